This is an optimization exercise on Yosys and OpenROAD, whose aim is small area and a short achievable clock period, not a production implementation.
The RTL was checked by simulation tests, not by an equivalence proof against the original design.
Order is by start time. A run may have started before the one above it ended, and the first run may already hold edits.
The series may have gaps, and a smaller design here may also do less where the tests do not look.
Power is estimated from default activity; no workload was simulated.

**flow/config.mk**
```make
export PLATFORM = sky130hd
export DESIGN_NAME = multiply
export DESIGN_NICKNAME = multiply
export VERILOG_FILES = /design/flow/design.v
export SDC_FILE = /design/flow/constraint.sdc
export NUM_CORES = 4
export LEC_CHECK = 0
export CAP_MARGIN = 20
export CORE_MARGIN = 2
export CORE_UTILIZATION = 40
export PLACE_DENSITY = 0.6
export SLEW_MARGIN = 20
```
**flow/run.sh**
```bash
#!/bin/bash
# synth_recipe.tcl (not shown) runs the flow's synth.tcl, then flattens the netlist and writes it again
# the make line also repeats each setting of config.mk as NAME=value (left out here)
make -C /OpenROAD-flow-scripts/flow DESIGN_CONFIG=/design/flow/config.mk WORK_HOME=/design/flow/orfs CLKGATE_MAP_FILE= SYNTH_SCRIPT=/design/flow/synth_recipe.tcl finish
```
**flow/design.v**
```verilog
module full_add(
    input wire a,
    input wire b,
    input wire ci,
    output wire co,
    output wire s
);
    assign s = ~a & ~b &  ci |
                ~a &  b & ~ci |
                a & ~b & ~ci |
                a &  b &  ci ;
    assign co= ~a &  b &  ci |
                a & ~b &  ci |
                a &  b & ~ci |
                a &  b &  ci ;
endmodule  
module half_add(
    input wire a,
    input wire b,
    output wire co,
    output wire s
);
    assign s  = a & ~b | ~a & b;
    assign co = a & b ;
endmodule  
module booth(
    input wire[2:0] y,
    input wire[67:0] X,
    output wire[67:0] P,
    output wire c
);
	wire [3:0]	s;
    assign s[0] = (y[2] & y[1] & ~y[0]) | (y[2] & ~y[1] & y[0]);	 
	assign s[1] = (~y[2] & y[1] & ~y[0])| (~y[2] & ~y[1] & y[0]); 	 
	assign s[2] = y[2] & ~y[1] & ~y[0];								 
	assign s[3] = ~y[2] & y[1] & y[0];								 
	assign c = s[0] | s[2];
	assign P[0] = (s[0] & ~X[0]) | (s[1] & X[0]) | s[2] ;
	generate
	   genvar i;
	   for (i = 1; i < 68; i = i + 1)
	   begin
		  assign P[i] = s[0] & ~X[i] | s[1] & X[i] | s[2] & ~X[i-1] | s[3] & X[i-1];
	   end
	endgenerate
endmodule  
module Wallace (
    input wire[16:0] P,
    input wire[14:0] ci,
    output wire[14:0] co,
    output wire s,
    output wire c
);
    wire[14:0] st;  
    full_add a0  ( .a(P[0 ] ), .b(P[1 ] ), .ci(P[2 ]), .co(co[0 ]), .s(st[0]) );
    full_add a1  ( .a(P[3 ] ), .b(P[4 ] ), .ci(P[5 ]), .co(co[1 ]), .s(st[1]) );
    full_add a2  ( .a(P[6 ] ), .b(P[7 ] ), .ci(P[8 ]), .co(co[2 ]), .s(st[2]) );
    full_add a3  ( .a(P[9 ] ), .b(P[10] ), .ci(P[11]), .co(co[3 ]), .s(st[3]) );
    full_add a4  ( .a(P[12] ), .b(P[13] ), .ci(P[14]), .co(co[4 ]), .s(st[4]) );
    half_add a5  ( .a(P[15] ), .b(P[16] ),             .co(co[5 ]), .s(st[5]) );  
    full_add a6  ( .a(st[0 ]), .b(st[1] ), .ci(st[2]), .co(co[6 ]), .s(st[6 ]) );
    full_add a7  ( .a(st[3 ]), .b(st[4] ), .ci(st[5]), .co(co[7 ]), .s(st[7 ]) );
    full_add a8  ( .a(ci[0 ]), .b(ci[1] ), .ci(ci[2]), .co(co[8 ]), .s(st[8 ]) );
    full_add a9  ( .a(ci[3 ]), .b(ci[4] ), .ci(ci[5]), .co(co[9 ]), .s(st[9 ]) );
    full_add a10 ( .a(st[6 ]), .b(st[7] ), .ci(st[8]), .co(co[10]), .s(st[10]) );
    full_add a11 ( .a(st[9 ]), .b(ci[6] ), .ci(ci[7]), .co(co[11]), .s(st[11]) );
    full_add a12 ( .a(st[10]), .b(st[11]), .ci(ci[8 ]), .co(co[12]), .s(st[12]) );
    full_add a13 ( .a(ci[9 ]), .b(ci[10]), .ci(ci[11]), .co(co[13]), .s(st[13]) );
    full_add a14 ( .a(st[12]), .b(st[13]), .ci(ci[12]), .co(co[14]), .s(st[14]) );
    full_add a15 ( .a(st[14]), .b(ci[13]), .ci(ci[14]), .co(c)     , .s(s)      );
endmodule 
module multiply(
    input wire clk,
    input wire resetn,
    input wire[31:0] A,
    input wire[31:0] B,
    input wire sign,
    output wire[63:0] result
);
    wire[67:0] op_a,op_b;
    assign op_a={{36{A[31] & sign}},A};
    assign op_b={{36{B[31] & sign}},B};
    wire[67:0] P[16:0];
    wire[16:0] cb;  
            booth boo_0( .y({op_b[1:0],1'b0}),  .X(op_a), .P(P[0]), .c(cb[0]) );
    generate
        genvar i;
        for(i=1 ; i<17 ; i=i+1) begin
            booth boo_i( .y(op_b[i*2+1:i*2-1]), .X({op_a[67-2*i:0],{i{2'b00}}}), .P(P[i]), .c(cb[i]) );
        end
    endgenerate
    wire[16:0] PP[67:0];
    reg[16:0] reg_PP[67:0];
    generate
        genvar j,k;
        for(j=0; j<17 ; j=j+1) begin
            for(k=0; k<68 ; k=k+1) begin
                assign PP[k][j] = P[j][k];
            end
        end
    endgenerate
    wire[67:0] sout,cout;
    wire[14:0] ct[67:0];  
            Wallace wal_0(.P(PP[0]), .ci(cb[14:0]), .co(ct[0]), .s(sout[0]), .c(cout[0]) );
    generate
        genvar y;
        for(y=1; y<68; y=y+1) begin
            Wallace wal_y(.P(PP[y]), .ci(ct[y-1]),  .co(ct[y]), .s(sout[y]), .c(cout[y]) );
        end
    endgenerate
    reg[67:0] reg_sout,reg_cout;
    always@(posedge clk) begin
        reg_sout <= sout;
        reg_cout <= cout;
    end
    reg[16:0] reg_cb;
    always@(posedge clk) begin
        reg_cb <= cb;
    end
    assign result = reg_sout[63:0] + {reg_cout[62:0], reg_cb[15]} + reg_cb[16];
endmodule  
```
**flow/constraint.sdc**
```tcl
create_clock -name core_clock -period 6.5 [get_ports {clk}]
set_input_delay 1.3000 -clock core_clock [delete_from_list [all_inputs] [get_ports {clk}]]
set_output_delay 1.3000 -clock core_clock [all_outputs]
set_load 0.01 [all_outputs]
```
==> results of run 1 <==
## stage by stage
stage	TNS [ps]	instances	setup WS (ps)
2_1_floorplan	0	5660	11.2
3_3_place_gp	-151	7015	-151
6_report	0	7060	237
3_5_place_dp	-131	7015	-131
4_1_cts	-10.3	7050	-10.3
5_1_grt	-29.1	7055	-29.1
## final timing paths
check	from	end	slack [ps]	cells after the start
setup / recovery	reg_sout[1]$_DFF_P_	result[57]	240	20
hold / removal	B[31]	reg_cb[15]$_DFF_P_	1260	2
## flip-flops by register name, summed over array words and instances, names as in the netlist
signal / cells
reg_sout: 64
reg_cout: 63
reg_cb: 2
## routing by layer
metal  wire length [um]  track usage (%)  share of wire, %  vias to the layer above
li1                   -                -                 -                    19247
met1              65900             36.5                44                    19443
met2              67800             43.7                45                     1567
met3              10500             3.37               7.0                      279
met4               5990             11.1               4.0                       14
met5                 93                0             0.062                        -
## cells in the mapped netlist (9+ instances only)
master / count
xnor2_1: 1106
xor2_1: 552
nor2_1: 484
a21oi_1: 384
maj3_1: 365
inv_1: 317
nand2_1: 313
clkbuf_1: 262
o21ai_0: 245
a221oi_1: 205
o22ai_1: 200
fa_1: 153
dfxtp_1: 129
buf_1: 104
a22oi_1: 100
ha_1: 96
a21o_1: 68
buf_2: 68
and2_1: 41
nor2b_1: 41
mux2i_1: 39
o221ai_1: 31
nand2b_1: 30
o21a_1: 29
nand3_1: 20
a211oi_1: 16
nor3_1: 14
o211ai_1: 14
and3_1: 13
or3b_2: 13
a31oi_1: 12
a22o_1: 11
nand4_1: 11
o21bai_1: 11
o31ai_1: 10
a21boi_0: 9
## critical path, delay by kind of cell, from the launching register on
kind / cells / cell delay [ps]
compound gates: 11 / 2060
xor+xnor: 1 / 150
fa+ha+maj: 1 / 280
buf+inv: 5 / 1290
flops: 1 / 330
simple gates: 2 / 270
## logic make-up after synthesis
group                      after synthesis  share of synthesized area (%)
buffers and inverters                  766                           7.12
DFF                                    129                           6.06
muxes                                   43                           1.06
and+or+nand+nor                       1015                           10.3
other                                    1                        0.00879
xor gates and xnor gates              1684                           35.4
adders and majority gates              619                           18.7
AOI/OAI and AO/OA                     1400                           21.4
## cell type report
type	instances	area (um2)
Fill cell	10616	58600
Multi-Input combinational cell	4765	37300
Timing Repair Buffer	420	3440
Sequential cell	129	2580
Tap cell	1391	1740
Inverter	318	1200
Clock buffer	20	457
Clock inverter	12	204
Antenna cell	5	12.5
## timing repair
item,in CTS,in global routing
resized for setup,26,18
endpoints found under the setup margin,16,14
pin swaps,3,5
setup buffers,3,5
hold buffers,0,0
==> qor.txt, run 1 <==
DRC violations left: 0
clock sinks: 129
Final nets: 5967
Mean Syn Cell Area: 7.54 um2
final instance area: 46900 um2
final setup fails: 0
CP max FO: 4
grt ovf: 0
initial DRC count: 4066
final worst-path cycle share: 96.3%
fraction of registers with async set/reset: 0%
H-tree depth: 4
Post-Syn Instances: 5657
most common cell after layout, fill and taps aside: xnor2_1
status: complete, no violations
area grow syn2layout: 10.0%
GRT Total Usage: 27.1%
sequential area share after synthesis: 6.06%
# port buffers: 129
Pins Over Slew Limit: 0
dominant cell type by area after synthesis: xnor2_1
largest net degree at the start of global routing: 50
f_max: 160 MHz
routed vias: 40550
clk slew on worst S/H paths: 70 ps
commonest non-fill, non-tap cells in the layout: 1103 x xnor2_1, 546 x xor2_1, 471 x nor2_1, 378 x a21oi_1, 365 x maj3_1
clk root buf: clkbuf_16
starting density of the core: 40.4%
max cap viols: 0
CP peak stage delay: 560 ps
die width: 330 um
Area contributors post-synth: xnor2_1 23%, xor2_1 11%, maj3_1 8.6%, fa_1 7.2%, dfxtp_1 6.1%
placed cell areas: 46000 um2
drt pass-1 iters: 6
hpwl dp: 119 mm
Util after Layout: 44.4%
Fin. Hold Viols: 0
routability cong.: 0.950
wire length per cell: 21.3 um
min Tclk post-route: 6260 ps
Inserted Clock Buffers: 17
CORE AREA: 106000 um2
Max Root-Sink Buffers: 2
Yosys warnings: 1
die area: 109000 um2
global-route wire length before repair: 229 mm
Max transition margin: 22.1%
hold crit path type: in2reg
I/O pin total: 131
Chip Height: 330 um
vias in the first global route: 37876
worst hold slack: 1260 ps
top-area cell type share of the netlist area: 22.7%
count of cell types in the netlist: 95
CTS tree: done
worst path required time: 5200 ps
Least-Margin Pin Slew: 1170 ps
prevailing post-synth register cell: dfxtp_1
number of synthesized register bits: 129
share of cells above drive strength 1: 8.79%
critical path data arrival time: 4960 ps
initial antenna violation count: 17
crit start category: flop
Slowest-stage cell, CP: clkdlybuf4s50_1
number of synthesized flops with an enable pin: 0
Via density: 5.74
crit-path cells: ha_1, nor2b_1, o21ai_2, a21boi_2, o32ai_1, buf_4, o31ai_2, buf_4, a21oi_4, buf_6, nand4b_1, o311ai_1, buf_4, a221o_1, a21oi_2, o21ai_1, a21o_1, a21boi_0, xnor2_1, clkdlybuf4s50_1
Detailed Route WL: 150 mm
Row Count: 119
Routed Antenna Nets: 0
Cell Area, Synth: 42600 um2
Crit. End Element: output port
critical path class: reg2out
cell repeated most along the worst path: buf_4
Power of run 1 is not shown: the default activity estimate is doubtful for this run.
--- run 2: outline of the changes from run 1 ---
flow/design.v: 121 -> 2748 lines; modules unchanged: 0
  multiply: edited, 50 -> 2748 lines, shown in part
  removed: full_add, half_add, booth, Wallace
==> module multiply, changes in run 2, first 80 of 2786 lines <==
@@ -6,45 +6,2743 @@
     input wire sign,
     output wire[63:0] result
 );
-    wire[67:0] op_a,op_b;
-    assign op_a={{36{A[31] & sign}},A};
-    assign op_b={{36{B[31] & sign}},B};
-    wire[67:0] P[16:0];
-    wire[16:0] cb;  
-            booth boo_0( .y({op_b[1:0],1'b0}),  .X(op_a), .P(P[0]), .c(cb[0]) );
-    generate
-        genvar i;
-        for(i=1 ; i<17 ; i=i+1) begin
-            booth boo_i( .y(op_b[i*2+1:i*2-1]), .X({op_a[67-2*i:0],{i{2'b00}}}), .P(P[i]), .c(cb[i]) );
-        end
-    endgenerate
-    wire[16:0] PP[67:0];
-    reg[16:0] reg_PP[67:0];
-    generate
-        genvar j,k;
-        for(j=0; j<17 ; j=j+1) begin
-            for(k=0; k<68 ; k=k+1) begin
-                assign PP[k][j] = P[j][k];
-            end
-        end
-    endgenerate
-    wire[67:0] sout,cout;
-    wire[14:0] ct[67:0];  
-            Wallace wal_0(.P(PP[0]), .ci(cb[14:0]), .co(ct[0]), .s(sout[0]), .c(cout[0]) );
-    generate
-        genvar y;
-        for(y=1; y<68; y=y+1) begin
-            Wallace wal_y(.P(PP[y]), .ci(ct[y-1]),  .co(ct[y]), .s(sout[y]), .c(cout[y]) );
-        end
-    endgenerate
-    reg[67:0] reg_sout,reg_cout;
-    always@(posedge clk) begin
-        reg_sout <= sout;
-        reg_cout <= cout;
-    end
-    reg[16:0] reg_cb;
-    always@(posedge clk) begin
-        reg_cb <= cb;
-    end
-    assign result = reg_sout[63:0] + {reg_cout[62:0], reg_cb[15]} + reg_cb[16];
-endmodule  
+wire s1;
+wire c2;
+wire s3;
+wire c4;
+wire s5;
+wire c6;
+wire s7;
+wire c8;
+wire s9;
+wire c10;
+wire s11;
+wire c12;
+wire s13;
+wire c14;
+wire s15;
+wire c16;
+wire s17;
+wire c18;
+wire s19;
+wire c20;
+wire s21;
+wire c22;
+wire s23;
+wire c24;
+wire s25;
+wire c26;
+wire s27;
+wire c28;
+wire s29;
+wire c30;
+wire s31;
+wire c32;
+wire s33;
+wire c34;
==> qor.txt, run 2 <==
hold_buf cts: 0 (unchanged)
share of cells above drive strength 1: 6.97% (-1.8 points)
crit-path cells: ha_1, nand3_1, nor4b_2, a211oi_2, a2111oi_4, o2111ai_2, a2111oi_4, o21ai_2, nand3_1, a41oi_1, xnor2_1, clkdlybuf4s50_1
Area contributors post-synth: fa_1 25%, nand2_1 7.2%, a21oi_1 7.0%, dfxtp_1 6.7%, inv_1 5.5%
Largest register FFs: 64 (unchanged)
Crit. End Element: output port
number of synthesized flops with an enable pin: 0 (unchanged)
# port buffers: 129 (unchanged)
CP peak stage delay: 750 ps (+190 ps)
min Tclk post-route: 6200 ps (-64.6 ps)
worst path required time: 5200 ps (about the same)
die area: 97900 um2 (-10%)
grt ovf: 0 (unchanged)
fraction of registers with async set/reset: 0% (unchanged)
Cell Area, Synth: 38200 um2 (-10%)
setup bufs post-CTS: 0 (-3)
drt pass-1 iters: 8 (+2)
max cap viols: 0 (unchanged)
Setup TNS Final: 0 ps (unchanged)
die width: 313 um (-5.3%)
largest family of logic cells by synthesized area: adder cells
routability cong.: 0.968 (+1.9%)
Mean Syn Cell Area: 7.03 um2 (-6.8%)
number of synthesized register bits: 127 (-1.6%)
commonest non-fill, non-tap cells in the layout: 735 x nand2_1, 560 x inv_1, 536 x a21oi_1, 468 x fa_1, 371 x nor2_1
area grow syn2layout: 6.92%
Detailed Route WL: 149 mm (-1.1%)
clk slew on worst S/H paths: 70 ps (about the same)
f_max: 161 MHz (+1.0%)
largest registers: rx: 64 flops, ry: 63 flops
Pins Over Slew Limit: 0 (unchanged)
starting density of the core: 40.2% (-0.14 points)
GRT Total Usage: 29.8% (+2.7 points)
crit path buf inv count: 1 (-4)
clock sinks: 127 (-1.6%)
unrepaired setup endpoints after global routing: no
hold crit path type: in2reg
Fin. Hold Viols: 0 (unchanged)
Row Count: 113 (-5.0%)
total power: 17100 uW
Layout fillers: 9696 (-8.7%)
Via density: 6.16 (+7.3%)
initial DRC count: 5358 (+32%)
CORE AREA: 94900 um2 (-10%)
Final nets: 5787 (-3.0%)
critical path class: reg2out
Adder-Cell Fraction of Synth Area: 33.0% (+14 points)
prevailing post-synth register cell: dfxtp_1
Least-Margin Pin Slew: 1040 ps (-126 ps)
critical path data arrival time: 4900 ps (-60 ps)
initial antenna violation count: 8 (-9)
DRC violations left: 0 (unchanged)
final worst-path cycle share: 95.4% (-0.99 points)
dominant cell type by area after synthesis: fa_1
clk root buf: clkbuf_16
Cell Pwr Density: 419 nW/um2
most frequent cell after synthesis: nand2_1
Synth Area in Compound Gates: 29.9% (+8.5 points)
final setup fails: 0 (unchanged)
hpwl dp: 113 mm (-4.8%)
xor/xnor share of the synthesized area: 2.04% (-33 points)
Yosys warnings: 1 (unchanged)
Max transition margin: 30.5% (+8.4 points)
Post-Syn Instances: 5434 (-3.9%)
H-tree depth: 4 (unchanged)
count of cell types in the netlist: 76 (-20%)
sequential area share after synthesis: 6.66% (+0.60 points)
Largest Register: rx
Max Root-Sink Buffers: 2 (unchanged)
global-route wire length before repair: 226 mm (-1.5%)
vias in the first global route: 35256 (-6.9%)
largest net degree at the start of global routing: 94 (+88%)
post-synthesis mux area share: 0.164% (-0.90 points)
CP max FO: 7 (+3)
top cells by count, synth: 735 x nand2_1, 560 x inv_1, 541 x clkbuf_1
simple-gate portion of the synthesized area: 15.9% (+5.6 points)
crit start category: flop
Routed Antenna Nets: 0 (unchanged)
most common cell after layout, fill and taps aside: nand2_1
CTS tree: done
worst vdd ir: 0.000421 V
Chip Height: 313 um (-5.3%)
wire length per cell: 23.2 um (+8.8%)
status: complete, no violations
Largest delay share family, worst path: compound AO/OA/AOI/OAI gates
Slowest-stage cell, CP: a2111oi_4
Pleak: 0.0168 uW
I/O pin total: 131 (unchanged)
CTS resizes: 0 (-100%)
Inserted Clock Buffers: 17 (unchanged)
routed vias: 39535 (-2.5%)
top-area cell type share of the netlist area: 24.5% (+1.8 points)
==> run 2: cell count changes in the layout (fill, tap and decap cells not counted), sizes merged, moves of 54 or more <==
| cell | previous run | this run |
|---|---|---|
| maj3 | 370 | 181 |
| o311a | 1 | 67 |
| nand2 | 315 | 735 |
| nor2b | 41 | 148 |
| a221oi | 206 | 152 |
| a21oi | 385 | 537 |
| xor2 | 554 | 36 |
| xnor2 | 1121 | 53 |
| nor2 | 487 | 380 |
| a22oi | 101 | 174 |
| o21ai | 247 | 318 |
| fa | 153 | 468 |
| inv | 319 | 567 |
==> run 2: through the flow <==
step           setup slack, ps  cell area, um2  hold WS, ps  cells  util [%]
6_report                   302           40800         1230   6416      43.0
5_1_grt                   81.3           40800         1240   6415      43.0
4_1_cts                    319           40800         1190   6414      43.0
3_5_place_dp               274           40200         1740   6383      42.4
3_3_place_gp               284           40200         1730   6383      42.4
2_1_floorplan              812           38200         1330   5434         -
==> run 2: layout make-up <==
| type | count | area (um2) | area share (%) |
|---|---|---|---|
| well taps | 1265 | 1580 | 3.88 |
| diodes | 2 | 5.00 | 0.0123 |
| multi-input cells | 4058 | 31000 | 75.9 |
| clock inverters | 14 | 158 | 0.386 |
| flip-flops and latches | 127 | 2540 | 6.23 |
| repair buffers | 370 | 3010 | 7.37 |
| clock buffers | 17 | 425 | 1.04 |
| inverters | 563 | 2110 | 5.18 |
==> run 2: report_power, final <==
group	internal (uW)	total [uW]	switching [uW]
logic	6180	14600	8410
clock network	567	1000	438
registers	1380	1530	144
total	8130	17100	8990
==> run 2: logic make-up after synthesis <==
logic type                 after synthesis
adders and majority gates              764
muxes                                    6
and+or+nand+nor                       1420
AOI/OAI and AO/OA                     1779
DFF                                    127
buffers and inverters                 1249
xor gates and xnor gates                89
==> run 2: final timing paths <==
| path | start | end | slack [ps] | cells past startpoint |
|---|---|---|---|---|
| setup / recovery | rx[11]$_DFF_P_ | result[62] | 300 | 12 |
| hold / removal | B[1] | ry[2]$_DFF_P_ | 1230 | 4 |
==> run 2: metal layers <==
| layer | up-vias | track usage [%] | part of all wire (%) |
|---|---|---|---|
| met2 | 2169 | 44.8 | 44 |
| li1 | 17966 | - | - |
| met5 | - | 0 | 0.043 |
| met1 | 19097 | 42.5 | 42 |
| met4 | 10 | 10.5 | 4.0 |
| met3 | 293 | 5.77 | 10 |
## Run 3: large edit since run 2, in outline
flow/design.v: 2748 -> 2911 lines; modules unchanged: 0
  full_add: new, 10 lines
  half_add: new, 9 lines
  half_add1: new, 9 lines
  pg_cell: new, 4 lines
  aoi_cell: new, 3 lines
  oai_cell: new, 3 lines
  nand_cell: new, 3 lines
  nor_cell: new, 3 lines
  xor_cell: new, 3 lines
  xnor_cell: new, 3 lines
  inv_cell: new, 3 lines
  ao_cell: new, 3 lines
  and_cell: new, 3 lines
  booth_enc: new, 12 lines
  booth_pp: new, 10 lines
  booth_ppn: new, 10 lines
  multiply: edited, 2748 -> 2820 lines, shown in part
==> module full_add as of run 3 <==
module full_add(
    input wire a,
    input wire b,
    input wire ci,
    output wire co,
    output wire s
);
    assign s  = a ^ b ^ ci;
    assign co = (a & b) | (a & ci) | (b & ci);
endmodule  
==> module half_add as of run 3 <==
module half_add(
    input wire a,
    input wire b,
    output wire co,
    output wire s
);
    assign s  = a ^ b;
    assign co = a & b;
endmodule  
==> module half_add1 as of run 3 <==
module half_add1(
    input wire a,
    input wire b,
    output wire co,
    output wire s
);
    assign s  = ~(a ^ b);
    assign co = a | b;
endmodule  
==> module pg_cell as of run 3 <==
module pg_cell(input a, input b, output g, output p);
    assign g = a & b;
    assign p = a ^ b;
endmodule
==> module aoi_cell as of run 3 <==
module aoi_cell(input g, input p, input gi, output y);
    assign y = ~(g | (p & gi));
endmodule
==> module oai_cell as of run 3 <==
module oai_cell(input g, input p, input gi, output y);
    assign y = ~(g & (p | gi));
endmodule
==> module nand_cell as of run 3 <==
module nand_cell(input a, input b, output y);
    assign y = ~(a & b);
endmodule
==> module nor_cell as of run 3 <==
module nor_cell(input a, input b, output y);
    assign y = ~(a | b);
endmodule
==> module xor_cell as of run 3 <==
module xor_cell(input a, input b, output y);
    assign y = a ^ b;
endmodule
==> module xnor_cell as of run 3 <==
module xnor_cell(input a, input b, output y);
    assign y = ~(a ^ b);
endmodule
==> module inv_cell as of run 3 <==
module inv_cell(input a, output y);
    assign y = ~a;
endmodule
==> module ao_cell as of run 3 <==
module ao_cell(input g, input p, input gi, output y);
    assign y = g | (p & gi);
endmodule
==> module and_cell as of run 3 <==
module and_cell(input a, input b, output y);
    assign y = a & b;
endmodule
==> module booth_enc as of run 3 <==
module booth_enc(
    input wire y2,
    input wire y1,
    input wire y0,
    output wire one,
    output wire two,
    output wire neg
);
    assign one = y1 ^ y0;
    assign two = (y2 & ~y1 & ~y0) | (~y2 & y1 & y0);
    assign neg = y2;
endmodule
==> module booth_pp as of run 3 <==
module booth_pp(
    input wire one,
    input wire two,
    input wire neg,
    input wire a,
    input wire a1,
    output wire p
);
    assign p = ((one & a) | (two & a1)) ^ neg;
endmodule
==> module booth_ppn as of run 3 <==
module booth_ppn(
    input wire one,
    input wire two,
    input wire neg,
    input wire a,
    input wire a1,
    output wire p
);
    assign p = ~(((one & a) | (two & a1)) ^ neg);
endmodule
==> module multiply as of run 3, first 107 of 2820 lines <==
module multiply(
    input wire clk,
    input wire resetn,
    input wire[31:0] A,
    input wire[31:0] B,
    input wire sign,
    output wire[63:0] result
);
    wire one0;
    wire two0;
    wire neg0;
    wire pp0_0;
    wire pp0_1;
    wire pp0_2;
    wire pp0_3;
    wire pp0_4;
    wire pp0_5;
    wire pp0_6;
    wire pp0_7;
    wire pp0_8;
    wire pp0_9;
    wire pp0_10;
    wire pp0_11;
    wire pp0_12;
    wire pp0_13;
    wire pp0_14;
    wire pp0_15;
    wire pp0_16;
    wire pp0_17;
    wire pp0_18;
    wire pp0_19;
    wire pp0_20;
    wire pp0_21;
    wire pp0_22;
    wire pp0_23;
    wire pp0_24;
    wire pp0_25;
    wire pp0_26;
    wire pp0_27;
    wire pp0_28;
    wire pp0_29;
    wire pp0_30;
    wire pp0_31;
    wire pp0_32;
    wire pp0_33;
    wire one1;
    wire two1;
    wire neg1;
    wire pp1_0;
    wire pp1_1;
    wire pp1_2;
    wire pp1_3;
    wire pp1_4;
    wire pp1_5;
    wire pp1_6;
    wire pp1_7;
    wire pp1_8;
    wire pp1_9;
    wire pp1_10;
    wire pp1_11;
    wire pp1_12;
    wire pp1_13;
    wire pp1_14;
    wire pp1_15;
    wire pp1_16;
    wire pp1_17;
    wire pp1_18;
    wire pp1_19;
    wire pp1_20;
    wire pp1_21;
    wire pp1_22;
    wire pp1_23;
    wire pp1_24;
    wire pp1_25;
    wire pp1_26;
    wire pp1_27;
    wire pp1_28;
    wire pp1_29;
    wire pp1_30;
    wire pp1_31;
    wire pp1_32;
    wire pp1_33;
    wire one2;
    wire two2;
    wire neg2;
    wire pp2_0;
    wire pp2_1;
    wire pp2_2;
    wire pp2_3;
    wire pp2_4;
    wire pp2_5;
    wire pp2_6;
    wire pp2_7;
    wire pp2_8;
    wire pp2_9;
    wire pp2_10;
    wire pp2_11;
    wire pp2_12;
    wire pp2_13;
    wire pp2_14;
    wire pp2_15;
    wire pp2_16;
    wire pp2_17;
    wire pp2_18;
    wire pp2_19;
    wire pp2_20;
    wire pp2_21;
--- a/flow/config.mk
+++ b/flow/config.mk
@@ -9,4 +9,6 @@
 export CORE_MARGIN = 2
 export CORE_UTILIZATION = 40
 export PLACE_DENSITY = 0.6
+export SETUP_SLACK_MARGIN = 2.0
 export SLEW_MARGIN = 20
+export SYNTH_HIERARCHICAL = 1
==> qor.txt, run 3 <==
hpwl dp: 80.7 mm (-29%)
post-synthesis mux area share: 0.0343% (-0.13 points)
clk root buf: clkbuf_16
number of synthesized flops with an enable pin: 0 (unchanged)
I/O pin total: 131 (unchanged)
routed vias: 24650 (-38%)
critical path data arrival time: 5280 ps (+380 ps)
vias in the first global route: 26718 (-24%)
DRC violations left: 0 (unchanged)
final setup fails: 0 (unchanged)
Post-Syn Instances: 2498 (-54%)
min Tclk post-route: 5030 ps (-1170 ps)
wire length per cell: 29.3 um (+26%)
largest net degree at the start of global routing: 36 (-62%)
count of cell types in the netlist: 69 (-9.2%)
final worst-path cycle share: 77.3% (-18 points)
Synth Area in Compound Gates: 29.4% (-0.52 points)
global-route wire length before repair: 174 mm (-23%)
Adder-Cell Fraction of Synth Area: 37.1% (+4.1 points)
Util after Layout: 54.4% (+11 points)
CTS tree: done
sequential area share after synthesis: 8.72% (+2.1 points)
CORE AREA: 71900 um2 (-24%)
simple-gate portion of the synthesized area: 4.43% (-11 points)
Area contributors post-synth: fa_1 32%, a22oi_2 23%, xnor2_1 17%, dfxtp_1 8.7%, ha_1 4.9%
# port buffers: 129 (unchanged)
Mean Syn Cell Area: 11.7 um2 (+66%)
placed cell areas: 33200 um2 (-18%)
fraction of registers with async set/reset: 0% (unchanged)
drt pass-1 iters: 7 (-1)
clk slew on worst S/H paths: 50 ps (-20 ps)
starting density of the core: 40.6% (+0.32 points)
Inserted Clock Buffers: 17 (unchanged)
Chip Height: 274 um (-12%)
crit start category: primary input
routability cong.: 0.945 (-2.4%)
Largest Register: rx
Layout fillers: 6059 (-38%)
Setup TNS Final: 0 ps (unchanged)
number of synthesized register bits: 127 (unchanged)
top-area cell type share of the netlist area: 32.2% (+7.7 points)
prevailing post-synth register cell: dfxtp_1
f_max: 199 MHz (+23%)
Cell Area, Synth: 29200 um2 (-24%)
commonest non-fill, non-tap cells in the layout: 545 x a22oi_2, 480 x xnor2_1, 261 x fa_1, 225 x buf_4, 208 x fa_2
Detailed Route WL: 116 mm (-22%)
Largest register FFs: 64 (unchanged)
dominant cell type by area after synthesis: fa_1
final instance area: 39100 um2 (-4.2%)
Routed Antenna Nets: 0 (unchanged)
Crit. End Element: flop
Final nets: 3658 (-37%)
most common cell after layout, fill and taps aside: a22oi_2
area grow syn2layout: 34.2%
critical path class: in2reg
Row Count: 98 (-13%)
hold_buf cts: 0 (unchanged)
hold crit path type: in2reg
GRT Total Usage: 31.1% (+1.3 points)
Pins Over Slew Limit: 0 (unchanged)
Yosys warnings: 7 (+6)
top cells by count, synth: 561 x xnor2_1, 544 x a22oi_2, 469 x fa_1
clock sinks: 127 (unchanged)
Least-Margin Pin Slew: 833 ps (-209 ps)
die width: 274 um (-12%)
largest registers: rx: 64 flops, ry: 63 flops
worst path required time: 6750 ps (+1550 ps)
initial DRC count: 2088 (-61%)
most frequent cell after synthesis: xnor2_1
grt ovf: 0 (unchanged)
share of cells above drive strength 1: 50.9% (+44 points)
Max transition margin: 44.5% (+14 points)
unrepaired setup endpoints after global routing: yes
H-tree depth: 4 (unchanged)
CP max FO: 6 (-1)
initial antenna violation count: 15 (+7)
Via density: 6.21 (+0.71%)
status: complete, no violations
Fin. Hold Viols: 0 (unchanged)
max cap viols: 0 (unchanged)
largest family of logic cells by synthesized area: adder cells
Max Root-Sink Buffers: 2 (unchanged)
die area: 75100 um2 (-23%)
xor/xnor share of the synthesized area: 18.5% (+16 points)
## run 3: cell types whose count changed after synthesis, sizes merged, moves of 144 or more
cell,previous run,this run
o22ai,253,16
maj3,181,0
nand2,735,85
a22oi,174,547
a221oi,152,4
inv,561,70
nor2,380,41
o21ai,318,46
nor2b,148,4
xnor2,53,561
a21oi,537,82
clkbuf,542,26
## run 3: layer usage
metal  share of wire, %  vias up  global-route usage, %
met1                 39    12707                   38.8
met2                 47     1393                   50.5
li1                   -    10104                      -
met5              0.055        -                      0
met3                7.9      436                   5.89
met4                6.6       10                   17.4
## run 3: what timing repair did
item,in CTS,in global routing
resized for setup,653,169
setup buffers,196,37
pin swaps,242,150
gates cloned,15,2
setup endpoints to repair,152,109
## run 3: Yosys stat by module (local to each module, per instance)
| module | area, um2 | flops+latches | copies in the design | cells inside |
|---|---|---|---|---|
| booth_enc | 38.8 | 0 | 16 | 5 |
| booth_pp | 21.3 | 0 | 528 | 2 |
| booth_ppn | 21.3 | 0 | 16 | 2 |
| full_add | 20.0 | 0 | 469 | 1 |
| half_add | 12.5 | 0 | 41 | 1 |
| half_add1 | 27.5 | 0 | 11 | 5 |
| multiply | 6760 | 127 | 1 | 765 |
## run 3: kinds of logic (layout without fill, tap and decap cells)
| logic type | Yosys count | after routing |
|---|---|---|
| AO/OA/AOI/OAI | 796 | 796 |
| XOR/XNOR | 617 | 617 |
| adder cells (fa/ha/maj) | 584 | 584 |
| buffers and inverters | 117 | 619 |
| flip-flops | 127 | 127 |
| multiplexers | 1 | 1 |
| other | 1 | 22 |
| AND/OR/NAND/NOR | 255 | 256 |
## run 3: final cells by class
| type | instances | area (um2) | share of cell area, % |
|---|---|---|---|
| well taps | 950 | 1190 | 3.04 |
| flip-flops and latches | 127 | 2550 | 6.53 |
| clock inverters | 11 | 83.8 | 0.214 |
| repair buffers | 518 | 5780 | 14.8 |
| diodes | 3 | 7.51 | 0.0192 |
| multi-input cells | 2273 | 28800 | 73.6 |
| inverters | 70 | 263 | 0.672 |
| clock buffers | 20 | 467 | 1.19 |
## run 3: metrics by stage
stage	setup WS, ps	hold WS [ps]	cells
after detailed placement	404	2100	3688
after CTS	1510	1520	3930
after global routing	1430	1540	3969
after global placement	458	2090	3688
after floorplan	1060	1480	2516
final	1470	1570	3972
## run 3: critical path: stages
cell	delay, ps
buf_8	100
nand2b_4	140
o22ai_4	190
buf_12	150
buf_4	130
a22oi_2	60
xnor2_1	230
fa_2	490
fa_2	560
fa_2	460
fa_2	390
fa_2	550
fa_2	510
## run 3: path summary, 6_finish.rpt
kind | start | end | slack [ps] | cells past startpoint
max | B[2] | ry[34]$_DFF_P_ | 1470 | 13
min | B[3] | ry[2]$_DFF_P_ | 1570 | 3
Power of run 3 is not shown: the default activity estimate is doubtful for this run.
## Run 4: large edit since run 3, in outline
flow/design.v: 2911 -> 3433 lines; modules unchanged: 5
  half_add1: edited, 9 -> 9 lines
  x2: new, 3 lines
  xn2: new, 3 lines
  an2: new, 3 lines
  or2: new, 3 lines
  inv1: new, 3 lines
  maj: new, 3 lines
  aoi_cell: edited, 3 -> 3 lines
  oai_cell: edited, 3 -> 3 lines
  nand_cell: edited, 3 -> 3 lines
  nor_cell: edited, 3 -> 3 lines
  fa_fast: new, 6 lines
  ha_fast: new, 4 lines
  booth8_enc: new, 20 lines
  booth8_pp: new, 14 lines
  booth8_ppn: new, 14 lines
  multiply: edited, 2820 -> 3285 lines, shown in part
  removed: pg_cell, xor_cell, xnor_cell, inv_cell, ao_cell, and_cell
==> module half_add1 as of run 4 <==
module half_add1(
    input wire a,
    input wire b,
    output wire co,
    output wire s
);
    xn2 u0 (.a(a), .b(b), .y(s));
    or2 u1 (.a(a), .b(b), .y(co));
endmodule  
==> module x2 as of run 4 <==
module x2(input wire a, input wire b, output wire y);
    assign y = a ^ b;
endmodule
==> module xn2 as of run 4 <==
module xn2(input wire a, input wire b, output wire y);
    assign y = ~(a ^ b);
endmodule
==> module an2 as of run 4 <==
module an2(input wire a, input wire b, output wire y);
    assign y = a & b;
endmodule
==> module or2 as of run 4 <==
module or2(input wire a, input wire b, output wire y);
    assign y = a | b;
endmodule
==> module inv1 as of run 4 <==
module inv1(input wire a, output wire y);
    assign y = ~a;
endmodule
==> module maj as of run 4 <==
module maj(input wire a, input wire b, input wire c, output wire y);
    assign y = (a & b) | (a & c) | (b & c);
endmodule
==> module aoi_cell as of run 4 <==
module aoi_cell(input wire g, input wire p, input wire gi, output wire y);
    assign y = ~(g | (p & gi));
endmodule
==> module oai_cell as of run 4 <==
module oai_cell(input wire g, input wire p, input wire gi, output wire y);
    assign y = ~(g & (p | gi));
endmodule
==> module nand_cell as of run 4 <==
module nand_cell(input wire a, input wire b, output wire y);
    assign y = ~(a & b);
endmodule
==> module nor_cell as of run 4 <==
module nor_cell(input wire a, input wire b, output wire y);
    assign y = ~(a | b);
endmodule
==> module fa_fast as of run 4 <==
module fa_fast(input wire a, input wire b, input wire ci, output wire co, output wire s);
    wire t;
    x2 u0 (.a(a), .b(b), .y(t));
    x2 u1 (.a(t), .b(ci), .y(s));
    maj u2 (.a(a), .b(b), .c(ci), .y(co));
endmodule
==> module ha_fast as of run 4 <==
module ha_fast(input wire a, input wire b, output wire co, output wire s);
    x2 u0 (.a(a), .b(b), .y(s));
    an2 u1 (.a(a), .b(b), .y(co));
endmodule
==> module booth8_enc as of run 4 <==
module booth8_enc(
    input wire y3,
    input wire y2,
    input wire y1,
    input wire y0,
    output wire s1,
    output wire s2,
    output wire s3,
    output wire s4,
    output wire neg
);
    wire u2 = y2 ^ y3;
    wire u1 = y1 ^ y3;
    wire u0 = y0 ^ y3;
    assign s1 = ~u2 & (u1 ^ u0);
    assign s2 = (~u2 & u1 & u0) | (u2 & ~u1 & ~u0);
    assign s3 = u2 & (u1 ^ u0);
    assign s4 = u2 & u1 & u0;
    assign neg = y3;
endmodule
==> module booth8_pp as of run 4 <==
module booth8_pp(
    input wire s1,
    input wire s2,
    input wire s3,
    input wire s4,
    input wire neg,
    input wire a,
    input wire a1,
    input wire t,
    input wire a2,
    output wire p
);
    assign p = ((s1 & a) | (s2 & a1) | (s3 & t) | (s4 & a2)) ^ neg;
endmodule
==> module booth8_ppn as of run 4 <==
module booth8_ppn(
    input wire s1,
    input wire s2,
    input wire s3,
    input wire s4,
    input wire neg,
    input wire a,
    input wire a1,
    input wire t,
    input wire a2,
    output wire p
);
    assign p = ~(((s1 & a) | (s2 & a1) | (s3 & t) | (s4 & a2)) ^ neg);
endmodule
==> module multiply, changes in run 4, first 99 of 4062 lines <==
@@ -6,9 +6,264 @@
     input wire sign,
     output wire[63:0] result
 );
-    wire one0;
-    wire two0;
-    wire neg0;
+    wire [34:0] a3;
+    wire t3_g0;
+    wire t3_p0;
+    wire t3_g1;
+    wire t3_p1;
+    wire t3_g2;
+    wire t3_p2;
+    wire t3_g3;
+    wire t3_p3;
+    wire t3_g4;
+    wire t3_p4;
+    wire t3_g5;
+    wire t3_p5;
+    wire t3_g6;
+    wire t3_p6;
+    wire t3_g7;
+    wire t3_p7;
+    wire t3_g8;
+    wire t3_p8;
+    wire t3_g9;
+    wire t3_p9;
+    wire t3_g10;
+    wire t3_p10;
+    wire t3_g11;
+    wire t3_p11;
+    wire t3_g12;
+    wire t3_p12;
+    wire t3_g13;
+    wire t3_p13;
+    wire t3_g14;
+    wire t3_p14;
+    wire t3_g15;
+    wire t3_p15;
+    wire t3_g16;
+    wire t3_p16;
+    wire t3_g17;
+    wire t3_p17;
+    wire t3_g18;
+    wire t3_p18;
+    wire t3_g19;
+    wire t3_p19;
+    wire t3_g20;
+    wire t3_p20;
+    wire t3_g21;
+    wire t3_p21;
+    wire t3_g22;
+    wire t3_p22;
+    wire t3_g23;
+    wire t3_p23;
+    wire t3_g24;
+    wire t3_p24;
+    wire t3_g25;
+    wire t3_p25;
+    wire t3_g26;
+    wire t3_p26;
+    wire t3_g27;
+    wire t3_p27;
+    wire t3_g28;
+    wire t3_p28;
+    wire t3_g29;
+    wire t3_p29;
+    wire t3_g30;
+    wire t3_p30;
+    wire t3_g31;
+    wire t3_p31;
+    wire t3_g32;
+    wire t3_p32;
+    wire t3_g33;
+    wire t3_p33;
+    wire t3_G1_1;
+    wire t3_G1_3;
+    wire t3_P1_3;
+    wire t3_G1_5;
+    wire t3_P1_5;
+    wire t3_G1_7;
+    wire t3_P1_7;
+    wire t3_G1_9;
+    wire t3_P1_9;
+    wire t3_G1_11;
+    wire t3_P1_11;
+    wire t3_G1_13;
+    wire t3_P1_13;
+    wire t3_G1_15;
+    wire t3_P1_15;
+    wire t3_G1_17;
+    wire t3_P1_17;
+    wire t3_G1_19;
+    wire t3_P1_19;
+    wire t3_G1_21;
+    wire t3_P1_21;
+    wire t3_G1_23;
+    wire t3_P1_23;
--- a/flow/config.mk
+++ b/flow/config.mk
@@ -7,8 +7,8 @@
 export LEC_CHECK = 0
 export CAP_MARGIN = 20
 export CORE_MARGIN = 2
-export CORE_UTILIZATION = 40
-export PLACE_DENSITY = 0.6
+export CORE_UTILIZATION = 50
+export PLACE_DENSITY = 0.65
 export SETUP_SLACK_MARGIN = 2.0
 export SLEW_MARGIN = 20
 export SYNTH_HIERARCHICAL = 1
==> qor.txt, run 4 <==
status: complete, no violations
unrepaired setup endpoints after global routing: yes
Post-Syn Instances: 2693 (+7.8%)
most common cell after layout, fill and taps aside: xnor2_1
clk root buf: clkbuf_16
worst path setup slack after routing: 1180 ps (-297 ps)
total power: 19700 uW
worst path required time: 6900 ps (+150 ps)
Mean Syn Cell Area: 10.3 um2 (-12%)
Pins Over Slew Limit: 0 (unchanged)
fraction of registers with async set/reset: 0% (unchanged)
initial antenna violation count: 1 (-14)
final setup fails: 0 (unchanged)
grt ovf: 0 (unchanged)
max cap viols: 0 (unchanged)
routed vias: 26580 (+7.8%)
Crit. End Element: flop
Sequential Area: 2300 um2 (-9.9%)
critical path class: in2reg
Max transition margin: 30.5% (-14 points)
Cell Area, Synth: 27700 um2 (-5.0%)
Yosys warnings: 7 (unchanged)
prevailing post-synth register cell: dfxtp_1
CTS tree: done
CP max FO: 7 (+1)
crit start category: primary input
die width: 239 um (-13%)
largest registers: rx: 50 flops, ry: 50 flops, rlo: 15 flops
hpwl dp: 70.8 mm (-12%)
final worst-path cycle share: 81.9% (+4.6 points)
hold crit path type: in2reg
global-route wire length before repair: 164 mm (-5.9%)
I/O pin total: 131 (unchanged)
ant diodes: 0 (-3)
most frequent cell after synthesis: xnor2_1
clk slew on worst S/H paths: 70 ps (+20 ps)
share of cells above drive strength 1: 42.6% (-8.3 points)
sequential area share after synthesis: 8.31% (-0.41 points)
f_max: 188 MHz (-5.6%)
Area contributors post-synth: a221oi_2 21%, fa_1 15%, xnor2_1 14%, a22o_1 12%, xor2_1 9.3%
# port buffers: 129 (unchanged)
CP peak stage delay: 560 ps (about the same)
commonest non-fill, non-tap cells in the layout: 408 x xnor2_1, 384 x a22o_1, 381 x a221oi_2, 275 x buf_4, 212 x xor2_1
Pleak: 0.0138 uW
worst vdd ir: 0.000456 V
multi-input logic area: 27500 um2 (-4.5%)
GRT Total Usage: 38.0% (+6.9 points)
area grow syn2layout: 31.6%
drt pass-1 iters: 6 (-1)
Via density: 6.69 (+7.7%)
CORE AREA: 55000 um2 (-23%)
dpl cells: 3762 (+2.0%)
starting density of the core: 50.4% (+9.8 points)
WHS Endpoint: rlo[0]$_DFF_P_
largest net degree at the start of global routing: 46 (+28%)
Chip Height: 239 um (-13%)
Inserted Clock Buffers: 17 (unchanged)
count of cell types in the netlist: 40 (-42%)
Finished Layout Cells: 3975 (+0.076%)
Least-Margin Pin Slew: 1040 ps (+210 ps)
min Tclk post-route: 5320 ps (+297 ps)
routability cong.: 0.939 (-0.63%)
DRC violations left: 0 (unchanged)
critical path data arrival time: 5720 ps (+440 ps)
worst slack at placement: -268 ps (-672 ps)
Routed Antenna Nets: 0 (unchanged)
vias in the first global route: 26494 (-0.84%)
Cell Pwr Density: 541 nW/um2
top cells by count, synth: 443 x xnor2_1, 385 x a221oi_2, 384 x a22o_1
die area: 57300 um2 (-24%)
Row Count: 86 (-12%)
Util after Layout: 66.3% (+12 points)
crit-path cells: buf_12, xor2_4, buf_6, nand2_4, nor2_4, nand2_2, o21ai_4, buf_12, buf_6, buf_6, inv_4, o21ai_4, xor2_4, buf_12, a22o_1, a221oi_2, xnor2_1, fa_2, fa_2, fa_2, maj3_2
Final nets: 3540 (-3.2%)
Fin. Hold Viols: 0 (unchanged)
hold_sp: B[2]
initial DRC count: 2916 (+40%)
Detailed Route WL: 109 mm (-6.2%)
H-tree depth: 4 (unchanged)
wire length per cell: 27.4 um (-6.2%)
hold_buf cts: 0 (unchanged)
top-area cell type share of the netlist area: 20.9% (-11 points)
Layout fillers: 4267 (-30%)
Slowest-stage cell, CP: fa_2
dominant cell type by area after synthesis: a221oi_2
number of synthesized register bits: 115 (-9.4%)
Max Root-Sink Buffers: 2 (unchanged)
clock sinks: 115 (-9.4%)
Setup TNS Final: 0 ps (unchanged)
Hold Path Stages: 2 (-1)
number of synthesized flops with an enable pin: 0 (unchanged)
==> run 4: worst max-delay path: cells and delay by family <==
| kind | cells | cell delay (ps) |
|---|---|---|
| adders and majority gates | 4 | 1840 |
| buffers and inverters | 7 | 890 |
| xor gates and xnor gates | 3 | 770 |
| AOI/OAI and AO/OA | 4 | 610 |
| and+or+nand+nor | 3 | 280 |
==> run 4: metrics by stage <==
| step | area (um2) | hold WS (ps) |
|---|---|---|
| 6_report | 36400 | 1160 |
| 3_5_place_dp | 32200 | 1680 |
| 4_1_cts | 35500 | 1130 |
| 5_1_grt | 36400 | 1190 |
| 2_1_floorplan | 28900 | 1520 |
| 3_3_place_gp | 32200 | 1660 |
==> run 4: cell families after synthesis <==
kind of cell | count (synthesis) | synth area share [%]
compound gates | 1028 | 39.6
xor+xnor | 738 | 23.3
fa+ha+maj | 330 | 20.2
simple gates | 311 | 5.89
buf+inv | 170 | 2.65
flops | 115 | 8.31
other cells | 1 | 0.0135
==> run 4: worst max path at each step <==
stage / from / to / slack [ps] / depth (start not counted)
after CTS: A[9] / ry[14]$_DFF_P_ / 1280 / 20
after global placement: A[9] / rx[13]$_DFF_P_ / -200 / 17
final: A[9] / rx[13]$_DFF_P_ / 1180 / 21
after floorplan: sign / rx[27]$_DFF_P_ / 900 / 18
after detailed placement: A[9] / rx[27]$_DFF_P_ / -270 / 17
after global routing: A[9] / rx[20]$_DFF_P_ / 1090 / 23
==> run 4: modules after synthesis (local to each module, per instance), excerpt <==
module      times used  cells inside
nor_cell            46             1
an2                 84             1
full_add           207             1
aoi_cell           127             1
multiply             1           209
maj                 71             1
oai_cell            85             1
inv1               134             1
booth8_enc          11            11
booth8_pp          374             3
half_add            39             1
or2                 11             1
==> run 4: timing repair <==
action / 4_1_cts / 5_1_grt
pin swaps: 196 / 145
gates resized for setup: 266 / 124
setup endpoints to repair: 140 / 113
cloned: 9 / 0
setup buffers: 136 / 36
==> run 4: metal layers <==
metal  GRT usage (%)  up-vias  share of wire (%)
met3            10.8      356                 11
li1                -    11376                  -
met5               0        -             0.0083
met2            57.3     1681                 44
met4            20.4        2                5.3
met1            49.2    13165                 39
==> run 4: power breakdown <==
group          internal, uW  switching (uW)  total, uW
Clock                   566             379        945
Combinational          8340            8870      17200
Sequential             1320             238       1560
Total                 10200            9490      19700
==> run 4: area by class of cell <==
| cell class | instances | share of cell area [%] |
|---|---|---|
| Clock buffer | 22 | 1.25 |
| Clock inverter | 10 | 0.299 |
| Inverter | 144 | 1.52 |
| Multi-Input combinational cell | 2450 | 75.4 |
| Sequential cell | 115 | 6.32 |
| Tap cell | 748 | 2.57 |
| Timing Repair Buffer | 486 | 12.7 |
--- run 5: outline of the changes from run 4 ---
flow/design.v: 3433 -> 3777 lines; modules unchanged: 21
  multiply: edited, 3285 -> 3629 lines, shown in part
==> module multiply as of run 5, first 107 of 3629 lines <==
module multiply(
    input wire clk,
    input wire resetn,
    input wire[31:0] A,
    input wire[31:0] B,
    input wire sign,
    output wire[63:0] result
);
    wire one0;
    wire two0;
    wire neg0;
    wire pp0_0;
    wire pp0_1;
    wire pp0_2;
    wire pp0_3;
    wire pp0_4;
    wire pp0_5;
    wire pp0_6;
    wire pp0_7;
    wire pp0_8;
    wire pp0_9;
    wire pp0_10;
    wire pp0_11;
    wire pp0_12;
    wire pp0_13;
    wire pp0_14;
    wire pp0_15;
    wire pp0_16;
    wire pp0_17;
    wire pp0_18;
    wire pp0_19;
    wire pp0_20;
    wire pp0_21;
    wire pp0_22;
    wire pp0_23;
    wire pp0_24;
    wire pp0_25;
    wire pp0_26;
    wire pp0_27;
    wire pp0_28;
    wire pp0_29;
    wire pp0_30;
    wire pp0_31;
    wire pp0_32;
    wire pp0_33;
    wire one1;
    wire two1;
    wire neg1;
    wire pp1_0;
    wire pp1_1;
    wire pp1_2;
    wire pp1_3;
    wire pp1_4;
    wire pp1_5;
    wire pp1_6;
    wire pp1_7;
    wire pp1_8;
    wire pp1_9;
    wire pp1_10;
    wire pp1_11;
    wire pp1_12;
    wire pp1_13;
    wire pp1_14;
    wire pp1_15;
    wire pp1_16;
    wire pp1_17;
    wire pp1_18;
    wire pp1_19;
    wire pp1_20;
    wire pp1_21;
    wire pp1_22;
    wire pp1_23;
    wire pp1_24;
    wire pp1_25;
    wire pp1_26;
    wire pp1_27;
    wire pp1_28;
    wire pp1_29;
    wire pp1_30;
    wire pp1_31;
    wire pp1_32;
    wire pp1_33;
    wire one2;
    wire two2;
    wire neg2;
    wire pp2_0;
    wire pp2_1;
    wire pp2_2;
    wire pp2_3;
    wire pp2_4;
    wire pp2_5;
    wire pp2_6;
    wire pp2_7;
    wire pp2_8;
    wire pp2_9;
    wire pp2_10;
    wire pp2_11;
    wire pp2_12;
    wire pp2_13;
    wire pp2_14;
    wire pp2_15;
    wire pp2_16;
    wire pp2_17;
    wire pp2_18;
    wire pp2_19;
    wire pp2_20;
    wire pp2_21;
--- a/flow/config.mk
+++ b/flow/config.mk
@@ -9,6 +9,6 @@
 export CORE_MARGIN = 2
 export CORE_UTILIZATION = 50
 export PLACE_DENSITY = 0.65
-export SETUP_SLACK_MARGIN = 2.0
+export SETUP_SLACK_MARGIN = 2.5
 export SLEW_MARGIN = 20
 export SYNTH_HIERARCHICAL = 1
==> qor.txt, run 5 <==
status: complete, no violations
initial DRC count: 2011 (-31%)
Detailed Route WL: 111 mm (+1.5%)
Mean Syn Cell Area: 11.2 um2 (+8.4%)
Max transition margin: 45.5% (+15 points)
Post-Syn Instances: 2738 (+1.7%)
routed vias: 25276 (-4.9%)
Chip Height: 251 um (+4.9%)
Setup crit start: rup[0]$_DFF_P_
crit-path cells: xor2_2, xor2_2, xor2_2, a21oi_2, inv_2, a21oi_4, o21ai_4, a21oi_4, o21ai_4, buf_12, a21oi_4, buf_6, buf_12, inv_1, a21oi_2, xnor2_1, buf_2
Yosys warnings: 7 (unchanged)
Hold Path Stages: 2 (unchanged)
H-tree depth: 4 (unchanged)
clk slew on worst S/H paths: 80 ps (about the same)
worst slack at placement: 791 ps (+1060 ps)
Crit. End Element: output port
Fin. Hold Viols: 0 (unchanged)
met1 Usage GRT: 43.2% (-6.0 points)
Largest delay share family, worst path: compound AO/OA/AOI/OAI gates
# port buffers: 129 (unchanged)
crit path buf inv count: 6 (-1)
final worst-path cycle share: 71.9% (-10 points)
Via density: 6.22 (-7.0%)
busiest grt layer: met2
f_max: 214 MHz (+14%)
share of cells above drive strength 1: 53.7% (+11 points)
Slowest-stage cell, CP: dfxtp_2
final instance area: 40700 um2 (+12%)
max cap viols: 0 (unchanged)
die width: 251 um (+4.9%)
Pins Over Slew Limit: 0 (unchanged)
initial antenna violation count: 2 (+1)
crit start category: flop
largest registers: rup: 151 flops, rlo: 15 flops
I/O pin total: 131 (unchanged)
final setup fails: 0 (unchanged)
DRC violations left: 0 (unchanged)
most common cell after layout, fill and taps aside: a22oi_2
routability cong.: 0.837 (-11%)
placed cell areas: 34400 um2 (+6.6%)
CORE AREA: 60400 um2 (+9.8%)
Least-Margin Pin Slew: 818 ps (-224 ps)
Cell Area, Synth: 30500 um2 (+10%)
hpwl dp: 66.8 mm (-5.5%)
vias in the first global route: 26089 (-1.5%)
CTS tree: done
wire length per cell: 27.2 um (-0.79%)
WHS Endpoint: rup[146]$_DFF_P_
critical path data arrival time: 3370 ps (-2350 ps)
worst path required time: 5200 ps (-1700 ps)
GRT Total Usage: 34.8% (-3.2 points)
drt pass-1 iters: 5 (-1)
die area: 63100 um2 (+10%)
commonest non-fill, non-tap cells in the layout: 544 x a22oi_2, 465 x xnor2_1, 332 x xor2_1, 254 x buf_4, 175 x fa_1
Largest register FFs: 151
min Tclk post-route: 4670 ps (-651 ps)
area grow syn2layout: 33.1%
Row Count: 90 (+4.7%)
critical path class: reg2out
largest net degree at the start of global routing: 37 (-20%)
unrepaired setup endpoints after global routing: yes
hold_sp: A[30]
Final nets: 3711 (+4.8%)
Global Route met2 Usage: 56.9% (-0.44 points)
clock sinks: 166 (+44%)
CP max FO: 9 (+2)
met3 GRT Util: 6.94% (-3.9 points)
CP peak stage delay: 370 ps (-190 ps)
clk root buf: clkbuf_16
grt ovf: 0 (unchanged)
Largest Register: rup
worst path setup slack after routing: 1830 ps (+651 ps)
Max Root-Sink Buffers: 2 (unchanged)
starting density of the core: 50.6% (+0.23 points)
hold crit path type: in2reg
Routed Antenna Nets: 0 (unchanged)
global-route wire length before repair: 165 mm (+0.80%)
Setup TNS Final: 0 ps (unchanged)
Inserted Clock Buffers: 17 (unchanged)
-- run 5: changes by cell type in the layout (fill, tap and decap cells not counted), moves of 57 or more --
| cell | before | now |
|---|---|---|
| a22oi_2 | 0 | 544 |
| a221oi_2 | 381 | 0 |
| maj3_2 | 71 | 148 |
| xor2_1 | 212 | 332 |
| fa_1 | 106 | 175 |
| xnor2_1 | 408 | 465 |
| a22o_1 | 384 | 0 |
| xnor2_2 | 27 | 106 |
-- run 5: worst max-delay path by stage --
stage / end / slack, ps / cells after the start
floorplan: rlo[13]$_DFF_P_ / 1400 / 13
global placement: rlo[14]$_DFF_P_ / 770 / 12
detailed placement: rlo[14]$_DFF_P_ / 790 / 12
CTS: result[57] / 1680 / 17
global route: result[53] / 1620 / 17
finish: result[57] / 1830 / 17
-- run 5: metrics by stage --
stage	hold WS (ps)	util, %	instances
finish	1350	67.4	4066
global placement	2000	56.9	3729
CTS	1280	63.7	3945
floorplan	1380	-	2756
global route	1340	67.4	4066
detailed placement	2010	56.9	3729
-- run 5: what timing repair did --
action,in CTS,in global routing
pin swaps,161,224
hold buffers,0,0
setup buffers,156,117
endpoints found under the setup margin,189,114
gates resized for setup,492,298
gates cloned,28,3
-- run 5: layer usage --
metal  vias up  part of all wire (%)
met5         -                 0.012
met4         2                   6.3
met3       380                   8.5
met2      1258                    47
met1     12934                    38
li1      10702                     -
-- run 5: final cells by class --
| type | count | area (um2) |
|---|---|---|
| Clock buffer | 17 | 425 |
| Clock inverter | 15 | 175 |
| Sequential cell | 166 | 3330 |
| Timing Repair Buffer | 527 | 5990 |
| Tap cell | 782 | 978 |
| Fill cell | 4409 | 19700 |
| Antenna cell | 1 | 2.50 |
| Inverter | 89 | 342 |
| Multi-Input combinational cell | 2469 | 29400 |
Power of run 5 is not shown: the default activity estimate is doubtful for this run.
==> inputs of run 6 (changes only) <==
--- a/flow/design.v
+++ b/flow/design.v
@@ -1731,6 +1731,106 @@
     wire c950;
     wire s951;
     wire c952;
+    wire s953;
+    wire c954;
+    wire s955;
+    wire c956;
+    wire s957;
+    wire c958;
+    wire s959;
+    wire c960;
+    wire s961;
+    wire c962;
+    wire s963;
+    wire c964;
+    wire s965;
+    wire c966;
+    wire s967;
+    wire c968;
+    wire s969;
+    wire c970;
+    wire s971;
+    wire c972;
+    wire s973;
+    wire c974;
+    wire s975;
+    wire c976;
+    wire s977;
+    wire c978;
+    wire s979;
+    wire c980;
+    wire s981;
+    wire c982;
+    wire s983;
+    wire c984;
+    wire s985;
+    wire c986;
+    wire s987;
+    wire c988;
+    wire s989;
+    wire c990;
+    wire s991;
+    wire c992;
+    wire s993;
+    wire c994;
+    wire s995;
+    wire c996;
+    wire s997;
+    wire c998;
+    wire s999;
+    wire c1000;
+    wire s1001;
+    wire c1002;
+    wire s1003;
+    wire c1004;
+    wire s1005;
+    wire c1006;
+    wire s1007;
+    wire c1008;
+    wire s1009;
+    wire c1010;
+    wire s1011;
+    wire c1012;
+    wire s1013;
+    wire c1014;
+    wire s1015;
+    wire c1016;
+    wire s1017;
+    wire c1018;
+    wire s1019;
+    wire c1020;
+    wire s1021;
+    wire c1022;
+    wire s1023;
+    wire c1024;
+    wire s1025;
+    wire c1026;
+    wire s1027;
+    wire c1028;
+    wire s1029;
+    wire c1030;
+    wire s1031;
+    wire c1032;
+    wire s1033;
+    wire c1034;
+    wire s1035;
+    wire c1036;
+    wire s1037;
+    wire c1038;
+    wire s1039;
+    wire c1040;
+    wire s1041;
+    wire c1042;
+    wire s1043;
+    wire c1044;
+    wire s1045;
+    wire c1046;
+    wire s1047;
+    wire c1048;
+    wire s1049;
+    wire c1050;
+    wire s1051;
+    wire c1052;
     wire a32 = A[31] & sign;
     wire b32 = B[31] & sign;
     booth_enc enc0 (.y2(B[1]), .y1(B[0]), .y0(1'b0), .one(one0), .two(two0), .neg(neg0));
@@ -2344,7 +2444,7 @@
     half_add add15 (.a(pp8_14), .b(pp9_12), .co(c32), .s(s31));
     fa_fast add16 (.a(pp0_31), .b(pp1_29), .ci(pp2_27), .co(c34), .s(s33));
     fa_fast add17 (.a(pp3_25), .b(pp4_23), .ci(pp5_21), .co(c36), .s(s35));
-    full_add add18 (.a(pp6_19), .b(pp7_17), .ci(pp8_15), .co(c38), .s(s37));
+    fa_fast add18 (.a(pp6_19), .b(pp7_17), .ci(pp8_15), .co(c38), .s(s37));
     half_add add19 (.a(pp9_13), .b(pp10_11), .co(c40), .s(s39));
     fa_fast add20 (.a(pp16_0), .b(pp0_32), .ci(pp1_30), .co(c42), .s(s41));
     fa_fast add21 (.a(pp2_28), .b(pp3_26), .ci(pp4_24), .co(c44), .s(s43));
@@ -2377,7 +2477,7 @@
     full_add add48 (.a(pp16_7), .b(pp3_33), .ci(pp4_31), .co(c98), .s(s97));
     full_add add49 (.a(pp5_29), .b(pp6_27), .ci(pp7_25), .co(c100), .s(s99));
     half_add1 add50 (.a(pp16_8), .b(pp4_32), .co(c102), .s(s101));
-    ha_fast add51 (.a(pp5_30), .b(pp6_28), .co(c104), .s(s103));
+    half_add add51 (.a(pp5_30), .b(pp6_28), .co(c104), .s(s103));
     full_add add52 (.a(pp16_9), .b(pp4_33), .ci(pp5_31), .co(c106), .s(s105));
     assign s107 = ~pp16_10;
     assign c108 = pp16_10;
@@ -2412,7 +2512,7 @@
     full_add add82 (.a(pp4_18), .b(pp5_16), .ci(pp6_14), .co(c166), .s(s165));
     full_add add83 (.a(pp7_12), .b(pp8_10), .ci(pp9_8), .co(c168), .s(s167));
     full_add add84 (.a(pp10_6), .b(pp11_4), .ci(pp12_2), .co(c170), .s(s169));
-    full_add add85 (.a(pp13_0), .b(c4), .ci(s7), .co(c172), .s(s171));
+    fa_fast add85 (.a(pp13_0), .b(c4), .ci(s7), .co(c172), .s(s171));
     full_add add86 (.a(pp5_17), .b(pp6_15), .ci(pp7_13), .co(c174), .s(s173));
     full_add add87 (.a(pp8_11), .b(pp9_9), .ci(pp10_7), .co(c176), .s(s175));
     full_add add88 (.a(pp11_5), .b(pp12_3), .ci(pp13_1), .co(c178), .s(s177));
@@ -2442,7 +2542,7 @@
     fa_fast add112 (.a(c42), .b(c44), .ci(c46), .co(c226), .s(s225));
     fa_fast add113 (.a(c48), .b(s51), .ci(s53), .co(c228), .s(s227));
     full_add add114 (.a(pp13_8), .b(pp14_6), .ci(pp15_4), .co(c230), .s(s229));
-    full_add add115 (.a(c50), .b(c58), .ci(s59), .co(c232), .s(s231));
+    fa_fast add115 (.a(c50), .b(c58), .ci(s59), .co(c232), .s(s231));
     fa_fast add116 (.a(s67), .b(c52), .ci(c54), .co(c234), .s(s233));
     fa_fast add117 (.a(c56), .b(s61), .ci(s63), .co(c236), .s(s235));
     full_add add118 (.a(pp12_11), .b(pp13_9), .ci(pp14_7), .co(c238), .s(s237));
@@ -2455,11 +2555,11 @@
     fa_fast add125 (.a(c74), .b(c76), .ci(s79), .co(c252), .s(s251));
     full_add add126 (.a(pp10_17), .b(pp11_15), .ci(pp12_13), .co(c254), .s(s253));
     full_add add127 (.a(pp13_11), .b(pp14_9), .ci(pp15_7), .co(c256), .s(s255));
-    full_add add128 (.a(c78), .b(c84), .ci(c80), .co(c258), .s(s257));
+    fa_fast add128 (.a(c78), .b(c84), .ci(c80), .co(c258), .s(s257));
     fa_fast add129 (.a(c82), .b(s85), .ci(s87), .co(c260), .s(s259));
     full_add add130 (.a(pp9_20), .b(pp10_18), .ci(pp11_16), .co(c262), .s(s261));
     full_add add131 (.a(pp12_14), .b(pp13_12), .ci(pp14_10), .co(c264), .s(s263));
-    full_add add132 (.a(pp15_8), .b(s91), .ci(s95), .co(c266), .s(s265));
+    fa_fast add132 (.a(pp15_8), .b(s91), .ci(s95), .co(c266), .s(s265));
     full_add add133 (.a(c86), .b(c88), .ci(c90), .co(c268), .s(s267));
     full_add add134 (.a(pp8_23), .b(pp9_21), .ci(pp10_19), .co(c270), .s(s269));
     full_add add135 (.a(pp11_17), .b(pp12_15), .ci(pp13_13), .co(c272), .s(s271));
@@ -2472,7 +2572,7 @@
     full_add add142 (.a(pp6_29), .b(pp7_27), .ci(pp8_25), .co(c286), .s(s285));
     full_add add143 (.a(pp9_23), .b(pp10_21), .ci(pp11_19), .co(c288), .s(s287));
     full_add add144 (.a(pp12_17), .b(pp13_15), .ci(pp14_13), .co(c290), .s(s289));
-    full_add add145 (.a(pp15_11), .b(c104), .ci(c102), .co(c292), .s(s291));
+    full_add add145 (.a(pp15_11), .b(c102), .ci(c104), .co(c292), .s(s291));
     full_add add146 (.a(s107), .b(pp5_32), .ci(pp6_30), .co(c294), .s(s293));
     full_add add147 (.a(pp7_28), .b(pp8_26), .ci(pp9_24), .co(c296), .s(s295));
     full_add add148 (.a(pp10_22), .b(pp11_20), .ci(pp12_18), .co(c298), .s(s297));
@@ -2542,7 +2642,7 @@
     fa_fast add211 (.a(s159), .b(s161), .ci(s163), .co(c424), .s(s423));
     full_add add212 (.a(c158), .b(c160), .ci(c162), .co(c426), .s(s425));
     full_add add213 (.a(s165), .b(s167), .ci(s169), .co(c428), .s(s427));
-    fa_fast add214 (.a(s5), .b(c164), .ci(s171), .co(c430), .s(s429));
+    full_add add214 (.a(s5), .b(c164), .ci(s171), .co(c430), .s(s429));
     full_add add215 (.a(c166), .b(c168), .ci(c170), .co(c432), .s(s431));
     full_add add216 (.a(s173), .b(s175), .ci(s177), .co(c434), .s(s433));
     fa_fast add217 (.a(s9), .b(c172), .ci(s179), .co(c436), .s(s435));
@@ -2552,34 +2652,34 @@
     full_add add221 (.a(c182), .b(c184), .ci(s189), .co(c444), .s(s443));
     full_add add222 (.a(s191), .b(s21), .ci(c186), .co(c446), .s(s445));
     fa_fast add223 (.a(s193), .b(c188), .ci(s195), .co(c448), .s(s447));
-    full_add add224 (.a(c190), .b(c192), .ci(s197), .co(c450), .s(s449));
+    fa_fast add224 (.a(c190), .b(c192), .ci(s197), .co(c450), .s(s449));
     full_add add225 (.a(s199), .b(s29), .ci(c194), .co(c452), .s(s451));
     fa_fast add226 (.a(c196), .b(s201), .ci(s203), .co(c454), .s(s453));
-    full_add add227 (.a(c198), .b(c200), .ci(s205), .co(c456), .s(s455));
+    fa_fast add227 (.a(c198), .b(c200), .ci(s205), .co(c456), .s(s455));
     full_add add228 (.a(s37), .b(s207), .ci(c202), .co(c458), .s(s457));
     fa_fast add229 (.a(c204), .b(s209), .ci(s211), .co(c460), .s(s459));
-    full_add add230 (.a(c206), .b(s215), .ci(s213), .co(c462), .s(s461));
+    fa_fast add230 (.a(c206), .b(s215), .ci(s213), .co(c462), .s(s461));
     fa_fast add231 (.a(s47), .b(c208), .ci(c210), .co(c464), .s(s463));
     fa_fast add232 (.a(c212), .b(s217), .ci(s219), .co(c466), .s(s465));
-    full_add add233 (.a(c214), .b(s221), .ci(s55), .co(c468), .s(s467));
-    full_add add234 (.a(c216), .b(s223), .ci(c218), .co(c470), .s(s469));
+    fa_fast add233 (.a(c214), .b(s221), .ci(s55), .co(c468), .s(s467));
+    fa_fast add234 (.a(c216), .b(s223), .ci(c218), .co(c470), .s(s469));
     fa_fast add235 (.a(c220), .b(s225), .ci(s227), .co(c472), .s(s471));
-    full_add add236 (.a(c222), .b(s229), .ci(s65), .co(c474), .s(s473));
-    fa_fast add237 (.a(c224), .b(c226), .ci(s231), .co(c476), .s(s475));
+    fa_fast add236 (.a(c222), .b(s229), .ci(s65), .co(c474), .s(s473));
+    fa_fast add237 (.a(s231), .b(c224), .ci(c226), .co(c476), .s(s475));
     fa_fast add238 (.a(c228), .b(s233), .ci(s235), .co(c478), .s(s477));
-    full_add add239 (.a(c230), .b(s237), .ci(s75), .co(c480), .s(s479));
+    fa_fast add239 (.a(c230), .b(s237), .ci(s75), .co(c480), .s(s479));
     full_add add240 (.a(c232), .b(c234), .ci(s239), .co(c482), .s(s481));
     fa_fast add241 (.a(c236), .b(s241), .ci(s243), .co(c484), .s(s483));
-    full_add add242 (.a(c238), .b(s245), .ci(s81), .co(c486), .s(s485));
+    fa_fast add242 (.a(c238), .b(s245), .ci(s81), .co(c486), .s(s485));
     fa_fast add243 (.a(s247), .b(c240), .ci(c242), .co(c488), .s(s487));
     fa_fast add244 (.a(c244), .b(s249), .ci(s251), .co(c490), .s(s489));
-    full_add add245 (.a(c246), .b(s253), .ci(s255), .co(c492), .s(s491));
+    fa_fast add245 (.a(c246), .b(s253), .ci(s255), .co(c492), .s(s491));
     fa_fast add246 (.a(s89), .b(c248), .ci(s257), .co(c494), .s(s493));
     fa_fast add247 (.a(c250), .b(c252), .ci(s259), .co(c496), .s(s495));
-    full_add add248 (.a(c254), .b(c256), .ci(s261), .co(c498), .s(s497));
+    fa_fast add248 (.a(c254), .b(c256), .ci(s261), .co(c498), .s(s497));
     fa_fast add249 (.a(s263), .b(s93), .ci(s265), .co(c500), .s(s499));
     fa_fast add250 (.a(c258), .b(c260), .ci(s267), .co(c502), .s(s501));
-    full_add add251 (.a(c262), .b(c264), .ci(s269), .co(c504), .s(s503));
+    fa_fast add251 (.a(c262), .b(c264), .ci(s269), .co(c504), .s(s503));
     full_add add252 (.a(s273), .b(s271), .ci(s99), .co(c506), .s(s505));
     fa_fast add253 (.a(c266), .b(c268), .ci(s275), .co(c508), .s(s507));
     full_add add254 (.a(c270), .b(c272), .ci(c100), .co(c510), .s(s509));
@@ -2587,7 +2687,7 @@
     fa_fast add256 (.a(c274), .b(s283), .ci(c276), .co(c514), .s(s513));
     full_add add257 (.a(c278), .b(c280), .ci(c282), .co(c516), .s(s515));
     full_add add258 (.a(s285), .b(s287), .ci(s289), .co(c518), .s(s517));
-    full_add add259 (.a(s105), .b(s291), .ci(c284), .co(c520), .s(s519));
+    full_add add259 (.a(s105), .b(c284), .ci(s291), .co(c520), .s(s519));
     full_add add260 (.a(c286), .b(c288), .ci(c290), .co(c522), .s(s521));
     full_add add261 (.a(c106), .b(s293), .ci(s295), .co(c524), .s(s523));
     full_add add262 (.a(s297), .b(s299), .ci(c292), .co(c526), .s(s525));
@@ -2666,41 +2766,41 @@
     full_add add334 (.a(c412), .b(s415), .ci(s417), .co(c670), .s(s669));
     full_add add335 (.a(c414), .b(c416), .ci(c418), .co(c672), .s(s671));
     full_add add336 (.a(s419), .b(s423), .ci(s421), .co(c674), .s(s673));
-    full_add add337 (.a(c420), .b(c422), .ci(c424), .co(c676), .s(s675));
-    full_add add338 (.a(s425), .b(s427), .ci(s429), .co(c678), .s(s677));
+    fa_fast add337 (.a(c420), .b(c422), .ci(c424), .co(c676), .s(s675));
+    fa_fast add338 (.a(s425), .b(s427), .ci(s429), .co(c678), .s(s677));
     full_add add339 (.a(c426), .b(c428), .ci(s431), .co(c680), .s(s679));
-    full_add add340 (.a(s433), .b(s435), .ci(c430), .co(c682), .s(s681));
+    full_add add340 (.a(s433), .b(c430), .ci(s435), .co(c682), .s(s681));
     full_add add341 (.a(c432), .b(c434), .ci(s437), .co(c684), .s(s683));
     full_add add342 (.a(s439), .b(s441), .ci(c436), .co(c686), .s(s685));
     full_add add343 (.a(c438), .b(c440), .ci(s443), .co(c688), .s(s687));
     full_add add344 (.a(s445), .b(c442), .ci(s447), .co(c690), .s(s689));
-    full_add add345 (.a(c444), .b(c446), .ci(s449), .co(c692), .s(s691));
-    fa_fast add346 (.a(s451), .b(c448), .ci(s453), .co(c694), .s(s693));
-    fa_fast add347 (.a(c450), .b(s455), .ci(c452), .co(c696), .s(s695));
+    fa_fast add345 (.a(s449), .b(c444), .ci(c446), .co(c692), .s(s691));
+    full_add add346 (.a(s451), .b(c448), .ci(s453), .co(c694), .s(s693));
+    fa_fast add347 (.a(s455), .b(c450), .ci(c452), .co(c696), .s(s695));
     fa_fast add348 (.a(s457), .b(c454), .ci(s459), .co(c698), .s(s697));
     fa_fast add349 (.a(c456), .b(s461), .ci(s463), .co(c700), .s(s699));
-    fa_fast add350 (.a(c458), .b(c460), .ci(s465), .co(c702), .s(s701));
+    full_add add350 (.a(c458), .b(c460), .ci(s465), .co(c702), .s(s701));
     fa_fast add351 (.a(c462), .b(s467), .ci(c464), .co(c704), .s(s703));
-    fa_fast add352 (.a(s469), .b(c466), .ci(s471), .co(c706), .s(s705));
+    full_add add352 (.a(s469), .b(c466), .ci(s471), .co(c706), .s(s705));
     fa_fast add353 (.a(c468), .b(s473), .ci(c470), .co(c708), .s(s707));
-    fa_fast add354 (.a(s475), .b(c472), .ci(s477), .co(c710), .s(s709));
+    full_add add354 (.a(s475), .b(c472), .ci(s477), .co(c710), .s(s709));
     fa_fast add355 (.a(c474), .b(s479), .ci(c476), .co(c712), .s(s711));
     fa_fast add356 (.a(s481), .b(c478), .ci(s483), .co(c714), .s(s713));
     fa_fast add357 (.a(c480), .b(s485), .ci(s487), .co(c716), .s(s715));
-    fa_fast add358 (.a(c482), .b(c484), .ci(s489), .co(c718), .s(s717));
+    full_add add358 (.a(c482), .b(c484), .ci(s489), .co(c718), .s(s717));
     fa_fast add359 (.a(c486), .b(s491), .ci(s493), .co(c720), .s(s719));
     full_add add360 (.a(c488), .b(c490), .ci(s495), .co(c722), .s(s721));
-    fa_fast add361 (.a(c492), .b(s497), .ci(s499), .co(c724), .s(s723));
-    fa_fast add362 (.a(c494), .b(c496), .ci(s501), .co(c726), .s(s725));
-    fa_fast add363 (.a(c498), .b(s503), .ci(s505), .co(c728), .s(s727));
+    fa_fast add361 (.a(s497), .b(c492), .ci(s499), .co(c724), .s(s723));
+    full_add add362 (.a(c494), .b(c496), .ci(s501), .co(c726), .s(s725));
+    fa_fast add363 (.a(s503), .b(c498), .ci(s505), .co(c728), .s(s727));
     full_add add364 (.a(c500), .b(s507), .ci(c502), .co(c730), .s(s729));
     full_add add365 (.a(c504), .b(c506), .ci(s509), .co(c732), .s(s731));
-    full_add add366 (.a(s511), .b(s513), .ci(c508), .co(c734), .s(s733));
+    fa_fast add366 (.a(s511), .b(c508), .ci(s513), .co(c734), .s(s733));
     full_add add367 (.a(c510), .b(c512), .ci(s515), .co(c736), .s(s735));
     full_add add368 (.a(s517), .b(c514), .ci(s519), .co(c738), .s(s737));
     full_add add369 (.a(c516), .b(c518), .ci(s521), .co(c740), .s(s739));
     full_add add370 (.a(s523), .b(s525), .ci(c520), .co(c742), .s(s741));
-    full_add add371 (.a(c522), .b(c524), .ci(s527), .co(c744), .s(s743));
+    fa_fast add371 (.a(c522), .b(c524), .ci(s527), .co(c744), .s(s743));
     full_add add372 (.a(s529), .b(c526), .ci(s531), .co(c746), .s(s745));
     full_add add373 (.a(c530), .b(s533), .ci(c528), .co(c748), .s(s747));
     full_add add374 (.a(s535), .b(c532), .ci(s537), .co(c750), .s(s749));
@@ -2757,30 +2857,30 @@
     full_add add424 (.a(c660), .b(s663), .ci(c662), .co(c850), .s(s849));
     full_add add425 (.a(c664), .b(s667), .ci(c666), .co(c852), .s(s851));
     full_add add426 (.a(c668), .b(c670), .ci(s671), .co(c854), .s(s853));
-    fa_fast add427 (.a(c672), .b(c674), .ci(s675), .co(c856), .s(s855));
-    full_add add428 (.a(s679), .b(c676), .ci(c678), .co(c858), .s(s857));
+    full_add add427 (.a(c672), .b(s675), .ci(c674), .co(c856), .s(s855));
+    fa_fast add428 (.a(c676), .b(s679), .ci(c678), .co(c858), .s(s857));
     fa_fast add429 (.a(c680), .b(s683), .ci(c682), .co(c860), .s(s859));
     fa_fast add430 (.a(c684), .b(s687), .ci(c686), .co(c862), .s(s861));
-    fa_fast add431 (.a(c688), .b(s691), .ci(c690), .co(c864), .s(s863));
+    fa_fast add431 (.a(s691), .b(c688), .ci(c690), .co(c864), .s(s863));
     fa_fast add432 (.a(c692), .b(s695), .ci(c694), .co(c866), .s(s865));
     fa_fast add433 (.a(c696), .b(s699), .ci(c698), .co(c868), .s(s867));
     fa_fast add434 (.a(c700), .b(s703), .ci(c702), .co(c870), .s(s869));
-    fa_fast add435 (.a(c704), .b(s707), .ci(c706), .co(c872), .s(s871));
+    fa_fast add435 (.a(s707), .b(c704), .ci(c706), .co(c872), .s(s871));
     fa_fast add436 (.a(s711), .b(c708), .ci(c710), .co(c874), .s(s873));
     fa_fast add437 (.a(s715), .b(c712), .ci(c714), .co(c876), .s(s875));
-    fa_fast add438 (.a(c716), .b(s719), .ci(c718), .co(c878), .s(s877));
-    fa_fast add439 (.a(c720), .b(s723), .ci(c722), .co(c880), .s(s879));
-    fa_fast add440 (.a(c724), .b(s727), .ci(c726), .co(c882), .s(s881));
+    fa_fast add438 (.a(s719), .b(c716), .ci(c718), .co(c878), .s(s877));
+    fa_fast add439 (.a(s723), .b(c720), .ci(c722), .co(c880), .s(s879));
+    fa_fast add440 (.a(s727), .b(c724), .ci(c726), .co(c882), .s(s881));
     fa_fast add441 (.a(c728), .b(s731), .ci(c730), .co(c884), .s(s883));
     fa_fast add442 (.a(c732), .b(s735), .ci(c734), .co(c886), .s(s885));
     fa_fast add443 (.a(c736), .b(s739), .ci(s741), .co(c888), .s(s887));
     fa_fast add444 (.a(c740), .b(s743), .ci(s745), .co(c890), .s(s889));
-    full_add add445 (.a(s747), .b(c744), .ci(c746), .co(c892), .s(s891));
+    fa_fast add445 (.a(c744), .b(s747), .ci(c746), .co(c892), .s(s891));
     full_add add446 (.a(c748), .b(s751), .ci(c750), .co(c894), .s(s893));
     full_add add447 (.a(c752), .b(s755), .ci(c754), .co(c896), .s(s895));
     full_add add448 (.a(s759), .b(c756), .ci(c758), .co(c898), .s(s897));
     full_add add449 (.a(c760), .b(s763), .ci(c762), .co(c900), .s(s899));
-    full_add add450 (.a(s767), .b(c764), .ci(s769), .co(c902), .s(s901));
+    fa_fast add450 (.a(s767), .b(c764), .ci(s769), .co(c902), .s(s901));
     full_add add451 (.a(c768), .b(s771), .ci(s773), .co(c904), .s(s903));
     full_add add452 (.a(c772), .b(s775), .ci(s777), .co(c906), .s(s905));
     full_add add453 (.a(s779), .b(c776), .ci(s781), .co(c908), .s(s907));
@@ -2807,117 +2907,67 @@
     full_add add473 (.a(s617), .b(c824), .ci(s825), .co(c948), .s(s947));
     full_add add474 (.a(s621), .b(c826), .ci(s827), .co(c950), .s(s949));
     full_add add475 (.a(s625), .b(c828), .ci(s829), .co(c952), .s(s951));
+    full_add add476 (.a(s629), .b(c830), .ci(s831), .co(c954), .s(s953));
+    full_add add477 (.a(s633), .b(c832), .ci(s833), .co(c956), .s(s955));
+    full_add add478 (.a(c834), .b(s637), .ci(s835), .co(c958), .s(s957));
+    full_add add479 (.a(c836), .b(s641), .ci(s837), .co(c960), .s(s959));
+    full_add add480 (.a(s645), .b(c838), .ci(s839), .co(c962), .s(s961));
+    full_add add481 (.a(s649), .b(c840), .ci(s841), .co(c964), .s(s963));
+    full_add add482 (.a(s653), .b(c842), .ci(s843), .co(c966), .s(s965));
+    fa_fast add483 (.a(s657), .b(c844), .ci(s845), .co(c968), .s(s967));
+    fa_fast add484 (.a(s661), .b(c846), .ci(s847), .co(c970), .s(s969));
+    fa_fast add485 (.a(s665), .b(c848), .ci(s849), .co(c972), .s(s971));
+    fa_fast add486 (.a(s669), .b(c850), .ci(s851), .co(c974), .s(s973));
+    fa_fast add487 (.a(s673), .b(c852), .ci(s853), .co(c976), .s(s975));
+    fa_fast add488 (.a(s677), .b(c854), .ci(s855), .co(c978), .s(s977));
+    fa_fast add489 (.a(s681), .b(c856), .ci(s857), .co(c980), .s(s979));
+    fa_fast add490 (.a(s685), .b(c858), .ci(s859), .co(c982), .s(s981));
+    fa_fast add491 (.a(s689), .b(c860), .ci(s861), .co(c984), .s(s983));
+    fa_fast add492 (.a(s693), .b(s863), .ci(c862), .co(c986), .s(s985));
+    fa_fast add493 (.a(s697), .b(s865), .ci(c864), .co(c988), .s(s987));
+    fa_fast add494 (.a(s701), .b(s867), .ci(c866), .co(c990), .s(s989));
+    fa_fast add495 (.a(s705), .b(s869), .ci(c868), .co(c992), .s(s991));
+    fa_fast add496 (.a(s709), .b(s871), .ci(c870), .co(c994), .s(s993));
+    fa_fast add497 (.a(s713), .b(s873), .ci(c872), .co(c996), .s(s995));
+    fa_fast add498 (.a(s717), .b(s875), .ci(c874), .co(c998), .s(s997));
+    fa_fast add499 (.a(s721), .b(s877), .ci(c876), .co(c1000), .s(s999));
+    fa_fast add500 (.a(s725), .b(s879), .ci(c878), .co(c1002), .s(s1001));
+    fa_fast add501 (.a(s729), .b(s881), .ci(c880), .co(c1004), .s(s1003));
+    fa_fast add502 (.a(s733), .b(s883), .ci(c882), .co(c1006), .s(s1005));
+    fa_fast add503 (.a(s737), .b(s885), .ci(c884), .co(c1008), .s(s1007));
+    fa_fast add504 (.a(c738), .b(s887), .ci(c886), .co(c1010), .s(s1009));
+    fa_fast add505 (.a(c742), .b(s889), .ci(c888), .co(c1012), .s(s1011));
+    fa_fast add506 (.a(s749), .b(s891), .ci(c890), .co(c1014), .s(s1013));
+    fa_fast add507 (.a(s753), .b(c892), .ci(s893), .co(c1016), .s(s1015));
+    fa_fast add508 (.a(s757), .b(c894), .ci(s895), .co(c1018), .s(s1017));
+    fa_fast add509 (.a(s761), .b(c896), .ci(s897), .co(c1020), .s(s1019));
+    fa_fast add510 (.a(s765), .b(c898), .ci(s899), .co(c1022), .s(s1021));
+    full_add add511 (.a(c766), .b(s901), .ci(c900), .co(c1024), .s(s1023));
+    full_add add512 (.a(c770), .b(c902), .ci(s903), .co(c1026), .s(s1025));
+    full_add add513 (.a(c774), .b(s905), .ci(c904), .co(c1028), .s(s1027));
+    full_add add514 (.a(c778), .b(s907), .ci(c906), .co(c1030), .s(s1029));
+    full_add add515 (.a(s785), .b(c908), .ci(s909), .co(c1032), .s(s1031));
+    full_add add516 (.a(s789), .b(c910), .ci(s911), .co(c1034), .s(s1033));
+    full_add add517 (.a(c790), .b(c912), .ci(s913), .co(c1036), .s(s1035));
+    full_add add518 (.a(c794), .b(s915), .ci(c914), .co(c1038), .s(s1037));
+    full_add add519 (.a(c798), .b(s917), .ci(c916), .co(c1040), .s(s1039));
+    full_add add520 (.a(c802), .b(s919), .ci(c918), .co(c1042), .s(s1041));
+    full_add add521 (.a(s807), .b(s921), .ci(c920), .co(c1044), .s(s1043));
+    full_add add522 (.a(c808), .b(s923), .ci(c922), .co(c1046), .s(s1045));
+    full_add add523 (.a(pp15_31), .b(c924), .ci(s925), .co(c1048), .s(s1047));
+    full_add add524 (.a(s927), .b(pp15_32), .ci(c926), .co(c1050), .s(s1049));
+    full_add add525 (.a(c928), .b(pp16_31), .ci(pp15_33), .co(c1052), .s(s1051));
     wire [13:0] xl = {c950, c948, c946, c944, c942, c940, c938, c936, c934, c932, c930, s929, pp0_1, neg0};
     wire [13:0] yl = {s951, s949, s947, s945, s943, s941, s939, s937, s935, s933, s931, pp1_0, 1'b0, pp0_0};
     wire [14:0] lo = xl + yl;
     reg [14:0] rlo;
-    wire [150:0] up = {pp15_33, pp16_31, c928, pp15_32, s927, c926, pp15_31, s925, c924, c808, s923, c922, s807, s921, c920, c802, s919, c918, c798, s917, c916, c794, s915, c914, c790, s913, c912, s789, s911, c910, s785, s909, c908, c778, s907, c906, c774, s905, c904, c770, s903, c902, c766, s901, c900, s765, s899, c898, s761, s897, c896, s757, s895, c894, s753, s893, c892, s749, s891, c890, c742, s889, c888, c738, s887, c886, s737, s885, c884, s733, s883, c882, s729, s881, c880, s725, s879, c878, s721, s877, c876, s717, s875, c874, s713, s873, c872, s709, s871, c870, s705, s869, c868, s701, s867, c866, s697, s865, c864, s693, s863, c862, s689, s861, c860, s685, s859, c858, s681, s857, c856, s677, s855, c854, s673, s853, c852, s669, s851, c850, s665, s849, c848, s661, s847, c846, s657, s845, c844, s653, s843, c842, s649, s841, c840, s645, s839, c838, s641, s837, c836, s637, s835, c834, s633, s833, c832, s629, s831, c830, c952};
-    reg [150:0] rup;
+    wire [99:0] up = {s1051, c1050, s1049, c1048, s1047, c1046, s1045, c1044, s1043, c1042, s1041, c1040, s1039, c1038, s1037, c1036, s1035, c1034, s1033, c1032, s1031, c1030, s1029, c1028, s1027, c1026, s1025, c1024, s1023, c1022, s1021, c1020, s1019, c1018, s1017, c1016, s1015, c1014, s1013, c1012, s1011, c1010, s1009, c1008, s1007, c1006, s1005, c1004, s1003, c1002, s1001, c1000, s999, c998, s997, c996, s995, c994, s993, c992, s991, c990, s989, c988, s987, c986, s985, c984, s983, c982, s981, c980, s979, c978, s977, c976, s975, c974, s973, c972, s971, c970, s969, c968, s967, c966, s965, c964, s963, c962, s961, c960, s959, c958, s957, c956, s955, c954, s953, c952};
+    reg [99:0] rup;
     always @(posedge clk) begin
         rlo <= lo;
         rup <= up;
     end
     assign result[13:0] = rlo[13:0];
-    wire ps1, pc1;
-    fa_fast padd1 (.a(rup[0]), .b(rup[1]), .ci(rup[2]), .co(pc1), .s(ps1));
-    wire ps2, pc2;
-    fa_fast padd2 (.a(rup[4]), .b(rup[5]), .ci(rup[6]), .co(pc2), .s(ps2));
-    wire ps3, pc3;
-    fa_fast padd3 (.a(rup[7]), .b(rup[8]), .ci(rup[9]), .co(pc3), .s(ps3));
-    wire ps4, pc4;
-    fa_fast padd4 (.a(rup[10]), .b(rup[11]), .ci(rup[12]), .co(pc4), .s(ps4));
-    wire ps5, pc5;
-    fa_fast padd5 (.a(rup[13]), .b(rup[14]), .ci(rup[15]), .co(pc5), .s(ps5));
-    wire ps6, pc6;
-    fa_fast padd6 (.a(rup[16]), .b(rup[17]), .ci(rup[18]), .co(pc6), .s(ps6));
-    wire ps7, pc7;
-    fa_fast padd7 (.a(rup[19]), .b(rup[20]), .ci(rup[21]), .co(pc7), .s(ps7));
-    wire ps8, pc8;
-    fa_fast padd8 (.a(rup[22]), .b(rup[23]), .ci(rup[24]), .co(pc8), .s(ps8));
-    wire ps9, pc9;
-    fa_fast padd9 (.a(rup[25]), .b(rup[26]), .ci(rup[27]), .co(pc9), .s(ps9));
-    wire ps10, pc10;
-    fa_fast padd10 (.a(rup[28]), .b(rup[29]), .ci(rup[30]), .co(pc10), .s(ps10));
-    wire ps11, pc11;
-    fa_fast padd11 (.a(rup[31]), .b(rup[32]), .ci(rup[33]), .co(pc11), .s(ps11));
-    wire ps12, pc12;
-    fa_fast padd12 (.a(rup[34]), .b(rup[35]), .ci(rup[36]), .co(pc12), .s(ps12));
-    wire ps13, pc13;
-    fa_fast padd13 (.a(rup[37]), .b(rup[38]), .ci(rup[39]), .co(pc13), .s(ps13));
-    wire ps14, pc14;
-    fa_fast padd14 (.a(rup[40]), .b(rup[41]), .ci(rup[42]), .co(pc14), .s(ps14));
-    wire ps15, pc15;
-    fa_fast padd15 (.a(rup[43]), .b(rup[44]), .ci(rup[45]), .co(pc15), .s(ps15));
-    wire ps16, pc16;
-    fa_fast padd16 (.a(rup[46]), .b(rup[47]), .ci(rup[48]), .co(pc16), .s(ps16));
-    wire ps17, pc17;
-    fa_fast padd17 (.a(rup[49]), .b(rup[50]), .ci(rup[51]), .co(pc17), .s(ps17));
-    wire ps18, pc18;
-    fa_fast padd18 (.a(rup[52]), .b(rup[53]), .ci(rup[54]), .co(pc18), .s(ps18));
-    wire ps19, pc19;
-    fa_fast padd19 (.a(rup[55]), .b(rup[56]), .ci(rup[57]), .co(pc19), .s(ps19));
-    wire ps20, pc20;
-    fa_fast padd20 (.a(rup[58]), .b(rup[59]), .ci(rup[60]), .co(pc20), .s(ps20));
-    wire ps21, pc21;
-    fa_fast padd21 (.a(rup[61]), .b(rup[62]), .ci(rup[63]), .co(pc21), .s(ps21));
-    wire ps22, pc22;
-    fa_fast padd22 (.a(rup[64]), .b(rup[65]), .ci(rup[66]), .co(pc22), .s(ps22));
-    wire ps23, pc23;
-    fa_fast padd23 (.a(rup[67]), .b(rup[68]), .ci(rup[69]), .co(pc23), .s(ps23));
-    wire ps24, pc24;
-    fa_fast padd24 (.a(rup[70]), .b(rup[71]), .ci(rup[72]), .co(pc24), .s(ps24));
-    wire ps25, pc25;
-    fa_fast padd25 (.a(rup[73]), .b(rup[74]), .ci(rup[75]), .co(pc25), .s(ps25));
-    wire ps26, pc26;
-    fa_fast padd26 (.a(rup[76]), .b(rup[77]), .ci(rup[78]), .co(pc26), .s(ps26));
-    wire ps27, pc27;
-    fa_fast padd27 (.a(rup[79]), .b(rup[80]), .ci(rup[81]), .co(pc27), .s(ps27));
-    wire ps28, pc28;
-    fa_fast padd28 (.a(rup[82]), .b(rup[83]), .ci(rup[84]), .co(pc28), .s(ps28));
-    wire ps29, pc29;
-    fa_fast padd29 (.a(rup[85]), .b(rup[86]), .ci(rup[87]), .co(pc29), .s(ps29));
-    wire ps30, pc30;
-    fa_fast padd30 (.a(rup[88]), .b(rup[89]), .ci(rup[90]), .co(pc30), .s(ps30));
-    wire ps31, pc31;
-    fa_fast padd31 (.a(rup[91]), .b(rup[92]), .ci(rup[93]), .co(pc31), .s(ps31));
-    wire ps32, pc32;
-    fa_fast padd32 (.a(rup[94]), .b(rup[95]), .ci(rup[96]), .co(pc32), .s(ps32));
-    wire ps33, pc33;
-    fa_fast padd33 (.a(rup[97]), .b(rup[98]), .ci(rup[99]), .co(pc33), .s(ps33));
-    wire ps34, pc34;
-    fa_fast padd34 (.a(rup[100]), .b(rup[101]), .ci(rup[102]), .co(pc34), .s(ps34));
-    wire ps35, pc35;
-    fa_fast padd35 (.a(rup[103]), .b(rup[104]), .ci(rup[105]), .co(pc35), .s(ps35));
-    wire ps36, pc36;
-    fa_fast padd36 (.a(rup[106]), .b(rup[107]), .ci(rup[108]), .co(pc36), .s(ps36));
-    wire ps37, pc37;
-    fa_fast padd37 (.a(rup[109]), .b(rup[110]), .ci(rup[111]), .co(pc37), .s(ps37));
-    wire ps38, pc38;
-    fa_fast padd38 (.a(rup[112]), .b(rup[113]), .ci(rup[114]), .co(pc38), .s(ps38));
-    wire ps39, pc39;
-    fa_fast padd39 (.a(rup[115]), .b(rup[116]), .ci(rup[117]), .co(pc39), .s(ps39));
-    wire ps40, pc40;
-    fa_fast padd40 (.a(rup[118]), .b(rup[119]), .ci(rup[120]), .co(pc40), .s(ps40));
-    wire ps41, pc41;
-    fa_fast padd41 (.a(rup[121]), .b(rup[122]), .ci(rup[123]), .co(pc41), .s(ps41));
-    wire ps42, pc42;
-    fa_fast padd42 (.a(rup[124]), .b(rup[125]), .ci(rup[126]), .co(pc42), .s(ps42));
-    wire ps43, pc43;
-    fa_fast padd43 (.a(rup[127]), .b(rup[128]), .ci(rup[129]), .co(pc43), .s(ps43));
-    wire ps44, pc44;
-    fa_fast padd44 (.a(rup[130]), .b(rup[131]), .ci(rup[132]), .co(pc44), .s(ps44));
-    wire ps45, pc45;
-    fa_fast padd45 (.a(rup[133]), .b(rup[134]), .ci(rup[135]), .co(pc45), .s(ps45));
-    wire ps46, pc46;
-    fa_fast padd46 (.a(rup[136]), .b(rup[137]), .ci(rup[138]), .co(pc46), .s(ps46));
-    wire ps47, pc47;
-    fa_fast padd47 (.a(rup[139]), .b(rup[140]), .ci(rup[141]), .co(pc47), .s(ps47));
-    wire ps48, pc48;
-    fa_fast padd48 (.a(rup[142]), .b(rup[143]), .ci(rup[144]), .co(pc48), .s(ps48));
-    wire ps49, pc49;
-    fa_fast padd49 (.a(rup[145]), .b(rup[146]), .ci(rup[147]), .co(pc49), .s(ps49));
-    wire ps50, pc50;
-    fa_fast padd50 (.a(rup[148]), .b(rup[149]), .ci(rup[150]), .co(pc50), .s(ps50));
     wire fad_g0;
     wire fad_p0;
     wire fad_g1;
@@ -3321,106 +3371,106 @@
     wire fad_G6_48;
     wire fad_pinv6_31_49;
     wire fad_G6_49;
-    an2 fad_u1 (.a(ps1), .b(rup[3]), .y(fad_g0));
-    x2 fad_u2 (.a(ps1), .b(rup[3]), .y(fad_p0));
-    an2 fad_u3 (.a(pc1), .b(ps2), .y(fad_g1));
-    x2 fad_u4 (.a(pc1), .b(ps2), .y(fad_p1));
-    an2 fad_u5 (.a(pc2), .b(ps3), .y(fad_g2));
-    x2 fad_u6 (.a(pc2), .b(ps3), .y(fad_p2));
-    an2 fad_u7 (.a(pc3), .b(ps4), .y(fad_g3));
-    x2 fad_u8 (.a(pc3), .b(ps4), .y(fad_p3));
-    an2 fad_u9 (.a(pc4), .b(ps5), .y(fad_g4));
-    x2 fad_u10 (.a(pc4), .b(ps5), .y(fad_p4));
-    an2 fad_u11 (.a(pc5), .b(ps6), .y(fad_g5));
-    x2 fad_u12 (.a(pc5), .b(ps6), .y(fad_p5));
-    an2 fad_u13 (.a(pc6), .b(ps7), .y(fad_g6));
-    x2 fad_u14 (.a(pc6), .b(ps7), .y(fad_p6));
-    an2 fad_u15 (.a(pc7), .b(ps8), .y(fad_g7));
-    x2 fad_u16 (.a(pc7), .b(ps8), .y(fad_p7));
-    an2 fad_u17 (.a(pc8), .b(ps9), .y(fad_g8));
-    x2 fad_u18 (.a(pc8), .b(ps9), .y(fad_p8));
-    an2 fad_u19 (.a(pc9), .b(ps10), .y(fad_g9));
-    x2 fad_u20 (.a(pc9), .b(ps10), .y(fad_p9));
-    an2 fad_u21 (.a(pc10), .b(ps11), .y(fad_g10));
-    x2 fad_u22 (.a(pc10), .b(ps11), .y(fad_p10));
-    an2 fad_u23 (.a(pc11), .b(ps12), .y(fad_g11));
-    x2 fad_u24 (.a(pc11), .b(ps12), .y(fad_p11));
-    an2 fad_u25 (.a(pc12), .b(ps13), .y(fad_g12));
-    x2 fad_u26 (.a(pc12), .b(ps13), .y(fad_p12));
-    an2 fad_u27 (.a(pc13), .b(ps14), .y(fad_g13));
-    x2 fad_u28 (.a(pc13), .b(ps14), .y(fad_p13));
-    an2 fad_u29 (.a(pc14), .b(ps15), .y(fad_g14));
-    x2 fad_u30 (.a(pc14), .b(ps15), .y(fad_p14));
-    an2 fad_u31 (.a(pc15), .b(ps16), .y(fad_g15));
-    x2 fad_u32 (.a(pc15), .b(ps16), .y(fad_p15));
-    an2 fad_u33 (.a(pc16), .b(ps17), .y(fad_g16));
-    x2 fad_u34 (.a(pc16), .b(ps17), .y(fad_p16));
-    an2 fad_u35 (.a(pc17), .b(ps18), .y(fad_g17));
-    x2 fad_u36 (.a(pc17), .b(ps18), .y(fad_p17));
-    an2 fad_u37 (.a(pc18), .b(ps19), .y(fad_g18));
-    x2 fad_u38 (.a(pc18), .b(ps19), .y(fad_p18));
-    an2 fad_u39 (.a(pc19), .b(ps20), .y(fad_g19));
-    x2 fad_u40 (.a(pc19), .b(ps20), .y(fad_p19));
-    an2 fad_u41 (.a(pc20), .b(ps21), .y(fad_g20));
-    x2 fad_u42 (.a(pc20), .b(ps21), .y(fad_p20));
-    an2 fad_u43 (.a(pc21), .b(ps22), .y(fad_g21));
-    x2 fad_u44 (.a(pc21), .b(ps22), .y(fad_p21));
-    an2 fad_u45 (.a(pc22), .b(ps23), .y(fad_g22));
-    x2 fad_u46 (.a(pc22), .b(ps23), .y(fad_p22));
-    an2 fad_u47 (.a(pc23), .b(ps24), .y(fad_g23));
-    x2 fad_u48 (.a(pc23), .b(ps24), .y(fad_p23));
-    an2 fad_u49 (.a(pc24), .b(ps25), .y(fad_g24));
-    x2 fad_u50 (.a(pc24), .b(ps25), .y(fad_p24));
-    an2 fad_u51 (.a(pc25), .b(ps26), .y(fad_g25));
-    x2 fad_u52 (.a(pc25), .b(ps26), .y(fad_p25));
-    an2 fad_u53 (.a(pc26), .b(ps27), .y(fad_g26));
-    x2 fad_u54 (.a(pc26), .b(ps27), .y(fad_p26));
-    an2 fad_u55 (.a(pc27), .b(ps28), .y(fad_g27));
-    x2 fad_u56 (.a(pc27), .b(ps28), .y(fad_p27));
-    an2 fad_u57 (.a(pc28), .b(ps29), .y(fad_g28));
-    x2 fad_u58 (.a(pc28), .b(ps29), .y(fad_p28));
-    an2 fad_u59 (.a(pc29), .b(ps30), .y(fad_g29));
-    x2 fad_u60 (.a(pc29), .b(ps30), .y(fad_p29));
-    an2 fad_u61 (.a(pc30), .b(ps31), .y(fad_g30));
-    x2 fad_u62 (.a(pc30), .b(ps31), .y(fad_p30));
-    an2 fad_u63 (.a(pc31), .b(ps32), .y(fad_g31));
-    x2 fad_u64 (.a(pc31), .b(ps32), .y(fad_p31));
-    an2 fad_u65 (.a(pc32), .b(ps33), .y(fad_g32));
-    x2 fad_u66 (.a(pc32), .b(ps33), .y(fad_p32));
-    an2 fad_u67 (.a(pc33), .b(ps34), .y(fad_g33));
-    x2 fad_u68 (.a(pc33), .b(ps34), .y(fad_p33));
-    an2 fad_u69 (.a(pc34), .b(ps35), .y(fad_g34));
-    x2 fad_u70 (.a(pc34), .b(ps35), .y(fad_p34));
-    an2 fad_u71 (.a(pc35), .b(ps36), .y(fad_g35));
-    x2 fad_u72 (.a(pc35), .b(ps36), .y(fad_p35));
-    an2 fad_u73 (.a(pc36), .b(ps37), .y(fad_g36));
-    x2 fad_u74 (.a(pc36), .b(ps37), .y(fad_p36));
-    an2 fad_u75 (.a(pc37), .b(ps38), .y(fad_g37));
-    x2 fad_u76 (.a(pc37), .b(ps38), .y(fad_p37));
-    an2 fad_u77 (.a(pc38), .b(ps39), .y(fad_g38));
-    x2 fad_u78 (.a(pc38), .b(ps39), .y(fad_p38));
-    an2 fad_u79 (.a(pc39), .b(ps40), .y(fad_g39));
-    x2 fad_u80 (.a(pc39), .b(ps40), .y(fad_p39));
-    an2 fad_u81 (.a(pc40), .b(ps41), .y(fad_g40));
-    x2 fad_u82 (.a(pc40), .b(ps41), .y(fad_p40));
-    an2 fad_u83 (.a(pc41), .b(ps42), .y(fad_g41));
-    x2 fad_u84 (.a(pc41), .b(ps42), .y(fad_p41));
-    an2 fad_u85 (.a(pc42), .b(ps43), .y(fad_g42));
-    x2 fad_u86 (.a(pc42), .b(ps43), .y(fad_p42));
-    an2 fad_u87 (.a(pc43), .b(ps44), .y(fad_g43));
-    x2 fad_u88 (.a(pc43), .b(ps44), .y(fad_p43));
-    an2 fad_u89 (.a(pc44), .b(ps45), .y(fad_g44));
-    x2 fad_u90 (.a(pc44), .b(ps45), .y(fad_p44));
-    an2 fad_u91 (.a(pc45), .b(ps46), .y(fad_g45));
-    x2 fad_u92 (.a(pc45), .b(ps46), .y(fad_p45));
-    an2 fad_u93 (.a(pc46), .b(ps47), .y(fad_g46));
-    x2 fad_u94 (.a(pc46), .b(ps47), .y(fad_p46));
-    an2 fad_u95 (.a(pc47), .b(ps48), .y(fad_g47));
-    x2 fad_u96 (.a(pc47), .b(ps48), .y(fad_p47));
-    an2 fad_u97 (.a(pc48), .b(ps49), .y(fad_g48));
-    x2 fad_u98 (.a(pc48), .b(ps49), .y(fad_p48));
-    an2 fad_u99 (.a(pc49), .b(ps50), .y(fad_g49));
-    x2 fad_u100 (.a(pc49), .b(ps50), .y(fad_p49));
+    an2 fad_u1 (.a(rup[0]), .b(rup[1]), .y(fad_g0));
+    x2 fad_u2 (.a(rup[0]), .b(rup[1]), .y(fad_p0));
+    an2 fad_u3 (.a(rup[2]), .b(rup[3]), .y(fad_g1));
+    x2 fad_u4 (.a(rup[2]), .b(rup[3]), .y(fad_p1));
+    an2 fad_u5 (.a(rup[4]), .b(rup[5]), .y(fad_g2));
+    x2 fad_u6 (.a(rup[4]), .b(rup[5]), .y(fad_p2));
+    an2 fad_u7 (.a(rup[6]), .b(rup[7]), .y(fad_g3));
+    x2 fad_u8 (.a(rup[6]), .b(rup[7]), .y(fad_p3));
+    an2 fad_u9 (.a(rup[8]), .b(rup[9]), .y(fad_g4));
+    x2 fad_u10 (.a(rup[8]), .b(rup[9]), .y(fad_p4));
+    an2 fad_u11 (.a(rup[10]), .b(rup[11]), .y(fad_g5));
+    x2 fad_u12 (.a(rup[10]), .b(rup[11]), .y(fad_p5));
+    an2 fad_u13 (.a(rup[12]), .b(rup[13]), .y(fad_g6));
+    x2 fad_u14 (.a(rup[12]), .b(rup[13]), .y(fad_p6));
+    an2 fad_u15 (.a(rup[14]), .b(rup[15]), .y(fad_g7));
+    x2 fad_u16 (.a(rup[14]), .b(rup[15]), .y(fad_p7));
+    an2 fad_u17 (.a(rup[16]), .b(rup[17]), .y(fad_g8));
+    x2 fad_u18 (.a(rup[16]), .b(rup[17]), .y(fad_p8));
+    an2 fad_u19 (.a(rup[18]), .b(rup[19]), .y(fad_g9));
+    x2 fad_u20 (.a(rup[18]), .b(rup[19]), .y(fad_p9));
+    an2 fad_u21 (.a(rup[20]), .b(rup[21]), .y(fad_g10));
+    x2 fad_u22 (.a(rup[20]), .b(rup[21]), .y(fad_p10));
+    an2 fad_u23 (.a(rup[22]), .b(rup[23]), .y(fad_g11));
+    x2 fad_u24 (.a(rup[22]), .b(rup[23]), .y(fad_p11));
+    an2 fad_u25 (.a(rup[24]), .b(rup[25]), .y(fad_g12));
+    x2 fad_u26 (.a(rup[24]), .b(rup[25]), .y(fad_p12));
+    an2 fad_u27 (.a(rup[26]), .b(rup[27]), .y(fad_g13));
+    x2 fad_u28 (.a(rup[26]), .b(rup[27]), .y(fad_p13));
+    an2 fad_u29 (.a(rup[28]), .b(rup[29]), .y(fad_g14));
+    x2 fad_u30 (.a(rup[28]), .b(rup[29]), .y(fad_p14));
+    an2 fad_u31 (.a(rup[30]), .b(rup[31]), .y(fad_g15));
+    x2 fad_u32 (.a(rup[30]), .b(rup[31]), .y(fad_p15));
+    an2 fad_u33 (.a(rup[32]), .b(rup[33]), .y(fad_g16));
+    x2 fad_u34 (.a(rup[32]), .b(rup[33]), .y(fad_p16));
+    an2 fad_u35 (.a(rup[34]), .b(rup[35]), .y(fad_g17));
+    x2 fad_u36 (.a(rup[34]), .b(rup[35]), .y(fad_p17));
+    an2 fad_u37 (.a(rup[36]), .b(rup[37]), .y(fad_g18));
+    x2 fad_u38 (.a(rup[36]), .b(rup[37]), .y(fad_p18));
+    an2 fad_u39 (.a(rup[38]), .b(rup[39]), .y(fad_g19));
+    x2 fad_u40 (.a(rup[38]), .b(rup[39]), .y(fad_p19));
+    an2 fad_u41 (.a(rup[40]), .b(rup[41]), .y(fad_g20));
+    x2 fad_u42 (.a(rup[40]), .b(rup[41]), .y(fad_p20));
+    an2 fad_u43 (.a(rup[42]), .b(rup[43]), .y(fad_g21));
+    x2 fad_u44 (.a(rup[42]), .b(rup[43]), .y(fad_p21));
+    an2 fad_u45 (.a(rup[44]), .b(rup[45]), .y(fad_g22));
+    x2 fad_u46 (.a(rup[44]), .b(rup[45]), .y(fad_p22));
+    an2 fad_u47 (.a(rup[46]), .b(rup[47]), .y(fad_g23));
+    x2 fad_u48 (.a(rup[46]), .b(rup[47]), .y(fad_p23));
+    an2 fad_u49 (.a(rup[48]), .b(rup[49]), .y(fad_g24));
+    x2 fad_u50 (.a(rup[48]), .b(rup[49]), .y(fad_p24));
+    an2 fad_u51 (.a(rup[50]), .b(rup[51]), .y(fad_g25));
+    x2 fad_u52 (.a(rup[50]), .b(rup[51]), .y(fad_p25));
+    an2 fad_u53 (.a(rup[52]), .b(rup[53]), .y(fad_g26));
+    x2 fad_u54 (.a(rup[52]), .b(rup[53]), .y(fad_p26));
+    an2 fad_u55 (.a(rup[54]), .b(rup[55]), .y(fad_g27));
+    x2 fad_u56 (.a(rup[54]), .b(rup[55]), .y(fad_p27));
+    an2 fad_u57 (.a(rup[56]), .b(rup[57]), .y(fad_g28));
+    x2 fad_u58 (.a(rup[56]), .b(rup[57]), .y(fad_p28));
+    an2 fad_u59 (.a(rup[58]), .b(rup[59]), .y(fad_g29));
+    x2 fad_u60 (.a(rup[58]), .b(rup[59]), .y(fad_p29));
+    an2 fad_u61 (.a(rup[60]), .b(rup[61]), .y(fad_g30));
+    x2 fad_u62 (.a(rup[60]), .b(rup[61]), .y(fad_p30));
+    an2 fad_u63 (.a(rup[62]), .b(rup[63]), .y(fad_g31));
+    x2 fad_u64 (.a(rup[62]), .b(rup[63]), .y(fad_p31));
+    an2 fad_u65 (.a(rup[64]), .b(rup[65]), .y(fad_g32));
+    x2 fad_u66 (.a(rup[64]), .b(rup[65]), .y(fad_p32));
+    an2 fad_u67 (.a(rup[66]), .b(rup[67]), .y(fad_g33));
+    x2 fad_u68 (.a(rup[66]), .b(rup[67]), .y(fad_p33));
+    an2 fad_u69 (.a(rup[68]), .b(rup[69]), .y(fad_g34));
+    x2 fad_u70 (.a(rup[68]), .b(rup[69]), .y(fad_p34));
+    an2 fad_u71 (.a(rup[70]), .b(rup[71]), .y(fad_g35));
+    x2 fad_u72 (.a(rup[70]), .b(rup[71]), .y(fad_p35));
+    an2 fad_u73 (.a(rup[72]), .b(rup[73]), .y(fad_g36));
+    x2 fad_u74 (.a(rup[72]), .b(rup[73]), .y(fad_p36));
+    an2 fad_u75 (.a(rup[74]), .b(rup[75]), .y(fad_g37));
+    x2 fad_u76 (.a(rup[74]), .b(rup[75]), .y(fad_p37));
+    an2 fad_u77 (.a(rup[76]), .b(rup[77]), .y(fad_g38));
+    x2 fad_u78 (.a(rup[76]), .b(rup[77]), .y(fad_p38));
+    an2 fad_u79 (.a(rup[78]), .b(rup[79]), .y(fad_g39));
+    x2 fad_u80 (.a(rup[78]), .b(rup[79]), .y(fad_p39));
+    an2 fad_u81 (.a(rup[80]), .b(rup[81]), .y(fad_g40));
+    x2 fad_u82 (.a(rup[80]), .b(rup[81]), .y(fad_p40));
+    an2 fad_u83 (.a(rup[82]), .b(rup[83]), .y(fad_g41));
+    x2 fad_u84 (.a(rup[82]), .b(rup[83]), .y(fad_p41));
+    an2 fad_u85 (.a(rup[84]), .b(rup[85]), .y(fad_g42));
+    x2 fad_u86 (.a(rup[84]), .b(rup[85]), .y(fad_p42));
+    an2 fad_u87 (.a(rup[86]), .b(rup[87]), .y(fad_g43));
+    x2 fad_u88 (.a(rup[86]), .b(rup[87]), .y(fad_p43));
+    an2 fad_u89 (.a(rup[88]), .b(rup[89]), .y(fad_g44));
+    x2 fad_u90 (.a(rup[88]), .b(rup[89]), .y(fad_p44));
+    an2 fad_u91 (.a(rup[90]), .b(rup[91]), .y(fad_g45));
+    x2 fad_u92 (.a(rup[90]), .b(rup[91]), .y(fad_p45));
+    an2 fad_u93 (.a(rup[92]), .b(rup[93]), .y(fad_g46));
+    x2 fad_u94 (.a(rup[92]), .b(rup[93]), .y(fad_p46));
+    an2 fad_u95 (.a(rup[94]), .b(rup[95]), .y(fad_g47));
+    x2 fad_u96 (.a(rup[94]), .b(rup[95]), .y(fad_p47));
+    an2 fad_u97 (.a(rup[96]), .b(rup[97]), .y(fad_g48));
+    x2 fad_u98 (.a(rup[96]), .b(rup[97]), .y(fad_p48));
+    an2 fad_u99 (.a(rup[98]), .b(rup[99]), .y(fad_g49));
+    x2 fad_u100 (.a(rup[98]), .b(rup[99]), .y(fad_p49));
     aoi_cell fad_u101 (.g(fad_g0), .p(fad_p0), .gi(rlo[14]), .y(fad_g0c));
     inv1 fad_u102 (.a(fad_g0c), .y(fad_g0ct));
     aoi_cell fad_u103 (.g(fad_g1), .p(fad_p1), .gi(fad_g0ct), .y(fad_G1_1));
--- a/flow/config.mk
+++ b/flow/config.mk
@@ -9,6 +9,6 @@
 export CORE_MARGIN = 2
 export CORE_UTILIZATION = 50
 export PLACE_DENSITY = 0.65
-export SETUP_SLACK_MARGIN = 2.5
+export SETUP_SLACK_MARGIN = 2.3
 export SLEW_MARGIN = 20
 export SYNTH_HIERARCHICAL = 1
==> qor.txt, run 6 <==
die area: 60900 um2 (-3.4%)
largest registers: rup: 100 flops, rlo: 15 flops
crit-path cells: buf_8, nand2b_4, o22ai_4, buf_12, buf_12, buf_16, buf_4, a22oi_2, xnor2_1, fa_2, fa_1, fa_1, fa_2
GRT Total Usage: 39.3% (+4.5 points)
met3 GRT Util: 12.4% (+5.5 points)
top cells by count, synth: 571 x xnor2_1, 544 x a22oi_2, 398 x xor2_1
share of cells above drive strength 1: 58.2% (+4.4 points)
final setup fails: 0 (unchanged)
crit path buf inv count: 5 (-1)
Area contributors post-synth: a22oi_2 23%, fa_1 22%, xnor2_1 17%, xor2_1 12%, dfxtp_1 7.8%
Least-Margin Pin Slew: 716 ps (-102 ps)
number of synthesized flops with an enable pin: 0
worst slack at placement: 766 ps (-24.9 ps)
CP max FO: 6 (-3)
Max transition margin: 52.2% (+6.8 points)
dominant cell type by area after synthesis: a22oi_2
vias in the first global route: 27619 (+5.9%)
prevailing post-synth register cell: dfxtp_1
Detailed Route WL: 120 mm (+8.6%)
max cap viols: 0 (unchanged)
hold_buf cts: 0 (unchanged)
top-area cell type share of the netlist area: 23.1%
routed vias: 26235 (+3.8%)
H-tree depth: 4 (unchanged)
Largest register FFs: 100 (-34%)
Largest delay share family, worst path: adder cells
Row Count: 89 (-1.1%)
drt pass-1 iters: 7 (+2)
Crit. End Element: flop
Inserted Clock Buffers: 17 (unchanged)
busiest grt layer: met2
wire length per cell: 29.3 um (+7.5%)
routability cong.: 0.888 (+6.2%)
hold crit path type: in2reg
Util after Layout: 71.0% (+3.6 points)
largest net degree at the start of global routing: 37 (unchanged)
most frequent cell after synthesis: xnor2_1
critical path class: in2reg
status: complete, no violations
fraction of registers with async set/reset: 0%
Setup TNS Final: 0 ps (unchanged)
clk slew on worst S/H paths: 60 ps (-20 ps)
die width: 247 um (-1.7%)
clk root buf: clkbuf_16
Global Route met2 Usage: 60.4% (+3.5 points)
critical path data arrival time: 4840 ps (+1470 ps)
grt ovf: 0 (unchanged)
final worst-path cycle share: 68.7% (-3.2 points)
met1 Usage GRT: 47.9% (+4.8 points)
unrepaired setup endpoints after global routing: yes
Chip Height: 247 um (-1.7%)
global-route wire length before repair: 176 mm (+6.7%)
initial antenna violation count: 1 (-1)
Post-Syn Instances: 2675 (-2.3%)
clock sinks: 115 (-31%)
Max Root-Sink Buffers: 2 (unchanged)
starting density of the core: 50.2% (-0.37 points)
count of cell types in the netlist: 36
min Tclk post-route: 4460 ps (-208 ps)
Fin. Hold Viols: 0 (unchanged)
crit start category: primary input
number of synthesized register bits: 115
ant diodes: 0 (-1)
hpwl dp: 67.8 mm (+1.4%)
Pins Over Slew Limit: 0 (unchanged)
CTS tree: done
Mean Syn Cell Area: 11.0 um2 (-1.2%)
# port buffers: 129 (unchanged)
CORE AREA: 58700 um2 (-2.8%)
I/O pin total: 131 (unchanged)
Stages on worst setup path: 13 (-4)
placed cell areas: 33700 um2 (-1.9%)
initial DRC count: 2640 (+31%)
Layout fillers: 3948 (-10%)
Largest Register: rup
worst path required time: 6880 ps (+1680 ps)
sequential area share after synthesis: 7.81%
Yosys warnings: 7 (unchanged)
Slowest-stage cell, CP: fa_1
DRC violations left: 0 (unchanged)
CP peak stage delay: 620 ps (+250 ps)
Via density: 6.39 (+2.7%)
area grow syn2layout: 41.4%
Routed Antenna Nets: 0 (unchanged)
commonest non-fill, non-tap cells in the layout: 544 x a22oi_2, 436 x xnor2_1, 310 x buf_4, 284 x xor2_1, 179 x fa_2
worst path setup slack after routing: 2040 ps (+208 ps)
most common cell after layout, fill and taps aside: a22oi_2
final instance area: 41700 um2 (+2.5%)
Final nets: 3770 (+1.6%)
Cell Area, Synth: 29500 um2 (-3.5%)
f_max: 224 MHz (+4.7%)
Hold Path Stages: 3 (+1)
[run 6: area by class of cell]
cell class | count | area [um2] | area share [%]
clock inverters | 12 | 225 | 0.540
well taps | 773 | 967 | 2.32
inverters | 89 | 354 | 0.849
multi-input cells | 2460 | 30000 | 71.9
repair buffers | 639 | 7400 | 17.8
flip-flops and latches | 115 | 2300 | 5.53
clock buffers | 20 | 467 | 1.12
[run 6: cell families after synthesis]
group,Yosys count,share of synthesized area [%]
AO/OA/AOI/OAI,723,27.8
XOR/XNOR,969,28.8
adder cells (fa/ha/maj),524,29.9
buffers and inverters,122,1.94
flip-flops,115,7.81
other,1,0.0127
AND/OR/NAND/NOR,221,3.76
[run 6: Yosys stat by module, one instance, submodules excluded, excerpt]
module     times used  cells inside
aoi_cell           78             1
half_add           41             1
inv1               82             1
nor_cell           29             1
booth_ppn          16             2
oai_cell           53             1
nand_cell          53             1
full_add          326             1
xn2                35             1
an2                49             1
multiply            1           245
x2                362             1
booth_pp          528             2
booth_enc          16             5
or2                11             1
maj               143             1
[run 6: tightest hold or removal path: stages]
cell	delay (ps)
buf_6	210
xnor2_1	180
fa_1	160
[run 6: timing repair]
item                       4_1_cts  5_1_grt
gates cloned                    33        2
setup endpoints to repair      143      117
pin swaps                      381      291
buffers inserted               264       77
resized for setup              567      249
[run 6: per-layer routing]
layer	wire (um)	share of wire (%)
met1	44300	37
met2	53400	44
met3	14000	12
met4	8450	7.0
met5	62	0.052
[run 6: per-stage QoR]
step | instances | hold WS [ps]
floorplan | 2693 | 1570
global placement | 3700 | 2040
detailed placement | 3700 | 2040
CTS | 4029 | 1440
global route | 4108 | 1420
finish | 4108 | 1400
[run 6: worst paths after layout]
check                 startpoint               to  slack (ps)
worst max-delay path        B[8]   rup[9]$_DFF_P_        2040
worst min-delay path       B[31]  rup[97]$_DFF_P_        1400
Power of run 6 is not shown: the default activity estimate is doubtful for this run.
==> inputs of run 7 (changes only) <==
==> flow/design.v: back to that of run 5 <==
==> flow/flow/run.sh (new file) <==
#!/bin/bash
# Own layout flow: the standard synthesis, then every combinational cell set to
# its smallest drive strength (registers untouched), then the standard layout,
# whose repair steps size cells up again where timing needs it.
set -euo pipefail
here=$(pwd)
res=$here/orfs/results/$FLOW_PLATFORM/multiply/base
bash standard.sh synth > $here/log_synth.txt 2>&1
cp $res/1_2_yosys.v $here/1_2_yosys.orig.v
python3 $here/flow/downsize.py $FLOW_HOME/platforms/$FLOW_PLATFORM/lib/sky130_fd_sc_hd__tt_025C_1v80.lib \
    $here/1_2_yosys.orig.v $res/1_2_yosys.v > $here/log_downsize.txt 2>&1
# make the netlist newer than its sources so only the later steps rerun
touch $res/1_2_yosys.v $res/1_2_yosys.sdc
bash standard.sh "BUFFER_PORTS_ARGS=-buffer_cell sky130_fd_sc_hd__buf_1" finish > $here/log_layout.txt 2>&1
==> flow/flow/downsize.py (new file) <==
#!/usr/bin/env python3
"""Set each combinational cell of a mapped netlist to the smallest drive strength
of its kind that the library has (registers and special cells untouched)."""
import re, sys
lib, src, dst = sys.argv[1:4]
cells = set(re.findall(r'cell\s*\(\s*"?(sky130_fd_sc_hd__\w+)"?\s*\)', open(lib).read()))
keep = re.compile(r'sky130_fd_sc_hd__(df|edf|sdf|sedf|dl|conb|clk|tap|fill|decap|diode|probe|lpflow)')
text = open(src).read()
count = {}
def repl(m):
    name = m.group(0)
    if keep.match(name):
        return name
    mm = re.match(r'(sky130_fd_sc_hd__\w+?)_(\d+)$', name)
    if not mm:
        return name
    base, size = mm.group(1), int(mm.group(2))
    for s in (1,):
        cand = f"{base}_{s}"
        if s < size and cand in cells:
            count[name] = count.get(name, 0) + 1
            return cand
    return name
out = re.sub(r'sky130_fd_sc_hd__\w+', repl, text)
open(dst, 'w').write(out)
for k, v in sorted(count.items(), key=lambda x: -x[1]):
    print(k, v)
==> flow/standard.sh (new file) <==
#!/bin/bash
# synth_recipe.tcl (not shown) runs the flow's synth.tcl, then flattens the netlist and writes it again
# the make line also repeats each setting of config.mk as NAME=value (left out here)
make -C /OpenROAD-flow-scripts/flow DESIGN_CONFIG=/design/flow/config.mk WORK_HOME=/design/flow/orfs CLKGATE_MAP_FILE= SYNTH_SCRIPT=/design/flow/synth_recipe.tcl "${@:-finish}"
--- a/flow/config.mk
+++ b/flow/config.mk
@@ -7,8 +7,8 @@
 export LEC_CHECK = 0
 export CAP_MARGIN = 20
 export CORE_MARGIN = 2
-export CORE_UTILIZATION = 50
-export PLACE_DENSITY = 0.65
-export SETUP_SLACK_MARGIN = 2.3
+export CORE_UTILIZATION = 45
+export PLACE_DENSITY = 0.6
+export SETUP_SLACK_MARGIN = 1.0
 export SLEW_MARGIN = 20
 export SYNTH_HIERARCHICAL = 1
removed: flow/run.sh
==> qor.txt, run 7 <==
Least-Margin Pin Slew: 1190 ps (+472 ps)
grt ovf: 0 (unchanged)
crit path buf inv count: 6 (+1)
Stages on worst setup path: 17 (+4)
placed cell areas: 29700 um2 (-12%)
CP max FO: 17 (+11)
H-tree depth: 4 (unchanged)
area grow syn2layout: 12.0%
M1 wire length: 37.2 mm (-16%)
starting density of the core: 45.8% (-4.5 points)
final setup fails: 0 (unchanged)
CORE AREA: 59200 um2 (+0.95%)
crit start category: flop
Chip Height: 249 um (+1.1%)
worst path required time: 5200 ps (-1680 ps)
largest registers: rup: 151 flops, rlo: 15 flops
wire length per cell: 24.9 um (-15%)
die width: 249 um (+1.1%)
Max Root-Sink Buffers: 2 (unchanged)
die area: 62200 um2 (+2.1%)
worst hold slack: 1310 ps (-89.8 ps)
clock sinks: 166 (+44%)
CP peak stage delay: 360 ps (-260 ps)
hold crit path type: in2reg
final instance area: 30400 um2 (-27%)
Mean Syn Cell Area: 9.90 um2 (-10%)
f_max: 196 MHz (-13%)
DRC violations left: 0 (unchanged)
uppermost routed layer: met5
CTS tree: done
Via density: 6.20 (-2.9%)
Largest register FFs: 151 (+51%)
met3 WL: 8.59 mm (-39%)
Max transition margin: 20.8% (-31 points)
hpwl dp: 65.8 mm (-2.9%)
global-route wire length before repair: 145 mm (-18%)
most common cell after layout, fill and taps aside: xnor2_1
largest net degree at the start of global routing: 37 (unchanged)
GRT Total Usage: 30.3% (-9.0 points)
Inserted Clock Buffers: 17 (unchanged)
routability cong.: 0.905 (+1.9%)
critical path data arrival time: 3800 ps (-1040 ps)
unrepaired setup endpoints after global routing: no
Pins Over Slew Limit: 0 (unchanged)
routed vias: 23444 (-11%)
Cell Area, Synth: 27100 um2 (-8.0%)
worst path setup slack after routing: 1400 ps (-639 ps)
Final nets: 3435 (-8.9%)
cell repeated most along the worst path: a21oi_1
Largest delay share family, worst path: compound AO/OA/AOI/OAI gates
clk slew on worst S/H paths: 80 ps (+20 ps)
Hold Path Stages: 3 (unchanged)
Row Count: 89 (unchanged)
clk root buf: clkbuf_16
Slowest-stage cell, CP: dfxtp_1
Detailed Route WL: 94.0 mm (-22%)
Fin. Hold Viols: 0 (unchanged)
Routed Antenna Nets: 0 (unchanged)
status: complete, no violations
initial antenna violation count: 4 (+3)
Post-Syn Instances: 2738 (+2.4%)
max cap viols: 0 (unchanged)
# port buffers: 129 (unchanged)
Setup TNS Final: 0 ps (unchanged)
met2 wire length: 43.6 mm (-18%)
vias in the first global route: 24078 (-13%)
final worst-path cycle share: 78.5% (+9.8 points)
crit-path cells: xor2_1, xor2_1, xor2_1, a21oi_1, inv_1, a21oi_1, o21ai_1, a21oi_1, buf_4, o21ai_4, buf_12, a21oi_4, buf_12, inv_1, a21oi_1, xnor2_1, buf_1
I/O pin total: 131 (unchanged)
hold_sp: A[30]
Largest Register: rup
min Tclk post-route: 5100 ps (+639 ps)
WHS Endpoint: rup[146]$_DFF_P_
share of cells above drive strength 1: 6.92% (-51 points)
Crit. End Element: output port
drt pass-1 iters: 9 (+2)
commonest non-fill, non-tap cells in the layout: 571 x xnor2_1, 545 x a22oi_1, 395 x xor2_1, 320 x fa_1, 166 x dfxtp_1
worst slack at placement: 995 ps (+228 ps)
critical path class: reg2out
initial DRC count: 2705 (+2.5%)
Yosys warnings: 7 (unchanged)
[run 7: through the flow]
stage | std cells | util (%)
2_1_floorplan | 2756 | -
3_3_place_gp | 3745 | 50.1
3_5_place_dp | 3745 | 50.1
4_1_cts | 3777 | 51.2
5_1_grt | 3781 | 51.3
6_report | 3781 | 51.3
[run 7: repair_timing]
action,in CTS,in global routing
hold buffers,0,0
setup endpoints to repair,18,18
pin swaps,0,2
setup buffers,0,3
gates resized for setup,2,0
gates cloned,0,0
[run 7: worst max-delay path by stage]
stage | to | slack (ps) | startpoint
after floorplan | rlo[13]$_DFF_P_ | 1000 | B[3]
final | result[50] | 1400 | rup[1]$_DFF_P_
after CTS | result[50] | 1030 | rup[1]$_DFF_P_
after detailed placement | rlo[14]$_DFF_P_ | 990 | B[5]
after global routing | result[52] | 1120 | rup[0]$_DFF_P_
after global placement | rlo[14]$_DFF_P_ | 1020 | B[5]
[run 7: layer usage]
metal / vias up / track usage [%]
li1: 10141 / -
met1: 11699 / 38.4
met2: 1293 / 49.3
met3: 305 / 6.13
met4: 6 / 15.0
met5: - / 0
[run 7: tightest hold or removal path: cells and delay by family]
family                 cells  cell delay [ps]
and+or+nand+nor            1              150
buffers and inverters      2              310
[run 7: final cells by class]
cell class | count | area (um2)
Antenna cell | 1 | 2.50
Clock inverter | 14 | 161
Timing Repair Buffer | 252 | 1490
Fill cell | 5448 | 28900
Inverter | 89 | 334
Multi-Input combinational cell | 2468 | 23700
Sequential cell | 166 | 3320
Tap cell | 773 | 967
Clock buffer | 18 | 429
Power of run 7 is not shown: the default activity estimate is doubtful for this run.
## Run 8: large edit since run 7, in outline
flow/design.v: 3777 -> 3379 lines; modules unchanged: 21
  multiply: edited, 3629 -> 3231 lines, shown in part
==> module multiply, changes in run 8, first 99 of 3111 lines <==
@@ -6,9 +6,264 @@
     input wire sign,
     output wire[63:0] result
 );
-    wire one0;
-    wire two0;
-    wire neg0;
+    wire [34:0] a3;
+    wire t3_g0;
+    wire t3_p0;
+    wire t3_g1;
+    wire t3_p1;
+    wire t3_g2;
+    wire t3_p2;
+    wire t3_g3;
+    wire t3_p3;
+    wire t3_g4;
+    wire t3_p4;
+    wire t3_g5;
+    wire t3_p5;
+    wire t3_g6;
+    wire t3_p6;
+    wire t3_g7;
+    wire t3_p7;
+    wire t3_g8;
+    wire t3_p8;
+    wire t3_g9;
+    wire t3_p9;
+    wire t3_g10;
+    wire t3_p10;
+    wire t3_g11;
+    wire t3_p11;
+    wire t3_g12;
+    wire t3_p12;
+    wire t3_g13;
+    wire t3_p13;
+    wire t3_g14;
+    wire t3_p14;
+    wire t3_g15;
+    wire t3_p15;
+    wire t3_g16;
+    wire t3_p16;
+    wire t3_g17;
+    wire t3_p17;
+    wire t3_g18;
+    wire t3_p18;
+    wire t3_g19;
+    wire t3_p19;
+    wire t3_g20;
+    wire t3_p20;
+    wire t3_g21;
+    wire t3_p21;
+    wire t3_g22;
+    wire t3_p22;
+    wire t3_g23;
+    wire t3_p23;
+    wire t3_g24;
+    wire t3_p24;
+    wire t3_g25;
+    wire t3_p25;
+    wire t3_g26;
+    wire t3_p26;
+    wire t3_g27;
+    wire t3_p27;
+    wire t3_g28;
+    wire t3_p28;
+    wire t3_g29;
+    wire t3_p29;
+    wire t3_g30;
+    wire t3_p30;
+    wire t3_g31;
+    wire t3_p31;
+    wire t3_g32;
+    wire t3_p32;
+    wire t3_g33;
+    wire t3_p33;
+    wire t3_G1_1;
+    wire t3_G1_3;
+    wire t3_P1_3;
+    wire t3_G1_5;
+    wire t3_P1_5;
+    wire t3_G1_7;
+    wire t3_P1_7;
+    wire t3_G1_9;
+    wire t3_P1_9;
+    wire t3_G1_11;
+    wire t3_P1_11;
+    wire t3_G1_13;
+    wire t3_P1_13;
+    wire t3_G1_15;
+    wire t3_P1_15;
+    wire t3_G1_17;
+    wire t3_P1_17;
+    wire t3_G1_19;
+    wire t3_P1_19;
+    wire t3_G1_21;
+    wire t3_P1_21;
+    wire t3_G1_23;
+    wire t3_P1_23;
--- a/flow/config.mk
+++ b/flow/config.mk
@@ -9,6 +9,6 @@
 export CORE_MARGIN = 2
 export CORE_UTILIZATION = 45
 export PLACE_DENSITY = 0.6
-export SETUP_SLACK_MARGIN = 1.0
+export SETUP_SLACK_MARGIN = 1.5
 export SLEW_MARGIN = 20
 export SYNTH_HIERARCHICAL = 1
==> qor.txt, run 8 <==
status: complete, no violations
Largest Register: rup
final instance area: 32100 um2 (+5.8%)
Routed Antenna Nets: 0 (unchanged)
M1 wire length: 40.8 mm (+9.6%)
largest registers: rup: 147 flops, rlo: 15 flops
Detailed Route WL: 105 mm (+12%)
ant diodes: 0 (-1)
max cap viols: 0 (unchanged)
Cell Area, Synth: 25800 um2 (-4.7%)
Post-Syn Instances: 2814 (+2.8%)
uppermost routed layer: met5
Crit. End Element: flop
met3 WL: 13.8 mm (+60%)
die width: 244 um (-2.3%)
unrepaired setup endpoints after global routing: yes
DRC violations left: 0 (unchanged)
met2 wire length: 45.7 mm (+4.8%)
vias in the first global route: 25648 (+6.5%)
Hold Path Stages: 3 (unchanged)
clk slew on worst S/H paths: 70 ps (about the same)
worst path required time: 6870 ps (+1670 ps)
CP peak stage delay: 540 ps (+180 ps)
min Tclk post-route: 5100 ps (-2.10 ps)
Pins Over Slew Limit: 0 (unchanged)
critical path data arrival time: 5470 ps (+1670 ps)
Layout fillers: 5177 (-5.0%)
worst hold slack: 1350 ps (+45.0 ps)
CTS tree: done
routed vias: 26510 (+13%)
crit path buf inv count: 5 (-1)
die area: 59400 um2 (-4.6%)
commonest non-fill, non-tap cells in the layout: 416 x xnor2_1, 384 x a22o_1, 326 x a221oi_1, 311 x xor2_1, 219 x buf_4
Slowest-stage cell, CP: fa_1
hold_sp: B[29]
share of cells above drive strength 1: 19.4% (+12 points)
hold crit path type: in2reg
starting density of the core: 45.7% (-0.11 points)
hpwl dp: 70.0 mm (+6.3%)
Setup TNS Final: 0 ps (unchanged)
Final nets: 3506 (+2.1%)
Mean Syn Cell Area: 9.18 um2 (-7.2%)
critical path class: in2reg
crit-path cells: clkbuf_8, xor2_4, a21oi_1, o21ai_1, a21oi_2, o21ai_4, buf_6, buf_12, buf_4, a21oi_2, xnor2_2, buf_4, a22o_1, a221oi_1, xnor2_1, ha_1, fa_1, fa_1, maj3_1
wire length per cell: 26.4 um (+6.3%)
grt ovf: 0 (unchanged)
largest net degree at the start of global routing: 68 (+84%)
global-route wire length before repair: 156 mm (+7.6%)
# port buffers: 129 (unchanged)
I/O pin total: 131 (unchanged)
most common cell after layout, fill and taps aside: xnor2_1
area grow syn2layout: 24.3%
placed cell areas: 29500 um2 (-0.80%)
initial antenna violation count: 1 (-3)
f_max: 196 MHz (about the same)
drt pass-1 iters: 10 (+1)
clock sinks: 162 (-2.4%)
WHS Endpoint: rup[143]$_DFF_P_
Yosys warnings: 7 (unchanged)
CORE AREA: 56600 um2 (-4.5%)
GRT Total Usage: 34.1% (+3.8 points)
Util after Layout: 56.8% (+5.5 points)
Max transition margin: 21.4% (+0.63 points)
H-tree depth: 4 (unchanged)
Max Root-Sink Buffers: 2 (unchanged)
final worst-path cycle share: 78.5% (about the same)
routability cong.: 0.946 (+4.5%)
CP max FO: 11 (-6)
final setup fails: 0 (unchanged)
crit start category: primary input
Chip Height: 244 um (-2.3%)
Row Count: 87 (-2.2%)
Fin. Hold Viols: 0 (unchanged)
Largest delay share family, worst path: adder cells
Stages on worst setup path: 19 (+2)
clk root buf: clkbuf_16
Via density: 6.66 (+7.4%)
initial DRC count: 3464 (+28%)
Inserted Clock Buffers: 17 (unchanged)
Largest register FFs: 147 (-2.6%)
Least-Margin Pin Slew: 1180 ps (-9.60 ps)
[run 8: layout make-up]
cell class	count	area, um2	area share [%]
flip-flops and latches	162	3240	10.1
well taps	756	946	2.94
multi-input cells	2521	24200	75.3
inverters	144	546	1.70
repair buffers	367	2650	8.25
clock inverters	12	100	0.312
clock buffers	20	457	1.42
[run 8: repair_timing]
item,in CTS,in global routing
endpoints found under the setup margin,96,97
cloned,0,3
buffers inserted,16,40
gates resized for setup,73,251
pin swaps,20,66
hold buffers,0,0
[run 8: worst max-delay path by stage]
| stage | endpoint | from | slack [ps] |
|---|---|---|---|
| floorplan | rlo[13]$_DFF_P_ | B[9] | 1360 |
| global placement | rup[61]$_DFF_P_ | A[15] | 690 |
| detailed placement | rup[61]$_DFF_P_ | A[15] | 640 |
| CTS | rup[23]$_DFF_P_ | A[7] | 1480 |
| global route | rup[64]$_DFF_P_ | A[15] | 1310 |
| finish | rup[43]$_DFF_P_ | A[15] | 1400 |
[run 8: through the flow]
| step | setup WS, ps | std cells |
|---|---|---|
| finish | 1400 | 3982 |
| detailed placement | 639 | 3890 |
| floorplan | 1360 | 2852 |
| global placement | 686 | 3890 |
| global route | 1310 | 3982 |
| CTS | 1480 | 3938 |
[run 8: routing by layer]
layer,up-vias,global-route usage [%]
met5,-,0
met4,2,15.2
met3,386,10.3
met2,1748,51.0
met1,12917,45.1
li1,11457,-
Power of run 8 is not shown: the default activity estimate is doubtful for this run.
--- run 9: outline of the changes from run 8 ---
flow/design.v: 3379 -> 4067 lines; modules unchanged: 21
  multiply: edited, 3231 -> 3919 lines, shown in part
==> module multiply as of run 9, first 107 of 3919 lines <==
module multiply(
    input wire clk,
    input wire resetn,
    input wire[31:0] A,
    input wire[31:0] B,
    input wire sign,
    output wire[63:0] result
);
    wire one0;
    wire two0;
    wire neg0;
    wire pp0_0;
    wire pp0_1;
    wire pp0_2;
    wire pp0_3;
    wire pp0_4;
    wire pp0_5;
    wire pp0_6;
    wire pp0_7;
    wire pp0_8;
    wire pp0_9;
    wire pp0_10;
    wire pp0_11;
    wire pp0_12;
    wire pp0_13;
    wire pp0_14;
    wire pp0_15;
    wire pp0_16;
    wire pp0_17;
    wire pp0_18;
    wire pp0_19;
    wire pp0_20;
    wire pp0_21;
    wire pp0_22;
    wire pp0_23;
    wire pp0_24;
    wire pp0_25;
    wire pp0_26;
    wire pp0_27;
    wire pp0_28;
    wire pp0_29;
    wire pp0_30;
    wire pp0_31;
    wire pp0_32;
    wire pp0_33;
    wire one1;
    wire two1;
    wire neg1;
    wire pp1_0;
    wire pp1_1;
    wire pp1_2;
    wire pp1_3;
    wire pp1_4;
    wire pp1_5;
    wire pp1_6;
    wire pp1_7;
    wire pp1_8;
    wire pp1_9;
    wire pp1_10;
    wire pp1_11;
    wire pp1_12;
    wire pp1_13;
    wire pp1_14;
    wire pp1_15;
    wire pp1_16;
    wire pp1_17;
    wire pp1_18;
    wire pp1_19;
    wire pp1_20;
    wire pp1_21;
    wire pp1_22;
    wire pp1_23;
    wire pp1_24;
    wire pp1_25;
    wire pp1_26;
    wire pp1_27;
    wire pp1_28;
    wire pp1_29;
    wire pp1_30;
    wire pp1_31;
    wire pp1_32;
    wire pp1_33;
    wire one2;
    wire two2;
    wire neg2;
    wire pp2_0;
    wire pp2_1;
    wire pp2_2;
    wire pp2_3;
    wire pp2_4;
    wire pp2_5;
    wire pp2_6;
    wire pp2_7;
    wire pp2_8;
    wire pp2_9;
    wire pp2_10;
    wire pp2_11;
    wire pp2_12;
    wire pp2_13;
    wire pp2_14;
    wire pp2_15;
    wire pp2_16;
    wire pp2_17;
    wire pp2_18;
    wire pp2_19;
    wire pp2_20;
    wire pp2_21;
--- a/flow/config.mk
+++ b/flow/config.mk
@@ -9,6 +9,6 @@
 export CORE_MARGIN = 2
 export CORE_UTILIZATION = 45
 export PLACE_DENSITY = 0.6
-export SETUP_SLACK_MARGIN = 1.5
+export SETUP_SLACK_MARGIN = 0.5
 export SLEW_MARGIN = 20
 export SYNTH_HIERARCHICAL = 1
==> qor.txt, run 9 <==
CTS resizes: 0 (-100%)
Fin. Hold Viols: 0 (unchanged)
Setup TNS Final: 0 ps (unchanged)
clock sinks: 166 (+2.5%)
Cell Area, Synth: 27800 um2 (+7.5%)
worst path required time: 5200 ps (-1670 ps)
Largest Register: rup
min Tclk post-route: 5220 ps (+118 ps)
Row Count: 91 (+4.6%)
clk slew on worst S/H paths: 80 ps (about the same)
most common cell after layout, fill and taps aside: xnor2_1
routed vias: 24601 (-7.2%)
Setup crit start: rup[0]$_DFF_P_
ant diodes: 0 (unchanged)
status: complete, no violations
die width: 252 um (+3.6%)
CP max FO: 7 (-4)
area grow syn2layout: 11.6%
CP peak stage delay: 460 ps (-80 ps)
Max Root-Sink Buffers: 2 (unchanged)
Detailed Route WL: 99.8 mm (-5.2%)
critical path capture point: result[61]
largest net degree at the start of global routing: 36 (-47%)
vias in the first global route: 25358 (-1.1%)
Via density: 6.25 (-6.1%)
critical path class: reg2out
worst path setup slack after routing: 1280 ps (-118 ps)
hold crit path type: in2reg
Max transition margin: 13.9% (-7.5 points)
Chip Height: 252 um (+3.6%)
initial DRC count: 2868 (-17%)
setup bufs post-CTS: 0 (-16)
CORE AREA: 61400 um2 (+8.4%)
Crit. End Element: output port
Inserted Clock Buffers: 17 (unchanged)
share of cells above drive strength 1: 6.49% (-13 points)
Yosys warnings: 7 (unchanged)
GRT Total Usage: 31.5% (-2.6 points)
die area: 63700 um2 (+7.3%)
Final nets: 3573 (+1.9%)
drt pass-1 iters: 7 (-3)
H-tree depth: 4 (unchanged)
final setup fails: 0 (unchanged)
Post-Syn Instances: 2880 (+2.3%)
Pins Over Slew Limit: 0 (unchanged)
initial antenna violation count: 0 (-1)
# port buffers: 129 (unchanged)
Layout fillers: 5726 (+11%)
Largest register FFs: 151 (+2.7%)
global-route wire length before repair: 153 mm (-1.9%)
starting density of the core: 45.3% (-0.41 points)
critical path data arrival time: 3920 ps (-1550 ps)
grt ovf: 0 (unchanged)
worst slack at placement: 918 ps (+278 ps)
cell repeated most along the worst path: xor2_1
clk root buf: clkbuf_16
wire length per cell: 25.4 um (-4.1%)
crit start category: flop
largest registers: rup: 151 flops, rlo: 15 flops
I/O pin total: 131 (unchanged)
hold_buf cts: 0 (unchanged)
routability cong.: 0.897 (-5.2%)
CTS tree: done
f_max: 192 MHz (-2.3%)
Mean Syn Cell Area: 9.64 um2 (+5.0%)
unrepaired setup endpoints after global routing: no
hpwl dp: 73.4 mm (+4.9%)
DRC violations left: 0 (unchanged)
Least-Margin Pin Slew: 1290 ps (+113 ps)
final worst-path cycle share: 80.3% (+1.8 points)
max cap viols: 0 (unchanged)
Slowest-stage cell, CP: o21ai_1
commonest non-fill, non-tap cells in the layout: 568 x xnor2_1, 545 x a22oi_1, 398 x xor2_1, 320 x fa_1, 166 x dfxtp_1
crit-path cells: xor2_1, xor2_1, xor2_1, a21oi_1, inv_1, inv_1, o21ai_1, a21oi_1, o21ai_1, inv_1, o21ai_1, xor2_1, buf_1
Routed Antenna Nets: 0 (unchanged)
==> run 9: worst max-delay path: cells and delay by family, from the launching register on <==
kind,cells,cell delay [ps]
AO/OA/AOI/OAI,5,1480
XOR/XNOR,4,930
buffers and inverters,4,670
flip-flops,1,350
==> run 9: stage by stage <==
stage	cell area [um2]	util, %	cells	hold slack (ps)
after floorplan	27800	-	2898	1380
after global placement	30300	49.4	3903	1690
after detailed placement	30400	49.5	3903	1690
after CTS	31000	50.5	3935	1320
after global routing	31000	50.5	3935	1370
final	31000	50.5	3935	1360
==> run 9: how the worst min path moves through the flow <==
stage	slack [ps]	endpoint	cells past startpoint	start
finish	1360	rup[144]$_DFF_P_	3	B[31]
global route	1370	rup[144]$_DFF_P_	3	B[31]
CTS	1320	rup[144]$_DFF_P_	3	B[31]
detailed placement	1690	result[12]	1	rlo[12]$_DFF_P_
global placement	1690	result[7]	1	rlo[7]$_DFF_P_
floorplan	1380	rup[146]$_DFF_P_	1	A[30]
==> run 9: layout make-up <==
type / count / area (um2) / area share (%)
multi-input combinational: 2670 / 24600 / 79.2
sequential: 166 / 3320 / 10.7
timing repair buffer: 248 / 1400 / 4.52
tap: 790 / 988 / 3.19
clock buffer: 17 / 425 / 1.37
clock inverter: 15 / 199 / 0.642
inverter: 29 / 109 / 0.351
==> run 9: layer usage <==
layer	GRT usage [%]	vias up	wire length (um)
li1	-	10731	-
met1	42.3	12213	41400
met2	49.9	1388	45100
met3	5.81	267	9610
met4	12.5	2	3630
met5	0.541	-	41
Power of run 9 is not shown: the default activity estimate is doubtful for this run.
==> inputs of run 10 (changes only) <==
--- a/flow/config.mk
+++ b/flow/config.mk
@@ -9,6 +9,5 @@
 export CORE_MARGIN = 2
 export CORE_UTILIZATION = 45
 export PLACE_DENSITY = 0.6
-export SETUP_SLACK_MARGIN = 0.5
 export SLEW_MARGIN = 20
 export SYNTH_HIERARCHICAL = 1
==> qor.txt, run 10 <==
final setup fails: 0 (unchanged)
DRC violations left: 0 (unchanged)
area grow syn2layout: 11.6% (unchanged)
Detailed Route WL: 99.8 mm (unchanged)
setup bufs post-CTS: 0 (unchanged)
grt ovf: 0 (unchanged)
clk slew on worst S/H paths: 80 ps (about the same)
worst path setup slack after routing: 1280 ps (unchanged)
Global Route met2 Usage: 49.9% (unchanged)
cell repeated most along the worst path: xor2_1
die area: 63700 um2 (unchanged)
worst slack at placement: 918 ps (unchanged)
I/O pin total: 131 (unchanged)
Chip Height: 252 um (unchanged)
hold_buf cts: 0 (unchanged)
H-tree depth: 4 (unchanged)
largest registers: rup: 151 flops, rlo: 15 flops
crit start category: flop
status: complete, no violations
CP max FO: 7 (unchanged)
CTS tree: done
die width: 252 um (unchanged)
Cell Area, Synth: 27800 um2 (unchanged)
busiest grt layer: met2
clock sinks: 166 (unchanged)
Max Root-Sink Buffers: 2 (unchanged)
critical path class: reg2out
hold crit path type: in2reg
Via density: 6.25 (unchanged)
initial antenna violation count: 0 (unchanged)
Post-Syn Instances: 2880 (unchanged)
global-route wire length before repair: 153 mm (unchanged)
wire length per cell: 25.4 um (unchanged)
routed vias: 24601 (unchanged)
drt pass-1 iters: 7 (unchanged)
ant diodes: 0 (unchanged)
critical path data arrival time: 3920 ps (about the same)
worst path required time: 5200 ps (about the same)
crit-path cells: xor2_1, xor2_1, xor2_1, a21oi_1, inv_1, inv_1, o21ai_1, a21oi_1, o21ai_1, inv_1, o21ai_1, xor2_1, buf_1
CORE AREA: 61400 um2 (unchanged)
Slowest-stage cell, CP: o21ai_1
Final nets: 3573 (unchanged)
worst hold slack: 1360 ps (unchanged)
max cap viols: 0 (unchanged)
min Tclk post-route: 5220 ps (unchanged)
share of cells above drive strength 1: 6.49% (unchanged)
Largest Register: rup
Pins Over Slew Limit: 0 (unchanged)
GRT Total Usage: 31.5% (unchanged)
clk root buf: clkbuf_16
Sequential Area: 3320 um2 (unchanged)
Row Count: 91 (unchanged)
f_max: 192 MHz (unchanged)
multi-input logic area: 24600 um2 (unchanged)
starting density of the core: 45.3% (unchanged)
met1 Usage GRT: 42.3% (unchanged)
hpwl dp: 73.4 mm (unchanged)
Fin. Hold Viols: 0 (unchanged)
Finished Layout Cells: 3935 (unchanged)
Largest register FFs: 151 (unchanged)
CP peak stage delay: 460 ps (about the same)
largest net degree at the start of global routing: 36 (unchanged)
initial DRC count: 2868 (unchanged)
Inserted Clock Buffers: 17 (unchanged)
Layout fillers: 5726 (unchanged)
routability cong.: 0.897 (unchanged)
Mean Syn Cell Area: 9.64 um2 (unchanged)
final worst-path cycle share: 80.3% (unchanged)
unrepaired setup endpoints after global routing: no
Max transition margin: 13.9% (unchanged)
Least-Margin Pin Slew: 1290 ps (unchanged)
dpl cells: 3903 (unchanged)
# port buffers: 129 (unchanged)
Yosys warnings: 7 (unchanged)
most common cell after layout, fill and taps aside: xnor2_1
commonest non-fill, non-tap cells in the layout: 568 x xnor2_1, 545 x a22oi_1, 398 x xor2_1, 320 x fa_1, 166 x dfxtp_1
Setup TNS Final: 0 ps (unchanged)
vias in the first global route: 25358 (unchanged)
met3 GRT Util: 5.81% (unchanged)
Crit. End Element: output port
CTS resizes: 0 (unchanged)
Routed Antenna Nets: 0 (unchanged)
==> run 10: through the flow <==
step                      util (%)  area [um2]
after detailed placement      49.5       30400
final                         50.5       31000
after global placement        49.4       30300
after floorplan                  -       27800
after global routing          50.5       31000
after CTS                     50.5       31000
==> run 10: per-layer routing <==
| metal | routed length, um | share of wire, % |
|---|---|---|
| met4 | 3630 | 3.6 |
| met5 | 41 | 0.041 |
| met3 | 9610 | 9.6 |
| met2 | 45100 | 45 |
| met1 | 41400 | 41 |
==> run 10: worst max-delay path, delay by kind of cell (launching register included) <==
family	cells	cell delay, ps
buffers and inverters	4	670
DFF	1	350
xor gates and xnor gates	4	930
AOI/OAI and AO/OA	5	1480
==> run 10: cell type report <==
cell class / instances / area share (%)
tap: 790 / 3.19
clock buffer: 17 / 1.37
inverter: 29 / 0.351
timing repair buffer: 248 / 4.52
sequential: 166 / 10.7
clock inverter: 15 / 0.642
multi-input combinational: 2670 / 79.2
==> run 10: final timing paths <==
kind,start,cells after the start,endpoint,slack [ps]
worst max-delay path,rup[0]$_DFF_P_,13,result[61],1280
worst min-delay path,B[31],3,rup[144]$_DFF_P_,1360
Power of run 10 is not shown: the default activity estimate is doubtful for this run.
==> inputs of run 11 (changes only) <==
==> flow/design.v: back to that of run 5 <==
--- a/flow/config.mk
+++ b/flow/config.mk
@@ -9,5 +9,6 @@
 export CORE_MARGIN = 2
 export CORE_UTILIZATION = 45
 export PLACE_DENSITY = 0.6
+export SETUP_SLACK_MARGIN = 1.5
 export SLEW_MARGIN = 20
 export SYNTH_HIERARCHICAL = 1
==> qor.txt, run 11 <==
largest net degree at the start of global routing: 37 (+2.8%)
Yosys warnings: 7 (unchanged)
hold crit path type: in2reg
initial antenna violation count: 4 (+4)
met1 Usage GRT: 37.9% (-4.4 points)
clk slew on worst S/H paths: 70 ps (about the same)
Crit. End Element: flop
global-route wire length before repair: 144 mm (-5.7%)
f_max: 201 MHz (+5.1%)
GRT Total Usage: 30.1% (-1.4 points)
Row Count: 89 (-2.2%)
Slowest-stage cell, CP: fa_1
DRC violations left: 0 (unchanged)
die width: 249 um (-1.2%)
Fin. Hold Viols: 0 (unchanged)
unrepaired setup endpoints after global routing: yes
WHS Endpoint: rup[146]$_DFF_P_
busiest grt layer: met2
Inserted Clock Buffers: 17 (unchanged)
Post-Syn Instances: 2738 (-4.9%)
status: complete, no violations
Global Route met2 Usage: 47.9% (-2.0 points)
Hold Path Stages: 2 (-1)
I/O pin total: 131 (unchanged)
Chip Height: 249 um (-1.2%)
vias in the first global route: 24480 (-3.5%)
worst path required time: 6890 ps (+1690 ps)
final worst-path cycle share: 76.4% (-3.9 points)
most common cell after layout, fill and taps aside: xnor2_1
starting density of the core: 45.8% (+0.51 points)
crit-path cells: clkbuf_2, nand2b_1, o22ai_4, buf_12, a22oi_1, xnor2_1, fa_1, fa_1, fa_1, ha_1, nor2b_1, a2111oi_1, o21bai_1, xor2_1
largest registers: rup: 151 flops, rlo: 15 flops
H-tree depth: 4 (unchanged)
Cell Area, Synth: 27100 um2 (-2.4%)
routability cong.: 0.914 (+1.9%)
CP peak stage delay: 540 ps (+80 ps)
Layout fillers: 5397 (-5.7%)
initial DRC count: 2399 (-16%)
Detailed Route WL: 94.8 mm (-5.0%)
critical path class: in2reg
# port buffers: 129 (unchanged)
Largest Register: rup
Max Root-Sink Buffers: 2 (unchanged)
met3 GRT Util: 7.53% (+1.7 points)
hpwl dp: 65.2 mm (-11%)
hold_sp: A[30]
CTS tree: done
area grow syn2layout: 13.7%
Via density: 6.22 (-0.56%)
CORE AREA: 59200 um2 (-3.5%)
clk root buf: clkbuf_16
cell repeated most along the worst path: fa_1
clock sinks: 166 (unchanged)
drt pass-1 iters: 7 (unchanged)
share of cells above drive strength 1: 8.14% (+1.7 points)
Pins Over Slew Limit: 0 (unchanged)
Max transition margin: 26.8% (+13 points)
final setup fails: 0 (unchanged)
crit start category: primary input
Largest register FFs: 151 (unchanged)
worst slack at placement: 939 ps (+21.2 ps)
Routed Antenna Nets: 0 (unchanged)
routed vias: 23605 (-4.0%)
commonest non-fill, non-tap cells in the layout: 571 x xnor2_1, 545 x a22oi_1, 393 x xor2_1, 320 x fa_1, 166 x dfxtp_1
Setup TNS Final: 0 ps (unchanged)
Mean Syn Cell Area: 9.90 um2 (+2.7%)
wire length per cell: 25.0 um (-1.5%)
hold_buf cts: 0 (unchanged)
Least-Margin Pin Slew: 1100 ps (-194 ps)
CP max FO: 11 (+4)
Setup crit start: B[1]
grt ovf: 0 (unchanged)
worst path setup slack after routing: 1530 ps (+253 ps)
Util after Layout: 52.0% (+1.5 points)
Final nets: 3451 (-3.4%)
min Tclk post-route: 4970 ps (-253 ps)
die area: 62200 um2 (-2.3%)
critical path data arrival time: 5360 ps (+1440 ps)
max cap viols: 0 (unchanged)
run 11: how the worst max path moves through the flow:
stage	to	slack, ps	cells after the start
global placement	rlo[13]$_DFF_P_	1000	14
finish	rlo[11]$_DFF_P_	1530	14
global route	result[49]	1440	17
floorplan	rlo[13]$_DFF_P_	1480	12
CTS	result[49]	1490	16
detailed placement	rup[82]$_DFF_P_	940	11
run 11: critical path: cells and delay by family:
| kind | cells | cell delay (ps) |
|---|---|---|
| buffers and inverters | 2 | 490 |
| xor gates and xnor gates | 2 | 360 |
| adders and majority gates | 4 | 1810 |
| AOI/OAI and AO/OA | 4 | 910 |
| and+or+nand+nor | 2 | 460 |
run 11: timing repair:
action / 4_1_cts / 5_1_grt
cloned: 0 / 7
buffers inserted: 3 / 11
endpoints found under the setup margin: 35 / 37
pin swaps: 4 / 11
gates resized for setup: 11 / 29
run 11: cell type report:
type	count	area [um2]	share of cell area, %
Clock inverter	14	213	0.690
Antenna cell	2	5.00	0.0162
Multi-Input combinational cell	2474	23900	77.6
Clock buffer	17	425	1.38
Sequential cell	166	3320	10.8
Inverter	89	334	1.08
Tap cell	773	967	3.14
Timing Repair Buffer	262	1640	5.32
run 11: routing by layer:
layer	routed length, um	vias to the layer above
met4	4170	6
li1	-	10186
met2	43500	1378
met1	37000	11786
met5	94	-
met3	10100	249
run 11: through the flow:
step	cells	instance area (um2)	hold WS [ps]
floorplan	2756	27500	1380
global placement	3743	29700	1690
detailed placement	3743	29800	1690
CTS	3777	30500	1240
global route	3796	30800	1280
finish	3797	30800	1300
Power of run 11 is not shown: the default activity estimate is doubtful for this run.
==> inputs of run 12 (changes only) <==
--- a/flow/config.mk
+++ b/flow/config.mk
@@ -8,7 +8,8 @@
 export CAP_MARGIN = 20
 export CORE_MARGIN = 2
 export CORE_UTILIZATION = 45
+export CTS_BUF_LIST = sky130_fd_sc_hd__clkbuf_8
 export PLACE_DENSITY = 0.6
-export SETUP_SLACK_MARGIN = 1.5
+export SETUP_SLACK_MARGIN = 1.25
 export SLEW_MARGIN = 20
 export SYNTH_HIERARCHICAL = 1
==> qor.txt, run 12 <==
hold crit path type: in2reg
largest registers: rup: 151 flops, rlo: 15 flops
final worst-path cycle share: 76.0% (-0.42 points)
Crit. End Element: output port
met3 GRT Util: 6.65% (-0.88 points)
Pins Over Slew Limit: 0 (unchanged)
initial DRC count: 2297 (-4.3%)
Inserted Clock Buffers: 17 (unchanged)
die width: 249 um (unchanged)
initial antenna violation count: 6 (+2)
f_max: 202 MHz (+0.56%)
clock sinks: 166 (unchanged)
worst path required time: 5200 ps (-1690 ps)
CP max FO: 18 (+7)
unrepaired setup endpoints after global routing: yes
Yosys warnings: 7 (unchanged)
Mean Syn Cell Area: 9.90 um2 (unchanged)
clk root buf: clkbuf_8
Final nets: 3440 (-0.32%)
final setup fails: 0 (unchanged)
status: complete, no violations
Finished Layout Cells: 3790 (-0.18%)
min Tclk post-route: 4940 ps (-27.5 ps)
I/O pin total: 131 (unchanged)
Least-Margin Pin Slew: 1150 ps (+53.6 ps)
max cap viols: 0 (unchanged)
Detailed Route WL: 91.8 mm (-3.2%)
dpl cells: 3752 (+0.24%)
critical path class: reg2out
grt ovf: 0 (unchanged)
crit start category: flop
hold_buf cts: 0 (unchanged)
largest net degree at the start of global routing: 36 (-2.7%)
Fin. Hold Viols: 0 (unchanged)
drt pass-1 iters: 6 (-1)
most common cell after layout, fill and taps aside: xnor2_1
starting density of the core: 45.8% (unchanged)
CTS tree: done
Largest Register: rup
area grow syn2layout: 11.6%
hpwl dp: 66.1 mm (+1.4%)
Row Count: 89 (unchanged)
Max Root-Sink Buffers: 2 (unchanged)
Chip Height: 249 um (unchanged)
Setup TNS Final: 0 ps (unchanged)
DRC violations left: 0 (unchanged)
wire length per cell: 24.2 um (-3.0%)
share of cells above drive strength 1: 7.30% (-0.84 points)
Cell Area, Synth: 27100 um2 (unchanged)
Post-Syn Instances: 2738 (unchanged)
H-tree depth: 4 (unchanged)
Layout fillers: 5462 (+1.2%)
Global Route met2 Usage: 47.2% (-0.72 points)
routed vias: 23346 (-1.1%)
worst hold slack: 1370 ps (+74.3 ps)
vias in the first global route: 24104 (-1.5%)
GRT Total Usage: 29.6% (-0.48 points)
Largest register FFs: 151 (unchanged)
CORE AREA: 59200 um2 (unchanged)
placed cell areas: 29700 um2 (about the same)
clk slew on worst S/H paths: 100 ps (+30 ps)
# port buffers: 129 (unchanged)
met1 Usage GRT: 37.9% (+0.060 points)
critical path data arrival time: 3640 ps (-1720 ps)
global-route wire length before repair: 142 mm (-1.5%)
Routed Antenna Nets: 0 (unchanged)
commonest non-fill, non-tap cells in the layout: 571 x xnor2_1, 545 x a22oi_1, 393 x xor2_1, 320 x fa_1, 166 x dfxtp_1
final instance area: 30200 um2 (-1.9%)
busiest grt layer: met2
routability cong.: 0.905 (-1.0%)
Max transition margin: 23.2% (-3.6 points)
Via density: 6.16 (-0.91%)
die area: 62200 um2 (unchanged)
==> run 12: routing by layer <==
metal | vias to the layer above | wire (um)
met2 | 1314 | 42700
met1 | 11632 | 36300
met3 | 259 | 8840
met5 | - | 13
met4 | 2 | 3950
li1 | 10139 | -
==> run 12: worst paths after layout <==
path / cells past startpoint / slack [ps] / end / from
worst min-delay path: 3 / 1370 / rlo[0]$_DFF_P_ / B[1]
worst max-delay path: 15 / 1560 / result[49] / rup[0]$_DFF_P_
==> run 12: stage by stage <==
step	util, %	setup slack (ps)
2_1_floorplan	-	1260
3_3_place_gp	50.2	1130
3_5_place_dp	50.2	1050
4_1_cts	51.0	1300
5_1_grt	51.1	1200
6_report	51.1	1560
==> run 12: area by class of cell <==
class / instances / area [um2] / area share (%)
sequential: 166 / 3320 / 11.0
inverter: 89 / 334 / 1.10
multi-input combinational: 2468 / 23700 / 78.3
antenna: 5 / 12.5 / 0.0414
clock inverter: 14 / 176 / 0.583
tap: 773 / 967 / 3.20
clock buffer: 18 / 248 / 0.819
timing repair buffer: 257 / 1510 / 5.01
==> run 12: repair_timing <==
item                                    4_1_cts  5_1_grt
pin swaps                                     2        6
gates resized for setup                       3       11
setup buffers                                 1        0
endpoints found under the setup margin       34        6
==> run 12: worst max-delay path, stage by stage, from the launching register on <==
cell	delay (ps)
dfxtp_1	360
xor2_1	180
xor2_1	230
xor2_1	240
a21oi_1	100
inv_1	100
a21oi_2	90
o21ai_2	230
a21oi_1	100
buf_4	200
o21ai_4	290
a21oi_2	110
buf_8	170
o21ai_2	190
xor2_2	250
buf_2	190
Power of run 12 is not shown: the default activity estimate is doubtful for this run.
==> inputs of run 13 (changes only) <==
--- a/flow/config.mk
+++ b/flow/config.mk
@@ -8,8 +8,7 @@
 export CAP_MARGIN = 20
 export CORE_MARGIN = 2
 export CORE_UTILIZATION = 45
-export CTS_BUF_LIST = sky130_fd_sc_hd__clkbuf_8
 export PLACE_DENSITY = 0.6
-export SETUP_SLACK_MARGIN = 1.25
+export SETUP_SLACK_MARGIN = 1.75
 export SLEW_MARGIN = 20
 export SYNTH_HIERARCHICAL = 1
==> qor.txt, run 13 <==
status: complete, no violations
routed vias: 23366 (+0.086%)
max cap viols: 0 (unchanged)
largest registers: rup: 151 flops, rlo: 15 flops
I/O pin total: 131 (unchanged)
share of cells above drive strength 1: 10.9% (+3.6 points)
initial DRC count: 2259 (-1.7%)
global-route wire length before repair: 144 mm (+1.5%)
final worst-path cycle share: 72.7% (-3.3 points)
crit start category: flop
Final nets: 3486 (+1.3%)
wire length per cell: 24.4 um (+0.60%)
# port buffers: 129 (unchanged)
GRT Total Usage: 30.0% (+0.46 points)
worst path required time: 5200 ps (about the same)
CP max FO: 9 (-9)
commonest non-fill, non-tap cells in the layout: 571 x xnor2_1, 541 x a22oi_1, 383 x xor2_1, 320 x fa_1, 164 x dfxtp_1
CTS tree: done
clock sinks: 166 (unchanged)
Yosys warnings: 7 (unchanged)
critical path class: reg2out
placed cell areas: 29800 um2 (+0.33%)
die area: 62200 um2 (unchanged)
hold crit path type: in2reg
Via density: 6.10 (-0.99%)
most common cell after layout, fill and taps aside: xnor2_1
Mean Syn Cell Area: 9.90 um2 (unchanged)
Setup TNS Final: 0 ps (unchanged)
drt pass-1 iters: 7 (+1)
Post-Syn Instances: 2738 (unchanged)
min Tclk post-route: 4730 ps (-212 ps)
Fin. Hold Viols: 0 (unchanged)
worst hold slack: 1490 ps (+118 ps)
f_max: 212 MHz (+4.5%)
hpwl dp: 65.3 mm (-1.3%)
unrepaired setup endpoints after global routing: yes
Inserted Clock Buffers: 17 (unchanged)
H-tree depth: 4 (unchanged)
Cell Area, Synth: 27100 um2 (unchanged)
final setup fails: 0 (unchanged)
area grow syn2layout: 16.1%
Max Root-Sink Buffers: 2 (unchanged)
final instance area: 31500 um2 (+4.1%)
clk slew on worst S/H paths: 80 ps (-20 ps)
Routed Antenna Nets: 0 (unchanged)
Detailed Route WL: 93.4 mm (+1.7%)
critical path capture point: result[49]
Chip Height: 249 um (unchanged)
initial antenna violation count: 4 (-2)
die width: 249 um (unchanged)
grt ovf: 0 (unchanged)
Setup crit start: rup[0]$_DFF_P_
Hold Path Stages: 4 (+1)
Pins Over Slew Limit: 0 (unchanged)
Crit. End Element: output port
critical path data arrival time: 3430 ps (-210 ps)
largest net degree at the start of global routing: 49 (+36%)
CORE AREA: 59200 um2 (unchanged)
Max transition margin: 17.6% (-5.5 points)
routability cong.: 0.878 (-3.0%)
vias in the first global route: 24263 (+0.66%)
Row Count: 89 (unchanged)
ant diodes: 0 (-5)
Largest register FFs: 151 (unchanged)
clk root buf: clkbuf_16
Finished Layout Cells: 3831 (+1.1%)
starting density of the core: 45.8% (unchanged)
dpl cells: 3743 (-0.24%)
Largest Register: rup
DRC violations left: 0 (unchanged)
hold_buf cts: 0 (unchanged)
Least-Margin Pin Slew: 1240 ps (+84.1 ps)
run 13: critical path, cell delays in order, from the launching register on:
cell and delay, ps:
dfxtp_2 360, xor2_2 150, xor2_1 220, xor2_1 240, a21oi_1 100, inv_1 110, a21oi_4 80, o21ai_4 190
a21oi_2 90, buf_6 140, o21ai_4 140, buf_12 140, a21oi_4 70, buf_12 170, o21ai_2 190, xor2_2 330
buf_1 200
run 13: timing repair:
item	in CTS	in global routing
resized for setup	31	92
pin swaps	15	22
buffers inserted	31	19
endpoints found under the hold margin	0	0
gates cloned	5	1
endpoints found under the setup margin	58	61
run 13: worst min path at each step:
stage	endpoint	slack, ps	from
finish	rup[146]$_DFF_P_	1490	sign
global route	rup[146]$_DFF_P_	1470	sign
CTS	rup[146]$_DFF_P_	1410	sign
detailed placement	result[9]	1690	rlo[9]$_DFF_P_
global placement	result[12]	1690	rlo[12]$_DFF_P_
floorplan	rup[146]$_DFF_P_	1380	A[30]
run 13: cell type report:
class	count	area [um2]
Multi-Input combinational cell	2473	24200
Clock inverter	15	178
Inverter	89	339
Fill cell	5431	27800
Sequential cell	166	3330
Tap cell	773	967
Clock buffer	17	425
Timing Repair Buffer	298	2050
run 13: per-stage QoR:
| stage | setup WS, ps | utilization (%) |
|---|---|---|
| global placement | 1020 | 50.4 |
| floorplan | 1690 | - |
| global route | 1590 | 53.2 |
| finish | 1770 | 53.2 |
| detailed placement | 997 | 50.4 |
| CTS | 1740 | 52.3 |
run 13: routing by layer:
metal / global-route usage, % / wire (um) / up-vias
li1: - / - / 10247
met1: 39.1 / 37100 / 11568
met2: 47.7 / 42900 / 1282
met3: 6.93 / 9240 / 265
met4: 13.3 / 4080 / 4
met5: 0 / 27 / -
Power of run 13 is not shown: the default activity estimate is doubtful for this run.
==> inputs of run 14 (changes only) <==
--- a/flow/config.mk
+++ b/flow/config.mk
@@ -7,8 +7,8 @@
 export LEC_CHECK = 0
 export CAP_MARGIN = 20
 export CORE_MARGIN = 2
-export CORE_UTILIZATION = 45
-export PLACE_DENSITY = 0.6
-export SETUP_SLACK_MARGIN = 1.75
+export CORE_UTILIZATION = 55
+export PLACE_DENSITY = 0.68
+export SETUP_SLACK_MARGIN = 1.5
 export SLEW_MARGIN = 20
 export SYNTH_HIERARCHICAL = 1
==> qor.txt, run 14 <==
Routed Antenna Nets: 0 (unchanged)
final setup fails: 0 (unchanged)
# port buffers: 129 (unchanged)
most common cell after layout, fill and taps aside: xnor2_1
final worst-path cycle share: 75.3% (+2.6 points)
Detailed Route WL: 89.1 mm (-4.6%)
min Tclk post-route: 4900 ps (+170 ps)
wire length per cell: 24.2 um (-0.92%)
starting density of the core: 55.5% (+9.7 points)
Largest register FFs: 151 (unchanged)
hold crit path type: in2reg
Mean Syn Cell Area: 9.90 um2 (unchanged)
Pins Over Slew Limit: 0 (unchanged)
Largest Register: rup
hpwl dp: 63.2 mm (-3.2%)
CTS tree: done
Inserted Clock Buffers: 17 (unchanged)
routed vias: 23561 (+0.83%)
worst path required time: 6910 ps (+1710 ps)
worst slack at placement: 837 ps (-160 ps)
routability cong.: 0.924 (+5.3%)
Via density: 6.39 (+4.7%)
critical path data arrival time: 5310 ps (+1880 ps)
Row Count: 81 (-9.0%)
critical path class: in2reg
global-route wire length before repair: 138 mm (-3.9%)
Chip Height: 226 um (-9.4%)
CP max FO: 15 (+6)
Least-Margin Pin Slew: 1190 ps (-41.1 ps)
Fin. Hold Viols: 0 (unchanged)
f_max: 204 MHz (-3.5%)
area grow syn2layout: 12.6%
initial DRC count: 2567 (+14%)
final instance area: 30500 um2 (-3.0%)
I/O pin total: 131 (unchanged)
largest registers: rup: 151 flops, rlo: 15 flops
placed cell areas: 29600 um2 (-0.83%)
Final nets: 3450 (-1.0%)
worst path setup slack after routing: 1600 ps (-169 ps)
die width: 226 um (-9.4%)
status: complete, no violations
H-tree depth: 4 (unchanged)
unrepaired setup endpoints after global routing: yes
clk root buf: clkbuf_16
Setup TNS Final: 0 ps (unchanged)
vias in the first global route: 24314 (+0.21%)
initial antenna violation count: 3 (-1)
Max Root-Sink Buffers: 2 (unchanged)
Cell Area, Synth: 27100 um2 (unchanged)
commonest non-fill, non-tap cells in the layout: 571 x xnor2_1, 545 x a22oi_1, 394 x xor2_1, 320 x fa_1, 165 x dfxtp_1
drt pass-1 iters: 7 (unchanged)
worst hold slack: 1510 ps (+14.9 ps)
Max transition margin: 20.4% (+2.7 points)
grt ovf: 0 (unchanged)
clk slew on worst S/H paths: 80 ps (about the same)
max cap viols: 0 (unchanged)
hold_buf cts: 0 (unchanged)
largest net degree at the start of global routing: 39 (-20%)
CORE AREA: 48800 um2 (-18%)
Hold Path Stages: 3 (-1)
share of cells above drive strength 1: 7.81% (-3.1 points)
clock sinks: 166 (unchanged)
DRC violations left: 0 (unchanged)
WHS Endpoint: rup[149]$_DFF_P_
crit start category: primary input
hold_sp: A[31]
Crit. End Element: flop
GRT Total Usage: 35.6% (+5.5 points)
die area: 51100 um2 (-18%)
Post-Syn Instances: 2738 (unchanged)
Yosys warnings: 7 (unchanged)
[run 14: worst max-delay path, stage by stage]
cell and delay (ps):
clkbuf_2 500, xor2_2 690, buf_4 320, buf_4 240, a22oi_1 120, xnor2_1 210
fa_1 490, fa_1 580, fa_1 460, maj3_1 370
[run 14: final cells by class]
cell class | instances | area [um2]
diodes | 2 | 5.00
clock buffers | 17 | 425
clock inverters | 15 | 205
fillers | 4116 | 18300
inverters | 89 | 334
multi-input cells | 2469 | 23800
flip-flops and latches | 166 | 3320
well taps | 664 | 831
repair buffers | 266 | 1610
[run 14: stage by stage]
stage / utilization (%) / std cells
2_1_floorplan: - / 2756
3_3_place_gp: 60.6 / 3633
3_5_place_dp: 60.6 / 3633
4_1_cts: 62.0 / 3669
5_1_grt: 62.5 / 3688
6_report: 62.5 / 3688
[run 14: metal layers]
layer,vias up,GRT usage [%],share of wire [%]
met1,11622,44.6,38
li1,10164,-,-
met5,-,0,0.020
met4,2,19.9,5.5
met3,309,9.07,11
met2,1464,55.9,46
[run 14: worst max-delay path by stage]
stage,startpoint,to,slack [ps],cells after the start
final,B[21],rup[91]$_DFF_P_,1600,10
after global routing,B[11],rlo[13]$_DFF_P_,1470,13
after CTS,rup[1]$_DFF_P_,result[58],1490,15
after detailed placement,B[5],rlo[13]$_DFF_P_,840,14
after global placement,B[5],rlo[13]$_DFF_P_,850,14
after floorplan,B[6],rlo[13]$_DFF_P_,1480,12
[run 14: repair_timing]
item | 4_1_cts | 5_1_grt
setup buffers | 4 | 16
gates resized for setup | 6 | 20
cloned | 0 | 1
setup endpoints to repair | 36 | 64
pin swaps | 3 | 12
Power of run 14 is not shown: the default activity estimate is doubtful for this run.
==> inputs of run 15 (changes only) <==
--- a/flow/config.mk
+++ b/flow/config.mk
@@ -7,8 +7,9 @@
 export LEC_CHECK = 0
 export CAP_MARGIN = 20
 export CORE_MARGIN = 2
-export CORE_UTILIZATION = 55
-export PLACE_DENSITY = 0.68
+export CORE_UTILIZATION = 50
+export CTS_BUF_LIST = sky130_fd_sc_hd__clkbuf_8
+export PLACE_DENSITY = 0.65
 export SETUP_SLACK_MARGIN = 1.5
 export SLEW_MARGIN = 20
 export SYNTH_HIERARCHICAL = 1
==> qor.txt, run 15 <==
status: complete, no violations
final setup fails: 0 (unchanged)
clk slew on worst S/H paths: 110 ps (+30 ps)
Yosys warnings: 7 (unchanged)
Inserted Clock Buffers: 17 (unchanged)
largest registers: rup: 151 flops, rlo: 15 flops
grt ovf: 0 (unchanged)
Via density: 6.33 (-0.84%)
min Tclk post-route: 4880 ps (-19.2 ps)
Final nets: 3447 (-0.087%)
wire length per cell: 24.1 um (-0.15%)
Least-Margin Pin Slew: 1160 ps (-31.2 ps)
Max Root-Sink Buffers: 2 (unchanged)
Layout fillers: 4662 (+13%)
Routed Antenna Nets: 0 (unchanged)
crit start category: primary input
Fin. Hold Viols: 0 (unchanged)
hold crit path type: in2reg
I/O pin total: 131 (unchanged)
hold_sp: A[30]
crit-path cells: clkbuf_2, xor2_2, buf_4, a22oi_1, xnor2_1, fa_1, maj3_1, fa_1, fa_1, maj3_1
initial antenna violation count: 5 (+2)
CTS tree: done
vias in the first global route: 23974 (-1.4%)
Row Count: 85 (+4.9%)
initial DRC count: 2582 (+0.58%)
routability cong.: 0.931 (+0.70%)
drt pass-1 iters: 8 (+1)
critical path class: in2reg
GRT Total Usage: 31.9% (-3.7 points)
DRC violations left: 0 (unchanged)
area grow syn2layout: 12.0%
hpwl dp: 64.1 mm (+1.4%)
critical path data arrival time: 5350 ps (+40 ps)
WHS Endpoint: rup[146]$_DFF_P_
cell repeated most along the worst path: fa_1
Pins Over Slew Limit: 0 (unchanged)
Chip Height: 237 um (+4.8%)
Hold Path Stages: 2 (-1)
Cell Area, Synth: 27100 um2 (unchanged)
clock sinks: 166 (unchanged)
Post-Syn Instances: 2738 (unchanged)
routed vias: 23559 (-0.0085%)
Largest delay share family, worst path: adder cells
global-route wire length before repair: 137 mm (-0.57%)
die width: 237 um (+4.8%)
CP max FO: 23 (+8)
Crit. End Element: flop
die area: 56100 um2 (+9.8%)
clk root buf: clkbuf_8
unrepaired setup endpoints after global routing: yes
final worst-path cycle share: 75.0% (-0.30 points)
f_max: 205 MHz (+0.39%)
CP peak stage delay: 550 ps (-140 ps)
worst path required time: 6980 ps (+70 ps)
Detailed Route WL: 89.7 mm (+0.69%)
share of cells above drive strength 1: 8.02% (+0.21 points)
Largest Register: rup
H-tree depth: 4 (unchanged)
Largest register FFs: 151 (unchanged)
Max transition margin: 22.5% (+2.1 points)
# port buffers: 129 (unchanged)
commonest non-fill, non-tap cells in the layout: 571 x xnor2_1, 545 x a22oi_1, 393 x xor2_1, 320 x fa_1, 166 x dfxtp_1
max cap viols: 0 (unchanged)
Mean Syn Cell Area: 9.90 um2 (unchanged)
Slowest-stage cell, CP: xor2_2
starting density of the core: 50.5% (-5.0 points)
crit path buf inv count: 2 (-1)
Setup TNS Final: 0 ps (unchanged)
CORE AREA: 53700 um2 (+9.9%)
most common cell after layout, fill and taps aside: xnor2_1
largest net degree at the start of global routing: 37 (-5.1%)
-- run 15: repair_timing --
action,4_1_cts,5_1_grt
pin swaps,2,9
endpoints found under the setup margin,34,29
resized for setup,7,24
hold buffers,0,0
buffers inserted,3,11
gates cloned,0,3
-- run 15: through the flow --
| stage | hold slack [ps] | utilization (%) | instances | area (um2) | worst slack [ps] |
|---|---|---|---|---|---|
| after floorplan | 1380 | - | 2756 | 27500 | 1480 |
| after global placement | 1690 | 55.2 | 3666 | 29600 | 1070 |
| after detailed placement | 1690 | 55.2 | 3666 | 29600 | 1030 |
| after CTS | 1270 | 56.0 | 3701 | 30100 | 1500 |
| after global routing | 1320 | 56.5 | 3718 | 30400 | 1450 |
| final | 1360 | 56.5 | 3719 | 30400 | 1620 |
-- run 15: cell type report --
class	count	area (um2)	share of cell area (%)
Antenna cell	4	10.0	0.0330
Clock buffer	17	234	0.771
Clock inverter	15	134	0.441
Multi-Input combinational cell	2471	23900	78.6
Inverter	89	334	1.10
Timing Repair Buffer	261	1590	5.25
Tap cell	696	871	2.87
Sequential cell	166	3320	10.9
-- run 15: worst max-delay path by stage --
stage / startpoint / slack (ps) / to / cells past startpoint
2_1_floorplan: B[6] / 1480 / rlo[13]$_DFF_P_ / 12
6_report: B[7] / 1620 / rup[88]$_DFF_P_ / 10
3_3_place_gp: B[3] / 1070 / rlo[14]$_DFF_P_ / 13
3_5_place_dp: B[5] / 1030 / rlo[13]$_DFF_P_ / 15
4_1_cts: rup[0]$_DFF_P_ / 1500 / result[51] / 16
5_1_grt: rup[0]$_DFF_P_ / 1450 / result[51] / 16
-- run 15: layer usage --
metal,share of wire (%),routed length (um),up-vias,global-route usage [%]
met5,0,0,-,0
met4,4.3,3820,0,15.1
met3,11,10200,272,8.16
met2,46,40900,1467,50.7
met1,39,34700,11665,40.6
li1,-,-,10155,-
Power of run 15 is not shown: the default activity estimate is doubtful for this run.
==> inputs of run 16 (changes only) <==
--- a/flow/config.mk
+++ b/flow/config.mk
@@ -7,9 +7,9 @@
 export LEC_CHECK = 0
 export CAP_MARGIN = 20
 export CORE_MARGIN = 2
-export CORE_UTILIZATION = 50
+export CORE_UTILIZATION = 45
 export CTS_BUF_LIST = sky130_fd_sc_hd__clkbuf_8
-export PLACE_DENSITY = 0.65
-export SETUP_SLACK_MARGIN = 1.5
+export PLACE_DENSITY = 0.6
+export SETUP_SLACK_MARGIN = 1.0
 export SLEW_MARGIN = 20
 export SYNTH_HIERARCHICAL = 1
==> qor.txt, run 16 <==
critical path class: reg2out
f_max: 193 MHz (-5.7%)
routability cong.: 0.905 (-2.8%)
area grow syn2layout: 11.3%
Via density: 6.20 (-2.1%)
worst hold slack: 1220 ps (-144 ps)
GRT Total Usage: 30.2% (-1.7 points)
DRC violations left: 0 (unchanged)
initial antenna violation count: 2 (-3)
min Tclk post-route: 5170 ps (+296 ps)
vias in the first global route: 24062 (+0.37%)
worst path setup slack after routing: 1330 ps (-296 ps)
die area: 62200 um2 (+11%)
die width: 249 um (+5.3%)
Largest register FFs: 151 (unchanged)
clk slew on worst S/H paths: 110 ps (about the same)
Post-Syn Instances: 2738 (unchanged)
clk root buf: clkbuf_8
starting density of the core: 45.8% (-4.7 points)
CTS tree: done
# port buffers: 129 (unchanged)
Inserted Clock Buffers: 17 (unchanged)
Setup TNS Final: 0 ps (unchanged)
Max transition margin: 22.2% (-0.26 points)
final instance area: 30200 um2 (-0.59%)
most common cell after layout, fill and taps aside: xnor2_1
Row Count: 89 (+4.7%)
largest net degree at the start of global routing: 37 (unchanged)
Routed Antenna Nets: 0 (unchanged)
Pins Over Slew Limit: 0 (unchanged)
drt pass-1 iters: 6 (-2)
max cap viols: 0 (unchanged)
placed cell areas: 29700 um2 (+0.21%)
global-route wire length before repair: 144 mm (+5.0%)
hold crit path type: in2reg
grt ovf: 0 (unchanged)
I/O pin total: 131 (unchanged)
unrepaired setup endpoints after global routing: no
Max Root-Sink Buffers: 2 (unchanged)
initial DRC count: 2576 (-0.23%)
final worst-path cycle share: 79.6% (+4.5 points)
wire length per cell: 24.8 um (+2.8%)
routed vias: 23443 (-0.49%)
Yosys warnings: 7 (unchanged)
Final nets: 3434 (-0.38%)
worst path required time: 5200 ps (-1780 ps)
clock sinks: 166 (unchanged)
CORE AREA: 59200 um2 (+10%)
Cell Area, Synth: 27100 um2 (unchanged)
crit start category: flop
hold_buf cts: 0 (unchanged)
share of cells above drive strength 1: 6.92% (-1.1 points)
Fin. Hold Viols: 0 (unchanged)
H-tree depth: 4 (unchanged)
Crit. End Element: output port
Mean Syn Cell Area: 9.90 um2 (unchanged)
critical path data arrival time: 3870 ps (-1480 ps)
final setup fails: 0 (unchanged)
status: complete, no violations
Detailed Route WL: 93.8 mm (+4.5%)
Largest Register: rup
commonest non-fill, non-tap cells in the layout: 571 x xnor2_1, 545 x a22oi_1, 395 x xor2_1, 320 x fa_1, 166 x dfxtp_1
Chip Height: 249 um (+5.3%)
Least-Margin Pin Slew: 1170 ps (+3.96 ps)
worst slack at placement: 995 ps (-32.9 ps)
largest registers: rup: 151 flops, rlo: 15 flops
hpwl dp: 65.8 mm (+2.7%)
CP max FO: 18 (-22%)
[run 16: cell types whose count changed in the layout (fill, tap and decap cells not counted), sizes merged]
cell,before,now
diode,4,2
clkbuf,39,34
xor2,412,411
buf,239,234
bufinv,0,1
o22ai,18,16
inv,99,98
[run 16: layer usage]
layer	track usage [%]	wire length, um
met5	0	8
met4	14.7	5010
met3	6.05	9120
met2	49.3	43400
met1	38.2	36200
[run 16: repair_timing]
action | in CTS | in global routing
resized for setup | 2 | 1
endpoints found under the setup margin | 22 | 21
pin swaps | 1 | 1
buffers inserted | 1 | 1
[run 16: final cells by class]
class / count / area, um2
Antenna cell: 2 / 5.00
Clock buffer: 17 / 234
Clock inverter: 15 / 165
Fill cell: 5467 / 29100
Inverter: 89 / 334
Multi-Input combinational cell: 2468 / 23700
Sequential cell: 166 / 3320
Tap cell: 773 / 967
Timing Repair Buffer: 251 / 1490
[run 16: path summary, 6_finish.rpt]
path	startpoint	endpoint	slack (ps)	cells past startpoint
max	rup[1]$_DFF_P_	result[50]	1330	17
min	A[30]	rup[146]$_DFF_P_	1220	3
[run 16: per-stage QoR]
step,cells,util (%)
6_report,3781,50.9
5_1_grt,3780,50.9
3_5_place_dp,3745,50.1
3_3_place_gp,3745,50.1
2_1_floorplan,2756,-
4_1_cts,3778,50.9
[run 16: critical path, cell delays in order (launching register included)]
cell and delay (ps):
dfxtp_1 370, xor2_1 180, xor2_1 240, xor2_1 130
a21oi_1 160, inv_1 70, a21oi_1 330, o21ai_2 190
a21oi_1 190, buf_4 230, o21ai_4 70, buf_12 150
a21oi_4 170, buf_12 170, inv_1 70, a21oi_1 150
xnor2_1 150, buf_1 180
Power of run 16 is not shown: the default activity estimate is doubtful for this run.
==> inputs of run 17 (changes only) <==
--- a/flow/config.mk
+++ b/flow/config.mk
@@ -10,6 +10,6 @@
 export CORE_UTILIZATION = 45
 export CTS_BUF_LIST = sky130_fd_sc_hd__clkbuf_8
 export PLACE_DENSITY = 0.6
-export SETUP_SLACK_MARGIN = 1.0
+export SETUP_SLACK_MARGIN = 2.0
 export SLEW_MARGIN = 20
 export SYNTH_HIERARCHICAL = 1
==> qor.txt, run 17 <==
Routed Antenna Nets: 0 (unchanged)
initial DRC count: 2508 (-2.6%)
crit start category: flop
clk root buf: clkbuf_8
largest registers: rup: 151 flops, rlo: 15 flops
Final nets: 3512 (+2.3%)
hold crit path type: in2reg
I/O pin total: 131 (unchanged)
global-route wire length before repair: 147 mm (+2.3%)
final worst-path cycle share: 73.5% (-6.0 points)
clk slew on worst S/H paths: 100 ps (about the same)
f_max: 209 MHz (+8.2%)
die area: 62200 um2 (unchanged)
area grow syn2layout: 18.2%
hold_buf cts: 0 (unchanged)
commonest non-fill, non-tap cells in the layout: 568 x xnor2_1, 540 x a22oi_1, 379 x xor2_1, 320 x fa_1, 164 x dfxtp_1
critical path data arrival time: 3480 ps (-390 ps)
status: complete, no violations
drt pass-1 iters: 8 (+2)
Layout fillers: 5342 (-2.3%)
max cap viols: 0 (unchanged)
DRC violations left: 0 (unchanged)
Inserted Clock Buffers: 17 (unchanged)
Via density: 6.25 (+0.78%)
worst path required time: 5200 ps (about the same)
die width: 249 um (unchanged)
Largest register FFs: 151 (unchanged)
Cell Area, Synth: 27100 um2 (unchanged)
GRT Total Usage: 30.9% (+0.66 points)
critical path class: reg2out
Fin. Hold Viols: 0 (unchanged)
Yosys warnings: 7 (unchanged)
H-tree depth: 4 (unchanged)
Mean Syn Cell Area: 9.90 um2 (unchanged)
unrepaired setup endpoints after global routing: yes
Post-Syn Instances: 2738 (unchanged)
cell repeated most along the worst path: a21oi_4
initial antenna violation count: 2 (unchanged)
starting density of the core: 45.8% (unchanged)
Pins Over Slew Limit: 0 (unchanged)
CTS tree: done
CP peak stage delay: 350 ps (-20 ps)
min Tclk post-route: 4780 ps (-392 ps)
Largest Register: rup
multi-input logic area: 24600 um2 (+3.9%)
Slowest-stage cell, CP: dfxtp_2
largest net degree at the start of global routing: 38 (+2.7%)
Setup TNS Final: 0 ps (unchanged)
Row Count: 89 (unchanged)
routed vias: 24106 (+2.8%)
clock sinks: 166 (unchanged)
share of cells above drive strength 1: 14.1% (+7.2 points)
Sequential Area: 3330 um2 (about the same)
Max Root-Sink Buffers: 2 (unchanged)
wire length per cell: 25.4 um (+2.3%)
vias in the first global route: 24756 (+2.9%)
Detailed Route WL: 97.8 mm (+4.3%)
Least-Margin Pin Slew: 1200 ps (+37.0 ps)
grt ovf: 0 (unchanged)
Max transition margin: 19.7% (-2.5 points)
Crit. End Element: output port
Chip Height: 249 um (unchanged)
CORE AREA: 59200 um2 (unchanged)
most common cell after layout, fill and taps aside: xnor2_1
final setup fails: 0 (unchanged)
routability cong.: 0.889 (-1.8%)
crit-path cells: xor2_2, xor2_2, xor2_1, a21oi_1, inv_1, a21oi_4, o21ai_4, a21oi_2, buf_6, o21ai_4, buf_12, a21oi_4, buf_12, inv_4, a21oi_4, xnor2_2, buf_2
# port buffers: 129 (unchanged)
CP max FO: 8 (-10)
hpwl dp: 65.1 mm (-1.2%)
==> run 17: critical path, delay by kind of cell (launching register included) <==
| family | cells | cell delay [ps] |
|---|---|---|
| compound gates | 7 | 1060 |
| buf+inv | 6 | 810 |
| xor+xnor | 4 | 650 |
| flops | 1 | 350 |
==> run 17: final cells by class <==
type	count	share of cell area [%]
Timing Repair Buffer	321	7.52
Inverter	89	1.09
Clock inverter	14	0.461
Multi-Input combinational cell	2476	76.7
Antenna cell	1	0.00781
Sequential cell	166	10.4
Clock buffer	18	0.773
Tap cell	773	3.02
==> run 17: worst paths after layout <==
path                to            from  depth (start not counted)  slack [ps]
min   rup[149]$_DFF_P_           A[31]                          3        1440
max         result[47]  rup[0]$_DFF_P_                         17        1720
==> run 17: layer usage <==
layer  track usage (%)  share of wire, %  up-vias
met5                 0             0.013        -
met4              15.0               5.0        2
met3              8.11                11      332
met2              49.2                46     1437
met1              38.9                38    12044
li1                  -                 -    10291
==> run 17: per-stage QoR <==
step,std cells,setup slack [ps],instance area (um2),utilization (%),hold slack [ps]
2_1_floorplan,2756,1700,27800,-,1380
3_3_place_gp,3738,1160,30000,50.6,1690
3_5_place_dp,3738,1130,30000,50.6,1690
4_1_cts,3833,1700,31300,52.8,1380
5_1_grt,3858,1550,32000,54.1,1400
6_report,3858,1720,32000,54.1,1440
==> run 17: timing repair <==
item | 4_1_cts | 5_1_grt
cloned | 7 | 3
setup endpoints to repair | 83 | 82
buffers inserted | 56 | 20
pin swaps | 29 | 59
resized for setup | 89 | 123
Power of run 17 is not shown: the default activity estimate is doubtful for this run.
==> inputs of run 18 (changes only) <==
--- a/flow/config.mk
+++ b/flow/config.mk
@@ -8,8 +8,7 @@
 export CAP_MARGIN = 20
 export CORE_MARGIN = 2
 export CORE_UTILIZATION = 45
-export CTS_BUF_LIST = sky130_fd_sc_hd__clkbuf_8
 export PLACE_DENSITY = 0.6
-export SETUP_SLACK_MARGIN = 2.0
+export SETUP_SLACK_MARGIN = 2.25
 export SLEW_MARGIN = 20
 export SYNTH_HIERARCHICAL = 1
==> qor.txt, run 18 <==
Largest Register: rup
f_max: 213 MHz (+1.7%)
DRC violations left: 0 (unchanged)
final worst-path cycle share: 72.3% (-1.2 points)
routability cong.: 0.868 (-2.3%)
initial DRC count: 2470 (-1.5%)
clk root buf: clkbuf_16
final setup fails: 0 (unchanged)
# port buffers: 129 (unchanged)
clock sinks: 166 (unchanged)
most common cell after layout, fill and taps aside: xnor2_1
worst path required time: 5200 ps (about the same)
wire length per cell: 26.2 um (+3.3%)
GRT Total Usage: 31.9% (+0.99 points)
critical path class: reg2out
vias in the first global route: 24825 (+0.28%)
commonest non-fill, non-tap cells in the layout: 549 x xnor2_1, 424 x a22oi_1, 369 x xor2_1, 242 x fa_1, 164 x dfxtp_1
status: complete, no violations
Via density: 6.27 (+0.39%)
Fin. Hold Viols: 0 (unchanged)
Sequential Area: 3330 um2 (unchanged)
initial antenna violation count: 4 (+2)
Chip Height: 249 um (unchanged)
grt ovf: 0 (unchanged)
CTS tree: done
drt pass-1 iters: 6 (-2)
Crit. End Element: output port
Inserted Clock Buffers: 17 (unchanged)
starting density of the core: 45.8% (unchanged)
Least-Margin Pin Slew: 1140 ps (-67.7 ps)
Cell Area, Synth: 27100 um2 (unchanged)
largest registers: rup: 151 flops, rlo: 15 flops
multi-input logic area: 25900 um2 (+5.2%)
Max transition margin: 24.2% (+4.5 points)
area grow syn2layout: 26.9%
die area: 62200 um2 (unchanged)
unrepaired setup endpoints after global routing: yes
die width: 249 um (unchanged)
hold crit path type: in2reg
H-tree depth: 4 (unchanged)
Largest register FFs: 151 (unchanged)
Post-Syn Instances: 2738 (unchanged)
crit start category: flop
clk slew on worst S/H paths: 70 ps (-30 ps)
Pins Over Slew Limit: 0 (unchanged)
share of cells above drive strength 1: 24.7% (+11 points)
Routed Antenna Nets: 0 (unchanged)
CP max FO: 8 (unchanged)
hpwl dp: 64.6 mm (-0.75%)
I/O pin total: 131 (unchanged)
Layout fillers: 5105 (-4.4%)
global-route wire length before repair: 151 mm (+2.8%)
max cap viols: 0 (unchanged)
critical path data arrival time: 3400 ps (-80 ps)
CORE AREA: 59200 um2 (unchanged)
Setup TNS Final: 0 ps (unchanged)
routed vias: 24301 (+0.81%)
Mean Syn Cell Area: 9.90 um2 (unchanged)
Final nets: 3527 (+0.43%)
Yosys warnings: 7 (unchanged)
largest net degree at the start of global routing: 37 (-2.6%)
Detailed Route WL: 101 mm (+3.7%)
min Tclk post-route: 4700 ps (-80.9 ps)
Row Count: 89 (unchanged)
Max Root-Sink Buffers: 2 (unchanged)
## run 18: layout make-up
class | count | share of cell area (%)
Antenna cell | 3 | 0.0218
Multi-Input combinational cell | 2472 | 75.2
Tap cell | 773 | 2.81
Timing Repair Buffer | 340 | 9.48
Clock inverter | 13 | 0.498
Clock buffer | 18 | 1.25
Sequential cell | 166 | 9.67
Inverter | 89 | 1.04
## run 18: final timing paths
kind	depth (start not counted)	start	slack (ps)	endpoint
setup / recovery	15	rup[1]$_DFF_P_	1800	result[48]
hold / removal	3	sign	1480	rup[146]$_DFF_P_
## run 18: through the flow
| stage | setup slack [ps] | std cells | hold WS (ps) | util [%] | instance area [um2] |
|---|---|---|---|---|---|
| 3_5_place_dp | 990 | 3708 | 1690 | 51.9 | 30700 |
| 6_report | 1800 | 3874 | 1480 | 58.1 | 34400 |
| 2_1_floorplan | 1700 | 2756 | 1380 | - | 28800 |
| 3_3_place_gp | 1090 | 3708 | 1690 | 51.9 | 30700 |
| 5_1_grt | 1670 | 3872 | 1440 | 58.0 | 34400 |
| 4_1_cts | 1760 | 3835 | 1370 | 56.2 | 33300 |
## run 18: worst max-delay path, cell delays in order (launching register included)
cell and delay (ps):
dfxtp_2 360, xor2_2 180, xor2_2 240, xor2_2 110
a21oi_1 130, inv_1 90, a21oi_4 170, o21ai_4 90
a21oi_4 270, o21ai_4 90, buf_12 150, a21oi_4 200
buf_12 200, o21ai_1 100, xor2_1 290, buf_2 190
## run 18: timing repair
| item | CTS | global route |
|---|---|---|
| hold buffers | 0 | 0 |
| pin swaps | 73 | 118 |
| gates resized for setup | 216 | 180 |
| cloned | 10 | 4 |
| setup endpoints to repair | 149 | 89 |
| setup buffers | 86 | 32 |
## run 18: layer usage
metal	global-route usage [%]	routed length, um
met5	0	12
met4	16.7	6200
met3	7.38	9770
met2	50.9	46300
met1	40.2	39200
Power of run 18 is not shown: the default activity estimate is doubtful for this run.
==> inputs of run 19 (changes only) <==
==> flow/design.v: back to that of run 9 <==
--- a/flow/config.mk
+++ b/flow/config.mk
@@ -9,6 +9,6 @@
 export CORE_MARGIN = 2
 export CORE_UTILIZATION = 45
 export PLACE_DENSITY = 0.6
-export SETUP_SLACK_MARGIN = 2.25
+export SETUP_SLACK_MARGIN = 1.75
 export SLEW_MARGIN = 20
 export SYNTH_HIERARCHICAL = 1
==> qor.txt, run 19 <==
status: complete, no violations
starting density of the core: 45.3% (-0.51 points)
initial DRC count: 2556 (+3.5%)
met1 Usage GRT: 41.6% (+1.5 points)
hold crit path type: in2reg
Final nets: 3587 (+1.7%)
Setup TNS Final: 0 ps (unchanged)
CP max FO: 23 (+15)
Mean Syn Cell Area: 9.64 um2 (-2.6%)
f_max: 212 MHz (-0.26%)
initial antenna violation count: 2 (-2)
Detailed Route WL: 105 mm (+3.6%)
min Tclk post-route: 4710 ps (+12.2 ps)
Row Count: 91 (+2.2%)
critical path class: in2reg
max cap viols: 0 (unchanged)
H-tree depth: 4 (unchanged)
Yosys warnings: 7 (unchanged)
die area: 63700 um2 (+2.4%)
Max transition margin: 21.7% (-2.6 points)
met3 GRT Util: 8.24% (+0.85 points)
hpwl dp: 72.7 mm (+13%)
clk slew on worst S/H paths: 80 ps (about the same)
Max Root-Sink Buffers: 2 (unchanged)
Chip Height: 252 um (+1.2%)
Routed Antenna Nets: 0 (unchanged)
clk root buf: clkbuf_16
routed vias: 25043 (+3.1%)
vias in the first global route: 25896 (+4.3%)
routability cong.: 0.909 (+4.6%)
Finished Layout Cells: 3949 (+1.9%)
Via density: 6.34 (+1.1%)
Inserted Clock Buffers: 17 (unchanged)
worst path required time: 6870 ps (+1670 ps)
die width: 252 um (+1.2%)
dpl cells: 3884 (+4.7%)
I/O pin total: 131 (unchanged)
drt pass-1 iters: 7 (+1)
# port buffers: 129 (unchanged)
Util after Layout: 51.9% (-6.2 points)
ant diodes: 0 (-3)
DRC violations left: 0 (unchanged)
placed cell areas: 30400 um2 (-1.2%)
Global Route met2 Usage: 51.9% (+1.0 points)
Least-Margin Pin Slew: 1180 ps (+38.8 ps)
Pins Over Slew Limit: 0 (unchanged)
largest net degree at the start of global routing: 38 (+2.7%)
unrepaired setup endpoints after global routing: yes
commonest non-fill, non-tap cells in the layout: 567 x xnor2_1, 541 x a22oi_1, 367 x xor2_1, 320 x fa_1, 166 x dfxtp_1
Largest register FFs: 151 (unchanged)
global-route wire length before repair: 156 mm (+3.3%)
Fin. Hold Viols: 0 (unchanged)
CORE AREA: 61400 um2 (+3.6%)
most common cell after layout, fill and taps aside: xnor2_1
Post-Syn Instances: 2880 (+5.2%)
clock sinks: 166 (unchanged)
busiest grt layer: met2
share of cells above drive strength 1: 9.15% (-16 points)
GRT Total Usage: 32.4% (+0.58 points)
hold_buf cts: 0 (unchanged)
final setup fails: 0 (unchanged)
Largest Register: rup
final worst-path cycle share: 72.5% (+0.19 points)
Cell Area, Synth: 27800 um2 (+2.4%)
Crit. End Element: flop
final instance area: 31800 um2 (-7.4%)
CTS tree: done
wire length per cell: 26.6 um (+1.6%)
grt ovf: 0 (unchanged)
critical path data arrival time: 5080 ps (+1680 ps)
area grow syn2layout: 14.6%
largest registers: rup: 151 flops, rlo: 15 flops
crit start category: primary input
[run 19: layout make-up]
class | instances | area (um2)
clock buffer | 17 | 425
clock inverter | 15 | 204
fill | 5762 | 29500
inverter | 29 | 111
multi-input combinational | 2676 | 25200
sequential | 166 | 3320
tap | 790 | 988
timing repair buffer | 256 | 1600
[run 19: final timing paths]
check	start	to	slack, ps	depth (start not counted)
worst max-delay path	B[5]	rlo[14]$_DFF_P_	1790	14
worst min-delay path	B[1]	rlo[0]$_DFF_P_	1350	3
[run 19: routing by layer]
metal / vias to the layer above / routed length, um
li1: 10747 / -
met1: 12377 / 41400
met2: 1598 / 48000
met3: 317 / 11700
met4: 4 / 4020
met5: - / 27
[run 19: repair_timing]
| action | 4_1_cts | 5_1_grt |
|---|---|---|
| resized for setup | 27 | 71 |
| endpoints found under the setup margin | 63 | 64 |
| setup buffers | 5 | 22 |
| pin swaps | 5 | 19 |
| gates cloned | 3 | 3 |
[run 19: metrics by stage]
step	worst slack (ps)	hold WS, ps
2_1_floorplan	1690	1380
3_3_place_gp	969	1690
3_5_place_dp	898	1690
4_1_cts	1750	1390
5_1_grt	1670	1330
6_report	1790	1350
[run 19: critical path, cell delays in order]
cell      delay, ps
clkbuf_4        330
buf_8           320
o22ai_4         170
buf_4           190
a22oi_1         210
xnor2_1         180
fa_1            490
fa_1            510
fa_1            550
ha_4            230
a21o_1          180
a21o_1          170
a21oi_1         140
o21ai_0          90
Power of run 19 is not shown: the default activity estimate is doubtful for this run.
==> run 20: too many edits to list; what changed since run 19 <==
flow/design.v: 4067 -> 3759 lines; modules unchanged: 21
  multiply: edited, 3919 -> 3611 lines, shown in part
==> module multiply, changes in run 20, first 104 of 2139 lines <==
@@ -9,6 +9,9 @@
     wire one0;
     wire two0;
     wire neg0;
+    wire one0_1;
+    wire two0_1;
+    wire neg0_1;
     wire pp0_0;
     wire pp0_1;
     wire pp0_2;
@@ -46,6 +49,9 @@
     wire one1;
     wire two1;
     wire neg1;
+    wire one1_1;
+    wire two1_1;
+    wire neg1_1;
     wire pp1_0;
     wire pp1_1;
     wire pp1_2;
@@ -83,6 +89,9 @@
     wire one2;
     wire two2;
     wire neg2;
+    wire one2_1;
+    wire two2_1;
+    wire neg2_1;
     wire pp2_0;
     wire pp2_1;
     wire pp2_2;
@@ -120,6 +129,9 @@
     wire one3;
     wire two3;
     wire neg3;
+    wire one3_1;
+    wire two3_1;
+    wire neg3_1;
     wire pp3_0;
     wire pp3_1;
     wire pp3_2;
@@ -157,6 +169,9 @@
     wire one4;
     wire two4;
     wire neg4;
+    wire one4_1;
+    wire two4_1;
+    wire neg4_1;
     wire pp4_0;
     wire pp4_1;
     wire pp4_2;
@@ -194,6 +209,9 @@
     wire one5;
     wire two5;
     wire neg5;
+    wire one5_1;
+    wire two5_1;
+    wire neg5_1;
     wire pp5_0;
     wire pp5_1;
     wire pp5_2;
@@ -231,6 +249,9 @@
     wire one6;
     wire two6;
     wire neg6;
+    wire one6_1;
+    wire two6_1;
+    wire neg6_1;
     wire pp6_0;
     wire pp6_1;
     wire pp6_2;
@@ -268,6 +289,9 @@
     wire one7;
     wire two7;
     wire neg7;
+    wire one7_1;
+    wire two7_1;
+    wire neg7_1;
     wire pp7_0;
     wire pp7_1;
     wire pp7_2;
@@ -305,6 +329,9 @@
     wire one8;
     wire two8;
     wire neg8;
+    wire one8_1;
+    wire two8_1;
+    wire neg8_1;
     wire pp8_0;
     wire pp8_1;
     wire pp8_2;
@@ -342,6 +369,9 @@
     wire one9;
     wire two9;
     wire neg9;
+    wire one9_1;
+    wire two9_1;
+    wire neg9_1;
     wire pp9_0;
     wire pp9_1;
     wire pp9_2;
@@ -379,6 +409,9 @@
     wire one10;
     wire two10;
     wire neg10;
==> qor.txt, run 20 <==
largest net degree at the start of global routing: 39 (+2.6%)
Pins Over Slew Limit: 0 (unchanged)
status: complete, no violations
GRT Total Usage: 28.5% (-3.9 points)
min Tclk post-route: 4680 ps (-26.7 ps)
Hold Path Stages: 4 (+1)
hold_buf cts: 0 (unchanged)
Global Route met2 Usage: 47.3% (-4.6 points)
Largest Register: rup
worst path setup slack after routing: 1820 ps (+26.8 ps)
met1 Usage GRT: 36.0% (-5.6 points)
largest registers: rup: 151 flops, rlo: 15 flops
CP max FO: 8 (-65%)
die area: 62900 um2 (-1.2%)
vias in the first global route: 24529 (-5.3%)
final setup fails: 0 (unchanged)
area grow syn2layout: 13.7%
crit start category: flop
critical path class: reg2out
most common cell after layout, fill and taps aside: xnor2_1
critical path data arrival time: 3380 ps (-1700 ps)
I/O pin total: 131 (unchanged)
starting density of the core: 45.4% (+0.18 points)
commonest non-fill, non-tap cells in the layout: 570 x xnor2_1, 545 x a22oi_1, 412 x xor2_1, 320 x fa_1, 163 x dfxtp_1
die width: 251 um (-0.62%)
routability cong.: 0.888 (-2.2%)
Post-Syn Instances: 2778 (-3.5%)
DRC violations left: 0 (unchanged)
Inserted Clock Buffers: 17 (unchanged)
final worst-path cycle share: 72.1% (-0.41 points)
worst slack at placement: 902 ps (+4.72 ps)
routed vias: 23507 (-6.1%)
unrepaired setup endpoints after global routing: yes
global-route wire length before repair: 139 mm (-11%)
Row Count: 90 (-1.1%)
hold_sp: sign
busiest grt layer: met2
wire length per cell: 23.2 um (-13%)
Routed Antenna Nets: 0 (unchanged)
CORE AREA: 60400 um2 (-1.6%)
grt ovf: 0 (unchanged)
WHS Endpoint: rup[146]$_DFF_P_
Least-Margin Pin Slew: 1230 ps (+57.2 ps)
hold crit path type: in2reg
Via density: 6.12 (-3.5%)
initial antenna violation count: 6 (+4)
Chip Height: 251 um (-0.62%)
hpwl dp: 63.9 mm (-12%)
Final nets: 3485 (-2.8%)
Mean Syn Cell Area: 9.87 um2 (+2.4%)
Max Root-Sink Buffers: 2 (unchanged)
Fin. Hold Viols: 0 (unchanged)
met3 GRT Util: 5.90% (-2.3 points)
worst path required time: 5200 ps (-1670 ps)
clk slew on worst S/H paths: 70 ps (about the same)
max cap viols: 0 (unchanged)
clock sinks: 166 (unchanged)
CTS tree: done
Setup TNS Final: 0 ps (unchanged)
initial DRC count: 2259 (-12%)
# port buffers: 129 (unchanged)
drt pass-1 iters: 6 (-1)
Cell Area, Synth: 27400 um2 (-1.3%)
Detailed Route WL: 89.0 mm (-15%)
f_max: 213 MHz (+0.57%)
share of cells above drive strength 1: 9.42% (+0.27 points)
Crit. End Element: output port
H-tree depth: 4 (unchanged)
Max transition margin: 17.8% (-3.8 points)
Yosys warnings: 7 (unchanged)
Largest register FFs: 151 (unchanged)
clk root buf: clkbuf_16
## run 20: changes by cell type in the layout (fill, tap and decap cells not counted), sizes merged, moves of 10 or more
cell,delta
o21ai,-52
a21oi,-49
nor2,-49
nand2,-36
buf,+19
nand2b,+16
inv,+14
o22ai,+13
xor2,+10
## run 20: critical path, cell delays in order (launching register included)
cell        delay, ps
dfxtp_2           340
xor2_1            170
xor2_1            230
xor2_1            120
a21oi_1           170
inv_2              80
a21oi_4           230
o21ai_4           110
a21oi_4           210
o21ai_4            90
buf_12            150
a21oi_2           140
buf_6             160
clkinvlp_4        100
buf_12            170
a21oi_4           140
xnor2_2           120
buf_2             150
## run 20: area by class of cell
class                      instances  area [um2]
fill                            5554       29200
multi-input combinational       2535       24300
sequential                       166        3330
timing repair buffer             275        1750
tap                              782         978
clock buffer                      20         457
clock inverter                    12         193
inverter                          49         191
antenna                            2        5.00
## run 20: what timing repair did
| action | in CTS | in global routing |
|---|---|---|
| pin swaps | 11 | 36 |
| gates cloned | 0 | 0 |
| setup endpoints to repair | 76 | 49 |
| buffers inserted | 12 | 10 |
| resized for setup | 30 | 110 |
## run 20: metrics by stage
step | cell area [um2] | hold slack (ps) | cells | utilization, %
after floorplan | 27600 | 1380 | 2799 | -
after global placement | 29800 | 1690 | 3784 | 49.4
after detailed placement | 29800 | 1690 | 3784 | 49.4
after CTS | 30700 | 1330 | 3828 | 50.9
after global routing | 31200 | 1380 | 3841 | 51.6
final | 31200 | 1350 | 3841 | 51.6
## run 20: how the worst max path moves through the flow
stage                     slack (ps)           start  cells past startpoint              end
after floorplan                 1720            B[3]                     11  rlo[13]$_DFF_P_
after global placement           980  rup[0]$_DFF_P_                     14       result[57]
after CTS                       1750            B[3]                     14  rlo[14]$_DFF_P_
after detailed placement         900  rup[0]$_DFF_P_                     14       result[56]
final                           1820  rup[1]$_DFF_P_                     17       result[62]
after global routing            1620  rup[1]$_DFF_P_                     17       result[62]
## run 20: layer usage
metal	vias up	wire [um]
met5	-	50
met4	8	3120
met3	221	8130
met2	1199	42000
met1	11747	35700
li1	10332	-
Power of run 20 is not shown: the default activity estimate is doubtful for this run.
==> inputs of run 21 (changes only) <==
--- a/flow/config.mk
+++ b/flow/config.mk
@@ -7,8 +7,8 @@
 export LEC_CHECK = 0
 export CAP_MARGIN = 20
 export CORE_MARGIN = 2
-export CORE_UTILIZATION = 45
-export PLACE_DENSITY = 0.6
+export CORE_UTILIZATION = 55
+export PLACE_DENSITY = 0.68
 export SETUP_SLACK_MARGIN = 1.75
 export SLEW_MARGIN = 20
 export SYNTH_HIERARCHICAL = 1
==> qor.txt, run 21 <==
status: complete, no violations
Fin. Hold Viols: 0 (unchanged)
Yosys warnings: 7 (unchanged)
Setup TNS Final: 0 ps (unchanged)
hpwl dp: 61.6 mm (-3.5%)
Cell Area, Synth: 27400 um2 (unchanged)
initial DRC count: 2661 (+18%)
Inserted Clock Buffers: 17 (unchanged)
routability cong.: 0.904 (+1.8%)
Crit. End Element: output port
share of cells above drive strength 1: 9.32% (-0.099 points)
Least-Margin Pin Slew: 1150 ps (-84.3 ps)
GRT Total Usage: 34.4% (+5.9 points)
hold_sp: sign
largest registers: rup: 151 flops, rlo: 15 flops
hold_buf cts: 0 (unchanged)
cell repeated most along the worst path: a21oi_4
Detailed Route WL: 87.3 mm (-1.9%)
H-tree depth: 4 (unchanged)
vias in the first global route: 24474 (-0.22%)
Routed Antenna Nets: 0 (unchanged)
Slowest-stage cell, CP: dfxtp_2
Mean Syn Cell Area: 9.87 um2 (unchanged)
max cap viols: 0 (unchanged)
crit-path cells: xor2_2, xor2_2, xor2_1, a21oi_1, inv_1, a21oi_4, o21ai_4, a21oi_4, o21ai_4, buf_12, a21oi_4, clkinvlp_4, buf_12, a21oi_1, xnor2_1, buf_2
DRC violations left: 0 (unchanged)
I/O pin total: 131 (unchanged)
Chip Height: 227 um (-9.4%)
worst path required time: 5200 ps (about the same)
grt ovf: 0 (unchanged)
area grow syn2layout: 12.9%
# port buffers: 129 (unchanged)
Layout fillers: 4177 (-25%)
clock sinks: 166 (unchanged)
starting density of the core: 55.9% (+10 points)
hold crit path type: in2reg
f_max: 207 MHz (-2.9%)
critical path class: reg2out
die area: 51700 um2 (-18%)
Final nets: 3496 (+0.32%)
clk slew on worst S/H paths: 70 ps (about the same)
Max transition margin: 23.5% (+5.6 points)
Pins Over Slew Limit: 0 (unchanged)
final setup fails: 0 (unchanged)
wire length per cell: 23.4 um (+0.85%)
clk root buf: clkbuf_16
Max Root-Sink Buffers: 2 (unchanged)
crit start category: flop
Largest Register: rup
min Tclk post-route: 4830 ps (+142 ps)
Setup crit start: rup[1]$_DFF_P_
Hold Path Stages: 4 (unchanged)
largest net degree at the start of global routing: 39 (unchanged)
Largest register FFs: 151 (unchanged)
die width: 227 um (-9.4%)
drt pass-1 iters: 7 (+1)
Post-Syn Instances: 2778 (unchanged)
global-route wire length before repair: 136 mm (-2.8%)
initial antenna violation count: 6 (unchanged)
most common cell after layout, fill and taps aside: xnor2_1
CORE AREA: 49100 um2 (-19%)
Row Count: 81 (-10%)
routed vias: 23817 (+1.3%)
CP peak stage delay: 360 ps (+20 ps)
CTS tree: done
critical path data arrival time: 3530 ps (+150 ps)
commonest non-fill, non-tap cells in the layout: 571 x xnor2_1, 545 x a22oi_1, 416 x xor2_1, 320 x fa_1, 163 x dfxtp_1
unrepaired setup endpoints after global routing: yes
WHS Endpoint: rup[146]$_DFF_P_
final worst-path cycle share: 74.3% (+2.2 points)
Via density: 6.38 (+4.2%)
CP max FO: 8 (unchanged)
run 21: layout make-up:
| cell class | count | area [um2] | area share, % |
|---|---|---|---|
| multi-input combinational | 2535 | 24200 | 78.1 |
| sequential | 166 | 3330 | 10.7 |
| timing repair buffer | 286 | 1810 | 5.84 |
| tap | 664 | 831 | 2.68 |
| clock buffer | 19 | 433 | 1.40 |
| inverter | 49 | 191 | 0.618 |
| clock inverter | 13 | 169 | 0.545 |
| antenna | 3 | 7.51 | 0.0242 |
run 21: worst max-delay path by stage:
stage	depth (start not counted)	slack [ps]	to
6_report	16	1670	result[47]
5_1_grt	16	1590	result[47]
4_1_cts	15	1700	result[59]
3_5_place_dp	14	930	rlo[14]$_DFF_P_
3_3_place_gp	14	990	rlo[14]$_DFF_P_
2_1_floorplan	11	1720	rlo[13]$_DFF_P_
run 21: critical path, delay by kind of cell (launching register included):
kind / cells / cell delay, ps
AOI/OAI and AO/OA: 7 / 1240
xor gates and xnor gates: 4 / 670
buffers and inverters: 5 / 750
DFF: 1 / 360
run 21: what timing repair did:
action                     in CTS  in global routing
pin swaps                      10                 23
setup endpoints to repair      57                 48
buffers inserted                9                 18
resized for setup              55                 61
run 21: per-layer routing:
layer	vias up	GRT usage (%)	routed length (um)
li1	10368	-	-
met1	11650	43.9	33100
met2	1460	53.8	39900
met3	329	8.04	9820
met4	10	19.3	4360
met5	-	0.759	112
run 21: metrics by stage:
step / utilization (%) / std cells / hold WS [ps] / setup WS, ps / cell area (um2)
6_report: 63.1 / 3735 / 1380 / 1670 / 31000
5_1_grt: 63.1 / 3733 / 1410 / 1590 / 31000
4_1_cts: 62.3 / 3714 / 1360 / 1700 / 30600
3_5_place_dp: 60.6 / 3673 / 1680 / 929 / 29700
3_3_place_gp: 60.6 / 3673 / 1690 / 986 / 29700
2_1_floorplan: - / 2799 / 1380 / 1720 / 27600
Power of run 21 is not shown: the default activity estimate is doubtful for this run.
==> inputs of run 22 (changes only) <==
==> flow/flow/run.sh (replaced) <==
#!/bin/bash
# Own layout flow: the standard synthesis, then every combinational cell set to
# its smallest drive strength (registers untouched), then the standard layout
# (with power recovery, which downsizes cells off the critical paths),
# whose repair steps size cells up again where timing needs it.
set -euo pipefail
here=$(pwd)
res=$here/orfs/results/$FLOW_PLATFORM/multiply/base
bash standard.sh synth > $here/log_synth.txt 2>&1
cp $res/1_2_yosys.v $here/1_2_yosys.orig.v
python3 $here/flow/downsize.py $FLOW_HOME/platforms/$FLOW_PLATFORM/lib/sky130_fd_sc_hd__tt_025C_1v80.lib \
    $here/1_2_yosys.orig.v $res/1_2_yosys.v > $here/log_downsize.txt 2>&1
# make the netlist newer than its sources so only the later steps rerun
touch $res/1_2_yosys.v $res/1_2_yosys.sdc
bash standard.sh "BUFFER_PORTS_ARGS=-buffer_cell sky130_fd_sc_hd__buf_1" RECOVER_POWER=100 finish > $here/log_layout.txt 2>&1
--- a/flow/config.mk
+++ b/flow/config.mk
@@ -7,8 +7,8 @@
 export LEC_CHECK = 0
 export CAP_MARGIN = 20
 export CORE_MARGIN = 2
-export CORE_UTILIZATION = 55
-export PLACE_DENSITY = 0.68
+export CORE_UTILIZATION = 45
+export PLACE_DENSITY = 0.6
 export SETUP_SLACK_MARGIN = 1.75
 export SLEW_MARGIN = 20
 export SYNTH_HIERARCHICAL = 1
==> qor.txt, run 22 <==
crit path buf inv count: 1 (-4)
hold crit path type: in2reg
Yosys warnings: 7 (unchanged)
grt ovf: 0 (unchanged)
Chip Height: 251 um (+10%)
hold_buf cts: 0 (unchanged)
die width: 251 um (+10%)
I/O pin total: 131 (unchanged)
initial antenna violation count: 6 (unchanged)
critical path class: in2reg
Largest Register: rup
min Tclk post-route: 5420 ps (+594 ps)
final setup fails: 0 (unchanged)
Largest delay share family, worst path: adder cells
Max Root-Sink Buffers: 2 (unchanged)
Row Count: 90 (+11%)
max cap viols: 1 (+1)
largest registers: rup: 151 flops, rlo: 15 flops
hpwl dp: 63.9 mm (+3.7%)
commonest non-fill, non-tap cells in the layout: 570 x xnor2_1, 545 x a22oi_1, 413 x xor2_1, 320 x fa_1, 164 x dfxtp_1
GRT Total Usage: 28.5% (-5.9 points)
wire length per cell: 23.2 um (-0.86%)
routed vias: 23543 (-1.2%)
Pins Over Slew Limit: 33 (+33)
Layout fillers: 5578 (+34%)
Largest register FFs: 151 (unchanged)
# port buffers: 129 (unchanged)
clock sinks: 166 (unchanged)
Detailed Route WL: 89.0 mm (+2.0%)
most common cell after layout, fill and taps aside: xnor2_1
largest net degree at the start of global routing: 39 (unchanged)
unrepaired setup endpoints after global routing: yes
worst path required time: 6870 ps (+1670 ps)
Post-Syn Instances: 2778 (unchanged)
Slowest-stage cell, CP: clkbuf_1
Via density: 6.13 (-3.9%)
status: complete, but fails checks
initial DRC count: 2104 (-21%)
Max transition margin: -3.01% (-26 points)
layout check faults: capacitance limit, slew limit
DRC violations left: 0 (unchanged)
drt pass-1 iters: 6 (-1)
Cell Area, Synth: 27400 um2 (unchanged)
CP max FO: 17 (+9)
crit-path cells: clkbuf_1, nand2b_1, o22ai_4, a22oi_1, xnor2_1, ha_1, fa_1, fa_1, fa_1, ha_1, a21o_1, a21o_1, a21oi_1, o21ai_0
area grow syn2layout: 13.1%
Inserted Clock Buffers: 17 (unchanged)
final worst-path cycle share: 83.4% (+9.1 points)
final instance area: 31000 um2 (+0.17%)
die area: 62900 um2 (+22%)
Routed Antenna Nets: 0 (unchanged)
Final nets: 3485 (-0.31%)
vias in the first global route: 24529 (+0.22%)
share of cells above drive strength 1: 8.15% (-1.2 points)
Crit. End Element: flop
H-tree depth: 4 (unchanged)
crit start category: primary input
starting density of the core: 45.4% (-10 points)
Setup TNS Final: 0 ps (unchanged)
routability cong.: 0.888 (-1.7%)
cell repeated most along the worst path: fa_1
CTS tree: done
clk root buf: clkbuf_16
Fin. Hold Viols: 0 (unchanged)
placed cell areas: 29800 um2 (+0.29%)
clk slew on worst S/H paths: 70 ps (about the same)
f_max: 184 MHz (-11%)
CP peak stage delay: 940 ps (+580 ps)
global-route wire length before repair: 139 mm (+2.8%)
Least-Margin Pin Slew: 1550 ps (+397 ps)
CORE AREA: 60400 um2 (+23%)
Mean Syn Cell Area: 9.87 um2 (unchanged)
critical path data arrival time: 5790 ps (+2260 ps)
[run 22: per-stage QoR]
stage	hold slack, ps	std cells	setup slack, ps	utilization, %
final	1380	3841	1080	51.4
after global routing	1380	3841	828	51.4
after CTS	1330	3828	1750	50.9
after detailed placement	1690	3784	902	49.4
after global placement	1690	3784	977	49.4
after floorplan	1380	2799	1720	-
[run 22: final timing paths]
check                 start                to  depth (start not counted)
worst max-delay path   B[1]   rlo[14]$_DFF_P_                         14
worst min-delay path  B[31]  rup[147]$_DFF_P_                          3
[run 22: per-layer routing]
layer | GRT usage [%] | wire length [um] | vias to the layer above
li1 | - | - | 10341
met1 | 36.0 | 35700 | 11793
met2 | 47.3 | 42300 | 1171
met3 | 5.90 | 7990 | 230
met4 | 12.3 | 3030 | 8
met5 | 0 | 50 | -
[run 22: final cells by class]
cell class / count / area, um2 / share of cell area [%]
multi-input combinational: 2535 / 24200 / 77.9
inverter: 49 / 191 / 0.617
clock inverter: 12 / 193 / 0.621
timing repair buffer: 275 / 1710 / 5.51
clock buffer: 20 / 457 / 1.47
tap: 782 / 978 / 3.15
sequential: 166 / 3330 / 10.7
antenna: 2 / 5.00 / 0.0161
[run 22: repair_timing]
action                                  4_1_cts  5_1_grt
endpoints found under the setup margin       76       49
resized for setup                            30      110
pin swaps                                    11       36
buffers inserted                             12       10
Power of run 22 is not shown: the default activity estimate is doubtful for this run.
==> inputs of run 23 (changes only) <==
--- a/flow/design.v
+++ b/flow/design.v
@@ -1779,6 +1779,106 @@
     wire c950;
     wire s951;
     wire c952;
+    wire s953;
+    wire c954;
+    wire s955;
+    wire c956;
+    wire s957;
+    wire c958;
+    wire s959;
+    wire c960;
+    wire s961;
+    wire c962;
+    wire s963;
+    wire c964;
+    wire s965;
+    wire c966;
+    wire s967;
+    wire c968;
+    wire s969;
+    wire c970;
+    wire s971;
+    wire c972;
+    wire s973;
+    wire c974;
+    wire s975;
+    wire c976;
+    wire s977;
+    wire c978;
+    wire s979;
+    wire c980;
+    wire s981;
+    wire c982;
+    wire s983;
+    wire c984;
+    wire s985;
+    wire c986;
+    wire s987;
+    wire c988;
+    wire s989;
+    wire c990;
+    wire s991;
+    wire c992;
+    wire s993;
+    wire c994;
+    wire s995;
+    wire c996;
+    wire s997;
+    wire c998;
+    wire s999;
+    wire c1000;
+    wire s1001;
+    wire c1002;
+    wire s1003;
+    wire c1004;
+    wire s1005;
+    wire c1006;
+    wire s1007;
+    wire c1008;
+    wire s1009;
+    wire c1010;
+    wire s1011;
+    wire c1012;
+    wire s1013;
+    wire c1014;
+    wire s1015;
+    wire c1016;
+    wire s1017;
+    wire c1018;
+    wire s1019;
+    wire c1020;
+    wire s1021;
+    wire c1022;
+    wire s1023;
+    wire c1024;
+    wire s1025;
+    wire c1026;
+    wire s1027;
+    wire c1028;
+    wire s1029;
+    wire c1030;
+    wire s1031;
+    wire c1032;
+    wire s1033;
+    wire c1034;
+    wire s1035;
+    wire c1036;
+    wire s1037;
+    wire c1038;
+    wire s1039;
+    wire c1040;
+    wire s1041;
+    wire c1042;
+    wire s1043;
+    wire c1044;
+    wire s1045;
+    wire c1046;
+    wire s1047;
+    wire c1048;
+    wire s1049;
+    wire c1050;
+    wire s1051;
+    wire c1052;
     wire a32 = A[31] & sign;
     wire b32 = B[31] & sign;
     booth_enc enc0 (.y2(B[1]), .y1(B[0]), .y0(1'b0), .one(one0), .two(two0), .neg(neg0));
@@ -2408,7 +2508,7 @@
     half_add add15 (.a(pp8_14), .b(pp9_12), .co(c32), .s(s31));
     fa_fast add16 (.a(pp0_31), .b(pp1_29), .ci(pp2_27), .co(c34), .s(s33));
     fa_fast add17 (.a(pp3_25), .b(pp4_23), .ci(pp5_21), .co(c36), .s(s35));
-    full_add add18 (.a(pp6_19), .b(pp7_17), .ci(pp8_15), .co(c38), .s(s37));
+    fa_fast add18 (.a(pp6_19), .b(pp7_17), .ci(pp8_15), .co(c38), .s(s37));
     half_add add19 (.a(pp9_13), .b(pp10_11), .co(c40), .s(s39));
     fa_fast add20 (.a(pp16_0), .b(pp0_32), .ci(pp1_30), .co(c42), .s(s41));
     fa_fast add21 (.a(pp2_28), .b(pp3_26), .ci(pp4_24), .co(c44), .s(s43));
@@ -2441,7 +2541,7 @@
     full_add add48 (.a(pp16_7), .b(pp3_33), .ci(pp4_31), .co(c98), .s(s97));
     full_add add49 (.a(pp5_29), .b(pp6_27), .ci(pp7_25), .co(c100), .s(s99));
     half_add1 add50 (.a(pp16_8), .b(pp4_32), .co(c102), .s(s101));
-    ha_fast add51 (.a(pp5_30), .b(pp6_28), .co(c104), .s(s103));
+    half_add add51 (.a(pp5_30), .b(pp6_28), .co(c104), .s(s103));
     full_add add52 (.a(pp16_9), .b(pp4_33), .ci(pp5_31), .co(c106), .s(s105));
     assign s107 = ~pp16_10;
     assign c108 = pp16_10;
@@ -2476,7 +2576,7 @@
     full_add add82 (.a(pp4_18), .b(pp5_16), .ci(pp6_14), .co(c166), .s(s165));
     full_add add83 (.a(pp7_12), .b(pp8_10), .ci(pp9_8), .co(c168), .s(s167));
     full_add add84 (.a(pp10_6), .b(pp11_4), .ci(pp12_2), .co(c170), .s(s169));
-    full_add add85 (.a(pp13_0), .b(c4), .ci(s7), .co(c172), .s(s171));
+    fa_fast add85 (.a(pp13_0), .b(c4), .ci(s7), .co(c172), .s(s171));
     full_add add86 (.a(pp5_17), .b(pp6_15), .ci(pp7_13), .co(c174), .s(s173));
     full_add add87 (.a(pp8_11), .b(pp9_9), .ci(pp10_7), .co(c176), .s(s175));
     full_add add88 (.a(pp11_5), .b(pp12_3), .ci(pp13_1), .co(c178), .s(s177));
@@ -2506,7 +2606,7 @@
     fa_fast add112 (.a(c42), .b(c44), .ci(c46), .co(c226), .s(s225));
     fa_fast add113 (.a(c48), .b(s51), .ci(s53), .co(c228), .s(s227));
     full_add add114 (.a(pp13_8), .b(pp14_6), .ci(pp15_4), .co(c230), .s(s229));
-    full_add add115 (.a(c50), .b(c58), .ci(s59), .co(c232), .s(s231));
+    fa_fast add115 (.a(c50), .b(c58), .ci(s59), .co(c232), .s(s231));
     fa_fast add116 (.a(s67), .b(c52), .ci(c54), .co(c234), .s(s233));
     fa_fast add117 (.a(c56), .b(s61), .ci(s63), .co(c236), .s(s235));
     full_add add118 (.a(pp12_11), .b(pp13_9), .ci(pp14_7), .co(c238), .s(s237));
@@ -2519,11 +2619,11 @@
     fa_fast add125 (.a(c74), .b(c76), .ci(s79), .co(c252), .s(s251));
     full_add add126 (.a(pp10_17), .b(pp11_15), .ci(pp12_13), .co(c254), .s(s253));
     full_add add127 (.a(pp13_11), .b(pp14_9), .ci(pp15_7), .co(c256), .s(s255));
-    full_add add128 (.a(c78), .b(c84), .ci(c80), .co(c258), .s(s257));
+    fa_fast add128 (.a(c78), .b(c84), .ci(c80), .co(c258), .s(s257));
     fa_fast add129 (.a(c82), .b(s85), .ci(s87), .co(c260), .s(s259));
     full_add add130 (.a(pp9_20), .b(pp10_18), .ci(pp11_16), .co(c262), .s(s261));
     full_add add131 (.a(pp12_14), .b(pp13_12), .ci(pp14_10), .co(c264), .s(s263));
-    full_add add132 (.a(pp15_8), .b(s91), .ci(s95), .co(c266), .s(s265));
+    fa_fast add132 (.a(pp15_8), .b(s91), .ci(s95), .co(c266), .s(s265));
     full_add add133 (.a(c86), .b(c88), .ci(c90), .co(c268), .s(s267));
     full_add add134 (.a(pp8_23), .b(pp9_21), .ci(pp10_19), .co(c270), .s(s269));
     full_add add135 (.a(pp11_17), .b(pp12_15), .ci(pp13_13), .co(c272), .s(s271));
@@ -2536,7 +2636,7 @@
     full_add add142 (.a(pp6_29), .b(pp7_27), .ci(pp8_25), .co(c286), .s(s285));
     full_add add143 (.a(pp9_23), .b(pp10_21), .ci(pp11_19), .co(c288), .s(s287));
     full_add add144 (.a(pp12_17), .b(pp13_15), .ci(pp14_13), .co(c290), .s(s289));
-    full_add add145 (.a(pp15_11), .b(c104), .ci(c102), .co(c292), .s(s291));
+    full_add add145 (.a(pp15_11), .b(c102), .ci(c104), .co(c292), .s(s291));
     full_add add146 (.a(s107), .b(pp5_32), .ci(pp6_30), .co(c294), .s(s293));
     full_add add147 (.a(pp7_28), .b(pp8_26), .ci(pp9_24), .co(c296), .s(s295));
     full_add add148 (.a(pp10_22), .b(pp11_20), .ci(pp12_18), .co(c298), .s(s297));
@@ -2606,7 +2706,7 @@
     fa_fast add211 (.a(s159), .b(s161), .ci(s163), .co(c424), .s(s423));
     full_add add212 (.a(c158), .b(c160), .ci(c162), .co(c426), .s(s425));
     full_add add213 (.a(s165), .b(s167), .ci(s169), .co(c428), .s(s427));
-    fa_fast add214 (.a(s5), .b(c164), .ci(s171), .co(c430), .s(s429));
+    full_add add214 (.a(s5), .b(c164), .ci(s171), .co(c430), .s(s429));
     full_add add215 (.a(c166), .b(c168), .ci(c170), .co(c432), .s(s431));
     full_add add216 (.a(s173), .b(s175), .ci(s177), .co(c434), .s(s433));
     fa_fast add217 (.a(s9), .b(c172), .ci(s179), .co(c436), .s(s435));
@@ -2616,34 +2716,34 @@
     full_add add221 (.a(c182), .b(c184), .ci(s189), .co(c444), .s(s443));
     full_add add222 (.a(s191), .b(s21), .ci(c186), .co(c446), .s(s445));
     fa_fast add223 (.a(s193), .b(c188), .ci(s195), .co(c448), .s(s447));
-    full_add add224 (.a(c190), .b(c192), .ci(s197), .co(c450), .s(s449));
+    fa_fast add224 (.a(c190), .b(c192), .ci(s197), .co(c450), .s(s449));
     full_add add225 (.a(s199), .b(s29), .ci(c194), .co(c452), .s(s451));
     fa_fast add226 (.a(c196), .b(s201), .ci(s203), .co(c454), .s(s453));
-    full_add add227 (.a(c198), .b(c200), .ci(s205), .co(c456), .s(s455));
+    fa_fast add227 (.a(c198), .b(c200), .ci(s205), .co(c456), .s(s455));
     full_add add228 (.a(s37), .b(s207), .ci(c202), .co(c458), .s(s457));
     fa_fast add229 (.a(c204), .b(s209), .ci(s211), .co(c460), .s(s459));
-    full_add add230 (.a(c206), .b(s215), .ci(s213), .co(c462), .s(s461));
+    fa_fast add230 (.a(c206), .b(s215), .ci(s213), .co(c462), .s(s461));
     fa_fast add231 (.a(s47), .b(c208), .ci(c210), .co(c464), .s(s463));
     fa_fast add232 (.a(c212), .b(s217), .ci(s219), .co(c466), .s(s465));
-    full_add add233 (.a(c214), .b(s221), .ci(s55), .co(c468), .s(s467));
-    full_add add234 (.a(c216), .b(s223), .ci(c218), .co(c470), .s(s469));
+    fa_fast add233 (.a(c214), .b(s221), .ci(s55), .co(c468), .s(s467));
+    fa_fast add234 (.a(c216), .b(s223), .ci(c218), .co(c470), .s(s469));
     fa_fast add235 (.a(c220), .b(s225), .ci(s227), .co(c472), .s(s471));
-    full_add add236 (.a(c222), .b(s229), .ci(s65), .co(c474), .s(s473));
-    fa_fast add237 (.a(c224), .b(c226), .ci(s231), .co(c476), .s(s475));
+    fa_fast add236 (.a(c222), .b(s229), .ci(s65), .co(c474), .s(s473));
+    fa_fast add237 (.a(s231), .b(c224), .ci(c226), .co(c476), .s(s475));
     fa_fast add238 (.a(c228), .b(s233), .ci(s235), .co(c478), .s(s477));
-    full_add add239 (.a(c230), .b(s237), .ci(s75), .co(c480), .s(s479));
+    fa_fast add239 (.a(c230), .b(s237), .ci(s75), .co(c480), .s(s479));
     full_add add240 (.a(c232), .b(c234), .ci(s239), .co(c482), .s(s481));
     fa_fast add241 (.a(c236), .b(s241), .ci(s243), .co(c484), .s(s483));
-    full_add add242 (.a(c238), .b(s245), .ci(s81), .co(c486), .s(s485));
+    fa_fast add242 (.a(c238), .b(s245), .ci(s81), .co(c486), .s(s485));
     fa_fast add243 (.a(s247), .b(c240), .ci(c242), .co(c488), .s(s487));
     fa_fast add244 (.a(c244), .b(s249), .ci(s251), .co(c490), .s(s489));
-    full_add add245 (.a(c246), .b(s253), .ci(s255), .co(c492), .s(s491));
+    fa_fast add245 (.a(c246), .b(s253), .ci(s255), .co(c492), .s(s491));
     fa_fast add246 (.a(s89), .b(c248), .ci(s257), .co(c494), .s(s493));
     fa_fast add247 (.a(c250), .b(c252), .ci(s259), .co(c496), .s(s495));
-    full_add add248 (.a(c254), .b(c256), .ci(s261), .co(c498), .s(s497));
+    fa_fast add248 (.a(c254), .b(c256), .ci(s261), .co(c498), .s(s497));
     fa_fast add249 (.a(s263), .b(s93), .ci(s265), .co(c500), .s(s499));
     fa_fast add250 (.a(c258), .b(c260), .ci(s267), .co(c502), .s(s501));
-    full_add add251 (.a(c262), .b(c264), .ci(s269), .co(c504), .s(s503));
+    fa_fast add251 (.a(c262), .b(c264), .ci(s269), .co(c504), .s(s503));
     full_add add252 (.a(s273), .b(s271), .ci(s99), .co(c506), .s(s505));
     fa_fast add253 (.a(c266), .b(c268), .ci(s275), .co(c508), .s(s507));
     full_add add254 (.a(c270), .b(c272), .ci(c100), .co(c510), .s(s509));
@@ -2651,7 +2751,7 @@
     fa_fast add256 (.a(c274), .b(s283), .ci(c276), .co(c514), .s(s513));
     full_add add257 (.a(c278), .b(c280), .ci(c282), .co(c516), .s(s515));
     full_add add258 (.a(s285), .b(s287), .ci(s289), .co(c518), .s(s517));
-    full_add add259 (.a(s105), .b(s291), .ci(c284), .co(c520), .s(s519));
+    full_add add259 (.a(s105), .b(c284), .ci(s291), .co(c520), .s(s519));
     full_add add260 (.a(c286), .b(c288), .ci(c290), .co(c522), .s(s521));
     full_add add261 (.a(c106), .b(s293), .ci(s295), .co(c524), .s(s523));
     full_add add262 (.a(s297), .b(s299), .ci(c292), .co(c526), .s(s525));
@@ -2730,41 +2830,41 @@
     full_add add334 (.a(c412), .b(s415), .ci(s417), .co(c670), .s(s669));
     full_add add335 (.a(c414), .b(c416), .ci(c418), .co(c672), .s(s671));
     full_add add336 (.a(s419), .b(s423), .ci(s421), .co(c674), .s(s673));
-    full_add add337 (.a(c420), .b(c422), .ci(c424), .co(c676), .s(s675));
-    full_add add338 (.a(s425), .b(s427), .ci(s429), .co(c678), .s(s677));
+    fa_fast add337 (.a(c420), .b(c422), .ci(c424), .co(c676), .s(s675));
+    fa_fast add338 (.a(s425), .b(s427), .ci(s429), .co(c678), .s(s677));
     full_add add339 (.a(c426), .b(c428), .ci(s431), .co(c680), .s(s679));
-    full_add add340 (.a(s433), .b(s435), .ci(c430), .co(c682), .s(s681));
+    full_add add340 (.a(s433), .b(c430), .ci(s435), .co(c682), .s(s681));
     full_add add341 (.a(c432), .b(c434), .ci(s437), .co(c684), .s(s683));
     full_add add342 (.a(s439), .b(s441), .ci(c436), .co(c686), .s(s685));
     full_add add343 (.a(c438), .b(c440), .ci(s443), .co(c688), .s(s687));
     full_add add344 (.a(s445), .b(c442), .ci(s447), .co(c690), .s(s689));
-    full_add add345 (.a(c444), .b(c446), .ci(s449), .co(c692), .s(s691));
-    fa_fast add346 (.a(s451), .b(c448), .ci(s453), .co(c694), .s(s693));
-    fa_fast add347 (.a(c450), .b(s455), .ci(c452), .co(c696), .s(s695));
+    fa_fast add345 (.a(s449), .b(c444), .ci(c446), .co(c692), .s(s691));
+    full_add add346 (.a(s451), .b(c448), .ci(s453), .co(c694), .s(s693));
+    fa_fast add347 (.a(s455), .b(c450), .ci(c452), .co(c696), .s(s695));
     fa_fast add348 (.a(s457), .b(c454), .ci(s459), .co(c698), .s(s697));
     fa_fast add349 (.a(c456), .b(s461), .ci(s463), .co(c700), .s(s699));
-    fa_fast add350 (.a(c458), .b(c460), .ci(s465), .co(c702), .s(s701));
+    full_add add350 (.a(c458), .b(c460), .ci(s465), .co(c702), .s(s701));
     fa_fast add351 (.a(c462), .b(s467), .ci(c464), .co(c704), .s(s703));
-    fa_fast add352 (.a(s469), .b(c466), .ci(s471), .co(c706), .s(s705));
+    full_add add352 (.a(s469), .b(c466), .ci(s471), .co(c706), .s(s705));
     fa_fast add353 (.a(c468), .b(s473), .ci(c470), .co(c708), .s(s707));
-    fa_fast add354 (.a(s475), .b(c472), .ci(s477), .co(c710), .s(s709));
+    full_add add354 (.a(s475), .b(c472), .ci(s477), .co(c710), .s(s709));
     fa_fast add355 (.a(c474), .b(s479), .ci(c476), .co(c712), .s(s711));
     fa_fast add356 (.a(s481), .b(c478), .ci(s483), .co(c714), .s(s713));
     fa_fast add357 (.a(c480), .b(s485), .ci(s487), .co(c716), .s(s715));
-    fa_fast add358 (.a(c482), .b(c484), .ci(s489), .co(c718), .s(s717));
+    full_add add358 (.a(c482), .b(c484), .ci(s489), .co(c718), .s(s717));
     fa_fast add359 (.a(c486), .b(s491), .ci(s493), .co(c720), .s(s719));
     full_add add360 (.a(c488), .b(c490), .ci(s495), .co(c722), .s(s721));
-    fa_fast add361 (.a(c492), .b(s497), .ci(s499), .co(c724), .s(s723));
-    fa_fast add362 (.a(c494), .b(c496), .ci(s501), .co(c726), .s(s725));
-    fa_fast add363 (.a(c498), .b(s503), .ci(s505), .co(c728), .s(s727));
+    fa_fast add361 (.a(s497), .b(c492), .ci(s499), .co(c724), .s(s723));
+    full_add add362 (.a(c494), .b(c496), .ci(s501), .co(c726), .s(s725));
+    fa_fast add363 (.a(s503), .b(c498), .ci(s505), .co(c728), .s(s727));
     full_add add364 (.a(c500), .b(s507), .ci(c502), .co(c730), .s(s729));
     full_add add365 (.a(c504), .b(c506), .ci(s509), .co(c732), .s(s731));
-    full_add add366 (.a(s511), .b(s513), .ci(c508), .co(c734), .s(s733));
+    fa_fast add366 (.a(s511), .b(c508), .ci(s513), .co(c734), .s(s733));
     full_add add367 (.a(c510), .b(c512), .ci(s515), .co(c736), .s(s735));
     full_add add368 (.a(s517), .b(c514), .ci(s519), .co(c738), .s(s737));
     full_add add369 (.a(c516), .b(c518), .ci(s521), .co(c740), .s(s739));
     full_add add370 (.a(s523), .b(s525), .ci(c520), .co(c742), .s(s741));
-    full_add add371 (.a(c522), .b(c524), .ci(s527), .co(c744), .s(s743));
+    fa_fast add371 (.a(c522), .b(c524), .ci(s527), .co(c744), .s(s743));
     full_add add372 (.a(s529), .b(c526), .ci(s531), .co(c746), .s(s745));
     full_add add373 (.a(c530), .b(s533), .ci(c528), .co(c748), .s(s747));
     full_add add374 (.a(s535), .b(c532), .ci(s537), .co(c750), .s(s749));
@@ -2821,30 +2921,30 @@
     full_add add424 (.a(c660), .b(s663), .ci(c662), .co(c850), .s(s849));
     full_add add425 (.a(c664), .b(s667), .ci(c666), .co(c852), .s(s851));
     full_add add426 (.a(c668), .b(c670), .ci(s671), .co(c854), .s(s853));
-    fa_fast add427 (.a(c672), .b(c674), .ci(s675), .co(c856), .s(s855));
-    full_add add428 (.a(s679), .b(c676), .ci(c678), .co(c858), .s(s857));
+    full_add add427 (.a(c672), .b(s675), .ci(c674), .co(c856), .s(s855));
+    fa_fast add428 (.a(c676), .b(s679), .ci(c678), .co(c858), .s(s857));
     fa_fast add429 (.a(c680), .b(s683), .ci(c682), .co(c860), .s(s859));
     fa_fast add430 (.a(c684), .b(s687), .ci(c686), .co(c862), .s(s861));
-    fa_fast add431 (.a(c688), .b(s691), .ci(c690), .co(c864), .s(s863));
+    fa_fast add431 (.a(s691), .b(c688), .ci(c690), .co(c864), .s(s863));
     fa_fast add432 (.a(c692), .b(s695), .ci(c694), .co(c866), .s(s865));
     fa_fast add433 (.a(c696), .b(s699), .ci(c698), .co(c868), .s(s867));
     fa_fast add434 (.a(c700), .b(s703), .ci(c702), .co(c870), .s(s869));
-    fa_fast add435 (.a(c704), .b(s707), .ci(c706), .co(c872), .s(s871));
+    fa_fast add435 (.a(s707), .b(c704), .ci(c706), .co(c872), .s(s871));
     fa_fast add436 (.a(s711), .b(c708), .ci(c710), .co(c874), .s(s873));
     fa_fast add437 (.a(s715), .b(c712), .ci(c714), .co(c876), .s(s875));
-    fa_fast add438 (.a(c716), .b(s719), .ci(c718), .co(c878), .s(s877));
-    fa_fast add439 (.a(c720), .b(s723), .ci(c722), .co(c880), .s(s879));
-    fa_fast add440 (.a(c724), .b(s727), .ci(c726), .co(c882), .s(s881));
+    fa_fast add438 (.a(s719), .b(c716), .ci(c718), .co(c878), .s(s877));
+    fa_fast add439 (.a(s723), .b(c720), .ci(c722), .co(c880), .s(s879));
+    fa_fast add440 (.a(s727), .b(c724), .ci(c726), .co(c882), .s(s881));
     fa_fast add441 (.a(c728), .b(s731), .ci(c730), .co(c884), .s(s883));
     fa_fast add442 (.a(c732), .b(s735), .ci(c734), .co(c886), .s(s885));
     fa_fast add443 (.a(c736), .b(s739), .ci(s741), .co(c888), .s(s887));
     fa_fast add444 (.a(c740), .b(s743), .ci(s745), .co(c890), .s(s889));
-    full_add add445 (.a(s747), .b(c744), .ci(c746), .co(c892), .s(s891));
+    fa_fast add445 (.a(c744), .b(s747), .ci(c746), .co(c892), .s(s891));
     full_add add446 (.a(c748), .b(s751), .ci(c750), .co(c894), .s(s893));
     full_add add447 (.a(c752), .b(s755), .ci(c754), .co(c896), .s(s895));
     full_add add448 (.a(s759), .b(c756), .ci(c758), .co(c898), .s(s897));
     full_add add449 (.a(c760), .b(s763), .ci(c762), .co(c900), .s(s899));
-    full_add add450 (.a(s767), .b(c764), .ci(s769), .co(c902), .s(s901));
+    fa_fast add450 (.a(s767), .b(c764), .ci(s769), .co(c902), .s(s901));
     full_add add451 (.a(c768), .b(s771), .ci(s773), .co(c904), .s(s903));
     full_add add452 (.a(c772), .b(s775), .ci(s777), .co(c906), .s(s905));
     full_add add453 (.a(s779), .b(c776), .ci(s781), .co(c908), .s(s907));
@@ -2871,117 +2971,67 @@
     full_add add473 (.a(s617), .b(c824), .ci(s825), .co(c948), .s(s947));
     full_add add474 (.a(s621), .b(c826), .ci(s827), .co(c950), .s(s949));
     full_add add475 (.a(s625), .b(c828), .ci(s829), .co(c952), .s(s951));
+    full_add add476 (.a(s629), .b(c830), .ci(s831), .co(c954), .s(s953));
+    full_add add477 (.a(s633), .b(c832), .ci(s833), .co(c956), .s(s955));
+    full_add add478 (.a(c834), .b(s637), .ci(s835), .co(c958), .s(s957));
+    full_add add479 (.a(c836), .b(s641), .ci(s837), .co(c960), .s(s959));
+    full_add add480 (.a(s645), .b(c838), .ci(s839), .co(c962), .s(s961));
+    full_add add481 (.a(s649), .b(c840), .ci(s841), .co(c964), .s(s963));
+    full_add add482 (.a(s653), .b(c842), .ci(s843), .co(c966), .s(s965));
+    fa_fast add483 (.a(s657), .b(c844), .ci(s845), .co(c968), .s(s967));
+    fa_fast add484 (.a(s661), .b(c846), .ci(s847), .co(c970), .s(s969));
+    fa_fast add485 (.a(s665), .b(c848), .ci(s849), .co(c972), .s(s971));
+    fa_fast add486 (.a(s669), .b(c850), .ci(s851), .co(c974), .s(s973));
+    fa_fast add487 (.a(s673), .b(c852), .ci(s853), .co(c976), .s(s975));
+    fa_fast add488 (.a(s677), .b(c854), .ci(s855), .co(c978), .s(s977));
+    fa_fast add489 (.a(s681), .b(c856), .ci(s857), .co(c980), .s(s979));
+    fa_fast add490 (.a(s685), .b(c858), .ci(s859), .co(c982), .s(s981));
+    fa_fast add491 (.a(s689), .b(c860), .ci(s861), .co(c984), .s(s983));
+    fa_fast add492 (.a(s693), .b(s863), .ci(c862), .co(c986), .s(s985));
+    fa_fast add493 (.a(s697), .b(s865), .ci(c864), .co(c988), .s(s987));
+    fa_fast add494 (.a(s701), .b(s867), .ci(c866), .co(c990), .s(s989));
+    fa_fast add495 (.a(s705), .b(s869), .ci(c868), .co(c992), .s(s991));
+    fa_fast add496 (.a(s709), .b(s871), .ci(c870), .co(c994), .s(s993));
+    fa_fast add497 (.a(s713), .b(s873), .ci(c872), .co(c996), .s(s995));
+    fa_fast add498 (.a(s717), .b(s875), .ci(c874), .co(c998), .s(s997));
+    fa_fast add499 (.a(s721), .b(s877), .ci(c876), .co(c1000), .s(s999));
+    fa_fast add500 (.a(s725), .b(s879), .ci(c878), .co(c1002), .s(s1001));
+    fa_fast add501 (.a(s729), .b(s881), .ci(c880), .co(c1004), .s(s1003));
+    fa_fast add502 (.a(s733), .b(s883), .ci(c882), .co(c1006), .s(s1005));
+    fa_fast add503 (.a(s737), .b(s885), .ci(c884), .co(c1008), .s(s1007));
+    fa_fast add504 (.a(c738), .b(s887), .ci(c886), .co(c1010), .s(s1009));
+    fa_fast add505 (.a(c742), .b(s889), .ci(c888), .co(c1012), .s(s1011));
+    fa_fast add506 (.a(s749), .b(s891), .ci(c890), .co(c1014), .s(s1013));
+    fa_fast add507 (.a(s753), .b(c892), .ci(s893), .co(c1016), .s(s1015));
+    fa_fast add508 (.a(s757), .b(c894), .ci(s895), .co(c1018), .s(s1017));
+    fa_fast add509 (.a(s761), .b(c896), .ci(s897), .co(c1020), .s(s1019));
+    fa_fast add510 (.a(s765), .b(c898), .ci(s899), .co(c1022), .s(s1021));
+    full_add add511 (.a(c766), .b(s901), .ci(c900), .co(c1024), .s(s1023));
+    full_add add512 (.a(c770), .b(c902), .ci(s903), .co(c1026), .s(s1025));
+    full_add add513 (.a(c774), .b(s905), .ci(c904), .co(c1028), .s(s1027));
+    full_add add514 (.a(c778), .b(s907), .ci(c906), .co(c1030), .s(s1029));
+    full_add add515 (.a(s785), .b(c908), .ci(s909), .co(c1032), .s(s1031));
+    full_add add516 (.a(s789), .b(c910), .ci(s911), .co(c1034), .s(s1033));
+    full_add add517 (.a(c790), .b(c912), .ci(s913), .co(c1036), .s(s1035));
+    full_add add518 (.a(c794), .b(s915), .ci(c914), .co(c1038), .s(s1037));
+    full_add add519 (.a(c798), .b(s917), .ci(c916), .co(c1040), .s(s1039));
+    full_add add520 (.a(c802), .b(s919), .ci(c918), .co(c1042), .s(s1041));
+    full_add add521 (.a(s807), .b(s921), .ci(c920), .co(c1044), .s(s1043));
+    full_add add522 (.a(c808), .b(s923), .ci(c922), .co(c1046), .s(s1045));
+    full_add add523 (.a(pp15_31), .b(c924), .ci(s925), .co(c1048), .s(s1047));
+    full_add add524 (.a(s927), .b(pp15_32), .ci(c926), .co(c1050), .s(s1049));
+    full_add add525 (.a(c928), .b(pp16_31), .ci(pp15_33), .co(c1052), .s(s1051));
     wire [13:0] xl = {c950, c948, c946, c944, c942, c940, c938, c936, c934, c932, c930, s929, pp0_1, neg0};
     wire [13:0] yl = {s951, s949, s947, s945, s943, s941, s939, s937, s935, s933, s931, pp1_0, 1'b0, pp0_0};
     wire [14:0] lo = xl + yl;
     reg [14:0] rlo;
-    wire [150:0] up = {pp15_33, pp16_31, c928, pp15_32, s927, c926, pp15_31, s925, c924, c808, s923, c922, s807, s921, c920, c802, s919, c918, c798, s917, c916, c794, s915, c914, c790, s913, c912, s789, s911, c910, s785, s909, c908, c778, s907, c906, c774, s905, c904, c770, s903, c902, c766, s901, c900, s765, s899, c898, s761, s897, c896, s757, s895, c894, s753, s893, c892, s749, s891, c890, c742, s889, c888, c738, s887, c886, s737, s885, c884, s733, s883, c882, s729, s881, c880, s725, s879, c878, s721, s877, c876, s717, s875, c874, s713, s873, c872, s709, s871, c870, s705, s869, c868, s701, s867, c866, s697, s865, c864, s693, s863, c862, s689, s861, c860, s685, s859, c858, s681, s857, c856, s677, s855, c854, s673, s853, c852, s669, s851, c850, s665, s849, c848, s661, s847, c846, s657, s845, c844, s653, s843, c842, s649, s841, c840, s645, s839, c838, s641, s837, c836, s637, s835, c834, s633, s833, c832, s629, s831, c830, c952};
-    reg [150:0] rup;
+    wire [99:0] up = {s1051, c1050, s1049, c1048, s1047, c1046, s1045, c1044, s1043, c1042, s1041, c1040, s1039, c1038, s1037, c1036, s1035, c1034, s1033, c1032, s1031, c1030, s1029, c1028, s1027, c1026, s1025, c1024, s1023, c1022, s1021, c1020, s1019, c1018, s1017, c1016, s1015, c1014, s1013, c1012, s1011, c1010, s1009, c1008, s1007, c1006, s1005, c1004, s1003, c1002, s1001, c1000, s999, c998, s997, c996, s995, c994, s993, c992, s991, c990, s989, c988, s987, c986, s985, c984, s983, c982, s981, c980, s979, c978, s977, c976, s975, c974, s973, c972, s971, c970, s969, c968, s967, c966, s965, c964, s963, c962, s961, c960, s959, c958, s957, c956, s955, c954, s953, c952};
+    reg [99:0] rup;
     always @(posedge clk) begin
         rlo <= lo;
         rup <= up;
     end
     assign result[13:0] = rlo[13:0];
-    wire ps1, pc1;
-    fa_fast padd1 (.a(rup[0]), .b(rup[1]), .ci(rup[2]), .co(pc1), .s(ps1));
-    wire ps2, pc2;
-    fa_fast padd2 (.a(rup[4]), .b(rup[5]), .ci(rup[6]), .co(pc2), .s(ps2));
-    wire ps3, pc3;
-    fa_fast padd3 (.a(rup[7]), .b(rup[8]), .ci(rup[9]), .co(pc3), .s(ps3));
-    wire ps4, pc4;
-    fa_fast padd4 (.a(rup[10]), .b(rup[11]), .ci(rup[12]), .co(pc4), .s(ps4));
-    wire ps5, pc5;
-    fa_fast padd5 (.a(rup[13]), .b(rup[14]), .ci(rup[15]), .co(pc5), .s(ps5));
-    wire ps6, pc6;
-    fa_fast padd6 (.a(rup[16]), .b(rup[17]), .ci(rup[18]), .co(pc6), .s(ps6));
-    wire ps7, pc7;
-    fa_fast padd7 (.a(rup[19]), .b(rup[20]), .ci(rup[21]), .co(pc7), .s(ps7));
-    wire ps8, pc8;
-    fa_fast padd8 (.a(rup[22]), .b(rup[23]), .ci(rup[24]), .co(pc8), .s(ps8));
-    wire ps9, pc9;
-    fa_fast padd9 (.a(rup[25]), .b(rup[26]), .ci(rup[27]), .co(pc9), .s(ps9));
-    wire ps10, pc10;
-    fa_fast padd10 (.a(rup[28]), .b(rup[29]), .ci(rup[30]), .co(pc10), .s(ps10));
-    wire ps11, pc11;
-    fa_fast padd11 (.a(rup[31]), .b(rup[32]), .ci(rup[33]), .co(pc11), .s(ps11));
-    wire ps12, pc12;
-    fa_fast padd12 (.a(rup[34]), .b(rup[35]), .ci(rup[36]), .co(pc12), .s(ps12));
-    wire ps13, pc13;
-    fa_fast padd13 (.a(rup[37]), .b(rup[38]), .ci(rup[39]), .co(pc13), .s(ps13));
-    wire ps14, pc14;
-    fa_fast padd14 (.a(rup[40]), .b(rup[41]), .ci(rup[42]), .co(pc14), .s(ps14));
-    wire ps15, pc15;
-    fa_fast padd15 (.a(rup[43]), .b(rup[44]), .ci(rup[45]), .co(pc15), .s(ps15));
-    wire ps16, pc16;
-    fa_fast padd16 (.a(rup[46]), .b(rup[47]), .ci(rup[48]), .co(pc16), .s(ps16));
-    wire ps17, pc17;
-    fa_fast padd17 (.a(rup[49]), .b(rup[50]), .ci(rup[51]), .co(pc17), .s(ps17));
-    wire ps18, pc18;
-    fa_fast padd18 (.a(rup[52]), .b(rup[53]), .ci(rup[54]), .co(pc18), .s(ps18));
-    wire ps19, pc19;
-    fa_fast padd19 (.a(rup[55]), .b(rup[56]), .ci(rup[57]), .co(pc19), .s(ps19));
-    wire ps20, pc20;
-    fa_fast padd20 (.a(rup[58]), .b(rup[59]), .ci(rup[60]), .co(pc20), .s(ps20));
-    wire ps21, pc21;
-    fa_fast padd21 (.a(rup[61]), .b(rup[62]), .ci(rup[63]), .co(pc21), .s(ps21));
-    wire ps22, pc22;
-    fa_fast padd22 (.a(rup[64]), .b(rup[65]), .ci(rup[66]), .co(pc22), .s(ps22));
-    wire ps23, pc23;
-    fa_fast padd23 (.a(rup[67]), .b(rup[68]), .ci(rup[69]), .co(pc23), .s(ps23));
-    wire ps24, pc24;
-    fa_fast padd24 (.a(rup[70]), .b(rup[71]), .ci(rup[72]), .co(pc24), .s(ps24));
-    wire ps25, pc25;
-    fa_fast padd25 (.a(rup[73]), .b(rup[74]), .ci(rup[75]), .co(pc25), .s(ps25));
-    wire ps26, pc26;
-    fa_fast padd26 (.a(rup[76]), .b(rup[77]), .ci(rup[78]), .co(pc26), .s(ps26));
-    wire ps27, pc27;
-    fa_fast padd27 (.a(rup[79]), .b(rup[80]), .ci(rup[81]), .co(pc27), .s(ps27));
-    wire ps28, pc28;
-    fa_fast padd28 (.a(rup[82]), .b(rup[83]), .ci(rup[84]), .co(pc28), .s(ps28));
-    wire ps29, pc29;
-    fa_fast padd29 (.a(rup[85]), .b(rup[86]), .ci(rup[87]), .co(pc29), .s(ps29));
-    wire ps30, pc30;
-    fa_fast padd30 (.a(rup[88]), .b(rup[89]), .ci(rup[90]), .co(pc30), .s(ps30));
-    wire ps31, pc31;
-    fa_fast padd31 (.a(rup[91]), .b(rup[92]), .ci(rup[93]), .co(pc31), .s(ps31));
-    wire ps32, pc32;
-    fa_fast padd32 (.a(rup[94]), .b(rup[95]), .ci(rup[96]), .co(pc32), .s(ps32));
-    wire ps33, pc33;
-    fa_fast padd33 (.a(rup[97]), .b(rup[98]), .ci(rup[99]), .co(pc33), .s(ps33));
-    wire ps34, pc34;
-    fa_fast padd34 (.a(rup[100]), .b(rup[101]), .ci(rup[102]), .co(pc34), .s(ps34));
-    wire ps35, pc35;
-    fa_fast padd35 (.a(rup[103]), .b(rup[104]), .ci(rup[105]), .co(pc35), .s(ps35));
-    wire ps36, pc36;
-    fa_fast padd36 (.a(rup[106]), .b(rup[107]), .ci(rup[108]), .co(pc36), .s(ps36));
-    wire ps37, pc37;
-    fa_fast padd37 (.a(rup[109]), .b(rup[110]), .ci(rup[111]), .co(pc37), .s(ps37));
-    wire ps38, pc38;
-    fa_fast padd38 (.a(rup[112]), .b(rup[113]), .ci(rup[114]), .co(pc38), .s(ps38));
-    wire ps39, pc39;
-    fa_fast padd39 (.a(rup[115]), .b(rup[116]), .ci(rup[117]), .co(pc39), .s(ps39));
-    wire ps40, pc40;
-    fa_fast padd40 (.a(rup[118]), .b(rup[119]), .ci(rup[120]), .co(pc40), .s(ps40));
-    wire ps41, pc41;
-    fa_fast padd41 (.a(rup[121]), .b(rup[122]), .ci(rup[123]), .co(pc41), .s(ps41));
-    wire ps42, pc42;
-    fa_fast padd42 (.a(rup[124]), .b(rup[125]), .ci(rup[126]), .co(pc42), .s(ps42));
-    wire ps43, pc43;
-    fa_fast padd43 (.a(rup[127]), .b(rup[128]), .ci(rup[129]), .co(pc43), .s(ps43));
-    wire ps44, pc44;
-    fa_fast padd44 (.a(rup[130]), .b(rup[131]), .ci(rup[132]), .co(pc44), .s(ps44));
-    wire ps45, pc45;
-    fa_fast padd45 (.a(rup[133]), .b(rup[134]), .ci(rup[135]), .co(pc45), .s(ps45));
-    wire ps46, pc46;
-    fa_fast padd46 (.a(rup[136]), .b(rup[137]), .ci(rup[138]), .co(pc46), .s(ps46));
-    wire ps47, pc47;
-    fa_fast padd47 (.a(rup[139]), .b(rup[140]), .ci(rup[141]), .co(pc47), .s(ps47));
-    wire ps48, pc48;
-    fa_fast padd48 (.a(rup[142]), .b(rup[143]), .ci(rup[144]), .co(pc48), .s(ps48));
-    wire ps49, pc49;
-    fa_fast padd49 (.a(rup[145]), .b(rup[146]), .ci(rup[147]), .co(pc49), .s(ps49));
-    wire ps50, pc50;
-    fa_fast padd50 (.a(rup[148]), .b(rup[149]), .ci(rup[150]), .co(pc50), .s(ps50));
     wire fad_g0;
     wire fad_p0;
     wire fad_g1;
@@ -3344,106 +3394,106 @@
     wire fad_G6_47;
     wire fad_G6_48;
     wire fad_G6_49;
-    an2 fad_u1 (.a(ps1), .b(rup[3]), .y(fad_g0));
-    x2 fad_u2 (.a(ps1), .b(rup[3]), .y(fad_p0));
-    an2 fad_u3 (.a(pc1), .b(ps2), .y(fad_g1));
-    x2 fad_u4 (.a(pc1), .b(ps2), .y(fad_p1));
-    an2 fad_u5 (.a(pc2), .b(ps3), .y(fad_g2));
-    x2 fad_u6 (.a(pc2), .b(ps3), .y(fad_p2));
-    an2 fad_u7 (.a(pc3), .b(ps4), .y(fad_g3));
-    x2 fad_u8 (.a(pc3), .b(ps4), .y(fad_p3));
-    an2 fad_u9 (.a(pc4), .b(ps5), .y(fad_g4));
-    x2 fad_u10 (.a(pc4), .b(ps5), .y(fad_p4));
-    an2 fad_u11 (.a(pc5), .b(ps6), .y(fad_g5));
-    x2 fad_u12 (.a(pc5), .b(ps6), .y(fad_p5));
-    an2 fad_u13 (.a(pc6), .b(ps7), .y(fad_g6));
-    x2 fad_u14 (.a(pc6), .b(ps7), .y(fad_p6));
-    an2 fad_u15 (.a(pc7), .b(ps8), .y(fad_g7));
-    x2 fad_u16 (.a(pc7), .b(ps8), .y(fad_p7));
-    an2 fad_u17 (.a(pc8), .b(ps9), .y(fad_g8));
-    x2 fad_u18 (.a(pc8), .b(ps9), .y(fad_p8));
-    an2 fad_u19 (.a(pc9), .b(ps10), .y(fad_g9));
-    x2 fad_u20 (.a(pc9), .b(ps10), .y(fad_p9));
-    an2 fad_u21 (.a(pc10), .b(ps11), .y(fad_g10));
-    x2 fad_u22 (.a(pc10), .b(ps11), .y(fad_p10));
-    an2 fad_u23 (.a(pc11), .b(ps12), .y(fad_g11));
-    x2 fad_u24 (.a(pc11), .b(ps12), .y(fad_p11));
-    an2 fad_u25 (.a(pc12), .b(ps13), .y(fad_g12));
-    x2 fad_u26 (.a(pc12), .b(ps13), .y(fad_p12));
-    an2 fad_u27 (.a(pc13), .b(ps14), .y(fad_g13));
-    x2 fad_u28 (.a(pc13), .b(ps14), .y(fad_p13));
-    an2 fad_u29 (.a(pc14), .b(ps15), .y(fad_g14));
-    x2 fad_u30 (.a(pc14), .b(ps15), .y(fad_p14));
-    an2 fad_u31 (.a(pc15), .b(ps16), .y(fad_g15));
-    x2 fad_u32 (.a(pc15), .b(ps16), .y(fad_p15));
-    an2 fad_u33 (.a(pc16), .b(ps17), .y(fad_g16));
-    x2 fad_u34 (.a(pc16), .b(ps17), .y(fad_p16));
-    an2 fad_u35 (.a(pc17), .b(ps18), .y(fad_g17));
-    x2 fad_u36 (.a(pc17), .b(ps18), .y(fad_p17));
-    an2 fad_u37 (.a(pc18), .b(ps19), .y(fad_g18));
-    x2 fad_u38 (.a(pc18), .b(ps19), .y(fad_p18));
-    an2 fad_u39 (.a(pc19), .b(ps20), .y(fad_g19));
-    x2 fad_u40 (.a(pc19), .b(ps20), .y(fad_p19));
-    an2 fad_u41 (.a(pc20), .b(ps21), .y(fad_g20));
-    x2 fad_u42 (.a(pc20), .b(ps21), .y(fad_p20));
-    an2 fad_u43 (.a(pc21), .b(ps22), .y(fad_g21));
-    x2 fad_u44 (.a(pc21), .b(ps22), .y(fad_p21));
-    an2 fad_u45 (.a(pc22), .b(ps23), .y(fad_g22));
-    x2 fad_u46 (.a(pc22), .b(ps23), .y(fad_p22));
-    an2 fad_u47 (.a(pc23), .b(ps24), .y(fad_g23));
-    x2 fad_u48 (.a(pc23), .b(ps24), .y(fad_p23));
-    an2 fad_u49 (.a(pc24), .b(ps25), .y(fad_g24));
-    x2 fad_u50 (.a(pc24), .b(ps25), .y(fad_p24));
-    an2 fad_u51 (.a(pc25), .b(ps26), .y(fad_g25));
-    x2 fad_u52 (.a(pc25), .b(ps26), .y(fad_p25));
-    an2 fad_u53 (.a(pc26), .b(ps27), .y(fad_g26));
-    x2 fad_u54 (.a(pc26), .b(ps27), .y(fad_p26));
-    an2 fad_u55 (.a(pc27), .b(ps28), .y(fad_g27));
-    x2 fad_u56 (.a(pc27), .b(ps28), .y(fad_p27));
-    an2 fad_u57 (.a(pc28), .b(ps29), .y(fad_g28));
-    x2 fad_u58 (.a(pc28), .b(ps29), .y(fad_p28));
-    an2 fad_u59 (.a(pc29), .b(ps30), .y(fad_g29));
-    x2 fad_u60 (.a(pc29), .b(ps30), .y(fad_p29));
-    an2 fad_u61 (.a(pc30), .b(ps31), .y(fad_g30));
-    x2 fad_u62 (.a(pc30), .b(ps31), .y(fad_p30));
-    an2 fad_u63 (.a(pc31), .b(ps32), .y(fad_g31));
-    x2 fad_u64 (.a(pc31), .b(ps32), .y(fad_p31));
-    an2 fad_u65 (.a(pc32), .b(ps33), .y(fad_g32));
-    x2 fad_u66 (.a(pc32), .b(ps33), .y(fad_p32));
-    an2 fad_u67 (.a(pc33), .b(ps34), .y(fad_g33));
-    x2 fad_u68 (.a(pc33), .b(ps34), .y(fad_p33));
-    an2 fad_u69 (.a(pc34), .b(ps35), .y(fad_g34));
-    x2 fad_u70 (.a(pc34), .b(ps35), .y(fad_p34));
-    an2 fad_u71 (.a(pc35), .b(ps36), .y(fad_g35));
-    x2 fad_u72 (.a(pc35), .b(ps36), .y(fad_p35));
-    an2 fad_u73 (.a(pc36), .b(ps37), .y(fad_g36));
-    x2 fad_u74 (.a(pc36), .b(ps37), .y(fad_p36));
-    an2 fad_u75 (.a(pc37), .b(ps38), .y(fad_g37));
-    x2 fad_u76 (.a(pc37), .b(ps38), .y(fad_p37));
-    an2 fad_u77 (.a(pc38), .b(ps39), .y(fad_g38));
-    x2 fad_u78 (.a(pc38), .b(ps39), .y(fad_p38));
-    an2 fad_u79 (.a(pc39), .b(ps40), .y(fad_g39));
-    x2 fad_u80 (.a(pc39), .b(ps40), .y(fad_p39));
-    an2 fad_u81 (.a(pc40), .b(ps41), .y(fad_g40));
-    x2 fad_u82 (.a(pc40), .b(ps41), .y(fad_p40));
-    an2 fad_u83 (.a(pc41), .b(ps42), .y(fad_g41));
-    x2 fad_u84 (.a(pc41), .b(ps42), .y(fad_p41));
-    an2 fad_u85 (.a(pc42), .b(ps43), .y(fad_g42));
-    x2 fad_u86 (.a(pc42), .b(ps43), .y(fad_p42));
-    an2 fad_u87 (.a(pc43), .b(ps44), .y(fad_g43));
-    x2 fad_u88 (.a(pc43), .b(ps44), .y(fad_p43));
-    an2 fad_u89 (.a(pc44), .b(ps45), .y(fad_g44));
-    x2 fad_u90 (.a(pc44), .b(ps45), .y(fad_p44));
-    an2 fad_u91 (.a(pc45), .b(ps46), .y(fad_g45));
-    x2 fad_u92 (.a(pc45), .b(ps46), .y(fad_p45));
-    an2 fad_u93 (.a(pc46), .b(ps47), .y(fad_g46));
-    x2 fad_u94 (.a(pc46), .b(ps47), .y(fad_p46));
-    an2 fad_u95 (.a(pc47), .b(ps48), .y(fad_g47));
-    x2 fad_u96 (.a(pc47), .b(ps48), .y(fad_p47));
-    an2 fad_u97 (.a(pc48), .b(ps49), .y(fad_g48));
-    x2 fad_u98 (.a(pc48), .b(ps49), .y(fad_p48));
-    an2 fad_u99 (.a(pc49), .b(ps50), .y(fad_g49));
-    x2 fad_u100 (.a(pc49), .b(ps50), .y(fad_p49));
+    an2 fad_u1 (.a(rup[0]), .b(rup[1]), .y(fad_g0));
+    x2 fad_u2 (.a(rup[0]), .b(rup[1]), .y(fad_p0));
+    an2 fad_u3 (.a(rup[2]), .b(rup[3]), .y(fad_g1));
+    x2 fad_u4 (.a(rup[2]), .b(rup[3]), .y(fad_p1));
+    an2 fad_u5 (.a(rup[4]), .b(rup[5]), .y(fad_g2));
+    x2 fad_u6 (.a(rup[4]), .b(rup[5]), .y(fad_p2));
+    an2 fad_u7 (.a(rup[6]), .b(rup[7]), .y(fad_g3));
+    x2 fad_u8 (.a(rup[6]), .b(rup[7]), .y(fad_p3));
+    an2 fad_u9 (.a(rup[8]), .b(rup[9]), .y(fad_g4));
+    x2 fad_u10 (.a(rup[8]), .b(rup[9]), .y(fad_p4));
+    an2 fad_u11 (.a(rup[10]), .b(rup[11]), .y(fad_g5));
+    x2 fad_u12 (.a(rup[10]), .b(rup[11]), .y(fad_p5));
+    an2 fad_u13 (.a(rup[12]), .b(rup[13]), .y(fad_g6));
+    x2 fad_u14 (.a(rup[12]), .b(rup[13]), .y(fad_p6));
+    an2 fad_u15 (.a(rup[14]), .b(rup[15]), .y(fad_g7));
+    x2 fad_u16 (.a(rup[14]), .b(rup[15]), .y(fad_p7));
+    an2 fad_u17 (.a(rup[16]), .b(rup[17]), .y(fad_g8));
+    x2 fad_u18 (.a(rup[16]), .b(rup[17]), .y(fad_p8));
+    an2 fad_u19 (.a(rup[18]), .b(rup[19]), .y(fad_g9));
+    x2 fad_u20 (.a(rup[18]), .b(rup[19]), .y(fad_p9));
+    an2 fad_u21 (.a(rup[20]), .b(rup[21]), .y(fad_g10));
+    x2 fad_u22 (.a(rup[20]), .b(rup[21]), .y(fad_p10));
+    an2 fad_u23 (.a(rup[22]), .b(rup[23]), .y(fad_g11));
+    x2 fad_u24 (.a(rup[22]), .b(rup[23]), .y(fad_p11));
+    an2 fad_u25 (.a(rup[24]), .b(rup[25]), .y(fad_g12));
+    x2 fad_u26 (.a(rup[24]), .b(rup[25]), .y(fad_p12));
+    an2 fad_u27 (.a(rup[26]), .b(rup[27]), .y(fad_g13));
+    x2 fad_u28 (.a(rup[26]), .b(rup[27]), .y(fad_p13));
+    an2 fad_u29 (.a(rup[28]), .b(rup[29]), .y(fad_g14));
+    x2 fad_u30 (.a(rup[28]), .b(rup[29]), .y(fad_p14));
+    an2 fad_u31 (.a(rup[30]), .b(rup[31]), .y(fad_g15));
+    x2 fad_u32 (.a(rup[30]), .b(rup[31]), .y(fad_p15));
+    an2 fad_u33 (.a(rup[32]), .b(rup[33]), .y(fad_g16));
+    x2 fad_u34 (.a(rup[32]), .b(rup[33]), .y(fad_p16));
+    an2 fad_u35 (.a(rup[34]), .b(rup[35]), .y(fad_g17));
+    x2 fad_u36 (.a(rup[34]), .b(rup[35]), .y(fad_p17));
+    an2 fad_u37 (.a(rup[36]), .b(rup[37]), .y(fad_g18));
+    x2 fad_u38 (.a(rup[36]), .b(rup[37]), .y(fad_p18));
+    an2 fad_u39 (.a(rup[38]), .b(rup[39]), .y(fad_g19));
+    x2 fad_u40 (.a(rup[38]), .b(rup[39]), .y(fad_p19));
+    an2 fad_u41 (.a(rup[40]), .b(rup[41]), .y(fad_g20));
+    x2 fad_u42 (.a(rup[40]), .b(rup[41]), .y(fad_p20));
+    an2 fad_u43 (.a(rup[42]), .b(rup[43]), .y(fad_g21));
+    x2 fad_u44 (.a(rup[42]), .b(rup[43]), .y(fad_p21));
+    an2 fad_u45 (.a(rup[44]), .b(rup[45]), .y(fad_g22));
+    x2 fad_u46 (.a(rup[44]), .b(rup[45]), .y(fad_p22));
+    an2 fad_u47 (.a(rup[46]), .b(rup[47]), .y(fad_g23));
+    x2 fad_u48 (.a(rup[46]), .b(rup[47]), .y(fad_p23));
+    an2 fad_u49 (.a(rup[48]), .b(rup[49]), .y(fad_g24));
+    x2 fad_u50 (.a(rup[48]), .b(rup[49]), .y(fad_p24));
+    an2 fad_u51 (.a(rup[50]), .b(rup[51]), .y(fad_g25));
+    x2 fad_u52 (.a(rup[50]), .b(rup[51]), .y(fad_p25));
+    an2 fad_u53 (.a(rup[52]), .b(rup[53]), .y(fad_g26));
+    x2 fad_u54 (.a(rup[52]), .b(rup[53]), .y(fad_p26));
+    an2 fad_u55 (.a(rup[54]), .b(rup[55]), .y(fad_g27));
+    x2 fad_u56 (.a(rup[54]), .b(rup[55]), .y(fad_p27));
+    an2 fad_u57 (.a(rup[56]), .b(rup[57]), .y(fad_g28));
+    x2 fad_u58 (.a(rup[56]), .b(rup[57]), .y(fad_p28));
+    an2 fad_u59 (.a(rup[58]), .b(rup[59]), .y(fad_g29));
+    x2 fad_u60 (.a(rup[58]), .b(rup[59]), .y(fad_p29));
+    an2 fad_u61 (.a(rup[60]), .b(rup[61]), .y(fad_g30));
+    x2 fad_u62 (.a(rup[60]), .b(rup[61]), .y(fad_p30));
+    an2 fad_u63 (.a(rup[62]), .b(rup[63]), .y(fad_g31));
+    x2 fad_u64 (.a(rup[62]), .b(rup[63]), .y(fad_p31));
+    an2 fad_u65 (.a(rup[64]), .b(rup[65]), .y(fad_g32));
+    x2 fad_u66 (.a(rup[64]), .b(rup[65]), .y(fad_p32));
+    an2 fad_u67 (.a(rup[66]), .b(rup[67]), .y(fad_g33));
+    x2 fad_u68 (.a(rup[66]), .b(rup[67]), .y(fad_p33));
+    an2 fad_u69 (.a(rup[68]), .b(rup[69]), .y(fad_g34));
+    x2 fad_u70 (.a(rup[68]), .b(rup[69]), .y(fad_p34));
+    an2 fad_u71 (.a(rup[70]), .b(rup[71]), .y(fad_g35));
+    x2 fad_u72 (.a(rup[70]), .b(rup[71]), .y(fad_p35));
+    an2 fad_u73 (.a(rup[72]), .b(rup[73]), .y(fad_g36));
+    x2 fad_u74 (.a(rup[72]), .b(rup[73]), .y(fad_p36));
+    an2 fad_u75 (.a(rup[74]), .b(rup[75]), .y(fad_g37));
+    x2 fad_u76 (.a(rup[74]), .b(rup[75]), .y(fad_p37));
+    an2 fad_u77 (.a(rup[76]), .b(rup[77]), .y(fad_g38));
+    x2 fad_u78 (.a(rup[76]), .b(rup[77]), .y(fad_p38));
+    an2 fad_u79 (.a(rup[78]), .b(rup[79]), .y(fad_g39));
+    x2 fad_u80 (.a(rup[78]), .b(rup[79]), .y(fad_p39));
+    an2 fad_u81 (.a(rup[80]), .b(rup[81]), .y(fad_g40));
+    x2 fad_u82 (.a(rup[80]), .b(rup[81]), .y(fad_p40));
+    an2 fad_u83 (.a(rup[82]), .b(rup[83]), .y(fad_g41));
+    x2 fad_u84 (.a(rup[82]), .b(rup[83]), .y(fad_p41));
+    an2 fad_u85 (.a(rup[84]), .b(rup[85]), .y(fad_g42));
+    x2 fad_u86 (.a(rup[84]), .b(rup[85]), .y(fad_p42));
+    an2 fad_u87 (.a(rup[86]), .b(rup[87]), .y(fad_g43));
+    x2 fad_u88 (.a(rup[86]), .b(rup[87]), .y(fad_p43));
+    an2 fad_u89 (.a(rup[88]), .b(rup[89]), .y(fad_g44));
+    x2 fad_u90 (.a(rup[88]), .b(rup[89]), .y(fad_p44));
+    an2 fad_u91 (.a(rup[90]), .b(rup[91]), .y(fad_g45));
+    x2 fad_u92 (.a(rup[90]), .b(rup[91]), .y(fad_p45));
+    an2 fad_u93 (.a(rup[92]), .b(rup[93]), .y(fad_g46));
+    x2 fad_u94 (.a(rup[92]), .b(rup[93]), .y(fad_p46));
+    an2 fad_u95 (.a(rup[94]), .b(rup[95]), .y(fad_g47));
+    x2 fad_u96 (.a(rup[94]), .b(rup[95]), .y(fad_p47));
+    an2 fad_u97 (.a(rup[96]), .b(rup[97]), .y(fad_g48));
+    x2 fad_u98 (.a(rup[96]), .b(rup[97]), .y(fad_p48));
+    an2 fad_u99 (.a(rup[98]), .b(rup[99]), .y(fad_g49));
+    x2 fad_u100 (.a(rup[98]), .b(rup[99]), .y(fad_p49));
     aoi_cell fad_u101 (.g(fad_g0), .p(fad_p0), .gi(rlo[14]), .y(fad_g0c));
     inv1 fad_u102 (.a(fad_g0c), .y(fad_g0ct));
     aoi_cell fad_u103 (.g(fad_g1), .p(fad_p1), .gi(fad_g0ct), .y(fad_G1_1));
==> flow/flow/run.sh (replaced) <==
#!/bin/bash
# Own layout flow: the standard synthesis, then every combinational cell set to
# its smallest drive strength (registers untouched), then the standard layout,
# whose repair steps size cells up again where timing needs it.
set -euo pipefail
here=$(pwd)
res=$here/orfs/results/$FLOW_PLATFORM/multiply/base
bash standard.sh synth > $here/log_synth.txt 2>&1
cp $res/1_2_yosys.v $here/1_2_yosys.orig.v
python3 $here/flow/downsize.py $FLOW_HOME/platforms/$FLOW_PLATFORM/lib/sky130_fd_sc_hd__tt_025C_1v80.lib \
    $here/1_2_yosys.orig.v $res/1_2_yosys.v > $here/log_downsize.txt 2>&1
# make the netlist newer than its sources so only the later steps rerun
touch $res/1_2_yosys.v $res/1_2_yosys.sdc
bash standard.sh "BUFFER_PORTS_ARGS=-buffer_cell sky130_fd_sc_hd__buf_1" finish > $here/log_layout.txt 2>&1
--- a/flow/config.mk
+++ b/flow/config.mk
@@ -9,6 +9,6 @@
 export CORE_MARGIN = 2
 export CORE_UTILIZATION = 45
 export PLACE_DENSITY = 0.6
-export SETUP_SLACK_MARGIN = 1.75
+export SETUP_SLACK_MARGIN = 1.9
 export SLEW_MARGIN = 20
 export SYNTH_HIERARCHICAL = 1
==> qor.txt, run 23 <==
Max Root-Sink Buffers: 2 (unchanged)
most common cell after layout, fill and taps aside: xnor2_1
Setup TNS Final: 0 ps (unchanged)
crit start category: primary input
Util after Layout: 55.4% (+4.1 points)
Yosys warnings: 7 (unchanged)
f_max: 220 MHz (+19%)
CP peak stage delay: 450 ps (-490 ps)
min Tclk post-route: 4540 ps (-882 ps)
worst path setup slack after routing: 1960 ps (+882 ps)
commonest non-fill, non-tap cells in the layout: 570 x xnor2_1, 540 x a22oi_1, 380 x xor2_1, 316 x fa_1, 185 x buf_4
Slowest-stage cell, CP: fa_1
Cell Area, Synth: 26400 um2 (-3.9%)
clock sinks: 115 (-31%)
max cap viols: 0 (-1)
unrepaired setup endpoints after global routing: yes
Chip Height: 246 um (-1.9%)
Sequential Area: 2300 um2 (-31%)
critical path class: in2reg
CORE AREA: 57800 um2 (-4.2%)
Via density: 6.12 (about the same)
die width: 246 um (-1.9%)
initial DRC count: 2561 (+22%)
largest net degree at the start of global routing: 49 (+26%)
Row Count: 88 (-2.2%)
largest registers: rup: 100 flops, rlo: 15 flops
H-tree depth: 4 (unchanged)
clk slew on worst S/H paths: 50 ps (-20 ps)
Pins Over Slew Limit: 0 (-100%)
# port buffers: 129 (unchanged)
hpwl dp: 63.3 mm (-0.89%)
vias in the first global route: 23691 (-3.4%)
starting density of the core: 45.6% (+0.17 points)
Final nets: 3529 (+1.3%)
multi-input logic area: 25000 um2 (+3.3%)
Max transition margin: 46.1% (+49 points)
Largest Register: rup
grt ovf: 0 (unchanged)
Largest register FFs: 100 (-34%)
crit-path cells: clkbuf_8, buf_12, xor2_2, buf_6, a22oi_1, xnor2_1, maj3_1, xor2_1, xor2_1, xor2_1, xor2_1, fa_1, maj3_1, maj3_1
drt pass-1 iters: 6 (unchanged)
area grow syn2layout: 21.6%
Detailed Route WL: 89.7 mm (+0.78%)
Crit. End Element: flop
global-route wire length before repair: 138 mm (-1.1%)
CP max FO: 17 (unchanged)
die area: 60500 um2 (-3.8%)
Routed Antenna Nets: 0 (unchanged)
Inserted Clock Buffers: 17 (unchanged)
GRT Total Usage: 29.6% (+1.1 points)
initial antenna violation count: 8 (+2)
DRC violations left: 0 (unchanged)
I/O pin total: 131 (unchanged)
cell repeated most along the worst path: xor2_1
hold crit path type: in2reg
Fin. Hold Viols: 0 (unchanged)
worst slack at placement: 843 ps (-59.3 ps)
Mean Syn Cell Area: 9.71 um2 (-1.6%)
ant diodes: 0 (-2)
CTS tree: done
clk root buf: clkbuf_16
final worst-path cycle share: 69.8% (-14 points)
final setup fails: 0 (unchanged)
routed vias: 23636 (+0.40%)
share of cells above drive strength 1: 14.0% (+5.8 points)
Least-Margin Pin Slew: 809 ps (-737 ps)
wire length per cell: 23.2 um (+0.31%)
critical path data arrival time: 4900 ps (-890 ps)
status: complete, no violations
Layout fillers: 5178 (-7.2%)
routability cong.: 0.874 (-1.7%)
worst path required time: 6860 ps (about the same)
Post-Syn Instances: 2715 (-2.3%)
Hold Path Stages: 4 (+1)
[run 23: cell type report]
type | instances | share of cell area, %
multi-input cells | 2526 | 77.9
repair buffers | 372 | 9.53
flip-flops and latches | 115 | 7.18
well taps | 765 | 2.99
clock buffers | 24 | 1.60
inverters | 49 | 0.586
clock inverters | 8 | 0.230
[run 23: metal layers]
metal	wire length, um	global-route usage, %	share of wire, %
met5	108	0	0.12
met4	2950	11.8	3.3
met3	8920	6.19	9.9
met2	41300	46.9	46
met1	36400	39.4	41
[run 23: path summary, 6_finish.rpt]
check / endpoint / from / slack (ps)
min: rup[97]$_DFF_P_ / A[30] / 1540
max: rup[44]$_DFF_P_ / B[7] / 1960
[run 23: timing repair]
action                     4_1_cts  5_1_grt
pin swaps                       37       46
resized for setup               99      105
gates cloned                     1        4
setup endpoints to repair      113       82
hold buffers                     0        0
setup buffers                   93       34
[run 23: stage by stage]
| stage | instance area [um2] | instances | hold slack [ps] |
|---|---|---|---|
| 5_1_grt | 32000 | 3859 | 1550 |
| 2_1_floorplan | 27300 | 2736 | 1570 |
| 6_report | 32000 | 3859 | 1540 |
| 3_5_place_dp | 29300 | 3695 | 1680 |
| 3_3_place_gp | 29300 | 3695 | 1690 |
| 4_1_cts | 31300 | 3821 | 1490 |
[run 23: worst max-delay path, delay by kind of cell]
family | cells | cell delay [ps]
fa+ha+maj | 4 | 1620
buf+inv | 3 | 580
xor+xnor | 6 | 1240
compound gates | 1 | 120
Power of run 23 is not shown: the default activity estimate is doubtful for this run.
==> inputs of run 24 (changes only) <==
--- a/flow/config.mk
+++ b/flow/config.mk
@@ -9,6 +9,6 @@
 export CORE_MARGIN = 2
 export CORE_UTILIZATION = 45
 export PLACE_DENSITY = 0.6
-export SETUP_SLACK_MARGIN = 1.9
+export SETUP_SLACK_MARGIN = 2.1
 export SLEW_MARGIN = 20
 export SYNTH_HIERARCHICAL = 1
==> qor.txt, run 24 <==
status: complete, no violations
hold_buf cts: 0 (unchanged)
sequential share of power: 8.0%
Max Root-Sink Buffers: 2 (unchanged)
critical path capture point: rlo[13]$_DFF_P_
Via density: 6.15 (+0.36%)
Largest delay share family, worst path: adder cells
worst vdd ir: 0.000619 V
die width: 246 um (unchanged)
Pins Over Slew Limit: 0 (unchanged)
Pleak: 0.0125 uW
initial DRC count: 2174 (-15%)
Largest Register: rup
CP max FO: 6 (-11)
Cell Pwr Density: 597 nW/um2
Chip Height: 246 um (unchanged)
Routed Antenna Nets: 0 (unchanged)
Row Count: 88 (unchanged)
unrepaired setup endpoints after global routing: yes
I/O pin total: 131 (unchanged)
critical path data arrival time: 4760 ps (-140 ps)
crit start category: primary input
drt pass-1 iters: 10 (+4)
most common cell after layout, fill and taps aside: xnor2_1
routability cong.: 0.869 (-0.48%)
Crit. End Element: flop
min Tclk post-route: 4380 ps (-154 ps)
Final nets: 3588 (+1.7%)
Inserted Clock Buffers: 17 (unchanged)
cell repeated most along the worst path: fa_2
crit path buf inv count: 2 (-1)
# port buffers: 129 (unchanged)
Clock Power Share: 4.9%
crit-path cells: buf_12, nand2b_4, o22ai_4, buf_6, a22oi_2, xnor2_1, ha_1, fa_2, fa_1, fa_2, ha_4, a21o_1, a21oi_1, o21ai_1, xor2_1
internal power: 10500 uW
Gate power share: 87.0%
Post-Syn Instances: 2715 (unchanged)
hold crit path type: in2reg
worst slack at placement: 866 ps (+22.5 ps)
final setup fails: 0 (unchanged)
Fin. Hold Viols: 0 (unchanged)
ant diodes: 0 (unchanged)
Layout fillers: 4825 (-6.8%)
DRC violations left: 0 (unchanged)
Largest register FFs: 100 (unchanged)
clk slew on worst S/H paths: 60 ps (about the same)
Yosys warnings: 7 (unchanged)
CTS tree: done
clock sinks: 115 (unchanged)
Slowest-stage cell, CP: fa_1
grt ovf: 0 (unchanged)
Stages on worst setup path: 15 (+1)
area grow syn2layout: 30.4%
Least-Margin Pin Slew: 757 ps (-51.9 ps)
largest net degree at the start of global routing: 36 (-27%)
initial antenna violation count: 5 (-3)
Setup TNS Final: 0 ps (unchanged)
hpwl dp: 63.0 mm (-0.46%)
wire length per cell: 23.8 um (+2.3%)
final worst-path cycle share: 67.4% (-2.4 points)
critical path class: in2reg
GRT Total Usage: 30.6% (+1.0 points)
Cell Area, Synth: 26400 um2 (unchanged)
H-tree depth: 4 (unchanged)
share of cells above drive strength 1: 24.7% (+11 points)
CORE AREA: 57800 um2 (unchanged)
largest registers: rup: 100 flops, rlo: 15 flops
Detailed Route WL: 93.1 mm (+3.8%)
f_max: 228 MHz (+3.5%)
vias in the first global route: 24550 (+3.6%)
die area: 60500 um2 (unchanged)
starting density of the core: 45.6% (unchanged)
worst path setup slack after routing: 2120 ps (+154 ps)
clk root buf: clkbuf_16
worst path required time: 6870 ps (about the same)
commonest non-fill, non-tap cells in the layout: 545 x xnor2_1, 473 x a22oi_1, 358 x xor2_1, 259 x fa_1, 200 x buf_4
P_sw: 10000 uW
Setup crit start: B[0]
Mean Syn Cell Area: 9.71 um2 (unchanged)
global-route wire length before repair: 143 mm (+3.4%)
Max transition margin: 49.6% (+3.5 points)
CP peak stage delay: 560 ps (+110 ps)
max cap viols: 0 (unchanged)
sw frac: 48.9%
routed vias: 24066 (+1.8%)
[run 24: worst min-delay path, delay by kind of cell]
kind | cells | cell delay (ps)
adders and majority gates | 1 | 170
buffers and inverters | 2 | 340
and+or+nand+nor | 1 | 170
[run 24: metrics by stage]
stage | area [um2] | hold WS [ps] | total power (uW) | util (%) | instances
global route | 34400 | 1590 | 22600 | 59.5 | 3915
finish | 34400 | 1540 | 20500 | 59.5 | 3915
global placement | 30000 | 1690 | 17800 | 51.9 | 3659
floorplan | 28300 | 1570 | 14400 | - | 2736
CTS | 32800 | 1510 | 19700 | 56.7 | 3840
detailed placement | 30000 | 1680 | 18100 | 51.9 | 3659
[run 24: area by class of cell]
type                       count  area (um2)  area share, %
clock buffer                  25         515           1.50
clock inverter                 4        95.1          0.276
tap                          765         957           2.78
multi-input combinational   2525       26200           76.1
inverter                      49         191          0.557
sequential                   115        2300           6.70
timing repair buffer         432        4150           12.1
[run 24: timing repair]
action,in CTS,in global routing
setup endpoints to repair,131,96
resized for setup,106,223
setup buffers,149,68
pin swaps,63,188
cloned,3,7
[run 24: power groups by stage]
stage | logic (uW) | registers [uW] | clock network [uW]
global route | 19800 | 1700 | 1070
global placement | 16200 | 1640 | 0
finish | 17900 | 1650 | 1020
CTS | 17000 | 1640 | 1040
detailed placement | 16500 | 1640 | 0
floorplan | 12800 | 1590 | 0
[run 24: worst min-delay path by stage]
| stage | startpoint | end | slack, ps | depth (start not counted) |
|---|---|---|---|---|
| floorplan | A[30] | rup[97]$_DFF_P_ | 1570 | 2 |
| global placement | rlo[12]$_DFF_P_ | result[12] | 1690 | 1 |
| detailed placement | rlo[11]$_DFF_P_ | result[11] | 1680 | 1 |
| CTS | A[30] | rup[98]$_DFF_P_ | 1510 | 4 |
| global route | A[30] | rup[98]$_DFF_P_ | 1590 | 4 |
| finish | A[30] | rup[98]$_DFF_P_ | 1540 | 4 |
[run 24: per-layer routing]
metal,up-vias,global-route usage [%],share of wire (%),wire [um]
met5,-,0,0.074,69
met4,10,13.6,3.9,3660
met3,257,6.85,9.6,8920
met2,1304,48.4,46,43100
met1,12047,40.0,40,37300
li1,10448,-,-,-
==> inputs of run 25 (changes only) <==
--- a/flow/config.mk
+++ b/flow/config.mk
@@ -9,6 +9,6 @@
 export CORE_MARGIN = 2
 export CORE_UTILIZATION = 45
 export PLACE_DENSITY = 0.6
-export SETUP_SLACK_MARGIN = 2.1
+export SETUP_SLACK_MARGIN = 2.3
 export SLEW_MARGIN = 20
 export SYNTH_HIERARCHICAL = 1
==> qor.txt, run 25 <==
status: complete, no violations
Layout fillers: 4002 (-17%)
Least-Margin Pin Slew: 716 ps (-40.4 ps)
drt pass-1 iters: 7 (-3)
unrepaired setup endpoints after global routing: yes
CORE AREA: 57800 um2 (unchanged)
Util after Layout: 69.2% (+9.7 points)
grt ovf: 0 (unchanged)
max cap viols: 0 (unchanged)
Via density: 6.36 (+3.5%)
WHS Endpoint: rup[98]$_DFF_P_
Pins Over Slew Limit: 0 (unchanged)
final worst-path cycle share: 67.4% (about the same)
wire length per cell: 27.0 um (+14%)
largest net degree at the start of global routing: 36 (unchanged)
hold_sp: B[31]
GRT Total Usage: 33.8% (+3.2 points)
Inserted Clock Buffers: 17 (unchanged)
clk root buf: clkbuf_16
Mean Syn Cell Area: 9.71 um2 (unchanged)
hpwl dp: 65.3 mm (+3.6%)
global-route wire length before repair: 156 mm (+9.3%)
multi-input logic area: 28700 um2 (+9.7%)
die area: 60500 um2 (unchanged)
initial DRC count: 3155 (+45%)
Largest Register: rup
Sequential Area: 2300 um2 (about the same)
die width: 246 um (unchanged)
Setup crit start: B[0]
Cell Area, Synth: 26400 um2 (unchanged)
worst path required time: 6890 ps (+20 ps)
# port buffers: 129 (unchanged)
Largest register FFs: 100 (unchanged)
Final nets: 3817 (+6.4%)
largest registers: rup: 100 flops, rlo: 15 flops
Finished Layout Cells: 4147 (+5.9%)
Detailed Route WL: 112 mm (+20%)
Setup TNS Final: 0 ps (unchanged)
min Tclk post-route: 4380 ps (-0.0600 ps)
critical path class: in2reg
critical path data arrival time: 4770 ps (about the same)
commonest non-fill, non-tap cells in the layout: 465 x xnor2_1, 355 x a22oi_1, 320 x buf_4, 289 x xor2_1, 190 x a22oi_2
I/O pin total: 131 (unchanged)
f_max: 228 MHz (about the same)
DRC violations left: 0 (unchanged)
clock sinks: 115 (unchanged)
Post-Syn Instances: 2715 (unchanged)
most common cell after layout, fill and taps aside: xnor2_1
routed vias: 26388 (+9.6%)
Max transition margin: 52.3% (+2.7 points)
dpl cells: 3658 (-0.027%)
crit start category: primary input
Fin. Hold Viols: 0 (unchanged)
starting density of the core: 45.6% (unchanged)
area grow syn2layout: 51.7%
Yosys warnings: 7 (unchanged)
Row Count: 88 (unchanged)
initial antenna violation count: 1 (-4)
clk slew on worst S/H paths: 60 ps (about the same)
final setup fails: 0 (unchanged)
Chip Height: 246 um (unchanged)
Crit. End Element: flop
CP max FO: 7 (+1)
routability cong.: 0.878 (+1.0%)
ant diodes: 0 (unchanged)
Max Root-Sink Buffers: 2 (unchanged)
H-tree depth: 4 (unchanged)
Routed Antenna Nets: 0 (unchanged)
vias in the first global route: 26208 (+6.8%)
hold_buf cts: 0 (unchanged)
hold crit path type: in2reg
CTS tree: done
share of cells above drive strength 1: 44.6% (+20 points)
Hold Path Stages: 3 (-1)
run 25: cell types whose count changed in the layout (fill, tap and decap cells not counted), moves of 59 or more:
cell     delta
a22oi_1   -118
a22oi_2   +118
buf_4     +120
fa_1       -77
fa_2       +77
xnor2_1    -80
xnor2_2    +80
xor2_1     -69
xor2_2     +59
run 25: worst max path at each step:
| stage | to | slack [ps] |
|---|---|---|
| after floorplan | rlo[13]$_DFF_P_ | 1930 |
| after global placement | rlo[13]$_DFF_P_ | 910 |
| after detailed placement | rup[24]$_DFF_P_ | 890 |
| after CTS | result[59] | 2190 |
| after global routing | rup[36]$_DFF_P_ | 2010 |
| final | rup[44]$_DFF_P_ | 2120 |
run 25: layer usage:
| layer | global-route usage [%] | routed length, um | part of all wire (%) |
|---|---|---|---|
| met5 | 0 | 0 | 0 |
| met4 | 16.3 | 7260 | 6.5 |
| met3 | 7.03 | 11700 | 10 |
| met2 | 54.9 | 52200 | 47 |
| met1 | 42.8 | 40900 | 36 |
run 25: metrics by stage:
| step | cell area (um2) | hold WS, ps | setup WS, ps |
|---|---|---|---|
| floorplan | 29000 | 1570 | 1930 |
| global placement | 30700 | 1690 | 910 |
| detailed placement | 30700 | 1690 | 888 |
| CTS | 35900 | 1430 | 2190 |
| global route | 40000 | 1390 | 2010 |
| finish | 40000 | 1340 | 2120 |
run 25: critical path, stage by stage:
cell	delay, ps
buf_12	110
nand2b_4	140
o22ai_4	270
clkbuf_16	220
a22oi_2	70
xnor2_2	260
xor2_1	270
xor2_1	150
buf_4	180
maj3_2	350
xor2_2	200
xor2_2	200
fa_2	420
maj3_2	340
maj3_2	290
run 25: layout make-up:
cell class / count / share of cell area [%]
multi-input cells: 2527 / 71.8
repair buffers: 659 / 18.1
flip-flops and latches: 115 / 5.76
well taps: 765 / 2.39
clock buffers: 23 / 1.17
inverters: 49 / 0.479
clock inverters: 9 / 0.322
run 25: repair_timing:
action | in CTS | in global routing
resized for setup | 346 | 505
buffers inserted | 279 | 150
cloned | 14 | 14
setup endpoints to repair | 139 | 107
pin swaps | 200 | 534
Power of run 25 is not shown: the default activity estimate is doubtful for this run.
==> inputs of run 26 (changes only) <==
--- a/flow/design.v
+++ b/flow/design.v
@@ -3025,113 +3025,163 @@
     wire [13:0] yl = {s951, s949, s947, s945, s943, s941, s939, s937, s935, s933, s931, pp1_0, 1'b0, pp0_0};
     wire [14:0] lo = xl + yl;
     reg [14:0] rlo;
-    wire [99:0] up = {s1051, c1050, s1049, c1048, s1047, c1046, s1045, c1044, s1043, c1042, s1041, c1040, s1039, c1038, s1037, c1036, s1035, c1034, s1033, c1032, s1031, c1030, s1029, c1028, s1027, c1026, s1025, c1024, s1023, c1022, s1021, c1020, s1019, c1018, s1017, c1016, s1015, c1014, s1013, c1012, s1011, c1010, s1009, c1008, s1007, c1006, s1005, c1004, s1003, c1002, s1001, c1000, s999, c998, s997, c996, s995, c994, s993, c992, s991, c990, s989, c988, s987, c986, s985, c984, s983, c982, s981, c980, s979, c978, s977, c976, s975, c974, s973, c972, s971, c970, s969, c968, s967, c966, s965, c964, s963, c962, s961, c960, s959, c958, s957, c956, s955, c954, s953, c952};
+    wire pg_g14, pg_p14;
+    an2 pgg14 (.a(c952), .b(s953), .y(pg_g14));
+    x2 pgp14 (.a(c952), .b(s953), .y(pg_p14));
+    wire pg_g15, pg_p15;
+    an2 pgg15 (.a(c954), .b(s955), .y(pg_g15));
+    x2 pgp15 (.a(c954), .b(s955), .y(pg_p15));
+    wire pg_g16, pg_p16;
+    an2 pgg16 (.a(c956), .b(s957), .y(pg_g16));
+    x2 pgp16 (.a(c956), .b(s957), .y(pg_p16));
+    wire pg_g17, pg_p17;
+    an2 pgg17 (.a(c958), .b(s959), .y(pg_g17));
+    x2 pgp17 (.a(c958), .b(s959), .y(pg_p17));
+    wire pg_g18, pg_p18;
+    an2 pgg18 (.a(c960), .b(s961), .y(pg_g18));
+    x2 pgp18 (.a(c960), .b(s961), .y(pg_p18));
+    wire pg_g19, pg_p19;
+    an2 pgg19 (.a(c962), .b(s963), .y(pg_g19));
+    x2 pgp19 (.a(c962), .b(s963), .y(pg_p19));
+    wire pg_g20, pg_p20;
+    an2 pgg20 (.a(c964), .b(s965), .y(pg_g20));
+    x2 pgp20 (.a(c964), .b(s965), .y(pg_p20));
+    wire pg_g21, pg_p21;
+    an2 pgg21 (.a(c966), .b(s967), .y(pg_g21));
+    x2 pgp21 (.a(c966), .b(s967), .y(pg_p21));
+    wire pg_g22, pg_p22;
+    an2 pgg22 (.a(c968), .b(s969), .y(pg_g22));
+    x2 pgp22 (.a(c968), .b(s969), .y(pg_p22));
+    wire pg_g23, pg_p23;
+    an2 pgg23 (.a(c970), .b(s971), .y(pg_g23));
+    x2 pgp23 (.a(c970), .b(s971), .y(pg_p23));
+    wire pg_g24, pg_p24;
+    an2 pgg24 (.a(c972), .b(s973), .y(pg_g24));
+    x2 pgp24 (.a(c972), .b(s973), .y(pg_p24));
+    wire pg_g25, pg_p25;
+    an2 pgg25 (.a(c974), .b(s975), .y(pg_g25));
+    x2 pgp25 (.a(c974), .b(s975), .y(pg_p25));
+    wire pg_g26, pg_p26;
+    an2 pgg26 (.a(c976), .b(s977), .y(pg_g26));
+    x2 pgp26 (.a(c976), .b(s977), .y(pg_p26));
+    wire pg_g27, pg_p27;
+    an2 pgg27 (.a(c978), .b(s979), .y(pg_g27));
+    x2 pgp27 (.a(c978), .b(s979), .y(pg_p27));
+    wire pg_g28, pg_p28;
+    an2 pgg28 (.a(c980), .b(s981), .y(pg_g28));
+    x2 pgp28 (.a(c980), .b(s981), .y(pg_p28));
+    wire pg_g29, pg_p29;
+    an2 pgg29 (.a(c982), .b(s983), .y(pg_g29));
+    x2 pgp29 (.a(c982), .b(s983), .y(pg_p29));
+    wire pg_g30, pg_p30;
+    an2 pgg30 (.a(c984), .b(s985), .y(pg_g30));
+    x2 pgp30 (.a(c984), .b(s985), .y(pg_p30));
+    wire pg_g31, pg_p31;
+    an2 pgg31 (.a(c986), .b(s987), .y(pg_g31));
+    x2 pgp31 (.a(c986), .b(s987), .y(pg_p31));
+    wire pg_g32, pg_p32;
+    an2 pgg32 (.a(c988), .b(s989), .y(pg_g32));
+    x2 pgp32 (.a(c988), .b(s989), .y(pg_p32));
+    wire pg_g33, pg_p33;
+    an2 pgg33 (.a(c990), .b(s991), .y(pg_g33));
+    x2 pgp33 (.a(c990), .b(s991), .y(pg_p33));
+    wire pg_g34, pg_p34;
+    an2 pgg34 (.a(c992), .b(s993), .y(pg_g34));
+    x2 pgp34 (.a(c992), .b(s993), .y(pg_p34));
+    wire pg_g35, pg_p35;
+    an2 pgg35 (.a(c994), .b(s995), .y(pg_g35));
+    x2 pgp35 (.a(c994), .b(s995), .y(pg_p35));
+    wire pg_g36, pg_p36;
+    an2 pgg36 (.a(c996), .b(s997), .y(pg_g36));
+    x2 pgp36 (.a(c996), .b(s997), .y(pg_p36));
+    wire pg_g37, pg_p37;
+    an2 pgg37 (.a(c998), .b(s999), .y(pg_g37));
+    x2 pgp37 (.a(c998), .b(s999), .y(pg_p37));
+    wire pg_g38, pg_p38;
+    an2 pgg38 (.a(c1000), .b(s1001), .y(pg_g38));
+    x2 pgp38 (.a(c1000), .b(s1001), .y(pg_p38));
+    wire pg_g39, pg_p39;
+    an2 pgg39 (.a(c1002), .b(s1003), .y(pg_g39));
+    x2 pgp39 (.a(c1002), .b(s1003), .y(pg_p39));
+    wire pg_g40, pg_p40;
+    an2 pgg40 (.a(c1004), .b(s1005), .y(pg_g40));
+    x2 pgp40 (.a(c1004), .b(s1005), .y(pg_p40));
+    wire pg_g41, pg_p41;
+    an2 pgg41 (.a(c1006), .b(s1007), .y(pg_g41));
+    x2 pgp41 (.a(c1006), .b(s1007), .y(pg_p41));
+    wire pg_g42, pg_p42;
+    an2 pgg42 (.a(c1008), .b(s1009), .y(pg_g42));
+    x2 pgp42 (.a(c1008), .b(s1009), .y(pg_p42));
+    wire pg_g43, pg_p43;
+    an2 pgg43 (.a(c1010), .b(s1011), .y(pg_g43));
+    x2 pgp43 (.a(c1010), .b(s1011), .y(pg_p43));
+    wire pg_g44, pg_p44;
+    an2 pgg44 (.a(c1012), .b(s1013), .y(pg_g44));
+    x2 pgp44 (.a(c1012), .b(s1013), .y(pg_p44));
+    wire pg_g45, pg_p45;
+    an2 pgg45 (.a(c1014), .b(s1015), .y(pg_g45));
+    x2 pgp45 (.a(c1014), .b(s1015), .y(pg_p45));
+    wire pg_g46, pg_p46;
+    an2 pgg46 (.a(c1016), .b(s1017), .y(pg_g46));
+    x2 pgp46 (.a(c1016), .b(s1017), .y(pg_p46));
+    wire pg_g47, pg_p47;
+    an2 pgg47 (.a(c1018), .b(s1019), .y(pg_g47));
+    x2 pgp47 (.a(c1018), .b(s1019), .y(pg_p47));
+    wire pg_g48, pg_p48;
+    an2 pgg48 (.a(c1020), .b(s1021), .y(pg_g48));
+    x2 pgp48 (.a(c1020), .b(s1021), .y(pg_p48));
+    wire pg_g49, pg_p49;
+    an2 pgg49 (.a(c1022), .b(s1023), .y(pg_g49));
+    x2 pgp49 (.a(c1022), .b(s1023), .y(pg_p49));
+    wire pg_g50, pg_p50;
+    an2 pgg50 (.a(c1024), .b(s1025), .y(pg_g50));
+    x2 pgp50 (.a(c1024), .b(s1025), .y(pg_p50));
+    wire pg_g51, pg_p51;
+    an2 pgg51 (.a(c1026), .b(s1027), .y(pg_g51));
+    x2 pgp51 (.a(c1026), .b(s1027), .y(pg_p51));
+    wire pg_g52, pg_p52;
+    an2 pgg52 (.a(c1028), .b(s1029), .y(pg_g52));
+    x2 pgp52 (.a(c1028), .b(s1029), .y(pg_p52));
+    wire pg_g53, pg_p53;
+    an2 pgg53 (.a(c1030), .b(s1031), .y(pg_g53));
+    x2 pgp53 (.a(c1030), .b(s1031), .y(pg_p53));
+    wire pg_g54, pg_p54;
+    an2 pgg54 (.a(c1032), .b(s1033), .y(pg_g54));
+    x2 pgp54 (.a(c1032), .b(s1033), .y(pg_p54));
+    wire pg_g55, pg_p55;
+    an2 pgg55 (.a(c1034), .b(s1035), .y(pg_g55));
+    x2 pgp55 (.a(c1034), .b(s1035), .y(pg_p55));
+    wire pg_g56, pg_p56;
+    an2 pgg56 (.a(c1036), .b(s1037), .y(pg_g56));
+    x2 pgp56 (.a(c1036), .b(s1037), .y(pg_p56));
+    wire pg_g57, pg_p57;
+    an2 pgg57 (.a(c1038), .b(s1039), .y(pg_g57));
+    x2 pgp57 (.a(c1038), .b(s1039), .y(pg_p57));
+    wire pg_g58, pg_p58;
+    an2 pgg58 (.a(c1040), .b(s1041), .y(pg_g58));
+    x2 pgp58 (.a(c1040), .b(s1041), .y(pg_p58));
+    wire pg_g59, pg_p59;
+    an2 pgg59 (.a(c1042), .b(s1043), .y(pg_g59));
+    x2 pgp59 (.a(c1042), .b(s1043), .y(pg_p59));
+    wire pg_g60, pg_p60;
+    an2 pgg60 (.a(c1044), .b(s1045), .y(pg_g60));
+    x2 pgp60 (.a(c1044), .b(s1045), .y(pg_p60));
+    wire pg_g61, pg_p61;
+    an2 pgg61 (.a(c1046), .b(s1047), .y(pg_g61));
+    x2 pgp61 (.a(c1046), .b(s1047), .y(pg_p61));
+    wire pg_g62, pg_p62;
+    an2 pgg62 (.a(c1048), .b(s1049), .y(pg_g62));
+    x2 pgp62 (.a(c1048), .b(s1049), .y(pg_p62));
+    wire pg_g63, pg_p63;
+    an2 pgg63 (.a(c1050), .b(s1051), .y(pg_g63));
+    x2 pgp63 (.a(c1050), .b(s1051), .y(pg_p63));
+    wire [99:0] up = {pg_p63, pg_g63, pg_p62, pg_g62, pg_p61, pg_g61, pg_p60, pg_g60, pg_p59, pg_g59, pg_p58, pg_g58, pg_p57, pg_g57, pg_p56, pg_g56, pg_p55, pg_g55, pg_p54, pg_g54, pg_p53, pg_g53, pg_p52, pg_g52, pg_p51, pg_g51, pg_p50, pg_g50, pg_p49, pg_g49, pg_p48, pg_g48, pg_p47, pg_g47, pg_p46, pg_g46, pg_p45, pg_g45, pg_p44, pg_g44, pg_p43, pg_g43, pg_p42, pg_g42, pg_p41, pg_g41, pg_p40, pg_g40, pg_p39, pg_g39, pg_p38, pg_g38, pg_p37, pg_g37, pg_p36, pg_g36, pg_p35, pg_g35, pg_p34, pg_g34, pg_p33, pg_g33, pg_p32, pg_g32, pg_p31, pg_g31, pg_p30, pg_g30, pg_p29, pg_g29, pg_p28, pg_g28, pg_p27, pg_g27, pg_p26, pg_g26, pg_p25, pg_g25, pg_p24, pg_g24, pg_p23, pg_g23, pg_p22, pg_g22, pg_p21, pg_g21, pg_p20, pg_g20, pg_p19, pg_g19, pg_p18, pg_g18, pg_p17, pg_g17, pg_p16, pg_g16, pg_p15, pg_g15, pg_p14, pg_g14};
     reg [99:0] rup;
     always @(posedge clk) begin
         rlo <= lo;
         rup <= up;
     end
     assign result[13:0] = rlo[13:0];
-    wire fad_g0;
-    wire fad_p0;
-    wire fad_g1;
-    wire fad_p1;
-    wire fad_g2;
-    wire fad_p2;
-    wire fad_g3;
-    wire fad_p3;
-    wire fad_g4;
-    wire fad_p4;
-    wire fad_g5;
-    wire fad_p5;
-    wire fad_g6;
-    wire fad_p6;
-    wire fad_g7;
-    wire fad_p7;
-    wire fad_g8;
-    wire fad_p8;
-    wire fad_g9;
-    wire fad_p9;
-    wire fad_g10;
-    wire fad_p10;
-    wire fad_g11;
-    wire fad_p11;
-    wire fad_g12;
-    wire fad_p12;
-    wire fad_g13;
-    wire fad_p13;
-    wire fad_g14;
-    wire fad_p14;
-    wire fad_g15;
-    wire fad_p15;
-    wire fad_g16;
-    wire fad_p16;
-    wire fad_g17;
-    wire fad_p17;
-    wire fad_g18;
-    wire fad_p18;
-    wire fad_g19;
-    wire fad_p19;
-    wire fad_g20;
-    wire fad_p20;
-    wire fad_g21;
-    wire fad_p21;
-    wire fad_g22;
-    wire fad_p22;
-    wire fad_g23;
-    wire fad_p23;
-    wire fad_g24;
-    wire fad_p24;
-    wire fad_g25;
-    wire fad_p25;
-    wire fad_g26;
-    wire fad_p26;
-    wire fad_g27;
-    wire fad_p27;
-    wire fad_g28;
-    wire fad_p28;
-    wire fad_g29;
-    wire fad_p29;
-    wire fad_g30;
-    wire fad_p30;
-    wire fad_g31;
-    wire fad_p31;
-    wire fad_g32;
-    wire fad_p32;
-    wire fad_g33;
-    wire fad_p33;
-    wire fad_g34;
-    wire fad_p34;
-    wire fad_g35;
-    wire fad_p35;
-    wire fad_g36;
-    wire fad_p36;
-    wire fad_g37;
-    wire fad_p37;
-    wire fad_g38;
-    wire fad_p38;
-    wire fad_g39;
-    wire fad_p39;
-    wire fad_g40;
-    wire fad_p40;
-    wire fad_g41;
-    wire fad_p41;
-    wire fad_g42;
-    wire fad_p42;
-    wire fad_g43;
-    wire fad_p43;
-    wire fad_g44;
-    wire fad_p44;
-    wire fad_g45;
-    wire fad_p45;
-    wire fad_g46;
-    wire fad_p46;
-    wire fad_g47;
-    wire fad_p47;
-    wire fad_g48;
-    wire fad_p48;
-    wire fad_g49;
-    wire fad_p49;
     wire fad_g0c;
     wire fad_g0ct;
     wire fad_G1_1;
@@ -3394,416 +3444,316 @@
     wire fad_G6_47;
     wire fad_G6_48;
     wire fad_G6_49;
-    an2 fad_u1 (.a(rup[0]), .b(rup[1]), .y(fad_g0));
-    x2 fad_u2 (.a(rup[0]), .b(rup[1]), .y(fad_p0));
-    an2 fad_u3 (.a(rup[2]), .b(rup[3]), .y(fad_g1));
-    x2 fad_u4 (.a(rup[2]), .b(rup[3]), .y(fad_p1));
-    an2 fad_u5 (.a(rup[4]), .b(rup[5]), .y(fad_g2));
-    x2 fad_u6 (.a(rup[4]), .b(rup[5]), .y(fad_p2));
-    an2 fad_u7 (.a(rup[6]), .b(rup[7]), .y(fad_g3));
-    x2 fad_u8 (.a(rup[6]), .b(rup[7]), .y(fad_p3));
-    an2 fad_u9 (.a(rup[8]), .b(rup[9]), .y(fad_g4));
-    x2 fad_u10 (.a(rup[8]), .b(rup[9]), .y(fad_p4));
-    an2 fad_u11 (.a(rup[10]), .b(rup[11]), .y(fad_g5));
-    x2 fad_u12 (.a(rup[10]), .b(rup[11]), .y(fad_p5));
-    an2 fad_u13 (.a(rup[12]), .b(rup[13]), .y(fad_g6));
-    x2 fad_u14 (.a(rup[12]), .b(rup[13]), .y(fad_p6));
-    an2 fad_u15 (.a(rup[14]), .b(rup[15]), .y(fad_g7));
-    x2 fad_u16 (.a(rup[14]), .b(rup[15]), .y(fad_p7));
-    an2 fad_u17 (.a(rup[16]), .b(rup[17]), .y(fad_g8));
-    x2 fad_u18 (.a(rup[16]), .b(rup[17]), .y(fad_p8));
-    an2 fad_u19 (.a(rup[18]), .b(rup[19]), .y(fad_g9));
-    x2 fad_u20 (.a(rup[18]), .b(rup[19]), .y(fad_p9));
-    an2 fad_u21 (.a(rup[20]), .b(rup[21]), .y(fad_g10));
-    x2 fad_u22 (.a(rup[20]), .b(rup[21]), .y(fad_p10));
-    an2 fad_u23 (.a(rup[22]), .b(rup[23]), .y(fad_g11));
-    x2 fad_u24 (.a(rup[22]), .b(rup[23]), .y(fad_p11));
-    an2 fad_u25 (.a(rup[24]), .b(rup[25]), .y(fad_g12));
-    x2 fad_u26 (.a(rup[24]), .b(rup[25]), .y(fad_p12));
-    an2 fad_u27 (.a(rup[26]), .b(rup[27]), .y(fad_g13));
-    x2 fad_u28 (.a(rup[26]), .b(rup[27]), .y(fad_p13));
-    an2 fad_u29 (.a(rup[28]), .b(rup[29]), .y(fad_g14));
-    x2 fad_u30 (.a(rup[28]), .b(rup[29]), .y(fad_p14));
-    an2 fad_u31 (.a(rup[30]), .b(rup[31]), .y(fad_g15));
-    x2 fad_u32 (.a(rup[30]), .b(rup[31]), .y(fad_p15));
-    an2 fad_u33 (.a(rup[32]), .b(rup[33]), .y(fad_g16));
-    x2 fad_u34 (.a(rup[32]), .b(rup[33]), .y(fad_p16));
-    an2 fad_u35 (.a(rup[34]), .b(rup[35]), .y(fad_g17));
-    x2 fad_u36 (.a(rup[34]), .b(rup[35]), .y(fad_p17));
-    an2 fad_u37 (.a(rup[36]), .b(rup[37]), .y(fad_g18));
-    x2 fad_u38 (.a(rup[36]), .b(rup[37]), .y(fad_p18));
-    an2 fad_u39 (.a(rup[38]), .b(rup[39]), .y(fad_g19));
-    x2 fad_u40 (.a(rup[38]), .b(rup[39]), .y(fad_p19));
-    an2 fad_u41 (.a(rup[40]), .b(rup[41]), .y(fad_g20));
-    x2 fad_u42 (.a(rup[40]), .b(rup[41]), .y(fad_p20));
-    an2 fad_u43 (.a(rup[42]), .b(rup[43]), .y(fad_g21));
-    x2 fad_u44 (.a(rup[42]), .b(rup[43]), .y(fad_p21));
-    an2 fad_u45 (.a(rup[44]), .b(rup[45]), .y(fad_g22));
-    x2 fad_u46 (.a(rup[44]), .b(rup[45]), .y(fad_p22));
-    an2 fad_u47 (.a(rup[46]), .b(rup[47]), .y(fad_g23));
-    x2 fad_u48 (.a(rup[46]), .b(rup[47]), .y(fad_p23));
-    an2 fad_u49 (.a(rup[48]), .b(rup[49]), .y(fad_g24));
-    x2 fad_u50 (.a(rup[48]), .b(rup[49]), .y(fad_p24));
-    an2 fad_u51 (.a(rup[50]), .b(rup[51]), .y(fad_g25));
-    x2 fad_u52 (.a(rup[50]), .b(rup[51]), .y(fad_p25));
-    an2 fad_u53 (.a(rup[52]), .b(rup[53]), .y(fad_g26));
-    x2 fad_u54 (.a(rup[52]), .b(rup[53]), .y(fad_p26));
-    an2 fad_u55 (.a(rup[54]), .b(rup[55]), .y(fad_g27));
-    x2 fad_u56 (.a(rup[54]), .b(rup[55]), .y(fad_p27));
-    an2 fad_u57 (.a(rup[56]), .b(rup[57]), .y(fad_g28));
-    x2 fad_u58 (.a(rup[56]), .b(rup[57]), .y(fad_p28));
-    an2 fad_u59 (.a(rup[58]), .b(rup[59]), .y(fad_g29));
-    x2 fad_u60 (.a(rup[58]), .b(rup[59]), .y(fad_p29));
-    an2 fad_u61 (.a(rup[60]), .b(rup[61]), .y(fad_g30));
-    x2 fad_u62 (.a(rup[60]), .b(rup[61]), .y(fad_p30));
-    an2 fad_u63 (.a(rup[62]), .b(rup[63]), .y(fad_g31));
-    x2 fad_u64 (.a(rup[62]), .b(rup[63]), .y(fad_p31));
-    an2 fad_u65 (.a(rup[64]), .b(rup[65]), .y(fad_g32));
-    x2 fad_u66 (.a(rup[64]), .b(rup[65]), .y(fad_p32));
-    an2 fad_u67 (.a(rup[66]), .b(rup[67]), .y(fad_g33));
-    x2 fad_u68 (.a(rup[66]), .b(rup[67]), .y(fad_p33));
-    an2 fad_u69 (.a(rup[68]), .b(rup[69]), .y(fad_g34));
-    x2 fad_u70 (.a(rup[68]), .b(rup[69]), .y(fad_p34));
-    an2 fad_u71 (.a(rup[70]), .b(rup[71]), .y(fad_g35));
-    x2 fad_u72 (.a(rup[70]), .b(rup[71]), .y(fad_p35));
-    an2 fad_u73 (.a(rup[72]), .b(rup[73]), .y(fad_g36));
-    x2 fad_u74 (.a(rup[72]), .b(rup[73]), .y(fad_p36));
-    an2 fad_u75 (.a(rup[74]), .b(rup[75]), .y(fad_g37));
-    x2 fad_u76 (.a(rup[74]), .b(rup[75]), .y(fad_p37));
-    an2 fad_u77 (.a(rup[76]), .b(rup[77]), .y(fad_g38));
-    x2 fad_u78 (.a(rup[76]), .b(rup[77]), .y(fad_p38));
-    an2 fad_u79 (.a(rup[78]), .b(rup[79]), .y(fad_g39));
-    x2 fad_u80 (.a(rup[78]), .b(rup[79]), .y(fad_p39));
-    an2 fad_u81 (.a(rup[80]), .b(rup[81]), .y(fad_g40));
-    x2 fad_u82 (.a(rup[80]), .b(rup[81]), .y(fad_p40));
-    an2 fad_u83 (.a(rup[82]), .b(rup[83]), .y(fad_g41));
-    x2 fad_u84 (.a(rup[82]), .b(rup[83]), .y(fad_p41));
-    an2 fad_u85 (.a(rup[84]), .b(rup[85]), .y(fad_g42));
-    x2 fad_u86 (.a(rup[84]), .b(rup[85]), .y(fad_p42));
-    an2 fad_u87 (.a(rup[86]), .b(rup[87]), .y(fad_g43));
-    x2 fad_u88 (.a(rup[86]), .b(rup[87]), .y(fad_p43));
-    an2 fad_u89 (.a(rup[88]), .b(rup[89]), .y(fad_g44));
-    x2 fad_u90 (.a(rup[88]), .b(rup[89]), .y(fad_p44));
-    an2 fad_u91 (.a(rup[90]), .b(rup[91]), .y(fad_g45));
-    x2 fad_u92 (.a(rup[90]), .b(rup[91]), .y(fad_p45));
-    an2 fad_u93 (.a(rup[92]), .b(rup[93]), .y(fad_g46));
-    x2 fad_u94 (.a(rup[92]), .b(rup[93]), .y(fad_p46));
-    an2 fad_u95 (.a(rup[94]), .b(rup[95]), .y(fad_g47));
-    x2 fad_u96 (.a(rup[94]), .b(rup[95]), .y(fad_p47));
-    an2 fad_u97 (.a(rup[96]), .b(rup[97]), .y(fad_g48));
-    x2 fad_u98 (.a(rup[96]), .b(rup[97]), .y(fad_p48));
-    an2 fad_u99 (.a(rup[98]), .b(rup[99]), .y(fad_g49));
-    x2 fad_u100 (.a(rup[98]), .b(rup[99]), .y(fad_p49));
-    aoi_cell fad_u101 (.g(fad_g0), .p(fad_p0), .gi(rlo[14]), .y(fad_g0c));
-    inv1 fad_u102 (.a(fad_g0c), .y(fad_g0ct));
-    aoi_cell fad_u103 (.g(fad_g1), .p(fad_p1), .gi(fad_g0ct), .y(fad_G1_1));
-    aoi_cell fad_u104 (.g(fad_g3), .p(fad_p3), .gi(fad_g2), .y(fad_G1_3));
-    nand_cell fad_u105 (.a(fad_p3), .b(fad_p2), .y(fad_P1_3));
-    aoi_cell fad_u106 (.g(fad_g5), .p(fad_p5), .gi(fad_g4), .y(fad_G1_5));
-    nand_cell fad_u107 (.a(fad_p5), .b(fad_p4), .y(fad_P1_5));
-    aoi_cell fad_u108 (.g(fad_g7), .p(fad_p7), .gi(fad_g6), .y(fad_G1_7));
-    nand_cell fad_u109 (.a(fad_p7), .b(fad_p6), .y(fad_P1_7));
-    aoi_cell fad_u110 (.g(fad_g9), .p(fad_p9), .gi(fad_g8), .y(fad_G1_9));
-    nand_cell fad_u111 (.a(fad_p9), .b(fad_p8), .y(fad_P1_9));
-    aoi_cell fad_u112 (.g(fad_g11), .p(fad_p11), .gi(fad_g10), .y(fad_G1_11));
-    nand_cell fad_u113 (.a(fad_p11), .b(fad_p10), .y(fad_P1_11));
-    aoi_cell fad_u114 (.g(fad_g13), .p(fad_p13), .gi(fad_g12), .y(fad_G1_13));
-    nand_cell fad_u115 (.a(fad_p13), .b(fad_p12), .y(fad_P1_13));
-    aoi_cell fad_u116 (.g(fad_g15), .p(fad_p15), .gi(fad_g14), .y(fad_G1_15));
-    nand_cell fad_u117 (.a(fad_p15), .b(fad_p14), .y(fad_P1_15));
-    aoi_cell fad_u118 (.g(fad_g17), .p(fad_p17), .gi(fad_g16), .y(fad_G1_17));
-    nand_cell fad_u119 (.a(fad_p17), .b(fad_p16), .y(fad_P1_17));
-    aoi_cell fad_u120 (.g(fad_g19), .p(fad_p19), .gi(fad_g18), .y(fad_G1_19));
-    nand_cell fad_u121 (.a(fad_p19), .b(fad_p18), .y(fad_P1_19));
-    aoi_cell fad_u122 (.g(fad_g21), .p(fad_p21), .gi(fad_g20), .y(fad_G1_21));
-    nand_cell fad_u123 (.a(fad_p21), .b(fad_p20), .y(fad_P1_21));
-    aoi_cell fad_u124 (.g(fad_g23), .p(fad_p23), .gi(fad_g22), .y(fad_G1_23));
-    nand_cell fad_u125 (.a(fad_p23), .b(fad_p22), .y(fad_P1_23));
-    aoi_cell fad_u126 (.g(fad_g25), .p(fad_p25), .gi(fad_g24), .y(fad_G1_25));
-    nand_cell fad_u127 (.a(fad_p25), .b(fad_p24), .y(fad_P1_25));
-    aoi_cell fad_u128 (.g(fad_g27), .p(fad_p27), .gi(fad_g26), .y(fad_G1_27));
-    nand_cell fad_u129 (.a(fad_p27), .b(fad_p26), .y(fad_P1_27));
-    aoi_cell fad_u130 (.g(fad_g29), .p(fad_p29), .gi(fad_g28), .y(fad_G1_29));
-    nand_cell fad_u131 (.a(fad_p29), .b(fad_p28), .y(fad_P1_29));
-    aoi_cell fad_u132 (.g(fad_g31), .p(fad_p31), .gi(fad_g30), .y(fad_G1_31));
-    nand_cell fad_u133 (.a(fad_p31), .b(fad_p30), .y(fad_P1_31));
-    aoi_cell fad_u134 (.g(fad_g33), .p(fad_p33), .gi(fad_g32), .y(fad_G1_33));
-    nand_cell fad_u135 (.a(fad_p33), .b(fad_p32), .y(fad_P1_33));
-    aoi_cell fad_u136 (.g(fad_g35), .p(fad_p35), .gi(fad_g34), .y(fad_G1_35));
-    nand_cell fad_u137 (.a(fad_p35), .b(fad_p34), .y(fad_P1_35));
-    aoi_cell fad_u138 (.g(fad_g37), .p(fad_p37), .gi(fad_g36), .y(fad_G1_37));
-    nand_cell fad_u139 (.a(fad_p37), .b(fad_p36), .y(fad_P1_37));
-    aoi_cell fad_u140 (.g(fad_g39), .p(fad_p39), .gi(fad_g38), .y(fad_G1_39));
-    nand_cell fad_u141 (.a(fad_p39), .b(fad_p38), .y(fad_P1_39));
-    aoi_cell fad_u142 (.g(fad_g41), .p(fad_p41), .gi(fad_g40), .y(fad_G1_41));
-    nand_cell fad_u143 (.a(fad_p41), .b(fad_p40), .y(fad_P1_41));
-    aoi_cell fad_u144 (.g(fad_g43), .p(fad_p43), .gi(fad_g42), .y(fad_G1_43));
-    nand_cell fad_u145 (.a(fad_p43), .b(fad_p42), .y(fad_P1_43));
-    aoi_cell fad_u146 (.g(fad_g45), .p(fad_p45), .gi(fad_g44), .y(fad_G1_45));
-    nand_cell fad_u147 (.a(fad_p45), .b(fad_p44), .y(fad_P1_45));
-    aoi_cell fad_u148 (.g(fad_g47), .p(fad_p47), .gi(fad_g46), .y(fad_G1_47));
-    nand_cell fad_u149 (.a(fad_p47), .b(fad_p46), .y(fad_P1_47));
-    aoi_cell fad_u150 (.g(fad_g49), .p(fad_p49), .gi(fad_g48), .y(fad_G1_49));
-    nand_cell fad_u151 (.a(fad_p49), .b(fad_p48), .y(fad_P1_49));
-    inv1 fad_u152 (.a(fad_G1_1), .y(fad_n_fad_G1_1));
-    aoi_cell fad_u153 (.g(fad_g2), .p(fad_p2), .gi(fad_n_fad_G1_1), .y(fad_G2_2));
-    oai_cell fad_u154 (.g(fad_G1_3), .p(fad_P1_3), .gi(fad_G1_1), .y(fad_G2_3));
-    inv1 fad_u155 (.a(fad_G1_5), .y(fad_n_fad_G1_5));
-    aoi_cell fad_u156 (.g(fad_g6), .p(fad_p6), .gi(fad_n_fad_G1_5), .y(fad_G2_6));
-    inv1 fad_u157 (.a(fad_P1_5), .y(fad_n_fad_P1_5));
-    nand_cell fad_u158 (.a(fad_p6), .b(fad_n_fad_P1_5), .y(fad_P2_6));
-    oai_cell fad_u159 (.g(fad_G1_7), .p(fad_P1_7), .gi(fad_G1_5), .y(fad_G2_7));
-    nor_cell fad_u160 (.a(fad_P1_7), .b(fad_P1_5), .y(fad_P2_7));
-    inv1 fad_u161 (.a(fad_G1_9), .y(fad_n_fad_G1_9));
-    aoi_cell fad_u162 (.g(fad_g10), .p(fad_p10), .gi(fad_n_fad_G1_9), .y(fad_G2_10));
-    inv1 fad_u163 (.a(fad_P1_9), .y(fad_n_fad_P1_9));
-    nand_cell fad_u164 (.a(fad_p10), .b(fad_n_fad_P1_9), .y(fad_P2_10));
-    oai_cell fad_u165 (.g(fad_G1_11), .p(fad_P1_11), .gi(fad_G1_9), .y(fad_G2_11));
-    nor_cell fad_u166 (.a(fad_P1_11), .b(fad_P1_9), .y(fad_P2_11));
-    inv1 fad_u167 (.a(fad_G1_13), .y(fad_n_fad_G1_13));
-    aoi_cell fad_u168 (.g(fad_g14), .p(fad_p14), .gi(fad_n_fad_G1_13), .y(fad_G2_14));
-    inv1 fad_u169 (.a(fad_P1_13), .y(fad_n_fad_P1_13));
-    nand_cell fad_u170 (.a(fad_p14), .b(fad_n_fad_P1_13), .y(fad_P2_14));
-    oai_cell fad_u171 (.g(fad_G1_15), .p(fad_P1_15), .gi(fad_G1_13), .y(fad_G2_15));
-    nor_cell fad_u172 (.a(fad_P1_15), .b(fad_P1_13), .y(fad_P2_15));
-    inv1 fad_u173 (.a(fad_G1_17), .y(fad_n_fad_G1_17));
-    aoi_cell fad_u174 (.g(fad_g18), .p(fad_p18), .gi(fad_n_fad_G1_17), .y(fad_G2_18));
-    inv1 fad_u175 (.a(fad_P1_17), .y(fad_n_fad_P1_17));
-    nand_cell fad_u176 (.a(fad_p18), .b(fad_n_fad_P1_17), .y(fad_P2_18));
-    oai_cell fad_u177 (.g(fad_G1_19), .p(fad_P1_19), .gi(fad_G1_17), .y(fad_G2_19));
-    nor_cell fad_u178 (.a(fad_P1_19), .b(fad_P1_17), .y(fad_P2_19));
-    inv1 fad_u179 (.a(fad_G1_21), .y(fad_n_fad_G1_21));
-    aoi_cell fad_u180 (.g(fad_g22), .p(fad_p22), .gi(fad_n_fad_G1_21), .y(fad_G2_22));
-    inv1 fad_u181 (.a(fad_P1_21), .y(fad_n_fad_P1_21));
-    nand_cell fad_u182 (.a(fad_p22), .b(fad_n_fad_P1_21), .y(fad_P2_22));
-    oai_cell fad_u183 (.g(fad_G1_23), .p(fad_P1_23), .gi(fad_G1_21), .y(fad_G2_23));
-    nor_cell fad_u184 (.a(fad_P1_23), .b(fad_P1_21), .y(fad_P2_23));
-    inv1 fad_u185 (.a(fad_G1_25), .y(fad_n_fad_G1_25));
-    aoi_cell fad_u186 (.g(fad_g26), .p(fad_p26), .gi(fad_n_fad_G1_25), .y(fad_G2_26));
-    inv1 fad_u187 (.a(fad_P1_25), .y(fad_n_fad_P1_25));
-    nand_cell fad_u188 (.a(fad_p26), .b(fad_n_fad_P1_25), .y(fad_P2_26));
-    oai_cell fad_u189 (.g(fad_G1_27), .p(fad_P1_27), .gi(fad_G1_25), .y(fad_G2_27));
-    nor_cell fad_u190 (.a(fad_P1_27), .b(fad_P1_25), .y(fad_P2_27));
-    inv1 fad_u191 (.a(fad_G1_29), .y(fad_n_fad_G1_29));
-    aoi_cell fad_u192 (.g(fad_g30), .p(fad_p30), .gi(fad_n_fad_G1_29), .y(fad_G2_30));
-    inv1 fad_u193 (.a(fad_P1_29), .y(fad_n_fad_P1_29));
-    nand_cell fad_u194 (.a(fad_p30), .b(fad_n_fad_P1_29), .y(fad_P2_30));
-    oai_cell fad_u195 (.g(fad_G1_31), .p(fad_P1_31), .gi(fad_G1_29), .y(fad_G2_31));
-    nor_cell fad_u196 (.a(fad_P1_31), .b(fad_P1_29), .y(fad_P2_31));
-    inv1 fad_u197 (.a(fad_G1_33), .y(fad_n_fad_G1_33));
-    aoi_cell fad_u198 (.g(fad_g34), .p(fad_p34), .gi(fad_n_fad_G1_33), .y(fad_G2_34));
-    inv1 fad_u199 (.a(fad_P1_33), .y(fad_n_fad_P1_33));
-    nand_cell fad_u200 (.a(fad_p34), .b(fad_n_fad_P1_33), .y(fad_P2_34));
-    oai_cell fad_u201 (.g(fad_G1_35), .p(fad_P1_35), .gi(fad_G1_33), .y(fad_G2_35));
-    nor_cell fad_u202 (.a(fad_P1_35), .b(fad_P1_33), .y(fad_P2_35));
-    inv1 fad_u203 (.a(fad_G1_37), .y(fad_n_fad_G1_37));
-    aoi_cell fad_u204 (.g(fad_g38), .p(fad_p38), .gi(fad_n_fad_G1_37), .y(fad_G2_38));
-    inv1 fad_u205 (.a(fad_P1_37), .y(fad_n_fad_P1_37));
-    nand_cell fad_u206 (.a(fad_p38), .b(fad_n_fad_P1_37), .y(fad_P2_38));
-    oai_cell fad_u207 (.g(fad_G1_39), .p(fad_P1_39), .gi(fad_G1_37), .y(fad_G2_39));
-    nor_cell fad_u208 (.a(fad_P1_39), .b(fad_P1_37), .y(fad_P2_39));
-    inv1 fad_u209 (.a(fad_G1_41), .y(fad_n_fad_G1_41));
-    aoi_cell fad_u210 (.g(fad_g42), .p(fad_p42), .gi(fad_n_fad_G1_41), .y(fad_G2_42));
-    inv1 fad_u211 (.a(fad_P1_41), .y(fad_n_fad_P1_41));
-    nand_cell fad_u212 (.a(fad_p42), .b(fad_n_fad_P1_41), .y(fad_P2_42));
-    oai_cell fad_u213 (.g(fad_G1_43), .p(fad_P1_43), .gi(fad_G1_41), .y(fad_G2_43));
-    nor_cell fad_u214 (.a(fad_P1_43), .b(fad_P1_41), .y(fad_P2_43));
-    inv1 fad_u215 (.a(fad_G1_45), .y(fad_n_fad_G1_45));
-    aoi_cell fad_u216 (.g(fad_g46), .p(fad_p46), .gi(fad_n_fad_G1_45), .y(fad_G2_46));
-    inv1 fad_u217 (.a(fad_P1_45), .y(fad_n_fad_P1_45));
-    nand_cell fad_u218 (.a(fad_p46), .b(fad_n_fad_P1_45), .y(fad_P2_46));
-    oai_cell fad_u219 (.g(fad_G1_47), .p(fad_P1_47), .gi(fad_G1_45), .y(fad_G2_47));
-    nor_cell fad_u220 (.a(fad_P1_47), .b(fad_P1_45), .y(fad_P2_47));
-    aoi_cell fad_u221 (.g(fad_g4), .p(fad_p4), .gi(fad_G2_3), .y(fad_G3_4));
-    inv1 fad_u222 (.a(fad_G2_3), .y(fad_n_fad_G2_3));
-    oai_cell fad_u223 (.g(fad_G1_5), .p(fad_P1_5), .gi(fad_n_fad_G2_3), .y(fad_G3_5));
-    oai_cell fad_u224 (.g(fad_G2_6), .p(fad_P2_6), .gi(fad_n_fad_G2_3), .y(fad_G3_6));
-    aoi_cell fad_u225 (.g(fad_G2_7), .p(fad_P2_7), .gi(fad_G2_3), .y(fad_G3_7));
-    aoi_cell fad_u226 (.g(fad_g12), .p(fad_p12), .gi(fad_G2_11), .y(fad_G3_12));
-    nand_cell fad_u227 (.a(fad_p12), .b(fad_P2_11), .y(fad_P3_12));
-    inv1 fad_u228 (.a(fad_G2_11), .y(fad_n_fad_G2_11));
-    oai_cell fad_u229 (.g(fad_G1_13), .p(fad_P1_13), .gi(fad_n_fad_G2_11), .y(fad_G3_13));
-    inv1 fad_u230 (.a(fad_P2_11), .y(fad_n_fad_P2_11));
-    nor_cell fad_u231 (.a(fad_P1_13), .b(fad_n_fad_P2_11), .y(fad_P3_13));
-    oai_cell fad_u232 (.g(fad_G2_14), .p(fad_P2_14), .gi(fad_n_fad_G2_11), .y(fad_G3_14));
-    nor_cell fad_u233 (.a(fad_P2_14), .b(fad_n_fad_P2_11), .y(fad_P3_14));
-    aoi_cell fad_u234 (.g(fad_G2_15), .p(fad_P2_15), .gi(fad_G2_11), .y(fad_G3_15));
-    nand_cell fad_u235 (.a(fad_P2_15), .b(fad_P2_11), .y(fad_P3_15));
-    aoi_cell fad_u236 (.g(fad_g20), .p(fad_p20), .gi(fad_G2_19), .y(fad_G3_20));
-    nand_cell fad_u237 (.a(fad_p20), .b(fad_P2_19), .y(fad_P3_20));
-    inv1 fad_u238 (.a(fad_G2_19), .y(fad_n_fad_G2_19));
-    oai_cell fad_u239 (.g(fad_G1_21), .p(fad_P1_21), .gi(fad_n_fad_G2_19), .y(fad_G3_21));
-    inv1 fad_u240 (.a(fad_P2_19), .y(fad_n_fad_P2_19));
-    nor_cell fad_u241 (.a(fad_P1_21), .b(fad_n_fad_P2_19), .y(fad_P3_21));
-    oai_cell fad_u242 (.g(fad_G2_22), .p(fad_P2_22), .gi(fad_n_fad_G2_19), .y(fad_G3_22));
-    nor_cell fad_u243 (.a(fad_P2_22), .b(fad_n_fad_P2_19), .y(fad_P3_22));
-    aoi_cell fad_u244 (.g(fad_G2_23), .p(fad_P2_23), .gi(fad_G2_19), .y(fad_G3_23));
-    nand_cell fad_u245 (.a(fad_P2_23), .b(fad_P2_19), .y(fad_P3_23));
-    aoi_cell fad_u246 (.g(fad_g28), .p(fad_p28), .gi(fad_G2_27), .y(fad_G3_28));
-    nand_cell fad_u247 (.a(fad_p28), .b(fad_P2_27), .y(fad_P3_28));
-    inv1 fad_u248 (.a(fad_G2_27), .y(fad_n_fad_G2_27));
-    oai_cell fad_u249 (.g(fad_G1_29), .p(fad_P1_29), .gi(fad_n_fad_G2_27), .y(fad_G3_29));
-    inv1 fad_u250 (.a(fad_P2_27), .y(fad_n_fad_P2_27));
-    nor_cell fad_u251 (.a(fad_P1_29), .b(fad_n_fad_P2_27), .y(fad_P3_29));
-    oai_cell fad_u252 (.g(fad_G2_30), .p(fad_P2_30), .gi(fad_n_fad_G2_27), .y(fad_G3_30));
-    nor_cell fad_u253 (.a(fad_P2_30), .b(fad_n_fad_P2_27), .y(fad_P3_30));
-    aoi_cell fad_u254 (.g(fad_G2_31), .p(fad_P2_31), .gi(fad_G2_27), .y(fad_G3_31));
-    nand_cell fad_u255 (.a(fad_P2_31), .b(fad_P2_27), .y(fad_P3_31));
-    aoi_cell fad_u256 (.g(fad_g36), .p(fad_p36), .gi(fad_G2_35), .y(fad_G3_36));
-    nand_cell fad_u257 (.a(fad_p36), .b(fad_P2_35), .y(fad_P3_36));
-    inv1 fad_u258 (.a(fad_G2_35), .y(fad_n_fad_G2_35));
-    oai_cell fad_u259 (.g(fad_G1_37), .p(fad_P1_37), .gi(fad_n_fad_G2_35), .y(fad_G3_37));
-    inv1 fad_u260 (.a(fad_P2_35), .y(fad_n_fad_P2_35));
-    nor_cell fad_u261 (.a(fad_P1_37), .b(fad_n_fad_P2_35), .y(fad_P3_37));
-    oai_cell fad_u262 (.g(fad_G2_38), .p(fad_P2_38), .gi(fad_n_fad_G2_35), .y(fad_G3_38));
-    nor_cell fad_u263 (.a(fad_P2_38), .b(fad_n_fad_P2_35), .y(fad_P3_38));
-    aoi_cell fad_u264 (.g(fad_G2_39), .p(fad_P2_39), .gi(fad_G2_35), .y(fad_G3_39));
-    nand_cell fad_u265 (.a(fad_P2_39), .b(fad_P2_35), .y(fad_P3_39));
-    aoi_cell fad_u266 (.g(fad_g44), .p(fad_p44), .gi(fad_G2_43), .y(fad_G3_44));
-    nand_cell fad_u267 (.a(fad_p44), .b(fad_P2_43), .y(fad_P3_44));
-    inv1 fad_u268 (.a(fad_G2_43), .y(fad_n_fad_G2_43));
-    oai_cell fad_u269 (.g(fad_G1_45), .p(fad_P1_45), .gi(fad_n_fad_G2_43), .y(fad_G3_45));
-    inv1 fad_u270 (.a(fad_P2_43), .y(fad_n_fad_P2_43));
-    nor_cell fad_u271 (.a(fad_P1_45), .b(fad_n_fad_P2_43), .y(fad_P3_45));
-    oai_cell fad_u272 (.g(fad_G2_46), .p(fad_P2_46), .gi(fad_n_fad_G2_43), .y(fad_G3_46));
-    nor_cell fad_u273 (.a(fad_P2_46), .b(fad_n_fad_P2_43), .y(fad_P3_46));
-    aoi_cell fad_u274 (.g(fad_G2_47), .p(fad_P2_47), .gi(fad_G2_43), .y(fad_G3_47));
-    nand_cell fad_u275 (.a(fad_P2_47), .b(fad_P2_43), .y(fad_P3_47));
-    inv1 fad_u276 (.a(fad_G3_7), .y(fad_n_fad_G3_7));
-    aoi_cell fad_u277 (.g(fad_g8), .p(fad_p8), .gi(fad_n_fad_G3_7), .y(fad_G4_8));
-    oai_cell fad_u278 (.g(fad_G1_9), .p(fad_P1_9), .gi(fad_G3_7), .y(fad_G4_9));
-    oai_cell fad_u279 (.g(fad_G2_10), .p(fad_P2_10), .gi(fad_G3_7), .y(fad_G4_10));
-    aoi_cell fad_u280 (.g(fad_G2_11), .p(fad_P2_11), .gi(fad_n_fad_G3_7), .y(fad_G4_11));
-    oai_cell fad_u281 (.g(fad_G3_12), .p(fad_P3_12), .gi(fad_G3_7), .y(fad_G4_12));
-    aoi_cell fad_u282 (.g(fad_G3_13), .p(fad_P3_13), .gi(fad_n_fad_G3_7), .y(fad_G4_13));
-    aoi_cell fad_u283 (.g(fad_G3_14), .p(fad_P3_14), .gi(fad_n_fad_G3_7), .y(fad_G4_14));
-    oai_cell fad_u284 (.g(fad_G3_15), .p(fad_P3_15), .gi(fad_G3_7), .y(fad_G4_15));
-    inv1 fad_u285 (.a(fad_G3_23), .y(fad_n_fad_G3_23));
-    aoi_cell fad_u286 (.g(fad_g24), .p(fad_p24), .gi(fad_n_fad_G3_23), .y(fad_G4_24));
-    inv1 fad_u287 (.a(fad_P3_23), .y(fad_n_fad_P3_23));
-    nand_cell fad_u288 (.a(fad_p24), .b(fad_n_fad_P3_23), .y(fad_P4_24));
-    oai_cell fad_u289 (.g(fad_G1_25), .p(fad_P1_25), .gi(fad_G3_23), .y(fad_G4_25));
-    nor_cell fad_u290 (.a(fad_P1_25), .b(fad_P3_23), .y(fad_P4_25));
-    oai_cell fad_u291 (.g(fad_G2_26), .p(fad_P2_26), .gi(fad_G3_23), .y(fad_G4_26));
-    nor_cell fad_u292 (.a(fad_P2_26), .b(fad_P3_23), .y(fad_P4_26));
-    aoi_cell fad_u293 (.g(fad_G2_27), .p(fad_P2_27), .gi(fad_n_fad_G3_23), .y(fad_G4_27));
-    nand_cell fad_u294 (.a(fad_P2_27), .b(fad_n_fad_P3_23), .y(fad_P4_27));
-    oai_cell fad_u295 (.g(fad_G3_28), .p(fad_P3_28), .gi(fad_G3_23), .y(fad_G4_28));
-    nor_cell fad_u296 (.a(fad_P3_28), .b(fad_P3_23), .y(fad_P4_28));
-    aoi_cell fad_u297 (.g(fad_G3_29), .p(fad_P3_29), .gi(fad_n_fad_G3_23), .y(fad_G4_29));
-    nand_cell fad_u298 (.a(fad_P3_29), .b(fad_n_fad_P3_23), .y(fad_P4_29));
-    aoi_cell fad_u299 (.g(fad_G3_30), .p(fad_P3_30), .gi(fad_n_fad_G3_23), .y(fad_G4_30));
-    nand_cell fad_u300 (.a(fad_P3_30), .b(fad_n_fad_P3_23), .y(fad_P4_30));
-    oai_cell fad_u301 (.g(fad_G3_31), .p(fad_P3_31), .gi(fad_G3_23), .y(fad_G4_31));
-    nor_cell fad_u302 (.a(fad_P3_31), .b(fad_P3_23), .y(fad_P4_31));
-    inv1 fad_u303 (.a(fad_G3_39), .y(fad_n_fad_G3_39));
-    aoi_cell fad_u304 (.g(fad_g40), .p(fad_p40), .gi(fad_n_fad_G3_39), .y(fad_G4_40));
-    inv1 fad_u305 (.a(fad_P3_39), .y(fad_n_fad_P3_39));
-    nand_cell fad_u306 (.a(fad_p40), .b(fad_n_fad_P3_39), .y(fad_P4_40));
-    oai_cell fad_u307 (.g(fad_G1_41), .p(fad_P1_41), .gi(fad_G3_39), .y(fad_G4_41));
-    nor_cell fad_u308 (.a(fad_P1_41), .b(fad_P3_39), .y(fad_P4_41));
-    oai_cell fad_u309 (.g(fad_G2_42), .p(fad_P2_42), .gi(fad_G3_39), .y(fad_G4_42));
-    nor_cell fad_u310 (.a(fad_P2_42), .b(fad_P3_39), .y(fad_P4_42));
-    aoi_cell fad_u311 (.g(fad_G2_43), .p(fad_P2_43), .gi(fad_n_fad_G3_39), .y(fad_G4_43));
-    nand_cell fad_u312 (.a(fad_P2_43), .b(fad_n_fad_P3_39), .y(fad_P4_43));
-    oai_cell fad_u313 (.g(fad_G3_44), .p(fad_P3_44), .gi(fad_G3_39), .y(fad_G4_44));
-    nor_cell fad_u314 (.a(fad_P3_44), .b(fad_P3_39), .y(fad_P4_44));
-    aoi_cell fad_u315 (.g(fad_G3_45), .p(fad_P3_45), .gi(fad_n_fad_G3_39), .y(fad_G4_45));
-    nand_cell fad_u316 (.a(fad_P3_45), .b(fad_n_fad_P3_39), .y(fad_P4_45));
-    aoi_cell fad_u317 (.g(fad_G3_46), .p(fad_P3_46), .gi(fad_n_fad_G3_39), .y(fad_G4_46));
-    nand_cell fad_u318 (.a(fad_P3_46), .b(fad_n_fad_P3_39), .y(fad_P4_46));
-    oai_cell fad_u319 (.g(fad_G3_47), .p(fad_P3_47), .gi(fad_G3_39), .y(fad_G4_47));
-    nor_cell fad_u320 (.a(fad_P3_47), .b(fad_P3_39), .y(fad_P4_47));
-    aoi_cell fad_u321 (.g(fad_g16), .p(fad_p16), .gi(fad_G4_15), .y(fad_G5_16));
-    inv1 fad_u322 (.a(fad_G4_15), .y(fad_n_fad_G4_15));
-    oai_cell fad_u323 (.g(fad_G1_17), .p(fad_P1_17), .gi(fad_n_fad_G4_15), .y(fad_G5_17));
-    oai_cell fad_u324 (.g(fad_G2_18), .p(fad_P2_18), .gi(fad_n_fad_G4_15), .y(fad_G5_18));
-    aoi_cell fad_u325 (.g(fad_G2_19), .p(fad_P2_19), .gi(fad_G4_15), .y(fad_G5_19));
-    oai_cell fad_u326 (.g(fad_G3_20), .p(fad_P3_20), .gi(fad_n_fad_G4_15), .y(fad_G5_20));
-    aoi_cell fad_u327 (.g(fad_G3_21), .p(fad_P3_21), .gi(fad_G4_15), .y(fad_G5_21));
-    aoi_cell fad_u328 (.g(fad_G3_22), .p(fad_P3_22), .gi(fad_G4_15), .y(fad_G5_22));
-    oai_cell fad_u329 (.g(fad_G3_23), .p(fad_P3_23), .gi(fad_n_fad_G4_15), .y(fad_G5_23));
-    oai_cell fad_u330 (.g(fad_G4_24), .p(fad_P4_24), .gi(fad_n_fad_G4_15), .y(fad_G5_24));
-    aoi_cell fad_u331 (.g(fad_G4_25), .p(fad_P4_25), .gi(fad_G4_15), .y(fad_G5_25));
-    aoi_cell fad_u332 (.g(fad_G4_26), .p(fad_P4_26), .gi(fad_G4_15), .y(fad_G5_26));
-    oai_cell fad_u333 (.g(fad_G4_27), .p(fad_P4_27), .gi(fad_n_fad_G4_15), .y(fad_G5_27));
-    aoi_cell fad_u334 (.g(fad_G4_28), .p(fad_P4_28), .gi(fad_G4_15), .y(fad_G5_28));
-    oai_cell fad_u335 (.g(fad_G4_29), .p(fad_P4_29), .gi(fad_n_fad_G4_15), .y(fad_G5_29));
-    oai_cell fad_u336 (.g(fad_G4_30), .p(fad_P4_30), .gi(fad_n_fad_G4_15), .y(fad_G5_30));
-    aoi_cell fad_u337 (.g(fad_G4_31), .p(fad_P4_31), .gi(fad_G4_15), .y(fad_G5_31));
-    aoi_cell fad_u338 (.g(fad_g48), .p(fad_p48), .gi(fad_G4_47), .y(fad_G5_48));
-    nand_cell fad_u339 (.a(fad_p48), .b(fad_P4_47), .y(fad_P5_48));
-    inv1 fad_u340 (.a(fad_G4_47), .y(fad_n_fad_G4_47));
-    oai_cell fad_u341 (.g(fad_G1_49), .p(fad_P1_49), .gi(fad_n_fad_G4_47), .y(fad_G5_49));
-    inv1 fad_u342 (.a(fad_P4_47), .y(fad_n_fad_P4_47));
-    nor_cell fad_u343 (.a(fad_P1_49), .b(fad_n_fad_P4_47), .y(fad_P5_49));
-    inv1 fad_u344 (.a(fad_G5_31), .y(fad_n_fad_G5_31));
-    aoi_cell fad_u345 (.g(fad_g32), .p(fad_p32), .gi(fad_n_fad_G5_31), .y(fad_G6_32));
-    oai_cell fad_u346 (.g(fad_G1_33), .p(fad_P1_33), .gi(fad_G5_31), .y(fad_G6_33));
-    oai_cell fad_u347 (.g(fad_G2_34), .p(fad_P2_34), .gi(fad_G5_31), .y(fad_G6_34));
-    aoi_cell fad_u348 (.g(fad_G2_35), .p(fad_P2_35), .gi(fad_n_fad_G5_31), .y(fad_G6_35));
-    oai_cell fad_u349 (.g(fad_G3_36), .p(fad_P3_36), .gi(fad_G5_31), .y(fad_G6_36));
-    aoi_cell fad_u350 (.g(fad_G3_37), .p(fad_P3_37), .gi(fad_n_fad_G5_31), .y(fad_G6_37));
-    aoi_cell fad_u351 (.g(fad_G3_38), .p(fad_P3_38), .gi(fad_n_fad_G5_31), .y(fad_G6_38));
-    oai_cell fad_u352 (.g(fad_G3_39), .p(fad_P3_39), .gi(fad_G5_31), .y(fad_G6_39));
-    oai_cell fad_u353 (.g(fad_G4_40), .p(fad_P4_40), .gi(fad_G5_31), .y(fad_G6_40));
-    aoi_cell fad_u354 (.g(fad_G4_41), .p(fad_P4_41), .gi(fad_n_fad_G5_31), .y(fad_G6_41));
-    aoi_cell fad_u355 (.g(fad_G4_42), .p(fad_P4_42), .gi(fad_n_fad_G5_31), .y(fad_G6_42));
-    oai_cell fad_u356 (.g(fad_G4_43), .p(fad_P4_43), .gi(fad_G5_31), .y(fad_G6_43));
-    aoi_cell fad_u357 (.g(fad_G4_44), .p(fad_P4_44), .gi(fad_n_fad_G5_31), .y(fad_G6_44));
-    oai_cell fad_u358 (.g(fad_G4_45), .p(fad_P4_45), .gi(fad_G5_31), .y(fad_G6_45));
-    oai_cell fad_u359 (.g(fad_G4_46), .p(fad_P4_46), .gi(fad_G5_31), .y(fad_G6_46));
-    aoi_cell fad_u360 (.g(fad_G4_47), .p(fad_P4_47), .gi(fad_n_fad_G5_31), .y(fad_G6_47));
-    oai_cell fad_u361 (.g(fad_G5_48), .p(fad_P5_48), .gi(fad_G5_31), .y(fad_G6_48));
-    aoi_cell fad_u362 (.g(fad_G5_49), .p(fad_P5_49), .gi(fad_n_fad_G5_31), .y(fad_G6_49));
-    x2 fad_u363 (.a(fad_p0), .b(rlo[14]), .y(result[14]));
-    x2 fad_u364 (.a(fad_p1), .b(fad_g0ct), .y(result[15]));
-    xn2 fad_u365 (.a(fad_p2), .b(fad_G1_1), .y(result[16]));
-    xn2 fad_u366 (.a(fad_p3), .b(fad_G2_2), .y(result[17]));
-    x2 fad_u367 (.a(fad_p4), .b(fad_G2_3), .y(result[18]));
-    xn2 fad_u368 (.a(fad_p5), .b(fad_G3_4), .y(result[19]));
-    x2 fad_u369 (.a(fad_p6), .b(fad_G3_5), .y(result[20]));
-    x2 fad_u370 (.a(fad_p7), .b(fad_G3_6), .y(result[21]));
-    xn2 fad_u371 (.a(fad_p8), .b(fad_G3_7), .y(result[22]));
-    xn2 fad_u372 (.a(fad_p9), .b(fad_G4_8), .y(result[23]));
-    x2 fad_u373 (.a(fad_p10), .b(fad_G4_9), .y(result[24]));
-    x2 fad_u374 (.a(fad_p11), .b(fad_G4_10), .y(result[25]));
-    xn2 fad_u375 (.a(fad_p12), .b(fad_G4_11), .y(result[26]));
-    x2 fad_u376 (.a(fad_p13), .b(fad_G4_12), .y(result[27]));
-    xn2 fad_u377 (.a(fad_p14), .b(fad_G4_13), .y(result[28]));
-    xn2 fad_u378 (.a(fad_p15), .b(fad_G4_14), .y(result[29]));
-    x2 fad_u379 (.a(fad_p16), .b(fad_G4_15), .y(result[30]));
-    xn2 fad_u380 (.a(fad_p17), .b(fad_G5_16), .y(result[31]));
-    x2 fad_u381 (.a(fad_p18), .b(fad_G5_17), .y(result[32]));
-    x2 fad_u382 (.a(fad_p19), .b(fad_G5_18), .y(result[33]));
-    xn2 fad_u383 (.a(fad_p20), .b(fad_G5_19), .y(result[34]));
-    x2 fad_u384 (.a(fad_p21), .b(fad_G5_20), .y(result[35]));
-    xn2 fad_u385 (.a(fad_p22), .b(fad_G5_21), .y(result[36]));
-    xn2 fad_u386 (.a(fad_p23), .b(fad_G5_22), .y(result[37]));
-    x2 fad_u387 (.a(fad_p24), .b(fad_G5_23), .y(result[38]));
-    x2 fad_u388 (.a(fad_p25), .b(fad_G5_24), .y(result[39]));
-    xn2 fad_u389 (.a(fad_p26), .b(fad_G5_25), .y(result[40]));
-    xn2 fad_u390 (.a(fad_p27), .b(fad_G5_26), .y(result[41]));
-    x2 fad_u391 (.a(fad_p28), .b(fad_G5_27), .y(result[42]));
-    xn2 fad_u392 (.a(fad_p29), .b(fad_G5_28), .y(result[43]));
-    x2 fad_u393 (.a(fad_p30), .b(fad_G5_29), .y(result[44]));
-    x2 fad_u394 (.a(fad_p31), .b(fad_G5_30), .y(result[45]));
-    xn2 fad_u395 (.a(fad_p32), .b(fad_G5_31), .y(result[46]));
-    xn2 fad_u396 (.a(fad_p33), .b(fad_G6_32), .y(result[47]));
-    x2 fad_u397 (.a(fad_p34), .b(fad_G6_33), .y(result[48]));
-    x2 fad_u398 (.a(fad_p35), .b(fad_G6_34), .y(result[49]));
-    xn2 fad_u399 (.a(fad_p36), .b(fad_G6_35), .y(result[50]));
-    x2 fad_u400 (.a(fad_p37), .b(fad_G6_36), .y(result[51]));
-    xn2 fad_u401 (.a(fad_p38), .b(fad_G6_37), .y(result[52]));
-    xn2 fad_u402 (.a(fad_p39), .b(fad_G6_38), .y(result[53]));
-    x2 fad_u403 (.a(fad_p40), .b(fad_G6_39), .y(result[54]));
-    x2 fad_u404 (.a(fad_p41), .b(fad_G6_40), .y(result[55]));
-    xn2 fad_u405 (.a(fad_p42), .b(fad_G6_41), .y(result[56]));
-    xn2 fad_u406 (.a(fad_p43), .b(fad_G6_42), .y(result[57]));
-    x2 fad_u407 (.a(fad_p44), .b(fad_G6_43), .y(result[58]));
-    xn2 fad_u408 (.a(fad_p45), .b(fad_G6_44), .y(result[59]));
-    x2 fad_u409 (.a(fad_p46), .b(fad_G6_45), .y(result[60]));
-    x2 fad_u410 (.a(fad_p47), .b(fad_G6_46), .y(result[61]));
-    xn2 fad_u411 (.a(fad_p48), .b(fad_G6_47), .y(result[62]));
-    x2 fad_u412 (.a(fad_p49), .b(fad_G6_48), .y(result[63]));
+    aoi_cell fad_u1 (.g(rup[0]), .p(rup[1]), .gi(rlo[14]), .y(fad_g0c));
+    inv1 fad_u2 (.a(fad_g0c), .y(fad_g0ct));
+    aoi_cell fad_u3 (.g(rup[2]), .p(rup[3]), .gi(fad_g0ct), .y(fad_G1_1));
+    aoi_cell fad_u4 (.g(rup[6]), .p(rup[7]), .gi(rup[4]), .y(fad_G1_3));
+    nand_cell fad_u5 (.a(rup[7]), .b(rup[5]), .y(fad_P1_3));
+    aoi_cell fad_u6 (.g(rup[10]), .p(rup[11]), .gi(rup[8]), .y(fad_G1_5));
+    nand_cell fad_u7 (.a(rup[11]), .b(rup[9]), .y(fad_P1_5));
+    aoi_cell fad_u8 (.g(rup[14]), .p(rup[15]), .gi(rup[12]), .y(fad_G1_7));
+    nand_cell fad_u9 (.a(rup[15]), .b(rup[13]), .y(fad_P1_7));
+    aoi_cell fad_u10 (.g(rup[18]), .p(rup[19]), .gi(rup[16]), .y(fad_G1_9));
+    nand_cell fad_u11 (.a(rup[19]), .b(rup[17]), .y(fad_P1_9));
+    aoi_cell fad_u12 (.g(rup[22]), .p(rup[23]), .gi(rup[20]), .y(fad_G1_11));
+    nand_cell fad_u13 (.a(rup[23]), .b(rup[21]), .y(fad_P1_11));
+    aoi_cell fad_u14 (.g(rup[26]), .p(rup[27]), .gi(rup[24]), .y(fad_G1_13));
+    nand_cell fad_u15 (.a(rup[27]), .b(rup[25]), .y(fad_P1_13));
+    aoi_cell fad_u16 (.g(rup[30]), .p(rup[31]), .gi(rup[28]), .y(fad_G1_15));
+    nand_cell fad_u17 (.a(rup[31]), .b(rup[29]), .y(fad_P1_15));
+    aoi_cell fad_u18 (.g(rup[34]), .p(rup[35]), .gi(rup[32]), .y(fad_G1_17));
+    nand_cell fad_u19 (.a(rup[35]), .b(rup[33]), .y(fad_P1_17));
+    aoi_cell fad_u20 (.g(rup[38]), .p(rup[39]), .gi(rup[36]), .y(fad_G1_19));
+    nand_cell fad_u21 (.a(rup[39]), .b(rup[37]), .y(fad_P1_19));
+    aoi_cell fad_u22 (.g(rup[42]), .p(rup[43]), .gi(rup[40]), .y(fad_G1_21));
+    nand_cell fad_u23 (.a(rup[43]), .b(rup[41]), .y(fad_P1_21));
+    aoi_cell fad_u24 (.g(rup[46]), .p(rup[47]), .gi(rup[44]), .y(fad_G1_23));
+    nand_cell fad_u25 (.a(rup[47]), .b(rup[45]), .y(fad_P1_23));
+    aoi_cell fad_u26 (.g(rup[50]), .p(rup[51]), .gi(rup[48]), .y(fad_G1_25));
+    nand_cell fad_u27 (.a(rup[51]), .b(rup[49]), .y(fad_P1_25));
+    aoi_cell fad_u28 (.g(rup[54]), .p(rup[55]), .gi(rup[52]), .y(fad_G1_27));
+    nand_cell fad_u29 (.a(rup[55]), .b(rup[53]), .y(fad_P1_27));
+    aoi_cell fad_u30 (.g(rup[58]), .p(rup[59]), .gi(rup[56]), .y(fad_G1_29));
+    nand_cell fad_u31 (.a(rup[59]), .b(rup[57]), .y(fad_P1_29));
+    aoi_cell fad_u32 (.g(rup[62]), .p(rup[63]), .gi(rup[60]), .y(fad_G1_31));
+    nand_cell fad_u33 (.a(rup[63]), .b(rup[61]), .y(fad_P1_31));
+    aoi_cell fad_u34 (.g(rup[66]), .p(rup[67]), .gi(rup[64]), .y(fad_G1_33));
+    nand_cell fad_u35 (.a(rup[67]), .b(rup[65]), .y(fad_P1_33));
+    aoi_cell fad_u36 (.g(rup[70]), .p(rup[71]), .gi(rup[68]), .y(fad_G1_35));
+    nand_cell fad_u37 (.a(rup[71]), .b(rup[69]), .y(fad_P1_35));
+    aoi_cell fad_u38 (.g(rup[74]), .p(rup[75]), .gi(rup[72]), .y(fad_G1_37));
+    nand_cell fad_u39 (.a(rup[75]), .b(rup[73]), .y(fad_P1_37));
+    aoi_cell fad_u40 (.g(rup[78]), .p(rup[79]), .gi(rup[76]), .y(fad_G1_39));
+    nand_cell fad_u41 (.a(rup[79]), .b(rup[77]), .y(fad_P1_39));
+    aoi_cell fad_u42 (.g(rup[82]), .p(rup[83]), .gi(rup[80]), .y(fad_G1_41));
+    nand_cell fad_u43 (.a(rup[83]), .b(rup[81]), .y(fad_P1_41));
+    aoi_cell fad_u44 (.g(rup[86]), .p(rup[87]), .gi(rup[84]), .y(fad_G1_43));
+    nand_cell fad_u45 (.a(rup[87]), .b(rup[85]), .y(fad_P1_43));
+    aoi_cell fad_u46 (.g(rup[90]), .p(rup[91]), .gi(rup[88]), .y(fad_G1_45));
+    nand_cell fad_u47 (.a(rup[91]), .b(rup[89]), .y(fad_P1_45));
+    aoi_cell fad_u48 (.g(rup[94]), .p(rup[95]), .gi(rup[92]), .y(fad_G1_47));
+    nand_cell fad_u49 (.a(rup[95]), .b(rup[93]), .y(fad_P1_47));
+    aoi_cell fad_u50 (.g(rup[98]), .p(rup[99]), .gi(rup[96]), .y(fad_G1_49));
+    nand_cell fad_u51 (.a(rup[99]), .b(rup[97]), .y(fad_P1_49));
+    inv1 fad_u52 (.a(fad_G1_1), .y(fad_n_fad_G1_1));
+    aoi_cell fad_u53 (.g(rup[4]), .p(rup[5]), .gi(fad_n_fad_G1_1), .y(fad_G2_2));
+    oai_cell fad_u54 (.g(fad_G1_3), .p(fad_P1_3), .gi(fad_G1_1), .y(fad_G2_3));
+    inv1 fad_u55 (.a(fad_G1_5), .y(fad_n_fad_G1_5));
+    aoi_cell fad_u56 (.g(rup[12]), .p(rup[13]), .gi(fad_n_fad_G1_5), .y(fad_G2_6));
+    inv1 fad_u57 (.a(fad_P1_5), .y(fad_n_fad_P1_5));
+    nand_cell fad_u58 (.a(rup[13]), .b(fad_n_fad_P1_5), .y(fad_P2_6));
+    oai_cell fad_u59 (.g(fad_G1_7), .p(fad_P1_7), .gi(fad_G1_5), .y(fad_G2_7));
+    nor_cell fad_u60 (.a(fad_P1_7), .b(fad_P1_5), .y(fad_P2_7));
+    inv1 fad_u61 (.a(fad_G1_9), .y(fad_n_fad_G1_9));
+    aoi_cell fad_u62 (.g(rup[20]), .p(rup[21]), .gi(fad_n_fad_G1_9), .y(fad_G2_10));
+    inv1 fad_u63 (.a(fad_P1_9), .y(fad_n_fad_P1_9));
+    nand_cell fad_u64 (.a(rup[21]), .b(fad_n_fad_P1_9), .y(fad_P2_10));
+    oai_cell fad_u65 (.g(fad_G1_11), .p(fad_P1_11), .gi(fad_G1_9), .y(fad_G2_11));
+    nor_cell fad_u66 (.a(fad_P1_11), .b(fad_P1_9), .y(fad_P2_11));
+    inv1 fad_u67 (.a(fad_G1_13), .y(fad_n_fad_G1_13));
+    aoi_cell fad_u68 (.g(rup[28]), .p(rup[29]), .gi(fad_n_fad_G1_13), .y(fad_G2_14));
+    inv1 fad_u69 (.a(fad_P1_13), .y(fad_n_fad_P1_13));
+    nand_cell fad_u70 (.a(rup[29]), .b(fad_n_fad_P1_13), .y(fad_P2_14));
+    oai_cell fad_u71 (.g(fad_G1_15), .p(fad_P1_15), .gi(fad_G1_13), .y(fad_G2_15));
+    nor_cell fad_u72 (.a(fad_P1_15), .b(fad_P1_13), .y(fad_P2_15));
+    inv1 fad_u73 (.a(fad_G1_17), .y(fad_n_fad_G1_17));
+    aoi_cell fad_u74 (.g(rup[36]), .p(rup[37]), .gi(fad_n_fad_G1_17), .y(fad_G2_18));
+    inv1 fad_u75 (.a(fad_P1_17), .y(fad_n_fad_P1_17));
+    nand_cell fad_u76 (.a(rup[37]), .b(fad_n_fad_P1_17), .y(fad_P2_18));
+    oai_cell fad_u77 (.g(fad_G1_19), .p(fad_P1_19), .gi(fad_G1_17), .y(fad_G2_19));
+    nor_cell fad_u78 (.a(fad_P1_19), .b(fad_P1_17), .y(fad_P2_19));
+    inv1 fad_u79 (.a(fad_G1_21), .y(fad_n_fad_G1_21));
+    aoi_cell fad_u80 (.g(rup[44]), .p(rup[45]), .gi(fad_n_fad_G1_21), .y(fad_G2_22));
+    inv1 fad_u81 (.a(fad_P1_21), .y(fad_n_fad_P1_21));
+    nand_cell fad_u82 (.a(rup[45]), .b(fad_n_fad_P1_21), .y(fad_P2_22));
+    oai_cell fad_u83 (.g(fad_G1_23), .p(fad_P1_23), .gi(fad_G1_21), .y(fad_G2_23));
+    nor_cell fad_u84 (.a(fad_P1_23), .b(fad_P1_21), .y(fad_P2_23));
+    inv1 fad_u85 (.a(fad_G1_25), .y(fad_n_fad_G1_25));
+    aoi_cell fad_u86 (.g(rup[52]), .p(rup[53]), .gi(fad_n_fad_G1_25), .y(fad_G2_26));
+    inv1 fad_u87 (.a(fad_P1_25), .y(fad_n_fad_P1_25));
+    nand_cell fad_u88 (.a(rup[53]), .b(fad_n_fad_P1_25), .y(fad_P2_26));
+    oai_cell fad_u89 (.g(fad_G1_27), .p(fad_P1_27), .gi(fad_G1_25), .y(fad_G2_27));
+    nor_cell fad_u90 (.a(fad_P1_27), .b(fad_P1_25), .y(fad_P2_27));
+    inv1 fad_u91 (.a(fad_G1_29), .y(fad_n_fad_G1_29));
+    aoi_cell fad_u92 (.g(rup[60]), .p(rup[61]), .gi(fad_n_fad_G1_29), .y(fad_G2_30));
+    inv1 fad_u93 (.a(fad_P1_29), .y(fad_n_fad_P1_29));
+    nand_cell fad_u94 (.a(rup[61]), .b(fad_n_fad_P1_29), .y(fad_P2_30));
+    oai_cell fad_u95 (.g(fad_G1_31), .p(fad_P1_31), .gi(fad_G1_29), .y(fad_G2_31));
+    nor_cell fad_u96 (.a(fad_P1_31), .b(fad_P1_29), .y(fad_P2_31));
+    inv1 fad_u97 (.a(fad_G1_33), .y(fad_n_fad_G1_33));
+    aoi_cell fad_u98 (.g(rup[68]), .p(rup[69]), .gi(fad_n_fad_G1_33), .y(fad_G2_34));
+    inv1 fad_u99 (.a(fad_P1_33), .y(fad_n_fad_P1_33));
+    nand_cell fad_u100 (.a(rup[69]), .b(fad_n_fad_P1_33), .y(fad_P2_34));
+    oai_cell fad_u101 (.g(fad_G1_35), .p(fad_P1_35), .gi(fad_G1_33), .y(fad_G2_35));
+    nor_cell fad_u102 (.a(fad_P1_35), .b(fad_P1_33), .y(fad_P2_35));
+    inv1 fad_u103 (.a(fad_G1_37), .y(fad_n_fad_G1_37));
+    aoi_cell fad_u104 (.g(rup[76]), .p(rup[77]), .gi(fad_n_fad_G1_37), .y(fad_G2_38));
+    inv1 fad_u105 (.a(fad_P1_37), .y(fad_n_fad_P1_37));
+    nand_cell fad_u106 (.a(rup[77]), .b(fad_n_fad_P1_37), .y(fad_P2_38));
+    oai_cell fad_u107 (.g(fad_G1_39), .p(fad_P1_39), .gi(fad_G1_37), .y(fad_G2_39));
+    nor_cell fad_u108 (.a(fad_P1_39), .b(fad_P1_37), .y(fad_P2_39));
+    inv1 fad_u109 (.a(fad_G1_41), .y(fad_n_fad_G1_41));
+    aoi_cell fad_u110 (.g(rup[84]), .p(rup[85]), .gi(fad_n_fad_G1_41), .y(fad_G2_42));
+    inv1 fad_u111 (.a(fad_P1_41), .y(fad_n_fad_P1_41));
+    nand_cell fad_u112 (.a(rup[85]), .b(fad_n_fad_P1_41), .y(fad_P2_42));
+    oai_cell fad_u113 (.g(fad_G1_43), .p(fad_P1_43), .gi(fad_G1_41), .y(fad_G2_43));
+    nor_cell fad_u114 (.a(fad_P1_43), .b(fad_P1_41), .y(fad_P2_43));
+    inv1 fad_u115 (.a(fad_G1_45), .y(fad_n_fad_G1_45));
+    aoi_cell fad_u116 (.g(rup[92]), .p(rup[93]), .gi(fad_n_fad_G1_45), .y(fad_G2_46));
+    inv1 fad_u117 (.a(fad_P1_45), .y(fad_n_fad_P1_45));
+    nand_cell fad_u118 (.a(rup[93]), .b(fad_n_fad_P1_45), .y(fad_P2_46));
+    oai_cell fad_u119 (.g(fad_G1_47), .p(fad_P1_47), .gi(fad_G1_45), .y(fad_G2_47));
+    nor_cell fad_u120 (.a(fad_P1_47), .b(fad_P1_45), .y(fad_P2_47));
+    aoi_cell fad_u121 (.g(rup[8]), .p(rup[9]), .gi(fad_G2_3), .y(fad_G3_4));
+    inv1 fad_u122 (.a(fad_G2_3), .y(fad_n_fad_G2_3));
+    oai_cell fad_u123 (.g(fad_G1_5), .p(fad_P1_5), .gi(fad_n_fad_G2_3), .y(fad_G3_5));
+    oai_cell fad_u124 (.g(fad_G2_6), .p(fad_P2_6), .gi(fad_n_fad_G2_3), .y(fad_G3_6));
+    aoi_cell fad_u125 (.g(fad_G2_7), .p(fad_P2_7), .gi(fad_G2_3), .y(fad_G3_7));
+    aoi_cell fad_u126 (.g(rup[24]), .p(rup[25]), .gi(fad_G2_11), .y(fad_G3_12));
+    nand_cell fad_u127 (.a(rup[25]), .b(fad_P2_11), .y(fad_P3_12));
+    inv1 fad_u128 (.a(fad_G2_11), .y(fad_n_fad_G2_11));
+    oai_cell fad_u129 (.g(fad_G1_13), .p(fad_P1_13), .gi(fad_n_fad_G2_11), .y(fad_G3_13));
+    inv1 fad_u130 (.a(fad_P2_11), .y(fad_n_fad_P2_11));
+    nor_cell fad_u131 (.a(fad_P1_13), .b(fad_n_fad_P2_11), .y(fad_P3_13));
+    oai_cell fad_u132 (.g(fad_G2_14), .p(fad_P2_14), .gi(fad_n_fad_G2_11), .y(fad_G3_14));
+    nor_cell fad_u133 (.a(fad_P2_14), .b(fad_n_fad_P2_11), .y(fad_P3_14));
+    aoi_cell fad_u134 (.g(fad_G2_15), .p(fad_P2_15), .gi(fad_G2_11), .y(fad_G3_15));
+    nand_cell fad_u135 (.a(fad_P2_15), .b(fad_P2_11), .y(fad_P3_15));
+    aoi_cell fad_u136 (.g(rup[40]), .p(rup[41]), .gi(fad_G2_19), .y(fad_G3_20));
+    nand_cell fad_u137 (.a(rup[41]), .b(fad_P2_19), .y(fad_P3_20));
+    inv1 fad_u138 (.a(fad_G2_19), .y(fad_n_fad_G2_19));
+    oai_cell fad_u139 (.g(fad_G1_21), .p(fad_P1_21), .gi(fad_n_fad_G2_19), .y(fad_G3_21));
+    inv1 fad_u140 (.a(fad_P2_19), .y(fad_n_fad_P2_19));
+    nor_cell fad_u141 (.a(fad_P1_21), .b(fad_n_fad_P2_19), .y(fad_P3_21));
+    oai_cell fad_u142 (.g(fad_G2_22), .p(fad_P2_22), .gi(fad_n_fad_G2_19), .y(fad_G3_22));
+    nor_cell fad_u143 (.a(fad_P2_22), .b(fad_n_fad_P2_19), .y(fad_P3_22));
+    aoi_cell fad_u144 (.g(fad_G2_23), .p(fad_P2_23), .gi(fad_G2_19), .y(fad_G3_23));
+    nand_cell fad_u145 (.a(fad_P2_23), .b(fad_P2_19), .y(fad_P3_23));
+    aoi_cell fad_u146 (.g(rup[56]), .p(rup[57]), .gi(fad_G2_27), .y(fad_G3_28));
+    nand_cell fad_u147 (.a(rup[57]), .b(fad_P2_27), .y(fad_P3_28));
+    inv1 fad_u148 (.a(fad_G2_27), .y(fad_n_fad_G2_27));
+    oai_cell fad_u149 (.g(fad_G1_29), .p(fad_P1_29), .gi(fad_n_fad_G2_27), .y(fad_G3_29));
+    inv1 fad_u150 (.a(fad_P2_27), .y(fad_n_fad_P2_27));
+    nor_cell fad_u151 (.a(fad_P1_29), .b(fad_n_fad_P2_27), .y(fad_P3_29));
+    oai_cell fad_u152 (.g(fad_G2_30), .p(fad_P2_30), .gi(fad_n_fad_G2_27), .y(fad_G3_30));
+    nor_cell fad_u153 (.a(fad_P2_30), .b(fad_n_fad_P2_27), .y(fad_P3_30));
+    aoi_cell fad_u154 (.g(fad_G2_31), .p(fad_P2_31), .gi(fad_G2_27), .y(fad_G3_31));
+    nand_cell fad_u155 (.a(fad_P2_31), .b(fad_P2_27), .y(fad_P3_31));
+    aoi_cell fad_u156 (.g(rup[72]), .p(rup[73]), .gi(fad_G2_35), .y(fad_G3_36));
+    nand_cell fad_u157 (.a(rup[73]), .b(fad_P2_35), .y(fad_P3_36));
+    inv1 fad_u158 (.a(fad_G2_35), .y(fad_n_fad_G2_35));
+    oai_cell fad_u159 (.g(fad_G1_37), .p(fad_P1_37), .gi(fad_n_fad_G2_35), .y(fad_G3_37));
+    inv1 fad_u160 (.a(fad_P2_35), .y(fad_n_fad_P2_35));
+    nor_cell fad_u161 (.a(fad_P1_37), .b(fad_n_fad_P2_35), .y(fad_P3_37));
+    oai_cell fad_u162 (.g(fad_G2_38), .p(fad_P2_38), .gi(fad_n_fad_G2_35), .y(fad_G3_38));
+    nor_cell fad_u163 (.a(fad_P2_38), .b(fad_n_fad_P2_35), .y(fad_P3_38));
+    aoi_cell fad_u164 (.g(fad_G2_39), .p(fad_P2_39), .gi(fad_G2_35), .y(fad_G3_39));
+    nand_cell fad_u165 (.a(fad_P2_39), .b(fad_P2_35), .y(fad_P3_39));
+    aoi_cell fad_u166 (.g(rup[88]), .p(rup[89]), .gi(fad_G2_43), .y(fad_G3_44));
+    nand_cell fad_u167 (.a(rup[89]), .b(fad_P2_43), .y(fad_P3_44));
+    inv1 fad_u168 (.a(fad_G2_43), .y(fad_n_fad_G2_43));
+    oai_cell fad_u169 (.g(fad_G1_45), .p(fad_P1_45), .gi(fad_n_fad_G2_43), .y(fad_G3_45));
+    inv1 fad_u170 (.a(fad_P2_43), .y(fad_n_fad_P2_43));
+    nor_cell fad_u171 (.a(fad_P1_45), .b(fad_n_fad_P2_43), .y(fad_P3_45));
+    oai_cell fad_u172 (.g(fad_G2_46), .p(fad_P2_46), .gi(fad_n_fad_G2_43), .y(fad_G3_46));
+    nor_cell fad_u173 (.a(fad_P2_46), .b(fad_n_fad_P2_43), .y(fad_P3_46));
+    aoi_cell fad_u174 (.g(fad_G2_47), .p(fad_P2_47), .gi(fad_G2_43), .y(fad_G3_47));
+    nand_cell fad_u175 (.a(fad_P2_47), .b(fad_P2_43), .y(fad_P3_47));
+    inv1 fad_u176 (.a(fad_G3_7), .y(fad_n_fad_G3_7));
+    aoi_cell fad_u177 (.g(rup[16]), .p(rup[17]), .gi(fad_n_fad_G3_7), .y(fad_G4_8));
+    oai_cell fad_u178 (.g(fad_G1_9), .p(fad_P1_9), .gi(fad_G3_7), .y(fad_G4_9));
+    oai_cell fad_u179 (.g(fad_G2_10), .p(fad_P2_10), .gi(fad_G3_7), .y(fad_G4_10));
+    aoi_cell fad_u180 (.g(fad_G2_11), .p(fad_P2_11), .gi(fad_n_fad_G3_7), .y(fad_G4_11));
+    oai_cell fad_u181 (.g(fad_G3_12), .p(fad_P3_12), .gi(fad_G3_7), .y(fad_G4_12));
+    aoi_cell fad_u182 (.g(fad_G3_13), .p(fad_P3_13), .gi(fad_n_fad_G3_7), .y(fad_G4_13));
+    aoi_cell fad_u183 (.g(fad_G3_14), .p(fad_P3_14), .gi(fad_n_fad_G3_7), .y(fad_G4_14));
+    oai_cell fad_u184 (.g(fad_G3_15), .p(fad_P3_15), .gi(fad_G3_7), .y(fad_G4_15));
+    inv1 fad_u185 (.a(fad_G3_23), .y(fad_n_fad_G3_23));
+    aoi_cell fad_u186 (.g(rup[48]), .p(rup[49]), .gi(fad_n_fad_G3_23), .y(fad_G4_24));
+    inv1 fad_u187 (.a(fad_P3_23), .y(fad_n_fad_P3_23));
+    nand_cell fad_u188 (.a(rup[49]), .b(fad_n_fad_P3_23), .y(fad_P4_24));
+    oai_cell fad_u189 (.g(fad_G1_25), .p(fad_P1_25), .gi(fad_G3_23), .y(fad_G4_25));
+    nor_cell fad_u190 (.a(fad_P1_25), .b(fad_P3_23), .y(fad_P4_25));
+    oai_cell fad_u191 (.g(fad_G2_26), .p(fad_P2_26), .gi(fad_G3_23), .y(fad_G4_26));
+    nor_cell fad_u192 (.a(fad_P2_26), .b(fad_P3_23), .y(fad_P4_26));
+    aoi_cell fad_u193 (.g(fad_G2_27), .p(fad_P2_27), .gi(fad_n_fad_G3_23), .y(fad_G4_27));
+    nand_cell fad_u194 (.a(fad_P2_27), .b(fad_n_fad_P3_23), .y(fad_P4_27));
+    oai_cell fad_u195 (.g(fad_G3_28), .p(fad_P3_28), .gi(fad_G3_23), .y(fad_G4_28));
+    nor_cell fad_u196 (.a(fad_P3_28), .b(fad_P3_23), .y(fad_P4_28));
+    aoi_cell fad_u197 (.g(fad_G3_29), .p(fad_P3_29), .gi(fad_n_fad_G3_23), .y(fad_G4_29));
+    nand_cell fad_u198 (.a(fad_P3_29), .b(fad_n_fad_P3_23), .y(fad_P4_29));
+    aoi_cell fad_u199 (.g(fad_G3_30), .p(fad_P3_30), .gi(fad_n_fad_G3_23), .y(fad_G4_30));
+    nand_cell fad_u200 (.a(fad_P3_30), .b(fad_n_fad_P3_23), .y(fad_P4_30));
+    oai_cell fad_u201 (.g(fad_G3_31), .p(fad_P3_31), .gi(fad_G3_23), .y(fad_G4_31));
+    nor_cell fad_u202 (.a(fad_P3_31), .b(fad_P3_23), .y(fad_P4_31));
+    inv1 fad_u203 (.a(fad_G3_39), .y(fad_n_fad_G3_39));
+    aoi_cell fad_u204 (.g(rup[80]), .p(rup[81]), .gi(fad_n_fad_G3_39), .y(fad_G4_40));
+    inv1 fad_u205 (.a(fad_P3_39), .y(fad_n_fad_P3_39));
+    nand_cell fad_u206 (.a(rup[81]), .b(fad_n_fad_P3_39), .y(fad_P4_40));
+    oai_cell fad_u207 (.g(fad_G1_41), .p(fad_P1_41), .gi(fad_G3_39), .y(fad_G4_41));
+    nor_cell fad_u208 (.a(fad_P1_41), .b(fad_P3_39), .y(fad_P4_41));
+    oai_cell fad_u209 (.g(fad_G2_42), .p(fad_P2_42), .gi(fad_G3_39), .y(fad_G4_42));
+    nor_cell fad_u210 (.a(fad_P2_42), .b(fad_P3_39), .y(fad_P4_42));
+    aoi_cell fad_u211 (.g(fad_G2_43), .p(fad_P2_43), .gi(fad_n_fad_G3_39), .y(fad_G4_43));
+    nand_cell fad_u212 (.a(fad_P2_43), .b(fad_n_fad_P3_39), .y(fad_P4_43));
+    oai_cell fad_u213 (.g(fad_G3_44), .p(fad_P3_44), .gi(fad_G3_39), .y(fad_G4_44));
+    nor_cell fad_u214 (.a(fad_P3_44), .b(fad_P3_39), .y(fad_P4_44));
+    aoi_cell fad_u215 (.g(fad_G3_45), .p(fad_P3_45), .gi(fad_n_fad_G3_39), .y(fad_G4_45));
+    nand_cell fad_u216 (.a(fad_P3_45), .b(fad_n_fad_P3_39), .y(fad_P4_45));
+    aoi_cell fad_u217 (.g(fad_G3_46), .p(fad_P3_46), .gi(fad_n_fad_G3_39), .y(fad_G4_46));
+    nand_cell fad_u218 (.a(fad_P3_46), .b(fad_n_fad_P3_39), .y(fad_P4_46));
+    oai_cell fad_u219 (.g(fad_G3_47), .p(fad_P3_47), .gi(fad_G3_39), .y(fad_G4_47));
+    nor_cell fad_u220 (.a(fad_P3_47), .b(fad_P3_39), .y(fad_P4_47));
+    aoi_cell fad_u221 (.g(rup[32]), .p(rup[33]), .gi(fad_G4_15), .y(fad_G5_16));
+    inv1 fad_u222 (.a(fad_G4_15), .y(fad_n_fad_G4_15));
+    oai_cell fad_u223 (.g(fad_G1_17), .p(fad_P1_17), .gi(fad_n_fad_G4_15), .y(fad_G5_17));
+    oai_cell fad_u224 (.g(fad_G2_18), .p(fad_P2_18), .gi(fad_n_fad_G4_15), .y(fad_G5_18));
+    aoi_cell fad_u225 (.g(fad_G2_19), .p(fad_P2_19), .gi(fad_G4_15), .y(fad_G5_19));
+    oai_cell fad_u226 (.g(fad_G3_20), .p(fad_P3_20), .gi(fad_n_fad_G4_15), .y(fad_G5_20));
+    aoi_cell fad_u227 (.g(fad_G3_21), .p(fad_P3_21), .gi(fad_G4_15), .y(fad_G5_21));
+    aoi_cell fad_u228 (.g(fad_G3_22), .p(fad_P3_22), .gi(fad_G4_15), .y(fad_G5_22));
+    oai_cell fad_u229 (.g(fad_G3_23), .p(fad_P3_23), .gi(fad_n_fad_G4_15), .y(fad_G5_23));
+    oai_cell fad_u230 (.g(fad_G4_24), .p(fad_P4_24), .gi(fad_n_fad_G4_15), .y(fad_G5_24));
+    aoi_cell fad_u231 (.g(fad_G4_25), .p(fad_P4_25), .gi(fad_G4_15), .y(fad_G5_25));
+    aoi_cell fad_u232 (.g(fad_G4_26), .p(fad_P4_26), .gi(fad_G4_15), .y(fad_G5_26));
+    oai_cell fad_u233 (.g(fad_G4_27), .p(fad_P4_27), .gi(fad_n_fad_G4_15), .y(fad_G5_27));
+    aoi_cell fad_u234 (.g(fad_G4_28), .p(fad_P4_28), .gi(fad_G4_15), .y(fad_G5_28));
+    oai_cell fad_u235 (.g(fad_G4_29), .p(fad_P4_29), .gi(fad_n_fad_G4_15), .y(fad_G5_29));
+    oai_cell fad_u236 (.g(fad_G4_30), .p(fad_P4_30), .gi(fad_n_fad_G4_15), .y(fad_G5_30));
+    aoi_cell fad_u237 (.g(fad_G4_31), .p(fad_P4_31), .gi(fad_G4_15), .y(fad_G5_31));
+    aoi_cell fad_u238 (.g(rup[96]), .p(rup[97]), .gi(fad_G4_47), .y(fad_G5_48));
+    nand_cell fad_u239 (.a(rup[97]), .b(fad_P4_47), .y(fad_P5_48));
+    inv1 fad_u240 (.a(fad_G4_47), .y(fad_n_fad_G4_47));
+    oai_cell fad_u241 (.g(fad_G1_49), .p(fad_P1_49), .gi(fad_n_fad_G4_47), .y(fad_G5_49));
+    inv1 fad_u242 (.a(fad_P4_47), .y(fad_n_fad_P4_47));
+    nor_cell fad_u243 (.a(fad_P1_49), .b(fad_n_fad_P4_47), .y(fad_P5_49));
+    inv1 fad_u244 (.a(fad_G5_31), .y(fad_n_fad_G5_31));
+    aoi_cell fad_u245 (.g(rup[64]), .p(rup[65]), .gi(fad_n_fad_G5_31), .y(fad_G6_32));
+    oai_cell fad_u246 (.g(fad_G1_33), .p(fad_P1_33), .gi(fad_G5_31), .y(fad_G6_33));
+    oai_cell fad_u247 (.g(fad_G2_34), .p(fad_P2_34), .gi(fad_G5_31), .y(fad_G6_34));
+    aoi_cell fad_u248 (.g(fad_G2_35), .p(fad_P2_35), .gi(fad_n_fad_G5_31), .y(fad_G6_35));
+    oai_cell fad_u249 (.g(fad_G3_36), .p(fad_P3_36), .gi(fad_G5_31), .y(fad_G6_36));
+    aoi_cell fad_u250 (.g(fad_G3_37), .p(fad_P3_37), .gi(fad_n_fad_G5_31), .y(fad_G6_37));
+    aoi_cell fad_u251 (.g(fad_G3_38), .p(fad_P3_38), .gi(fad_n_fad_G5_31), .y(fad_G6_38));
+    oai_cell fad_u252 (.g(fad_G3_39), .p(fad_P3_39), .gi(fad_G5_31), .y(fad_G6_39));
+    oai_cell fad_u253 (.g(fad_G4_40), .p(fad_P4_40), .gi(fad_G5_31), .y(fad_G6_40));
+    aoi_cell fad_u254 (.g(fad_G4_41), .p(fad_P4_41), .gi(fad_n_fad_G5_31), .y(fad_G6_41));
+    aoi_cell fad_u255 (.g(fad_G4_42), .p(fad_P4_42), .gi(fad_n_fad_G5_31), .y(fad_G6_42));
+    oai_cell fad_u256 (.g(fad_G4_43), .p(fad_P4_43), .gi(fad_G5_31), .y(fad_G6_43));
+    aoi_cell fad_u257 (.g(fad_G4_44), .p(fad_P4_44), .gi(fad_n_fad_G5_31), .y(fad_G6_44));
+    oai_cell fad_u258 (.g(fad_G4_45), .p(fad_P4_45), .gi(fad_G5_31), .y(fad_G6_45));
+    oai_cell fad_u259 (.g(fad_G4_46), .p(fad_P4_46), .gi(fad_G5_31), .y(fad_G6_46));
+    aoi_cell fad_u260 (.g(fad_G4_47), .p(fad_P4_47), .gi(fad_n_fad_G5_31), .y(fad_G6_47));
+    oai_cell fad_u261 (.g(fad_G5_48), .p(fad_P5_48), .gi(fad_G5_31), .y(fad_G6_48));
+    aoi_cell fad_u262 (.g(fad_G5_49), .p(fad_P5_49), .gi(fad_n_fad_G5_31), .y(fad_G6_49));
+    x2 fad_u263 (.a(rup[1]), .b(rlo[14]), .y(result[14]));
+    x2 fad_u264 (.a(rup[3]), .b(fad_g0ct), .y(result[15]));
+    xn2 fad_u265 (.a(rup[5]), .b(fad_G1_1), .y(result[16]));
+    xn2 fad_u266 (.a(rup[7]), .b(fad_G2_2), .y(result[17]));
+    x2 fad_u267 (.a(rup[9]), .b(fad_G2_3), .y(result[18]));
+    xn2 fad_u268 (.a(rup[11]), .b(fad_G3_4), .y(result[19]));
+    x2 fad_u269 (.a(rup[13]), .b(fad_G3_5), .y(result[20]));
+    x2 fad_u270 (.a(rup[15]), .b(fad_G3_6), .y(result[21]));
+    xn2 fad_u271 (.a(rup[17]), .b(fad_G3_7), .y(result[22]));
+    xn2 fad_u272 (.a(rup[19]), .b(fad_G4_8), .y(result[23]));
+    x2 fad_u273 (.a(rup[21]), .b(fad_G4_9), .y(result[24]));
+    x2 fad_u274 (.a(rup[23]), .b(fad_G4_10), .y(result[25]));
+    xn2 fad_u275 (.a(rup[25]), .b(fad_G4_11), .y(result[26]));
+    x2 fad_u276 (.a(rup[27]), .b(fad_G4_12), .y(result[27]));
+    xn2 fad_u277 (.a(rup[29]), .b(fad_G4_13), .y(result[28]));
+    xn2 fad_u278 (.a(rup[31]), .b(fad_G4_14), .y(result[29]));
+    x2 fad_u279 (.a(rup[33]), .b(fad_G4_15), .y(result[30]));
+    xn2 fad_u280 (.a(rup[35]), .b(fad_G5_16), .y(result[31]));
+    x2 fad_u281 (.a(rup[37]), .b(fad_G5_17), .y(result[32]));
+    x2 fad_u282 (.a(rup[39]), .b(fad_G5_18), .y(result[33]));
+    xn2 fad_u283 (.a(rup[41]), .b(fad_G5_19), .y(result[34]));
+    x2 fad_u284 (.a(rup[43]), .b(fad_G5_20), .y(result[35]));
+    xn2 fad_u285 (.a(rup[45]), .b(fad_G5_21), .y(result[36]));
+    xn2 fad_u286 (.a(rup[47]), .b(fad_G5_22), .y(result[37]));
+    x2 fad_u287 (.a(rup[49]), .b(fad_G5_23), .y(result[38]));
+    x2 fad_u288 (.a(rup[51]), .b(fad_G5_24), .y(result[39]));
+    xn2 fad_u289 (.a(rup[53]), .b(fad_G5_25), .y(result[40]));
+    xn2 fad_u290 (.a(rup[55]), .b(fad_G5_26), .y(result[41]));
+    x2 fad_u291 (.a(rup[57]), .b(fad_G5_27), .y(result[42]));
+    xn2 fad_u292 (.a(rup[59]), .b(fad_G5_28), .y(result[43]));
+    x2 fad_u293 (.a(rup[61]), .b(fad_G5_29), .y(result[44]));
+    x2 fad_u294 (.a(rup[63]), .b(fad_G5_30), .y(result[45]));
+    xn2 fad_u295 (.a(rup[65]), .b(fad_G5_31), .y(result[46]));
+    xn2 fad_u296 (.a(rup[67]), .b(fad_G6_32), .y(result[47]));
+    x2 fad_u297 (.a(rup[69]), .b(fad_G6_33), .y(result[48]));
+    x2 fad_u298 (.a(rup[71]), .b(fad_G6_34), .y(result[49]));
+    xn2 fad_u299 (.a(rup[73]), .b(fad_G6_35), .y(result[50]));
+    x2 fad_u300 (.a(rup[75]), .b(fad_G6_36), .y(result[51]));
+    xn2 fad_u301 (.a(rup[77]), .b(fad_G6_37), .y(result[52]));
+    xn2 fad_u302 (.a(rup[79]), .b(fad_G6_38), .y(result[53]));
+    x2 fad_u303 (.a(rup[81]), .b(fad_G6_39), .y(result[54]));
+    x2 fad_u304 (.a(rup[83]), .b(fad_G6_40), .y(result[55]));
+    xn2 fad_u305 (.a(rup[85]), .b(fad_G6_41), .y(result[56]));
+    xn2 fad_u306 (.a(rup[87]), .b(fad_G6_42), .y(result[57]));
+    x2 fad_u307 (.a(rup[89]), .b(fad_G6_43), .y(result[58]));
+    xn2 fad_u308 (.a(rup[91]), .b(fad_G6_44), .y(result[59]));
+    x2 fad_u309 (.a(rup[93]), .b(fad_G6_45), .y(result[60]));
+    x2 fad_u310 (.a(rup[95]), .b(fad_G6_46), .y(result[61]));
+    xn2 fad_u311 (.a(rup[97]), .b(fad_G6_47), .y(result[62]));
+    x2 fad_u312 (.a(rup[99]), .b(fad_G6_48), .y(result[63]));
 endmodule
--- a/flow/flow/run.sh
+++ b/flow/flow/run.sh
@@ -11,4 +11,4 @@
     $here/1_2_yosys.orig.v $res/1_2_yosys.v > $here/log_downsize.txt 2>&1
 # make the netlist newer than its sources so only the later steps rerun
 touch $res/1_2_yosys.v $res/1_2_yosys.sdc
-bash standard.sh "BUFFER_PORTS_ARGS=-buffer_cell sky130_fd_sc_hd__buf_1" finish > $here/log_layout.txt 2>&1
+bash standard.sh "BUFFER_PORTS_ARGS=-buffer_cell sky130_fd_sc_hd__buf_4" finish > $here/log_layout.txt 2>&1
--- a/flow/config.mk
+++ b/flow/config.mk
@@ -9,6 +9,6 @@
 export CORE_MARGIN = 2
 export CORE_UTILIZATION = 45
 export PLACE_DENSITY = 0.6
-export SETUP_SLACK_MARGIN = 2.3
+export SETUP_SLACK_MARGIN = 2.1
 export SLEW_MARGIN = 20
 export SYNTH_HIERARCHICAL = 1
==> qor.txt, run 26 <==
Largest register FFs: 99 (-1.0%)
routability cong.: 0.873 (-0.57%)
starting density of the core: 45.6% (about the same)
min Tclk post-route: 4620 ps (+236 ps)
Via density: 6.36 (about the same)
global-route wire length before repair: 151 mm (-2.9%)
CTS tree: done
drt pass-1 iters: 6 (-1)
Layout fillers: 4457 (+11%)
Post-Syn Instances: 2714 (-0.037%)
clock sinks: 114 (-0.87%)
Final nets: 3692 (-3.3%)
f_max: 216 MHz (-5.1%)
WHS Endpoint: rlo[0]$_DFF_P_
clk slew on worst S/H paths: 60 ps (about the same)
Max Root-Sink Buffers: 2 (unchanged)
Largest Register: rup
I/O pin total: 131 (unchanged)
initial antenna violation count: 1 (unchanged)
max cap viols: 0 (unchanged)
wire length per cell: 26.3 um (-2.8%)
Finished Layout Cells: 4021 (-3.0%)
Mean Syn Cell Area: 9.71 um2 (about the same)
grt ovf: 0 (unchanged)
Sequential Area: 2280 um2 (-0.98%)
Least-Margin Pin Slew: 686 ps (-30.4 ps)
unrepaired setup endpoints after global routing: yes
Util after Layout: 65.0% (-4.2 points)
Fin. Hold Viols: 0 (unchanged)
vias in the first global route: 25396 (-3.1%)
ant diodes: 0 (unchanged)
final instance area: 37600 um2 (-6.1%)
die area: 60500 um2 (about the same)
Yosys warnings: 7 (unchanged)
DRC violations left: 0 (unchanged)
Hold Path Stages: 2 (-1)
Routed Antenna Nets: 0 (unchanged)
Row Count: 88 (unchanged)
area grow syn2layout: 42.6%
die width: 246 um (about the same)
multi-input logic area: 27200 um2 (-5.3%)
Setup TNS Final: 0 ps (unchanged)
largest registers: rup: 99 flops, rlo: 15 flops
worst path required time: 6880 ps (about the same)
Inserted Clock Buffers: 17 (unchanged)
Pins Over Slew Limit: 0 (unchanged)
clk root buf: clkbuf_16
# port buffers: 129 (unchanged)
commonest non-fill, non-tap cells in the layout: 515 x xnor2_1, 432 x a22oi_1, 344 x buf_4, 313 x xor2_1, 211 x fa_1
Detailed Route WL: 106 mm (-5.7%)
H-tree depth: 4 (unchanged)
GRT Total Usage: 32.9% (-0.91 points)
critical path data arrival time: 5000 ps (+230 ps)
CORE AREA: 57800 um2 (unchanged)
Cell Area, Synth: 26300 um2 (about the same)
Max transition margin: 54.3% (+2.0 points)
initial DRC count: 2706 (-14%)
most common cell after layout, fill and taps aside: xnor2_1
hold crit path type: in2reg
final worst-path cycle share: 71.1% (+3.6 points)
largest net degree at the start of global routing: 36 (unchanged)
Crit. End Element: flop
share of cells above drive strength 1: 36.1% (-8.5 points)
placed cell areas: 30200 um2 (-1.6%)
final setup fails: 0 (unchanged)
Chip Height: 246 um (about the same)
crit start category: primary input
hold_sp: B[1]
critical path class: in2reg
CP max FO: 6 (-1)
dpl cells: 3623 (-0.96%)
routed vias: 25576 (-3.1%)
status: complete, no violations
hpwl dp: 63.4 mm (-3.0%)
-- run 26: cell count changes in the layout (fill, tap and decap cells not counted), sizes merged, moves of 2 or more --
cell,before,now
o22ai,34,32
clkbuf,56,40
bufinv,3,5
bufbuf,2,9
clkinvlp,4,2
buf,624,511
-- run 26: layout make-up --
type                    instances  share of cell area, %
multi-input cells            2524                   72.4
repair buffers                538                   16.8
flip-flops and latches        114                   6.07
well taps                     765                   2.55
clock buffers                  22                   1.29
inverters                      49                  0.499
clock inverters                 9                  0.469
-- run 26: through the flow --
stage                     hold WS [ps]  setup slack [ps]
after global placement            1700               851
after detailed placement          1690               777
after floorplan                   1640              1840
after global routing              1330              1820
final                             1330              1880
after CTS                         1290              2080
-- run 26: how the worst max path moves through the flow --
stage	startpoint	to	slack [ps]	depth (start not counted)
final	B[8]	rup[43]$_DFF_P_	1880	15
after global placement	B[13]	rup[50]$_DFF_P_	850	14
after detailed placement	B[13]	rup[45]$_DFF_P_	780	16
after floorplan	B[2]	rup[24]$_DFF_P_	1840	10
after CTS	B[22]	rup[31]$_DFF_P_	2080	14
after global routing	B[8]	rup[39]$_DFF_P_	1820	16
-- run 26: routing by layer --
layer / wire length (um) / global-route usage (%) / up-vias
met4: 6460 / 14.9 / 0
met5: 0 / 0 / -
met2: 48200 / 52.6 / 1729
li1: - / - / 10648
met1: 39700 / 42.8 / 12757
met3: 11300 / 6.65 / 442
-- run 26: worst max-delay path, cell delays in order --
cell and delay [ps]:
buf_12 120, nand2b_4 150, o22ai_4 290, clkbuf_16 230
a22oi_1 110, xnor2_1 220, maj3_2 340, xor2_1 240
xor2_1 340, xor2_1 240, xor2_1 160, fa_2 440
maj3_2 340, maj3_2 320, xor2_1 140
-- run 26: what timing repair did --
item / CTS / global route
hold endpoints to repair: 0 / 0
setup buffers: 210 / 128
cloned: 12 / 17
hold buffers: 0 / 0
pin swaps: 142 / 396
gates resized for setup: 174 / 353
endpoints found under the setup margin: 129 / 96
Power of run 26 is not shown: the default activity estimate is doubtful for this run.
==> inputs of run 27 (changes only) <==
==> flow/design.v: back to that of run 23 <==
--- a/flow/flow/run.sh
+++ b/flow/flow/run.sh
@@ -11,4 +11,4 @@
     $here/1_2_yosys.orig.v $res/1_2_yosys.v > $here/log_downsize.txt 2>&1
 # make the netlist newer than its sources so only the later steps rerun
 touch $res/1_2_yosys.v $res/1_2_yosys.sdc
-bash standard.sh "BUFFER_PORTS_ARGS=-buffer_cell sky130_fd_sc_hd__buf_4" finish > $here/log_layout.txt 2>&1
+bash standard.sh "BUFFER_PORTS_ARGS=-buffer_cell sky130_fd_sc_hd__buf_2" finish > $here/log_layout.txt 2>&1
--- a/flow/config.mk
+++ b/flow/config.mk
@@ -9,6 +9,6 @@
 export CORE_MARGIN = 2
 export CORE_UTILIZATION = 45
 export PLACE_DENSITY = 0.6
-export SETUP_SLACK_MARGIN = 2.1
+export SETUP_SLACK_MARGIN = 2.0
 export SLEW_MARGIN = 20
 export SYNTH_HIERARCHICAL = 1
==> qor.txt, run 27 <==
status: complete, no violations
sw frac: 49.5%
CTS tree: done
commonest non-fill, non-tap cells in the layout: 558 x xnor2_1, 514 x a22oi_1, 380 x xor2_1, 295 x fa_1, 159 x buf_4
Crit. End Element: flop
Fin. Hold Viols: 0 (unchanged)
Slowest-stage cell, CP: fa_1
Max Root-Sink Buffers: 2 (unchanged)
hpwl dp: 63.2 mm (-0.29%)
initial antenna violation count: 7 (+6)
met2 wire length: 42.5 mm (-12%)
worst vdd ir: 0.000489 V
initial DRC count: 2535 (-6.3%)
Pleak: 0.0122 uW
Row Count: 88 (unchanged)
Util after Layout: 57.1% (-7.9 points)
Max transition margin: 45.5% (-8.8 points)
final setup fails: 0 (unchanged)
area grow syn2layout: 25.1%
M1 wire length: 36.6 mm (-7.8%)
die width: 246 um (about the same)
drt pass-1 iters: 6 (unchanged)
Detailed Route WL: 91.9 mm (-13%)
die area: 60500 um2 (about the same)
crit path buf inv count: 4 (+2)
starting density of the core: 45.6% (about the same)
most common cell after layout, fill and taps aside: xnor2_1
unrepaired setup endpoints after global routing: yes
hold crit path type: in2reg
worst slack at placement: 817 ps (+40.4 ps)
Cell Area, Synth: 26400 um2 (about the same)
DRC violations left: 0 (unchanged)
critical path data arrival time: 4860 ps (-140 ps)
Routed Antenna Nets: 0 (unchanged)
final worst-path cycle share: 69.2% (-1.8 points)
clk root buf: clkbuf_16
Least-Margin Pin Slew: 818 ps (+132 ps)
max cap viols: 0 (unchanged)
Layout fillers: 5033 (+13%)
Setup crit start: B[13]
Gate power share: 86.5%
critical path capture point: rup[38]$_DFF_P_
Largest register FFs: 100 (+1.0%)
met3 WL: 9.15 mm (-19%)
Largest Register: rup
Pins Over Slew Limit: 0 (unchanged)
cell repeated most along the worst path: maj3_1
Mean Syn Cell Area: 9.71 um2 (about the same)
worst path required time: 6860 ps (-20 ps)
min Tclk post-route: 4500 ps (-120 ps)
clock sinks: 115 (+0.88%)
clk slew on worst S/H paths: 60 ps (about the same)
critical path class: in2reg
worst path setup slack after routing: 2000 ps (+120 ps)
crit-path cells: buf_8, buf_12, buf_4, o22ai_4, clkbuf_16, a22oi_1, xnor2_1, ha_1, maj3_1, fa_1, fa_2, maj3_1, maj3_1
Inserted Clock Buffers: 17 (unchanged)
I/O pin total: 131 (unchanged)
H-tree depth: 4 (unchanged)
Yosys warnings: 7 (unchanged)
wire length per cell: 23.9 um (-9.2%)
sequential share of power: 8.2%
Via density: 6.16 (-3.2%)
Cell Pwr Density: 598 nW/um2
Chip Height: 246 um (about the same)
global-route wire length before repair: 139 mm (-7.9%)
Largest delay share family, worst path: adder cells
internal power: 9970 uW
routability cong.: 0.855 (-2.0%)
largest net degree at the start of global routing: 49 (+36%)
crit start category: primary input
CP peak stage delay: 480 ps (+40 ps)
P_sw: 9760 uW
Final nets: 3520 (-4.7%)
CORE AREA: 57800 um2 (unchanged)
routed vias: 23723 (-7.2%)
f_max: 222 MHz (+2.7%)
Post-Syn Instances: 2715 (+0.037%)
largest registers: rup: 100 flops, rlo: 15 flops
uppermost routed layer: met5
grt ovf: 0 (unchanged)
Stages on worst setup path: 13 (-2)
# port buffers: 129 (unchanged)
Clock Power Share: 5.3%
share of cells above drive strength 1: 19.4% (-17 points)
Setup TNS Final: 0 ps (unchanged)
CP max FO: 8 (+2)
vias in the first global route: 23711 (-6.6%)
GRT Total Usage: 30.1% (-2.8 points)
## run 27: power by group through the flow
stage,combinational [uW],clock (uW),sequential (uW)
after global placement,16000,0,1630
after CTS,16700,1070,1630
after detailed placement,16300,0,1640
after global routing,18900,1100,1680
final,17100,1040,1630
after floorplan,12400,0,1590
## run 27: repair_timing
| item | CTS | global route |
|---|---|---|
| hold buffers | 0 | 0 |
| hold endpoints to repair | 0 | 0 |
| gates cloned | 4 | 7 |
| buffers inserted | 108 | 40 |
| gates resized for setup | 88 | 112 |
| setup endpoints to repair | 122 | 83 |
| pin swaps | 44 | 82 |
## run 27: worst min path at each step
stage | slack, ps | cells after the start | endpoint | startpoint
floorplan | 1570 | 2 | rup[97]$_DFF_P_ | A[30]
global placement | 1700 | 1 | result[12] | rlo[12]$_DFF_P_
detailed placement | 1690 | 1 | result[11] | rlo[11]$_DFF_P_
CTS | 1570 | 3 | rup[98]$_DFF_P_ | A[30]
global route | 1580 | 3 | rlo[0]$_DFF_P_ | B[1]
finish | 1570 | 3 | rlo[0]$_DFF_P_ | B[1]
## run 27: per-stage QoR
step	hold slack, ps	total power (uW)	cells	area, um2
4_1_cts	1570	19400	3802	31900
3_5_place_dp	1690	18000	3659	29500
6_report	1570	19700	3852	33000
5_1_grt	1580	21700	3851	33000
3_3_place_gp	1700	17700	3659	29500
2_1_floorplan	1570	14000	2736	27700
## run 27: final cells by class
type / count / area, um2 / share of cell area [%]
Clock buffer: 23 / 488 / 1.48
Tap cell: 765 / 957 / 2.90
Clock inverter: 8 / 149 / 0.451
Multi-Input combinational cell: 2525 / 25300 / 76.8
Antenna cell: 3 / 7.51 / 0.0228
Timing Repair Buffer: 364 / 3560 / 10.8
Sequential cell: 115 / 2300 / 6.98
Inverter: 49 / 191 / 0.580
## run 27: per-layer routing
metal / vias up / GRT usage [%]
li1: 10335 / -
met1: 11870 / 39.2
met2: 1276 / 48.1
met3: 232 / 6.08
met4: 10 / 13.1
met5: - / 0
==> inputs of run 28 (changes only) <==
==> flow/design.v: back to that of run 20 <==
--- a/flow/flow/run.sh
+++ b/flow/flow/run.sh
@@ -11,4 +11,4 @@
     $here/1_2_yosys.orig.v $res/1_2_yosys.v > $here/log_downsize.txt 2>&1
 # make the netlist newer than its sources so only the later steps rerun
 touch $res/1_2_yosys.v $res/1_2_yosys.sdc
-bash standard.sh "BUFFER_PORTS_ARGS=-buffer_cell sky130_fd_sc_hd__buf_2" finish > $here/log_layout.txt 2>&1
+bash standard.sh "BUFFER_PORTS_ARGS=-buffer_cell sky130_fd_sc_hd__buf_1" finish > $here/log_layout.txt 2>&1
--- a/flow/config.mk
+++ b/flow/config.mk
@@ -8,7 +8,8 @@
 export CAP_MARGIN = 20
 export CORE_MARGIN = 2
 export CORE_UTILIZATION = 45
+export CTS_BUF_LIST = sky130_fd_sc_hd__clkbuf_8
 export PLACE_DENSITY = 0.6
-export SETUP_SLACK_MARGIN = 2.0
+export SETUP_SLACK_MARGIN = 1.75
 export SLEW_MARGIN = 20
 export SYNTH_HIERARCHICAL = 1
==> qor.txt, run 28 <==
Largest Register: rup
drt pass-1 iters: 6 (unchanged)
global-route wire length before repair: 139 mm (-0.10%)
crit start category: flop
Fin. Hold Viols: 0 (unchanged)
area grow syn2layout: 12.6%
Mean Syn Cell Area: 9.87 um2 (+1.7%)
most common cell after layout, fill and taps aside: xnor2_1
starting density of the core: 45.4% (-0.17 points)
critical path class: reg2out
Max Root-Sink Buffers: 2 (unchanged)
hpwl dp: 63.9 mm (+1.1%)
Setup TNS Final: 0 ps (unchanged)
Max transition margin: 18.9% (-27 points)
Final nets: 3488 (-0.91%)
DRC violations left: 0 (unchanged)
final setup fails: 0 (unchanged)
Post-Syn Instances: 2778 (+2.3%)
die width: 251 um (+2.0%)
Row Count: 90 (+2.3%)
die area: 62900 um2 (+4.0%)
H-tree depth: 4 (unchanged)
Crit. End Element: output port
CP max FO: 8 (unchanged)
wire length per cell: 23.1 um (-3.3%)
Detailed Route WL: 88.7 mm (-3.5%)
clk root buf: clkbuf_8
initial antenna violation count: 7 (unchanged)
hold_buf cts: 0 (unchanged)
commonest non-fill, non-tap cells in the layout: 571 x xnor2_1, 545 x a22oi_1, 415 x xor2_1, 320 x fa_1, 163 x dfxtp_1
hold crit path type: in2reg
worst path required time: 5200 ps (-1660 ps)
I/O pin total: 131 (unchanged)
# port buffers: 129 (unchanged)
largest registers: rup: 151 flops, rlo: 15 flops
CTS tree: done
CORE AREA: 60400 um2 (+4.4%)
unrepaired setup endpoints after global routing: yes
routability cong.: 0.888 (+3.9%)
Chip Height: 251 um (+2.0%)
grt ovf: 0 (unchanged)
clk slew on worst S/H paths: 100 ps (+40 ps)
Largest register FFs: 151 (+51%)
status: complete, no violations
GRT Total Usage: 28.5% (-1.6 points)
Least-Margin Pin Slew: 1220 ps (+399 ps)
Yosys warnings: 7 (unchanged)
min Tclk post-route: 4720 ps (+221 ps)
f_max: 212 MHz (-4.7%)
critical path data arrival time: 3420 ps (-1440 ps)
Inserted Clock Buffers: 17 (unchanged)
vias in the first global route: 24554 (+3.6%)
initial DRC count: 2275 (-10%)
clock sinks: 166 (+44%)
final worst-path cycle share: 72.6% (+3.4 points)
Via density: 6.13 (-0.44%)
share of cells above drive strength 1: 8.86% (-11 points)
Pins Over Slew Limit: 0 (unchanged)
Cell Area, Synth: 27400 um2 (+4.0%)
largest net degree at the start of global routing: 39 (-20%)
Routed Antenna Nets: 0 (unchanged)
max cap viols: 0 (unchanged)
routed vias: 23576 (-0.62%)
## run 28: critical path: stages (launching register included)
cell        delay (ps)
dfxtp_2            350
xor2_1             170
xor2_1             240
xor2_1             120
a21oi_1            140
inv_1              100
a21oi_4            190
o21ai_4            100
a21oi_4            220
o21ai_4             80
buf_12             140
a21oi_2            140
buf_6              150
clkinvlp_4         100
buf_12             160
a21oi_2            130
xnor2_1            140
buf_2              160
## run 28: final timing paths
check	from	endpoint	depth (start not counted)
hold / removal	sign	rup[146]$_DFF_P_	4
setup / recovery	rup[1]$_DFF_P_	result[62]	17
## run 28: metrics by stage
step	area (um2)	setup slack, ps	cells	util (%)	hold slack (ps)
2_1_floorplan	27600	1720	2799	-	1380
3_3_place_gp	29800	977	3784	49.4	1690
3_5_place_dp	29800	902	3784	49.4	1690
4_1_cts	30600	1730	3828	50.7	1230
5_1_grt	30900	1540	3844	51.2	1280
6_report	30900	1780	3845	51.2	1270
## run 28: area by class of cell
cell class,count,area (um2)
Fill cell,5581,29500
Multi-Input combinational cell,2535,24200
Sequential cell,166,3330
Timing Repair Buffer,278,1750
Tap cell,782,978
Clock buffer,19,262
Clock inverter,13,196
Inverter,49,191
Antenna cell,3,7.51
## run 28: metal layers
layer	share of wire, %	global-route usage [%]	up-vias
met1	40	36.0	11761
met2	47	46.7	1225
met4	3.4	12.3	10
met3	9.1	6.50	236
met5	0.065	0	-
li1	-	-	10344
## run 28: timing repair
action | in CTS | in global routing
setup endpoints to repair | 61 | 38
buffers inserted | 12 | 14
pin swaps | 13 | 18
gates resized for setup | 46 | 44
Power of run 28 is not shown: the default activity estimate is doubtful for this run.
==> inputs of run 29 (changes only) <==
--- a/flow/config.mk
+++ b/flow/config.mk
@@ -8,8 +8,7 @@
 export CAP_MARGIN = 20
 export CORE_MARGIN = 2
 export CORE_UTILIZATION = 45
-export CTS_BUF_LIST = sky130_fd_sc_hd__clkbuf_8
-export PLACE_DENSITY = 0.6
+export PLACE_DENSITY = 0.8
 export SETUP_SLACK_MARGIN = 1.75
 export SLEW_MARGIN = 20
 export SYNTH_HIERARCHICAL = 1
==> qor.txt, run 29 <==
multi-input logic area: 24200 um2 (about the same)
Least-Margin Pin Slew: 1310 ps (+90.4 ps)
die area: 62900 um2 (unchanged)
crit-path cells: buf_2, nand2b_1, o22ai_1, buf_4, a22oi_1, xnor2_1, fa_1, fa_1, maj3_1, fa_1, maj3_1
hpwl dp: 61.0 mm (-4.5%)
Setup TNS Final: 0 ps (unchanged)
Largest Register: rup
worst slack at placement: 988 ps (+85.6 ps)
Largest register FFs: 151 (unchanged)
# port buffers: 129 (unchanged)
routed vias: 23994 (+1.8%)
most common cell after layout, fill and taps aside: xnor2_1
met3 GRT Util: 6.74% (+0.24 points)
largest registers: rup: 151 flops, rlo: 15 flops
hold_buf cts: 0 (unchanged)
Sequential Area: 3330 um2 (about the same)
drt pass-1 iters: 8 (+2)
Crit. End Element: flop
Via density: 6.23 (+1.6%)
H-tree depth: 4 (unchanged)
wire length per cell: 21.9 um (-5.1%)
Final nets: 3495 (+0.20%)
Row Count: 90 (unchanged)
global-route wire length before repair: 132 mm (-5.3%)
routability cong.: 0.955 (+7.5%)
Routed Antenna Nets: 0 (unchanged)
Post-Syn Instances: 2778 (unchanged)
f_max: 214 MHz (+0.86%)
Cell Area, Synth: 27400 um2 (unchanged)
Fin. Hold Viols: 0 (unchanged)
CP max FO: 24 (+16)
Mean Syn Cell Area: 9.87 um2 (unchanged)
Largest delay share family, worst path: adder cells
clk slew on worst S/H paths: 70 ps (-30 ps)
final setup fails: 0 (unchanged)
Chip Height: 251 um (unchanged)
crit path buf inv count: 2 (-4)
min Tclk post-route: 4680 ps (-40.1 ps)
initial antenna violation count: 6 (-1)
Inserted Clock Buffers: 17 (unchanged)
crit start category: primary input
Pins Over Slew Limit: 0 (unchanged)
final instance area: 31100 um2 (+0.67%)
die width: 251 um (unchanged)
Detailed Route WL: 84.4 mm (-4.9%)
grt ovf: 0 (unchanged)
CP peak stage delay: 580 ps (+230 ps)
hold crit path type: in2reg
status: complete, no violations
vias in the first global route: 24237 (-1.3%)
CTS tree: done
met1 Usage GRT: 32.8% (-3.2 points)
starting density of the core: 45.4% (unchanged)
Yosys warnings: 7 (unchanged)
I/O pin total: 131 (unchanged)
clk root buf: clkbuf_16
GRT Total Usage: 26.5% (-1.9 points)
Max Root-Sink Buffers: 2 (unchanged)
unrepaired setup endpoints after global routing: no
Slowest-stage cell, CP: buf_2
placed cell areas: 29900 um2 (+0.31%)
area grow syn2layout: 13.4%
worst path setup slack after routing: 1820 ps (+40.1 ps)
Layout fillers: 5283 (-5.3%)
clock sinks: 166 (unchanged)
initial DRC count: 3184 (+40%)
commonest non-fill, non-tap cells in the layout: 571 x xnor2_1, 545 x a22oi_1, 412 x xor2_1, 320 x fa_1, 162 x dfxtp_1
Global Route met2 Usage: 43.1% (-3.6 points)
cell repeated most along the worst path: fa_1
busiest grt layer: met2
share of cells above drive strength 1: 8.64% (-0.22 points)
final worst-path cycle share: 72.0% (-0.62 points)
critical path data arrival time: 5040 ps (+1620 ps)
Max transition margin: 12.9% (-6.0 points)
DRC violations left: 0 (unchanged)
CORE AREA: 60400 um2 (unchanged)
max cap viols: 0 (unchanged)
largest net degree at the start of global routing: 42 (+7.7%)
critical path class: in2reg
worst path required time: 6860 ps (+1660 ps)
## run 29: timing repair
item                       4_1_cts  5_1_grt
setup endpoints to repair       62       52
pin swaps                        5       27
setup buffers                    5       15
resized for setup               23       69
## run 29: metrics by stage
stage | cells | util (%) | hold WS (ps)
6_report | 3852 | 51.5 | 1400
5_1_grt | 3851 | 51.5 | 1400
4_1_cts | 3833 | 50.8 | 1360
3_5_place_dp | 3796 | 49.5 | 1690
3_3_place_gp | 3796 | 49.5 | 1690
2_1_floorplan | 2799 | - | 1380
## run 29: final timing paths
path,startpoint,endpoint,cells after the start
hold / removal,sign,rup[146]$_DFF_P_,4
setup / recovery,B[15],rup[82]$_DFF_P_,11
## run 29: per-layer routing
metal	vias to the layer above	routed length, um
met5	-	30
met4	6	4340
met3	410	10100
met2	1669	39200
met1	11558	30700
li1	10351	-
## run 29: tightest hold or removal path: stages
cell     delay, ps
buf_1          190
nor2b_1         90
buf_4          190
nand2_1         90
## run 29: final cells by class
type                    instances  area share [%]
clock buffers                  18            1.38
diodes                          3          0.0241
repair buffers                285            5.75
inverters                      49           0.612
flip-flops and latches        166            10.7
multi-input cells            2535            77.8
well taps                     782            3.15
clock inverters                14           0.600
Power of run 29 is not shown: the default activity estimate is doubtful for this run.

-- afterwards: timing with drivers on the ports --
The flow's constraints put no driver on any port. The routed layouts listed below were extracted and timed again, unchanged, in two steps.
Step 1 sets driving cells, clkbuf_16 on the clock port and buf_2 on the other inputs (assumed; they add their load-dependent delay and slew).
Step 2 adds t to the input delays and takes it off the output delays; t is the mean of the earliest and latest rising clock arrival at the registers after step 1. Input paths then give back, and output paths get back, about the clock's delay inside the block.
a / b / c = ideal / step 1 / step 2; a / b = the first two.
| run | shift t [ns] | setup WS [ns] | worst slew at a driven data input, ns | pins driven straight from the clock port |
|---|---|---|---|---|
| run 1 | 0.601 | 0.237 / 0.167 / 0.013 | 0.18 | 1 |
| run 2 | 0.577 | 0.302 / 0.231 / 0.233 | 0.16 | 1 |
| run 3 | 0.464 | 1.473 / 1.483 / 1.019 | 0.10 | 1 |
| run 4 | 0.564 | 1.176 / 1.083 / 0.519 | 0.17 | 1 |
| run 5 | 0.580 | 1.827 / 1.764 / 1.625 | 0.11 | 1 |
| run 6 | 0.559 | 2.035 / 2.063 / 1.504 | 0.08 | 1 |
| run 7 | 0.576 | 1.397 / 1.331 / 0.883 | 0.09 | 1 |
| run 8 | 0.552 | 1.399 / 1.428 / 0.875 | 0.09 | 1 |
| run 9 | 0.547 | 1.281 / 1.219 / 0.833 | 0.09 | 1 |
| run 10 | 0.547 | 1.281 / 1.219 / 0.833 | 0.09 | 1 |
| run 11 | 0.575 | 1.534 / 1.573 / 0.999 | 0.11 | 1 |
| run 12 | 0.640 | 1.561 / 1.500 / 0.984 | 0.13 | 1 |
| run 13 | 0.571 | 1.774 / 1.711 / 1.302 | 0.16 | 1 |
| run 14 | 0.586 | 1.604 / 1.624 / 1.055 | 0.15 | 1 |
| run 15 | 0.651 | 1.623 / 1.635 / 0.983 | 0.21 | 1 |
| run 16 | 0.663 | 1.328 / 1.269 / 0.915 | 0.09 | 1 |
| run 17 | 0.631 | 1.720 / 1.665 / 1.453 | 0.04 | 1 |
| run 18 | 0.575 | 1.801 / 1.736 / 1.575 | 0.19 | 1 |
| run 19 | 0.546 | 1.788 / 1.811 / 1.277 | 0.06 | 1 |
| run 20 | 0.556 | 1.815 / 1.753 / 1.344 | 0.12 | 1 |
| run 21 | 0.556 | 1.673 / 1.613 / 1.244 | 0.09 | 1 |
| run 22 | 0.553 | 1.080 / 1.112 / 0.559 | 0.12 | 1 |
| run 23 | 0.546 | 1.962 / 1.974 / 1.428 | 0.11 | 1 |
| run 24 | 0.552 | 2.116 / 2.072 / 1.520 | 0.18 | 1 |
| run 25 | 0.564 | 2.116 / 2.018 / 1.454 | 0.25 | 1 |
| run 26 | 0.548 | 1.880 / 1.686 / 1.137 | 0.30 | 1 |
| run 27 | 0.551 | 2.000 / 1.998 / 1.447 | 0.11 | 1 |
| run 28 | 0.639 | 1.779 / 1.718 / 1.185 | 0.11 | 1 |
| run 29 | 0.542 | 1.820 / 1.760 / 1.218 | 0.13 | 1 |
The setup slack of run 26, which loses most, moves by -0.194 ns with the drivers and by -0.743 ns with both steps.
